Source: an optimization exercise on an open RTL-to-GDS flow (aim: small area and a short achievable clock period). Production flows keep margins and buffers that such runs may drop. RTL that was checked went through simulation tests only; none was proved equivalent to the original. Runs are listed by start time; runs that overlapped did not see each other's results, and the first one shown may already differ from the original design. The series may have gaps, and a smaller design here may also do less where the tests do not look. Function not checked in runs 2 to 5, 7, 8, 10, 16, 21, 24, 25, 27, 28, 32, 33, 37 and 38: the RTL went through the layout flow alone.

<file path="flow/design.v">
module goertzel_filter
  (input  [13:0] input_signal,
   input  clk,
   input  rst,
   output [39:0] magnitude);
  reg [17:0] n6_q1;
  reg [17:0] n6_q2;
  wire [35:0] n16_o;
  wire [35:0] n17_o;
  wire [35:0] n20_o;
  wire [17:0] n21_o;
  wire [17:0] n22_o;
  wire [30:0] n23_o;
  wire [30:0] n25_o;
  wire [13:0] n26_o;
  wire [17:0] n28_o;
  wire [17:0] n29_o;
  wire [35:0] n30_o;
  wire [35:0] n33_o;
  wire [35:0] n36_o;
  wire [17:0] n37_o;
  wire [17:0] n38_o;
  wire [35:0] n39_o;
  wire [35:0] n42_o;
  wire [35:0] n45_o;
  wire [17:0] n46_o;
  wire [35:0] n47_o;
  wire [35:0] n48_o;
  wire [35:0] n49_o;
  wire [39:0] n50_o;
  wire [35:0] n51_o;
  wire [35:0] n52_o;
  wire [35:0] n53_o;
  wire [39:0] n54_o;
  wire [39:0] n55_o;
  reg [17:0] n84_q;
  reg [17:0] n85_q;
  wire n101_o;
  wire [39:0] n102_o;
  reg [39:0] n103_q;
  assign magnitude = n103_q;
  always @*
    n6_q1 = n84_q;  
  always @*
    n6_q2 = n85_q;  
  assign n16_o = {{18{n6_q1[17]}}, n6_q1};  
  assign n17_o = 36'b000000000000000000000100101001111111 * n16_o;  
  assign n20_o = $signed(n17_o) / $signed(36'b000000000000000000000010011100010000);  
  assign n21_o = n20_o[17:0];   
  assign n22_o = n21_o - n6_q2;
  assign n23_o = {17'b0, input_signal};   
  assign n25_o = n23_o / 31'b0000000000000000000000001100100;  
  assign n26_o = n25_o[13:0];   
  assign n28_o = {4'b0000, n26_o};
  assign n29_o = n22_o + n28_o;
  assign n30_o = {{18{n6_q1[17]}}, n6_q1};  
  assign n33_o = n30_o * 36'b000000000000000000000000001110110111;  
  assign n36_o = $signed(n33_o) / $signed(36'b000000000000000000000000001111101000);  
  assign n37_o = n36_o[17:0];   
  assign n38_o = n29_o - n37_o;
  assign n39_o = {{18{n6_q1[17]}}, n6_q1};  
  assign n42_o = n39_o * 36'b000000000000000000000000000100110101;  
  assign n45_o = $signed(n42_o) / $signed(36'b000000000000000000000000001111101000);  
  assign n46_o = n45_o[17:0];   
  assign n47_o = {{18{n38_o[17]}}, n38_o};  
  assign n48_o = {{18{n38_o[17]}}, n38_o};  
  assign n49_o = n47_o * n48_o;  
  assign n50_o = {{4{n49_o[35]}}, n49_o};  
  assign n51_o = {{18{n46_o[17]}}, n46_o};  
  assign n52_o = {{18{n46_o[17]}}, n46_o};  
  assign n53_o = n51_o * n52_o;  
  assign n54_o = {{4{n53_o[35]}}, n53_o};  
  assign n55_o = n50_o + n54_o;
  always @(posedge clk or posedge rst)
    if (rst)
      n84_q <= 18'b000000000000000000;
    else
      n84_q <= n29_o;
  always @(posedge clk or posedge rst)
    if (rst)
      n85_q <= 18'b000000000000000000;
    else
      n85_q <= n6_q1;
  assign n101_o = ~rst;
  assign n102_o = n101_o ? n55_o : n103_q;
  always @(posedge clk)
    n103_q <= n102_o;
endmodule
</file>
<file path="flow/constraint.sdc">
create_clock -name core_clock -period 45.0 [get_ports {clk}]
set_input_delay 9.0000 -clock core_clock [delete_from_list [all_inputs] [get_ports {clk}]]
set_output_delay 9.0000 -clock core_clock [all_outputs]
set_load 0.01 [all_outputs]
</file>
<file path="flow/config.mk">
export PLATFORM = sky130hd
export DESIGN_NAME = goertzel_filter
export DESIGN_NICKNAME = goertzel_filter
export VERILOG_FILES = /design/flow/design.v
export SDC_FILE = /design/flow/constraint.sdc
export NUM_CORES = 4
export LEC_CHECK = 0
export CAP_MARGIN = 20
export CORE_MARGIN = 2
export CORE_UTILIZATION = 40
export SLEW_MARGIN = 20
</file>
<file path="flow/run.sh">
#!/bin/bash
# synth_recipe.tcl (not shown) runs the flow's synth.tcl, then flattens the netlist and writes it again
# the make line also repeats each setting of config.mk as NAME=value (left out here)
make -C /OpenROAD-flow-scripts/flow DESIGN_CONFIG=/design/flow/config.mk WORK_HOME=/design/flow/orfs CLKGATE_MAP_FILE= SYNTH_SCRIPT=/design/flow/synth_recipe.tcl finish
</file>
==> flow_summary_export.csv, run 1 <==
group,metric,value,unit
timing,fin_skew,0.02038,ns
timing,relSlewSlack,0.2371,
drt,antenna_left,0,
drt,firstDrtPassIters,6,
hold_path,hold_depth,1,
critical_path,arrival,41.68,ns
clocking,cts_buffer_depth,2,
grt,grt_pass1_wl,283100,um
grt,grt_pass1_vias,52530,
floorplanning,die_area,154000,um^2
layout,final_cell_mix,"inv_1 (1488), fa_1 (929), nand2_1 (567)",
layout,final_cell_area,63720,um^2
critical_path,reg2reg_slack,3.49,ns
synthesis,synth_area,60350,um^2
place,port_buffers,55,
synthesis,ys_ff_latch,73,
critical_path,path_class,"register to register",
drt,drtIter0Drc,3349,
timing,fmax,24.09,MHz
timing,final_hold_viol_count,0,
critical_path,r2r.worst_path.cells,137,
critical_path,cp_common_cell,"a21oi_1",
floorplanning,ioPinCount,56,
timing,setup-tns-final,0,ns
drt,wire_per_inst,18.23,um
drt,vias,52140,
layout,area_delta_synth_final,5.579,%
synthesis,ys_async_sr_fraction,0.4932,
clocking,root_buffer,"clkbuf_16",
hold_path,hold_path_class,"register to register",
clocking,h-tree-depth,3,
critical_path,worstPathRequired,45.17,ns
layout,final_common_cell,"inv_1",
timing,setup_viol,0,
synthesis,synth.area.top_cells,"fa_1 (31%), ha_1 (10%), inv_1 (9.3%)",
place,dpl.cell_count,9415,
synthesis,syn_area_per_cell,8.107,um^2
critical_path,cp_max_fo,33,
clocking,clkSinkCount,73,
timing,final_max_slew_viol_count,0,
critical_path,crit_path_start_kind,"register",
hold_path,hp-start,"n84_q[0]",
drt,post-route-drc-count,0,
drt,avgViaCountPerCell,5.527,
clocking,cts_tree,"built",
layout,finalNonFillerCells,9434,
critical_path,critical_path.max_stage_delay,0.87,ns
synthesis,synthFlopType,"edfxtp_1",
place,dpl_cell_area,63360,um^2
floorplanning,start_util,0.4030,
synthesis,synthCells,7445,
critical_path,r2r-start,"n84_q[11]",
floorplanning,coreArea,149800,um^2
place,place.gp.congestion,0.9036,
synthesis,yosys.area.top_type,"fa_1",
outcome,outcome,"no timing/DRC/antenna violations",
clocking,clk_latency,0.42,ns
place,dpl.hpwl,146100,um
floorplanning,die_w,392.4,um
grt,grt_overflow,0,
critical_path,cp_slowest_cell,"dfrtp_1",
synthesis,synth.distinct_cells,134,
clocking,cts_hold_buffers,0,
clocking,path_clk_slew,0.09,ns
timing,period_needed,41.51,ns
timing,worst_pin_slew,1.139,ns
synthesis,synth-edff-count,37,
critical_path,r2r-end,"n103_q[38]",
drt,totalWireLength,172000,um
critical_path,end_kind,"register",
layout,post-route-util,0.4254,
synthesis,synth-seq-area-share,0.03334,
floorplanning,rows,142,
floorplanning,die_height,392.4,um
grt,grt_use_total,0.2267,
layout,drive_above_1_share,0.04490,
job,max_cap_violations,0,
synthesis,yosys_warnings,1,
hold_path,min_to,"n85_q[0]",
timing,rsz0062_at_grt,"false",
synthesis,synth_top_area_share,0.3085,
grt,grt_start_max_net_pins,60,
clocking,numCtsBuffers,9,
grt,antenna_found_initial,7,
timing,post-route-period-util,0.9225,
layout,nets,8845,
==> cells in the mapped netlist, drive strengths merged, types with 90 or more instances <==
cell type  instances
xnor2            393
a21oi            366
nor3             179
ha               487
a31oi            107
nand2            569
nor2             519
inv             1501
nand3            143
o21ai            256
clkbuf           137
xor2             145
fa               930
and2              90
==> how the worst max path moves through the flow <==
| stage | endpoint | start | slack [ns] | cells after the start |
|---|---|---|---|---|
| 6_report | n103_q[38] | n84_q[11] | 3.49 | 137 |
| 5_1_grt | n103_q[38] | n84_q[17] | 0.22 | 144 |
| 4_1_cts | n103_q[38] | n84_q[17] | 3.01 | 143 |
| 3_5_place_dp | n103_q[38] | n84_q[17] | 3.08 | 143 |
| 3_3_place_gp | n103_q[38] | n84_q[17] | 4.15 | 144 |
| 2_1_floorplan | n103_q[38] | n84_q[17] | 9.05 | 148 |
==> timing repair <==
action | CTS | global route
endpoints found under the setup margin | 0 | 2
setup buffers | 0 | 2
gates resized for setup | 0 | 2
==> flip-flops by register name, summed over array words and instances (netlist names) <==
register and cells:
n84_q 18, n85_q 18, n103_q 37
==> per-layer routing <==
layer  wire, um  track usage  vias up
li1           -            -    24900
met1      76560       0.3071    25650
met2      82250       0.3879     1336
met3       8170      0.01993      244
met4       4945      0.05755       10
met5         68            0        -
==> per-stage QoR <==
| stage | setup WS, ns | hold slack (ns) |
|---|---|---|
| 6_report | 3.487 | 0.6460 |
| 5_1_grt | 0.2164 | 0.6629 |
| 4_1_cts | 3.008 | 0.6468 |
| 3_5_place_dp | 3.082 | 0.6370 |
| 3_3_place_gp | 4.151 | 0.6369 |
| 2_1_floorplan | 9.052 | 0.6354 |
==> cell families (layout without fill, tap and decap cells) <==
| logic type | after synthesis | in the layout | share of synthesized area |
|---|---|---|---|
| fa+ha+maj | 1437 | 1437 | 0.4128 |
| simple gates | 1970 | 1970 | 0.1582 |
| mux | 107 | 107 | 0.01876 |
| flops | 73 | 73 | 0.03334 |
| buf+inv | 1681 | 1653 | 0.1058 |
| compound gates | 1638 | 1638 | 0.1915 |
| other cells | 0 | 1 | 0 |
| xor+xnor | 539 | 539 | 0.07963 |
==> critical path: cells and delay by family (launching register included) <==
family	cells	cell delay [ns]
AO/OA/AOI/OAI	74	19.48
XOR/XNOR	8	2.01
adder cells (fa/ha/maj)	21	9.65
buffers and inverters	8	0.92
flip-flops	1	0.87
multiplexers	6	2.42
AND/OR/NAND/NOR	20	5.89
==> cell type report <==
cell class,count,area (um^2)
Multi-Input combinational cell,5691,52110
Inverter,1509,5665
Clock inverter,7,78.83
Tap cell,2016,2522
Clock buffer,9,225.2
Sequential cell,73,2016
Timing Repair Buffer,128,1102
Antenna cell,1,2.502
Fill cell,15100,86060
Power of run 1 is not shown: default switching activity piles up to over one toggle a cycle in this logic, so the estimate is an artifact.
--- run 2: outline of the changes from run 1 ---
flow/design.v: 88 -> 2048 lines; modules unchanged: 0
  goertzel_filter: edited, 88 -> 2040 lines, shown in part
  gz_fa: new, 4 lines
  gz_ha: new, 4 lines
==> module goertzel_filter as of run 2, first 47 of 2040 lines <==
module goertzel_filter
  (input  [13:0] input_signal,
   input  clk,
   input  rst,
   output [39:0] magnitude);
  reg [17:0] q1, q2;
  reg [34:0] mag;
  assign magnitude = {5'b00000, mag};
  wire n1 = ~input_signal[0];
  wire n2 = ~input_signal[1];
  wire n3 = ~input_signal[2];
  wire n4 = ~input_signal[3];
  wire n5 = ~input_signal[4];
  wire n6 = ~input_signal[5];
  wire n7 = ~input_signal[6];
  wire n8 = ~input_signal[7];
  wire n9 = ~input_signal[8];
  wire n10 = ~input_signal[9];
  wire n11 = ~input_signal[10];
  wire n12 = ~input_signal[11];
  wire n13 = ~input_signal[12];
  wire n14 = ~input_signal[13];
  wire s15, c16;
  gz_ha us15 (.a(n13), .b(n11), .s(s15), .co(c16));
  wire s17, c18;
  gz_fa us17 (.a(n14), .b(n12), .c(input_signal[6]), .s(s17), .co(c18));
  wire s19, c20;
  gz_fa us19 (.a(n13), .b(input_signal[7]), .c(input_signal[4]), .s(s19), .co(c20));
  wire s21, c22;
  gz_fa us21 (.a(n14), .b(input_signal[8]), .c(input_signal[5]), .s(s21), .co(c22));
  wire s23, c24;
  gz_ha us23 (.a(n11), .b(n9), .s(s23), .co(c24));
  wire s25, c26;
  gz_fa us25 (.a(n12), .b(n10), .c(input_signal[4]), .s(s25), .co(c26));
  wire s27, c28;
  gz_fa us27 (.a(input_signal[5]), .b(input_signal[2]), .c(input_signal[0]), .s(s27), .co(c28));
  wire s29, c30;
  gz_fa us29 (.a(input_signal[3]), .b(input_signal[1]), .c(s17), .s(s29), .co(c30));
  wire s31, c32;
  gz_fa us31 (.a(input_signal[2]), .b(1'b1), .c(s19), .s(s31), .co(c32));
  wire s33, c34;
  gz_fa us33 (.a(input_signal[3]), .b(1'b1), .c(s21), .s(s33), .co(c34));
  wire s35, c36;
  gz_fa us35 (.a(input_signal[9]), .b(input_signal[6]), .c(input_signal[4]), .s(s35), .co(c36));
  wire s37, c38;
  gz_fa us37 (.a(input_signal[10]), .b(input_signal[7]), .c(input_signal[5]), .s(s37), .co(c38));
  wire s39, c40;
==> module gz_fa as of run 2 <==
module gz_fa(input a, input b, input c, output s, output co);
  assign s = a ^ b ^ c;
  assign co = (a & b) | (a & c) | (b & c);
endmodule
==> module gz_ha as of run 2 <==
module gz_ha(input a, input b, output s, output co);
  assign s = a ^ b;
  assign co = a & b;
endmodule
--- a/flow/config.mk
+++ b/flow/config.mk
@@ -9,3 +9,5 @@
 export CORE_MARGIN = 2
 export CORE_UTILIZATION = 40
 export SLEW_MARGIN = 20
+export SYNTH_HIERARCHICAL = 1
+export SYNTH_MINIMUM_KEEP_SIZE = 0
==> flow_summary_export.csv, run 2 <==
group,metric,value,unit
outcome,outcome,"no timing/DRC/antenna violations",
critical_path,r2r-start,"q1[17]",
timing,relSlewSlack,0.3510,
timing,whs,0.7050,ns
clocking,cts_setup_buffers,0,
synthesis,synth-edff-count,35,
clocking,clk_latency,0.39,ns
critical_path,worstSetupStartpoint,"input_signal[11]",
drt,wire_per_inst,20.72,um
synthesis,synth.distinct_cells,63,
clocking,cts_buffer_depth,2,
drt,firstDrtPassIters,5,
synthesis,synth_area,26060,um^2
layout,largest_register_ff_count,35,
place,place.gp.congestion,0.8975,
grt,antenna_found_initial,0,
layout,post-route-util,0.4423,
drt,vias,17120,
grt,grt_pass1_vias,20050,
floorplanning,die_height,259.2,um
critical_path,crit_path_start_kind,"input pin",
timing,fmax,46.65,MHz
hold_path,hold_path_class,"register to register",
synthesis,ys_async_sr_fraction,0.5070,
clocking,root_buffer,"clkbuf_16",
synthesis,synthCells,2199,
layout,antenna_cells,0,
critical_path,cp_common_cell,"fa_1",
synthesis,synth.area.top_cells,"fa_1 (56%), ha_1 (15%), nor2_1 (4.5%)",
synthesis,syn_area_per_cell,11.85,um^2
layout,nets,3411,
floorplanning,start_util,0.4042,
timing,final_hold_viol_count,0,
drt,totalWireLength,66610,um
hold_path,hp-start,"q1[0]",
floorplanning,rows,93,
timing,period_needed,21.44,ns
critical_path,cp_slowest_cell,"a41oi_1",
synthesis,synthFlopType,"dfrtp_1",
clocking,cts_hold_buffers,0,
critical_path,path_class,"input pin to register",
floorplanning,die_area,67200,um^2
job,max_cap_violations,0,
floorplanning,ioPinCount,56,
drt,avgViaCountPerCell,5.326,
timing,setup_slack,23.56,ns
grt,grt_overflow,0,
drt,post-route-drc-count,0,
critical_path,cp_max_fo,17,
critical_path,end_kind,"register",
layout,drive_above_1_share,0.03900,
floorplanning,coreArea,64460,um^2
timing,setup-tns-final,0,ns
timing,final_max_slew_viol_count,0,
synthesis,yosys_warnings,7,
drt,drtIter0Drc,950,
critical_path,critical_path.max_stage_delay,0.64,ns
place,place_ws,23.28,ns
layout,top_register,"mag",
synthesis,synth_commonest_cells,"fa_1 (733), nor2_1 (311), ha_1 (308)",
clocking,path_clk_slew,0.08,ns
synthesis,ys_ff_latch,71,
place,port_buffers,50,
layout,area_delta_synth_final,9.411,%
drt,antenna_left,0,
timing,post-route-period-util,0.4764,
synthesis,synth_top_area_share,0.5631,
grt,grt_use_total,0.2160,
place,dpl.hpwl,53770,um
timing,worst_pin_slew,0.9724,ns
clocking,clkSinkCount,71,
synthesis,yosysMostFrequentCell,"fa_1",
synthesis,synth-seq-area-share,0.07491,
floorplanning,die_w,259.2,um
clocking,numCtsBuffers,9,
critical_path,arrival,21.58,ns
timing,fin_skew,0.01556,ns
layout,final_cell_mix,"fa_1 (733), nor2_1 (311), ha_1 (308)",
clocking,ctsResizeCount,0,
synthesis,yosys.area.top_type,"fa_1",
layout,final_common_cell,"fa_1",
grt,grt_start_max_net_pins,40,
layout,reg.largest.list,"mag: 35 flops, q1: 18 flops, q2: 18 flops",
clocking,cts_tree,"built",
timing,setup_viol,0,
grt,grt_pass1_wl,111900,um
critical_path,worstPathRequired,45.14,ns
timing,rsz0062_at_grt,"false",
clocking,h-tree-depth,3,
## run 2: cell types whose count changed after synthesis, moves of 129 or more
cell,previous run,this run
ha_1,487,308
nand2_1,567,80
nor3_1,172,13
xnor2_1,385,40
a21oi_1,362,90
inv_1,1489,172
o21ai_0,201,51
fa_1,930,733
nand3_1,142,13
nor2_1,515,311
## run 2: area by class of cell
type | count | area [um^2]
clock inverter | 4 | 33.78
inverter | 172 | 646.9
fill | 6040 | 35950
sequential | 71 | 1953
timing repair buffer | 115 | 988.4
tap | 855 | 1070
clock buffer | 12 | 279.0
multi-input combinational | 1985 | 23540
## run 2: logic make-up (layout without fill, tap and decap cells)
kind of cell | Yosys count | in the layout | synth area share
XOR/XNOR | 77 | 77 | 0.02675
other | 2 | 86 | 0.0002882
buffers and inverters | 227 | 303 | 0.03428
adder cells (fa/ha/maj) | 1041 | 1041 | 0.7110
flip-flops | 71 | 71 | 0.07491
AND/OR/NAND/NOR | 480 | 480 | 0.07755
AO/OA/AOI/OAI | 301 | 301 | 0.07519
## run 2: critical path, delay by kind of cell
family / cells / cell delay, ns
xor gates and xnor gates: 2 / 0.38
adders and majority gates: 15 / 6.32
AOI/OAI and AO/OA: 16 / 3.67
buffers and inverters: 4 / 1.00
and+or+nand+nor: 5 / 1.17
## run 2: stage by stage
stage | std cells | area [um^2]
2_1_floorplan | 2283 | 26370
3_3_place_gp | 3198 | 28200
3_5_place_dp | 3198 | 28200
4_1_cts | 3214 | 28510
5_1_grt | 3214 | 28510
6_report | 3214 | 28510
## run 2: worst paths after layout
kind	end	slack, ns	cells past startpoint
setup / recovery	mag[30]	23.56	42
hold / removal	q2[0]	0.71	1
setup reg to reg	mag[30]	28.35	48
hold reg to reg	q2[0]	0.71	1
max in group asynchronous	q1[17]	34.95	3
min in group asynchronous	q1[6]	9.59	3
## run 2: per-module statistics from Yosys (local to each module, per instance)
| module | copies in the design | flip-flops and latches | cells inside |
|---|---|---|---|
| goertzel_filter | 1 | 71 | 1365 |
| gz_fa | 712 | 0 | 1 |
| gz_ha | 122 | 0 | 1 |
## run 2: per-layer routing
metal  vias up  wire [um]  share of wire  global-route usage
met2       442      32900           0.49              0.3616
met3        99       2829          0.042             0.02753
met1      9105      28850           0.43              0.2943
met5         -          0              0                   0
li1       7473          -              -                   -
met4         0       2031          0.030             0.06625
Power of run 2 is left out for the same reason.
## Run 3: large edit since run 2, in outline
flow/design.v: 2048 -> 1832 lines; modules unchanged: 2
  goertzel_filter: edited, 2040 -> 1824 lines, shown in part
==> module goertzel_filter as of run 3, first 45 of 1824 lines <==
module goertzel_filter
  (input  [13:0] input_signal,
   input  clk,
   input  rst,
   output [39:0] magnitude);
  reg [17:0] q1, q2;
  reg [34:0] mag;
  assign magnitude = {5'b00000, mag};
  wire n1 = ~input_signal[11];
  wire n2 = ~input_signal[12];
  wire n3 = ~input_signal[13];
  wire n4 = ~input_signal[9];
  wire n5 = ~input_signal[10];
  wire s6, c7;
  gz_fa us6 (.a(input_signal[4]), .b(input_signal[1]), .c(n1), .s(s6), .co(c7));
  wire s8 = ~(input_signal[5] ^ input_signal[2]);
  wire c9 = input_signal[5] | input_signal[2];
  wire s10, c11;
  gz_fa us10 (.a(input_signal[0]), .b(n2), .c(n5), .s(s10), .co(c11));
  wire s12, c13;
  gz_fa us12 (.a(s8), .b(c7), .c(s10), .s(s12), .co(c13));
  wire s14, c15;
  gz_fa us14 (.a(input_signal[6]), .b(input_signal[3]), .c(input_signal[1]), .s(s14), .co(c15));
  wire s16, c17;
  gz_fa us16 (.a(n3), .b(n1), .c(c9), .s(s16), .co(c17));
  wire s18, c19;
  gz_fa us18 (.a(s14), .b(c11), .c(s16), .s(s18), .co(c19));
  wire s20 = ~(input_signal[7] ^ input_signal[4]);
  wire c21 = input_signal[7] | input_signal[4];
  wire s22, c23;
  gz_fa us22 (.a(input_signal[2]), .b(n2), .c(s20), .s(s22), .co(c23));
  wire s24, c25;
  gz_fa us24 (.a(c15), .b(c17), .c(s22), .s(s24), .co(c25));
  wire s26 = ~(input_signal[8] ^ input_signal[5]);
  wire c27 = input_signal[8] | input_signal[5];
  wire s28, c29;
  gz_fa us28 (.a(input_signal[3]), .b(n3), .c(c21), .s(s28), .co(c29));
  wire s30, c31;
  gz_fa us30 (.a(s26), .b(c23), .c(s28), .s(s30), .co(c31));
  wire s32, c33;
  gz_fa us32 (.a(input_signal[9]), .b(input_signal[6]), .c(input_signal[4]), .s(s32), .co(c33));
  wire s34, c35;
  gz_fa us34 (.a(c27), .b(s32), .c(c29), .s(s34), .co(c35));
  wire s36 = ~(input_signal[10] ^ input_signal[7]);
  wire c37 = input_signal[10] | input_signal[7];
==> flow_summary_export.csv, run 3 <==
group,metric,value,unit
outcome,outcome,"no timing/DRC/antenna violations",
critical_path,r2r.worst_path.cells,54,
layout,regArea,1952,um^2
grt,antenna_found_initial,0,
synthesis,synth-seq-area-share,0.09308,
timing,worst_pin_slew,1.100,ns
critical_path,r2r-start,"q1[2]",
synthesis,synthMuxAreaShare,0,
critical_path,worstPathRequired,45.11,ns
critical_path,arrival,20.78,ns
layout,top_register,"mag",
grt,grt_start_max_net_pins,72,
clocking,clkSinkCount,71,
layout,fillers,4699,
layout,area_delta_synth_final,9.153,%
critical_path,end_kind,"register",
synthesis,syn_area_per_cell,12.30,um^2
synthesis,synthFlopType,"dfrtp_1",
synthesis,yosys_warnings,7,
synthesis,synthCells,1705,
job,max_cap_violations,0,
critical_path,worst-path-stages,35,
synthesis,synth_compound_area_frac,0.03652,
place,port_buffers,50,
synthesis,synth.area.top_cells,"fa_1 (63%), ha_1 (7.4%), edfxtp_1 (5.0%)",
clocking,clk_latency,0.38,ns
critical_path,critical_path.max_stage_delay,0.88,ns
drt,wire_per_inst,20.49,um
hold_path,hold_path_class,"register to register",
timing,final_hold_viol_count,0,
critical_path,cp_common_cell,"fa_1",
layout,largest_register_ff_count,35,
timing,fmax,48.37,MHz
drt,firstDrtPassIters,7,
synthesis,ys_async_sr_fraction,0.5070,
drt,avgViaCountPerCell,5.161,
place,place_ws,23.88,ns
layout,final_cell_mix,"fa_1 (663), nor2_1 (276), inv_1 (212)",
critical_path,cp_slowest_cell,"fa_1",
floorplanning,die_w,233.0,um
clocking,cts_tree,"built",
critical_path,worstSetupStartpoint,"input_signal[13]",
timing,setup_viol,0,
clocking,cts_buffer_depth,2,
clocking,numCtsBuffers,9,
layout,multiInputGateArea,18040,um^2
clocking,h-tree-depth,3,
timing,rsz0062_at_grt,"false",
timing,period_needed,20.67,ns
critical_path,crit_family,"adder cells",
floorplanning,ioPinCount,56,
place,dpl.cell_count,2451,
grt,grt_pass1_wl,83520,um
synthesis,yosysMostFrequentCell,"fa_1",
place,dpl.hpwl,40840,um
synthesis,synth_top_family_by_area,"adder cells",
floorplanning,die_area,54270,um^2
timing,setup_slack,24.33,ns
critical_path,cp-endpoint,"mag[34]",
grt,grt_pass1_vias,15000,
drt,antenna_left,0,
grt,grt_overflow,0,
clocking,cts_hold_buffers,0,
synthesis,synth_top_area_share,0.6330,
floorplanning,coreArea,51610,um^2
synthesis,yosys.area.top_type,"fa_1",
layout,final_common_cell,"fa_1",
place,place.gp.congestion,0.8741,
synthesis,ys_ff_latch,71,
drt,totalWireLength,50580,um
drt,vias,12740,
timing,relSlewSlack,0.2662,
timing,post-route-period-util,0.4594,
grt,grt_use_total,0.2038,
layout,reg.largest.list,"mag: 35 flops, q1: 18 flops, q2: 18 flops",
synthesis,synth-simple-area-share,0.08079,
layout,nets,2585,
layout,drive_above_1_share,0.05204,
clocking,root_buffer,"clkbuf_16",
clocking,ctsResizeCount,0,
drt,drtIter0Drc,755,
timing,fin_skew,0.01638,ns
synthesis,synth-xor-area-share,0.03353,
floorplanning,start_util,0.4063,
clocking,path_clk_slew,0.07,ns
drt,post-route-drc-count,0,
synthesis,synth.distinct_cells,59,
critical_path,path_class,"input pin to register",
synthesis,synth_commonest_cells,"fa_1 (663), nor2_1 (276), inv_1 (213)",
floorplanning,rows,83,
synthesis,synth-edff-count,35,
critical_path,r2r-end,"mag[32]",
synthesis,synth_area,20970,um^2
critical_path,crit_path_start_kind,"input pin",
timing,final_max_slew_viol_count,0,
layout,finalNonFillerCells,2468,
floorplanning,die_height,233.0,um
critical_path,path_buf_inv,4,
critical_path,cp_max_fo,17,
clocking,cts_setup_buffers,0,
timing,setup-tns-final,0,ns
critical_path,reg2reg_slack,27.23,ns
synthesis,synthAdderAreaFrac,0.7070,
==> run 3: worst reg2reg max path, delay by kind of cell (launching register included) <==
family	cells	cell delay, ns
adders and majority gates	32	13.02
AOI/OAI and AO/OA	10	2.15
buffers and inverters	4	1.06
and+or+nand+nor	6	0.66
DFF	1	0.37
xor gates and xnor gates	2	0.27
==> run 3: logic make-up after synthesis <==
logic type / count (synthesis)
compound gates: 106
xor+xnor: 76
fa+ha+maj: 787
buf+inv: 257
flops: 71
other cells: 1
simple gates: 407
==> run 3: worst min-delay path by stage <==
stage	slack [ns]	cells past startpoint	to	from
after detailed placement	0.64	1	q2[16]	q1[16]
final	0.64	1	q2[16]	q1[16]
after floorplan	0.60	0	q2[16]	q1[16]
after global routing	0.66	1	q2[16]	q1[16]
after CTS	0.66	1	q2[3]	q1[3]
after global placement	0.63	1	q2[16]	q1[16]
==> run 3: layer usage <==
layer  vias to the layer above  global-route usage  wire (um)
met2                       349              0.3445      25070
met1                      6929              0.2758      22080
li1                       5399                   -          -
met5                         -                   0          0
met4                         0             0.05533       1106
met3                        60             0.02904       2323
==> run 3: cell type report <==
class,count,area share
multi-input combinational,1381,0.7880
sequential,71,0.08528
timing repair buffer,105,0.03991
tap,680,0.03717
inverter,214,0.03510
clock buffer,10,0.01044
clock inverter,6,0.003991
antenna,1,0.0001093
==> run 3: metrics by stage <==
stage | utilization | cell area [um^2] | hold WS [ns]
after CTS | 0.4434 | 22890 | 0.6580
final | 0.4435 | 22890 | 0.6442
after global placement | 0.4370 | 22560 | 0.6303
after floorplan | - | 20980 | 0.6034
after detailed placement | 0.4370 | 22560 | 0.6394
after global routing | 0.4434 | 22890 | 0.6601
==> run 3: modules after synthesis (local to each module, per instance) <==
module | cell area, um^2 | flops+latches
gz_fa | 20.02 | 0
goertzel_filter | 7756 | 71
Power of run 3 is left out for the same reason.
==> run 4: too many edits to list; what changed since run 3 <==
flow/design.v: 1832 -> 1908 lines; modules unchanged: 2
  goertzel_filter: edited, 1824 -> 1900 lines, shown in part
==> module goertzel_filter, changes in run 4, first 37 of 3180 lines <==
@@ -11,1806 +11,1882 @@
   wire n3 = ~input_signal[13];
   wire n4 = ~input_signal[9];
   wire n5 = ~input_signal[10];
-  wire s6, c7;
-  gz_fa us6 (.a(input_signal[4]), .b(input_signal[1]), .c(n1), .s(s6), .co(c7));
-  wire s8 = ~(input_signal[5] ^ input_signal[2]);
-  wire c9 = input_signal[5] | input_signal[2];
-  wire s10, c11;
-  gz_fa us10 (.a(input_signal[0]), .b(n2), .c(n5), .s(s10), .co(c11));
-  wire s12, c13;
-  gz_fa us12 (.a(s8), .b(c7), .c(s10), .s(s12), .co(c13));
+  wire s6 = ~(input_signal[5] ^ input_signal[2]);
+  wire c7 = input_signal[5] | input_signal[2];
+  wire s8, c9;
+  gz_fa us8 (.a(input_signal[6]), .b(input_signal[3]), .c(input_signal[1]), .s(s8), .co(c9));
+  wire s10 = ~(input_signal[7] ^ input_signal[4]);
+  wire c11 = input_signal[7] | input_signal[4];
+  wire s12 = ~(input_signal[8] ^ input_signal[5]);
+  wire c13 = input_signal[8] | input_signal[5];
   wire s14, c15;
-  gz_fa us14 (.a(input_signal[6]), .b(input_signal[3]), .c(input_signal[1]), .s(s14), .co(c15));
+  gz_ha us14 (.a(input_signal[4]), .b(input_signal[1]), .s(s14), .co(c15));
   wire s16, c17;
-  gz_fa us16 (.a(n3), .b(n1), .c(c9), .s(s16), .co(c17));
+  gz_fa us16 (.a(input_signal[0]), .b(n2), .c(n5), .s(s16), .co(c17));
   wire s18, c19;
-  gz_fa us18 (.a(s14), .b(c11), .c(s16), .s(s18), .co(c19));
-  wire s20 = ~(input_signal[7] ^ input_signal[4]);
-  wire c21 = input_signal[7] | input_signal[4];
+  gz_fa us18 (.a(n3), .b(n1), .c(c7), .s(s18), .co(c19));
+  wire s20, c21;
+  gz_fa us20 (.a(input_signal[2]), .b(n2), .c(s10), .s(s20), .co(c21));
   wire s22, c23;
-  gz_fa us22 (.a(input_signal[2]), .b(n2), .c(s20), .s(s22), .co(c23));
+  gz_fa us22 (.a(input_signal[3]), .b(n3), .c(s12), .s(s22), .co(c23));
   wire s24, c25;
==> flow_summary_export.csv, run 4 <==
group,metric,value,unit
floorplanning,rows,88,
critical_path,cp_max_fo,19,
layout,post-route-util,0.4390,
grt,grt_start_max_net_pins,72,
critical_path,r2r.worst_path.cells,37,
synthesis,yosys_warnings,7,
critical_path,r2r-start,"q1[7]",
clocking,cts_setup_buffers,0,
drt,post-route-drc-count,0,
place,dpl.cell_count,2851,
clocking,cts_hold_buffers,0,
floorplanning,die_w,245.2,um
timing,fmax,51.93,MHz
synthesis,syn_area_per_cell,11.49,um^2
synthesis,yosysMostFrequentCell,"fa_1",
drt,firstDrtPassIters,5,
layout,reg.largest.list,"mag: 35 flops, q1: 18 flops, q2: 18 flops",
timing,rsz0062_at_grt,"false",
synthesis,synthAdderAreaFrac,0.6845,
synthesis,synth_top_area_share,0.5480,
synthesis,synth-simple-area-share,0.08156,
place,dpl_cell_area,24960,um^2
synthesis,synth-edff-count,35,
critical_path,worstPathRequired,45.13,ns
grt,grt_overflow,0,
layout,nets,3005,
layout,antenna_cells,0,
outcome,outcome,"no timing/DRC/antenna violations",
layout,finalNonFillerCells,2868,
synthesis,synth_compound_area_frac,0.07806,
clocking,clk_latency,0.38,ns
synthesis,synthCells,2025,
floorplanning,die_height,245.2,um
place,place.gp.congestion,0.9087,
synthesis,synth-xor-area-share,0.02672,
hold_path,hp-start,"q1[0]",
drt,vias,15600,
drt,drtIter0Drc,1168,
timing,setup_viol,0,
clocking,ctsResizeCount,0,
synthesis,synthFlopType,"dfrtp_1",
layout,final_cell_area,25280,um^2
synthesis,ys_async_sr_fraction,0.5070,
hold_path,hold_depth,1,
critical_path,path_class,"input pin to register",
clocking,clkSinkCount,71,
timing,post-route-period-util,0.4280,
synthesis,synth-seq-area-share,0.08387,
timing,worst_pin_slew,1.094,ns
clocking,cts_tree,"built",
timing,final_max_slew_viol_count,0,
clocking,path_clk_slew,0.07,ns
layout,regArea,1952,um^2
grt,grt_pass1_vias,17900,
layout,final_cell_mix,"fa_1 (637), nor2_1 (301), ha_1 (254)",
critical_path,r2r-end,"mag[29]",
synthesis,yosys.area.top_type,"fa_1",
floorplanning,ioPinCount,56,
job,max_cap_violations,0,
clocking,numCtsBuffers,9,
layout,top_register,"mag",
critical_path,end_kind,"register",
place,dpl.hpwl,48200,um
timing,fin_skew,0.01493,ns
critical_path,crit_path_start_kind,"input pin",
hold_path,min_to,"q2[0]",
layout,final_common_cell,"fa_1",
timing,setup-tns-final,0,ns
clocking,h-tree-depth,3,
layout,largest_register_ff_count,35,
drt,antenna_left,0,
drt,avgViaCountPerCell,5.440,
timing,final_hold_viol_count,0,
floorplanning,start_util,0.4041,
layout,multiInputGateArea,20310,um^2
critical_path,arrival,19.39,ns
clocking,cts_buffer_depth,2,
synthesis,synth_top_family_by_area,"adder cells",
grt,antenna_found_initial,0,
critical_path,reg2reg_slack,30.52,ns
synthesis,ys_ff_latch,71,
layout,drive_above_1_share,0.04184,
floorplanning,coreArea,57590,um^2
timing,relSlewSlack,0.2679,
grt,grt_pass1_wl,99520,um
drt,totalWireLength,60030,um
synthesis,synth.area.top_cells,"fa_1 (55%), ha_1 (14%), nor2_1 (4.9%)",
synthesis,synth_area,23270,um^2
synthesis,synth_commonest_cells,"fa_1 (637), nor2_1 (301), ha_1 (254)",
clocking,root_buffer,"clkbuf_16",
place,port_buffers,50,
drt,wire_per_inst,20.93,um
layout,area_delta_synth_final,8.618,%
hold_path,hold_path_class,"register to register",
floorplanning,die_area,60130,um^2
synthesis,synth.distinct_cells,65,
layout,fillers,5326,
synthesis,synthMuxAreaShare,0.0009140,
timing,period_needed,19.26,ns
grt,grt_use_total,0.2165,
## run 4: cell count changes after synthesis, moves of 16 or more
cell      change
o21a_1       +18
ha_1        +130
a211oi_1     +16
a21o_1       +26
a21oi_1      +39
fa_1         -26
o21ai_0      +40
nor2_1       +25
## run 4: area by class of cell
cell class                 count  share of cell area
multi-input combinational   1692              0.8036
timing repair buffer         108             0.03752
clock inverter                 7            0.002772
tap                          765             0.03787
sequential                    71             0.07722
inverter                     216             0.03212
clock buffer                   9            0.008910
## run 4: how the worst max path moves through the flow
stage | startpoint | endpoint | slack [ns] | cells past startpoint
finish | input_signal[12] | mag[29] | 25.74 | 27
global route | input_signal[12] | mag[29] | 25.22 | 32
CTS | input_signal[12] | mag[29] | 25.75 | 32
detailed placement | input_signal[12] | mag[29] | 25.36 | 32
global placement | input_signal[12] | mag[29] | 25.49 | 32
floorplan | input_signal[12] | mag[33] | 27.06 | 34
## run 4: critical path, cell delays in order
cell and delay (ns):
clkdlybuf4s50_1 0.72, fa_1 0.50, fa_1 0.40, fa_1 0.51
fa_1 0.43, fa_1 0.47, ha_1 0.35, o21ai_0 0.26
a211oi_1 0.17, a221oi_4 0.40, o21bai_1 0.17, or3b_1 0.44
a32oi_4 0.54, nor2_1 0.16, fa_1 0.45, fa_1 0.52
fa_1 0.44, fa_1 0.50, fa_1 0.52, fa_1 0.42
ha_1 0.39, and4_1 0.26, a221o_1 0.35, a22o_1 0.24
a31oi_1 0.42, o21ai_0 0.19, xnor2_1 0.15
## run 4: Yosys stat by module, one instance, submodules excluded
module           cells inside  flops+latches  area [um^2]
goertzel_filter          1310             71         9574
gz_fa                       1              0        20.02
gz_ha                       1              0        12.51
## run 4: cell families after synthesis
logic type,Yosys count
buf+inv,266
compound gates,272
simple gates,451
flops,71
xor+xnor,71
mux,2
other cells,1
fa+ha+maj,891
## run 4: through the flow
| step | setup slack, ns | hold slack [ns] |
|---|---|---|
| 5_1_grt | 25.22 | 0.6750 |
| 3_3_place_gp | 25.49 | 0.6484 |
| 2_1_floorplan | 27.06 | 0.6316 |
| 3_5_place_dp | 25.36 | 0.6584 |
| 6_report | 25.74 | 0.6650 |
| 4_1_cts | 25.75 | 0.6680 |
## run 4: layer usage
layer  vias up  part of all wire  track usage
li1       6714                 -            -
met1      8314              0.42       0.2918
met2       484              0.49       0.3530
met3        90             0.064      0.04570
met4         0             0.026      0.06241
met5         -                 0            0
Power of run 4 is left out for the same reason.
==> inputs of run 5 (changes only) <==
==> flow/design.v (replaced) <==
module goertzel_filter
  (input  [13:0] input_signal,
   input  clk,
   input  rst,
   output [39:0] magnitude);
  reg [17:0] q1, q2;
  reg [34:0] mag;
  assign magnitude = {5'b00000, mag};
  wire [19:0] q1x3 = {{2{q1[17]}}, q1} + {q1[17], q1, 1'b0};
  wire n1 = ~input_signal[11];
  wire n2 = ~input_signal[12];
  wire n3 = ~input_signal[13];
  wire n4 = ~input_signal[9];
  wire n5 = ~input_signal[10];
  wire s6 = ~(input_signal[5] ^ input_signal[2]);
  wire c7 = input_signal[5] | input_signal[2];
  wire s8, c9;
  gz_fa us8 (.a(input_signal[6]), .b(input_signal[3]), .c(input_signal[1]), .s(s8), .co(c9));
  wire s10 = ~(input_signal[7] ^ input_signal[4]);
  wire c11 = input_signal[7] | input_signal[4];
  wire s12 = ~(input_signal[8] ^ input_signal[5]);
  wire c13 = input_signal[8] | input_signal[5];
  wire s14, c15;
  gz_ha us14 (.a(input_signal[4]), .b(input_signal[1]), .s(s14), .co(c15));
  wire s16, c17;
  gz_fa us16 (.a(input_signal[0]), .b(n2), .c(n5), .s(s16), .co(c17));
  wire s18, c19;
  gz_fa us18 (.a(n3), .b(n1), .c(c7), .s(s18), .co(c19));
  wire s20, c21;
  gz_fa us20 (.a(input_signal[2]), .b(n2), .c(s10), .s(s20), .co(c21));
  wire s22, c23;
  gz_fa us22 (.a(input_signal[3]), .b(n3), .c(s12), .s(s22), .co(c23));
  wire s24, c25;
  gz_fa us24 (.a(input_signal[9]), .b(input_signal[6]), .c(input_signal[4]), .s(s24), .co(c25));
  wire s26 = ~(input_signal[10] ^ input_signal[7]);
  wire c27 = input_signal[10] | input_signal[7];
  wire s28 = ~(input_signal[11] ^ input_signal[8]);
  wire c29 = input_signal[11] | input_signal[8];
  wire s30, c31;
  gz_ha us30 (.a(n1), .b(n4), .s(s30), .co(c31));
  wire s32, c33;
  gz_fa us32 (.a(s6), .b(c15), .c(s16), .s(s32), .co(c33));
  wire s34, c35;
  gz_fa us34 (.a(s8), .b(c17), .c(s18), .s(s34), .co(c35));
  wire s36, c37;
  gz_fa us36 (.a(c9), .b(c19), .c(s20), .s(s36), .co(c37));
  wire s38, c39;
  gz_fa us38 (.a(c11), .b(c21), .c(s22), .s(s38), .co(c39));
  wire s40, c41;
  gz_fa us40 (.a(c13), .b(s24), .c(c23), .s(s40), .co(c41));
  wire s42, c43;
  gz_fa us42 (.a(input_signal[5]), .b(s26), .c(c25), .s(s42), .co(c43));
  wire s44, c45;
  gz_fa us44 (.a(input_signal[6]), .b(s28), .c(c27), .s(s44), .co(c45));
  wire [19:0] dlo = {s44, s42, s40, s38, s36, s34, s32, s14, 1'b0, 1'b0, 1'b0, 1'b0, 1'b0, 1'b0, 1'b0, 1'b0, 1'b0, 1'b0, 1'b0} + {c43, c41, c39, c37, c35, c33, c31, s30, 1'b0, 1'b0, 1'b0, 1'b0, 1'b0, 1'b0, 1'b0, 1'b0, 1'b0, 1'b0, 1'b0};
  wire n46 = ~q1[17];
  wire n47 = ~q1x3[7];
  wire n48 = ~q1x3[8];
  wire n49 = ~q1x3[9];
  wire n50 = ~q1x3[10];
  wire n51 = ~q1x3[11];
  wire n52 = ~q1x3[12];
  wire n53 = ~q1x3[13];
  wire n54 = ~q1x3[14];
  wire n55 = ~q1x3[15];
  wire n56 = ~q1x3[16];
  wire n57 = ~q1x3[17];
  wire n58 = ~q1x3[18];
  wire n59 = ~q1[3];
  wire n60 = ~q1[4];
  wire n61 = ~q1[5];
  wire n62 = ~q1[6];
  wire n63 = ~q1[7];
  wire n64 = ~q1[8];
  wire n65 = ~q1[9];
  wire n66 = ~q1[10];
  wire n67 = ~q1[11];
  wire n68 = ~q1[12];
  wire n69 = ~q1[13];
  wire n70 = ~q1[14];
  wire n71 = ~q1[15];
  wire n72 = ~q1[16];
  wire n73 = ~q1x3[19];
  wire n74 = ~q1x3[0];
  wire n75 = ~q1x3[1];
  wire n76 = ~q1x3[2];
  wire n77 = ~q1x3[3];
  wire n78 = ~q1x3[4];
  wire n79 = ~q1x3[5];
  wire n80 = ~q1x3[6];
  wire s81 = ~(q1[15] ^ q1[13]);
  wire c82 = q1[15] | q1[13];
  wire s83 = ~(q1[16] ^ q1[14]);
  wire c84 = q1[16] | q1[14];
  wire s85, c86;
  gz_ha us85 (.a(q1[15]), .b(q1[3]), .s(s85), .co(c86));
  wire s87 = ~(q1[12] ^ q1[10]);
  wire c88 = q1[12] | q1[10];
  wire s89, c90;
  gz_ha us89 (.a(q1[13]), .b(q1[11]), .s(s89), .co(c90));
  wire s91 = ~(q1[14] ^ q1[12]);
  wire c92 = q1[14] | q1[12];
  wire s93, c94;
  gz_ha us93 (.a(q1[0]), .b(n61), .s(s93), .co(c94));
  wire s95, c96;
  gz_fa us95 (.a(q1[1]), .b(n62), .c(n46), .s(s95), .co(c96));
  wire s97, c98;
  gz_fa us97 (.a(s81), .b(q1x3[0]), .c(n50), .s(s97), .co(c98));
  wire s99, c100;
  gz_fa us99 (.a(q1[2]), .b(n63), .c(s83), .s(s99), .co(c100));
  wire s101, c102;
  gz_fa us101 (.a(c82), .b(q1x3[1]), .c(n51), .s(s101), .co(c102));
  wire s103, c104;
  gz_fa us103 (.a(n46), .b(n64), .c(s85), .s(s103), .co(c104));
  wire s105, c106;
  gz_fa us105 (.a(c84), .b(q1x3[2]), .c(n52), .s(s105), .co(c106));
  wire s107, c108;
  gz_fa us107 (.a(q1[4]), .b(n65), .c(n72), .s(s107), .co(c108));
  wire s109, c110;
  gz_fa us109 (.a(c86), .b(q1x3[3]), .c(n53), .s(s109), .co(c110));
  wire s111, c112;
  gz_fa us111 (.a(q1[5]), .b(q1[16]), .c(n46), .s(s111), .co(c112));
  wire s113, c114;
  gz_fa us113 (.a(n66), .b(q1x3[4]), .c(n54), .s(s113), .co(c114));
  wire s115 = ~(q1[6] ^ n67);
  wire c116 = q1[6] | n67;
  wire s117, c118;
  gz_ha us117 (.a(q1x3[5]), .b(n55), .s(s117), .co(c118));
  wire s119 = ~(q1[7] ^ n68);
  wire c120 = q1[7] | n68;
  wire s121, c122;
  gz_ha us121 (.a(q1x3[6]), .b(n56), .s(s121), .co(c122));
  wire s123, c124;
  gz_fa us123 (.a(q1[8]), .b(n69), .c(q1x3[7]), .s(s123), .co(c124));
  wire s125, c126;
  gz_ha us125 (.a(n57), .b(n74), .s(s125), .co(c126));
  wire s127, c128;
  gz_fa us127 (.a(q1[9]), .b(n70), .c(q1x3[8]), .s(s127), .co(c128));
  wire s129, c130;
  gz_ha us129 (.a(n58), .b(n75), .s(s129), .co(c130));
  wire s131 = ~(q1[10] ^ n71);
  wire c132 = q1[10] | n71;
  wire s133, c134;
  gz_fa us133 (.a(q1x3[19]), .b(q1x3[9]), .c(n76), .s(s133), .co(c134));
  wire s135 = ~(q1[11] ^ n72);
  wire c136 = q1[11] | n72;
  wire s137, c138;
  gz_ha us137 (.a(q1x3[10]), .b(n77), .s(s137), .co(c138));
  wire s139, c140;
  gz_fa us139 (.a(q1[17]), .b(q1[12]), .c(q1x3[11]), .s(s139), .co(c140));
  wire s141, c142;
  gz_ha us141 (.a(q1[17]), .b(n59), .s(s141), .co(c142));
  wire s143, c144;
  gz_fa us143 (.a(n60), .b(s89), .c(c88), .s(s143), .co(c144));
  wire s145, c146;
  gz_fa us145 (.a(s91), .b(c90), .c(s93), .s(s145), .co(c146));
  wire s147, c148;
  gz_fa us147 (.a(c92), .b(c94), .c(s95), .s(s147), .co(c148));
  wire s149, c150;
  gz_fa us149 (.a(c96), .b(s99), .c(c98), .s(s149), .co(c150));
  wire s151, c152;
  gz_fa us151 (.a(c100), .b(s103), .c(c102), .s(s151), .co(c152));
  wire s153, c154;
  gz_fa us153 (.a(s107), .b(c104), .c(c106), .s(s153), .co(c154));
  wire s155, c156;
  gz_fa us155 (.a(c108), .b(s111), .c(c110), .s(s155), .co(c156));
  wire s157, c158;
  gz_fa us157 (.a(s115), .b(c112), .c(s117), .s(s157), .co(c158));
  wire s159, c160;
  gz_fa us159 (.a(s119), .b(c116), .c(s121), .s(s159), .co(c160));
  wire s161, c162;
  gz_fa us161 (.a(c120), .b(s125), .c(c122), .s(s161), .co(c162));
  wire s163, c164;
  gz_fa us163 (.a(s129), .b(c126), .c(c124), .s(s163), .co(c164));
  wire s165, c166;
  gz_fa us165 (.a(s131), .b(c130), .c(c128), .s(s165), .co(c166));
  wire s167, c168;
  gz_fa us167 (.a(s135), .b(c132), .c(s137), .s(s167), .co(c168));
  wire s169, c170;
  gz_fa us169 (.a(c136), .b(n78), .c(c138), .s(s169), .co(c170));
  wire s171, c172;
  gz_ha us171 (.a(s87), .b(s141), .s(s171), .co(c172));
  wire s173, c174;
  gz_fa us173 (.a(c142), .b(s143), .c(n48), .s(s173), .co(c174));
  wire s175, c176;
  gz_fa us175 (.a(c144), .b(s145), .c(n49), .s(s175), .co(c176));
  wire s177, c178;
  gz_fa us177 (.a(c146), .b(s147), .c(s97), .s(s177), .co(c178));
  wire s179, c180;
  gz_fa us179 (.a(c148), .b(s101), .c(s149), .s(s179), .co(c180));
  wire s181, c182;
  gz_fa us181 (.a(s105), .b(c150), .c(s151), .s(s181), .co(c182));
  wire s183, c184;
  gz_fa us183 (.a(s109), .b(c152), .c(s153), .s(s183), .co(c184));
  wire s185, c186;
  gz_fa us185 (.a(s113), .b(c154), .c(s155), .s(s185), .co(c186));
  wire s187, c188;
  gz_fa us187 (.a(c114), .b(s157), .c(c156), .s(s187), .co(c188));
  wire s189, c190;
  gz_fa us189 (.a(c118), .b(c158), .c(s159), .s(s189), .co(c190));
  wire s191, c192;
  gz_fa us191 (.a(s123), .b(c160), .c(s161), .s(s191), .co(c192));
  wire s193, c194;
  gz_fa us193 (.a(s127), .b(c162), .c(s163), .s(s193), .co(c194));
  wire s195, c196;
  gz_fa us195 (.a(s133), .b(c164), .c(s165), .s(s195), .co(c196));
  wire s197, c198;
  gz_fa us197 (.a(c134), .b(s167), .c(c166), .s(s197), .co(c198));
  wire s199, c200;
  gz_fa us199 (.a(s139), .b(c168), .c(s169), .s(s199), .co(c200));
  wire [27:0] p1lo = {s199, s197, s195, s193, s191, s189, s187, s185, s183, s181, s179, s177, s175, s173, n47, 1'b0, 1'b0, 1'b0, 1'b0, 1'b0, 1'b0, 1'b0, 1'b0, 1'b0, 1'b0, 1'b0, 1'b0} + {c198, c196, c194, c192, c190, c188, c186, c184, c182, c180, c178, c176, c174, c172, s171, 1'b0, 1'b0, 1'b0, 1'b0, 1'b0, 1'b0, 1'b0, 1'b0, 1'b0, 1'b0, 1'b0, 1'b0};
  wire n201 = ~q2[0];
  wire n202 = ~q2[1];
  wire n203 = ~q2[2];
  wire n204 = ~q2[3];
  wire n205 = ~q2[4];
  wire n206 = ~q2[5];
  wire n207 = ~q2[6];
  wire n208 = ~q2[7];
  wire n209 = ~q2[8];
  wire n210 = ~q2[9];
  wire n211 = ~q2[10];
  wire n212 = ~q2[11];
  wire n213 = ~q2[12];
  wire n214 = ~q2[13];
  wire n215 = ~q2[14];
  wire n216 = ~q2[15];
  wire n217 = ~q2[16];
  wire s218, c219;
  gz_fa us218 (.a(q1[17]), .b(q1[13]), .c(n201), .s(s218), .co(c219));
  wire s220, c221;
  gz_ha us220 (.a(q1x3[12]), .b(n79), .s(s220), .co(c221));
  wire s222, c223;
  gz_ha us222 (.a(q1[0]), .b(n202), .s(s222), .co(c223));
  wire s224 = ~(q1[15] ^ q1[1]);
  wire c225 = q1[15] | q1[1];
  wire s226, c227;
  gz_fa us226 (.a(s218), .b(s220), .c(c140), .s(s226), .co(c227));
  wire s228, c229;
  gz_fa us228 (.a(q1[14]), .b(s222), .c(c219), .s(s228), .co(c229));
  wire s230, c231;
  gz_ha us230 (.a(q1x3[13]), .b(n80), .s(s230), .co(c231));
  wire s232 = ~(n203 ^ s224);
  wire c233 = n203 | s224;
  wire s234, c235;
  gz_fa us234 (.a(c223), .b(q1x3[14]), .c(n47), .s(s234), .co(c235));
  wire s236, c237;
  gz_fa us236 (.a(q1[2]), .b(n204), .c(n72), .s(s236), .co(c237));
  wire s238, c239;
  gz_fa us238 (.a(c225), .b(q1x3[15]), .c(n48), .s(s238), .co(c239));
  wire s240, c241;
  gz_fa us240 (.a(q1[3]), .b(q1[16]), .c(n46), .s(s240), .co(c241));
  wire s242, c243;
  gz_fa us242 (.a(n205), .b(q1x3[16]), .c(n49), .s(s242), .co(c243));
  wire s244 = ~(q1[4] ^ n206);
  wire c245 = q1[4] | n206;
  wire s246, c247;
  gz_ha us246 (.a(q1x3[17]), .b(n50), .s(s246), .co(c247));
  wire s248 = ~(q1[5] ^ n207);
  wire c249 = q1[5] | n207;
  wire s250, c251;
  gz_ha us250 (.a(q1x3[18]), .b(n51), .s(s250), .co(c251));
  wire s252, c253;
  gz_fa us252 (.a(q1[6]), .b(n208), .c(n73), .s(s252), .co(c253));
  wire s254, c255;
  gz_ha us254 (.a(c170), .b(s226), .s(s254), .co(c255));
  wire s256, c257;
  gz_fa us256 (.a(s228), .b(c221), .c(s230), .s(s256), .co(c257));
  wire s258, c259;
  gz_fa us258 (.a(s232), .b(c229), .c(c231), .s(s258), .co(c259));
  wire s260, c261;
  gz_fa us260 (.a(s236), .b(c233), .c(c235), .s(s260), .co(c261));
  wire s262, c263;
  gz_fa us262 (.a(c237), .b(s240), .c(c239), .s(s262), .co(c263));
  wire s264, c265;
  gz_fa us264 (.a(s244), .b(c241), .c(s246), .s(s264), .co(c265));
  wire s266, c267;
  gz_fa us266 (.a(s248), .b(c245), .c(s250), .s(s266), .co(c267));
  wire s268, c269;
  gz_fa us268 (.a(c249), .b(n52), .c(c251), .s(s268), .co(c269));
  wire s270, c271;
  gz_fa us270 (.a(n209), .b(n63), .c(n53), .s(s270), .co(c271));
  wire s272, c273;
  gz_fa us272 (.a(q1[7]), .b(n210), .c(n64), .s(s272), .co(c273));
  wire s274, c275;
  gz_fa us274 (.a(q1[8]), .b(n211), .c(n65), .s(s274), .co(c275));
  wire s276, c277;
  gz_fa us276 (.a(q1[9]), .b(n212), .c(n66), .s(s276), .co(c277));
  wire s278, c279;
  gz_fa us278 (.a(q1[10]), .b(n213), .c(n67), .s(s278), .co(c279));
  wire s280, c281;
  gz_fa us280 (.a(q1[11]), .b(n214), .c(n68), .s(s280), .co(c281));
  wire s282, c283;
  gz_fa us282 (.a(q1[13]), .b(q1[12]), .c(n215), .s(s282), .co(c283));
  wire s284, c285;
  gz_ha us284 (.a(s254), .b(c200), .s(s284), .co(c285));
  wire s286, c287;
  gz_fa us286 (.a(s256), .b(c227), .c(c255), .s(s286), .co(c287));
  wire s288, c289;
  gz_fa us288 (.a(s234), .b(c257), .c(s258), .s(s288), .co(c289));
  wire s290, c291;
  gz_fa us290 (.a(s238), .b(c259), .c(s260), .s(s290), .co(c291));
  wire s292, c293;
  gz_fa us292 (.a(s242), .b(c261), .c(s262), .s(s292), .co(c293));
  wire s294, c295;
  gz_fa us294 (.a(c243), .b(s264), .c(c263), .s(s294), .co(c295));
  wire s296, c297;
  gz_fa us296 (.a(c247), .b(c265), .c(s266), .s(s296), .co(c297));
  wire s298, c299;
  gz_fa us298 (.a(s252), .b(c267), .c(s268), .s(s298), .co(c299));
  wire s300, c301;
  gz_fa us300 (.a(c253), .b(s270), .c(c269), .s(s300), .co(c301));
  wire s302, c303;
  gz_fa us302 (.a(s272), .b(n54), .c(c271), .s(s302), .co(c303));
  wire s304, c305;
  gz_fa us304 (.a(c273), .b(s274), .c(n55), .s(s304), .co(c305));
  wire s306, c307;
  gz_fa us306 (.a(c275), .b(s276), .c(n56), .s(s306), .co(c307));
  wire s308, c309;
  gz_fa us308 (.a(c277), .b(s278), .c(n57), .s(s308), .co(c309));
  wire s310, c311;
  gz_fa us310 (.a(c279), .b(s280), .c(n58), .s(s310), .co(c311));
  wire s312, c313;
  gz_fa us312 (.a(c281), .b(s282), .c(q1x3[19]), .s(s312), .co(c313));
  wire s314, c315;
  gz_fa us314 (.a(n216), .b(n70), .c(c283), .s(s314), .co(c315));
  wire s316, c317;
  gz_fa us316 (.a(q1[14]), .b(n217), .c(n71), .s(s316), .co(c317));
  wire s318, c319;
  gz_fa us318 (.a(q2[17]), .b(q1[16]), .c(q1[15]), .s(s318), .co(c319));
  wire n320 = ~q1[0];
  wire n321 = ~q1[1];
  wire n322 = ~q1[2];
  wire s323 = ~(q1[10] ^ q1[17]);
  wire c324 = q1[10] | q1[17];
  wire s325, c326;
  gz_ha us325 (.a(q1[11]), .b(n70), .s(s325), .co(c326));
  wire s327, c328;
  gz_ha us327 (.a(q1[12]), .b(n71), .s(s327), .co(c328));
  wire s329, c330;
  gz_fa us329 (.a(q1[13]), .b(q1[0]), .c(n72), .s(s329), .co(c330));
  wire s331 = ~(q1[17] ^ q1[14]);
  wire c332 = q1[17] | q1[14];
  wire s333, c334;
  gz_ha us333 (.a(q1[1]), .b(q1x3[6]), .s(s333), .co(c334));
  wire s335 = ~(q1[15] ^ q1[2]);
  wire c336 = q1[15] | q1[2];
  wire s337, c338;
  gz_ha us337 (.a(q1x3[7]), .b(n51), .s(s337), .co(c338));
  wire s339 = ~(q1[16] ^ q1[3]);
  wire c340 = q1[16] | q1[3];
  wire s341, c342;
  gz_fa us341 (.a(q1x3[8]), .b(q1x3[0]), .c(n52), .s(s341), .co(c342));
  wire s343, c344;
  gz_fa us343 (.a(q1[4]), .b(n46), .c(q1x3[9]), .s(s343), .co(c344));
  wire s345, c346;
  gz_ha us345 (.a(q1x3[1]), .b(n53), .s(s345), .co(c346));
  wire s347 = ~(q1[5] ^ q1x3[10]);
  wire c348 = q1[5] | q1x3[10];
  wire s349, c350;
  gz_ha us349 (.a(q1x3[2]), .b(n54), .s(s349), .co(c350));
  wire s351 = ~(q1[6] ^ q1x3[11]);
  wire c352 = q1[6] | q1x3[11];
  wire s353, c354;
  gz_ha us353 (.a(q1x3[3]), .b(n55), .s(s353), .co(c354));
  wire s355 = ~(q1[7] ^ q1x3[12]);
  wire c356 = q1[7] | q1x3[12];
  wire s357, c358;
  gz_ha us357 (.a(q1x3[4]), .b(n56), .s(s357), .co(c358));
  wire s359 = ~(q1[8] ^ q1x3[13]);
  wire c360 = q1[8] | q1x3[13];
  wire s361, c362;
  gz_ha us361 (.a(q1x3[5]), .b(n57), .s(s361), .co(c362));
  wire s363, c364;
  gz_ha us363 (.a(n69), .b(s323), .s(s363), .co(c364));
  wire s365, c366;
  gz_fa us365 (.a(c324), .b(s325), .c(q1x3[3]), .s(s365), .co(c366));
  wire s367, c368;
  gz_fa us367 (.a(s327), .b(c326), .c(q1x3[4]), .s(s367), .co(c368));
  wire s369, c370;
  gz_fa us369 (.a(c328), .b(s329), .c(q1x3[5]), .s(s369), .co(c370));
  wire s371, c372;
  gz_fa us371 (.a(s331), .b(c330), .c(n50), .s(s371), .co(c372));
  wire s373, c374;
  gz_fa us373 (.a(s335), .b(c332), .c(c334), .s(s373), .co(c374));
  wire s375, c376;
  gz_fa us375 (.a(s339), .b(c336), .c(c338), .s(s375), .co(c376));
  wire s377, c378;
  gz_fa us377 (.a(c340), .b(s345), .c(c342), .s(s377), .co(c378));
  wire s379, c380;
  gz_fa us379 (.a(s347), .b(s349), .c(c346), .s(s379), .co(c380));
  wire s381, c382;
  gz_fa us381 (.a(s351), .b(c348), .c(s353), .s(s381), .co(c382));
  wire s383, c384;
  gz_fa us383 (.a(s355), .b(c352), .c(s357), .s(s383), .co(c384));
  wire s385, c386;
  gz_fa us385 (.a(s359), .b(c356), .c(s361), .s(s385), .co(c386));
  wire s387, c388;
  gz_ha us387 (.a(s363), .b(q1x3[2]), .s(s387), .co(c388));
  wire s389, c390;
  gz_fa us389 (.a(c364), .b(n47), .c(s365), .s(s389), .co(c390));
  wire s391, c392;
  gz_fa us391 (.a(n48), .b(c366), .c(s367), .s(s391), .co(c392));
  wire s393, c394;
  gz_fa us393 (.a(n49), .b(c368), .c(s369), .s(s393), .co(c394));
  wire s395, c396;
  gz_fa us395 (.a(s333), .b(c370), .c(s371), .s(s395), .co(c396));
  wire s397, c398;
  gz_fa us397 (.a(s337), .b(c372), .c(s373), .s(s397), .co(c398));
  wire s399, c400;
  gz_fa us399 (.a(s341), .b(c374), .c(s375), .s(s399), .co(c400));
  wire s401, c402;
  gz_fa us401 (.a(s343), .b(c376), .c(s377), .s(s401), .co(c402));
  wire s403, c404;
  gz_fa us403 (.a(c344), .b(s379), .c(c378), .s(s403), .co(c404));
  wire s405, c406;
  gz_fa us405 (.a(c350), .b(c380), .c(s381), .s(s405), .co(c406));
  wire s407, c408;
  gz_fa us407 (.a(c354), .b(c382), .c(s383), .s(s407), .co(c408));
  wire s409, c410;
  gz_fa us409 (.a(c358), .b(c384), .c(s385), .s(s409), .co(c410));
  wire [27:0] p2lo = {s409, s407, s405, s403, s401, s399, s397, s395, s393, s391, s389, n80, 1'b1, 1'b1, 1'b1, 1'b1, 1'b1, 1'b1, 1'b1, 1'b1, 1'b1, 1'b1, 1'b1, 1'b1, 1'b1, 1'b1, 1'b1} + {c408, c406, c404, c402, c400, c398, c396, c394, c392, c390, c388, s387, 1'b0, 1'b0, 1'b0, 1'b0, 1'b0, 1'b0, 1'b0, 1'b0, 1'b0, 1'b0, 1'b0, 1'b0, 1'b0, 1'b0, 1'b0};
  wire s411, c412;
  gz_ha us411 (.a(n71), .b(n46), .s(s411), .co(c412));
  wire s413, c414;
  gz_ha us413 (.a(n72), .b(q1x3[6]), .s(s413), .co(c414));
  wire s415 = ~(q1[17] ^ q1x3[7]);
  wire c416 = q1[17] | q1x3[7];
  wire s417, c418;
  gz_ha us417 (.a(n320), .b(q1x3[8]), .s(s417), .co(c418));
  wire s419, c420;
  gz_ha us419 (.a(n321), .b(q1x3[9]), .s(s419), .co(c420));
  wire s421, c422;
  gz_ha us421 (.a(n322), .b(q1x3[10]), .s(s421), .co(c422));
  wire s423, c424;
  gz_ha us423 (.a(n59), .b(q1x3[11]), .s(s423), .co(c424));
  wire s425, c426;
  gz_fa us425 (.a(q1[0]), .b(n60), .c(q1x3[12]), .s(s425), .co(c426));
  wire s427, c428;
  gz_fa us427 (.a(q1[1]), .b(n61), .c(q1x3[13]), .s(s427), .co(c428));
  wire s429, c430;
  gz_fa us429 (.a(q1[2]), .b(q1[0]), .c(n62), .s(s429), .co(c430));
  wire s431, c432;
  gz_ha us431 (.a(q1x3[14]), .b(q1x3[11]), .s(s431), .co(c432));
  wire s433, c434;
  gz_fa us433 (.a(q1[3]), .b(q1[1]), .c(n63), .s(s433), .co(c434));
  wire s435, c436;
  gz_fa us435 (.a(q1x3[15]), .b(q1x3[12]), .c(n58), .s(s435), .co(c436));
  wire s437, c438;
  gz_ha us437 (.a(n70), .b(q1x3[4]), .s(s437), .co(c438));
  wire s439, c440;
  gz_fa us439 (.a(s411), .b(q1x3[5]), .c(q1x3[2]), .s(s439), .co(c440));
  wire s441, c442;
  gz_fa us441 (.a(c412), .b(q1x3[3]), .c(n49), .s(s441), .co(c442));
  wire s443, c444;
  gz_fa us443 (.a(q1x3[4]), .b(n50), .c(s415), .s(s443), .co(c444));
  wire s445, c446;
  gz_fa us445 (.a(q1x3[5]), .b(n51), .c(s417), .s(s445), .co(c446));
  wire s447, c448;
  gz_fa us447 (.a(q1x3[6]), .b(n52), .c(s419), .s(s447), .co(c448));
  wire s449, c450;
  gz_fa us449 (.a(q1x3[7]), .b(n53), .c(s421), .s(s449), .co(c450));
  wire s451, c452;
  gz_fa us451 (.a(q1x3[8]), .b(n54), .c(s423), .s(s451), .co(c452));
  wire s453, c454;
  gz_fa us453 (.a(q1x3[9]), .b(n55), .c(c424), .s(s453), .co(c454));
  wire s455, c456;
  gz_fa us455 (.a(q1x3[10]), .b(n56), .c(c426), .s(s455), .co(c456));
  wire s457, c458;
  gz_fa us457 (.a(s429), .b(n57), .c(s431), .s(s457), .co(c458));
  wire s459, c460;
  gz_fa us459 (.a(c430), .b(s433), .c(c432), .s(s459), .co(c460));
  wire s461, c462;
  gz_ha us461 (.a(q1x3[1]), .b(n47), .s(s461), .co(c462));
  wire s463, c464;
  gz_fa us463 (.a(n48), .b(c438), .c(s439), .s(s463), .co(c464));
  wire s465, c466;
  gz_fa us465 (.a(s413), .b(c440), .c(s441), .s(s465), .co(c466));
  wire s467, c468;
  gz_fa us467 (.a(c414), .b(c442), .c(s443), .s(s467), .co(c468));
  wire s469, c470;
  gz_fa us469 (.a(c416), .b(c444), .c(s445), .s(s469), .co(c470));
  wire s471, c472;
  gz_fa us471 (.a(c418), .b(c446), .c(s447), .s(s471), .co(c472));
  wire s473, c474;
  gz_fa us473 (.a(c420), .b(c448), .c(s449), .s(s473), .co(c474));
  wire s475, c476;
  gz_fa us475 (.a(c422), .b(c450), .c(s451), .s(s475), .co(c476));
  wire s477, c478;
  gz_fa us477 (.a(s425), .b(c452), .c(s453), .s(s477), .co(c478));
  wire s479, c480;
  gz_fa us479 (.a(s427), .b(c454), .c(s455), .s(s479), .co(c480));
  wire s481, c482;
  gz_fa us481 (.a(c428), .b(s457), .c(c456), .s(s481), .co(c482));
  wire s483, c484;
  gz_fa us483 (.a(s435), .b(c458), .c(s459), .s(s483), .co(c484));
  wire [27:0] p3lo = {s483, s481, s479, s477, s475, s473, s471, s469, s467, s465, s463, s437, 1'b0, 1'b0, 1'b0, 1'b0, 1'b0, 1'b0, 1'b0, 1'b0, 1'b0, 1'b0, 1'b0, 1'b0, 1'b0, 1'b0, 1'b0} + {c482, c480, c478, c476, c474, c472, c470, c468, c466, c464, c462, s461, 1'b0, 1'b0, 1'b0, 1'b0, 1'b0, 1'b0, 1'b0, 1'b0, 1'b0, 1'b0, 1'b0, 1'b0, 1'b0, 1'b0, 1'b0};
  wire s485 = ~(q1[4] ^ q1[2]);
  wire c486 = q1[4] | q1[2];
  wire s487, c488;
  gz_fa us487 (.a(q1[17]), .b(n64), .c(c434), .s(s487), .co(c488));
  wire s489, c490;
  gz_fa us489 (.a(s485), .b(s487), .c(q1x3[19]), .s(s489), .co(c490));
  wire s491, c492;
  gz_ha us491 (.a(q1x3[16]), .b(q1x3[13]), .s(s491), .co(c492));
  wire s493 = ~(q1[5] ^ q1[3]);
  wire c494 = q1[5] | q1[3];
  wire s495, c496;
  gz_fa us495 (.a(n65), .b(c486), .c(c488), .s(s495), .co(c496));
  wire s497 = ~(q1[6] ^ q1[4]);
  wire c498 = q1[6] | q1[4];
  wire s499, c500;
  gz_fa us499 (.a(s491), .b(c436), .c(s489), .s(s499), .co(c500));
  wire s501, c502;
  gz_fa us501 (.a(s493), .b(s495), .c(q1x3[17]), .s(s501), .co(c502));
  wire s503, c504;
  gz_ha us503 (.a(q1x3[14]), .b(c492), .s(s503), .co(c504));
  wire s505, c506;
  gz_fa us505 (.a(n66), .b(s497), .c(c494), .s(s505), .co(c506));
  wire s507, c508;
  gz_fa us507 (.a(c496), .b(q1x3[18]), .c(q1x3[15]), .s(s507), .co(c508));
  wire s509, c510;
  gz_fa us509 (.a(q1[7]), .b(q1[5]), .c(n67), .s(s509), .co(c510));
  wire s511, c512;
  gz_fa us511 (.a(c498), .b(q1x3[16]), .c(n73), .s(s511), .co(c512));
  wire s513 = ~(q1[8] ^ q1[6]);
  wire c514 = q1[8] | q1[6];
  wire s515, c516;
  gz_ha us515 (.a(n68), .b(q1x3[17]), .s(s515), .co(c516));
  wire s517 = ~(q1[9] ^ q1[7]);
  wire c518 = q1[9] | q1[7];
  wire s519, c520;
  gz_ha us519 (.a(n69), .b(q1x3[18]), .s(s519), .co(c520));
  wire s521, c522;
  gz_fa us521 (.a(q1[10]), .b(q1[8]), .c(n70), .s(s521), .co(c522));
  wire s523, c524;
  gz_ha us523 (.a(c460), .b(s499), .s(s523), .co(c524));
  wire s525, c526;
  gz_fa us525 (.a(c490), .b(s501), .c(s503), .s(s525), .co(c526));
  wire s527, c528;
  gz_fa us527 (.a(s505), .b(c502), .c(s507), .s(s527), .co(c528));
  wire s529, c530;
  gz_fa us529 (.a(s509), .b(c506), .c(c508), .s(s529), .co(c530));
  wire s531, c532;
  gz_fa us531 (.a(s513), .b(c510), .c(s515), .s(s531), .co(c532));
  wire s533, c534;
  gz_fa us533 (.a(s517), .b(c514), .c(s519), .s(s533), .co(c534));
  wire s535, c536;
  gz_fa us535 (.a(c518), .b(s521), .c(n73), .s(s535), .co(c536));
  wire s537, c538;
  gz_fa us537 (.a(q1[9]), .b(n71), .c(n67), .s(s537), .co(c538));
  wire s539, c540;
  gz_fa us539 (.a(q1[10]), .b(q1[11]), .c(n72), .s(s539), .co(c540));
  wire s541, c542;
  gz_fa us541 (.a(q1[17]), .b(q1[13]), .c(q1[11]), .s(s541), .co(c542));
  wire s543, c544;
  gz_ha us543 (.a(c484), .b(s523), .s(s543), .co(c544));
  wire s545, c546;
  gz_fa us545 (.a(c500), .b(s525), .c(c524), .s(s545), .co(c546));
  wire s547, c548;
  gz_fa us547 (.a(c504), .b(c526), .c(s527), .s(s547), .co(c548));
  wire s549, c550;
  gz_fa us549 (.a(s511), .b(s529), .c(c528), .s(s549), .co(c550));
  wire s551, c552;
  gz_fa us551 (.a(c512), .b(s531), .c(c530), .s(s551), .co(c552));
  wire s553, c554;
  gz_fa us553 (.a(c516), .b(c532), .c(s533), .s(s553), .co(c554));
  wire s555, c556;
  gz_fa us555 (.a(c520), .b(s535), .c(c534), .s(s555), .co(c556));
  wire s557, c558;
  gz_fa us557 (.a(c522), .b(s537), .c(c536), .s(s557), .co(c558));
  wire s559, c560;
  gz_fa us559 (.a(n68), .b(c538), .c(s539), .s(s559), .co(c560));
  wire s561, c562;
  gz_fa us561 (.a(q1[12]), .b(s541), .c(c540), .s(s561), .co(c562));
  wire s563, c564;
  gz_fa us563 (.a(q1[12]), .b(n70), .c(c542), .s(s563), .co(c564));
  wire s565, c566;
  gz_fa us565 (.a(q1[13]), .b(q1[14]), .c(n71), .s(s565), .co(c566));
  wire s567, c568;
  gz_fa us567 (.a(q1[14]), .b(q1[15]), .c(n72), .s(s567), .co(c568));
  wire s569, c570;
  gz_fa us569 (.a(q1[15]), .b(q1[16]), .c(n46), .s(s569), .co(c570));
  wire [16:0] im = {1'b1, n46, n72, s569, s567, s565, s563, s561, s559, s557, s555, s553, s551, s549, s547, s545, p3lo[27]} + {1'b0, q1[16], c570, c568, c566, c564, c562, c560, c558, c556, c554, c552, c550, c548, c546, c544, s543};
  wire s571 = ~(s284 ^ p1lo[27]);
  wire c572 = s284 | p1lo[27];
  wire s573, c574;
  gz_ha us573 (.a(input_signal[12]), .b(input_signal[9]), .s(s573), .co(c574));
  wire s575 = ~(c285 ^ s286);
  wire c576 = c285 | s286;
  wire s577, c578;
  gz_fa us577 (.a(s571), .b(input_signal[7]), .c(c29), .s(s577), .co(c578));
  wire s579, c580;
  gz_fa us579 (.a(s575), .b(c572), .c(input_signal[13]), .s(s579), .co(c580));
  wire s581, c582;
  gz_ha us581 (.a(input_signal[10]), .b(input_signal[8]), .s(s581), .co(c582));
  wire s583 = ~(s288 ^ c287);
  wire c584 = s288 | c287;
  wire s585, c586;
  gz_fa us585 (.a(c576), .b(input_signal[11]), .c(input_signal[9]), .s(s585), .co(c586));
  wire s587 = ~(c289 ^ s290);
  wire c588 = c289 | s290;
  wire s589, c590;
  gz_ha us589 (.a(input_signal[12]), .b(input_signal[10]), .s(s589), .co(c590));
  wire s591 = ~(c291 ^ s292);
  wire c592 = c291 | s292;
  wire s593, c594;
  gz_ha us593 (.a(input_signal[13]), .b(input_signal[11]), .s(s593), .co(c594));
  wire s595 = ~(s294 ^ c293);
  wire c596 = s294 | c293;
  wire n597 = ~s296;
  wire s598, c599;
  gz_ha us598 (.a(s573), .b(c45), .s(s598), .co(c599));
  wire s600, c601;
  gz_fa us600 (.a(c574), .b(s581), .c(s579), .s(s600), .co(c601));
  wire s602, c603;
  gz_fa us602 (.a(s583), .b(c582), .c(c580), .s(s602), .co(c603));
  wire s604, c605;
  gz_fa us604 (.a(s587), .b(c584), .c(s589), .s(s604), .co(c605));
  wire s606, c607;
  gz_fa us606 (.a(s591), .b(c588), .c(s593), .s(s606), .co(c607));
  wire s608, c609;
  gz_fa us608 (.a(s595), .b(c592), .c(input_signal[12]), .s(s608), .co(c609));
  wire s610, c611;
  gz_fa us610 (.a(c295), .b(n597), .c(c596), .s(s610), .co(c611));
  wire s612 = ~(c297 ^ s298);
  wire c613 = c297 | s298;
  wire n614 = ~s300;
  wire n615 = ~s302;
  wire n616 = ~s304;
  wire n617 = ~c305;
  wire n618 = ~c307;
  wire n619 = ~c309;
  wire n620 = ~c311;
  wire n621 = ~s314;
  wire n622 = ~s316;
  wire n623 = ~s318;
  wire s624, c625;
  gz_ha us624 (.a(s577), .b(s598), .s(s624), .co(c625));
  wire s626, c627;
  gz_fa us626 (.a(c578), .b(s600), .c(c599), .s(s626), .co(c627));
  wire s628, c629;
  gz_fa us628 (.a(s585), .b(s602), .c(c601), .s(s628), .co(c629));
  wire s630, c631;
  gz_fa us630 (.a(c586), .b(s604), .c(c603), .s(s630), .co(c631));
  wire s632, c633;
  gz_fa us632 (.a(c590), .b(c605), .c(s606), .s(s632), .co(c633));
  wire s634, c635;
  gz_fa us634 (.a(c594), .b(s608), .c(c607), .s(s634), .co(c635));
  wire s636, c637;
  gz_fa us636 (.a(s610), .b(input_signal[13]), .c(c609), .s(s636), .co(c637));
  wire s638, c639;
  gz_fa us638 (.a(s296), .b(s612), .c(c611), .s(s638), .co(c639));
  wire s640, c641;
  gz_fa us640 (.a(c299), .b(n614), .c(c613), .s(s640), .co(c641));
  wire s642, c643;
  gz_fa us642 (.a(n615), .b(c301), .c(s300), .s(s642), .co(c643));
  wire s644, c645;
  gz_fa us644 (.a(n616), .b(c303), .c(s302), .s(s644), .co(c645));
  wire s646, c647;
  gz_fa us646 (.a(n617), .b(s306), .c(s304), .s(s646), .co(c647));
  wire s648, c649;
  gz_fa us648 (.a(c305), .b(n618), .c(s308), .s(s648), .co(c649));
  wire s650, c651;
  gz_fa us650 (.a(c307), .b(n619), .c(s310), .s(s650), .co(c651));
  wire s652, c653;
  gz_fa us652 (.a(c309), .b(s312), .c(n620), .s(s652), .co(c653));
  wire s654, c655;
  gz_fa us654 (.a(n621), .b(c313), .c(c311), .s(s654), .co(c655));
  wire s656, c657;
  gz_fa us656 (.a(n622), .b(c315), .c(s314), .s(s656), .co(c657));
  wire s658, c659;
  gz_fa us658 (.a(c317), .b(s316), .c(n623), .s(s658), .co(c659));
  wire [17:0] q0 = {s658, s656, s654, s652, s650, s648, s646, s644, s642, s640, s638, s636, s634, s632, s630, s628, s626, dlo[19]} + {c657, c655, c653, c651, c649, c647, c645, c643, c641, c639, c637, c635, c633, c631, c629, c627, c625, s624};
  wire s660, c661;
  gz_fa us660 (.a(n320), .b(n46), .c(n65), .s(s660), .co(c661));
  wire s662, c663;
  gz_fa us662 (.a(q1x3[14]), .b(q1x3[6]), .c(n58), .s(s662), .co(c663));
  wire s664, c665;
  gz_fa us664 (.a(c360), .b(c362), .c(c386), .s(s664), .co(c665));
  wire s666, c667;
  gz_ha us666 (.a(q1[9]), .b(n321), .s(s666), .co(c667));
  wire s668, c669;
  gz_fa us668 (.a(s660), .b(s662), .c(c410), .s(s668), .co(c669));
  wire s670, c671;
  gz_fa us670 (.a(s664), .b(s284), .c(p1lo[27]), .s(s670), .co(c671));
  wire s672, c673;
  gz_fa us672 (.a(q1[10]), .b(s666), .c(c661), .s(s672), .co(c673));
  wire s674, c675;
  gz_fa us674 (.a(q1x3[19]), .b(q1x3[15]), .c(q1x3[7]), .s(s674), .co(c675));
  wire s676, c677;
  gz_fa us676 (.a(c663), .b(c665), .c(c285), .s(s676), .co(c677));
  wire s678, c679;
  gz_fa us678 (.a(q1[11]), .b(n322), .c(c667), .s(s678), .co(c679));
  wire s680, c681;
  gz_fa us680 (.a(q1x3[16]), .b(q1x3[8]), .c(s288), .s(s680), .co(c681));
  wire s682, c683;
  gz_fa us682 (.a(n59), .b(q1x3[17]), .c(q1x3[9]), .s(s682), .co(c683));
  wire s684, c685;
  gz_ha us684 (.a(n60), .b(q1x3[18]), .s(s684), .co(c685));
  wire s686, c687;
  gz_fa us686 (.a(s668), .b(p2lo[27]), .c(s670), .s(s686), .co(c687));
  wire s688, c689;
  gz_ha us688 (.a(input_signal[12]), .b(input_signal[9]), .s(s688), .co(c689));
  wire s690, c691;
  gz_fa us690 (.a(s672), .b(s674), .c(c669), .s(s690), .co(c691));
  wire s692, c693;
  gz_fa us692 (.a(s286), .b(s676), .c(c671), .s(s692), .co(c693));
  wire s694, c695;
  gz_ha us694 (.a(input_signal[13]), .b(input_signal[10]), .s(s694), .co(c695));
  wire s696 = ~(s678 ^ c673);
  wire c697 = s678 | c673;
  wire s698, c699;
  gz_fa us698 (.a(c675), .b(c287), .c(s680), .s(s698), .co(c699));
  wire s700, c701;
  gz_fa us700 (.a(c677), .b(input_signal[11]), .c(input_signal[9]), .s(s700), .co(c701));
  wire s702 = ~(q1[12] ^ c679);
  wire c703 = q1[12] | c679;
  wire s704, c705;
  gz_fa us704 (.a(s682), .b(c289), .c(s290), .s(s704), .co(c705));
  wire s706, c707;
  gz_fa us706 (.a(c681), .b(input_signal[12]), .c(input_signal[10]), .s(s706), .co(c707));
  wire s708 = ~(q1[13] ^ q1x3[10]);
  wire c709 = q1[13] | q1x3[10];
  wire s710, c711;
  gz_fa us710 (.a(s684), .b(c683), .c(c291), .s(s710), .co(c711));
  wire s712, c713;
  gz_fa us712 (.a(s292), .b(input_signal[13]), .c(input_signal[11]), .s(s712), .co(c713));
  wire s714 = ~(n61 ^ n70);
  wire c715 = n61 | n70;
  wire s716, c717;
  gz_fa us716 (.a(q1x3[11]), .b(n73), .c(c685), .s(s716), .co(c717));
  wire s718, c719;
  gz_fa us718 (.a(s294), .b(c293), .c(input_signal[12]), .s(s718), .co(c719));
  wire s720, c721;
  gz_fa us720 (.a(q1[14]), .b(n62), .c(q1x3[12]), .s(s720), .co(c721));
  wire s722, c723;
  gz_fa us722 (.a(s296), .b(c295), .c(input_signal[13]), .s(s722), .co(c723));
  wire s724, c725;
  gz_fa us724 (.a(n63), .b(q1x3[13]), .c(c297), .s(s724), .co(c725));
  wire s726 = ~(n46 ^ n64);
  wire c727 = n46 | n64;
  wire s728, c729;
  gz_fa us728 (.a(s686), .b(input_signal[7]), .c(c29), .s(s728), .co(c729));
  wire s730, c731;
  gz_fa us730 (.a(s690), .b(s692), .c(c687), .s(s730), .co(c731));
  wire s732, c733;
  gz_ha us732 (.a(input_signal[8]), .b(s694), .s(s732), .co(c733));
  wire s734, c735;
  gz_fa us734 (.a(s696), .b(c691), .c(s698), .s(s734), .co(c735));
  wire s736, c737;
  gz_fa us736 (.a(c693), .b(c695), .c(s700), .s(s736), .co(c737));
  wire s738, c739;
  gz_fa us738 (.a(s702), .b(c697), .c(s704), .s(s738), .co(c739));
  wire s740, c741;
  gz_fa us740 (.a(c699), .b(c701), .c(s706), .s(s740), .co(c741));
  wire s742, c743;
  gz_fa us742 (.a(c703), .b(s708), .c(s710), .s(s742), .co(c743));
  wire s744, c745;
  gz_fa us744 (.a(c705), .b(c707), .c(s712), .s(s744), .co(c745));
  wire s746, c747;
  gz_fa us746 (.a(s714), .b(c709), .c(s716), .s(s746), .co(c747));
  wire s748, c749;
  gz_fa us748 (.a(c711), .b(c713), .c(s718), .s(s748), .co(c749));
  wire s750, c751;
  gz_fa us750 (.a(q1[15]), .b(c715), .c(s720), .s(s750), .co(c751));
  wire s752, c753;
  gz_fa us752 (.a(c717), .b(c719), .c(s722), .s(s752), .co(c753));
  wire s754 = ~(q1[16] ^ c721);
  wire c755 = q1[16] | c721;
  wire s756, c757;
  gz_fa us756 (.a(s298), .b(s724), .c(c723), .s(s756), .co(c757));
  wire s758 = ~(s726 ^ q1x3[14]);
  wire c759 = s726 | q1x3[14];
  wire s760, c761;
  gz_fa us760 (.a(s300), .b(c299), .c(c725), .s(s760), .co(c761));
  wire s762, c763;
  gz_fa us762 (.a(n65), .b(c727), .c(q1x3[15]), .s(s762), .co(c763));
  wire s764, c765;
  gz_ha us764 (.a(s302), .b(c301), .s(s764), .co(c765));
  wire s766 = ~(n66 ^ q1x3[16]);
  wire c767 = n66 | q1x3[16];
  wire s768, c769;
  gz_ha us768 (.a(s304), .b(c303), .s(s768), .co(c769));
  wire s770 = ~(n67 ^ q1x3[17]);
  wire c771 = n67 | q1x3[17];
  wire s772, c773;
  gz_ha us772 (.a(c305), .b(s306), .s(s772), .co(c773));
  wire s774 = ~(n68 ^ q1x3[18]);
  wire c775 = n68 | q1x3[18];
  wire s776, c777;
  gz_ha us776 (.a(c307), .b(s308), .s(s776), .co(c777));
  wire s778, c779;
  gz_fa us778 (.a(n73), .b(c309), .c(s310), .s(s778), .co(c779));
  wire s780, c781;
  gz_ha us780 (.a(c311), .b(s312), .s(s780), .co(c781));
  wire s782, c783;
  gz_ha us782 (.a(s314), .b(c313), .s(s782), .co(c783));
  wire s784, c785;
  gz_ha us784 (.a(s316), .b(c315), .s(s784), .co(c785));
  wire s786 = ~(q1[17] ^ s318);
  wire c787 = q1[17] | s318;
  wire s788, c789;
  gz_ha us788 (.a(s688), .b(c45), .s(s788), .co(c789));
  wire s790, c791;
  gz_fa us790 (.a(s730), .b(c689), .c(s732), .s(s790), .co(c791));
  wire s792, c793;
  gz_fa us792 (.a(s734), .b(c731), .c(c733), .s(s792), .co(c793));
  wire s794, c795;
  gz_fa us794 (.a(s738), .b(c735), .c(c737), .s(s794), .co(c795));
  wire s796, c797;
  gz_fa us796 (.a(s742), .b(c739), .c(c741), .s(s796), .co(c797));
  wire s798, c799;
  gz_fa us798 (.a(s746), .b(c743), .c(c745), .s(s798), .co(c799));
  wire s800, c801;
  gz_fa us800 (.a(s750), .b(c747), .c(c749), .s(s800), .co(c801));
  wire s802, c803;
  gz_fa us802 (.a(s754), .b(c751), .c(s756), .s(s802), .co(c803));
  wire s804, c805;
  gz_fa us804 (.a(s758), .b(c755), .c(s760), .s(s804), .co(c805));
  wire s806, c807;
  gz_fa us806 (.a(c759), .b(s762), .c(s764), .s(s806), .co(c807));
  wire s808, c809;
  gz_fa us808 (.a(s766), .b(c763), .c(s768), .s(s808), .co(c809));
  wire s810, c811;
  gz_fa us810 (.a(s770), .b(c767), .c(s772), .s(s810), .co(c811));
  wire s812, c813;
  gz_fa us812 (.a(s774), .b(c771), .c(s776), .s(s812), .co(c813));
  wire s814, c815;
  gz_fa us814 (.a(n69), .b(c775), .c(c777), .s(s814), .co(c815));
  wire s816 = ~(n70 ^ s780);
  wire c817 = n70 | s780;
  wire s818 = ~(n71 ^ s782);
  wire c819 = n71 | s782;
  wire s820 = ~(n72 ^ s784);
  wire c821 = n72 | s784;
  wire s822 = ~(c317 ^ s786);
  wire c823 = c317 | s786;
  wire s824, c825;
  gz_ha us824 (.a(s728), .b(s788), .s(s824), .co(c825));
  wire s826, c827;
  gz_fa us826 (.a(c729), .b(c789), .c(s790), .s(s826), .co(c827));
  wire s828, c829;
  gz_fa us828 (.a(s736), .b(c791), .c(s792), .s(s828), .co(c829));
  wire s830, c831;
  gz_fa us830 (.a(s740), .b(c793), .c(s794), .s(s830), .co(c831));
  wire s832, c833;
  gz_fa us832 (.a(s744), .b(c795), .c(s796), .s(s832), .co(c833));
  wire s834, c835;
  gz_fa us834 (.a(s748), .b(c797), .c(s798), .s(s834), .co(c835));
  wire s836, c837;
  gz_fa us836 (.a(s752), .b(c799), .c(s800), .s(s836), .co(c837));
  wire s838, c839;
  gz_fa us838 (.a(c753), .b(c801), .c(s802), .s(s838), .co(c839));
  wire s840, c841;
  gz_fa us840 (.a(s804), .b(c757), .c(c803), .s(s840), .co(c841));
  wire s842, c843;
  gz_fa us842 (.a(s806), .b(c761), .c(c805), .s(s842), .co(c843));
  wire s844, c845;
  gz_fa us844 (.a(c765), .b(s808), .c(c807), .s(s844), .co(c845));
  wire s846, c847;
  gz_fa us846 (.a(c769), .b(s810), .c(c809), .s(s846), .co(c847));
  wire s848, c849;
  gz_fa us848 (.a(c773), .b(c811), .c(s812), .s(s848), .co(c849));
  wire s850, c851;
  gz_fa us850 (.a(s778), .b(c813), .c(s814), .s(s850), .co(c851));
  wire s852, c853;
  gz_fa us852 (.a(c779), .b(s816), .c(c815), .s(s852), .co(c853));
  wire s854, c855;
  gz_fa us854 (.a(c781), .b(s818), .c(c817), .s(s854), .co(c855));
  wire s856, c857;
  gz_fa us856 (.a(s820), .b(c783), .c(c819), .s(s856), .co(c857));
  wire s858, c859;
  gz_fa us858 (.a(s822), .b(c785), .c(c821), .s(s858), .co(c859));
  wire [17:0] re = {s858, s856, s854, s852, s850, s848, s846, s844, s842, s840, s838, s836, s834, s832, s830, s828, s826, dlo[19]} + {c857, c855, c853, c851, c849, c847, c845, c843, c841, c839, c837, c835, c833, c831, c829, c827, c825, s824};
  wire pp860 = im[0] & im[1];
  wire pp861 = im[0] & im[2];
  wire pp862 = im[0] & im[3];
  wire pp863 = im[0] & im[4];
  wire pp864 = im[0] & im[5];
  wire pp865 = im[0] & im[6];
  wire pp866 = im[0] & im[7];
  wire pp867 = im[0] & im[8];
  wire pp868 = im[0] & im[9];
  wire pp869 = im[0] & im[10];
  wire pp870 = im[0] & im[11];
  wire pp871 = im[0] & im[12];
  wire pp872 = im[0] & im[13];
  wire pp873 = im[0] & im[14];
  wire pp874 = im[0] & im[15];
  wire pp875 = im[1] & im[2];
  wire pp876 = im[1] & im[3];
  wire pp877 = im[1] & im[4];
  wire pp878 = im[1] & im[5];
  wire pp879 = im[1] & im[6];
  wire pp880 = im[1] & im[7];
  wire pp881 = im[1] & im[8];
  wire pp882 = im[1] & im[9];
  wire pp883 = im[1] & im[10];
  wire pp884 = im[1] & im[11];
  wire pp885 = im[1] & im[12];
  wire pp886 = im[1] & im[13];
  wire pp887 = im[1] & im[14];
  wire pp888 = im[1] & im[15];
  wire pp889 = im[2] & im[3];
  wire pp890 = im[2] & im[4];
  wire pp891 = im[2] & im[5];
  wire pp892 = im[2] & im[6];
  wire pp893 = im[2] & im[7];
  wire pp894 = im[2] & im[8];
  wire pp895 = im[2] & im[9];
  wire pp896 = im[2] & im[10];
  wire pp897 = im[2] & im[11];
  wire pp898 = im[2] & im[12];
  wire pp899 = im[2] & im[13];
  wire pp900 = im[2] & im[14];
  wire pp901 = im[2] & im[15];
  wire pp902 = im[3] & im[4];
  wire pp903 = im[3] & im[5];
  wire pp904 = im[3] & im[6];
  wire pp905 = im[3] & im[7];
  wire pp906 = im[3] & im[8];
  wire pp907 = im[3] & im[9];
  wire pp908 = im[3] & im[10];
  wire pp909 = im[3] & im[11];
  wire pp910 = im[3] & im[12];
  wire pp911 = im[3] & im[13];
  wire pp912 = im[3] & im[14];
  wire pp913 = im[3] & im[15];
  wire pp914 = im[4] & im[5];
  wire pp915 = im[4] & im[6];
  wire pp916 = im[4] & im[7];
  wire pp917 = im[4] & im[8];
  wire pp918 = im[4] & im[9];
  wire pp919 = im[4] & im[10];
  wire pp920 = im[4] & im[11];
  wire pp921 = im[4] & im[12];
  wire pp922 = im[4] & im[13];
  wire pp923 = im[4] & im[14];
  wire pp924 = im[4] & im[15];
  wire pp925 = im[5] & im[6];
  wire pp926 = im[5] & im[7];
  wire pp927 = im[5] & im[8];
  wire pp928 = im[5] & im[9];
  wire pp929 = im[5] & im[10];
  wire pp930 = im[5] & im[11];
  wire pp931 = im[5] & im[12];
  wire pp932 = im[5] & im[13];
  wire pp933 = im[5] & im[14];
  wire pp934 = im[5] & im[15];
  wire pp935 = im[6] & im[7];
  wire pp936 = im[6] & im[8];
  wire pp937 = im[6] & im[9];
  wire pp938 = im[6] & im[10];
  wire pp939 = im[6] & im[11];
  wire pp940 = im[6] & im[12];
  wire pp941 = im[6] & im[13];
  wire pp942 = im[6] & im[14];
  wire pp943 = im[6] & im[15];
  wire pp944 = im[7] & im[8];
  wire pp945 = im[7] & im[9];
  wire pp946 = im[7] & im[10];
  wire pp947 = im[7] & im[11];
  wire pp948 = im[7] & im[12];
  wire pp949 = im[7] & im[13];
  wire pp950 = im[7] & im[14];
  wire pp951 = im[7] & im[15];
  wire pp952 = im[8] & im[9];
  wire pp953 = im[8] & im[10];
  wire pp954 = im[8] & im[11];
  wire pp955 = im[8] & im[12];
  wire pp956 = im[8] & im[13];
  wire pp957 = im[8] & im[14];
  wire pp958 = im[8] & im[15];
  wire pp959 = im[9] & im[10];
  wire pp960 = im[9] & im[11];
  wire pp961 = im[9] & im[12];
  wire pp962 = im[9] & im[13];
  wire pp963 = im[9] & im[14];
  wire pp964 = im[9] & im[15];
  wire pp965 = im[10] & im[11];
  wire pp966 = im[10] & im[12];
  wire pp967 = im[10] & im[13];
  wire pp968 = im[10] & im[14];
  wire pp969 = im[10] & im[15];
  wire pp970 = im[11] & im[12];
  wire pp971 = im[11] & im[13];
  wire pp972 = im[11] & im[14];
  wire pp973 = im[11] & im[15];
  wire pp974 = im[12] & im[13];
  wire pp975 = im[12] & im[14];
  wire pp976 = im[12] & im[15];
  wire pp977 = im[13] & im[14];
  wire pp978 = im[13] & im[15];
  wire pp979 = im[14] & im[15];
  wire pp980 = ~(im[16] & im[0]);
  wire pp981 = ~(im[16] & im[1]);
  wire pp982 = ~(im[16] & im[2]);
  wire pp983 = ~(im[16] & im[3]);
  wire pp984 = ~(im[16] & im[4]);
  wire pp985 = ~(im[16] & im[5]);
  wire pp986 = ~(im[16] & im[6]);
  wire pp987 = ~(im[16] & im[7]);
  wire pp988 = ~(im[16] & im[8]);
  wire pp989 = ~(im[16] & im[9]);
  wire pp990 = ~(im[16] & im[10]);
  wire pp991 = ~(im[16] & im[11]);
  wire pp992 = ~(im[16] & im[12]);
  wire pp993 = ~(im[16] & im[13]);
  wire pp994 = ~(im[16] & im[14]);
  wire pp995 = ~(im[16] & im[15]);
  wire pp996 = re[0] & re[1];
  wire pp997 = re[0] & re[2];
  wire pp998 = re[0] & re[3];
  wire pp999 = re[0] & re[4];
  wire pp1000 = re[0] & re[5];
  wire pp1001 = re[0] & re[6];
  wire pp1002 = re[0] & re[7];
  wire pp1003 = re[0] & re[8];
  wire pp1004 = re[0] & re[9];
  wire pp1005 = re[0] & re[10];
  wire pp1006 = re[0] & re[11];
  wire pp1007 = re[0] & re[12];
  wire pp1008 = re[0] & re[13];
  wire pp1009 = re[0] & re[14];
  wire pp1010 = re[0] & re[15];
  wire pp1011 = re[0] & re[16];
  wire pp1012 = re[1] & re[2];
  wire pp1013 = re[1] & re[3];
  wire pp1014 = re[1] & re[4];
  wire pp1015 = re[1] & re[5];
  wire pp1016 = re[1] & re[6];
  wire pp1017 = re[1] & re[7];
  wire pp1018 = re[1] & re[8];
  wire pp1019 = re[1] & re[9];
  wire pp1020 = re[1] & re[10];
  wire pp1021 = re[1] & re[11];
  wire pp1022 = re[1] & re[12];
  wire pp1023 = re[1] & re[13];
  wire pp1024 = re[1] & re[14];
  wire pp1025 = re[1] & re[15];
  wire pp1026 = re[1] & re[16];
  wire pp1027 = re[2] & re[3];
  wire pp1028 = re[2] & re[4];
  wire pp1029 = re[2] & re[5];
  wire pp1030 = re[2] & re[6];
  wire pp1031 = re[2] & re[7];
  wire pp1032 = re[2] & re[8];
  wire pp1033 = re[2] & re[9];
  wire pp1034 = re[2] & re[10];
  wire pp1035 = re[2] & re[11];
  wire pp1036 = re[2] & re[12];
  wire pp1037 = re[2] & re[13];
  wire pp1038 = re[2] & re[14];
  wire pp1039 = re[2] & re[15];
  wire pp1040 = re[2] & re[16];
  wire pp1041 = re[3] & re[4];
  wire pp1042 = re[3] & re[5];
  wire pp1043 = re[3] & re[6];
  wire pp1044 = re[3] & re[7];
  wire pp1045 = re[3] & re[8];
  wire pp1046 = re[3] & re[9];
  wire pp1047 = re[3] & re[10];
  wire pp1048 = re[3] & re[11];
  wire pp1049 = re[3] & re[12];
  wire pp1050 = re[3] & re[13];
  wire pp1051 = re[3] & re[14];
  wire pp1052 = re[3] & re[15];
  wire pp1053 = re[3] & re[16];
  wire pp1054 = re[4] & re[5];
  wire pp1055 = re[4] & re[6];
  wire pp1056 = re[4] & re[7];
  wire pp1057 = re[4] & re[8];
  wire pp1058 = re[4] & re[9];
  wire pp1059 = re[4] & re[10];
  wire pp1060 = re[4] & re[11];
  wire pp1061 = re[4] & re[12];
  wire pp1062 = re[4] & re[13];
  wire pp1063 = re[4] & re[14];
  wire pp1064 = re[4] & re[15];
  wire pp1065 = re[4] & re[16];
  wire pp1066 = re[5] & re[6];
  wire pp1067 = re[5] & re[7];
  wire pp1068 = re[5] & re[8];
  wire pp1069 = re[5] & re[9];
  wire pp1070 = re[5] & re[10];
  wire pp1071 = re[5] & re[11];
  wire pp1072 = re[5] & re[12];
  wire pp1073 = re[5] & re[13];
  wire pp1074 = re[5] & re[14];
  wire pp1075 = re[5] & re[15];
  wire pp1076 = re[5] & re[16];
  wire pp1077 = re[6] & re[7];
  wire pp1078 = re[6] & re[8];
  wire pp1079 = re[6] & re[9];
  wire pp1080 = re[6] & re[10];
  wire pp1081 = re[6] & re[11];
  wire pp1082 = re[6] & re[12];
  wire pp1083 = re[6] & re[13];
  wire pp1084 = re[6] & re[14];
  wire pp1085 = re[6] & re[15];
  wire pp1086 = re[6] & re[16];
  wire pp1087 = re[7] & re[8];
  wire pp1088 = re[7] & re[9];
  wire pp1089 = re[7] & re[10];
  wire pp1090 = re[7] & re[11];
  wire pp1091 = re[7] & re[12];
  wire pp1092 = re[7] & re[13];
  wire pp1093 = re[7] & re[14];
  wire pp1094 = re[7] & re[15];
  wire pp1095 = re[7] & re[16];
  wire pp1096 = re[8] & re[9];
  wire pp1097 = re[8] & re[10];
  wire pp1098 = re[8] & re[11];
  wire pp1099 = re[8] & re[12];
  wire pp1100 = re[8] & re[13];
  wire pp1101 = re[8] & re[14];
  wire pp1102 = re[8] & re[15];
  wire pp1103 = re[8] & re[16];
  wire pp1104 = re[9] & re[10];
  wire pp1105 = re[9] & re[11];
  wire pp1106 = re[9] & re[12];
  wire pp1107 = re[9] & re[13];
  wire pp1108 = re[9] & re[14];
  wire pp1109 = re[9] & re[15];
  wire pp1110 = re[9] & re[16];
  wire pp1111 = re[10] & re[11];
  wire pp1112 = re[10] & re[12];
  wire pp1113 = re[10] & re[13];
  wire pp1114 = re[10] & re[14];
  wire pp1115 = re[10] & re[15];
  wire pp1116 = re[10] & re[16];
  wire pp1117 = re[11] & re[12];
  wire pp1118 = re[11] & re[13];
  wire pp1119 = re[11] & re[14];
  wire pp1120 = re[11] & re[15];
  wire pp1121 = re[11] & re[16];
  wire pp1122 = re[12] & re[13];
  wire pp1123 = re[12] & re[14];
  wire pp1124 = re[12] & re[15];
  wire pp1125 = re[12] & re[16];
  wire pp1126 = re[13] & re[14];
  wire pp1127 = re[13] & re[15];
  wire pp1128 = re[13] & re[16];
  wire pp1129 = re[14] & re[15];
  wire pp1130 = re[14] & re[16];
  wire pp1131 = re[15] & re[16];
  wire pp1132 = ~(re[17] & re[0]);
  wire pp1133 = ~(re[17] & re[1]);
  wire pp1134 = ~(re[17] & re[2]);
  wire pp1135 = ~(re[17] & re[3]);
  wire pp1136 = ~(re[17] & re[4]);
  wire pp1137 = ~(re[17] & re[5]);
  wire pp1138 = ~(re[17] & re[6]);
  wire pp1139 = ~(re[17] & re[7]);
  wire pp1140 = ~(re[17] & re[8]);
  wire pp1141 = ~(re[17] & re[9]);
  wire pp1142 = ~(re[17] & re[10]);
  wire pp1143 = ~(re[17] & re[11]);
  wire pp1144 = ~(re[17] & re[12]);
  wire pp1145 = ~(re[17] & re[13]);
  wire pp1146 = ~(re[17] & re[14]);
  wire pp1147 = ~(re[17] & re[15]);
  wire pp1148 = ~(re[17] & re[16]);
  wire n1149 = ~im[9];
  wire s1150, c1151;
  gz_ha us1150 (.a(im[6]), .b(pp870), .s(s1150), .co(c1151));
  wire s1152, c1153;
  gz_fa us1152 (.a(im[7]), .b(pp872), .c(pp885), .s(s1152), .co(c1153));
  wire s1154, c1155;
  gz_ha us1154 (.a(pp897), .b(pp908), .s(s1154), .co(c1155));
  wire s1156, c1157;
  gz_fa us1156 (.a(pp873), .b(pp886), .c(pp898), .s(s1156), .co(c1157));
  wire s1158, c1159;
  gz_ha us1158 (.a(pp909), .b(pp919), .s(s1158), .co(c1159));
  wire s1160, c1161;
  gz_fa us1160 (.a(im[8]), .b(pp874), .c(pp887), .s(s1160), .co(c1161));
  wire s1162, c1163;
  gz_fa us1162 (.a(pp899), .b(pp910), .c(pp920), .s(s1162), .co(c1163));
  wire s1164, c1165;
  gz_fa us1164 (.a(pp929), .b(pp937), .c(pp944), .s(s1164), .co(c1165));
  wire s1166, c1167;
  gz_ha us1166 (.a(re[8]), .b(pp1010), .s(s1166), .co(c1167));
  wire s1168 = ~(pp888 ^ pp900);
  wire c1169 = pp888 | pp900;
  wire s1170, c1171;
  gz_fa us1170 (.a(pp911), .b(pp921), .c(pp930), .s(s1170), .co(c1171));
  wire s1172, c1173;
  gz_fa us1172 (.a(pp938), .b(pp945), .c(pp980), .s(s1172), .co(c1173));
  wire s1174, c1175;
  gz_fa us1174 (.a(pp1011), .b(pp1025), .c(pp1038), .s(s1174), .co(c1175));
  wire s1176, c1177;
  gz_fa us1176 (.a(n1149), .b(pp901), .c(pp912), .s(s1176), .co(c1177));
  wire s1178, c1179;
  gz_fa us1178 (.a(pp922), .b(pp931), .c(pp939), .s(s1178), .co(c1179));
  wire s1180, c1181;
  gz_fa us1180 (.a(pp946), .b(pp952), .c(pp981), .s(s1180), .co(c1181));
  wire s1182, c1183;
  gz_fa us1182 (.a(re[9]), .b(pp1026), .c(pp1039), .s(s1182), .co(c1183));
  wire s1184, c1185;
  gz_fa us1184 (.a(pp1051), .b(pp1062), .c(pp1072), .s(s1184), .co(c1185));
  wire s1186, c1187;
  gz_fa us1186 (.a(im[9]), .b(pp913), .c(pp923), .s(s1186), .co(c1187));
  wire s1188, c1189;
  gz_fa us1188 (.a(pp932), .b(pp940), .c(pp947), .s(s1188), .co(c1189));
  wire s1190, c1191;
  gz_fa us1190 (.a(pp953), .b(pp982), .c(pp1040), .s(s1190), .co(c1191));
  wire s1192, c1193;
  gz_fa us1192 (.a(pp1052), .b(pp1063), .c(pp1073), .s(s1192), .co(c1193));
  wire s1194, c1195;
  gz_fa us1194 (.a(im[10]), .b(pp924), .c(pp933), .s(s1194), .co(c1195));
  wire s1196, c1197;
  gz_fa us1196 (.a(pp941), .b(pp948), .c(pp954), .s(s1196), .co(c1197));
  wire s1198, c1199;
  gz_fa us1198 (.a(pp959), .b(pp983), .c(re[10]), .s(s1198), .co(c1199));
  wire s1200, c1201;
  gz_fa us1200 (.a(pp1053), .b(pp1064), .c(pp1074), .s(s1200), .co(c1201));
  wire s1202, c1203;
  gz_fa us1202 (.a(pp934), .b(pp942), .c(pp949), .s(s1202), .co(c1203));
  wire s1204, c1205;
  gz_fa us1204 (.a(pp955), .b(pp960), .c(pp984), .s(s1204), .co(c1205));
  wire s1206, c1207;
  gz_fa us1206 (.a(im[11]), .b(pp943), .c(pp950), .s(s1206), .co(c1207));
  wire s1208, c1209;
  gz_fa us1208 (.a(pp956), .b(pp961), .c(pp965), .s(s1208), .co(c1209));
  wire s1210, c1211;
  gz_ha us1210 (.a(im[4]), .b(pp866), .s(s1210), .co(c1211));
  wire s1212, c1213;
  gz_fa us1212 (.a(im[5]), .b(pp868), .c(pp881), .s(s1212), .co(c1213));
  wire s1214, c1215;
  gz_ha us1214 (.a(pp893), .b(pp904), .s(s1214), .co(c1215));
  wire s1216, c1217;
  gz_fa us1216 (.a(pp869), .b(pp882), .c(pp894), .s(s1216), .co(c1217));
  wire s1218, c1219;
  gz_ha us1218 (.a(pp905), .b(pp915), .s(s1218), .co(c1219));
  wire s1220, c1221;
  gz_fa us1220 (.a(pp883), .b(pp895), .c(pp906), .s(s1220), .co(c1221));
  wire s1222, c1223;
  gz_fa us1222 (.a(pp916), .b(pp925), .c(s1150), .s(s1222), .co(c1223));
  wire s1224, c1225;
  gz_fa us1224 (.a(re[6]), .b(pp1006), .c(pp1020), .s(s1224), .co(c1225));
  wire s1226, c1227;
  gz_fa us1226 (.a(pp871), .b(pp884), .c(pp896), .s(s1226), .co(c1227));
  wire s1228, c1229;
  gz_fa us1228 (.a(pp907), .b(pp917), .c(pp926), .s(s1228), .co(c1229));
  wire s1230, c1231;
  gz_fa us1230 (.a(c1151), .b(pp1007), .c(pp1021), .s(s1230), .co(c1231));
  wire s1232, c1233;
  gz_ha us1232 (.a(pp1034), .b(pp1046), .s(s1232), .co(c1233));
  wire s1234, c1235;
  gz_fa us1234 (.a(pp918), .b(pp927), .c(pp935), .s(s1234), .co(c1235));
  wire s1236, c1237;
  gz_fa us1236 (.a(s1154), .b(s1152), .c(re[7]), .s(s1236), .co(c1237));
  wire s1238, c1239;
  gz_fa us1238 (.a(pp1008), .b(pp1022), .c(pp1035), .s(s1238), .co(c1239));
  wire s1240, c1241;
  gz_fa us1240 (.a(pp1047), .b(pp1058), .c(pp1068), .s(s1240), .co(c1241));
  wire s1242, c1243;
  gz_fa us1242 (.a(pp928), .b(pp936), .c(s1158), .s(s1242), .co(c1243));
  wire s1244, c1245;
  gz_fa us1244 (.a(c1155), .b(c1153), .c(s1156), .s(s1244), .co(c1245));
  wire s1246, c1247;
  gz_fa us1246 (.a(pp1009), .b(pp1023), .c(pp1036), .s(s1246), .co(c1247));
  wire s1248, c1249;
  gz_fa us1248 (.a(pp1048), .b(pp1059), .c(pp1069), .s(s1248), .co(c1249));
  wire s1250, c1251;
  gz_fa us1250 (.a(c1159), .b(c1157), .c(s1160), .s(s1250), .co(c1251));
  wire s1252, c1253;
  gz_fa us1252 (.a(s1162), .b(s1164), .c(pp1024), .s(s1252), .co(c1253));
  wire s1254, c1255;
  gz_fa us1254 (.a(pp1037), .b(pp1049), .c(pp1060), .s(s1254), .co(c1255));
  wire s1256, c1257;
  gz_fa us1256 (.a(pp1070), .b(pp1079), .c(pp1087), .s(s1256), .co(c1257));
  wire s1258, c1259;
  gz_fa us1258 (.a(s1168), .b(c1161), .c(c1163), .s(s1258), .co(c1259));
  wire s1260, c1261;
  gz_fa us1260 (.a(c1165), .b(s1170), .c(s1172), .s(s1260), .co(c1261));
  wire s1262, c1263;
  gz_fa us1262 (.a(pp1050), .b(pp1061), .c(pp1071), .s(s1262), .co(c1263));
  wire s1264, c1265;
  gz_fa us1264 (.a(pp1080), .b(pp1088), .c(c1167), .s(s1264), .co(c1265));
  wire s1266, c1267;
  gz_fa us1266 (.a(c1169), .b(c1171), .c(c1173), .s(s1266), .co(c1267));
  wire s1268, c1269;
  gz_fa us1268 (.a(s1176), .b(s1178), .c(s1180), .s(s1268), .co(c1269));
  wire s1270, c1271;
  gz_fa us1270 (.a(pp1081), .b(pp1089), .c(pp1096), .s(s1270), .co(c1271));
  wire s1272, c1273;
  gz_fa us1272 (.a(pp1132), .b(c1175), .c(s1182), .s(s1272), .co(c1273));
  wire s1274, c1275;
  gz_fa us1274 (.a(c1177), .b(c1179), .c(c1181), .s(s1274), .co(c1275));
  wire s1276, c1277;
  gz_fa us1276 (.a(s1186), .b(s1188), .c(pp1082), .s(s1276), .co(c1277));
  wire s1278, c1279;
  gz_fa us1278 (.a(pp1090), .b(pp1097), .c(pp1133), .s(s1278), .co(c1279));
  wire s1280, c1281;
  gz_fa us1280 (.a(c1183), .b(c1185), .c(s1190), .s(s1280), .co(c1281));
  wire s1282, c1283;
  gz_fa us1282 (.a(c1187), .b(c1189), .c(s1194), .s(s1282), .co(c1283));
  wire s1284, c1285;
  gz_fa us1284 (.a(s1196), .b(pp1083), .c(pp1091), .s(s1284), .co(c1285));
  wire s1286, c1287;
  gz_fa us1286 (.a(pp1098), .b(pp1104), .c(pp1134), .s(s1286), .co(c1287));
  wire s1288, c1289;
  gz_fa us1288 (.a(s1198), .b(c1191), .c(c1193), .s(s1288), .co(c1289));
  wire s1290, c1291;
  gz_fa us1290 (.a(c1195), .b(c1197), .c(s1202), .s(s1290), .co(c1291));
  wire s1292, c1293;
  gz_fa us1292 (.a(s1204), .b(pp1065), .c(pp1075), .s(s1292), .co(c1293));
  wire s1294, c1295;
  gz_fa us1294 (.a(pp1084), .b(pp1092), .c(pp1099), .s(s1294), .co(c1295));
  wire s1296, c1297;
  gz_fa us1296 (.a(pp1105), .b(pp1135), .c(c1199), .s(s1296), .co(c1297));
  wire s1298, c1299;
  gz_fa us1298 (.a(pp985), .b(c1203), .c(c1205), .s(s1298), .co(c1299));
  wire s1300, c1301;
  gz_fa us1300 (.a(s1206), .b(s1208), .c(re[11]), .s(s1300), .co(c1301));
  wire s1302, c1303;
  gz_fa us1302 (.a(pp1076), .b(pp1085), .c(pp1093), .s(s1302), .co(c1303));
  wire s1304, c1305;
  gz_fa us1304 (.a(pp1100), .b(pp1106), .c(pp1111), .s(s1304), .co(c1305));
  wire s1306, c1307;
  gz_fa us1306 (.a(pp951), .b(pp957), .c(pp962), .s(s1306), .co(c1307));
  wire s1308, c1309;
  gz_fa us1308 (.a(pp966), .b(pp986), .c(c1207), .s(s1308), .co(c1309));
  wire s1310, c1311;
  gz_fa us1310 (.a(c1209), .b(pp1086), .c(pp1094), .s(s1310), .co(c1311));
  wire s1312, c1313;
  gz_fa us1312 (.a(pp1101), .b(pp1107), .c(pp1112), .s(s1312), .co(c1313));
  wire s1314, c1315;
  gz_fa us1314 (.a(im[12]), .b(pp958), .c(pp963), .s(s1314), .co(c1315));
  wire s1316, c1317;
  gz_fa us1316 (.a(pp967), .b(pp970), .c(pp987), .s(s1316), .co(c1317));
  wire s1318, c1319;
  gz_fa us1318 (.a(re[12]), .b(pp1095), .c(pp1102), .s(s1318), .co(c1319));
  wire s1320, c1321;
  gz_fa us1320 (.a(pp1108), .b(pp1113), .c(pp1117), .s(s1320), .co(c1321));
  wire s1322, c1323;
  gz_fa us1322 (.a(pp964), .b(pp968), .c(pp971), .s(s1322), .co(c1323));
  wire s1324, c1325;
  gz_fa us1324 (.a(pp988), .b(pp1103), .c(pp1109), .s(s1324), .co(c1325));
  wire s1326, c1327;
  gz_fa us1326 (.a(im[13]), .b(pp969), .c(pp972), .s(s1326), .co(c1327));
  wire s1328, c1329;
  gz_fa us1328 (.a(pp974), .b(pp989), .c(re[13]), .s(s1328), .co(c1329));
  wire s1330, c1331;
  gz_fa us1330 (.a(im[3]), .b(pp864), .c(pp877), .s(s1330), .co(c1331));
  wire s1332, c1333;
  gz_ha us1332 (.a(pp865), .b(pp878), .s(s1332), .co(c1333));
  wire s1334, c1335;
  gz_fa us1334 (.a(pp879), .b(pp891), .c(pp902), .s(s1334), .co(c1335));
  wire s1336, c1337;
  gz_fa us1336 (.a(s1210), .b(re[4]), .c(pp1002), .s(s1336), .co(c1337));
  wire s1338, c1339;
  gz_fa us1338 (.a(pp867), .b(pp880), .c(pp892), .s(s1338), .co(c1339));
  wire s1340, c1341;
  gz_fa us1340 (.a(pp903), .b(c1211), .c(pp1003), .s(s1340), .co(c1341));
  wire s1342, c1343;
  gz_ha us1342 (.a(pp1017), .b(pp1030), .s(s1342), .co(c1343));
  wire s1344, c1345;
  gz_fa us1344 (.a(pp914), .b(s1214), .c(s1212), .s(s1344), .co(c1345));
  wire s1346, c1347;
  gz_fa us1346 (.a(re[5]), .b(pp1004), .c(pp1018), .s(s1346), .co(c1347));
  wire s1348, c1349;
  gz_fa us1348 (.a(pp1031), .b(pp1043), .c(pp1054), .s(s1348), .co(c1349));
  wire s1350, c1351;
  gz_fa us1350 (.a(s1218), .b(c1215), .c(c1213), .s(s1350), .co(c1351));
  wire s1352, c1353;
  gz_fa us1352 (.a(s1216), .b(pp1005), .c(pp1019), .s(s1352), .co(c1353));
  wire s1354, c1355;
  gz_fa us1354 (.a(pp1032), .b(pp1044), .c(pp1055), .s(s1354), .co(c1355));
  wire s1356, c1357;
  gz_fa us1356 (.a(c1219), .b(c1217), .c(s1220), .s(s1356), .co(c1357));
  wire s1358, c1359;
  gz_fa us1358 (.a(s1222), .b(pp1033), .c(pp1045), .s(s1358), .co(c1359));
  wire s1360, c1361;
  gz_fa us1360 (.a(pp1056), .b(pp1066), .c(s1224), .s(s1360), .co(c1361));
  wire s1362, c1363;
  gz_fa us1362 (.a(c1221), .b(s1226), .c(s1228), .s(s1362), .co(c1363));
  wire s1364, c1365;
  gz_fa us1364 (.a(c1223), .b(pp1057), .c(pp1067), .s(s1364), .co(c1365));
  wire s1366, c1367;
  gz_fa us1366 (.a(s1232), .b(c1225), .c(s1230), .s(s1366), .co(c1367));
  wire s1368, c1369;
  gz_fa us1368 (.a(c1227), .b(c1229), .c(s1234), .s(s1368), .co(c1369));
  wire s1370, c1371;
  gz_fa us1370 (.a(pp1077), .b(c1233), .c(s1236), .s(s1370), .co(c1371));
  wire s1372, c1373;
  gz_fa us1372 (.a(c1231), .b(s1238), .c(s1240), .s(s1372), .co(c1373));
  wire s1374, c1375;
  gz_fa us1374 (.a(c1235), .b(s1242), .c(s1244), .s(s1374), .co(c1375));
  wire s1376, c1377;
  gz_fa us1376 (.a(pp1078), .b(c1237), .c(c1239), .s(s1376), .co(c1377));
  wire s1378, c1379;
  gz_fa us1378 (.a(c1241), .b(s1246), .c(s1248), .s(s1378), .co(c1379));
  wire s1380, c1381;
  gz_fa us1380 (.a(c1243), .b(c1245), .c(s1250), .s(s1380), .co(c1381));
  wire s1382, c1383;
  gz_fa us1382 (.a(s1166), .b(c1247), .c(c1249), .s(s1382), .co(c1383));
  wire s1384, c1385;
  gz_fa us1384 (.a(s1252), .b(s1254), .c(s1256), .s(s1384), .co(c1385));
  wire s1386, c1387;
  gz_fa us1386 (.a(s1258), .b(c1251), .c(s1260), .s(s1386), .co(c1387));
  wire s1388, c1389;
  gz_fa us1388 (.a(c1253), .b(c1255), .c(c1257), .s(s1388), .co(c1389));
  wire s1390, c1391;
  gz_fa us1390 (.a(s1174), .b(s1262), .c(s1264), .s(s1390), .co(c1391));
  wire s1392, c1393;
  gz_fa us1392 (.a(c1259), .b(s1266), .c(c1261), .s(s1392), .co(c1393));
  wire s1394, c1395;
  gz_fa us1394 (.a(s1268), .b(c1263), .c(s1184), .s(s1394), .co(c1395));
  wire s1396, c1397;
  gz_fa us1396 (.a(s1270), .b(c1265), .c(s1272), .s(s1396), .co(c1397));
  wire s1398, c1399;
  gz_fa us1398 (.a(c1267), .b(s1274), .c(c1269), .s(s1398), .co(c1399));
  wire s1400, c1401;
  gz_fa us1400 (.a(c1271), .b(s1192), .c(s1276), .s(s1400), .co(c1401));
  wire s1402, c1403;
  gz_fa us1402 (.a(s1278), .b(c1273), .c(s1280), .s(s1402), .co(c1403));
  wire s1404, c1405;
  gz_fa us1404 (.a(c1275), .b(s1282), .c(c1277), .s(s1404), .co(c1405));
  wire s1406, c1407;
  gz_fa us1406 (.a(c1279), .b(s1200), .c(s1284), .s(s1406), .co(c1407));
  wire s1408, c1409;
  gz_fa us1408 (.a(s1286), .b(s1288), .c(c1281), .s(s1408), .co(c1409));
  wire s1410, c1411;
  gz_fa us1410 (.a(c1283), .b(s1290), .c(c1201), .s(s1410), .co(c1411));
  wire s1412, c1413;
  gz_fa us1412 (.a(c1285), .b(c1287), .c(s1292), .s(s1412), .co(c1413));
  wire s1414, c1415;
  gz_fa us1414 (.a(s1294), .b(s1296), .c(c1289), .s(s1414), .co(c1415));
  wire s1416, c1417;
  gz_fa us1416 (.a(s1298), .b(c1291), .c(pp1136), .s(s1416), .co(c1417));
  wire s1418, c1419;
  gz_fa us1418 (.a(s1300), .b(c1293), .c(c1295), .s(s1418), .co(c1419));
  wire s1420, c1421;
  gz_fa us1420 (.a(s1302), .b(s1304), .c(c1297), .s(s1420), .co(c1421));
  wire s1422, c1423;
  gz_fa us1422 (.a(s1306), .b(c1299), .c(s1308), .s(s1422), .co(c1423));
  wire s1424, c1425;
  gz_fa us1424 (.a(pp1137), .b(c1301), .c(c1303), .s(s1424), .co(c1425));
  wire s1426, c1427;
  gz_fa us1426 (.a(c1305), .b(s1310), .c(s1312), .s(s1426), .co(c1427));
  wire s1428, c1429;
  gz_fa us1428 (.a(c1307), .b(s1314), .c(s1316), .s(s1428), .co(c1429));
  wire s1430, c1431;
  gz_fa us1430 (.a(c1309), .b(pp1138), .c(c1311), .s(s1430), .co(c1431));
  wire s1432, c1433;
  gz_fa us1432 (.a(c1313), .b(s1318), .c(s1320), .s(s1432), .co(c1433));
  wire s1434, c1435;
  gz_fa us1434 (.a(c1315), .b(c1317), .c(s1322), .s(s1434), .co(c1435));
  wire s1436, c1437;
  gz_fa us1436 (.a(pp1114), .b(pp1118), .c(pp1139), .s(s1436), .co(c1437));
  wire s1438, c1439;
  gz_fa us1438 (.a(c1319), .b(c1321), .c(s1324), .s(s1438), .co(c1439));
  wire s1440, c1441;
  gz_fa us1440 (.a(c1323), .b(s1326), .c(pp1110), .s(s1440), .co(c1441));
  wire s1442, c1443;
  gz_fa us1442 (.a(pp1115), .b(pp1119), .c(pp1122), .s(s1442), .co(c1443));
  wire s1444, c1445;
  gz_fa us1444 (.a(pp1140), .b(s1328), .c(c1325), .s(s1444), .co(c1445));
  wire s1446, c1447;
  gz_fa us1446 (.a(pp973), .b(pp975), .c(pp990), .s(s1446), .co(c1447));
  wire s1448, c1449;
  gz_fa us1448 (.a(c1327), .b(pp1116), .c(pp1120), .s(s1448), .co(c1449));
  wire s1450, c1451;
  gz_fa us1450 (.a(pp1123), .b(pp1141), .c(c1329), .s(s1450), .co(c1451));
  wire s1452, c1453;
  gz_fa us1452 (.a(im[14]), .b(pp976), .c(pp977), .s(s1452), .co(c1453));
  wire s1454, c1455;
  gz_fa us1454 (.a(pp991), .b(re[14]), .c(pp1121), .s(s1454), .co(c1455));
  wire s1456, c1457;
  gz_fa us1456 (.a(pp1124), .b(pp1126), .c(pp1142), .s(s1456), .co(c1457));
  wire s1458, c1459;
  gz_fa us1458 (.a(pp978), .b(pp992), .c(pp1125), .s(s1458), .co(c1459));
  wire s1460, c1461;
  gz_fa us1460 (.a(im[15]), .b(pp979), .c(pp993), .s(s1460), .co(c1461));
  wire s1462, c1463;
  gz_fa us1462 (.a(im[2]), .b(pp862), .c(pp875), .s(s1462), .co(c1463));
  wire s1464, c1465;
  gz_ha us1464 (.a(pp863), .b(pp876), .s(s1464), .co(c1465));
  wire s1466, c1467;
  gz_fa us1466 (.a(pp889), .b(s1330), .c(re[3]), .s(s1466), .co(c1467));
  wire s1468, c1469;
  gz_ha us1468 (.a(pp1000), .b(pp1014), .s(s1468), .co(c1469));
  wire s1470, c1471;
  gz_fa us1470 (.a(pp890), .b(s1332), .c(c1331), .s(s1470), .co(c1471));
  wire s1472, c1473;
  gz_fa us1472 (.a(pp1001), .b(pp1015), .c(pp1028), .s(s1472), .co(c1473));
  wire s1474, c1475;
  gz_fa us1474 (.a(c1333), .b(s1334), .c(pp1016), .s(s1474), .co(c1475));
  wire s1476, c1477;
  gz_fa us1476 (.a(pp1029), .b(pp1041), .c(s1336), .s(s1476), .co(c1477));
  wire s1478, c1479;
  gz_fa us1478 (.a(c1335), .b(s1338), .c(pp1042), .s(s1478), .co(c1479));
  wire s1480, c1481;
  gz_fa us1480 (.a(s1342), .b(c1337), .c(s1340), .s(s1480), .co(c1481));
  wire s1482, c1483;
  gz_fa us1482 (.a(c1339), .b(s1344), .c(c1343), .s(s1482), .co(c1483));
  wire s1484, c1485;
  gz_fa us1484 (.a(c1341), .b(s1346), .c(s1348), .s(s1484), .co(c1485));
  wire s1486, c1487;
  gz_fa us1486 (.a(s1350), .b(c1345), .c(c1347), .s(s1486), .co(c1487));
  wire s1488, c1489;
  gz_fa us1488 (.a(c1349), .b(s1352), .c(s1354), .s(s1488), .co(c1489));
  wire s1490, c1491;
  gz_fa us1490 (.a(c1351), .b(s1356), .c(c1353), .s(s1490), .co(c1491));
  wire s1492, c1493;
  gz_fa us1492 (.a(c1355), .b(s1358), .c(s1360), .s(s1492), .co(c1493));
  wire s1494, c1495;
  gz_fa us1494 (.a(c1357), .b(s1362), .c(c1359), .s(s1494), .co(c1495));
  wire s1496, c1497;
  gz_fa us1496 (.a(s1364), .b(c1361), .c(s1366), .s(s1496), .co(c1497));
  wire s1498, c1499;
  gz_fa us1498 (.a(c1363), .b(s1368), .c(c1365), .s(s1498), .co(c1499));
  wire s1500, c1501;
  gz_fa us1500 (.a(s1370), .b(c1367), .c(s1372), .s(s1500), .co(c1501));
  wire s1502, c1503;
  gz_fa us1502 (.a(c1369), .b(s1374), .c(c1371), .s(s1502), .co(c1503));
  wire s1504, c1505;
  gz_fa us1504 (.a(s1376), .b(c1373), .c(s1378), .s(s1504), .co(c1505));
  wire s1506, c1507;
  gz_fa us1506 (.a(c1375), .b(s1380), .c(c1377), .s(s1506), .co(c1507));
  wire s1508, c1509;
  gz_fa us1508 (.a(s1382), .b(c1379), .c(s1384), .s(s1508), .co(c1509));
  wire s1510, c1511;
  gz_fa us1510 (.a(c1381), .b(s1386), .c(c1383), .s(s1510), .co(c1511));
  wire s1512, c1513;
  gz_fa us1512 (.a(s1388), .b(c1385), .c(s1390), .s(s1512), .co(c1513));
  wire s1514, c1515;
  gz_fa us1514 (.a(s1392), .b(c1387), .c(c1389), .s(s1514), .co(c1515));
  wire s1516, c1517;
  gz_fa us1516 (.a(s1394), .b(c1391), .c(s1396), .s(s1516), .co(c1517));
  wire s1518, c1519;
  gz_fa us1518 (.a(c1393), .b(s1398), .c(c1395), .s(s1518), .co(c1519));
  wire s1520, c1521;
  gz_fa us1520 (.a(s1400), .b(c1397), .c(s1402), .s(s1520), .co(c1521));
  wire s1522, c1523;
  gz_fa us1522 (.a(c1399), .b(s1404), .c(c1401), .s(s1522), .co(c1523));
  wire s1524, c1525;
  gz_fa us1524 (.a(s1406), .b(s1408), .c(c1403), .s(s1524), .co(c1525));
  wire s1526, c1527;
  gz_fa us1526 (.a(c1405), .b(s1410), .c(c1407), .s(s1526), .co(c1527));
  wire s1528, c1529;
  gz_fa us1528 (.a(s1412), .b(s1414), .c(c1409), .s(s1528), .co(c1529));
  wire s1530, c1531;
  gz_fa us1530 (.a(s1416), .b(c1411), .c(s1418), .s(s1530), .co(c1531));
  wire s1532, c1533;
  gz_fa us1532 (.a(c1413), .b(s1420), .c(c1415), .s(s1532), .co(c1533));
  wire s1534, c1535;
  gz_fa us1534 (.a(s1422), .b(c1417), .c(c1419), .s(s1534), .co(c1535));
  wire s1536, c1537;
  gz_fa us1536 (.a(s1424), .b(s1426), .c(c1421), .s(s1536), .co(c1537));
  wire s1538, c1539;
  gz_fa us1538 (.a(s1428), .b(c1423), .c(c1425), .s(s1538), .co(c1539));
  wire s1540, c1541;
  gz_fa us1540 (.a(s1430), .b(c1427), .c(s1432), .s(s1540), .co(c1541));
  wire s1542, c1543;
  gz_fa us1542 (.a(c1429), .b(s1434), .c(s1436), .s(s1542), .co(c1543));
  wire s1544, c1545;
  gz_fa us1544 (.a(c1431), .b(c1433), .c(s1438), .s(s1544), .co(c1545));
  wire s1546, c1547;
  gz_fa us1546 (.a(c1435), .b(c1437), .c(s1440), .s(s1546), .co(c1547));
  wire s1548, c1549;
  gz_fa us1548 (.a(s1442), .b(s1444), .c(c1439), .s(s1548), .co(c1549));
  wire s1550, c1551;
  gz_fa us1550 (.a(s1446), .b(c1441), .c(c1443), .s(s1550), .co(c1551));
  wire s1552, c1553;
  gz_fa us1552 (.a(s1448), .b(s1450), .c(c1445), .s(s1552), .co(c1553));
  wire s1554, c1555;
  gz_fa us1554 (.a(c1447), .b(s1452), .c(c1449), .s(s1554), .co(c1555));
  wire s1556, c1557;
  gz_fa us1556 (.a(s1454), .b(s1456), .c(c1451), .s(s1556), .co(c1557));
  wire s1558, c1559;
  gz_fa us1558 (.a(c1453), .b(pp1127), .c(pp1143), .s(s1558), .co(c1559));
  wire s1560, c1561;
  gz_fa us1560 (.a(c1455), .b(c1457), .c(s1458), .s(s1560), .co(c1561));
  wire s1562, c1563;
  gz_fa us1562 (.a(s1460), .b(re[15]), .c(pp1128), .s(s1562), .co(c1563));
  wire s1564, c1565;
  gz_fa us1564 (.a(pp1129), .b(pp1144), .c(c1459), .s(s1564), .co(c1565));
  wire s1566, c1567;
  gz_fa us1566 (.a(pp994), .b(c1461), .c(pp1130), .s(s1566), .co(c1567));
  wire s1568, c1569;
  gz_fa us1568 (.a(im[16]), .b(pp995), .c(re[16]), .s(s1568), .co(c1569));
  wire s1570, c1571;
  gz_ha us1570 (.a(im[1]), .b(pp860), .s(s1570), .co(c1571));
  wire s1572, c1573;
  gz_ha us1572 (.a(s1462), .b(re[2]), .s(s1572), .co(c1573));
  wire s1574, c1575;
  gz_fa us1574 (.a(s1464), .b(c1463), .c(pp999), .s(s1574), .co(c1575));
  wire s1576, c1577;
  gz_fa us1576 (.a(c1465), .b(pp1027), .c(s1468), .s(s1576), .co(c1577));
  wire s1578, c1579;
  gz_fa us1578 (.a(s1470), .b(c1467), .c(c1469), .s(s1578), .co(c1579));
  wire s1580, c1581;
  gz_fa us1580 (.a(c1471), .b(c1473), .c(s1474), .s(s1580), .co(c1581));
  wire s1582, c1583;
  gz_fa us1582 (.a(c1475), .b(s1478), .c(c1477), .s(s1582), .co(c1583));
  wire s1584, c1585;
  gz_fa us1584 (.a(c1479), .b(s1482), .c(c1481), .s(s1584), .co(c1585));
  wire s1586, c1587;
  gz_fa us1586 (.a(c1483), .b(s1486), .c(c1485), .s(s1586), .co(c1587));
  wire s1588, c1589;
  gz_fa us1588 (.a(c1487), .b(s1490), .c(c1489), .s(s1588), .co(c1589));
  wire s1590, c1591;
  gz_fa us1590 (.a(c1491), .b(s1494), .c(c1493), .s(s1590), .co(c1591));
  wire s1592, c1593;
  gz_fa us1592 (.a(c1495), .b(s1498), .c(c1497), .s(s1592), .co(c1593));
  wire s1594, c1595;
  gz_fa us1594 (.a(c1499), .b(s1502), .c(c1501), .s(s1594), .co(c1595));
  wire s1596, c1597;
  gz_fa us1596 (.a(c1503), .b(s1506), .c(c1505), .s(s1596), .co(c1597));
  wire s1598, c1599;
  gz_fa us1598 (.a(c1507), .b(s1510), .c(c1509), .s(s1598), .co(c1599));
  wire s1600, c1601;
  gz_fa us1600 (.a(c1511), .b(s1514), .c(c1513), .s(s1600), .co(c1601));
  wire s1602, c1603;
  gz_fa us1602 (.a(c1515), .b(s1518), .c(c1517), .s(s1602), .co(c1603));
  wire s1604, c1605;
  gz_fa us1604 (.a(c1519), .b(s1522), .c(s1524), .s(s1604), .co(c1605));
  wire s1606, c1607;
  gz_fa us1606 (.a(c1523), .b(s1526), .c(s1528), .s(s1606), .co(c1607));
  wire s1608, c1609;
  gz_fa us1608 (.a(c1527), .b(s1530), .c(s1532), .s(s1608), .co(c1609));
  wire s1610, c1611;
  gz_fa us1610 (.a(s1534), .b(c1531), .c(s1536), .s(s1610), .co(c1611));
  wire s1612, c1613;
  gz_fa us1612 (.a(c1535), .b(s1538), .c(s1540), .s(s1612), .co(c1613));
  wire s1614, c1615;
  gz_fa us1614 (.a(s1542), .b(c1539), .c(c1541), .s(s1614), .co(c1615));
  wire s1616, c1617;
  gz_fa us1616 (.a(c1543), .b(s1546), .c(s1548), .s(s1616), .co(c1617));
  wire s1618, c1619;
  gz_fa us1618 (.a(s1550), .b(c1547), .c(s1552), .s(s1618), .co(c1619));
  wire s1620, c1621;
  gz_fa us1620 (.a(c1551), .b(s1554), .c(s1556), .s(s1620), .co(c1621));
  wire s1622, c1623;
  gz_fa us1622 (.a(s1558), .b(c1555), .c(s1560), .s(s1622), .co(c1623));
  wire s1624, c1625;
  gz_fa us1624 (.a(c1559), .b(s1562), .c(s1564), .s(s1624), .co(c1625));
  wire s1626, c1627;
  gz_fa us1626 (.a(pp1145), .b(c1563), .c(s1566), .s(s1626), .co(c1627));
  wire s1628, c1629;
  gz_fa us1628 (.a(pp1131), .b(pp1146), .c(s1568), .s(s1628), .co(c1629));
  wire n1630 = ~pp1147;
  wire n1631 = ~re[17];
  wire s1632, c1633;
  gz_ha us1632 (.a(s1570), .b(re[1]), .s(s1632), .co(c1633));
  wire s1634, c1635;
  gz_fa us1634 (.a(pp861), .b(c1571), .c(pp997), .s(s1634), .co(c1635));
  wire s1636, c1637;
  gz_fa us1636 (.a(pp998), .b(pp1012), .c(s1572), .s(s1636), .co(c1637));
  wire s1638, c1639;
  gz_fa us1638 (.a(pp1013), .b(c1573), .c(s1574), .s(s1638), .co(c1639));
  wire s1640, c1641;
  gz_fa us1640 (.a(s1466), .b(c1575), .c(s1576), .s(s1640), .co(c1641));
  wire s1642, c1643;
  gz_fa us1642 (.a(s1472), .b(c1577), .c(s1578), .s(s1642), .co(c1643));
  wire s1644, c1645;
  gz_fa us1644 (.a(c1579), .b(s1476), .c(s1580), .s(s1644), .co(c1645));
  wire s1646, c1647;
  gz_fa us1646 (.a(c1581), .b(s1480), .c(s1582), .s(s1646), .co(c1647));
  wire s1648, c1649;
  gz_fa us1648 (.a(s1484), .b(c1583), .c(s1584), .s(s1648), .co(c1649));
  wire s1650, c1651;
  gz_fa us1650 (.a(s1488), .b(c1585), .c(s1586), .s(s1650), .co(c1651));
  wire s1652, c1653;
  gz_fa us1652 (.a(c1587), .b(s1588), .c(s1492), .s(s1652), .co(c1653));
  wire s1654, c1655;
  gz_fa us1654 (.a(c1589), .b(s1496), .c(s1590), .s(s1654), .co(c1655));
  wire s1656, c1657;
  gz_fa us1656 (.a(s1500), .b(c1591), .c(s1592), .s(s1656), .co(c1657));
  wire s1658, c1659;
  gz_fa us1658 (.a(s1504), .b(c1593), .c(s1594), .s(s1658), .co(c1659));
  wire s1660, c1661;
  gz_fa us1660 (.a(s1508), .b(c1595), .c(s1596), .s(s1660), .co(c1661));
  wire s1662, c1663;
  gz_fa us1662 (.a(s1512), .b(c1597), .c(s1598), .s(s1662), .co(c1663));
  wire s1664, c1665;
  gz_fa us1664 (.a(c1599), .b(s1516), .c(s1600), .s(s1664), .co(c1665));
  wire s1666, c1667;
  gz_fa us1666 (.a(s1520), .b(c1601), .c(s1602), .s(s1666), .co(c1667));
  wire s1668, c1669;
  gz_fa us1668 (.a(c1521), .b(c1603), .c(s1604), .s(s1668), .co(c1669));
  wire s1670, c1671;
  gz_fa us1670 (.a(c1525), .b(c1605), .c(s1606), .s(s1670), .co(c1671));
  wire s1672, c1673;
  gz_fa us1672 (.a(c1529), .b(s1608), .c(c1607), .s(s1672), .co(c1673));
  wire s1674, c1675;
  gz_fa us1674 (.a(c1533), .b(s1610), .c(c1609), .s(s1674), .co(c1675));
  wire s1676, c1677;
  gz_fa us1676 (.a(c1537), .b(s1612), .c(c1611), .s(s1676), .co(c1677));
  wire s1678, c1679;
  gz_fa us1678 (.a(s1544), .b(s1614), .c(c1613), .s(s1678), .co(c1679));
  wire s1680, c1681;
  gz_fa us1680 (.a(c1545), .b(c1615), .c(s1616), .s(s1680), .co(c1681));
  wire s1682, c1683;
  gz_fa us1682 (.a(c1549), .b(s1618), .c(c1617), .s(s1682), .co(c1683));
  wire s1684, c1685;
  gz_fa us1684 (.a(c1553), .b(s1620), .c(c1619), .s(s1684), .co(c1685));
  wire s1686, c1687;
  gz_fa us1686 (.a(c1557), .b(s1622), .c(c1621), .s(s1686), .co(c1687));
  wire s1688, c1689;
  gz_fa us1688 (.a(c1561), .b(s1624), .c(c1623), .s(s1688), .co(c1689));
  wire s1690, c1691;
  gz_fa us1690 (.a(c1565), .b(s1626), .c(c1625), .s(s1690), .co(c1691));
  wire s1692, c1693;
  gz_fa us1692 (.a(c1567), .b(s1628), .c(c1627), .s(s1692), .co(c1693));
  wire s1694, c1695;
  gz_fa us1694 (.a(n1630), .b(c1569), .c(c1629), .s(s1694), .co(c1695));
  wire s1696, c1697;
  gz_fa us1696 (.a(n1631), .b(pp1148), .c(pp1147), .s(s1696), .co(c1697));
  wire [34:0] mag_n = {s1696, s1694, s1692, s1690, s1688, s1686, s1684, s1682, s1680, s1678, s1676, s1674, s1672, s1670, s1668, s1666, s1664, s1662, s1660, s1658, s1656, s1654, s1652, s1650, s1648, s1646, s1644, s1642, s1640, s1638, s1636, s1634, pp996, 1'b0, im[0]} + {c1695, c1693, c1691, c1689, c1687, c1685, c1683, c1681, c1679, c1677, c1675, c1673, c1671, c1669, c1667, c1665, c1663, c1661, c1659, c1657, c1655, c1653, c1651, c1649, c1647, c1645, c1643, c1641, c1639, c1637, c1635, c1633, s1632, 1'b0, re[0]};
  always @(posedge clk or posedge rst)
    if (rst) begin
      q1 <= 18'd0;
      q2 <= 18'd0;
    end else begin
      q1 <= q0;
      q2 <= q1;
    end
  always @(posedge clk)
    if (!rst) mag <= mag_n;
endmodule
module gz_fa(input a, input b, input c, output s, output co);
  assign s = a ^ b ^ c;
  assign co = (a & b) | (a & c) | (b & c);
endmodule
module gz_maj(input a, input b, input c, output co);
  assign co = (a & b) | (a & c) | (b & c);
endmodule
module gz_ha(input a, input b, output s, output co);
  assign s = a ^ b;
  assign co = a & b;
endmodule
==> flow_summary_export.csv, run 5 <==
group,metric,value,unit
layout,post-route-util,0.4355,
hold_path,min_to,"q2[6]",
clocking,cts_setup_buffers,0,
layout,final_cell_mix,"fa_1 (538), nor2_1 (292), ha_1 (275)",
floorplanning,ioPinCount,56,
drt,antenna_left,0,
critical_path,crit_path_start_kind,"input pin",
critical_path,cp_max_fo,18,
floorplanning,die_height,239.3,um
synthesis,synth.area.top_cells,"fa_1 (49%), ha_1 (16%), nor2_1 (4.9%)",
critical_path,r2r.worst_path.cells,44,
critical_path,critical_path.max_stage_delay,0.69,ns
timing,worst_pin_slew,1.103,ns
synthesis,synthCells,2032,
critical_path,r2r-end,"mag[29]",
timing,fmax,52.14,MHz
clocking,numCtsBuffers,9,
synthesis,synth-seq-area-share,0.08814,
clocking,path_clk_slew,0.07,ns
drt,totalWireLength,60410,um
synthesis,synth_commonest_cells,"fa_1 (538), nor2_1 (292), ha_1 (275)",
synthesis,synthFlopType,"dfrtp_1",
layout,antenna_cells,0,
place,place.gp.congestion,0.9206,
clocking,clkSinkCount,71,
hold_path,hp-start,"q1[6]",
job,max_cap_violations,0,
synthesis,synth_area,22150,um^2
grt,antenna_found_initial,0,
layout,reg.largest.list,"mag: 35 flops, q1: 18 flops, q2: 18 flops",
synthesis,ys_async_sr_fraction,0.5070,
drt,post-route-drc-count,0,
drt,vias,15440,
synthesis,ys_ff_latch,71,
timing,post-route-period-util,0.4262,
drt,wire_per_inst,21.61,um
layout,area_delta_synth_final,7.915,%
hold_path,hold_path_class,"register to register",
clocking,root_buffer,"clkbuf_16",
critical_path,end_kind,"register",
grt,grt_pass1_vias,17340,
drt,drtIter0Drc,1074,
timing,final_hold_viol_count,0,
place,port_buffers,50,
timing,fin_skew,0.01992,ns
layout,nets,2916,
clocking,cts_buffer_depth,2,
timing,final_max_slew_viol_count,0,
grt,grt_pass1_wl,96910,um
grt,grt_start_max_net_pins,72,
timing,rsz0062_at_grt,"false",
timing,whs,0.5973,ns
layout,top_register,"mag",
synthesis,yosys_warnings,7,
synthesis,synth-edff-count,35,
clocking,cts_tree,"built",
timing,period_needed,19.18,ns
clocking,h-tree-depth,3,
critical_path,path_class,"input pin to register",
floorplanning,rows,86,
floorplanning,start_util,0.4036,
critical_path,cp_slowest_cell,"clkdlybuf4s50_1",
critical_path,arrival,19.29,ns
place,dpl.hpwl,50080,um
clocking,cts_hold_buffers,0,
layout,largest_register_ff_count,35,
critical_path,reg2reg_slack,29.03,ns
clocking,clk_latency,0.37,ns
timing,setup-tns-final,0,ns
synthesis,yosys.area.top_type,"fa_1",
timing,setup_viol,0,
grt,grt_overflow,0,
floorplanning,coreArea,54880,um^2
clocking,ctsResizeCount,0,
drt,firstDrtPassIters,5,
outcome,outcome,"no timing/DRC/antenna violations",
synthesis,synth_top_area_share,0.4863,
floorplanning,die_w,239.3,um
hold_path,hold_depth,0,
critical_path,r2r-start,"q1[0]",
floorplanning,die_area,57260,um^2
grt,grt_use_total,0.2230,
timing,relSlewSlack,0.2607,
critical_path,worstSetupStartpoint,"input_signal[12]",
synthesis,yosysMostFrequentCell,"fa_1",
layout,drive_above_1_share,0.04159,
layout,final_common_cell,"fa_1",
synthesis,syn_area_per_cell,10.90,um^2
drt,avgViaCountPerCell,5.523,
synthesis,synth.distinct_cells,67,
critical_path,cp_common_cell,"fa_1",
critical_path,worstPathRequired,45.11,ns
## run 5: metrics by stage
stage	cell area, um^2	std cells	setup slack [ns]
after detailed placement	23620	2780	25.55
after CTS	23900	2796	25.94
after global routing	23900	2796	25.35
final	23900	2796	25.82
after global placement	23620	2780	25.78
after floorplan	22160	2036	27.14
## run 5: cells by family (layout without fill, tap and decap cells)
group                    count (synthesis)  count (layout)  synth area share
adder cells (fa/ha/maj)                813             813            0.6417
AND/OR/NAND/NOR                        445             445           0.08441
XOR/XNOR                                95              95           0.04028
buffers and inverters                  296             352           0.05282
flip-flops                              71              71           0.08814
other                                    1               5         0.0001693
AO/OA/AOI/OAI                          311             311           0.09249
## run 5: how the worst max path moves through the flow
| stage | end | slack (ns) |
|---|---|---|
| after CTS | mag[29] | 25.94 |
| after global routing | mag[29] | 25.35 |
| after global placement | mag[29] | 25.78 |
| after floorplan | mag[28] | 27.14 |
| after detailed placement | mag[29] | 25.55 |
| final | mag[29] | 25.82 |
## run 5: critical path: cells and delay by family
kind / cells / cell delay, ns
AOI/OAI and AO/OA: 15 / 3.19
and+or+nand+nor: 4 / 0.44
adders and majority gates: 12 / 5.14
buffers and inverters: 2 / 0.85
xor gates and xnor gates: 2 / 0.66
## run 5: layer usage
layer / share of wire / vias to the layer above / track usage
met5: 0 / - / 0
met1: 0.42 / 8080 / 0.2929
met4: 0.028 / 0 / 0.06345
li1: - / 6713 / -
met3: 0.060 / 99 / 0.03653
met2: 0.49 / 550 / 0.3812
## run 5: layout make-up
type	instances	area, um^2
sequential	71	1952
inverter	247	928.4
timing repair buffer	89	793.3
tap	704	880.8
clock buffer	10	232.7
fill	5203	30980
clock inverter	6	42.54
multi-input combinational	1669	19070
## run 5: modules after synthesis (local to each module, per instance)
module / flip-flops and latches / copies in the design / cells
goertzel_filter: 71 / 1 / 1419
gz_fa: 0 / 533 / 1
gz_ha: 0 / 80 / 1
Power of run 5 is left out for the same reason.
--- run 6: outline of the changes from run 5 ---
flow/design.v: 1736 -> 1857 lines; modules unchanged: 3
  goertzel_filter: edited, 1725 -> 1846 lines, shown in part
==> module goertzel_filter as of run 6, first 45 of 1846 lines <==
module goertzel_filter
  (input  [13:0] input_signal,
   input  clk,
   input  rst,
   output [39:0] magnitude);
  reg [17:0] q1, q2;
  reg [34:0] mag;
  assign magnitude = {5'b00000, mag};
  wire [19:0] q1x3 = {{2{q1[17]}}, q1} + {q1[17], q1, 1'b0};
  wire n1 = ~input_signal[11];
  wire n2 = ~input_signal[12];
  wire n3 = ~input_signal[13];
  wire n4 = ~input_signal[9];
  wire n5 = ~input_signal[10];
  wire s6 = ~(input_signal[5] ^ input_signal[2]);
  wire c7 = input_signal[5] | input_signal[2];
  wire s8, c9;
  gz_fa us8 (.a(input_signal[6]), .b(input_signal[3]), .c(input_signal[1]), .s(s8), .co(c9));
  wire s10 = ~(input_signal[7] ^ input_signal[4]);
  wire c11 = input_signal[7] | input_signal[4];
  wire s12 = ~(input_signal[8] ^ input_signal[5]);
  wire c13 = input_signal[8] | input_signal[5];
  wire s14, c15;
  gz_ha us14 (.a(input_signal[4]), .b(input_signal[1]), .s(s14), .co(c15));
  wire s16, c17;
  gz_fa us16 (.a(input_signal[0]), .b(n2), .c(n5), .s(s16), .co(c17));
  wire s18, c19;
  gz_fa us18 (.a(n3), .b(n1), .c(c7), .s(s18), .co(c19));
  wire s20, c21;
  gz_fa us20 (.a(input_signal[2]), .b(n2), .c(s10), .s(s20), .co(c21));
  wire s22, c23;
  gz_fa us22 (.a(input_signal[3]), .b(n3), .c(s12), .s(s22), .co(c23));
  wire s24, c25;
  gz_fa us24 (.a(input_signal[9]), .b(input_signal[6]), .c(input_signal[4]), .s(s24), .co(c25));
  wire s26 = ~(input_signal[10] ^ input_signal[7]);
  wire c27 = input_signal[10] | input_signal[7];
  wire s28 = ~(input_signal[11] ^ input_signal[8]);
  wire c29 = input_signal[11] | input_signal[8];
  wire s30, c31;
  gz_ha us30 (.a(n1), .b(n4), .s(s30), .co(c31));
  wire s32, c33;
  gz_fa us32 (.a(s6), .b(c15), .c(s16), .s(s32), .co(c33));
  wire s34, c35;
  gz_fa us34 (.a(s8), .b(c17), .c(s18), .s(s34), .co(c35));
  wire s36, c37;
==> flow_summary_export.csv, run 6 <==
group,metric,value,unit
synthesis,synth_top_area_share,0.5041,
grt,grt_pass1_wl,91840,um
synthesis,ys_async_sr_fraction,0.5070,
drt,post-route-drc-count,0,
clocking,h-tree-depth,3,
timing,fin_skew,0.01453,ns
layout,area_delta_synth_final,7.997,%
synthesis,synth-edff-count,35,
timing,setup-tns-final,0,ns
critical_path,cp_slowest_cell,"fa_1",
clocking,clkSinkCount,71,
clocking,cts_buffer_depth,2,
grt,grt_start_max_net_pins,72,
drt,antenna_left,0,
synthesis,synthFlopType,"dfrtp_1",
synthesis,syn_area_per_cell,11.16,um^2
grt,antenna_found_initial,0,
critical_path,path_class,"register to register",
critical_path,critical_path.max_stage_delay,1.00,ns
critical_path,worstPathRequired,45.15,ns
timing,post-route-period-util,0.4202,
timing,final_hold_viol_count,0,
layout,drive_above_1_share,0.05693,
grt,grt_use_total,0.2116,
place,place.gp.congestion,0.9305,
layout,final_cell_mix,"fa_1 (552), inv_1 (234), ha_1 (224)",
synthesis,yosysMostFrequentCell,"fa_1",
floorplanning,die_area,56690,um^2
timing,relSlewSlack,0.2943,
critical_path,cp_max_fo,17,
timing,final_max_slew_viol_count,0,
floorplanning,coreArea,54030,um^2
layout,nets,2808,
drt,totalWireLength,57010,um
synthesis,yosys_warnings,7,
hold_path,hold_path_class,"register to register",
synthesis,synth_commonest_cells,"fa_1 (552), inv_1 (235), ha_1 (224)",
drt,vias,14580,
synthesis,synthCells,1964,
clocking,numCtsBuffers,9,
layout,largest_register_ff_count,35,
clocking,cts_hold_buffers,0,
clocking,cts_tree,"built",
layout,final_common_cell,"fa_1",
timing,rsz0062_at_grt,"false",
synthesis,synth.area.top_cells,"fa_1 (50%), ha_1 (13%), edfxtp_1 (4.8%)",
timing,period_needed,18.91,ns
clocking,clk_latency,0.40,ns
drt,drtIter0Drc,793,
clocking,cts_setup_buffers,0,
layout,antenna_cells,0,
layout,reg.largest.list,"mag: 35 flops, q1: 18 flops, q2: 18 flops",
job,max_cap_violations,0,
critical_path,arrival,19.06,ns
clocking,ctsResizeCount,0,
synthesis,synth.distinct_cells,71,
floorplanning,ioPinCount,56,
grt,grt_overflow,0,
critical_path,end_kind,"register",
timing,fmax,52.89,MHz
grt,grt_pass1_vias,16240,
floorplanning,die_w,238.1,um
synthesis,synth-seq-area-share,0.08905,
clocking,root_buffer,"clkbuf_16",
place,port_buffers,50,
floorplanning,start_util,0.4057,
synthesis,ys_ff_latch,71,
layout,top_register,"mag",
place,dpl.hpwl,47180,um
clocking,path_clk_slew,0.07,ns
floorplanning,rows,85,
drt,wire_per_inst,20.99,um
synthesis,synth_area,21920,um^2
critical_path,cp_common_cell,"fa_1",
synthesis,yosys.area.top_type,"fa_1",
outcome,outcome,"no timing/DRC/antenna violations",
timing,setup_viol,0,
floorplanning,die_height,238.1,um
timing,worst_pin_slew,1.055,ns
critical_path,crit_path_start_kind,"register",
drt,avgViaCountPerCell,5.367,
drt,firstDrtPassIters,5,
[run 6: layer usage]
| layer | track usage | up-vias | routed length (um) |
|---|---|---|---|
| li1 | - | 6431 | - |
| met1 | 0.2926 | 7678 | 25790 |
| met2 | 0.3506 | 411 | 27280 |
| met3 | 0.03089 | 57 | 2719 |
| met4 | 0.05511 | 0 | 1221 |
| met5 | 0 | - | 0 |
[run 6: logic make-up after synthesis]
| kind of cell | count (synthesis) | synth area share |
|---|---|---|
| muxes | 5 | 0.002454 |
| other | 1 | 0.0001711 |
| and+or+nand+nor | 492 | 0.1112 |
| DFF | 71 | 0.08905 |
| buffers and inverters | 287 | 0.05080 |
| adders and majority gates | 813 | 0.6510 |
| AOI/OAI and AO/OA | 221 | 0.06576 |
| xor gates and xnor gates | 74 | 0.02957 |
[run 6: layout make-up]
class / count / area, um^2
fill: 5002 / 30350
clock buffer: 9 / 225.2
clock inverter: 6 / 86.33
inverter: 237 / 890.9
tap: 696 / 870.8
multi-input combinational: 1611 / 18870
timing repair buffer: 86 / 774.5
sequential: 71 / 1952
[run 6: stage by stage]
stage	setup WS, ns	cells	instance area (um^2)	util	hold slack [ns]
after floorplan	27.21	1969	21940	-	0.4565
after global placement	26.01	2701	23360	0.4323	0.6148
after detailed placement	25.80	2701	23360	0.4323	0.6071
after CTS	26.14	2716	23670	0.4381	0.6273
after global routing	25.44	2716	23670	0.4382	0.6416
final	26.09	2716	23670	0.4382	0.6320
[run 6: final timing paths]
| path | startpoint | end | slack [ns] | cells past startpoint |
|---|---|---|---|---|
| worst max-delay path | q1[1] | mag[29] | 26.09 | 49 |
| worst min-delay path | q1[7] | q2[7] | 0.63 | 0 |
| worst max register to register | q1[1] | mag[29] | 26.09 | 49 |
| worst min register to register | q1[7] | q2[7] | 0.63 | 0 |
| max in group asynchronous | rst | q1[0] | 35.32 | 3 |
| min in group asynchronous | rst | q1[17] | 9.16 | 3 |
[run 6: critical path: cells and delay by family, from the launching register on]
family / cells / cell delay (ns)
AOI/OAI and AO/OA: 7 / 1.64
xor gates and xnor gates: 2 / 0.87
adders and majority gates: 35 / 14.22
buffers and inverters: 1 / 0.42
DFF: 1 / 0.56
and+or+nand+nor: 4 / 0.96
[run 6: modules after synthesis, one instance, submodules excluded]
module / copies in the design / flip-flops and latches
goertzel_filter: 1 / 71
gz_fa: 548 / 0
gz_ha: 81 / 0
gz_maj: 37 / 0
Power of run 6 is left out for the same reason.
==> run 7: too many edits to list; what changed since run 6 <==
flow/design.v: 1857 -> 1853 lines; modules unchanged: 3
  goertzel_filter: edited, 1846 -> 1842 lines, shown in part
==> module goertzel_filter, changes in run 7, first 34 of 2140 lines <==
@@ -669,1170 +669,1166 @@
   gz_fa us621 (.a(q1[14]), .b(q1[15]), .c(n72), .s(s621), .co(c622));
   wire s623, c624;
   gz_fa us623 (.a(q1[15]), .b(q1[16]), .c(n46), .s(s623), .co(c624));
-  wire s625, c626;
-  gz_ha us625 (.a(s597), .b(m538), .s(s625), .co(c626));
+  wire [16:0] im = {1'b1, n46, n72, s623, s621, s619, s617, s615, s613, s611, s609, s607, s605, s603, s601, s599, m538} + {1'b0, q1[16], c624, c622, c620, c618, c616, c614, c612, c610, c608, c606, c604, c602, c600, c598, s597};
+  wire s625 = ~(s299 ^ m215);
+  wire c626 = s299 | m215;
   wire s627, c628;
-  gz_fa us627 (.a(c598), .b(s599), .c(c626), .s(s627), .co(c628));
-  wire s629, c630;
-  gz_fa us629 (.a(s601), .b(c600), .c(c628), .s(s629), .co(c630));
+  gz_ha us627 (.a(input_signal[12]), .b(input_signal[9]), .s(s627), .co(c628));
+  wire s629 = ~(c300 ^ s301);
+  wire c630 = c300 | s301;
   wire s631, c632;
-  gz_fa us631 (.a(s603), .b(c602), .c(c630), .s(s631), .co(c632));
+  gz_fa us631 (.a(s625), .b(input_signal[7]), .c(c29), .s(s631), .co(c632));
   wire s633, c634;
-  gz_fa us633 (.a(s605), .b(c604), .c(c632), .s(s633), .co(c634));
+  gz_fa us633 (.a(s629), .b(c626), .c(input_signal[13]), .s(s633), .co(c634));
   wire s635, c636;
-  gz_fa us635 (.a(s607), .b(c606), .c(c634), .s(s635), .co(c636));
-  wire s637, c638;
-  gz_fa us637 (.a(s609), .b(c608), .c(c636), .s(s637), .co(c638));
+  gz_ha us635 (.a(input_signal[10]), .b(input_signal[8]), .s(s635), .co(c636));
+  wire s637 = ~(s303 ^ c302);
+  wire c638 = s303 | c302;
   wire s639, c640;
-  gz_fa us639 (.a(s611), .b(c610), .c(c638), .s(s639), .co(c640));
-  wire s641, c642;
-  gz_fa us641 (.a(s613), .b(c612), .c(c640), .s(s641), .co(c642));
+  gz_fa us639 (.a(c630), .b(input_signal[11]), .c(input_signal[9]), .s(s639), .co(c640));
==> flow_summary_export.csv, run 7 <==
group,metric,value,unit
outcome,outcome,"no timing/DRC/antenna violations",
synthesis,synthCells,2046,
drt,drtIter0Drc,901,
critical_path,crit_path_start_kind,"input pin",
timing,post-route-period-util,0.4209,
drt,totalWireLength,59010,um
grt,grt_pass1_vias,16770,
layout,largest_register_ff_count,35,
layout,top_register,"mag",
synthesis,synthFlopType,"dfrtp_1",
timing,setup_viol,0,
synthesis,synth_area,22140,um^2
synthesis,synth-edff-count,35,
layout,area_delta_synth_final,8.148,%
layout,reg.largest.list,"mag: 35 flops, q1: 18 flops, q2: 18 flops",
hold_path,hold_path_class,"register to register",
drt,vias,15160,
critical_path,cp_slowest_cell,"clkdlybuf4s50_1",
timing,period_needed,18.94,ns
grt,grt_overflow,0,
layout,final_common_cell,"fa_1",
clocking,h-tree-depth,3,
synthesis,synth.area.top_cells,"fa_1 (49%), ha_1 (14%), nor2_1 (5.0%)",
critical_path,critical_path.max_stage_delay,0.71,ns
synthesis,synth_commonest_cells,"fa_1 (537), nor2_1 (295), inv_1 (257)",
timing,worst_pin_slew,1.027,ns
grt,grt_pass1_wl,94360,um
layout,nets,2909,
synthesis,synth.distinct_cells,66,
timing,fin_skew,0.02179,ns
clocking,cts_setup_buffers,0,
grt,antenna_found_initial,0,
timing,setup-tns-final,0,ns
clocking,cts_buffer_depth,2,
drt,firstDrtPassIters,5,
clocking,clk_latency,0.40,ns
timing,relSlewSlack,0.3105,
clocking,numCtsBuffers,9,
synthesis,ys_async_sr_fraction,0.5070,
layout,drive_above_1_share,0.05461,
place,dpl.hpwl,48820,um
floorplanning,die_w,239.3,um
drt,wire_per_inst,21.00,um
layout,antenna_cells,0,
layout,final_cell_mix,"fa_1 (537), nor2_1 (295), inv_1 (256)",
synthesis,ys_ff_latch,71,
grt,grt_use_total,0.2152,
timing,rsz0062_at_grt,"false",
floorplanning,coreArea,54880,um^2
clocking,cts_hold_buffers,0,
critical_path,path_class,"input pin to register",
timing,final_hold_viol_count,0,
synthesis,yosys.area.top_type,"fa_1",
critical_path,arrival,19.10,ns
drt,post-route-drc-count,0,
job,max_cap_violations,0,
floorplanning,rows,86,
clocking,path_clk_slew,0.07,ns
floorplanning,start_util,0.4035,
critical_path,worstPathRequired,45.16,ns
grt,grt_start_max_net_pins,38,
place,port_buffers,50,
timing,final_max_slew_viol_count,0,
hold_path,hold_depth,0,
critical_path,end_kind,"register",
floorplanning,die_height,239.3,um
timing,whs,0.5920,ns
critical_path,cp_common_cell,"fa_1",
place,place.gp.congestion,0.9347,
synthesis,synth_top_area_share,0.4855,
clocking,ctsResizeCount,0,
floorplanning,ioPinCount,56,
drt,antenna_left,0,
critical_path,r2r.worst_path.cells,48,
timing,fmax,52.80,MHz
clocking,clkSinkCount,71,
synthesis,syn_area_per_cell,10.82,um^2
critical_path,cp_max_fo,18,
drt,avgViaCountPerCell,5.396,
clocking,cts_tree,"built",
floorplanning,die_area,57260,um^2
synthesis,yosysMostFrequentCell,"fa_1",
clocking,root_buffer,"clkbuf_16",
synthesis,synth-seq-area-share,0.08815,
synthesis,yosys_warnings,7,
run 7: changes by cell type after synthesis, moves of 10 or more:
cell     delta
a21o_1     +12
ha_1       +31
and2_1    -117
fa_1       -15
nor2_1    +111
xnor2_1    +10
inv_1      +22
a21oi_1    +17
run 7: worst paths after layout:
check	startpoint	endpoint	slack [ns]
worst max-delay path	input_signal[12]	mag[34]	26.06
worst min-delay path	q1[6]	q2[6]	0.59
worst max register to register	q1[2]	mag[34]	27.54
worst min register to register	q1[6]	q2[6]	0.59
max in group asynchronous	rst	q2[11]	34.92
min in group asynchronous	rst	q1[0]	9.10
run 7: area by class of cell:
type | count | area (um^2)
clock buffer | 9 | 225.2
clock inverter | 7 | 62.56
fill | 5168 | 30930
inverter | 257 | 965.9
multi-input combinational | 1670 | 19040
sequential | 71 | 1952
tap | 704 | 880.8
timing repair buffer | 92 | 819.5
run 7: critical path, delay by kind of cell:
family | cells | cell delay (ns)
buf+inv | 2 | 0.88
compound gates | 15 | 3.83
fa+ha+maj | 11 | 4.47
simple gates | 5 | 0.77
mux | 1 | 0.13
run 7: routing by layer:
| metal | global-route usage | wire, um | vias up |
|---|---|---|---|
| met1 | 0.2886 | 26130 | 7939 |
| li1 | - | - | 6744 |
| met2 | 0.3687 | 29030 | 414 |
| met5 | 0 | 0 | - |
| met3 | 0.03308 | 2714 | 67 |
| met4 | 0.04697 | 1129 | 0 |
run 7: Yosys stat by module (local to each module, per instance):
module | cells | flip-flops and latches
goertzel_filter | 1382 | 71
gz_maj | 1 | 0
gz_ha | 1 | 0
gz_fa | 1 | 0
run 7: cells by family after synthesis:
kind of cell,synth area share
buffers and inverters,0.05492
DFF,0.08815
xor gates and xnor gates,0.03435
AOI/OAI and AO/OA,0.08165
adders and majority gates,0.6484
other,0.0001693
muxes,0.001808
and+or+nand+nor,0.09058
run 7: per-stage QoR:
stage | cell area (um^2) | setup WS (ns) | util | std cells
finish | 23950 | 26.06 | 0.4364 | 2810
global route | 23950 | 25.41 | 0.4364 | 2810
CTS | 23940 | 26.02 | 0.4362 | 2809
detailed placement | 23650 | 25.56 | 0.4309 | 2793
global placement | 23650 | 25.84 | 0.4309 | 2793
floorplan | 22160 | 27.39 | - | 2051
Power of run 7 is left out for the same reason.
--- run 8: outline of the changes from run 7 ---
flow/design.v: 1853 -> 1886 lines; modules unchanged: 3
  goertzel_filter: edited, 1842 -> 1875 lines, shown in part
==> module goertzel_filter, changes in run 8, first 35 of 2350 lines <==
@@ -669,1166 +669,1199 @@
   gz_fa us621 (.a(q1[14]), .b(q1[15]), .c(n72), .s(s621), .co(c622));
   wire s623, c624;
   gz_fa us623 (.a(q1[15]), .b(q1[16]), .c(n46), .s(s623), .co(c624));
-  wire [16:0] im = {1'b1, n46, n72, s623, s621, s619, s617, s615, s613, s611, s609, s607, s605, s603, s601, s599, m538} + {1'b0, q1[16], c624, c622, c620, c618, c616, c614, c612, c610, c608, c606, c604, c602, c600, c598, s597};
-  wire s625 = ~(s299 ^ m215);
-  wire c626 = s299 | m215;
+  wire s625, c626;
+  gz_ha us625 (.a(s597), .b(m538), .s(s625), .co(c626));
   wire s627, c628;
-  gz_ha us627 (.a(input_signal[12]), .b(input_signal[9]), .s(s627), .co(c628));
-  wire s629 = ~(c300 ^ s301);
-  wire c630 = c300 | s301;
+  gz_fa us627 (.a(c598), .b(s599), .c(c626), .s(s627), .co(c628));
+  wire s629, c630;
+  gz_fa us629 (.a(s601), .b(c600), .c(c628), .s(s629), .co(c630));
   wire s631, c632;
-  gz_fa us631 (.a(s625), .b(input_signal[7]), .c(c29), .s(s631), .co(c632));
+  gz_fa us631 (.a(s603), .b(c602), .c(c630), .s(s631), .co(c632));
   wire s633, c634;
-  gz_fa us633 (.a(s629), .b(c626), .c(input_signal[13]), .s(s633), .co(c634));
+  gz_fa us633 (.a(s605), .b(c604), .c(c632), .s(s633), .co(c634));
   wire s635, c636;
-  gz_ha us635 (.a(input_signal[10]), .b(input_signal[8]), .s(s635), .co(c636));
-  wire s637 = ~(s303 ^ c302);
-  wire c638 = s303 | c302;
+  gz_fa us635 (.a(s607), .b(c606), .c(c634), .s(s635), .co(c636));
+  wire s637, c638;
+  gz_fa us637 (.a(s609), .b(c608), .c(c636), .s(s637), .co(c638));
   wire s639, c640;
-  gz_fa us639 (.a(c630), .b(input_signal[11]), .c(input_signal[9]), .s(s639), .co(c640));
-  wire s641 = ~(c304 ^ s305);
-  wire c642 = c304 | s305;
+  gz_fa us639 (.a(s611), .b(c610), .c(c638), .s(s639), .co(c640));
+  wire s641, c642;
==> flow_summary_export.csv, run 8 <==
group,metric,value,unit
outcome,outcome,"no timing/DRC/antenna violations",
synthesis,synth_top_area_share,0.5040,
grt,grt_use_total,0.2097,
timing,post-route-period-util,0.4357,
synthesis,synth_area,21890,um^2
layout,area_delta_synth_final,7.970,%
synthesis,synth.area.top_cells,"fa_1 (50%), ha_1 (14%), edfxtp_1 (4.8%)",
timing,fmax,51.00,MHz
critical_path,worstPathRequired,45.12,ns
layout,finalNonFillerCells,2699,
critical_path,cp_common_cell,"fa_1",
timing,setup_viol,0,
clocking,numCtsBuffers,9,
floorplanning,start_util,0.4059,
timing,worst_pin_slew,1.001,ns
synthesis,ys_async_sr_fraction,0.5070,
synthesis,yosys_warnings,7,
hold_path,hold_depth,0,
critical_path,cp_max_fo,17,
grt,grt_start_max_net_pins,72,
clocking,cts_hold_buffers,0,
synthesis,synth-edff-count,35,
critical_path,arrival,19.73,ns
place,port_buffers,50,
clocking,clkSinkCount,71,
synthesis,synth_commonest_cells,"fa_1 (551), ha_1 (240), inv_1 (235)",
layout,largest_register_ff_count,35,
timing,relSlewSlack,0.3280,
floorplanning,die_height,237.9,um
clocking,h-tree-depth,3,
critical_path,end_kind,"register",
place,dpl.hpwl,46790,um
critical_path,r2r-start,"q1[0]",
grt,grt_overflow,0,
layout,fillers,5006,
critical_path,reg2reg_slack,25.39,ns
job,max_cap_violations,0,
synthesis,synth.distinct_cells,58,
layout,reg.largest.list,"mag: 35 flops, q1: 18 flops, q2: 18 flops",
floorplanning,ioPinCount,56,
critical_path,r2r.worst_path.cells,55,
clocking,ctsResizeCount,0,
clocking,clk_latency,0.38,ns
synthesis,syn_area_per_cell,11.24,um^2
place,dpl.cell_count,2682,
clocking,path_clk_slew,0.07,ns
layout,drive_above_1_share,0.05145,
clocking,root_buffer,"clkbuf_16",
layout,multiInputGateArea,18830,um^2
layout,final_common_cell,"fa_1",
critical_path,critical_path.max_stage_delay,0.90,ns
critical_path,crit_path_start_kind,"register",
timing,final_max_slew_viol_count,0,
drt,post-route-drc-count,0,
timing,rsz0062_at_grt,"false",
hold_path,min_to,"q2[6]",
clocking,cts_buffer_depth,2,
critical_path,path_class,"register to register",
floorplanning,rows,85,
timing,fin_skew,0.01687,ns
drt,avgViaCountPerCell,5.323,
clocking,cts_tree,"built",
drt,drtIter0Drc,841,
grt,grt_pass1_wl,90340,um
synthesis,yosysMostFrequentCell,"fa_1",
layout,final_cell_mix,"fa_1 (551), ha_1 (240), inv_1 (234)",
drt,antenna_left,0,
synthesis,synthFlopType,"dfrtp_1",
place,place.gp.congestion,0.9096,
drt,wire_per_inst,20.89,um
hold_path,hp-start,"q1[6]",
timing,setup-tns-final,0,ns
layout,top_register,"mag",
synthesis,yosys.area.top_type,"fa_1",
hold_path,hold_path_class,"register to register",
synthesis,ys_ff_latch,71,
synthesis,synthCells,1948,
critical_path,cp_slowest_cell,"fa_1",
clocking,cts_setup_buffers,0,
floorplanning,die_area,56600,um^2
floorplanning,die_w,237.9,um
grt,grt_pass1_vias,16020,
layout,regArea,1952,um^2
timing,period_needed,19.61,ns
layout,nets,2804,
floorplanning,coreArea,53920,um^2
grt,antenna_found_initial,1,
critical_path,r2r-end,"mag[28]",
timing,final_hold_viol_count,0,
synthesis,synth-seq-area-share,0.08918,
drt,firstDrtPassIters,5,
drt,vias,14370,
drt,totalWireLength,56370,um
## run 8: layout make-up
class                      instances  area share
multi-input combinational       1591      0.7970
sequential                        71     0.08260
inverter                         236     0.03754
tap                              696     0.03685
timing repair buffer              88     0.03341
clock buffer                      13     0.01059
clock inverter                     3    0.001853
antenna                            1   0.0001059
## run 8: logic make-up after synthesis
kind of cell | after synthesis | share of synthesized area
adder cells (fa/ha/maj) | 828 | 0.6602
AND/OR/NAND/NOR | 450 | 0.09885
buffers and inverters | 291 | 0.05145
AO/OA/AOI/OAI | 223 | 0.06597
XOR/XNOR | 81 | 0.03276
flip-flops | 71 | 0.08918
multiplexers | 3 | 0.001372
other | 1 | 0.0001713
## run 8: modules after synthesis (local to each module, per instance)
module / flops+latches / cells
goertzel_filter: 71 / 1268
gz_fa: 0 / 1
gz_ha: 0 / 1
gz_maj: 0 / 1
## run 8: how the worst max path moves through the flow
stage | startpoint | to | slack (ns)
finish | q1[0] | mag[28] | 25.39
global route | q1[0] | mag[28] | 24.43
CTS | q1[0] | mag[28] | 25.41
detailed placement | q1[0] | mag[28] | 25.47
global placement | q1[0] | mag[28] | 25.69
floorplan | q1[0] | mag[28] | 26.58
## run 8: through the flow
step / hold WS [ns] / worst slack [ns] / area, um^2 / util
global placement: 0.5991 / 25.69 / 23320 / 0.4325
floorplan: 0.4565 / 26.58 / 21900 / -
CTS: 0.6080 / 25.41 / 23620 / 0.4381
finish: 0.6043 / 25.39 / 23630 / 0.4382
global route: 0.6303 / 24.43 / 23630 / 0.4382
detailed placement: 0.5938 / 25.47 / 23330 / 0.4327
## run 8: critical path: cells and delay by family, from the launching register on
family                   cells  cell delay, ns
AND/OR/NAND/NOR              2            0.43
flip-flops                   1            0.58
buffers and inverters        2            0.37
AO/OA/AOI/OAI               10            2.18
XOR/XNOR                     2            0.30
adder cells (fa/ha/maj)     39           15.48
## run 8: per-layer routing
layer / track usage / wire length [um]
met1: 0.2806 / 24800
met3: 0.03980 / 3271
met2: 0.3454 / 26740
met5: 0 / 0
met4: 0.06670 / 1558
Power of run 8 is left out for the same reason.
--- run 9: outline of the changes from run 8 ---
flow/design.v: 1886 -> 1852 lines; modules unchanged: 3
  goertzel_filter: edited, 1875 -> 1841 lines, shown in part
==> module goertzel_filter as of run 9, first 45 of 1841 lines <==
module goertzel_filter
  (input  [13:0] input_signal,
   input  clk,
   input  rst,
   output [39:0] magnitude);
  reg [17:0] q1, q2;
  reg [34:0] mag;
  assign magnitude = {5'b00000, mag};
  wire [19:0] q1x3 = {{2{q1[17]}}, q1} + {q1[17], q1, 1'b0};
  wire n1 = ~input_signal[11];
  wire n2 = ~input_signal[12];
  wire n3 = ~input_signal[13];
  wire n4 = ~input_signal[9];
  wire n5 = ~input_signal[10];
  wire s6 = ~(input_signal[5] ^ input_signal[2]);
  wire c7 = input_signal[5] | input_signal[2];
  wire s8, c9;
  gz_fa us8 (.a(input_signal[6]), .b(input_signal[3]), .c(input_signal[1]), .s(s8), .co(c9));
  wire s10 = ~(input_signal[7] ^ input_signal[4]);
  wire c11 = input_signal[7] | input_signal[4];
  wire s12 = ~(input_signal[8] ^ input_signal[5]);
  wire c13 = input_signal[8] | input_signal[5];
  wire s14, c15;
  gz_ha us14 (.a(input_signal[4]), .b(input_signal[1]), .s(s14), .co(c15));
  wire s16, c17;
  gz_fa us16 (.a(input_signal[0]), .b(n2), .c(n5), .s(s16), .co(c17));
  wire s18, c19;
  gz_fa us18 (.a(n3), .b(n1), .c(c7), .s(s18), .co(c19));
  wire s20, c21;
  gz_fa us20 (.a(input_signal[2]), .b(n2), .c(s10), .s(s20), .co(c21));
  wire s22, c23;
  gz_fa us22 (.a(input_signal[3]), .b(n3), .c(s12), .s(s22), .co(c23));
  wire s24, c25;
  gz_fa us24 (.a(input_signal[9]), .b(input_signal[6]), .c(input_signal[4]), .s(s24), .co(c25));
  wire s26 = ~(input_signal[10] ^ input_signal[7]);
  wire c27 = input_signal[10] | input_signal[7];
  wire s28 = ~(input_signal[11] ^ input_signal[8]);
  wire c29 = input_signal[11] | input_signal[8];
  wire s30, c31;
  gz_ha us30 (.a(n1), .b(n4), .s(s30), .co(c31));
  wire s32, c33;
  gz_fa us32 (.a(s6), .b(c15), .c(s16), .s(s32), .co(c33));
  wire s34, c35;
  gz_fa us34 (.a(s8), .b(c17), .c(s18), .s(s34), .co(c35));
  wire s36, c37;
==> flow_summary_export.csv, run 9 <==
group,metric,value,unit
critical_path,worst-path-stages,29,
timing,rsz0062_at_grt,"false",
timing,relSlewSlack,0.2545,
clocking,h-tree-depth,3,
timing,worst_pin_slew,1.107,ns
hold_path,hold_path_class,"register to register",
layout,final_cell_mix,"fa_1 (548), inv_1 (226), ha_1 (223)",
floorplanning,die_w,234.4,um
grt,antenna_found_initial,0,
grt,grt_start_max_net_pins,72,
synthesis,synth_top_area_share,0.5168,
layout,antenna_cells,0,
outcome,outcome,"no timing/DRC/antenna violations",
critical_path,path_class,"input pin to register",
job,max_cap_violations,0,
clocking,root_buffer,"clkbuf_16",
drt,drtIter0Drc,702,
drt,wire_per_inst,20.66,um
clocking,cts_hold_buffers,0,
clocking,numCtsBuffers,9,
critical_path,reg2reg_slack,25.79,ns
timing,setup_viol,0,
synthesis,synth.area.top_cells,"fa_1 (52%), ha_1 (13%), edfxtp_1 (5.0%)",
critical_path,path_buf_inv,1,
synthesis,synthCells,1827,
grt,grt_pass1_wl,87550,um
synthesis,synthFlopType,"dfrtp_1",
grt,grt_overflow,0,
timing,period_needed,19.24,ns
timing,setup-tns-final,0,ns
clocking,clk_latency,0.39,ns
place,dpl.hpwl,43450,um
timing,final_max_slew_viol_count,0,
layout,reg.largest.list,"mag: 35 flops, q1: 18 flops, q2: 18 flops",
layout,largest_register_ff_count,35,
floorplanning,start_util,0.4039,
critical_path,end_kind,"register",
grt,grt_use_total,0.2120,
layout,nets,2666,
timing,post-route-period-util,0.4275,
floorplanning,rows,84,
drt,post-route-drc-count,0,
critical_path,critical_path.max_stage_delay,0.75,ns
synthesis,syn_area_per_cell,11.62,um^2
hold_path,hold_depth,1,
place,port_buffers,50,
clocking,cts_tree,"built",
drt,firstDrtPassIters,5,
drt,antenna_left,0,
place,place_ws,25.45,ns
critical_path,cp_max_fo,18,
clocking,ctsResizeCount,0,
synthesis,synth_commonest_cells,"fa_1 (548), inv_1 (227), ha_1 (223)",
critical_path,arrival,19.38,ns
synthesis,ys_async_sr_fraction,0.5070,
layout,final_common_cell,"fa_1",
layout,post-route-util,0.4368,
synthesis,synth_area,21230,um^2
clocking,path_clk_slew,0.07,ns
layout,top_register,"mag",
floorplanning,coreArea,52550,um^2
critical_path,r2r.worst_path.cells,56,
timing,setup_slack,25.76,ns
layout,drive_above_1_share,0.05467,
critical_path,cp_common_cell,"fa_1",
timing,whs,0.6402,ns
critical_path,cp_slowest_cell,"clkdlybuf4s50_1",
synthesis,yosys_warnings,7,
timing,final_hold_viol_count,0,
timing,fmax,51.98,MHz
clocking,clkSinkCount,71,
synthesis,yosysMostFrequentCell,"fa_1",
floorplanning,ioPinCount,56,
floorplanning,die_height,234.4,um
floorplanning,die_area,54920,um^2
drt,totalWireLength,53130,um
synthesis,synth.distinct_cells,66,
drt,avgViaCountPerCell,5.257,
critical_path,crit_path_start_kind,"input pin",
timing,fin_skew,0.01439,ns
clocking,cts_buffer_depth,2,
drt,vias,13520,
place,place.gp.congestion,0.9057,
synthesis,synth-seq-area-share,0.09195,
synthesis,ys_ff_latch,71,
synthesis,yosys.area.top_type,"fa_1",
clocking,cts_setup_buffers,0,
critical_path,crit_family,"adder cells",
layout,area_delta_synth_final,8.146,%
critical_path,worstPathRequired,45.15,ns
grt,grt_pass1_vias,15600,
synthesis,synth-edff-count,35,
run 9: cell count changes in the layout (fill, tap and decap cells not counted), sizes merged, moves of 6 or more:
cell    before  now
a21oi       77   58
ha         240  223
nand2       73   57
nor2       177  162
o21ai       36   21
a21o        27   37
nand4       13    4
buf         38   30
inv        234  226
o211ai       9    1
nor3        13    6
o21a         8   14
run 9: area by class of cell:
cell class	count	area [um^2]
Clock buffer	14	295.3
Clock inverter	2	35.03
Fill cell	4925	29590
Inverter	228	857.1
Multi-Input combinational cell	1489	18230
Sequential cell	71	1952
Tap cell	688	860.8
Timing Repair Buffer	80	729.5
run 9: through the flow:
step / instances / instance area, um^2
final: 2572 / 22960
after floorplan: 1832 / 21250
after detailed placement: 2556 / 22620
after CTS: 2572 / 22950
after global routing: 2572 / 22960
after global placement: 2556 / 22620
run 9: cell families (layout without fill, tap and decap cells):
kind of cell | Yosys count | after routing | share of synthesized area
fa+ha+maj | 808 | 808 | 0.6679
simple gates | 403 | 403 | 0.09254
buf+inv | 272 | 324 | 0.05034
compound gates | 192 | 192 | 0.06290
xor+xnor | 79 | 79 | 0.03366
flops | 71 | 71 | 0.09195
other cells | 1 | 6 | 0.0001767
mux | 1 | 1 | 0.0005305
run 9: path summary, 6_finish.rpt:
kind | start | to
worst max register to register | q1[1] | mag[34]
max in group asynchronous | rst | q1[10]
worst max-delay path | input_signal[12] | mag[34]
worst min-delay path | q1[0] | q2[0]
worst min register to register | q1[0] | q2[0]
min in group asynchronous | rst | q1[3]
run 9: layer usage:
layer,track usage,up-vias,wire [um]
met5,0,-,0
met4,0.07095,0,1358
met3,0.02383,65,1808
met2,0.3648,300,26690
met1,0.2793,7226,23270
li1,-,5930,-
run 9: modules after synthesis, one instance, submodules excluded:
module / copies in the design / cells inside / cell area, um^2 / flops+latches
goertzel_filter: 1 / 1164 / 8879 / 71
gz_maj: 37 / 1 / 11.26 / 0
gz_fa: 546 / 1 / 20.02 / 0
gz_ha: 80 / 1 / 12.51 / 0
Power of run 9 is left out for the same reason.
## Run 10: large edit since run 9, in outline
flow/design.v: 1852 -> 2508 lines; modules unchanged: 3
  goertzel_filter: edited, 1841 -> 2497 lines, shown in part
==> module goertzel_filter as of run 10, first 45 of 2497 lines <==
module goertzel_filter
  (input  [13:0] input_signal,
   input  clk,
   input  rst,
   output [39:0] magnitude);
  reg [17:0] q1, q2;
  reg [34:0] mag;
  assign magnitude = {5'b00000, mag};
  wire [19:0] q1x3 = {{2{q1[17]}}, q1} + {q1[17], q1, 1'b0};
  wire n1 = ~input_signal[11];
  wire n2 = ~input_signal[12];
  wire n3 = ~input_signal[13];
  wire n4 = ~input_signal[9];
  wire n5 = ~input_signal[10];
  wire s6 = ~(input_signal[5] ^ input_signal[2]);
  wire c7 = input_signal[5] | input_signal[2];
  wire s8, c9;
  gz_fa us8 (.a(input_signal[6]), .b(input_signal[3]), .c(input_signal[1]), .s(s8), .co(c9));
  wire s10 = ~(input_signal[7] ^ input_signal[4]);
  wire c11 = input_signal[7] | input_signal[4];
  wire s12 = ~(input_signal[8] ^ input_signal[5]);
  wire c13 = input_signal[8] | input_signal[5];
  wire s14, c15;
  gz_ha us14 (.a(input_signal[4]), .b(input_signal[1]), .s(s14), .co(c15));
  wire s16, c17;
  gz_fa us16 (.a(input_signal[0]), .b(n2), .c(n5), .s(s16), .co(c17));
  wire s18, c19;
  gz_fa us18 (.a(n3), .b(n1), .c(c7), .s(s18), .co(c19));
  wire s20, c21;
  gz_fa us20 (.a(input_signal[2]), .b(n2), .c(s10), .s(s20), .co(c21));
  wire s22, c23;
  gz_fa us22 (.a(input_signal[3]), .b(n3), .c(s12), .s(s22), .co(c23));
  wire s24, c25;
  gz_fa us24 (.a(input_signal[9]), .b(input_signal[6]), .c(input_signal[4]), .s(s24), .co(c25));
  wire s26 = ~(input_signal[10] ^ input_signal[7]);
  wire c27 = input_signal[10] | input_signal[7];
  wire s28 = ~(input_signal[11] ^ input_signal[8]);
  wire c29 = input_signal[11] | input_signal[8];
  wire s30, c31;
  gz_ha us30 (.a(n1), .b(n4), .s(s30), .co(c31));
  wire s32, c33;
  gz_fa us32 (.a(s6), .b(c15), .c(s16), .s(s32), .co(c33));
  wire s34, c35;
  gz_fa us34 (.a(s8), .b(c17), .c(s18), .s(s34), .co(c35));
  wire s36, c37;
==> flow_summary_export.csv, run 10 <==
group,metric,value,unit
grt,grt_busiest_layer,"met2",
floorplanning,ioPinCount,56,
clocking,cts_buffer_depth,2,
synthesis,synth_top_family_by_area,"adder cells",
synthesis,synth.distinct_cells,60,
job,max_cap_violations,0,
timing,fin_skew,0.01841,ns
grt,grt_util_met1,0.2786,
drt,firstDrtPassIters,5,
synthesis,synth_top_area_share,0.5321,
layout,largest_register_ff_count,35,
layout,nets,2634,
grt,grt_pass1_vias,15080,
synthesis,yosysMostFrequentCell,"fa_1",
critical_path,worstPathRequired,45.14,ns
synthesis,synthMuxAreaShare,0,
clocking,cts_tree,"built",
synthesis,synth_compound_area_frac,0.04737,
synthesis,synth_area,20920,um^2
layout,fillers,4836,
synthesis,synth.area.top_cells,"fa_1 (53%), ha_1 (13%), edfxtp_1 (5.0%)",
hold_path,hold_depth,0,
critical_path,cp_max_fo,19,
critical_path,cp_common_cell,"fa_1",
drt,vias,13120,
floorplanning,start_util,0.4061,
synthesis,yosys.area.top_type,"fa_1",
synthesis,synthAdderAreaFrac,0.6848,
layout,top_register,"mag",
clocking,h-tree-depth,3,
grt,grt_pass1_wl,85520,um
clocking,clk_latency,0.40,ns
clocking,numCtsBuffers,9,
timing,setup-tns-final,0,ns
clocking,clkSinkCount,71,
layout,drive_above_1_share,0.05366,
timing,rsz0062_at_grt,"false",
layout,area_delta_synth_final,8.380,%
floorplanning,rows,83,
layout,reg.largest.list,"mag: 35 flops, q1: 18 flops, q2: 18 flops",
timing,final_hold_viol_count,0,
synthesis,synth-xor-area-share,0.02973,
synthesis,synth_commonest_cells,"fa_1 (556), inv_1 (246), ha_1 (222)",
timing,final_max_slew_viol_count,0,
timing,fmax,50.94,MHz
grt,grtUsageMet3,0.02941,
timing,relSlewSlack,0.3699,
clocking,cts_setup_buffers,0,
timing,post-route-period-util,0.4363,
synthesis,synth-seq-area-share,0.09331,
critical_path,crit_path_start_kind,"input pin",
floorplanning,die_w,232.7,um
clocking,path_clk_slew,0.06,ns
layout,final_common_cell,"fa_1",
critical_path,critical_path.max_stage_delay,0.73,ns
layout,final_cell_mix,"fa_1 (556), inv_1 (245), ha_1 (222)",
grt,grt_start_max_net_pins,72,
timing,setup_viol,0,
place,port_buffers,50,
clocking,cts_hold_buffers,0,
floorplanning,coreArea,51510,um^2
synthesis,ys_async_sr_fraction,0.5070,
synthesis,syn_area_per_cell,11.73,um^2
outcome,outcome,"no timing/DRC/antenna violations",
grt,grt_overflow,0,
clocking,ctsResizeCount,0,
timing,worst_pin_slew,0.9452,ns
clocking,root_buffer,"clkbuf_16",
drt,totalWireLength,52620,um
drt,post-route-drc-count,0,
synthesis,synth-simple-area-share,0.09104,
timing,period_needed,19.63,ns
synthesis,synthCells,1784,
synthesis,synth-edff-count,35,
place,place.gp.congestion,0.9185,
layout,antenna_cells,0,
drt,antenna_left,0,
critical_path,end_kind,"register",
floorplanning,die_area,54140,um^2
drt,wire_per_inst,20.84,um
grt,grtUsageMet2,0.3589,
critical_path,r2r.worst_path.cells,57,
place,dpl.hpwl,42620,um
critical_path,cp_slowest_cell,"clkdlybuf4s50_1",
synthesis,yosys_warnings,7,
synthesis,synthFlopType,"dfrtp_1",
drt,avgViaCountPerCell,5.195,
critical_path,arrival,19.77,ns
synthesis,ys_ff_latch,71,
critical_path,path_class,"input pin to register",
grt,antenna_found_initial,1,
hold_path,hold_path_class,"register to register",
drt,drtIter0Drc,695,
grt,grt_use_total,0.2101,
floorplanning,die_height,232.7,um
## run 10: per-stage QoR
step | std cells | worst slack (ns) | hold slack, ns | instance area [um^2] | utilization
2_1_floorplan | 1789 | 26.38 | 0.4565 | 20940 | -
3_3_place_gp | 2509 | 25.24 | 0.6150 | 22330 | 0.4336
3_5_place_dp | 2509 | 24.94 | 0.6118 | 22330 | 0.4336
4_1_cts | 2525 | 25.37 | 0.6177 | 22670 | 0.4401
5_1_grt | 2525 | 24.64 | 0.6138 | 22670 | 0.4401
6_report | 2525 | 25.37 | 0.6187 | 22670 | 0.4401
## run 10: logic make-up (layout without fill, tap and decap cells)
kind of cell,count (synthesis),after routing
adders and majority gates,815,815
xor gates and xnor gates,71,71
and+or+nand+nor,391,391
AOI/OAI and AO/OA,146,146
DFF,71,71
other,1,6
buffers and inverters,289,345
## run 10: per-layer routing
metal  routed length (um)  share of wire
met1                22880           0.43
met2                26440           0.50
met3                 2093          0.040
met4                 1201          0.023
met5                    8        0.00015
## run 10: area by class of cell
| type | count | area [um^2] | share of cell area |
|---|---|---|---|
| Tap cell | 680 | 850.8 | 0.03753 |
| Timing Repair Buffer | 81 | 737.0 | 0.03251 |
| Multi-Input combinational cell | 1429 | 17860 | 0.7880 |
| Clock inverter | 5 | 58.81 | 0.002594 |
| Inverter | 248 | 932.1 | 0.04112 |
| Sequential cell | 71 | 1952 | 0.08610 |
| Clock buffer | 11 | 275.3 | 0.01214 |
## run 10: path summary, 6_finish.rpt
path / start / to / slack, ns
max reg2reg: q1[1] / mag[33] / 25.46
max in group asynchronous: rst / q2[16] / 35.36
min reg2reg: q1[6] / q2[6] / 0.62
min in group asynchronous: rst / q2[0] / 9.14
max: input_signal[13] / mag[33] / 25.37
min: q1[6] / q2[6] / 0.62
## run 10: per-module statistics from Yosys, one instance, submodules excluded
module | cell area, um^2 | cells
gz_fa | 20.02 | 1
goertzel_filter | 8569 | 1121
gz_ha | 12.51 | 1
gz_maj | 11.26 | 1
## run 10: critical path: cells and delay by family
family,cells,cell delay (ns)
adders and majority gates,13,5.71
xor gates and xnor gates,1,0.17
buffers and inverters,2,0.97
and+or+nand+nor,6,0.98
AOI/OAI and AO/OA,10,2.93
Power of run 10 is left out for the same reason.
==> inputs of run 11 (changes only) <==
==> flow/design.v: back to that of run 9 <==
==> flow/flow/run.sh (new file) <==
#!/bin/bash
set -euo pipefail
bash standard.sh SETUP_SLACK_MARGIN=26 finish > orfs_make.log 2>&1
==> flow/standard.sh (new file) <==
#!/bin/bash
# synth_recipe.tcl (not shown) runs the flow's synth.tcl, then flattens the netlist and writes it again
# the make line also repeats each setting of config.mk as NAME=value (left out here)
make -C /OpenROAD-flow-scripts/flow DESIGN_CONFIG=/design/flow/config.mk WORK_HOME=/design/flow/orfs CLKGATE_MAP_FILE= SYNTH_SCRIPT=/design/flow/synth_recipe.tcl "${@:-finish}"
removed: flow/run.sh
==> flow_summary_export.csv, run 11 <==
group,metric,value,unit
timing,period_needed,18.63,ns
timing,post-route-period-util,0.4140,
hold_path,hp-start,"q1[2]",
hold_path,hold_depth,0,
job,max_cap_violations,0,
critical_path,path_buf_inv,1,
critical_path,crit_family,"adder cells",
drt,drtIter0Drc,728,
timing,relSlewSlack,0.3514,
layout,reg.largest.list,"mag: 35 flops, q1: 18 flops, q2: 18 flops",
grt,grt_use_total,0.2119,
clocking,root_buffer,"clkbuf_16",
synthesis,synth-seq-area-share,0.09195,
clocking,clkSinkCount,71,
timing,rsz0062_at_grt,"true",
clocking,cts_buffer_depth,2,
critical_path,worstPathRequired,45.15,ns
synthesis,synth_top_area_share,0.5168,
outcome,outcome,"no timing/DRC/antenna violations",
floorplanning,ioPinCount,56,
clocking,cts_tree,"built",
drt,firstDrtPassIters,5,
critical_path,path_class,"input pin to register",
place,port_buffers,50,
layout,area_delta_synth_final,8.529,%
timing,fmax,53.68,MHz
critical_path,worst-path-stages,29,
synthesis,synth.distinct_cells,66,
grt,grt_overflow,0,
timing,worst_pin_slew,0.9659,ns
critical_path,critical_path.max_stage_delay,0.75,ns
drt,totalWireLength,53330,um
critical_path,cp_slowest_cell,"clkdlybuf4s50_1",
synthesis,synth_area,21230,um^2
layout,final_cell_mix,"fa_1 (545), inv_1 (226), ha_1 (223)",
clocking,clk_latency,0.39,ns
clocking,path_clk_slew,0.07,ns
floorplanning,start_util,0.4039,
layout,fillers,4927,
place,dpl.hpwl,43450,um
layout,final_common_cell,"fa_1",
timing,fin_skew,0.01440,ns
synthesis,ys_async_sr_fraction,0.5070,
layout,drive_above_1_share,0.06240,
timing,setup-tns-final,0,ns
drt,post-route-drc-count,0,
clocking,h-tree-depth,3,
synthesis,synthCells,1827,
synthesis,synth.area.top_cells,"fa_1 (52%), ha_1 (13%), edfxtp_1 (5.0%)",
synthesis,yosys.area.top_type,"fa_1",
grt,antenna_found_initial,0,
drt,vias,13560,
synthesis,yosysMostFrequentCell,"fa_1",
drt,wire_per_inst,20.68,um
floorplanning,coreArea,52550,um^2
layout,largest_register_ff_count,35,
hold_path,hold_path_class,"register to register",
synthesis,ys_ff_latch,71,
synthesis,synthFlopType,"dfrtp_1",
floorplanning,rows,84,
grt,grt_start_max_net_pins,72,
synthesis,synth_commonest_cells,"fa_1 (548), inv_1 (227), ha_1 (223)",
layout,nets,2673,
clocking,numCtsBuffers,9,
floorplanning,die_height,234.4,um
timing,final_max_slew_viol_count,0,
drt,antenna_left,0,
drt,avgViaCountPerCell,5.258,
critical_path,arrival,18.78,ns
critical_path,cp_max_fo,18,
floorplanning,die_area,54920,um^2
synthesis,syn_area_per_cell,11.62,um^2
critical_path,crit_path_start_kind,"input pin",
layout,antenna_cells,0,
timing,setup_viol,0,
critical_path,cp_common_cell,"fa_1",
synthesis,synth-edff-count,35,
floorplanning,die_w,234.4,um
critical_path,r2r.worst_path.cells,57,
critical_path,end_kind,"register",
place,place.gp.congestion,0.9057,
timing,final_hold_viol_count,0,
critical_path,worstSetupStartpoint,"input_signal[12]",
synthesis,yosys_warnings,7,
grt,grt_pass1_vias,15590,
layout,top_register,"mag",
grt,grt_pass1_wl,87510,um
critical_path,r2r-start,"q1[0]",
[run 11: cell types whose count changed in the layout (fill, tap and decap cells not counted), moves of 7 or more]
| cell | change |
|---|---|
| inv_1 | -19 |
| a21oi_1 | +11 |
| fa_1 | -11 |
| o21a_1 | +8 |
| nand2_1 | +7 |
| nand3_1 | +7 |
| nor3_1 | -7 |
[run 11: worst reg2reg max path, delay by kind of cell, from the launching register on]
family	cells	cell delay, ns
adder cells (fa/ha/maj)	36	13.93
AO/OA/AOI/OAI	10	1.97
AND/OR/NAND/NOR	7	1.18
buffers and inverters	3	0.65
flip-flops	1	0.35
XOR/XNOR	1	0.14
[run 11: cells by family after synthesis]
family | count (synthesis) | share of synthesized area
AND/OR/NAND/NOR | 403 | 0.09254
buffers and inverters | 272 | 0.05034
multiplexers | 1 | 0.0005305
other | 1 | 0.0001767
flip-flops | 71 | 0.09195
AO/OA/AOI/OAI | 192 | 0.06290
adder cells (fa/ha/maj) | 808 | 0.6679
XOR/XNOR | 79 | 0.03366
[run 11: metrics by stage]
stage                       util  setup WS (ns)  cell area, um^2  std cells  hold slack, ns
after global routing      0.4384          25.85            23040       2579          0.6406
after CTS                 0.4369          26.01            22960       2572          0.6353
final                     0.4384          26.37            23040       2579          0.6214
after global placement    0.4305          25.58            22620       2556          0.6309
after floorplan                -          27.29            21250       1832          0.4565
after detailed placement  0.4305          25.45            22620       2556          0.6137
[run 11: per-module statistics from Yosys (local to each module, per instance)]
module | area (um^2) | cells inside | flip-flops and latches | copies in the design
goertzel_filter | 8879 | 1164 | 71 | 1
gz_fa | 20.02 | 1 | 0 | 546
gz_ha | 12.51 | 1 | 0 | 80
gz_maj | 11.26 | 1 | 0 | 37
[run 11: cell type report]
type / instances / area, um^2 / area share
clock buffer: 14 / 295.3 / 0.01282
clock inverter: 2 / 35.03 / 0.001521
inverter: 228 / 857.1 / 0.03720
multi-input combinational: 1489 / 18250 / 0.7923
sequential: 71 / 1954 / 0.08484
tap: 688 / 860.8 / 0.03737
timing repair buffer: 87 / 782.0 / 0.03395
[run 11: layer usage]
metal,vias to the layer above,wire length (um),track usage
li1,5944,-,-
met1,7235,23080,0.2792
met2,313,26910,0.3646
met3,68,1964,0.02383
met4,0,1374,0.07095
met5,-,0,0
[run 11: worst paths after layout]
| path | endpoint | slack, ns |
|---|---|---|
| setup / recovery | mag[34] | 26.37 |
| hold / removal | q2[2] | 0.62 |
| setup reg to reg | mag[34] | 26.54 |
| hold reg to reg | q2[2] | 0.62 |
| max in group asynchronous | q1[1] | 35.35 |
| min in group asynchronous | q1[3] | 9.13 |
[run 11: repair_timing]
item / CTS / global route
setup buffers: 0 / 7
resized for setup: 3 / 8
hold buffers: 0 / 0
endpoints found under the setup margin: 2 / 10
cloned: 0 / 0
endpoints found under the hold margin: 0 / 0
pin swaps: 0 / 2
Power of run 11 is left out for the same reason.
==> inputs of run 12 (changes only) <==
==> flow/flow/run.sh (replaced) <==
#!/bin/bash
set -euo pipefail
bash standard.sh SETUP_SLACK_MARGIN=28 finish > orfs_make.log 2>&1
==> flow_summary_export.csv, run 12 <==
group,metric,value,unit
outcome,outcome,"no timing/DRC/antenna violations",
layout,nets,2741,
critical_path,worstPathRequired,45.20,ns
clocking,clkSinkCount,71,
layout,final_common_cell,"fa_1",
synthesis,synthCells,1827,
clocking,numCtsBuffers,9,
layout,largest_register_ff_count,35,
synthesis,synth-edff-count,35,
clocking,root_buffer,"clkbuf_16",
synthesis,synth-seq-area-share,0.09195,
timing,final_max_slew_viol_count,0,
floorplanning,rows,84,
drt,totalWireLength,55790,um
critical_path,r2r.worst_path.cells,58,
drt,vias,14070,
critical_path,r2r-end,"mag[30]",
drt,avgViaCountPerCell,5.314,
critical_path,critical_path.max_stage_delay,0.54,ns
synthesis,synth.area.top_cells,"fa_1 (52%), ha_1 (13%), edfxtp_1 (5.0%)",
timing,rsz0062_at_grt,"true",
timing,fmax,57.31,MHz
hold_path,hold_depth,0,
clocking,cts_buffer_depth,2,
synthesis,yosysMostFrequentCell,"fa_1",
grt,grt_start_max_net_pins,72,
layout,antenna_cells,0,
synthesis,synth.distinct_cells,66,
hold_path,hp-start,"q1[3]",
drt,wire_per_inst,21.08,um
grt,antenna_found_initial,1,
synthesis,synth_top_area_share,0.5168,
floorplanning,die_area,54920,um^2
grt,grt_pass1_vias,16090,
synthesis,syn_area_per_cell,11.62,um^2
floorplanning,die_w,234.4,um
place,port_buffers,50,
critical_path,cp_slowest_cell,"fa_2",
grt,grt_pass1_wl,90700,um
grt,grt_overflow,0,
timing,post-route-period-util,0.3878,
critical_path,r2r-start,"q1[0]",
place,place.gp.congestion,0.9121,
layout,drive_above_1_share,0.1521,
place,dpl.hpwl,43250,um
critical_path,cp_common_cell,"buf_6",
clocking,cts_tree,"built",
floorplanning,ioPinCount,56,
hold_path,min_to,"q2[3]",
critical_path,arrival,17.65,ns
clocking,h-tree-depth,3,
synthesis,ys_ff_latch,71,
synthesis,yosys.area.top_type,"fa_1",
synthesis,ys_async_sr_fraction,0.5070,
floorplanning,start_util,0.4039,
grt,grt_use_total,0.2184,
timing,worst_pin_slew,1.188,ns
drt,antenna_left,0,
timing,relSlewSlack,0.2021,
critical_path,end_kind,"register",
clocking,cts_hold_buffers,0,
clocking,clk_latency,0.39,ns
floorplanning,die_height,234.4,um
timing,fin_skew,0.01154,ns
synthesis,synth_area,21230,um^2
job,max_cap_violations,0,
critical_path,reg2reg_slack,27.77,ns
critical_path,crit_path_start_kind,"input pin",
synthesis,synthFlopType,"dfrtp_1",
hold_path,hold_path_class,"register to register",
clocking,path_clk_slew,0.06,ns
synthesis,yosys_warnings,7,
drt,firstDrtPassIters,5,
layout,area_delta_synth_final,13.96,%
drt,drtIter0Drc,759,
critical_path,cp_max_fo,5,
synthesis,synth_commonest_cells,"fa_1 (548), inv_1 (227), ha_1 (223)",
layout,final_cell_mix,"fa_1 (523), inv_1 (220), ha_1 (203)",
timing,period_needed,17.45,ns
timing,final_hold_viol_count,0,
layout,reg.largest.list,"mag: 35 flops, q1: 18 flops, q2: 18 flops",
timing,setup_viol,0,
floorplanning,coreArea,52550,um^2
drt,post-route-drc-count,0,
layout,top_register,"mag",
critical_path,path_class,"input pin to register",
timing,setup-tns-final,0,ns
run 12: stage by stage:
| stage | utilization | hold WS (ns) | area [um^2] | worst slack (ns) | cells |
|---|---|---|---|---|---|
| 2_1_floorplan | - | 0.4565 | 21400 | 27.68 | 1832 |
| 3_3_place_gp | 0.4334 | 0.5936 | 22770 | 26.00 | 2559 |
| 3_5_place_dp | 0.4334 | 0.6024 | 22770 | 25.80 | 2559 |
| 4_1_cts | 0.4541 | 0.6013 | 23860 | 27.61 | 2625 |
| 5_1_grt | 0.4603 | 0.6144 | 24190 | 27.28 | 2647 |
| 6_report | 0.4603 | 0.6045 | 24190 | 27.55 | 2647 |
run 12: kinds of logic (layout without fill, tap and decap cells):
family,after synthesis,count (layout),share of synthesized area
adder cells (fa/ha/maj),808,808,0.6679
AND/OR/NAND/NOR,403,403,0.09254
buffers and inverters,272,399,0.05034
AO/OA/AOI/OAI,192,192,0.06290
XOR/XNOR,79,79,0.03366
flip-flops,71,71,0.09195
other,1,6,0.0001767
multiplexers,1,1,0.0005305
run 12: what timing repair did:
item                                   in CTS  in global routing
endpoints found under the hold margin       0                  0
pin swaps                                  60                 34
setup endpoints to repair                  21                 16
cloned                                      0                  1
gates resized for setup                   160                 37
setup buffers                              50                 20
run 12: Yosys stat by module, one instance, submodules excluded:
| module | cells inside | cell area (um^2) |
|---|---|---|
| gz_maj | 1 | 11.26 |
| gz_fa | 1 | 20.02 |
| gz_ha | 1 | 12.51 |
| goertzel_filter | 1164 | 8879 |
run 12: worst max-delay path by stage:
stage	startpoint	end	slack [ns]	depth (start not counted)
floorplan	input_signal[12]	mag[34]	27.68	29
global placement	input_signal[12]	mag[34]	26.00	29
detailed placement	input_signal[12]	mag[34]	25.80	29
CTS	input_signal[12]	mag[34]	27.61	32
global route	input_signal[12]	mag[34]	27.28	30
finish	input_signal[12]	mag[30]	27.55	35
run 12: critical path, delay by kind of cell:
kind	cells	cell delay [ns]
AO/OA/AOI/OAI	6	1.17
XOR/XNOR	1	0.23
adder cells (fa/ha/maj)	12	5.20
buffers and inverters	9	1.09
AND/OR/NAND/NOR	7	0.91
run 12: cell type report:
| class | count | area (um^2) |
|---|---|---|
| inverters | 228 | 870.8 |
| multi-input cells | 1489 | 18830 |
| repair buffers | 155 | 1390 |
| fillers | 4742 | 28360 |
| clock buffers | 9 | 225.2 |
| clock inverters | 7 | 52.55 |
| flip-flops and latches | 71 | 1957 |
| well taps | 688 | 860.8 |
run 12: layer usage:
| layer | vias to the layer above | wire length [um] | global-route usage |
|---|---|---|---|
| li1 | 6087 | - | - |
| met1 | 7520 | 23730 | 0.2928 |
| met2 | 381 | 27760 | 0.3732 |
| met3 | 79 | 2862 | 0.02444 |
| met4 | 0 | 1439 | 0.06702 |
| met5 | - | 0 | 0 |
Power of run 12 is left out for the same reason.
==> inputs of run 13 (changes only) <==
==> flow/flow/run.sh (replaced) <==
#!/bin/bash
set -euo pipefail
bash standard.sh SETUP_SLACK_MARGIN=29 finish > orfs_make.log 2>&1
==> flow_summary_export.csv, run 13 <==
group,metric,value,unit
clocking,clkSinkCount,71,
floorplanning,die_height,234.4,um
layout,multiInputGateArea,19140,um^2
synthesis,synth.distinct_cells,66,
clocking,root_buffer,"clkbuf_16",
timing,setup-tns-final,0,ns
hold_path,hp-start,"q1[3]",
clocking,numCtsBuffers,9,
grt,grt_start_max_net_pins,72,
critical_path,arrival,17.46,ns
timing,setup_slack,27.69,ns
critical_path,critical_path.max_stage_delay,0.56,ns
critical_path,path_buf_inv,2,
drt,vias,14120,
clocking,h-tree-depth,3,
drt,avgViaCountPerCell,5.283,
layout,regArea,1962,um^2
clocking,cts_hold_buffers,0,
drt,antenna_left,0,
critical_path,worstSetupStartpoint,"input_signal[10]",
timing,setup_viol,0,
grt,grt_pass1_wl,90270,um
place,dpl.cell_count,2561,
layout,fillers,4783,
clocking,cts_tree,"built",
critical_path,cp_max_fo,7,
clocking,cts_buffer_depth,2,
critical_path,end_kind,"register",
drt,wire_per_inst,21.01,um
synthesis,ys_async_sr_fraction,0.5070,
synthesis,syn_area_per_cell,11.62,um^2
layout,top_register,"mag",
critical_path,worstPathRequired,45.14,ns
timing,relSlewSlack,0.3256,
critical_path,crit_family,"adder cells",
job,max_cap_violations,0,
synthesis,yosysMostFrequentCell,"fa_1",
place,dpl.hpwl,43500,um
grt,grt_overflow,0,
hold_path,hold_path_class,"register to register",
layout,finalNonFillerCells,2672,
clocking,path_clk_slew,0.06,ns
drt,totalWireLength,56140,um
place,port_buffers,50,
timing,final_hold_viol_count,0,
drt,post-route-drc-count,0,
timing,fmax,57.76,MHz
synthesis,yosys_warnings,7,
layout,antenna_cells,0,
grt,antenna_found_initial,0,
synthesis,yosys.area.top_type,"fa_1",
timing,rsz0062_at_grt,"true",
timing,final_max_slew_viol_count,0,
layout,nets,2766,
layout,reg.largest.list,"mag: 35 flops, q1: 18 flops, q2: 18 flops",
synthesis,synth_top_area_share,0.5168,
synthesis,ys_ff_latch,71,
floorplanning,start_util,0.4039,
floorplanning,ioPinCount,56,
grt,grt_pass1_vias,15970,
floorplanning,die_w,234.4,um
synthesis,synth_commonest_cells,"fa_1 (548), inv_1 (227), ha_1 (223)",
critical_path,cp_common_cell,"fa_1",
layout,final_common_cell,"fa_1",
floorplanning,die_area,54920,um^2
synthesis,synthCells,1827,
synthesis,synth-edff-count,35,
synthesis,synth_area,21230,um^2
critical_path,crit_path_start_kind,"input pin",
place,place.gp.congestion,0.9098,
floorplanning,coreArea,52550,um^2
drt,firstDrtPassIters,5,
grt,grt_use_total,0.2197,
critical_path,path_class,"input pin to register",
timing,fin_skew,0.02083,ns
clocking,clk_latency,0.40,ns
drt,drtIter0Drc,744,
layout,drive_above_1_share,0.1840,
critical_path,reg2reg_slack,28.04,ns
timing,post-route-period-util,0.3847,
critical_path,r2r-start,"q1[0]",
outcome,outcome,"no timing/DRC/antenna violations",
synthesis,synthFlopType,"dfrtp_1",
layout,area_delta_synth_final,16.86,%
synthesis,synth.area.top_cells,"fa_1 (52%), ha_1 (13%), edfxtp_1 (5.0%)",
place,place_ws,26.01,ns
layout,largest_register_ff_count,35,
layout,final_cell_mix,"fa_1 (503), inv_1 (221), ha_1 (201)",
timing,period_needed,17.31,ns
timing,worst_pin_slew,1.012,ns
synthesis,synth-seq-area-share,0.09195,
critical_path,cp_slowest_cell,"fa_1",
floorplanning,rows,84,
==> run 13: cell counts after synthesis <==
No cell type changed its count.
==> run 13: cell families (layout without fill, tap and decap cells) <==
logic type / after synthesis / count (layout) / share of synthesized area
AO/OA/AOI/OAI: 192 / 192 / 0.06290
multiplexers: 1 / 1 / 0.0005305
XOR/XNOR: 79 / 79 / 0.03366
AND/OR/NAND/NOR: 403 / 403 / 0.09254
adder cells (fa/ha/maj): 808 / 808 / 0.6679
flip-flops: 71 / 71 / 0.09195
buffers and inverters: 272 / 424 / 0.05034
other: 1 / 6 / 0.0001767
==> run 13: final cells by class <==
class / count / share of cell area
clock buffer: 13 / 0.01135
tap: 688 / 0.03470
sequential: 71 / 0.07909
clock inverter: 3 / 0.0008575
timing repair buffer: 180 / 0.06734
multi-input combinational: 1489 / 0.7716
inverter: 228 / 0.03506
==> run 13: what timing repair did <==
action,CTS,global route
buffers inserted,59,35
setup endpoints to repair,22,22
gates resized for setup,167,71
gates cloned,1,0
pin swaps,72,51
==> run 13: stage by stage <==
step                      area, um^2    util  hold slack [ns]
after floorplan                21520       -           0.4565
after global placement         22920  0.4361           0.6212
after detailed placement       22920  0.4361           0.6140
after CTS                      24200  0.4605           0.5994
after global routing           24810  0.4720           0.6049
final                          24810  0.4720           0.6001
==> run 13: per-module statistics from Yosys (local to each module, per instance) <==
module           area (um^2)  flip-flops and latches  times used  cells inside
goertzel_filter         8879                      71           1          1164
gz_fa                  20.02                       0         546             1
gz_ha                  12.51                       0          80             1
gz_maj                 11.26                       0          37             1
==> run 13: worst paths after layout <==
| path | to | depth (start not counted) |
|---|---|---|
| max | mag[34] | 30 |
| min | q2[3] | 0 |
| max reg2reg | mag[34] | 55 |
| min reg2reg | q2[3] | 0 |
| max in group asynchronous | q1[1] | 3 |
| min in group asynchronous | q2[17] | 3 |
==> run 13: per-layer routing <==
metal | routed length (um) | global-route usage | vias up
met1 | 23350 | 0.2822 | 7503
met2 | 27970 | 0.3737 | 366
met5 | 0 | 0 | -
met3 | 3084 | 0.03660 | 96
li1 | - | - | 6151
met4 | 1745 | 0.08156 | 0
Power of run 13 is left out for the same reason.
==> inputs of run 14 (changes only) <==
==> flow/flow/run.sh (replaced) <==
#!/bin/bash
set -euo pipefail
bash standard.sh SETUP_SLACK_MARGIN=27.5 finish > orfs_make.log 2>&1
==> flow_summary_export.csv, run 14 <==
group,metric,value,unit
synthesis,synth_commonest_cells,"fa_1 (548), inv_1 (227), ha_1 (223)",
hold_path,hold_path_class,"register to register",
synthesis,yosys_warnings,7,
place,place.gp.congestion,0.8947,
timing,period_needed,17.45,ns
drt,wire_per_inst,20.78,um
timing,fin_skew,0.009524,ns
synthesis,synth-seq-area-share,0.09195,
layout,fillers,4851,
critical_path,cp_slowest_cell,"fa_1",
layout,drive_above_1_share,0.1263,
critical_path,end_kind,"register",
critical_path,r2r-end,"mag[34]",
floorplanning,die_height,234.4,um
outcome,outcome,"no timing/DRC/antenna violations",
grt,grtUsageMet3,0.02712,
grt,grt_busiest_layer,"met2",
synthesis,synthCells,1827,
synthesis,synthFlopType,"dfrtp_1",
timing,rsz0062_at_grt,"true",
drt,vias,13810,
synthesis,syn_area_per_cell,11.62,um^2
layout,largest_register_ff_count,35,
synthesis,synth-edff-count,35,
grt,grt_pass1_vias,15810,
timing,relSlewSlack,0.3105,
grt,grt_overflow,0,
timing,post-route-period-util,0.3878,
clocking,root_buffer,"clkbuf_16",
drt,avgViaCountPerCell,5.255,
hold_path,min_to,"q2[2]",
clocking,clk_latency,0.39,ns
synthesis,ys_ff_latch,71,
place,port_buffers,50,
critical_path,path_class,"input pin to register",
floorplanning,die_area,54920,um^2
job,max_cap_violations,0,
timing,setup-tns-final,0,ns
clocking,path_clk_slew,0.06,ns
grt,grt_pass1_wl,88800,um
synthesis,yosys.area.top_type,"fa_1",
drt,drtIter0Drc,909,
critical_path,r2r-start,"q1[0]",
hold_path,hp-start,"q1[2]",
synthesis,yosysMostFrequentCell,"fa_1",
layout,top_register,"mag",
clocking,cts_tree,"built",
place,dpl.hpwl,43570,um
critical_path,cp_common_cell,"fa_1",
critical_path,reg2reg_slack,27.82,ns
critical_path,crit_path_start_kind,"input pin",
drt,antenna_left,0,
synthesis,ys_async_sr_fraction,0.5070,
timing,setup_viol,0,
clocking,numCtsBuffers,9,
grt,antenna_found_initial,0,
critical_path,arrival,17.59,ns
synthesis,synth_area,21230,um^2
critical_path,critical_path.max_stage_delay,0.57,ns
floorplanning,coreArea,52550,um^2
layout,area_delta_synth_final,12.37,%
floorplanning,rows,84,
timing,final_max_slew_viol_count,0,
clocking,cts_buffer_depth,2,
critical_path,worstPathRequired,45.14,ns
layout,nets,2723,
layout,final_common_cell,"fa_1",
clocking,clkSinkCount,71,
synthesis,synth.distinct_cells,66,
layout,reg.largest.list,"mag: 35 flops, q1: 18 flops, q2: 18 flops",
drt,firstDrtPassIters,5,
timing,fmax,57.30,MHz
synthesis,synth_top_area_share,0.5168,
timing,worst_pin_slew,1.027,ns
floorplanning,start_util,0.4039,
layout,post-route-util,0.4539,
hold_path,hold_depth,0,
clocking,h-tree-depth,3,
layout,antenna_cells,0,
grt,grtUsageMet2,0.3697,
grt,grt_util_met1,0.2832,
drt,post-route-drc-count,0,
synthesis,synth.area.top_cells,"fa_1 (52%), ha_1 (13%), edfxtp_1 (5.0%)",
floorplanning,die_w,234.4,um
layout,final_cell_mix,"fa_1 (525), inv_1 (221), ha_1 (209)",
grt,grt_use_total,0.2148,
floorplanning,ioPinCount,56,
drt,totalWireLength,54620,um
critical_path,r2r.worst_path.cells,58,
timing,final_hold_viol_count,0,
critical_path,cp_max_fo,8,
grt,grt_start_max_net_pins,37,
[run 14: cell types whose count changed in the layout (fill, tap and decap cells not counted), moves of 7 or more]
cell	before	now
buf_6	28	4
fa_1	503	525
fa_2	45	23
buf_4	98	82
a21oi_1	35	47
a21oi_2	18	8
ha_1	201	209
ha_4	18	11
nor2_1	150	157
[run 14: worst max-delay path, delay by kind of cell]
kind | cells | cell delay, ns
compound gates | 9 | 1.89
buf+inv | 2 | 0.27
simple gates | 7 | 1.20
fa+ha+maj | 12 | 5.21
[run 14: stage by stage]
| stage | hold WS, ns | setup slack, ns | instance area, um^2 | std cells |
|---|---|---|---|---|
| 2_1_floorplan | 0.4565 | 27.52 | 21290 | 1832 |
| 3_3_place_gp | 0.6266 | 25.77 | 22680 | 2558 |
| 3_5_place_dp | 0.6212 | 25.59 | 22680 | 2558 |
| 4_1_cts | 0.6060 | 27.50 | 23480 | 2606 |
| 5_1_grt | 0.5418 | 27.34 | 23850 | 2628 |
| 6_report | 0.5338 | 27.55 | 23850 | 2628 |
[run 14: per-layer routing]
layer / vias to the layer above / part of all wire
met4: 0 / 0.027
li1: 6052 / -
met1: 7353 / 0.43
met2: 329 / 0.50
met3: 77 / 0.042
met5: - / 0
[run 14: per-module statistics from Yosys, one instance, submodules excluded]
| module | cells inside | cell area (um^2) | flops+latches |
|---|---|---|---|
| goertzel_filter | 1164 | 8879 | 71 |
| gz_fa | 1 | 20.02 | 0 |
| gz_ha | 1 | 12.51 | 0 |
| gz_maj | 1 | 11.26 | 0 |
[run 14: logic make-up (layout without fill, tap and decap cells)]
family,after synthesis,in the layout,share of synthesized area
AO/OA/AOI/OAI,192,192,0.06290
adder cells (fa/ha/maj),808,808,0.6679
buffers and inverters,272,380,0.05034
multiplexers,1,1,0.0005305
XOR/XNOR,79,79,0.03366
AND/OR/NAND/NOR,403,403,0.09254
other,1,6,0.0001767
flip-flops,71,71,0.09195
[run 14: cell type report]
| cell class | instances | area, um^2 | area share |
|---|---|---|---|
| Multi-Input combinational cell | 1489 | 18710 | 0.7845 |
| Sequential cell | 71 | 1956 | 0.08199 |
| Timing Repair Buffer | 137 | 1194 | 0.05004 |
| Inverter | 228 | 860.8 | 0.03609 |
| Tap cell | 688 | 860.8 | 0.03609 |
| Clock buffer | 14 | 264.0 | 0.01107 |
| Clock inverter | 1 | 5.005 | 0.0002098 |
[run 14: worst max-delay path by stage]
stage,from,end,slack (ns),cells past startpoint
floorplan,input_signal[12],mag[34],27.52,30
global placement,input_signal[12],mag[33],25.77,27
detailed placement,input_signal[12],mag[29],25.59,27
CTS,input_signal[9],mag[34],27.50,31
global route,input_signal[12],mag[34],27.34,30
finish,input_signal[12],mag[34],27.55,30
[run 14: timing repair]
item / CTS / global route
endpoints found under the setup margin: 20 / 13
hold buffers: 0 / 0
setup buffers: 33 / 22
resized for setup: 90 / 65
pin swaps: 22 / 42
Power of run 14 is left out for the same reason.
==> run 15: too many edits to list; what changed since run 14 <==
flow/design.v: 1852 -> 1890 lines; modules unchanged: 3
  goertzel_filter: edited, 1841 -> 1879 lines, shown in part
==> module goertzel_filter, changes in run 15, first 37 of 2191 lines <==
@@ -668,1166 +668,1204 @@
   gz_fa us621 (.a(q1[14]), .b(q1[15]), .c(n72), .s(s621), .co(c622));
   wire s623, c624;
   gz_fa us623 (.a(q1[15]), .b(q1[16]), .c(n46), .s(s623), .co(c624));
-  wire s625, c626;
-  gz_ha us625 (.a(s597), .b(m538), .s(s625), .co(c626));
-  wire s627, c628;
-  gz_fa us627 (.a(c598), .b(s599), .c(c626), .s(s627), .co(c628));
-  wire s629, c630;
-  gz_fa us629 (.a(s601), .b(c600), .c(c628), .s(s629), .co(c630));
-  wire s631, c632;
-  gz_fa us631 (.a(s603), .b(c602), .c(c630), .s(s631), .co(c632));
-  wire s633, c634;
-  gz_fa us633 (.a(s605), .b(c604), .c(c632), .s(s633), .co(c634));
-  wire s635, c636;
-  gz_fa us635 (.a(s607), .b(c606), .c(c634), .s(s635), .co(c636));
-  wire s637, c638;
-  gz_fa us637 (.a(s609), .b(c608), .c(c636), .s(s637), .co(c638));
-  wire s639, c640;
-  gz_fa us639 (.a(s611), .b(c610), .c(c638), .s(s639), .co(c640));
-  wire s641, c642;
-  gz_fa us641 (.a(s613), .b(c612), .c(c640), .s(s641), .co(c642));
-  wire s643, c644;
-  gz_fa us643 (.a(s615), .b(c614), .c(c642), .s(s643), .co(c644));
-  wire s645, c646;
-  gz_fa us645 (.a(s617), .b(c616), .c(c644), .s(s645), .co(c646));
-  wire s647, c648;
-  gz_fa us647 (.a(s619), .b(c618), .c(c646), .s(s647), .co(c648));
+  wire [16:0] im = {1'b1, n46, n72, s623, s621, s619, s617, s615, s613, s611, s609, s607, s605, s603, s601, s599, m538} + {1'b0, q1[16], c624, c622, c620, c618, c616, c614, c612, c610, c608, c606, c604, c602, c600, c598, s597};
+  wire s625 = ~(s299 ^ m215);
+  wire c626 = s299 | m215;
+  wire n627 = ~c300;
+  wire s628, c629;
+  gz_fa us628 (.a(s625), .b(input_signal[12]), .c(input_signal[9]), .s(s628), .co(c629));
+  wire s630, c631;
+  gz_fa us630 (.a(n627), .b(s301), .c(c626), .s(s630), .co(c631));
+  wire s632, c633;
==> flow_summary_export.csv, run 15 <==
group,metric,value,unit
drt,avgViaCountPerCell,5.248,
synthesis,synth-simple-area-share,0.08602,
grt,antenna_found_initial,0,
hold_path,min_to,"q2[6]",
synthesis,synth-seq-area-share,0.08835,
layout,reg.largest.list,"mag: 35 flops, q1: 18 flops, q2: 18 flops",
hold_path,hold_depth,0,
floorplanning,die_area,57130,um^2
grt,grt_pass1_wl,90710,um
timing,final_hold_viol_count,0,
critical_path,end_kind,"register",
timing,worst_pin_slew,1.051,ns
clocking,path_clk_slew,0.07,ns
drt,wire_per_inst,20.44,um
critical_path,path_class,"input pin to register",
layout,top_register,"mag",
hold_path,hp-start,"q1[6]",
critical_path,reg2reg_slack,28.22,ns
critical_path,arrival,17.35,ns
grt,grt_start_max_net_pins,72,
synthesis,syn_area_per_cell,11.00,um^2
synthesis,synth_top_area_share,0.4975,
synthesis,synth_top_family_by_area,"adder cells",
place,port_buffers,50,
synthesis,synth.distinct_cells,69,
layout,final_cell_area,24110,um^2
floorplanning,start_util,0.4026,
timing,setup-tns-final,0,ns
place,dpl.hpwl,46400,um
synthesis,synth.area.top_cells,"fa_1 (50%), ha_1 (14%), nor2_1 (5.3%)",
synthesis,synthFlopType,"dfrtp_1",
layout,antenna_cells,0,
drt,post-route-drc-count,0,
drt,drtIter0Drc,888,
clocking,cts_buffer_depth,2,
critical_path,worstSetupStartpoint,"input_signal[11]",
clocking,clkSinkCount,71,
synthesis,synth_compound_area_frac,0.07283,
clocking,clk_latency,0.39,ns
synthesis,synth-edff-count,35,
clocking,cts_tree,"built",
critical_path,r2r.worst_path.cells,54,
floorplanning,die_height,239.0,um
floorplanning,rows,86,
timing,relSlewSlack,0.2997,
layout,nets,2897,
drt,vias,14620,
timing,fmax,58.08,MHz
clocking,numCtsBuffers,9,
timing,setup_viol,0,
clocking,root_buffer,"clkbuf_16",
timing,final_max_slew_viol_count,0,
timing,post-route-period-util,0.3826,
critical_path,cp_max_fo,17,
floorplanning,coreArea,54880,um^2
synthesis,synth_area,22090,um^2
synthesis,yosys.area.top_type,"fa_1",
floorplanning,die_w,239.0,um
outcome,outcome,"no timing/DRC/antenna violations",
drt,firstDrtPassIters,5,
synthesis,synthCells,2008,
layout,largest_register_ff_count,35,
floorplanning,ioPinCount,56,
synthesis,ys_ff_latch,71,
timing,rsz0062_at_grt,"true",
synthesis,synthAdderAreaFrac,0.6607,
timing,fin_skew,0.01369,ns
critical_path,worstPathRequired,45.14,ns
place,place.gp.congestion,0.8930,
timing,period_needed,17.22,ns
synthesis,synthMuxAreaShare,0,
synthesis,synth_commonest_cells,"fa_1 (549), nor2_1 (310), inv_1 (264)",
critical_path,r2r-end,"mag[31]",
clocking,cts_hold_buffers,0,
place,dpl_cell_area,23640,um^2
hold_path,hold_path_class,"register to register",
clocking,h-tree-depth,3,
synthesis,ys_async_sr_fraction,0.5070,
grt,grt_pass1_vias,16310,
grt,grt_use_total,0.2091,
synthesis,yosysMostFrequentCell,"fa_1",
synthesis,synth-xor-area-share,0.03472,
layout,final_cell_mix,"fa_1 (549), nor2_1 (310), inv_1 (263)",
drt,totalWireLength,56960,um
critical_path,r2r-start,"q1[1]",
grt,grt_overflow,0,
synthesis,yosys_warnings,7,
critical_path,crit_path_start_kind,"input pin",
job,max_cap_violations,0,
layout,drive_above_1_share,0.07205,
drt,antenna_left,0,
layout,final_common_cell,"fa_1",
layout,area_delta_synth_final,9.118,%
[run 15: changes by cell type after synthesis, sizes merged, moves of 5 or more]
cell | previous run | this run
nand3 | 16 | 9
inv | 227 | 265
nor3 | 6 | 16
and2 | 125 | 5
xnor2 | 49 | 58
nand2 | 57 | 64
nor2b | 6 | 11
ha | 223 | 255
a21oi | 58 | 70
nor2 | 162 | 311
a21o | 37 | 46
o21ai | 21 | 42
o21a | 14 | 19
[run 15: repair_timing]
action,CTS,global route
setup buffers,2,3
setup endpoints to repair,10,10
pin swaps,2,4
gates resized for setup,9,15
[run 15: logic make-up (layout without fill, tap and decap cells)]
kind of cell	Yosys count	after routing
AND/OR/NAND/NOR	457	457
AO/OA/AOI/OAI	238	238
buffers and inverters	315	384
other	1	6
flip-flops	71	71
adder cells (fa/ha/maj)	841	841
XOR/XNOR	85	85
[run 15: per-layer routing]
| layer | global-route usage | wire (um) | vias up |
|---|---|---|---|
| met5 | 0 | 0 | - |
| met4 | 0.05795 | 1323 | 0 |
| met3 | 0.03303 | 2460 | 70 |
| met2 | 0.3457 | 27490 | 360 |
| met1 | 0.2861 | 25680 | 7627 |
| li1 | - | - | 6563 |
[run 15: cell type report]
class / count / area [um^2]
fill: 5111 / 30770
multi-input combinational: 1627 / 19060
sequential: 71 / 1952
inverter: 265 / 996.0
timing repair buffer: 103 / 918.4
tap: 704 / 880.8
clock buffer: 10 / 229.0
clock inverter: 6 / 68.82
[run 15: modules after synthesis, one instance, submodules excluded]
module | flops+latches | times used
goertzel_filter | 71 | 1
gz_fa | 0 | 546
gz_ha | 0 | 96
gz_maj | 0 | 37
[run 15: how the worst max path moves through the flow]
stage / to / cells past startpoint / slack, ns
finish: mag[31] / 28 / 27.78
global route: mag[31] / 28 / 27.46
CTS: mag[31] / 32 / 27.51
detailed placement: mag[31] / 29 / 26.62
global placement: mag[31] / 29 / 26.83
floorplan: mag[31] / 32 / 28.45
[run 15: worst max-delay path, stage by stage]
cell and delay, ns:
clkdlybuf4s50_1 0.63, inv_1 0.17, fa_1 0.55, fa_1 0.42
ha_1 0.32, nand4_1 0.14, a211oi_4 0.34, o2111ai_2 0.20
a21o_2 0.29, a31oi_4 0.20, a21oi_4 0.12, a221o_2 0.56
nor2_1 0.21, fa_1 0.45, fa_1 0.47, fa_1 0.40
fa_1 0.51, fa_1 0.41, ha_1 0.36, nand2_1 0.14
a2bb2oi_1 0.27, a21oi_1 0.14, nor3_2 0.22, a211oi_2 0.14
o2111ai_2 0.24, nand3_1 0.10, and2_1 0.17, xor2_1 0.13
[run 15: stage by stage]
step	util	hold slack, ns	cells	worst slack, ns
after floorplan	-	0.4565	2013	28.45
after global placement	0.4306	0.5689	2765	26.83
after detailed placement	0.4308	0.5687	2765	26.62
after CTS	0.4373	0.5882	2783	27.51
after global routing	0.4393	0.6117	2786	27.46
final	0.4393	0.5984	2786	27.78
Power of run 15 is left out for the same reason.
## Run 16: large edit since run 15, in outline
flow/design.v: 1890 -> 1894 lines; modules unchanged: 3
  goertzel_filter: edited, 1879 -> 1883 lines, shown in part
==> module goertzel_filter, changes in run 16, first 38 of 2211 lines <==
@@ -668,1204 +668,1208 @@
   gz_fa us621 (.a(q1[14]), .b(q1[15]), .c(n72), .s(s621), .co(c622));
   wire s623, c624;
   gz_fa us623 (.a(q1[15]), .b(q1[16]), .c(n46), .s(s623), .co(c624));
-  wire [16:0] im = {1'b1, n46, n72, s623, s621, s619, s617, s615, s613, s611, s609, s607, s605, s603, s601, s599, m538} + {1'b0, q1[16], c624, c622, c620, c618, c616, c614, c612, c610, c608, c606, c604, c602, c600, c598, s597};
-  wire s625 = ~(s299 ^ m215);
-  wire c626 = s299 | m215;
-  wire n627 = ~c300;
-  wire s628, c629;
-  gz_fa us628 (.a(s625), .b(input_signal[12]), .c(input_signal[9]), .s(s628), .co(c629));
-  wire s630, c631;
-  gz_fa us630 (.a(n627), .b(s301), .c(c626), .s(s630), .co(c631));
-  wire s632, c633;
-  gz_ha us632 (.a(input_signal[13]), .b(input_signal[10]), .s(s632), .co(c633));
-  wire s634 = ~(s303 ^ c300);
-  wire c635 = s303 | c300;
-  wire s636, c637;
-  gz_fa us636 (.a(c302), .b(input_signal[11]), .c(input_signal[9]), .s(s636), .co(c637));
-  wire s638 = ~(c304 ^ s305);
-  wire c639 = c304 | s305;
-  wire s640, c641;
-  gz_ha us640 (.a(input_signal[12]), .b(input_signal[10]), .s(s640), .co(c641));
-  wire s642 = ~(c306 ^ s307);
-  wire c643 = c306 | s307;
-  wire s644, c645;
-  gz_ha us644 (.a(input_signal[13]), .b(input_signal[11]), .s(s644), .co(c645));
-  wire s646 = ~(s309 ^ c308);
-  wire c647 = s309 | c308;
-  wire n648 = ~s311;
+  wire s625, c626;
+  gz_ha us625 (.a(s597), .b(m538), .s(s625), .co(c626));
+  wire s627, c628;
+  gz_fa us627 (.a(c598), .b(s599), .c(c626), .s(s627), .co(c628));
+  wire s629, c630;
+  gz_fa us629 (.a(s601), .b(c600), .c(c628), .s(s629), .co(c630));
+  wire s631, c632;
+  gz_fa us631 (.a(s603), .b(c602), .c(c630), .s(s631), .co(c632));
+  wire s633, c634;
==> flow_summary_export.csv, run 16 <==
group,metric,value,unit
synthesis,synth_top_area_share,0.5137,
grt,grt_pass1_wl,91630,um
drt,drtIter0Drc,791,
layout,reg.largest.list,"mag: 35 flops, q1: 18 flops, q2: 18 flops",
place,dpl.cell_count,2640,
timing,period_needed,17.15,ns
synthesis,synth-simple-area-share,0.1011,
critical_path,cp_common_cell,"fa_1",
floorplanning,coreArea,54030,um^2
floorplanning,die_area,56840,um^2
synthesis,synth-seq-area-share,0.08880,
synthesis,synth-edff-count,35,
synthesis,yosys.area.top_type,"fa_1",
synthesis,ys_async_sr_fraction,0.5070,
synthesis,syn_area_per_cell,11.54,um^2
layout,area_delta_synth_final,11.12,%
clocking,h-tree-depth,3,
floorplanning,ioPinCount,56,
timing,final_hold_viol_count,0,
critical_path,path_class,"input pin to register",
synthesis,yosysMostFrequentCell,"fa_1",
synthesis,synth_area,21980,um^2
critical_path,worstPathRequired,45.14,ns
critical_path,crit_path_start_kind,"input pin",
timing,fin_skew,0.03132,ns
synthesis,synth_top_family_by_area,"adder cells",
job,max_cap_violations,0,
outcome,outcome,"no timing/DRC/antenna violations",
layout,antenna_cells,0,
synthesis,ys_ff_latch,71,
floorplanning,die_w,238.4,um
timing,rsz0062_at_grt,"false",
clocking,clkSinkCount,71,
synthesis,synthMuxAreaShare,0,
place,port_buffers,50,
synthesis,synthCells,1904,
synthesis,synth_commonest_cells,"fa_1 (564), inv_1 (234), ha_1 (224)",
grt,antenna_found_initial,0,
drt,firstDrtPassIters,5,
synthesis,synth.area.top_cells,"fa_1 (51%), ha_1 (13%), edfxtp_1 (4.8%)",
floorplanning,rows,85,
hold_path,hold_path_class,"register to register",
drt,antenna_left,0,
place,place.gp.congestion,0.9302,
place,dpl.hpwl,46150,um
synthesis,synth.distinct_cells,73,
layout,finalNonFillerCells,2699,
critical_path,cp_slowest_cell,"fa_1",
synthesis,yosys_warnings,7,
timing,worst_pin_slew,0.9698,ns
grt,grt_overflow,0,
layout,nets,2802,
timing,setup-tns-final,0,ns
synthesis,synth_compound_area_frac,0.06330,
clocking,numCtsBuffers,9,
synthesis,synth-xor-area-share,0.03438,
drt,wire_per_inst,21.55,um
critical_path,cp_max_fo,6,
grt,grt_use_total,0.2140,
critical_path,end_kind,"register",
grt,grt_pass1_vias,16190,
drt,totalWireLength,58170,um
layout,drive_above_1_share,0.1078,
layout,largest_register_ff_count,35,
clocking,clk_latency,0.41,ns
layout,final_common_cell,"fa_1",
clocking,cts_tree,"built",
layout,final_cell_mix,"fa_1 (549), inv_1 (231), ha_1 (214)",
drt,post-route-drc-count,0,
floorplanning,die_height,238.4,um
clocking,root_buffer,"clkbuf_16",
critical_path,critical_path.max_stage_delay,0.55,ns
clocking,path_clk_slew,0.07,ns
timing,fmax,58.32,MHz
layout,top_register,"mag",
timing,setup_viol,0,
critical_path,arrival,17.29,ns
timing,post-route-period-util,0.3811,
floorplanning,start_util,0.4069,
timing,final_max_slew_viol_count,0,
drt,vias,14410,
clocking,cts_hold_buffers,0,
synthesis,synthFlopType,"dfrtp_1",
drt,avgViaCountPerCell,5.337,
clocking,cts_buffer_depth,2,
timing,relSlewSlack,0.3513,
grt,grt_start_max_net_pins,72,
synthesis,synthAdderAreaFrac,0.6601,
## run 16: stage by stage
| step | cell area, um^2 | util | hold slack [ns] | setup slack, ns |
|---|---|---|---|---|
| finish | 24420 | 0.4521 | 0.6119 | 27.85 |
| global route | 24420 | 0.4521 | 0.6324 | 27.48 |
| CTS | 24090 | 0.4459 | 0.6291 | 27.47 |
| detailed placement | 23370 | 0.4326 | 0.6109 | 26.40 |
| global placement | 23370 | 0.4326 | 0.6050 | 26.53 |
| floorplan | 22000 | - | 0.4565 | 27.84 |
## run 16: cells by family after synthesis
kind of cell             after synthesis
adder cells (fa/ha/maj)              825
XOR/XNOR                              76
buffers and inverters                286
flip-flops                            71
AND/OR/NAND/NOR                      450
AO/OA/AOI/OAI                        195
other                                  1
## run 16: routing by layer
metal  vias up  GRT usage  part of all wire
met5         -          0                 0
met1      7635     0.2821              0.44
met4         0    0.08125             0.033
met2       426     0.3629              0.49
li1       6252          -                 -
met3        92    0.02557             0.043
## run 16: path summary, 6_finish.rpt
path / end / slack, ns / start / cells past startpoint
min: q2[0] / 0.61 / q1[0] / 1
max: mag[29] / 27.85 / input_signal[6] / 29
min in group asynchronous: q2[15] / 9.40 / rst / 4
max reg2reg: mag[31] / 28.04 / q1[2] / 50
min reg2reg: q2[0] / 0.61 / q1[0] / 1
max in group asynchronous: q1[1] / 35.35 / rst / 4
## run 16: per-module statistics from Yosys (local to each module, per instance)
module           cell area [um^2]  copies in the design  cells
gz_maj                      11.26                    37      1
gz_ha                       12.51                    82      1
gz_fa                       20.02                   562      1
goertzel_filter              9288                     1   1223
## run 16: layout make-up
cell class | instances | area [um^2]
Sequential cell | 71 | 1953
Multi-Input combinational cell | 1552 | 19220
Clock buffer | 12 | 267.8
Tap cell | 696 | 870.8
Fill cell | 4993 | 29600
Clock inverter | 4 | 52.55
Timing Repair Buffer | 127 | 1161
Inverter | 237 | 894.6
## run 16: timing repair
| item | in CTS | in global routing |
|---|---|---|
| setup buffers | 33 | 9 |
| endpoints found under the setup margin | 15 | 14 |
| pin swaps | 8 | 23 |
| resized for setup | 26 | 62 |
## run 16: critical path, delay by kind of cell
| kind | cells | cell delay (ns) |
|---|---|---|
| and+or+nand+nor | 3 | 0.61 |
| adders and majority gates | 10 | 4.43 |
| AOI/OAI and AO/OA | 10 | 1.91 |
| buffers and inverters | 4 | 0.89 |
| xor gates and xnor gates | 2 | 0.42 |
Power of run 16 is left out for the same reason.
==> inputs of run 17 (changes only) <==
==> flow/design.v: back to that of run 15 <==
==> flow/flow/run.sh (replaced) <==
#!/bin/bash
set -euo pipefail
bash standard.sh SETUP_SLACK_MARGIN=28.5 finish > orfs_make.log 2>&1
==> flow_summary_export.csv, run 17 <==
group,metric,value,unit
synthesis,synth_top_area_share,0.4975,
critical_path,cp_slowest_cell,"fa_2",
critical_path,critical_path.max_stage_delay,0.61,ns
drt,totalWireLength,58120,um
timing,period_needed,16.40,ns
synthesis,yosys_warnings,7,
synthesis,synth.distinct_cells,69,
synthesis,syn_area_per_cell,11.00,um^2
clocking,clkSinkCount,71,
floorplanning,start_util,0.4026,
timing,post-route-period-util,0.3644,
synthesis,ys_ff_latch,71,
critical_path,arrival,16.53,ns
clocking,h-tree-depth,3,
clocking,clk_latency,0.39,ns
timing,worst_pin_slew,1.081,ns
drt,vias,15030,
layout,nets,2933,
floorplanning,die_area,57130,um^2
layout,post-route-util,0.4506,
synthesis,synth.area.top_cells,"fa_1 (50%), ha_1 (14%), nor2_1 (5.3%)",
grt,grt_pass1_vias,16420,
floorplanning,rows,86,
layout,final_cell_mix,"fa_1 (541), nor2_1 (298), inv_1 (253)",
layout,top_register,"mag",
place,port_buffers,50,
drt,antenna_left,0,
drt,avgViaCountPerCell,5.327,
place,place.gp.congestion,0.9180,
timing,setup-tns-final,0,ns
clocking,cts_hold_buffers,0,
synthesis,synth_commonest_cells,"fa_1 (549), nor2_1 (310), inv_1 (264)",
critical_path,worstPathRequired,45.13,ns
layout,antenna_cells,0,
synthesis,ys_async_sr_fraction,0.5070,
layout,reg.largest.list,"mag: 35 flops, q1: 18 flops, q2: 18 flops",
timing,final_max_slew_viol_count,0,
drt,firstDrtPassIters,7,
layout,largest_register_ff_count,35,
critical_path,cp_max_fo,7,
layout,finalNonFillerCells,2822,
critical_path,end_kind,"register",
layout,drive_above_1_share,0.1232,
grt,grt_pass1_wl,91540,um
outcome,outcome,"no timing/DRC/antenna violations",
synthesis,synth-edff-count,35,
drt,wire_per_inst,20.59,um
timing,fin_skew,0.01275,ns
grt,antenna_found_initial,0,
layout,fillers,5109,
floorplanning,die_height,239.0,um
drt,drtIter0Drc,874,
synthesis,yosys.area.top_type,"fa_1",
critical_path,crit_family,"adder cells",
critical_path,cp_common_cell,"fa_1",
layout,final_common_cell,"fa_1",
clocking,numCtsBuffers,9,
place,dpl_cell_area,23660,um^2
place,dpl.hpwl,46980,um
critical_path,crit_path_start_kind,"input pin",
synthesis,synthCells,2008,
synthesis,synth-seq-area-share,0.08835,
grt,grt_start_max_net_pins,72,
job,max_cap_violations,0,
floorplanning,coreArea,54880,um^2
timing,fmax,60.98,MHz
synthesis,yosysMostFrequentCell,"fa_1",
synthesis,synthFlopType,"dfrtp_1",
place,dpl.cell_count,2768,
timing,setup_viol,0,
critical_path,path_class,"input pin to register",
clocking,root_buffer,"clkbuf_16",
grt,grt_use_total,0.2111,
clocking,path_clk_slew,0.07,ns
timing,final_hold_viol_count,0,
grt,grt_overflow,0,
floorplanning,die_w,239.0,um
floorplanning,ioPinCount,56,
clocking,cts_buffer_depth,2,
timing,rsz0062_at_grt,"true",
hold_path,hold_path_class,"register to register",
synthesis,synth_area,22090,um^2
layout,area_delta_synth_final,11.92,%
drt,post-route-drc-count,0,
critical_path,path_buf_inv,5,
clocking,cts_tree,"built",
timing,relSlewSlack,0.2792,
layout,final_cell_area,24730,um^2
-- run 17: changes by cell type after synthesis, sizes merged, moves of 6 or more --
cell	change
and3	-6
nor2	+135
fa	-15
inv	+29
a21oi	+11
nand2	+9
o21ai	+10
o21bai	+6
nand2b	-6
a21o	+17
and2	-118
ha	+31
nand3	-7
-- run 17: area by class of cell --
type	count	area, um^2	area share
Multi-Input combinational cell	1627	19380	0.7836
Sequential cell	71	1952	0.07894
Clock buffer	12	256.5	0.01037
Inverter	265	1008	0.04078
Timing Repair Buffer	139	1227	0.04964
Clock inverter	4	26.28	0.001063
Tap cell	704	880.8	0.03562
-- run 17: worst paths after layout --
path / slack, ns / start / end / cells past startpoint
min in group asynchronous: 9.14 / rst / q2[16] / 3
max in group asynchronous: 35.34 / rst / q1[0] / 3
min: 0.62 / q1[6] / q2[6] / 0
min reg2reg: 0.62 / q1[6] / q2[6] / 0
max: 28.60 / input_signal[5] / mag[31] / 33
max reg2reg: 28.92 / q1[1] / mag[31] / 55
-- run 17: through the flow --
stage	hold WS, ns	worst slack [ns]
finish	0.6167	28.60
global route	0.6312	28.32
CTS	0.6078	28.51
detailed placement	0.5879	26.85
global placement	0.5943	26.98
floorplan	0.4565	28.51
-- run 17: Yosys stat by module, one instance, submodules excluded --
module           times used  flip-flops and latches  cell area, um^2
gz_fa                   546                       0            20.02
gz_maj                   37                       0            11.26
gz_ha                    96                       0            12.51
goertzel_filter           1                      71             9545
-- run 17: timing repair --
| item | in CTS | in global routing |
|---|---|---|
| resized for setup | 108 | 69 |
| setup endpoints to repair | 18 | 17 |
| pin swaps | 41 | 49 |
| endpoints found under the hold margin | 0 | 0 |
| buffers inserted | 24 | 14 |
-- run 17: cell families after synthesis --
kind of cell / synth area share
other cells: 0.0001697
buf+inv: 0.05720
compound gates: 0.07283
simple gates: 0.08602
flops: 0.08835
xor+xnor: 0.03472
fa+ha+maj: 0.6607
-- run 17: metal layers --
metal | share of wire | GRT usage | wire length (um)
met1 | 0.45 | 0.2891 | 25900
met2 | 0.48 | 0.3421 | 27890
met3 | 0.047 | 0.03441 | 2731
met4 | 0.027 | 0.07008 | 1594
met5 | 0 | 0 | 0
-- run 17: worst register-to-register path: cells and delay by family (launching register included) --
kind            cells  cell delay [ns]
simple gates        5             0.65
buf+inv             5             0.78
fa+ha+maj          27            10.44
compound gates     16             3.00
flops               1             0.67
xor+xnor            2             0.32
Power of run 17 is left out for the same reason.
==> inputs of run 18 (changes only) <==
==> flow/flow/run.sh (replaced) <==
#!/bin/bash
set -euo pipefail
bash standard.sh SETUP_SLACK_MARGIN=29.5 finish > orfs_make.log 2>&1
==> flow_summary_export.csv, run 18 <==
group,metric,value,unit
synthesis,ys_ff_latch,71,
synthesis,synth_commonest_cells,"fa_1 (549), nor2_1 (310), inv_1 (264)",
timing,worst_pin_slew,1.122,ns
layout,drive_above_1_share,0.1437,
drt,antenna_left,0,
hold_path,hold_path_class,"register to register",
timing,fmax,60.86,MHz
timing,relSlewSlack,0.2485,
grt,antenna_found_initial,0,
critical_path,path_class,"input pin to register",
clocking,cts_tree,"built",
job,max_cap_violations,0,
synthesis,synth_area,22090,um^2
timing,rsz0062_at_grt,"true",
synthesis,syn_area_per_cell,11.00,um^2
layout,top_register,"mag",
timing,post-route-period-util,0.3652,
floorplanning,die_w,239.0,um
synthesis,synth-seq-area-share,0.08835,
layout,largest_register_ff_count,35,
clocking,numCtsBuffers,9,
critical_path,cp_slowest_cell,"fa_1",
drt,totalWireLength,58250,um
place,port_buffers,50,
timing,setup-tns-final,0,ns
synthesis,synth_top_area_share,0.4975,
place,place.gp.congestion,0.9176,
grt,grt_start_max_net_pins,72,
critical_path,critical_path.max_stage_delay,0.57,ns
drt,post-route-drc-count,0,
synthesis,synthFlopType,"dfrtp_1",
synthesis,synth.area.top_cells,"fa_1 (50%), ha_1 (14%), nor2_1 (5.3%)",
drt,vias,15080,
layout,final_common_cell,"fa_1",
grt,grt_pass1_vias,16730,
synthesis,yosysMostFrequentCell,"fa_1",
critical_path,arrival,16.56,ns
synthesis,synthCells,2008,
floorplanning,die_area,57130,um^2
synthesis,synth-edff-count,35,
synthesis,ys_async_sr_fraction,0.5070,
clocking,clkSinkCount,71,
timing,setup_viol,0,
floorplanning,die_height,239.0,um
clocking,cts_buffer_depth,2,
grt,grt_overflow,0,
clocking,path_clk_slew,0.07,ns
clocking,h-tree-depth,3,
layout,nets,2951,
grt,grt_pass1_wl,92530,um
critical_path,cp_common_cell,"fa_1",
timing,final_max_slew_viol_count,0,
critical_path,worstPathRequired,45.12,ns
drt,drtIter0Drc,849,
clocking,clk_latency,0.39,ns
clocking,root_buffer,"clkbuf_16",
critical_path,cp_max_fo,8,
timing,period_needed,16.43,ns
critical_path,end_kind,"register",
layout,antenna_cells,0,
floorplanning,start_util,0.4026,
floorplanning,ioPinCount,56,
floorplanning,coreArea,54880,um^2
floorplanning,rows,86,
grt,grt_use_total,0.2133,
timing,final_hold_viol_count,0,
drt,wire_per_inst,20.51,um
timing,setup_slack,28.57,ns
place,dpl.hpwl,46990,um
layout,post-route-util,0.4591,
layout,area_delta_synth_final,14.04,%
layout,final_cell_mix,"fa_1 (533), nor2_1 (294), inv_1 (255)",
place,place_ws,26.98,ns
critical_path,crit_path_start_kind,"input pin",
outcome,outcome,"no timing/DRC/antenna violations",
timing,fin_skew,0.01407,ns
synthesis,yosys_warnings,7,
layout,reg.largest.list,"mag: 35 flops, q1: 18 flops, q2: 18 flops",
drt,avgViaCountPerCell,5.308,
drt,firstDrtPassIters,5,
timing,whs,0.5975,ns
synthesis,yosys.area.top_type,"fa_1",
synthesis,synth.distinct_cells,69,
## run 18: cell counts after synthesis
Identical to the previous run, type by type.
## run 18: layout make-up
| class | instances | area [um^2] |
|---|---|---|
| multi-input cells | 1627 | 19640 |
| flip-flops and latches | 71 | 1953 |
| fillers | 4993 | 29680 |
| clock inverters | 4 | 51.30 |
| inverters | 265 | 1016 |
| repair buffers | 157 | 1385 |
| clock buffers | 12 | 267.8 |
| well taps | 704 | 880.8 |
## run 18: worst max-delay path, delay by kind of cell
kind | cells | cell delay (ns)
buffers and inverters | 6 | 0.60
AOI/OAI and AO/OA | 11 | 1.98
xor gates and xnor gates | 2 | 0.30
adders and majority gates | 10 | 4.08
and+or+nand+nor | 5 | 0.58
## run 18: worst paths after layout
path / start / to / slack [ns] / depth (start not counted)
worst max register to register: q1[1] / mag[31] / 29.05 / 52
max in group asynchronous: rst / q1[1] / 35.28 / 3
worst min-delay path: q1[6] / q2[6] / 0.60 / 0
min in group asynchronous: rst / q2[16] / 9.16 / 3
worst min register to register: q1[6] / q2[6] / 0.60 / 0
worst max-delay path: input_signal[2] / mag[31] / 28.57 / 34
## run 18: Yosys stat by module, one instance, submodules excluded
module	cell area, um^2	cells inside
goertzel_filter	9545	1329
gz_maj	11.26	1
gz_fa	20.02	1
gz_ha	12.51	1
## run 18: per-stage QoR
step	cells	instance area (um^2)
2_1_floorplan	2013	22330
3_3_place_gp	2762	23800
3_5_place_dp	2762	23800
4_1_cts	2814	24770
5_1_grt	2840	25200
6_report	2840	25200
## run 18: per-layer routing
metal  part of all wire  vias up  GRT usage
met5                  0        -          0
met4              0.031        0    0.06686
met3              0.049       76    0.04238
met2               0.49      400     0.3578
met1               0.43     7930     0.2786
li1                   -     6669          -
## run 18: kinds of logic after synthesis
family                     share of synthesized area
and+or+nand+nor                              0.08602
adders and majority gates                     0.6607
other                                      0.0001697
AOI/OAI and AO/OA                            0.07283
buffers and inverters                        0.05720
DFF                                          0.08835
xor gates and xnor gates                     0.03472
## run 18: timing repair
action,4_1_cts,5_1_grt
gates cloned,0,0
resized for setup,124,61
pin swaps,59,47
endpoints found under the setup margin,24,21
hold buffers,0,0
setup buffers,36,26
Power of run 18 is left out for the same reason.
==> inputs of run 19 (changes only) <==
==> flow/flow/run.sh (replaced) <==
#!/bin/bash
set -euo pipefail
bash standard.sh SETUP_SLACK_MARGIN=28.5 finish > orfs_make.log 2>&1
--- a/flow/config.mk
+++ b/flow/config.mk
@@ -7,7 +7,7 @@
 export LEC_CHECK = 0
 export CAP_MARGIN = 20
 export CORE_MARGIN = 2
-export CORE_UTILIZATION = 40
+export CORE_UTILIZATION = 70
 export SLEW_MARGIN = 20
 export SYNTH_HIERARCHICAL = 1
 export SYNTH_MINIMUM_KEEP_SIZE = 0
==> flow_summary_export.csv, run 19 <==
group,metric,value,unit
grt,grt_use_total,0.3536,
outcome,outcome,"no timing/DRC/antenna violations",
place,port_buffers,50,
clocking,cts_hold_buffers,0,
clocking,cts_tree,"built",
critical_path,crit_path_start_kind,"input pin",
critical_path,path_class,"input pin to register",
job,max_cap_violations,0,
clocking,clkSinkCount,71,
synthesis,synth-simple-area-share,0.08602,
hold_path,hold_path_class,"register to register",
timing,final_max_slew_viol_count,0,
floorplanning,die_height,181.7,um
grt,antenna_found_initial,0,
critical_path,reg2reg_slack,28.89,ns
layout,area_delta_synth_final,10.01,%
layout,drive_above_1_share,0.1148,
synthesis,synthFlopType,"dfrtp_1",
synthesis,yosys.area.top_type,"fa_1",
floorplanning,ioPinCount,56,
timing,final_hold_viol_count,0,
critical_path,arrival,16.58,ns
critical_path,r2r.worst_path.cells,56,
synthesis,ys_async_sr_fraction,0.5070,
timing,setup_viol,0,
layout,fillers,2079,
place,dpl.hpwl,43760,um
synthesis,synth-xor-area-share,0.03472,
critical_path,worstPathRequired,45.14,ns
timing,whs,0.5602,ns
drt,vias,15410,
layout,nets,2932,
layout,top_register,"mag",
synthesis,synth_area,22090,um^2
synthesis,ys_ff_latch,71,
critical_path,end_kind,"register",
synthesis,synth_top_area_share,0.4975,
grt,grt_pass1_vias,16680,
drt,firstDrtPassIters,6,
synthesis,synth-edff-count,35,
layout,multiInputGateArea,19340,um^2
floorplanning,start_util,0.7056,
floorplanning,coreArea,31310,um^2
timing,period_needed,16.44,ns
critical_path,r2r-start,"q1[2]",
synthesis,synth-seq-area-share,0.08835,
place,dpl.cell_count,2464,
timing,post-route-period-util,0.3654,
critical_path,cp-endpoint,"mag[31]",
layout,regArea,1953,um^2
place,place.gp.congestion,0.9576,
timing,fin_skew,0.01469,ns
critical_path,cp_slowest_cell,"fa_1",
synthesis,yosysMostFrequentCell,"fa_1",
grt,grt_start_max_net_pins,72,
layout,final_common_cell,"fa_1",
critical_path,cp_max_fo,5,
layout,final_cell_mix,"fa_1 (545), nor2_1 (302), inv_1 (258)",
layout,antenna_cells,0,
layout,finalNonFillerCells,2519,
grt,grt_overflow,0,
critical_path,critical_path.max_stage_delay,0.57,ns
drt,wire_per_inst,21.55,um
layout,post-route-util,0.7762,
synthesis,synthCells,2008,
clocking,numCtsBuffers,9,
synthesis,synth.area.top_cells,"fa_1 (50%), ha_1 (14%), nor2_1 (5.3%)",
layout,reg.largest.list,"mag: 35 flops, q1: 18 flops, q2: 18 flops",
synthesis,syn_area_per_cell,11.00,um^2
clocking,cts_buffer_depth,2,
synthesis,synthMuxAreaShare,0,
drt,antenna_left,0,
critical_path,worstSetupStartpoint,"input_signal[11]",
floorplanning,die_area,33000,um^2
clocking,root_buffer,"clkbuf_16",
clocking,path_clk_slew,0.07,ns
synthesis,synth_top_family_by_area,"adder cells",
timing,relSlewSlack,0.2926,
drt,totalWireLength,54300,um
floorplanning,rows,65,
grt,grt_pass1_wl,88120,um
drt,drtIter0Drc,1210,
timing,rsz0062_at_grt,"true",
synthesis,synth_commonest_cells,"fa_1 (549), nor2_1 (310), inv_1 (264)",
synthesis,synthAdderAreaFrac,0.6607,
synthesis,synth.distinct_cells,69,
synthesis,yosys_warnings,7,
floorplanning,die_w,181.7,um
clocking,h-tree-depth,3,
critical_path,cp_common_cell,"fa_1",
synthesis,synth_compound_area_frac,0.07283,
critical_path,r2r-end,"mag[31]",
timing,fmax,60.81,MHz
timing,setup-tns-final,0,ns
layout,largest_register_ff_count,35,
timing,worst_pin_slew,1.061,ns
clocking,clk_latency,0.38,ns
drt,post-route-drc-count,0,
drt,avgViaCountPerCell,6.116,
## run 19: metal layers
layer | vias to the layer above | wire [um] | global-route usage
li1 | 6632 | - | -
met1 | 8002 | 21890 | 0.5013
met2 | 665 | 25930 | 0.5539
met3 | 106 | 5279 | 0.09146
met4 | 0 | 1194 | 0.09008
met5 | - | 0 | 0
## run 19: worst min-delay path by stage
stage	from	to	slack, ns	cells past startpoint
CTS	q1[6]	q2[6]	0.56	0
detailed placement	q1[6]	q2[6]	0.55	0
global placement	q1[6]	q2[6]	0.54	0
floorplan	q1[6]	q2[6]	0.46	0
global route	q1[6]	q2[6]	0.57	0
finish	q1[6]	q2[6]	0.56	0
## run 19: kinds of logic after synthesis
logic type	Yosys count
buffers and inverters	315
AND/OR/NAND/NOR	457
XOR/XNOR	85
flip-flops	71
AO/OA/AOI/OAI	238
other	1
adder cells (fa/ha/maj)	841
## run 19: Yosys stat by module (local to each module, per instance)
module | flops+latches | area, um^2
goertzel_filter | 71 | 9545
gz_fa | 0 | 20.02
gz_ha | 0 | 12.51
gz_maj | 0 | 11.26
## run 19: metrics by stage
| step | cell area [um^2] | setup slack [ns] |
|---|---|---|
| 2_1_floorplan | 22130 | 28.51 |
| 5_1_grt | 24300 | 28.29 |
| 4_1_cts | 23870 | 28.50 |
| 3_5_place_dp | 23240 | 26.80 |
| 3_3_place_gp | 23240 | 27.05 |
| 6_report | 24300 | 28.56 |
## run 19: layout make-up
type	count	area share
Clock buffer	11	0.01133
Inverter	265	0.04149
Tap cell	402	0.02069
Sequential cell	71	0.08036
Clock inverter	5	0.001750
Multi-Input combinational cell	1627	0.7957
Timing Repair Buffer	138	0.04870
## run 19: timing repair
action	4_1_cts	5_1_grt
setup endpoints to repair	18	14
pin swaps	20	48
setup buffers	16	23
resized for setup	62	89
## run 19: critical path: cells and delay by family
family          cells  cell delay [ns]
fa+ha+maj          10             4.09
xor+xnor            2             0.45
simple gates        5             0.84
buf+inv             3             0.58
compound gates     10             1.60
Power of run 19 is left out for the same reason.
==> inputs of run 20 (changes only) <==
--- a/flow/config.mk
+++ b/flow/config.mk
@@ -7,7 +7,7 @@
 export LEC_CHECK = 0
 export CAP_MARGIN = 20
 export CORE_MARGIN = 2
-export CORE_UTILIZATION = 70
+export CORE_UTILIZATION = 55
 export SLEW_MARGIN = 20
 export SYNTH_HIERARCHICAL = 1
 export SYNTH_MINIMUM_KEEP_SIZE = 0
==> flow_summary_export.csv, run 20 <==
group,metric,value,unit
critical_path,cp_max_fo,5,
clocking,path_clk_slew,0.07,ns
synthesis,syn_area_per_cell,11.00,um^2
floorplanning,die_height,204.4,um
layout,final_common_cell,"fa_1",
timing,relSlewSlack,0.3837,
place,dpl_cell_area,23400,um^2
clocking,root_buffer,"clkbuf_16",
layout,antenna_cells,0,
drt,post-route-drc-count,0,
layout,area_delta_synth_final,10.58,%
synthesis,synth.distinct_cells,69,
drt,vias,15020,
critical_path,r2r.worst_path.cells,55,
timing,fmax,61.09,MHz
synthesis,synth-seq-area-share,0.08835,
place,place.gp.congestion,0.9314,
clocking,clkSinkCount,71,
clocking,cts_tree,"built",
grt,grt_pass1_vias,16200,
synthesis,synth_commonest_cells,"fa_1 (549), nor2_1 (310), inv_1 (264)",
synthesis,synth_area,22090,um^2
job,max_cap_violations,0,
drt,avgViaCountPerCell,5.694,
synthesis,ys_async_sr_fraction,0.5070,
layout,post-route-util,0.6149,
critical_path,cp_slowest_cell,"fa_1",
place,port_buffers,50,
synthesis,ys_ff_latch,71,
synthesis,synth-edff-count,35,
critical_path,end_kind,"register",
drt,totalWireLength,55890,um
floorplanning,ioPinCount,56,
hold_path,hold_path_class,"register to register",
floorplanning,die_w,204.4,um
synthesis,yosysMostFrequentCell,"fa_1",
synthesis,synthFlopType,"dfrtp_1",
timing,worst_pin_slew,0.9200,ns
floorplanning,rows,73,
floorplanning,start_util,0.5561,
drt,antenna_left,0,
timing,final_hold_viol_count,0,
timing,period_needed,16.37,ns
floorplanning,die_area,41790,um^2
layout,reg.largest.list,"mag: 35 flops, q1: 18 flops, q2: 18 flops",
grt,grt_pass1_wl,88760,um
timing,setup_viol,0,
critical_path,worstSetupStartpoint,"input_signal[5]",
timing,fin_skew,0.01080,ns
layout,final_cell_mix,"fa_1 (543), nor2_1 (301), inv_1 (254)",
critical_path,path_class,"input pin to register",
layout,largest_register_ff_count,35,
layout,final_cell_area,24430,um^2
critical_path,cp_common_cell,"fa_1",
drt,firstDrtPassIters,5,
critical_path,cp-endpoint,"mag[31]",
layout,drive_above_1_share,0.1160,
critical_path,crit_path_start_kind,"input pin",
critical_path,worstPathRequired,45.12,ns
drt,drtIter0Drc,990,
grt,grt_overflow,0,
grt,grt_start_max_net_pins,72,
timing,setup-tns-final,0,ns
critical_path,reg2reg_slack,29.06,ns
critical_path,r2r-start,"q1[1]",
timing,post-route-period-util,0.3638,
outcome,outcome,"no timing/DRC/antenna violations",
critical_path,arrival,16.49,ns
clocking,cts_buffer_depth,2,
drt,wire_per_inst,21.19,um
critical_path,r2r-end,"mag[31]",
synthesis,synth_top_area_share,0.4975,
synthesis,synthCells,2008,
timing,final_max_slew_viol_count,0,
clocking,numCtsBuffers,9,
synthesis,yosys.area.top_type,"fa_1",
place,dpl.hpwl,46170,um
floorplanning,coreArea,39730,um^2
critical_path,critical_path.max_stage_delay,0.55,ns
synthesis,yosys_warnings,7,
grt,grt_use_total,0.2846,
layout,nets,2927,
clocking,h-tree-depth,3,
synthesis,synth.area.top_cells,"fa_1 (50%), ha_1 (14%), nor2_1 (5.3%)",
layout,top_register,"mag",
grt,antenna_found_initial,0,
clocking,clk_latency,0.38,ns
timing,rsz0062_at_grt,"true",
-- run 20: worst min-delay path by stage --
stage,from,to,cells after the start
final,q1[13],q2[13],0
after global routing,q1[6],q2[6],0
after CTS,q1[6],q2[6],0
after detailed placement,q1[6],q2[6],0
after global placement,q1[6],q2[6],0
after floorplan,q1[6],q2[6],0
-- run 20: timing repair --
action                     CTS  global route
resized for setup          114            50
pin swaps                   41            27
buffers inserted            22            12
setup endpoints to repair   20            18
hold buffers                 0             0
-- run 20: cells by family after synthesis --
kind of cell,after synthesis,synth area share
other,1,0.0001697
XOR/XNOR,85,0.03472
flip-flops,71,0.08835
adder cells (fa/ha/maj),841,0.6607
buffers and inverters,315,0.05720
AND/OR/NAND/NOR,457,0.08602
AO/OA/AOI/OAI,238,0.07283
-- run 20: stage by stage --
step	hold slack, ns	cells	setup WS [ns]
after floorplan	0.4565	2013	28.51
after global routing	0.5980	2637	28.37
final	0.5812	2637	28.63
after CTS	0.5876	2625	28.51
after detailed placement	0.5714	2587	26.55
after global placement	0.5731	2587	26.82
-- run 20: Yosys stat by module, one instance, submodules excluded --
module | flops+latches | cell area [um^2] | cells inside
gz_maj | 0 | 11.26 | 1
gz_fa | 0 | 20.02 | 1
goertzel_filter | 71 | 9545 | 1329
gz_ha | 0 | 12.51 | 1
-- run 20: metal layers --
metal  GRT usage  up-vias  wire length [um]
met2      0.4406      485             26150
met5           0        -                 0
met3     0.07876       42              4896
li1            -     6626                 -
met4     0.05072        0               661
met1      0.4082     7862             24180
-- run 20: cell type report --
cell class	instances	area (um^2)
Timing Repair Buffer	133	1176
Inverter	265	1003
Sequential cell	71	1954
Clock buffer	11	257.7
Fill cell	3327	15300
Tap cell	525	656.9
Multi-Input combinational cell	1627	19350
Clock inverter	5	37.54
-- run 20: worst max-delay path: cells and delay by family --
family	cells	cell delay [ns]
buffers and inverters	5	0.51
XOR/XNOR	2	0.33
adder cells (fa/ha/maj)	10	3.93
AO/OA/AOI/OAI	11	2.09
AND/OR/NAND/NOR	5	0.60
Power of run 20 is left out for the same reason.
## Run 21: large edit since run 20, in outline
flow/design.v: 1890 -> 1888 lines; modules unchanged: 3
  goertzel_filter: edited, 1879 -> 1877 lines, shown in part
==> module goertzel_filter, changes in run 21, first 41 of 2648 lines <==
@@ -254,199 +254,199 @@
   wire n231 = ~q2[15];
   wire n232 = ~q2[16];
   wire s233, c234;
-  gz_fa us233 (.a(q1[17]), .b(q1[13]), .c(n216), .s(s233), .co(c234));
+  gz_fa us233 (.a(q1[13]), .b(q1[17]), .c(n216), .s(s233), .co(c234));
   wire s235, c236;
   gz_ha us235 (.a(q1x3[12]), .b(n79), .s(s235), .co(c236));
   wire s237, c238;
-  gz_ha us237 (.a(q1[0]), .b(n217), .s(s237), .co(c238));
-  wire s239 = ~(q1[15] ^ q1[1]);
-  wire c240 = q1[15] | q1[1];
+  gz_ha us237 (.a(q1[14]), .b(q1[0]), .s(s237), .co(c238));
+  wire s239, c240;
+  gz_fa us239 (.a(s233), .b(s235), .c(c140), .s(s239), .co(c240));
   wire s241, c242;
-  gz_fa us241 (.a(s233), .b(s235), .c(c140), .s(s241), .co(c242));
+  gz_fa us241 (.a(n217), .b(s237), .c(c234), .s(s241), .co(c242));
   wire s243, c244;
-  gz_fa us243 (.a(q1[14]), .b(s237), .c(c234), .s(s243), .co(c244));
+  gz_ha us243 (.a(q1x3[13]), .b(n80), .s(s243), .co(c244));
   wire s245, c246;
-  gz_ha us245 (.a(q1x3[13]), .b(n80), .s(s245), .co(c246));
-  wire s247 = ~(n218 ^ s239);
-  wire c248 = n218 | s239;
+  gz_fa us245 (.a(q1[15]), .b(q1[1]), .c(n218), .s(s245), .co(c246));
+  wire s247, c248;
+  gz_fa us247 (.a(c238), .b(q1x3[14]), .c(n47), .s(s247), .co(c248));
   wire s249, c250;
-  gz_fa us249 (.a(c238), .b(q1x3[14]), .c(n47), .s(s249), .co(c250));
+  gz_fa us249 (.a(q1[16]), .b(q1[2]), .c(n219), .s(s249), .co(c250));
   wire s251, c252;
-  gz_fa us251 (.a(q1[2]), .b(n219), .c(n72), .s(s251), .co(c252));
-  wire s253, c254;
-  gz_fa us253 (.a(c240), .b(q1x3[15]), .c(n48), .s(s253), .co(c254));
+  gz_ha us251 (.a(q1x3[15]), .b(n48), .s(s251), .co(c252));
+  wire s253 = ~(q1[3] ^ n46);
+  wire c254 = q1[3] | n46;
   wire s255, c256;
-  gz_fa us255 (.a(q1[3]), .b(q1[16]), .c(n46), .s(s255), .co(c256));
-  wire s257, c258;
==> flow_summary_export.csv, run 21 <==
group,metric,value,unit
timing,setup-tns-final,0,ns
drt,antenna_left,0,
drt,vias,14600,
floorplanning,coreArea,38830,um^2
timing,relSlewSlack,0.2251,
drt,dr_wl_met2,25800,um
synthesis,syn_area_per_cell,11.16,um^2
grt,grt_pass1_vias,15910,
drt,routed.top_layer,"met4",
layout,final_cell_mix,"fa_1 (539), nor2_1 (284), inv_1 (247)",
clocking,clkSinkCount,71,
floorplanning,die_height,202.9,um
timing,worst_pin_slew,1.154,ns
drt,post-route-drc-count,0,
synthesis,yosys.area.top_type,"fa_1",
drt,routedLengthMet1,24710,um
drt,wire_per_inst,21.43,um
synthesis,synthCells,1949,
grt,antenna_found_initial,0,
layout,post-route-util,0.6299,
layout,reg.largest.list,"mag: 35 flops, q1: 18 flops, q2: 18 flops",
layout,largest_register_ff_count,35,
clocking,cts_tree,"built",
floorplanning,die_area,41160,um^2
job,max_cap_violations,0,
synthesis,synth.area.top_cells,"fa_1 (50%), ha_1 (15%), nor2_1 (5.0%)",
layout,nets,2880,
layout,drive_above_1_share,0.1278,
synthesis,synth-seq-area-share,0.08971,
clocking,cts_buffer_depth,2,
critical_path,cp_max_fo,5,
timing,final_hold_viol_count,0,
synthesis,ys_async_sr_fraction,0.5070,
drt,drtIter0Drc,897,
timing,final_max_slew_viol_count,0,
timing,rsz0062_at_grt,"true",
clocking,h-tree-depth,3,
synthesis,synthFlopType,"dfrtp_1",
outcome,outcome,"no timing/DRC/antenna violations",
synthesis,synth-edff-count,35,
timing,fin_skew,0.01443,ns
layout,fillers,3252,
floorplanning,start_util,0.5604,
place,dpl.hpwl,44590,um
critical_path,critical_path.max_stage_delay,0.57,ns
clocking,numCtsBuffers,9,
critical_path,worstPathRequired,45.15,ns
critical_path,crit_path_start_kind,"input pin",
grt,grt_pass1_wl,88820,um
layout,top_register,"mag",
place,port_buffers,50,
critical_path,cp_common_cell,"fa_1",
grt,grt_start_max_net_pins,72,
synthesis,synth_commonest_cells,"fa_1 (548), nor2_1 (289), inv_1 (259)",
clocking,clk_latency,0.39,ns
critical_path,end_kind,"register",
synthesis,synth.distinct_cells,62,
critical_path,cp_slowest_cell,"fa_1",
timing,period_needed,16.64,ns
critical_path,arrival,16.78,ns
critical_path,path_class,"input pin to register",
synthesis,synth_top_area_share,0.5042,
drt,wl_met3,3953,um
timing,setup_viol,0,
layout,final_common_cell,"fa_1",
grt,grt_overflow,0,
floorplanning,rows,72,
floorplanning,die_w,202.9,um
synthesis,yosysMostFrequentCell,"fa_1",
timing,post-route-period-util,0.3697,
timing,fmax,60.11,MHz
clocking,root_buffer,"clkbuf_16",
hold_path,hold_path_class,"register to register",
synthesis,synth_area,21760,um^2
synthesis,yosys_warnings,7,
drt,firstDrtPassIters,5,
layout,area_delta_synth_final,12.40,%
grt,grt_use_total,0.2866,
drt,avgViaCountPerCell,5.651,
floorplanning,ioPinCount,56,
layout,antenna_cells,0,
place,place.gp.congestion,0.9186,
synthesis,ys_ff_latch,71,
clocking,path_clk_slew,0.07,ns
drt,totalWireLength,55380,um
-- run 21: changes by cell type after synthesis, moves of 6 or more --
cell	previous run	this run
xnor2_1	56	64
nand4_1	8	2
o21a_1	19	7
nor2_1	310	289
o21ai_0	38	18
nand3_1	9	19
-- run 21: through the flow --
stage / hold WS [ns] / area, um^2 / worst slack (ns) / std cells
after floorplan: 0.4565 / 21900 / 28.45 / 1954
after CTS: 0.6152 / 24090 / 28.38 / 2573
after global routing: 0.6117 / 24460 / 28.07 / 2584
after detailed placement: 0.5983 / 23200 / 26.56 / 2525
after global placement: 0.5952 / 23200 / 26.78 / 2525
final: 0.6082 / 24460 / 28.36 / 2584
-- run 21: cell families after synthesis --
family / Yosys count / share of synthesized area
buf+inv: 303 / 0.05440
flops: 71 / 0.08971
compound gates: 191 / 0.05935
other cells: 1 / 0.0001724
xor+xnor: 96 / 0.04037
simple gates: 447 / 0.08597
fa+ha+maj: 840 / 0.6700
-- run 21: worst paths after layout --
kind                                 start       to  slack (ns)  cells after the start
hold / removal                       q1[3]    q2[3]        0.61                      0
setup reg to reg                     q1[0]  mag[29]       28.72                     58
setup / recovery           input_signal[7]  mag[29]       28.36                     33
hold reg to reg                      q1[3]    q2[3]        0.61                      0
min in group asynchronous              rst    q1[5]        9.29                      3
max in group asynchronous              rst    q1[2]       35.01                      3
-- run 21: what timing repair did --
action	4_1_cts	5_1_grt
resized for setup	122	57
buffers inserted	32	11
setup endpoints to repair	21	16
pin swaps	38	44
hold buffers	0	0
-- run 21: layout make-up --
| cell class | instances | area [um^2] | share of cell area |
|---|---|---|---|
| tap | 518 | 648.1 | 0.02650 |
| inverter | 260 | 987.2 | 0.04037 |
| clock buffer | 9 | 225.2 | 0.009209 |
| sequential | 71 | 1954 | 0.07991 |
| timing repair buffer | 139 | 1229 | 0.05024 |
| clock inverter | 7 | 121.4 | 0.004963 |
| multi-input combinational | 1580 | 19290 | 0.7888 |
-- run 21: Yosys stat by module, one instance, submodules excluded --
module           cell area, um^2  times used
gz_ha                      12.51          97
gz_maj                     11.26          37
gz_fa                      20.02         545
goertzel_filter             9216           1
-- run 21: critical path: cells and delay by family --
| family | cells | cell delay (ns) |
|---|---|---|
| AND/OR/NAND/NOR | 6 | 0.53 |
| XOR/XNOR | 2 | 0.30 |
| AO/OA/AOI/OAI | 9 | 2.23 |
| buffers and inverters | 6 | 0.62 |
| adder cells (fa/ha/maj) | 10 | 4.08 |
-- run 21: metal layers --
metal  up-vias  GRT usage
met4         0    0.06465
li1       6416          -
met5         -          0
met1      7711     0.4228
met3        53    0.05907
met2       423     0.4407
Power of run 21 is left out for the same reason.
==> inputs of run 22 (changes only) <==
==> flow/design.v: back to that of run 15 <==
==> flow/flow/run.sh (replaced) <==
#!/bin/bash
set -euo pipefail
bash standard.sh SETUP_SLACK_MARGIN=29 SETUP_MOVE_SEQUENCE=unbuffer,sizeup,swap finish > orfs_make.log 2>&1
==> flow_summary_export.csv, run 22 <==
group,metric,value,unit
grt,grt_pass1_vias,15980,
clocking,cts_tree,"built",
synthesis,synthFlopType,"dfrtp_1",
drt,post-route-drc-count,0,
floorplanning,rows,73,
floorplanning,die_area,41790,um^2
drt,antenna_left,0,
critical_path,reg2reg_slack,28.61,ns
timing,final_hold_viol_count,0,
grt,grt_use_total,0.2793,
clocking,cts_buffer_depth,2,
synthesis,syn_area_per_cell,11.00,um^2
clocking,numCtsBuffers,9,
layout,final_common_cell,"fa_1",
grt,grt_start_max_net_pins,72,
place,port_buffers,50,
layout,antenna_cells,0,
clocking,clk_latency,0.38,ns
grt,grt_overflow,0,
layout,top_register,"mag",
hold_path,min_to,"q2[6]",
hold_path,hold_depth,0,
synthesis,ys_async_sr_fraction,0.5070,
critical_path,critical_path.max_stage_delay,0.57,ns
critical_path,cp_common_cell,"fa_2",
synthesis,synth-edff-count,35,
synthesis,ys_ff_latch,71,
drt,firstDrtPassIters,7,
layout,final_cell_area,24370,um^2
synthesis,synthCells,2008,
place,dpl_cell_area,23530,um^2
critical_path,cp_max_fo,18,
drt,totalWireLength,54760,um
critical_path,cp_slowest_cell,"xor2_4",
outcome,outcome,"no timing/DRC/antenna violations",
timing,fmax,60.31,MHz
synthesis,synth_area,22090,um^2
drt,drtIter0Drc,921,
place,dpl.hpwl,45840,um
clocking,root_buffer,"clkbuf_16",
critical_path,worstPathRequired,45.12,ns
floorplanning,die_height,204.4,um
timing,setup-tns-final,0,ns
synthesis,yosysMostFrequentCell,"fa_1",
drt,avgViaCountPerCell,5.642,
synthesis,synth-xor-area-share,0.03472,
synthesis,synth.distinct_cells,69,
critical_path,r2r-end,"mag[31]",
critical_path,end_kind,"register",
synthesis,synth_top_area_share,0.4975,
drt,vias,14660,
critical_path,r2r-start,"q1[11]",
critical_path,path_class,"input pin to register",
job,max_cap_violations,0,
layout,final_cell_mix,"fa_1 (533), nor2_1 (294), inv_1 (253)",
synthesis,synth_compound_area_frac,0.07283,
layout,drive_above_1_share,0.1138,
clocking,clkSinkCount,71,
clocking,path_clk_slew,0.08,ns
synthesis,synthAdderAreaFrac,0.6607,
floorplanning,coreArea,39730,um^2
floorplanning,die_w,204.4,um
synthesis,synthMuxAreaShare,0,
clocking,cts_hold_buffers,0,
layout,fillers,3379,
grt,antenna_found_initial,1,
synthesis,synth-simple-area-share,0.08602,
layout,area_delta_synth_final,10.28,%
synthesis,synth_commonest_cells,"fa_1 (549), nor2_1 (310), inv_1 (264)",
clocking,h-tree-depth,3,
drt,wire_per_inst,21.07,um
timing,fin_skew,0.01790,ns
floorplanning,ioPinCount,56,
synthesis,yosys_warnings,7,
timing,post-route-period-util,0.3685,
timing,relSlewSlack,0.2381,
layout,reg.largest.list,"mag: 35 flops, q1: 18 flops, q2: 18 flops",
timing,setup_viol,0,
timing,worst_pin_slew,1.135,ns
synthesis,synth_top_family_by_area,"adder cells",
critical_path,r2r.worst_path.cells,50,
hold_path,hp-start,"q1[6]",
synthesis,yosys.area.top_type,"fa_1",
layout,nets,2889,
layout,multiInputGateArea,19590,um^2
layout,post-route-util,0.6133,
synthesis,synth.area.top_cells,"fa_1 (50%), ha_1 (14%), nor2_1 (5.3%)",
grt,grt_pass1_wl,87550,um
critical_path,arrival,16.70,ns
timing,final_max_slew_viol_count,0,
layout,regArea,1954,um^2
timing,period_needed,16.58,ns
floorplanning,start_util,0.5561,
timing,rsz0062_at_grt,"true",
place,place.gp.congestion,0.9318,
hold_path,hold_path_class,"register to register",
layout,largest_register_ff_count,35,
synthesis,synth-seq-area-share,0.08835,
critical_path,crit_path_start_kind,"input pin",
run 22: cell type report:
cell class | count | share of cell area
Sequential cell | 71 | 0.08021
Multi-Input combinational cell | 1627 | 0.8038
Clock buffer | 9 | 0.009243
Timing Repair Buffer | 95 | 0.03384
Tap cell | 525 | 0.02696
Inverter | 265 | 0.04175
Clock inverter | 7 | 0.004159
run 22: modules after synthesis, one instance, submodules excluded:
module	cells	cell area, um^2	times used	flip-flops and latches
gz_fa	1	20.02	546	0
gz_maj	1	11.26	37	0
goertzel_filter	1329	9545	1	71
gz_ha	1	12.51	96	0
run 22: per-layer routing:
layer,up-vias,global-route usage,part of all wire
met3,37,0.07717,0.081
li1,6541,-,-
met4,0,0.05254,0.013
met1,7691,0.4077,0.44
met2,394,0.4230,0.46
met5,-,0,0
run 22: how the worst max path moves through the flow:
stage	from	slack, ns	cells past startpoint	endpoint
after detailed placement	input_signal[13]	26.95	29	mag[31]
after floorplan	input_signal[8]	28.73	31	mag[31]
after global placement	input_signal[13]	27.08	29	mag[31]
after global routing	q1[11]	28.11	50	mag[31]
final	input_signal[8]	28.42	31	mag[31]
after CTS	input_signal[8]	28.26	31	mag[31]
run 22: worst max-delay path: cells and delay by family:
kind | cells | cell delay [ns]
AO/OA/AOI/OAI | 9 | 1.86
XOR/XNOR | 2 | 0.62
adder cells (fa/ha/maj) | 10 | 4.25
buffers and inverters | 3 | 0.16
AND/OR/NAND/NOR | 7 | 0.78
run 22: logic make-up (layout without fill, tap and decap cells):
family,count (synthesis),count (layout)
adders and majority gates,841,841
and+or+nand+nor,457,457
buffers and inverters,315,376
AOI/OAI and AO/OA,238,238
xor gates and xnor gates,85,85
DFF,71,71
other,1,6
run 22: stage by stage:
| step | worst slack (ns) | cells | hold slack [ns] |
|---|---|---|---|
| after CTS | 28.26 | 2599 | 0.5845 |
| after detailed placement | 26.95 | 2583 | 0.5649 |
| after global routing | 28.11 | 2599 | 0.6083 |
| after floorplan | 28.73 | 2013 | 0.4565 |
| after global placement | 27.08 | 2583 | 0.5635 |
| final | 28.42 | 2599 | 0.5825 |
run 22: timing repair:
item	in CTS	in global routing
pin swaps	53	52
gates resized for setup	131	42
buffers inserted	0	0
endpoints found under the setup margin	22	20
Power of run 22 is left out for the same reason.
==> inputs of run 23 (changes only) <==
==> flow/flow/run.sh (replaced) <==
#!/bin/bash
set -euo pipefail
bash standard.sh SETUP_SLACK_MARGIN=28.5 SETUP_MOVE_SEQUENCE=unbuffer,sizeup,swap,buffer finish > orfs_make.log 2>&1
==> flow_summary_export.csv, run 23 <==
group,metric,value,unit
grt,grt_overflow,0,
timing,worst_pin_slew,0.9200,ns
drt,antenna_left,0,
synthesis,syn_area_per_cell,11.00,um^2
layout,top_register,"mag",
synthesis,ys_async_sr_fraction,0.5070,
layout,area_delta_synth_final,10.58,%
critical_path,worstPathRequired,45.12,ns
critical_path,path_class,"input pin to register",
clocking,path_clk_slew,0.07,ns
synthesis,synth.distinct_cells,69,
clocking,cts_hold_buffers,0,
layout,reg.largest.list,"mag: 35 flops, q1: 18 flops, q2: 18 flops",
layout,final_common_cell,"fa_1",
clocking,root_buffer,"clkbuf_16",
place,dpl.hpwl,46170,um
timing,final_max_slew_viol_count,0,
drt,wire_per_inst,21.19,um
drt,totalWireLength,55890,um
layout,nets,2927,
critical_path,cp_slowest_cell,"fa_1",
timing,fmax,61.09,MHz
drt,post-route-drc-count,0,
grt,grt_start_max_net_pins,72,
synthesis,synthCells,2008,
critical_path,cp_common_cell,"fa_1",
timing,final_hold_viol_count,0,
critical_path,cp_max_fo,5,
floorplanning,die_w,204.4,um
synthesis,synth.area.top_cells,"fa_1 (50%), ha_1 (14%), nor2_1 (5.3%)",
synthesis,synth_commonest_cells,"fa_1 (549), nor2_1 (310), inv_1 (264)",
clocking,clkSinkCount,71,
timing,fin_skew,0.01080,ns
place,place.gp.congestion,0.9314,
drt,vias,15020,
place,port_buffers,50,
synthesis,ys_ff_latch,71,
synthesis,synthFlopType,"dfrtp_1",
grt,grt_pass1_wl,88760,um
timing,setup_viol,0,
synthesis,synth_top_area_share,0.4975,
timing,post-route-period-util,0.3638,
critical_path,crit_path_start_kind,"input pin",
grt,antenna_found_initial,0,
synthesis,synth_area,22090,um^2
critical_path,end_kind,"register",
drt,drtIter0Drc,990,
synthesis,yosys_warnings,7,
grt,grt_pass1_vias,16200,
floorplanning,start_util,0.5561,
layout,fillers,3327,
hold_path,hold_path_class,"register to register",
timing,rsz0062_at_grt,"true",
floorplanning,rows,73,
critical_path,arrival,16.49,ns
timing,period_needed,16.37,ns
synthesis,yosysMostFrequentCell,"fa_1",
layout,largest_register_ff_count,35,
drt,avgViaCountPerCell,5.694,
floorplanning,die_height,204.4,um
grt,grt_use_total,0.2846,
clocking,h-tree-depth,3,
synthesis,synth-seq-area-share,0.08835,
critical_path,critical_path.max_stage_delay,0.55,ns
clocking,clk_latency,0.38,ns
clocking,cts_buffer_depth,2,
timing,setup-tns-final,0,ns
synthesis,yosys.area.top_type,"fa_1",
drt,firstDrtPassIters,5,
timing,relSlewSlack,0.3837,
job,max_cap_violations,0,
synthesis,synth-edff-count,35,
floorplanning,ioPinCount,56,
layout,final_cell_area,24430,um^2
clocking,numCtsBuffers,9,
outcome,outcome,"no timing/DRC/antenna violations",
floorplanning,die_area,41790,um^2
clocking,cts_tree,"built",
floorplanning,coreArea,39730,um^2
place,dpl_cell_area,23400,um^2
layout,antenna_cells,0,
layout,drive_above_1_share,0.1160,
timing,whs,0.5812,ns
layout,final_cell_mix,"fa_1 (543), nor2_1 (301), inv_1 (254)",
==> run 23: cell counts after synthesis <==
No cell type changed its count.
==> run 23: repair_timing <==
item,4_1_cts,5_1_grt
setup buffers,22,12
endpoints found under the setup margin,20,18
resized for setup,114,50
pin swaps,41,27
==> run 23: path summary, 6_finish.rpt <==
check	slack, ns	start	endpoint	cells past startpoint
max	28.63	input_signal[5]	mag[31]	33
max reg2reg	29.06	q1[1]	mag[31]	55
max in group asynchronous	35.31	rst	q1[2]	3
min	0.58	q1[13]	q2[13]	0
min in group asynchronous	9.16	rst	q1[0]	3
min reg2reg	0.58	q1[13]	q2[13]	0
==> run 23: cell families (layout without fill, tap and decap cells) <==
group                      Yosys count  in the layout  synth area share
other                                1              6         0.0001697
DFF                                 71             71           0.08835
AOI/OAI and AO/OA                  238            238           0.07283
xor gates and xnor gates            85             85           0.03472
adders and majority gates          841            841            0.6607
and+or+nand+nor                    457            457           0.08602
buffers and inverters              315            414           0.05720
==> run 23: per-layer routing <==
layer  up-vias  part of all wire  global-route usage
li1       6626                 -                   -
met4         0             0.012             0.05072
met2       485              0.47              0.4406
met3        42             0.088             0.07876
met1      7862              0.43              0.4082
met5         -                 0                   0
==> run 23: worst max-delay path, delay by kind of cell <==
kind	cells	cell delay, ns
compound gates	11	2.09
xor+xnor	2	0.33
fa+ha+maj	10	3.93
buf+inv	5	0.51
simple gates	5	0.60
==> run 23: Yosys stat by module, one instance, submodules excluded <==
module	cells	times used	flip-flops and latches
gz_fa	1	546	0
goertzel_filter	1329	1	71
gz_maj	1	37	0
gz_ha	1	96	0
==> run 23: stage by stage <==
step / worst slack, ns / utilization / std cells
finish: 28.63 / 0.6149 / 2637
global route: 28.37 / 0.6149 / 2637
CTS: 28.51 / 0.6076 / 2625
detailed placement: 26.55 / 0.5889 / 2587
global placement: 26.82 / 0.5889 / 2587
floorplan: 28.51 / - / 2013
==> run 23: final cells by class <==
| class | instances | area, um^2 | share of cell area |
|---|---|---|---|
| tap | 525 | 656.9 | 0.02689 |
| sequential | 71 | 1954 | 0.07999 |
| multi-input combinational | 1627 | 19350 | 0.7918 |
| inverter | 265 | 1003 | 0.04107 |
| clock buffer | 11 | 257.7 | 0.01055 |
| timing repair buffer | 133 | 1176 | 0.04814 |
| clock inverter | 5 | 37.54 | 0.001536 |
Power of run 23 is left out for the same reason.
==> inputs of run 24 (changes only) <==
==> flow/design.v: back to that of run 21 <==
==> flow/flow/run.sh (replaced) <==
#!/bin/bash
set -euo pipefail
bash standard.sh SETUP_SLACK_MARGIN=28 finish > orfs_make.log 2>&1
==> flow_summary_export.csv, run 24 <==
group,metric,value,unit
layout,final_cell_area,24150,um^2
drt,vias,14410,
synthesis,syn_area_per_cell,11.16,um^2
synthesis,ys_ff_latch,71,
grt,grtUsageMet3,0.08170,
drt,post-route-drc-count,0,
timing,setup_viol,0,
synthesis,synth-edff-count,35,
place,place_ws,26.27,ns
timing,final_hold_viol_count,0,
drt,wire_per_inst,20.78,um
clocking,clk_latency,0.39,ns
clocking,path_clk_slew,0.07,ns
synthesis,synth_commonest_cells,"fa_1 (548), nor2_1 (289), inv_1 (259)",
clocking,cts_hold_buffers,0,
drt,totalWireLength,53690,um
synthesis,synth_top_area_share,0.5042,
clocking,h-tree-depth,3,
critical_path,cp_max_fo,5,
place,dpl_cell_area,23160,um^2
grt,grt_util_met1,0.4024,
critical_path,crit_path_start_kind,"input pin",
grt,grt_pass1_vias,16260,
critical_path,critical_path.max_stage_delay,0.58,ns
hold_path,hold_depth,0,
grt,grt_use_total,0.2831,
layout,final_common_cell,"fa_1",
timing,setup_slack,28.21,ns
synthesis,synth-seq-area-share,0.08971,
timing,rsz0062_at_grt,"true",
floorplanning,coreArea,38830,um^2
layout,largest_register_ff_count,35,
hold_path,hold_path_class,"register to register",
timing,setup-tns-final,0,ns
grt,grtUsageMet2,0.4445,
layout,antenna_cells,0,
layout,reg.largest.list,"mag: 35 flops, q1: 18 flops, q2: 18 flops",
synthesis,yosys_warnings,7,
clocking,numCtsBuffers,9,
timing,worst_pin_slew,0.9866,ns
grt,grt_overflow,0,
drt,antenna_left,0,
place,dpl.hpwl,44140,um
grt,antenna_found_initial,0,
clocking,cts_tree,"built",
synthesis,yosysMostFrequentCell,"fa_1",
outcome,outcome,"no timing/DRC/antenna violations",
layout,post-route-util,0.6219,
clocking,clkSinkCount,71,
floorplanning,ioPinCount,56,
floorplanning,die_area,41160,um^2
critical_path,end_kind,"register",
timing,fin_skew,0.01622,ns
job,max_cap_violations,0,
critical_path,path_class,"input pin to register",
layout,area_delta_synth_final,10.99,%
synthesis,yosys.area.top_type,"fa_1",
grt,grt_start_max_net_pins,54,
timing,period_needed,16.79,ns
synthesis,ys_async_sr_fraction,0.5070,
drt,avgViaCountPerCell,5.577,
grt,grt_busiest_layer,"met2",
clocking,cts_buffer_depth,2,
timing,final_max_slew_viol_count,0,
layout,nets,2880,
floorplanning,rows,72,
critical_path,arrival,16.93,ns
critical_path,r2r.worst_path.cells,57,
layout,top_register,"mag",
timing,fmax,59.55,MHz
timing,relSlewSlack,0.3390,
grt,grt_pass1_wl,87910,um
synthesis,synth.distinct_cells,62,
drt,drtIter0Drc,952,
synthesis,synthFlopType,"dfrtp_1",
place,port_buffers,50,
layout,drive_above_1_share,0.1123,
timing,post-route-period-util,0.3732,
floorplanning,die_height,202.9,um
clocking,root_buffer,"clkbuf_16",
critical_path,cp_slowest_cell,"fa_1",
layout,final_cell_mix,"fa_1 (543), nor2_1 (286), inv_1 (251)",
critical_path,cp_common_cell,"fa_1",
synthesis,synth.area.top_cells,"fa_1 (50%), ha_1 (15%), nor2_1 (5.0%)",
place,place.gp.congestion,0.9048,
synthesis,synthCells,1949,
synthesis,synth_area,21760,um^2
critical_path,worstPathRequired,45.13,ns
floorplanning,die_w,202.9,um
drt,firstDrtPassIters,5,
floorplanning,start_util,0.5604,
## run 24: per-layer routing
layer | wire, um | share of wire
met1 | 23470 | 0.44
met2 | 25530 | 0.48
met3 | 4094 | 0.076
met4 | 598 | 0.011
met5 | 0 | 0
## run 24: area by class of cell
type / count / area (um^2)
fill: 3188 / 14680
tap: 518 / 648.1
inverter: 260 / 984.7
sequential: 71 / 1952
clock buffer: 10 / 239.0
timing repair buffer: 139 / 1181
clock inverter: 6 / 88.84
multi-input combinational: 1580 / 19050
## run 24: kinds of logic (layout without fill, tap and decap cells)
kind of cell / Yosys count / count (layout) / synth area share
AO/OA/AOI/OAI: 191 / 191 / 0.05935
XOR/XNOR: 96 / 96 / 0.04037
adder cells (fa/ha/maj): 840 / 840 / 0.6700
buffers and inverters: 303 / 415 / 0.05440
flip-flops: 71 / 71 / 0.08971
other: 1 / 6 / 0.0001724
AND/OR/NAND/NOR: 447 / 447 / 0.08597
## run 24: repair_timing
action                                  CTS  global route
gates resized for setup                  47            86
buffers inserted                         24             9
pin swaps                                21            39
endpoints found under the setup margin   17            13
## run 24: modules after synthesis, one instance, submodules excluded
module / cells / cell area [um^2] / times used
goertzel_filter: 1270 / 9216 / 1
gz_fa: 1 / 20.02 / 545
gz_ha: 1 / 12.51 / 97
gz_maj: 1 / 11.26 / 37
## run 24: per-stage QoR
| stage | instances | hold slack, ns |
|---|---|---|
| final | 2584 | 0.5962 |
| after global routing | 2584 | 0.6257 |
| after CTS | 2575 | 0.6178 |
| after detailed placement | 2535 | 0.6017 |
| after global placement | 2535 | 0.5967 |
| after floorplan | 1954 | 0.4565 |
## run 24: worst max-delay path: cells and delay by family
kind	cells	cell delay, ns
xor+xnor	2	0.40
simple gates	2	0.16
compound gates	14	2.62
fa+ha+maj	10	4.20
buf+inv	5	0.50
## run 24: worst paths after layout
kind                                       from       to  slack (ns)
worst max-delay path            input_signal[8]  mag[30]       28.21
worst min-delay path                     q1[13]   q2[13]        0.60
worst max register to register            q1[3]  mag[30]       28.68
worst min register to register           q1[13]   q2[13]        0.60
max in group asynchronous                   rst   q1[14]       34.97
min in group asynchronous                   rst    q1[1]        8.90
Power of run 24 is left out for the same reason.
==> inputs of run 25 (changes only) <==
==> flow/flow/run.sh (replaced) <==
#!/bin/bash
set -euo pipefail
bash standard.sh SETUP_SLACK_MARGIN=29 finish > orfs_make.log 2>&1
==> flow_summary_export.csv, run 25 <==
group,metric,value,unit
outcome,outcome,"no timing/DRC/antenna violations",
synthesis,synth.area.top_cells,"fa_1 (50%), ha_1 (15%), nor2_1 (5.0%)",
layout,area_delta_synth_final,13.03,%
layout,final_cell_mix,"fa_1 (538), nor2_1 (283), inv_1 (250)",
synthesis,yosysMostFrequentCell,"fa_1",
layout,reg.largest.list,"mag: 35 flops, q1: 18 flops, q2: 18 flops",
synthesis,ys_ff_latch,71,
synthesis,yosys_warnings,7,
floorplanning,start_util,0.5604,
clocking,clk_latency,0.39,ns
synthesis,synth_top_area_share,0.5042,
timing,final_max_slew_viol_count,0,
timing,final_hold_viol_count,0,
drt,firstDrtPassIters,5,
grt,grt_pass1_wl,88930,um
synthesis,synth_area,21760,um^2
drt,avgViaCountPerCell,5.622,
drt,antenna_left,0,
synthesis,syn_area_per_cell,11.16,um^2
clocking,numCtsBuffers,9,
timing,relSlewSlack,0.3635,
hold_path,hold_path_class,"register to register",
floorplanning,rows,72,
place,place.gp.congestion,0.9128,
timing,setup-tns-final,0,ns
floorplanning,die_area,41160,um^2
critical_path,critical_path.max_stage_delay,0.60,ns
layout,multiInputGateArea,19420,um^2
timing,post-route-period-util,0.3673,
drt,post-route-drc-count,0,
place,dpl.cell_count,2529,
synthesis,synth.distinct_cells,62,
place,port_buffers,50,
layout,final_common_cell,"fa_1",
grt,grt_start_max_net_pins,72,
timing,rsz0062_at_grt,"true",
critical_path,worstPathRequired,45.14,ns
grt,grtUsageMet3,0.06918,
drt,totalWireLength,55380,um
critical_path,arrival,16.67,ns
clocking,cts_buffer_depth,2,
grt,grt_util_met1,0.4170,
floorplanning,die_height,202.9,um
floorplanning,coreArea,38830,um^2
clocking,cts_tree,"built",
clocking,path_clk_slew,0.06,ns
timing,setup_slack,28.47,ns
layout,antenna_cells,0,
layout,fillers,3169,
job,max_cap_violations,0,
drt,vias,14530,
timing,fin_skew,0.01656,ns
timing,worst_pin_slew,0.9501,ns
critical_path,cp_slowest_cell,"fa_1",
critical_path,crit_path_start_kind,"input pin",
grt,grt_use_total,0.2878,
floorplanning,die_w,202.9,um
layout,largest_register_ff_count,35,
critical_path,cp_common_cell,"fa_1",
grt,grt_overflow,0,
synthesis,synth-seq-area-share,0.08971,
grt,antenna_found_initial,1,
floorplanning,ioPinCount,56,
timing,period_needed,16.53,ns
layout,regArea,1954,um^2
synthesis,synth_commonest_cells,"fa_1 (548), nor2_1 (289), inv_1 (259)",
place,dpl.hpwl,44980,um
synthesis,yosys.area.top_type,"fa_1",
timing,whs,0.6057,ns
grt,grtUsageMet2,0.4430,
clocking,root_buffer,"clkbuf_16",
critical_path,path_class,"input pin to register",
synthesis,synthCells,1949,
layout,nets,2881,
layout,finalNonFillerCells,2585,
layout,drive_above_1_share,0.1326,
grt,grt_pass1_vias,16220,
synthesis,synth-edff-count,35,
layout,top_register,"mag",
timing,fmax,60.50,MHz
drt,drtIter0Drc,1010,
synthesis,ys_async_sr_fraction,0.5070,
critical_path,end_kind,"register",
drt,wire_per_inst,21.42,um
place,place_ws,26.56,ns
timing,setup_viol,0,
clocking,clkSinkCount,71,
clocking,h-tree-depth,3,
critical_path,cp_max_fo,5,
grt,grt_busiest_layer,"met2",
clocking,cts_hold_buffers,0,
synthesis,synthFlopType,"dfrtp_1",
[run 25: cell count changes in the layout (fill, tap and decap cells not counted), moves of 3 or more]
cell / previous run / this run
dlygate4sd2_1: 0 / 3
clkbuf_2: 4 / 1
dlymetal6s2s_1: 4 / 0
xnor2_1: 61 / 58
fa_1: 543 / 538
buf_6: 8 / 11
a21oi_2: 9 / 15
nor2_1: 286 / 283
fa_2: 5 / 10
ha_1: 239 / 232
ha_4: 12 / 20
nor2_2: 1 / 4
a21oi_1: 62 / 54
[run 25: logic make-up after synthesis]
kind of cell | count (synthesis) | share of synthesized area
fa+ha+maj | 840 | 0.6700
simple gates | 447 | 0.08597
buf+inv | 303 | 0.05440
compound gates | 191 | 0.05935
xor+xnor | 96 | 0.04037
flops | 71 | 0.08971
other cells | 1 | 0.0001724
[run 25: what timing repair did]
item	CTS	global route
resized for setup	110	70
pin swaps	30	41
setup endpoints to repair	22	20
setup buffers	25	14
[run 25: worst paths after layout]
kind,startpoint,endpoint,slack (ns),cells past startpoint
hold / removal,q1[13],q2[13],0.61,0
hold reg to reg,q1[13],q2[13],0.61,0
setup / recovery,input_signal[10],mag[29],28.47,30
min in group asynchronous,rst,q1[11],9.42,4
max in group asynchronous,rst,q1[2],35.34,4
setup reg to reg,q1[2],mag[29],28.77,58
[run 25: per-layer routing]
layer / vias to the layer above / routed length, um
met5: - / 13
met4: 2 / 815
met3: 48 / 4401
met2: 431 / 25710
met1: 7633 / 24440
li1: 6418 / -
[run 25: final cells by class]
class	instances	area share
well taps	518	0.02636
clock buffers	12	0.01002
repair buffers	140	0.04986
inverters	260	0.04055
multi-input cells	1580	0.7899
flip-flops and latches	71	0.07947
clock inverters	4	0.003816
[run 25: per-module statistics from Yosys, one instance, submodules excluded]
| module | times used | flops+latches | cells |
|---|---|---|---|
| gz_ha | 97 | 0 | 1 |
| gz_maj | 37 | 0 | 1 |
| goertzel_filter | 1 | 71 | 1270 |
| gz_fa | 545 | 0 | 1 |
[run 25: per-stage QoR]
stage	utilization	instance area, um^2
floorplan	-	21980
global placement	0.6002	23300
detailed placement	0.6002	23300
CTS	0.6207	24100
global route	0.6333	24590
finish	0.6333	24590
[run 25: worst max-delay path, delay by kind of cell]
kind | cells | cell delay (ns)
buffers and inverters | 2 | 0.31
xor gates and xnor gates | 2 | 0.31
and+or+nand+nor | 4 | 0.37
adders and majority gates | 10 | 4.15
AOI/OAI and AO/OA | 12 | 2.51
Power of run 25 is left out for the same reason.
==> inputs of run 26 (changes only) <==
==> flow/design.v: back to that of run 15 <==
==> flow/flow/run.sh (replaced) <==
#!/bin/bash
set -euo pipefail
bash standard.sh SETUP_SLACK_MARGIN=28.5 finish > orfs_make.log 2>&1
--- a/flow/config.mk
+++ b/flow/config.mk
@@ -8,6 +8,7 @@
 export CAP_MARGIN = 20
 export CORE_MARGIN = 2
 export CORE_UTILIZATION = 55
+export CTS_BUF_LIST = sky130_fd_sc_hd__clkbuf_4 sky130_fd_sc_hd__clkbuf_8
 export SLEW_MARGIN = 20
 export SYNTH_HIERARCHICAL = 1
 export SYNTH_MINIMUM_KEEP_SIZE = 0
==> flow_summary_export.csv, run 26 <==
group,metric,value,unit
timing,setup_viol,0,
place,port_buffers,50,
drt,post-route-drc-count,0,
synthesis,synth.area.top_cells,"fa_1 (50%), ha_1 (14%), nor2_1 (5.3%)",
drt,drtIter0Drc,857,
grt,grt_pass1_vias,16130,
drt,antenna_left,0,
synthesis,synth-seq-area-share,0.08835,
critical_path,r2r.worst_path.cells,56,
critical_path,path_class,"input pin to register",
timing,worst_pin_slew,0.9402,ns
layout,multiInputGateArea,19310,um^2
timing,period_needed,16.37,ns
job,max_cap_violations,0,
place,dpl.hpwl,46170,um
hold_path,hold_depth,0,
critical_path,end_kind,"register",
timing,final_hold_viol_count,0,
layout,largest_register_ff_count,35,
layout,top_register,"mag",
critical_path,crit_path_start_kind,"input pin",
layout,drive_above_1_share,0.1096,
critical_path,critical_path.max_stage_delay,0.56,ns
synthesis,synthCells,2008,
floorplanning,die_w,204.4,um
layout,area_delta_synth_final,9.843,%
clocking,cts_hold_buffers,0,
timing,post-route-period-util,0.3637,
floorplanning,coreArea,39730,um^2
drt,firstDrtPassIters,5,
synthesis,syn_area_per_cell,11.00,um^2
clocking,clk_latency,0.44,ns
layout,final_common_cell,"fa_1",
synthesis,ys_async_sr_fraction,0.5070,
drt,avgViaCountPerCell,5.685,
layout,final_cell_mix,"fa_1 (542), nor2_1 (302), inv_1 (256)",
clocking,numCtsBuffers,9,
grt,grtUsageMet2,0.4413,
clocking,path_clk_slew,0.09,ns
floorplanning,rows,73,
hold_path,hold_path_class,"register to register",
grt,grt_overflow,0,
drt,totalWireLength,55800,um
floorplanning,start_util,0.5561,
clocking,cts_tree,"built",
grt,grt_util_met1,0.4072,
synthesis,synth_commonest_cells,"fa_1 (549), nor2_1 (310), inv_1 (264)",
layout,regArea,1954,um^2
timing,setup-tns-final,0,ns
hold_path,min_to,"q2[13]",
drt,vias,14960,
drt,wire_per_inst,21.20,um
synthesis,synthFlopType,"dfrtp_1",
grt,grt_busiest_layer,"met2",
synthesis,ys_ff_latch,71,
critical_path,cp_common_cell,"fa_1",
synthesis,synth_top_area_share,0.4975,
timing,fmax,61.10,MHz
timing,final_max_slew_viol_count,0,
synthesis,synth-edff-count,35,
floorplanning,die_area,41790,um^2
synthesis,yosys.area.top_type,"fa_1",
grt,grtUsageMet3,0.08355,
floorplanning,die_height,204.4,um
outcome,outcome,"no timing/DRC/antenna violations",
clocking,h-tree-depth,3,
critical_path,arrival,16.55,ns
synthesis,synth.distinct_cells,69,
critical_path,r2r-start,"q1[1]",
synthesis,yosys_warnings,7,
grt,grt_start_max_net_pins,72,
synthesis,synth_area,22090,um^2
timing,relSlewSlack,0.3727,
timing,rsz0062_at_grt,"true",
layout,nets,2922,
clocking,clkSinkCount,71,
grt,grt_pass1_wl,88580,um
layout,reg.largest.list,"mag: 35 flops, q1: 18 flops, q2: 18 flops",
critical_path,cp_slowest_cell,"fa_1",
critical_path,worstPathRequired,45.18,ns
critical_path,cp_max_fo,5,
place,place.gp.congestion,0.9314,
synthesis,yosysMostFrequentCell,"fa_1",
critical_path,r2r-end,"mag[31]",
grt,antenna_found_initial,0,
grt,grt_use_total,0.2844,
layout,fillers,3339,
critical_path,reg2reg_slack,28.99,ns
floorplanning,ioPinCount,56,
hold_path,hp-start,"q1[13]",
clocking,root_buffer,"clkbuf_8",
layout,antenna_cells,0,
timing,fin_skew,0.02098,ns
clocking,cts_buffer_depth,2,
## run 26: cell types whose count changed in the layout (fill, tap and decap cells not counted), moves of 7 or more
cell	before	now
buf_4	81	70
ha_4	20	8
clkbuf_8	1	9
nor2_1	283	302
clkbuf_16	9	0
a21oi_2	15	8
o21a_1	6	19
nand3_1	18	9
o21ai_0	14	35
ha_1	232	242
## run 26: cell families (layout without fill, tap and decap cells)
logic type	count (synthesis)	count (layout)	share of synthesized area
xor+xnor	85	85	0.03472
other cells	1	6	0.0001697
fa+ha+maj	841	841	0.6607
simple gates	457	457	0.08602
buf+inv	315	409	0.05720
flops	71	71	0.08835
compound gates	238	238	0.07283
## run 26: worst max-delay path: cells and delay by family
family	cells	cell delay, ns
AOI/OAI and AO/OA	11	1.98
xor gates and xnor gates	2	0.33
adders and majority gates	10	4.22
buffers and inverters	5	0.51
and+or+nand+nor	5	0.48
## run 26: cell type report
cell class / count / area share
Multi-Input combinational cell: 1627 / 0.7956
Clock buffer: 10 / 0.005413
Inverter: 265 / 0.04135
Tap cell: 525 / 0.02707
Clock inverter: 6 / 0.002784
Sequential cell: 71 / 0.08053
Timing Repair Buffer: 128 / 0.04728
## run 26: modules after synthesis, one instance, submodules excluded
module,flip-flops and latches,cells
goertzel_filter,71,1329
gz_fa,0,1
gz_ha,0,1
gz_maj,0,1
## run 26: how the worst max path moves through the flow
stage | start | end | slack (ns) | depth (start not counted)
final | input_signal[4] | mag[31] | 28.63 | 33
after global placement | input_signal[13] | mag[31] | 26.82 | 29
after global routing | input_signal[13] | mag[31] | 28.41 | 30
after detailed placement | input_signal[13] | mag[33] | 26.55 | 28
after floorplan | input_signal[5] | mag[31] | 28.51 | 32
after CTS | input_signal[8] | mag[31] | 28.51 | 33
## run 26: timing repair
action                                  CTS  global route
endpoints found under the setup margin   20            14
resized for setup                       109            44
pin swaps                                38            33
buffers inserted                         22             6
## run 26: through the flow
step,worst slack [ns],hold slack (ns),cells,area (um^2),utilization
after CTS,28.51,0.5900,2625,24020,0.6046
final,28.63,0.5837,2632,24270,0.6108
after floorplan,28.51,0.4565,2013,22130,-
after global placement,26.82,0.5731,2587,23400,0.5889
after global routing,28.41,0.6032,2632,24270,0.6108
after detailed placement,26.55,0.5714,2587,23400,0.5889
## run 26: metal layers
layer  share of wire  routed length, um
met4           0.011                632
met1            0.43              24080
met5               0                  0
met2            0.47              26130
met3           0.089               4952
Power of run 26 is left out for the same reason.
## Run 27: large edit since run 26, in outline
flow/design.v: 1890 -> 1927 lines; modules unchanged: 3
  goertzel_filter: edited, 1879 -> 1916 lines, shown in part
==> module goertzel_filter, changes in run 27, first 42 of 1954 lines <==
@@ -910,962 +910,999 @@
   gz_fa us861 (.a(c330), .b(s825), .c(c824), .s(s861), .co(c862));
   wire s863, c864;
   gz_fa us863 (.a(c332), .b(s827), .c(c826), .s(s863), .co(c864));
-  wire s865 = ~(s829 ^ m452);
-  wire c866 = s829 | m452;
-  wire n867 = ~s831;
-  wire s868, c869;
-  gz_fa us868 (.a(s865), .b(input_signal[12]), .c(input_signal[9]), .s(s868), .co(c869));
-  wire s870, c871;
-  gz_fa us870 (.a(n867), .b(c830), .c(c866), .s(s870), .co(c871));
-  wire s872, c873;
-  gz_ha us872 (.a(input_signal[13]), .b(input_signal[10]), .s(s872), .co(c873));
-  wire s874 = ~(c832 ^ s831);
-  wire c875 = c832 | s831;
-  wire s876, c877;
-  gz_fa us876 (.a(s833), .b(input_signal[11]), .c(input_signal[9]), .s(s876), .co(c877));
-  wire s878 = ~(c834 ^ s835);
-  wire c879 = c834 | s835;
-  wire s880, c881;
-  gz_ha us880 (.a(input_signal[12]), .b(input_signal[10]), .s(s880), .co(c881));
-  wire s882 = ~(s837 ^ c836);
-  wire c883 = s837 | c836;
-  wire s884, c885;
-  gz_ha us884 (.a(input_signal[13]), .b(input_signal[11]), .s(s884), .co(c885));
-  wire s886 = ~(s839 ^ c838);
-  wire c887 = s839 | c838;
-  wire n888 = ~s841;
+  wire s865 = ~(input_signal[5] ^ input_signal[2]);
+  wire c866 = input_signal[5] | input_signal[2];
+  wire s867, c868;
+  gz_fa us867 (.a(input_signal[6]), .b(input_signal[3]), .c(input_signal[1]), .s(s867), .co(c868));
+  wire s869 = ~(input_signal[7] ^ input_signal[4]);
+  wire c870 = input_signal[7] | input_signal[4];
+  wire s871 = ~(input_signal[8] ^ input_signal[5]);
+  wire c872 = input_signal[8] | input_signal[5];
+  wire s873 = ~(s829 ^ m452);
+  wire c874 = s829 | m452;
+  wire s875 = ~(s831 ^ c830);
+  wire c876 = s831 | c830;
+  wire s877, c878;
+  gz_ha us877 (.a(input_signal[13]), .b(input_signal[10]), .s(s877), .co(c878));
--- a/flow/config.mk
+++ b/flow/config.mk
@@ -8,7 +8,6 @@
 export CAP_MARGIN = 20
 export CORE_MARGIN = 2
 export CORE_UTILIZATION = 55
-export CTS_BUF_LIST = sky130_fd_sc_hd__clkbuf_4 sky130_fd_sc_hd__clkbuf_8
 export SLEW_MARGIN = 20
 export SYNTH_HIERARCHICAL = 1
 export SYNTH_MINIMUM_KEEP_SIZE = 0
==> flow_summary_export.csv, run 27 <==
group,metric,value,unit
grt,grt_use_total,0.2855,
synthesis,synth-xor-area-share,0.03820,
synthesis,synth.distinct_cells,64,
clocking,clk_latency,0.39,ns
critical_path,critical_path.max_stage_delay,0.58,ns
critical_path,reg2reg_slack,28.98,ns
floorplanning,ioPinCount,56,
timing,fmax,60.71,MHz
floorplanning,die_w,206.3,um
clocking,cts_buffer_depth,2,
critical_path,r2r-end,"mag[34]",
timing,final_max_slew_viol_count,0,
drt,avgViaCountPerCell,5.682,
drt,totalWireLength,56640,um
synthesis,synth_area,22500,um^2
timing,final_hold_viol_count,0,
floorplanning,coreArea,40650,um^2
critical_path,cp_slowest_cell,"fa_2",
timing,setup-tns-final,0,ns
outcome,outcome,"no timing/DRC/antenna violations",
grt,grt_start_max_net_pins,45,
synthesis,synth-edff-count,35,
hold_path,hp-start,"q1[6]",
synthesis,synth.area.top_cells,"fa_1 (50%), ha_1 (15%), nor2_1 (4.9%)",
synthesis,synth_commonest_cells,"fa_1 (561), nor2_1 (291), inv_1 (269)",
clocking,root_buffer,"clkbuf_16",
layout,reg.largest.list,"mag: 35 flops, q1: 18 flops, q2: 18 flops",
place,port_buffers,50,
synthesis,ys_ff_latch,71,
layout,multiInputGateArea,19790,um^2
clocking,cts_hold_buffers,0,
hold_path,hold_depth,0,
synthesis,synth-seq-area-share,0.08675,
grt,grt_pass1_wl,89760,um
layout,final_cell_mix,"fa_1 (553), nor2_1 (288), inv_1 (258)",
synthesis,synth_top_area_share,0.4991,
critical_path,path_class,"input pin to register",
synthesis,yosysMostFrequentCell,"fa_1",
floorplanning,die_area,42540,um^2
drt,drtIter0Drc,961,
critical_path,cp_common_cell,"fa_1",
job,max_cap_violations,0,
layout,final_common_cell,"fa_1",
synthesis,yosys_warnings,7,
grt,grt_pass1_vias,16300,
grt,antenna_found_initial,0,
timing,fin_skew,0.01464,ns
clocking,h-tree-depth,3,
grt,grt_overflow,0,
layout,antenna_cells,0,
timing,worst_pin_slew,0.9176,ns
synthesis,synth_compound_area_frac,0.06512,
synthesis,syn_area_per_cell,11.05,um^2
floorplanning,rows,74,
synthesis,synthAdderAreaFrac,0.6645,
place,dpl_cell_area,23920,um^2
synthesis,yosys.area.top_type,"fa_1",
critical_path,worstPathRequired,45.14,ns
synthesis,synth_top_family_by_area,"adder cells",
timing,period_needed,16.47,ns
critical_path,crit_family,"adder cells",
floorplanning,start_util,0.5536,
critical_path,path_buf_inv,5,
timing,setup_viol,0,
layout,largest_register_ff_count,35,
critical_path,end_kind,"register",
synthesis,ys_async_sr_fraction,0.5070,
layout,top_register,"mag",
critical_path,crit_path_start_kind,"input pin",
timing,post-route-period-util,0.3660,
critical_path,r2r.worst_path.cells,55,
layout,nets,2990,
drt,antenna_left,0,
drt,firstDrtPassIters,5,
clocking,clkSinkCount,71,
hold_path,hold_path_class,"register to register",
critical_path,cp_max_fo,5,
layout,final_cell_area,25000,um^2
layout,fillers,3440,
drt,vias,15260,
place,place.gp.congestion,0.9029,
layout,drive_above_1_share,0.1212,
drt,post-route-drc-count,0,
clocking,cts_tree,"built",
timing,rsz0062_at_grt,"true",
synthesis,synth-simple-area-share,0.08942,
floorplanning,die_height,206.3,um
clocking,numCtsBuffers,9,
layout,area_delta_synth_final,11.12,%
synthesis,synthFlopType,"dfrtp_1",
synthesis,synthCells,2037,
layout,regArea,1952,um^2
hold_path,min_to,"q2[6]",
timing,relSlewSlack,0.3853,
critical_path,arrival,16.61,ns
drt,wire_per_inst,21.09,um
place,dpl.hpwl,46550,um
clocking,path_clk_slew,0.08,ns
critical_path,r2r-start,"q1[1]",
synthesis,synthMuxAreaShare,0.0006673,
-- run 27: changes by cell type after synthesis, sizes merged, moves of 8 or more --
cell,before,now
o21a,19,2
nor2b,11,19
nand3,9,19
xor2,27,37
ha,255,264
fa,549,561
a21o,46,35
nor2,311,291
-- run 27: area by class of cell --
cell class              instances  area share
inverters                     269     0.04139
flip-flops and latches         71     0.07807
clock inverters                 5    0.001501
clock buffers                  11     0.01011
well taps                     532     0.02662
repair buffers                147     0.05090
multi-input cells            1651      0.7914
-- run 27: routing by layer --
metal	GRT usage	vias to the layer above	wire [um]
met5	0	-	0
met4	0.07041	0	1128
met3	0.06591	70	4109
met2	0.4424	444	26780
met1	0.4100	8013	24620
li1	-	6736	-
-- run 27: stage by stage --
stage	cells	worst slack, ns	hold slack [ns]	util
5_1_grt	2686	28.27	0.5870	0.6151
3_3_place_gp	2630	26.71	0.5626	0.5886
3_5_place_dp	2630	26.59	0.5635	0.5886
2_1_floorplan	2042	28.50	0.4565	-
6_report	2686	28.53	0.5681	0.6151
4_1_cts	2669	28.48	0.5792	0.6039
-- run 27: kinds of logic (layout without fill, tap and decap cells) --
kind of cell | after synthesis | in the layout
XOR/XNOR | 93 | 93
AND/OR/NAND/NOR | 470 | 470
buffers and inverters | 320 | 432
AO/OA/AOI/OAI | 219 | 219
other | 1 | 6
multiplexers | 1 | 1
adder cells (fa/ha/maj) | 862 | 862
flip-flops | 71 | 71
-- run 27: worst max path at each step --
stage / start / slack, ns / to / depth (start not counted)
floorplan: input_signal[2] / 28.50 / mag[29] / 29
global placement: input_signal[13] / 26.71 / mag[29] / 27
detailed placement: input_signal[13] / 26.59 / mag[29] / 27
CTS: input_signal[5] / 28.48 / mag[29] / 29
global route: input_signal[5] / 28.27 / mag[34] / 32
finish: input_signal[4] / 28.53 / mag[34] / 31
-- run 27: repair_timing --
item | 4_1_cts | 5_1_grt
setup buffers | 23 | 17
pin swaps | 9 | 56
gates resized for setup | 65 | 117
endpoints found under the setup margin | 20 | 13
-- run 27: per-module statistics from Yosys (local to each module, per instance) --
module | flops+latches | times used | area (um^2) | cells inside
goertzel_filter | 71 | 1 | 9699 | 1345
gz_ha | 0 | 97 | 12.51 | 1
gz_fa | 0 | 558 | 20.02 | 1
gz_maj | 0 | 37 | 11.26 | 1
Power of run 27 is left out for the same reason.
==> run 28: too many edits to list; what changed since run 27 <==
flow/design.v: 1927 -> 1925 lines; modules unchanged: 3
  goertzel_filter: edited, 1916 -> 1914 lines, shown in part
==> module goertzel_filter, changes in run 28, first 41 of 2709 lines <==
@@ -254,199 +254,199 @@
   wire n231 = ~q2[15];
   wire n232 = ~q2[16];
   wire s233, c234;
-  gz_fa us233 (.a(q1[17]), .b(q1[13]), .c(n216), .s(s233), .co(c234));
+  gz_fa us233 (.a(q1[13]), .b(q1[17]), .c(n216), .s(s233), .co(c234));
   wire s235, c236;
   gz_ha us235 (.a(q1x3[12]), .b(n79), .s(s235), .co(c236));
   wire s237, c238;
-  gz_ha us237 (.a(q1[0]), .b(n217), .s(s237), .co(c238));
-  wire s239 = ~(q1[15] ^ q1[1]);
-  wire c240 = q1[15] | q1[1];
+  gz_ha us237 (.a(q1[14]), .b(q1[0]), .s(s237), .co(c238));
+  wire s239, c240;
+  gz_fa us239 (.a(s233), .b(s235), .c(c140), .s(s239), .co(c240));
   wire s241, c242;
-  gz_fa us241 (.a(s233), .b(s235), .c(c140), .s(s241), .co(c242));
+  gz_fa us241 (.a(n217), .b(s237), .c(c234), .s(s241), .co(c242));
   wire s243, c244;
-  gz_fa us243 (.a(q1[14]), .b(s237), .c(c234), .s(s243), .co(c244));
+  gz_ha us243 (.a(q1x3[13]), .b(n80), .s(s243), .co(c244));
   wire s245, c246;
-  gz_ha us245 (.a(q1x3[13]), .b(n80), .s(s245), .co(c246));
-  wire s247 = ~(n218 ^ s239);
-  wire c248 = n218 | s239;
+  gz_fa us245 (.a(q1[15]), .b(q1[1]), .c(n218), .s(s245), .co(c246));
+  wire s247, c248;
+  gz_fa us247 (.a(c238), .b(q1x3[14]), .c(n47), .s(s247), .co(c248));
   wire s249, c250;
-  gz_fa us249 (.a(c238), .b(q1x3[14]), .c(n47), .s(s249), .co(c250));
+  gz_fa us249 (.a(q1[16]), .b(q1[2]), .c(n219), .s(s249), .co(c250));
   wire s251, c252;
-  gz_fa us251 (.a(q1[2]), .b(n219), .c(n72), .s(s251), .co(c252));
-  wire s253, c254;
-  gz_fa us253 (.a(c240), .b(q1x3[15]), .c(n48), .s(s253), .co(c254));
+  gz_ha us251 (.a(q1x3[15]), .b(n48), .s(s251), .co(c252));
+  wire s253 = ~(q1[3] ^ n46);
+  wire c254 = q1[3] | n46;
   wire s255, c256;
-  gz_fa us255 (.a(q1[3]), .b(q1[16]), .c(n46), .s(s255), .co(c256));
-  wire s257, c258;
==> flow_summary_export.csv, run 28 <==
group,metric,value,unit
synthesis,synth-xor-area-share,0.03846,
layout,regArea,1953,um^2
timing,fmax,60.75,MHz
floorplanning,die_w,207.0,um
floorplanning,coreArea,40740,um^2
critical_path,worstSetupStartpoint,"input_signal[5]",
clocking,cts_tree,"built",
synthesis,synth-seq-area-share,0.08608,
synthesis,synthFlopType,"dfrtp_1",
grt,grt_overflow,0,
grt,grt_start_max_net_pins,72,
critical_path,cp_max_fo,4,
hold_path,hold_path_class,"register to register",
layout,fillers,3443,
floorplanning,die_area,42870,um^2
floorplanning,rows,74,
clocking,numCtsBuffers,9,
synthesis,yosys_warnings,7,
synthesis,synthCells,2067,
clocking,clk_latency,0.40,ns
clocking,clkSinkCount,71,
layout,final_cell_mix,"fa_1 (546), nor2_1 (292), inv_1 (264)",
timing,relSlewSlack,0.2933,
place,dpl.hpwl,48360,um
critical_path,r2r-start,"q1[1]",
layout,top_register,"mag",
layout,largest_register_ff_count,35,
critical_path,arrival,16.60,ns
synthesis,yosysMostFrequentCell,"fa_1",
timing,final_hold_viol_count,0,
clocking,cts_hold_buffers,0,
drt,avgViaCountPerCell,5.629,
clocking,cts_buffer_depth,2,
critical_path,crit_path_start_kind,"input pin",
critical_path,worstPathRequired,45.14,ns
synthesis,yosys.area.top_type,"fa_1",
job,max_cap_violations,0,
layout,multiInputGateArea,19880,um^2
layout,drive_above_1_share,0.1232,
drt,totalWireLength,59210,um
synthesis,synthAdderAreaFrac,0.6585,
critical_path,path_class,"input pin to register",
layout,antenna_cells,0,
timing,period_needed,16.46,ns
drt,drtIter0Drc,825,
timing,setup_viol,0,
synthesis,synth_top_family_by_area,"adder cells",
timing,rsz0062_at_grt,"true",
hold_path,hp-start,"q1[13]",
drt,wire_per_inst,21.74,um
critical_path,critical_path.max_stage_delay,0.60,ns
synthesis,ys_ff_latch,71,
critical_path,end_kind,"register",
synthesis,synth_compound_area_frac,0.06809,
critical_path,cp_slowest_cell,"fa_2",
floorplanning,start_util,0.5566,
drt,vias,15330,
drt,antenna_left,0,
clocking,h-tree-depth,3,
drt,firstDrtPassIters,5,
synthesis,synth-simple-area-share,0.09166,
grt,grt_pass1_vias,16970,
timing,post-route-period-util,0.3658,
synthesis,synthMuxAreaShare,0.001104,
layout,final_cell_area,25220,um^2
critical_path,cp_common_cell,"fa_2",
timing,fin_skew,0.01671,ns
synthesis,synth_commonest_cells,"fa_1 (560), nor2_1 (300), inv_1 (277)",
clocking,root_buffer,"clkbuf_16",
synthesis,synth-edff-count,35,
place,dpl_cell_area,24130,um^2
place,port_buffers,50,
synthesis,syn_area_per_cell,10.97,um^2
layout,area_delta_synth_final,11.23,%
layout,reg.largest.list,"mag: 35 flops, q1: 18 flops, q2: 18 flops",
outcome,outcome,"no timing/DRC/antenna violations",
layout,nets,3027,
timing,setup-tns-final,0,ns
grt,antenna_found_initial,0,
timing,worst_pin_slew,1.060,ns
timing,final_max_slew_viol_count,0,
floorplanning,die_height,207.0,um
synthesis,synth.distinct_cells,78,
synthesis,synth_area,22670,um^2
synthesis,synth_top_area_share,0.4944,
layout,final_common_cell,"fa_1",
synthesis,ys_async_sr_fraction,0.5070,
clocking,path_clk_slew,0.07,ns
place,place.gp.congestion,0.9649,
floorplanning,ioPinCount,56,
grt,grt_pass1_wl,94450,um
synthesis,synth.area.top_cells,"fa_1 (49%), ha_1 (15%), nor2_1 (5.0%)",
drt,post-route-drc-count,0,
grt,grt_use_total,0.2887,
[run 28: cell types whose count changed after synthesis, sizes merged, moves of 4 or more]
cell | before | now
nor2b | 19 | 13
nand3 | 19 | 24
nand2 | 70 | 79
nand2b | 16 | 22
nand4 | 5 | 9
a211o | 1 | 5
nor2 | 291 | 300
nor3 | 19 | 13
a31oi | 10 | 6
o21a | 2 | 6
inv | 269 | 277
[run 28: timing repair]
| action | in CTS | in global routing |
|---|---|---|
| buffers inserted | 25 | 17 |
| gates resized for setup | 99 | 82 |
| setup endpoints to repair | 18 | 13 |
| pin swaps | 28 | 52 |
[run 28: path summary, 6_finish.rpt]
| kind | endpoint | slack (ns) | cells past startpoint |
|---|---|---|---|
| max | mag[34] | 28.54 | 32 |
| min | q2[13] | 0.58 | 0 |
| max reg2reg | mag[34] | 28.90 | 53 |
| min reg2reg | q2[13] | 0.58 | 0 |
| max in group asynchronous | q1[1] | 35.03 | 3 |
| min in group asynchronous | q2[2] | 9.27 | 3 |
[run 28: final cells by class]
type / count / area share
Tap cell: 532 / 0.02639
Timing Repair Buffer: 151 / 0.05274
Inverter: 277 / 0.04222
Multi-Input combinational cell: 1677 / 0.7884
Clock inverter: 6 / 0.002927
Sequential cell: 71 / 0.07744
Clock buffer: 10 / 0.009922
[run 28: routing by layer]
layer / up-vias / track usage / share of wire
li1: 6845 / - / -
met1: 7966 / 0.3740 / 0.42
met2: 418 / 0.4955 / 0.49
met3: 104 / 0.03548 / 0.041
met4: 0 / 0.1167 / 0.040
met5: - / 0 / 0
[run 28: stage by stage]
stage,std cells,worst slack [ns],utilization,hold slack (ns)
floorplan,2072,28.50,-,0.4565
global placement,2666,26.91,0.5924,0.5781
detailed placement,2666,26.77,0.5924,0.5724
CTS,2707,28.51,0.6094,0.5865
global route,2724,28.31,0.6191,0.5994
finish,2724,28.54,0.6191,0.5775
[run 28: cells by family after synthesis]
| group | Yosys count |
|---|---|
| simple gates | 489 |
| mux | 2 |
| other cells | 1 |
| fa+ha+maj | 861 |
| xor+xnor | 94 |
| flops | 71 |
| compound gates | 225 |
| buf+inv | 324 |
[run 28: per-module statistics from Yosys, one instance, submodules excluded]
module | copies in the design | cells inside | area, um^2
goertzel_filter | 1 | 1375 | 9881
gz_ha | 98 | 1 | 12.51
gz_fa | 557 | 1 | 20.02
gz_maj | 37 | 1 | 11.26
[run 28: worst max-delay path, delay by kind of cell]
kind | cells | cell delay (ns)
AOI/OAI and AO/OA | 12 | 2.67
xor gates and xnor gates | 2 | 0.35
adders and majority gates | 10 | 3.90
buffers and inverters | 4 | 0.34
and+or+nand+nor | 4 | 0.32
Power of run 28 is left out for the same reason.
==> inputs of run 29 (changes only) <==
==> flow/design.v: back to that of run 15 <==
--- a/flow/config.mk
+++ b/flow/config.mk
@@ -8,6 +8,8 @@
 export CAP_MARGIN = 20
 export CORE_MARGIN = 2
 export CORE_UTILIZATION = 55
+export CTS_BUF_LIST = sky130_fd_sc_hd__clkbuf_8
+export CTS_CLUSTER_SIZE = 40
 export SLEW_MARGIN = 20
 export SYNTH_HIERARCHICAL = 1
 export SYNTH_MINIMUM_KEEP_SIZE = 0
==> flow_summary_export.csv, run 29 <==
group,metric,value,unit
floorplanning,die_height,204.4,um
synthesis,synthCells,2008,
drt,vias,14990,
critical_path,critical_path.max_stage_delay,0.56,ns
floorplanning,rows,73,
layout,largest_register_ff_count,35,
layout,drive_above_1_share,0.1106,
critical_path,arrival,16.54,ns
clocking,numCtsBuffers,9,
critical_path,reg2reg_slack,28.97,ns
layout,final_common_cell,"fa_1",
synthesis,yosysMostFrequentCell,"fa_1",
synthesis,ys_ff_latch,71,
clocking,cts_buffer_depth,2,
clocking,h-tree-depth,3,
timing,rsz0062_at_grt,"true",
layout,antenna_cells,0,
critical_path,cp_common_cell,"fa_1",
critical_path,path_class,"input pin to register",
place,place_ws,26.55,ns
grt,grt_start_max_net_pins,72,
timing,setup-tns-final,0,ns
drt,firstDrtPassIters,5,
timing,fin_skew,0.02231,ns
synthesis,synth-seq-area-share,0.08835,
drt,routedLengthMet1,24230,um
grt,grt_overflow,0,
synthesis,synth-edff-count,35,
timing,final_hold_viol_count,0,
timing,period_needed,16.37,ns
synthesis,syn_area_per_cell,11.00,um^2
critical_path,worst-path-stages,33,
floorplanning,coreArea,39730,um^2
synthesis,synth_area,22090,um^2
clocking,clk_latency,0.44,ns
synthesis,synth.area.top_cells,"fa_1 (50%), ha_1 (14%), nor2_1 (5.3%)",
timing,relSlewSlack,0.3790,
critical_path,r2r-end,"mag[31]",
synthesis,synth_commonest_cells,"fa_1 (549), nor2_1 (310), inv_1 (264)",
timing,fmax,61.11,MHz
synthesis,yosys_warnings,7,
critical_path,cp_slowest_cell,"fa_1",
drt,wire_per_inst,21.18,um
timing,setup_slack,28.63,ns
layout,final_cell_mix,"fa_1 (542), nor2_1 (302), inv_1 (256)",
layout,reg.largest.list,"mag: 35 flops, q1: 18 flops, q2: 18 flops",
grt,grt_pass1_wl,88580,um
drt,avgViaCountPerCell,5.695,
timing,worst_pin_slew,0.9270,ns
critical_path,path_buf_inv,5,
synthesis,synthFlopType,"dfrtp_1",
critical_path,crit_family,"adder cells",
drt,routed.top_layer,"met4",
drt,dr_wl_met2,26100,um
drt,antenna_left,0,
critical_path,end_kind,"register",
critical_path,worstSetupStartpoint,"input_signal[5]",
floorplanning,die_w,204.4,um
floorplanning,start_util,0.5561,
clocking,cts_hold_buffers,0,
critical_path,worstPathRequired,45.18,ns
timing,post-route-period-util,0.3637,
timing,final_max_slew_viol_count,0,
critical_path,crit_path_start_kind,"input pin",
layout,area_delta_synth_final,9.797,%
synthesis,ys_async_sr_fraction,0.5070,
place,place.gp.congestion,0.9314,
floorplanning,die_area,41790,um^2
drt,totalWireLength,55750,um
layout,top_register,"mag",
synthesis,yosys.area.top_type,"fa_1",
outcome,outcome,"no timing/DRC/antenna violations",
job,max_cap_violations,0,
place,dpl.hpwl,46170,um
place,port_buffers,50,
grt,grt_pass1_vias,16150,
grt,grt_use_total,0.2844,
clocking,root_buffer,"clkbuf_8",
clocking,clkSinkCount,71,
floorplanning,ioPinCount,56,
critical_path,r2r.worst_path.cells,56,
drt,post-route-drc-count,0,
critical_path,r2r-start,"q1[1]",
drt,drtIter0Drc,967,
clocking,path_clk_slew,0.09,ns
timing,setup_viol,0,
critical_path,cp_max_fo,5,
drt,wl_met3,4846,um
grt,antenna_found_initial,0,
clocking,cts_tree,"built",
critical_path,cp-endpoint,"mag[31]",
layout,nets,2922,
synthesis,synth_top_area_share,0.4975,
hold_path,hold_path_class,"register to register",
synthesis,synth.distinct_cells,69,
==> run 29: cell types whose count changed in the layout (fill, tap and decap cells not counted), sizes merged, moves of 11 or more <==
| cell | before | now |
|---|---|---|
| buf | 111 | 87 |
| nand2 | 79 | 64 |
| nand3 | 24 | 9 |
| a21o | 33 | 46 |
| o21a | 6 | 19 |
| fa | 560 | 549 |
| nor2 | 300 | 311 |
==> run 29: kinds of logic (layout without fill, tap and decap cells) <==
logic type,after synthesis,after routing,synth area share
adders and majority gates,841,841,0.6607
and+or+nand+nor,457,457,0.08602
DFF,71,71,0.08835
xor gates and xnor gates,85,85,0.03472
other,1,6,0.0001697
AOI/OAI and AO/OA,238,238,0.07283
buffers and inverters,315,409,0.05720
==> run 29: routing by layer <==
| metal | vias to the layer above | GRT usage |
|---|---|---|
| li1 | 6611 | - |
| met5 | - | 0 |
| met1 | 7837 | 0.4070 |
| met3 | 40 | 0.08355 |
| met2 | 500 | 0.4412 |
| met4 | 0 | 0.04296 |
==> run 29: modules after synthesis (local to each module, per instance) <==
module,area (um^2),flops+latches,cells inside
goertzel_filter,9545,71,1329
gz_ha,12.51,0,1
gz_fa,20.02,0,1
gz_maj,11.26,0,1
==> run 29: timing repair <==
item / CTS / global route
endpoints found under the setup margin: 20 / 14
buffers inserted: 22 / 6
pin swaps: 38 / 32
resized for setup: 108 / 50
==> run 29: final cells by class <==
type | count | area (um^2)
Clock inverter | 7 | 71.32
Sequential cell | 71 | 1954
Clock buffer | 9 | 123.9
Timing Repair Buffer | 128 | 1137
Tap cell | 525 | 656.9
Fill cell | 3338 | 15470
Inverter | 265 | 1003
Multi-Input combinational cell | 1627 | 19310
==> run 29: worst min path at each step <==
stage            from  depth (start not counted)      to  slack [ns]
2_1_floorplan   q1[6]                          0   q2[6]        0.46
3_3_place_gp    q1[6]                          0   q2[6]        0.57
3_5_place_dp    q1[6]                          0   q2[6]        0.57
4_1_cts         q1[6]                          0   q2[6]        0.59
5_1_grt         q1[6]                          0   q2[6]        0.60
6_report       q1[13]                          0  q2[13]        0.58
==> run 29: stage by stage <==
stage	instance area [um^2]	hold slack (ns)	instances	utilization
after floorplan	22130	0.4565	2013	-
after detailed placement	23400	0.5714	2587	0.5889
final	24260	0.5797	2632	0.6106
after global placement	23400	0.5731	2587	0.5889
after global routing	24260	0.6032	2632	0.6106
after CTS	24020	0.5900	2625	0.6045
==> run 29: worst reg2reg max path: cells and delay by family, from the launching register on <==
kind	cells	cell delay [ns]
AND/OR/NAND/NOR	5	0.51
XOR/XNOR	3	0.84
AO/OA/AOI/OAI	16	2.87
flip-flops	1	0.56
buffers and inverters	5	0.87
adder cells (fa/ha/maj)	27	10.14
Power of run 29 is left out for the same reason.
==> inputs of run 30 (changes only) <==
--- a/flow/config.mk
+++ b/flow/config.mk
@@ -8,8 +8,7 @@
 export CAP_MARGIN = 20
 export CORE_MARGIN = 2
 export CORE_UTILIZATION = 55
-export CTS_BUF_LIST = sky130_fd_sc_hd__clkbuf_8
-export CTS_CLUSTER_SIZE = 40
 export SLEW_MARGIN = 20
 export SYNTH_HIERARCHICAL = 1
 export SYNTH_MINIMUM_KEEP_SIZE = 0
+export TNS_END_PERCENT = 10
==> flow_summary_export.csv, run 30 <==
group,metric,value,unit
synthesis,synth-seq-area-share,0.08835,
clocking,path_clk_slew,0.07,ns
timing,setup_slack,28.58,ns
layout,largest_register_ff_count,35,
job,max_cap_violations,0,
floorplanning,die_height,204.4,um
layout,area_delta_synth_final,9.690,%
layout,drive_above_1_share,0.1023,
synthesis,synth_commonest_cells,"fa_1 (549), nor2_1 (310), inv_1 (264)",
layout,final_cell_mix,"fa_1 (546), nor2_1 (306), inv_1 (255)",
clocking,root_buffer,"clkbuf_16",
grt,antenna_found_initial,0,
critical_path,worstPathRequired,45.12,ns
floorplanning,ioPinCount,56,
layout,top_register,"mag",
floorplanning,coreArea,39730,um^2
drt,firstDrtPassIters,5,
timing,fin_skew,0.01058,ns
synthesis,syn_area_per_cell,11.00,um^2
critical_path,crit_path_start_kind,"input pin",
critical_path,r2r-end,"mag[31]",
drt,avgViaCountPerCell,5.700,
synthesis,ys_ff_latch,71,
critical_path,end_kind,"register",
critical_path,reg2reg_slack,28.98,ns
timing,final_max_slew_viol_count,0,
hold_path,hold_depth,0,
drt,antenna_left,0,
layout,nets,2917,
grt,grt_start_max_net_pins,72,
place,dpl_cell_area,23400,um^2
outcome,outcome,"no timing/DRC/antenna violations",
critical_path,arrival,16.54,ns
floorplanning,die_area,41790,um^2
clocking,h-tree-depth,3,
floorplanning,start_util,0.5561,
critical_path,critical_path.max_stage_delay,0.57,ns
clocking,cts_hold_buffers,0,
timing,setup_viol,0,
synthesis,synthCells,2008,
floorplanning,rows,73,
synthesis,synth.distinct_cells,69,
timing,period_needed,16.42,ns
timing,post-route-period-util,0.3650,
clocking,cts_buffer_depth,2,
critical_path,cp_common_cell,"fa_1",
clocking,numCtsBuffers,9,
hold_path,min_to,"q2[13]",
critical_path,r2r-start,"q1[1]",
grt,grt_pass1_wl,88760,um
drt,wire_per_inst,21.22,um
timing,final_hold_viol_count,0,
critical_path,path_class,"input pin to register",
place,place.gp.congestion,0.9314,
layout,antenna_cells,0,
synthesis,yosys.area.top_type,"fa_1",
place,port_buffers,50,
clocking,clkSinkCount,71,
drt,drtIter0Drc,970,
grt,grt_use_total,0.2846,
synthesis,synth.area.top_cells,"fa_1 (50%), ha_1 (14%), nor2_1 (5.3%)",
synthesis,synth-edff-count,35,
critical_path,r2r.worst_path.cells,55,
layout,final_common_cell,"fa_1",
layout,reg.largest.list,"mag: 35 flops, q1: 18 flops, q2: 18 flops",
clocking,cts_tree,"built",
critical_path,cp_slowest_cell,"fa_1",
floorplanning,die_w,204.4,um
timing,worst_pin_slew,0.9364,ns
layout,final_cell_area,24230,um^2
synthesis,synth_top_area_share,0.4975,
clocking,clk_latency,0.38,ns
place,place_ws,26.55,ns
hold_path,hp-start,"q1[13]",
synthesis,synthFlopType,"dfrtp_1",
timing,fmax,60.89,MHz
synthesis,yosys_warnings,7,
timing,setup-tns-final,0,ns
hold_path,hold_path_class,"register to register",
synthesis,synth_area,22090,um^2
grt,grt_overflow,0,
synthesis,ys_async_sr_fraction,0.5070,
place,dpl.hpwl,46170,um
drt,vias,14970,
drt,post-route-drc-count,0,
grt,grt_pass1_vias,16200,
critical_path,cp_max_fo,5,
timing,relSlewSlack,0.3727,
synthesis,yosysMostFrequentCell,"fa_1",
timing,rsz0062_at_grt,"true",
drt,totalWireLength,55740,um
[run 30: how the worst max path moves through the flow]
stage                      from  slack (ns)  endpoint  cells past startpoint
2_1_floorplan   input_signal[5]       28.51   mag[31]                     32
3_3_place_gp   input_signal[13]       26.82   mag[31]                     29
3_5_place_dp   input_signal[13]       26.55   mag[33]                     28
4_1_cts         input_signal[8]       28.51   mag[31]                     33
5_1_grt         input_signal[8]       28.31   mag[31]                     33
6_report        input_signal[2]       28.58   mag[31]                     32
[run 30: per-stage QoR]
step	utilization	cells	hold slack (ns)
after floorplan	-	2013	0.4565
after global placement	0.5889	2587	0.5731
after detailed placement	0.5889	2587	0.5714
after CTS	0.6076	2625	0.5876
after global routing	0.6100	2627	0.5980
final	0.6100	2627	0.5750
[run 30: modules after synthesis (local to each module, per instance)]
module	copies in the design	cell area, um^2	flops+latches
gz_maj	37	11.26	0
gz_fa	546	20.02	0
gz_ha	96	12.51	0
goertzel_filter	1	9545	71
[run 30: logic make-up (layout without fill, tap and decap cells)]
group	count (synthesis)	after routing	share of synthesized area
and+or+nand+nor	457	457	0.08602
xor gates and xnor gates	85	85	0.03472
buffers and inverters	315	404	0.05720
AOI/OAI and AO/OA	238	238	0.07283
DFF	71	71	0.08835
adders and majority gates	841	841	0.6607
other	1	6	0.0001697
[run 30: critical path: cells and delay by family]
| family | cells | cell delay (ns) |
|---|---|---|
| fa+ha+maj | 10 | 4.04 |
| buf+inv | 4 | 0.37 |
| compound gates | 10 | 1.79 |
| simple gates | 6 | 1.01 |
| xor+xnor | 2 | 0.32 |
[run 30: layout make-up]
type	instances	area (um^2)
multi-input combinational	1627	19250
clock buffer	11	257.7
tap	525	656.9
sequential	71	1954
timing repair buffer	123	1080
inverter	265	998.5
clock inverter	5	37.54
fill	3350	15500
[run 30: timing repair]
item                                    in CTS  in global routing
gates resized for setup                    114                 19
endpoints found under the setup margin      20                 18
endpoints found under the hold margin        0                  0
pin swaps                                   41                 16
buffers inserted                            22                  2
[run 30: per-layer routing]
layer / wire length, um / up-vias / track usage / part of all wire
met5: 0 / - / 0 / 0
met4: 621 / 0 / 0.05072 / 0.011
met3: 4604 / 32 / 0.07876 / 0.083
met2: 26200 / 470 / 0.4406 / 0.47
met1: 24310 / 7873 / 0.4082 / 0.44
li1: - / 6599 / - / -
Power of run 30 is left out for the same reason.
==> inputs of run 31 (changes only) <==
--- a/flow/config.mk
+++ b/flow/config.mk
@@ -11,4 +11,4 @@
 export SLEW_MARGIN = 20
 export SYNTH_HIERARCHICAL = 1
 export SYNTH_MINIMUM_KEEP_SIZE = 0
-export TNS_END_PERCENT = 10
+export TNS_END_PERCENT = 30
==> flow_summary_export.csv, run 31 <==
group,metric,value,unit
critical_path,cp_common_cell,"fa_1",
layout,nets,2921,
critical_path,critical_path.max_stage_delay,0.55,ns
critical_path,arrival,16.55,ns
clocking,cts_buffer_depth,2,
timing,setup_viol,0,
synthesis,synthCells,2008,
clocking,clkSinkCount,71,
synthesis,yosys_warnings,7,
drt,drtIter0Drc,957,
grt,grt_pass1_vias,16200,
synthesis,yosysMostFrequentCell,"fa_1",
synthesis,synth-edff-count,35,
grt,grt_use_total,0.2846,
drt,vias,14920,
timing,relSlewSlack,0.3749,
critical_path,worstPathRequired,45.12,ns
layout,final_cell_mix,"fa_1 (546), nor2_1 (302), inv_1 (255)",
clocking,cts_tree,"built",
layout,top_register,"mag",
synthesis,syn_area_per_cell,11.00,um^2
layout,final_common_cell,"fa_1",
drt,antenna_left,0,
floorplanning,start_util,0.5561,
clocking,h-tree-depth,3,
job,max_cap_violations,0,
drt,avgViaCountPerCell,5.671,
synthesis,synth_area,22090,um^2
synthesis,synth-seq-area-share,0.08835,
synthesis,ys_ff_latch,71,
timing,post-route-period-util,0.3652,
timing,rsz0062_at_grt,"true",
timing,fmax,60.84,MHz
place,port_buffers,50,
clocking,clk_latency,0.38,ns
timing,setup-tns-final,0,ns
critical_path,cp_max_fo,5,
outcome,outcome,"no timing/DRC/antenna violations",
drt,wire_per_inst,21.22,um
synthesis,synth_commonest_cells,"fa_1 (549), nor2_1 (310), inv_1 (264)",
drt,post-route-drc-count,0,
critical_path,crit_path_start_kind,"input pin",
layout,fillers,3339,
floorplanning,ioPinCount,56,
critical_path,cp_slowest_cell,"fa_1",
synthesis,yosys.area.top_type,"fa_1",
grt,antenna_found_initial,0,
floorplanning,rows,73,
grt,grt_start_max_net_pins,72,
synthesis,synth.distinct_cells,69,
timing,fin_skew,0.01094,ns
critical_path,end_kind,"register",
floorplanning,die_w,204.4,um
layout,reg.largest.list,"mag: 35 flops, q1: 18 flops, q2: 18 flops",
drt,totalWireLength,55830,um
floorplanning,die_area,41790,um^2
layout,drive_above_1_share,0.1092,
layout,regArea,1954,um^2
clocking,root_buffer,"clkbuf_16",
floorplanning,coreArea,39730,um^2
synthesis,ys_async_sr_fraction,0.5070,
timing,final_max_slew_viol_count,0,
synthesis,synthFlopType,"dfrtp_1",
floorplanning,die_height,204.4,um
critical_path,path_class,"input pin to register",
synthesis,synth_top_area_share,0.4975,
clocking,numCtsBuffers,9,
drt,firstDrtPassIters,6,
timing,final_hold_viol_count,0,
layout,antenna_cells,0,
hold_path,hold_path_class,"register to register",
layout,largest_register_ff_count,35,
layout,area_delta_synth_final,10.16,%
clocking,path_clk_slew,0.07,ns
place,dpl.hpwl,46170,um
grt,grt_pass1_wl,88760,um
grt,grt_overflow,0,
synthesis,synth.area.top_cells,"fa_1 (50%), ha_1 (14%), nor2_1 (5.3%)",
timing,worst_pin_slew,0.9330,ns
layout,multiInputGateArea,19320,um^2
place,place.gp.congestion,0.9314,
timing,period_needed,16.44,ns
==> run 31: path summary, 6_finish.rpt <==
kind	startpoint	end	slack (ns)	cells after the start
setup / recovery	input_signal[2]	mag[31]	28.56	33
hold / removal	q1[13]	q2[13]	0.59	0
setup reg to reg	q1[1]	mag[31]	29.01	55
hold reg to reg	q1[13]	q2[13]	0.59	0
max in group asynchronous	rst	q1[2]	35.31	3
min in group asynchronous	rst	q1[0]	9.16	3
==> run 31: logic make-up (layout without fill, tap and decap cells) <==
group                      Yosys count  count (layout)  synth area share
AOI/OAI and AO/OA                  238             238           0.07283
xor gates and xnor gates            85              85           0.03472
adders and majority gates          841             841            0.6607
buffers and inverters              315             408           0.05720
DFF                                 71              71           0.08835
other                                1               6         0.0001697
and+or+nand+nor                    457             457           0.08602
==> run 31: metrics by stage <==
step           cell area [um^2]  setup slack (ns)  cells  hold WS (ns)  utilization
2_1_floorplan             22130             28.51   2013        0.4565            -
3_3_place_gp              23400             26.82   2587        0.5731       0.5889
3_5_place_dp              23400             26.55   2587        0.5714       0.5889
6_report                  24340             28.56   2631        0.5896       0.6126
4_1_cts                   24140             28.51   2625        0.5876       0.6076
5_1_grt                   24340             28.32   2631        0.5980       0.6126
==> run 31: per-module statistics from Yosys (local to each module, per instance) <==
module | cells inside | flip-flops and latches
goertzel_filter | 1329 | 71
gz_fa | 1 | 0
gz_ha | 1 | 0
gz_maj | 1 | 0
==> run 31: what timing repair did <==
| action | CTS | global route |
|---|---|---|
| pin swaps | 41 | 18 |
| setup endpoints to repair | 20 | 18 |
| gates resized for setup | 114 | 35 |
| hold buffers | 0 | 0 |
| buffers inserted | 22 | 6 |
==> run 31: layout make-up <==
class,count,share of cell area
Sequential cell,71,0.08030
Inverter,265,0.04102
Multi-Input combinational cell,1627,0.7936
Clock inverter,5,0.001542
Timing Repair Buffer,127,0.04591
Clock buffer,11,0.01059
Tap cell,525,0.02699
==> run 31: worst max-delay path, delay by kind of cell <==
family                     cells  cell delay (ns)
xor gates and xnor gates       2             0.33
adders and majority gates     10             3.97
AOI/OAI and AO/OA             11             2.09
buffers and inverters          5             0.53
and+or+nand+nor                5             0.60
==> run 31: metal layers <==
layer | wire [um] | part of all wire | global-route usage | vias up
li1 | - | - | - | 6609
met1 | 24280 | 0.43 | 0.4082 | 7803
met2 | 26150 | 0.47 | 0.4406 | 470
met3 | 4757 | 0.085 | 0.07876 | 38
met4 | 639 | 0.011 | 0.05072 | 0
met5 | 0 | 0 | 0 | -
Power of run 31 is left out for the same reason.
==> inputs of run 32 (changes only) <==
==> flow/design.v: back to that of run 21 <==
--- a/flow/config.mk
+++ b/flow/config.mk
@@ -11,4 +11,4 @@
 export SLEW_MARGIN = 20
 export SYNTH_HIERARCHICAL = 1
 export SYNTH_MINIMUM_KEEP_SIZE = 0
-export TNS_END_PERCENT = 30
+export TNS_END_PERCENT = 10
==> flow_summary_export.csv, run 32 <==
group,metric,value,unit
timing,rsz0062_at_grt,"true",
synthesis,yosys_warnings,7,
floorplanning,die_area,41160,um^2
floorplanning,ioPinCount,56,
layout,final_cell_mix,"fa_1 (541), nor2_1 (283), inv_1 (248)",
timing,final_hold_viol_count,0,
floorplanning,coreArea,38830,um^2
critical_path,reg2reg_slack,28.77,ns
critical_path,critical_path.max_stage_delay,0.53,ns
critical_path,worstPathRequired,45.13,ns
drt,totalWireLength,54940,um
job,max_cap_violations,0,
timing,worst_pin_slew,1.059,ns
synthesis,synth.area.top_cells,"fa_1 (50%), ha_1 (15%), nor2_1 (5.0%)",
clocking,root_buffer,"clkbuf_16",
drt,wire_per_inst,21.22,um
drt,firstDrtPassIters,8,
critical_path,cp_common_cell,"fa_1",
synthesis,synthFlopType,"dfrtp_1",
drt,avgViaCountPerCell,5.663,
synthesis,synth_commonest_cells,"fa_1 (548), nor2_1 (289), inv_1 (259)",
synthesis,synth-edff-count,35,
synthesis,synthCells,1949,
drt,vias,14660,
place,place.gp.congestion,0.8899,
layout,largest_register_ff_count,35,
clocking,clkSinkCount,71,
clocking,clk_latency,0.38,ns
synthesis,syn_area_per_cell,11.16,um^2
grt,antenna_found_initial,0,
critical_path,r2r.worst_path.cells,53,
floorplanning,rows,72,
grt,grt_use_total,0.2866,
timing,post-route-period-util,0.3658,
synthesis,synth_top_area_share,0.5042,
synthesis,yosys.area.top_type,"fa_1",
outcome,outcome,"no timing/DRC/antenna violations",
layout,final_common_cell,"fa_1",
grt,grtUsageMet2,0.4381,
critical_path,arrival,16.59,ns
hold_path,hold_path_class,"register to register",
synthesis,ys_ff_latch,71,
hold_path,min_to,"q2[6]",
critical_path,crit_path_start_kind,"input pin",
clocking,cts_hold_buffers,0,
floorplanning,die_height,202.9,um
critical_path,r2r-end,"mag[33]",
synthesis,synth-seq-area-share,0.08971,
hold_path,hp-start,"q1[6]",
layout,antenna_cells,0,
drt,antenna_left,0,
grt,grt_busiest_layer,"met2",
place,port_buffers,50,
synthesis,ys_async_sr_fraction,0.5070,
layout,top_register,"mag",
synthesis,synth_area,21760,um^2
timing,fin_skew,0.009851,ns
grt,grtUsageMet3,0.07368,
grt,grt_util_met1,0.4167,
clocking,cts_buffer_depth,2,
floorplanning,die_w,202.9,um
clocking,path_clk_slew,0.07,ns
critical_path,cp_slowest_cell,"fa_1",
timing,final_max_slew_viol_count,0,
clocking,numCtsBuffers,9,
clocking,cts_tree,"built",
critical_path,cp_max_fo,5,
place,dpl.hpwl,44840,um
critical_path,worstSetupStartpoint,"input_signal[13]",
floorplanning,start_util,0.5604,
critical_path,r2r-start,"q1[9]",
critical_path,end_kind,"register",
clocking,h-tree-depth,3,
drt,drtIter0Drc,854,
grt,grt_pass1_wl,88690,um
grt,grt_pass1_vias,16240,
layout,area_delta_synth_final,12.32,%
layout,reg.largest.list,"mag: 35 flops, q1: 18 flops, q2: 18 flops",
timing,setup-tns-final,0,ns
layout,fillers,3198,
hold_path,hold_depth,0,
synthesis,synth.distinct_cells,62,
layout,nets,2885,
synthesis,yosysMostFrequentCell,"fa_1",
grt,grt_start_max_net_pins,72,
critical_path,path_class,"input pin to register",
drt,post-route-drc-count,0,
timing,setup_viol,0,
timing,fmax,60.75,MHz
timing,relSlewSlack,0.2916,
timing,period_needed,16.46,ns
layout,drive_above_1_share,0.1284,
grt,grt_overflow,0,
run 32: changes by cell type after synthesis, moves of 5 or more:
cell     previous run  this run
nand4_1             8         2
o21ai_0            38        18
nor2_1            310       289
inv_1             264       259
xnor2_1            56        64
nand3_1             9        19
o21a_1             19         7
run 32: modules after synthesis, one instance, submodules excluded:
module | flip-flops and latches | cells inside
gz_fa | 0 | 1
goertzel_filter | 71 | 1270
gz_maj | 0 | 1
gz_ha | 0 | 1
run 32: kinds of logic after synthesis:
logic type                 Yosys count  synth area share
adders and majority gates          840            0.6700
and+or+nand+nor                    447           0.08597
buffers and inverters              303           0.05440
AOI/OAI and AO/OA                  191           0.05935
xor gates and xnor gates            96           0.04037
DFF                                 71           0.08971
other                                1         0.0001724
run 32: worst max path at each step:
stage / endpoint / slack (ns) / depth (start not counted)
floorplan: mag[31] / 28.41 / 29
global placement: mag[34] / 26.69 / 28
detailed placement: mag[34] / 26.49 / 28
CTS: mag[29] / 28.31 / 33
global route: mag[29] / 28.30 / 33
finish: mag[33] / 28.54 / 30
run 32: stage by stage:
step	cells	setup slack [ns]	utilization	area (um^2)	hold WS (ns)
after floorplan	1954	28.41	-	21840	0.4565
after global placement	2529	26.69	0.5967	23170	0.5689
after detailed placement	2529	26.49	0.5967	23170	0.5681
after CTS	2580	28.31	0.6216	24130	0.5851
after global routing	2589	28.30	0.6294	24440	0.6049
final	2589	28.54	0.6294	24440	0.5978
run 32: critical path: cells and delay by family:
kind,cells,cell delay [ns]
fa+ha+maj,10,4.11
buf+inv,5,0.75
compound gates,9,1.94
simple gates,4,0.43
xor+xnor,2,0.33
run 32: routing by layer:
metal,vias to the layer above,wire length (um)
li1,6427,-
met1,7728,24380
met2,441,25540
met3,65,4051
met4,0,963
met5,-,0
run 32: final cells by class:
class	instances	area, um^2	share of cell area
Multi-Input combinational cell	1580	19270	0.7884
Sequential cell	71	1953	0.07992
Clock buffer	9	225.2	0.009216
Timing Repair Buffer	144	1264	0.05171
Clock inverter	7	87.58	0.003584
Inverter	260	993.5	0.04065
Tap cell	518	648.1	0.02652
run 32: repair_timing:
item,4_1_cts,5_1_grt
resized for setup,130,51
pin swaps,57,49
buffers inserted,35,9
setup endpoints to repair,21,18
Power of run 32 is left out for the same reason.
--- run 33: outline of the changes from run 32 ---
flow/design.v: 1888 -> 1802 lines; modules unchanged: 3
  goertzel_filter: edited, 1877 -> 1791 lines, shown in part
==> module goertzel_filter as of run 33, first 45 of 1791 lines <==
module goertzel_filter
  (input  [13:0] input_signal,
   input  clk,
   input  rst,
   output [39:0] magnitude);
  reg [17:0] q1, q2;
  reg [34:0] mag;
  assign magnitude = {5'b00000, mag};
  wire [19:0] q1x3 = {{2{q1[17]}}, q1} + {q1[17], q1, 1'b0};
  wire n1 = ~input_signal[11];
  wire n2 = ~input_signal[12];
  wire n3 = ~input_signal[13];
  wire n4 = ~input_signal[9];
  wire n5 = ~input_signal[10];
  wire s6 = ~(input_signal[5] ^ input_signal[2]);
  wire c7 = input_signal[5] | input_signal[2];
  wire s8, c9;
  gz_fa us8 (.a(input_signal[6]), .b(input_signal[3]), .c(input_signal[1]), .s(s8), .co(c9));
  wire s10 = ~(input_signal[7] ^ input_signal[4]);
  wire c11 = input_signal[7] | input_signal[4];
  wire s12 = ~(input_signal[8] ^ input_signal[5]);
  wire c13 = input_signal[8] | input_signal[5];
  wire s14, c15;
  gz_ha us14 (.a(input_signal[4]), .b(input_signal[1]), .s(s14), .co(c15));
  wire s16, c17;
  gz_fa us16 (.a(input_signal[0]), .b(n2), .c(n5), .s(s16), .co(c17));
  wire s18, c19;
  gz_fa us18 (.a(n3), .b(n1), .c(c7), .s(s18), .co(c19));
  wire s20, c21;
  gz_fa us20 (.a(input_signal[2]), .b(n2), .c(s10), .s(s20), .co(c21));
  wire s22, c23;
  gz_fa us22 (.a(input_signal[3]), .b(n3), .c(s12), .s(s22), .co(c23));
  wire s24, c25;
  gz_fa us24 (.a(input_signal[9]), .b(input_signal[6]), .c(input_signal[4]), .s(s24), .co(c25));
  wire s26 = ~(input_signal[10] ^ input_signal[7]);
  wire c27 = input_signal[10] | input_signal[7];
  wire s28 = ~(input_signal[11] ^ input_signal[8]);
  wire c29 = input_signal[11] | input_signal[8];
  wire s30, c31;
  gz_ha us30 (.a(n1), .b(n4), .s(s30), .co(c31));
  wire s32, c33;
  gz_fa us32 (.a(s6), .b(c15), .c(s16), .s(s32), .co(c33));
  wire s34, c35;
  gz_fa us34 (.a(s8), .b(c17), .c(s18), .s(s34), .co(c35));
  wire s36, c37;
==> flow_summary_export.csv, run 33 <==
group,metric,value,unit
synthesis,yosys.area.top_type,"fa_1",
layout,reg.largest.list,"mag: 35 flops, q1: 18 flops, q2: 18 flops",
critical_path,r2r-start,"q1[1]",
floorplanning,coreArea,40830,um^2
timing,fin_skew,0.02151,ns
layout,fillers,3383,
place,port_buffers,50,
clocking,numCtsBuffers,9,
synthesis,synth_commonest_cells,"fa_1 (549), ha_1 (291), nor2_1 (284)",
hold_path,hold_path_class,"register to register",
synthesis,yosys_warnings,7,
synthesis,synth-edff-count,35,
hold_path,hold_depth,0,
place,dpl.cell_count,2672,
place,place.gp.congestion,0.9311,
critical_path,arrival,16.60,ns
synthesis,ys_ff_latch,71,
timing,worst_pin_slew,1.086,ns
grt,grt_pass1_vias,17630,
hold_path,min_to,"q2[6]",
layout,multiInputGateArea,20100,um^2
timing,fmax,61.15,MHz
drt,drtIter0Drc,1112,
critical_path,worstPathRequired,45.25,ns
critical_path,path_buf_inv,5,
critical_path,cp_max_fo,7,
clocking,root_buffer,"clkbuf_16",
critical_path,cp_slowest_cell,"fa_1",
timing,setup-tns-final,0,ns
timing,relSlewSlack,0.2707,
clocking,cts_buffer_depth,2,
grt,grt_use_total,0.3082,
timing,post-route-period-util,0.3634,
layout,finalNonFillerCells,2750,
place,dpl_cell_area,24130,um^2
critical_path,r2r.worst_path.cells,44,
critical_path,r2r-end,"mag[29]",
clocking,h-tree-depth,3,
clocking,path_clk_slew,0.07,ns
drt,avgViaCountPerCell,5.823,
timing,final_hold_viol_count,0,
timing,rsz0062_at_grt,"true",
clocking,cts_tree,"built",
synthesis,syn_area_per_cell,10.92,um^2
hold_path,hp-start,"q1[6]",
clocking,clkSinkCount,71,
synthesis,synth.area.top_cells,"fa_1 (48%), ha_1 (16%), nor2_1 (4.7%)",
layout,regArea,1952,um^2
floorplanning,start_util,0.5575,
clocking,clk_latency,0.39,ns
layout,area_delta_synth_final,11.59,%
drt,vias,16010,
grt,grt_start_max_net_pins,41,
critical_path,crit_path_start_kind,"input pin",
drt,wire_per_inst,23.27,um
layout,top_register,"mag",
floorplanning,ioPinCount,56,
synthesis,synth.distinct_cells,72,
layout,largest_register_ff_count,35,
layout,drive_above_1_share,0.1159,
synthesis,synth_area,22760,um^2
synthesis,synth_top_area_share,0.4828,
grt,grt_pass1_wl,100300,um
place,dpl.hpwl,51270,um
layout,final_cell_area,25400,um^2
outcome,outcome,"no timing/DRC/antenna violations",
drt,antenna_left,0,
synthesis,synth-seq-area-share,0.08575,
layout,final_cell_mix,"fa_1 (538), ha_1 (278), nor2_1 (277)",
layout,antenna_cells,0,
timing,final_max_slew_viol_count,0,
drt,firstDrtPassIters,5,
job,max_cap_violations,0,
timing,period_needed,16.35,ns
clocking,cts_hold_buffers,0,
drt,post-route-drc-count,0,
synthesis,ys_async_sr_fraction,0.5070,
critical_path,crit_family,"adder cells",
critical_path,path_class,"input pin to register",
floorplanning,die_height,207.4,um
layout,nets,3069,
synthesis,yosysMostFrequentCell,"fa_1",
floorplanning,die_w,207.4,um
drt,totalWireLength,64000,um
floorplanning,rows,74,
critical_path,cp_common_cell,"fa_1",
synthesis,synthCells,2085,
grt,antenna_found_initial,0,
layout,final_common_cell,"fa_1",
critical_path,end_kind,"register",
grt,grt_overflow,0,
timing,setup_viol,0,
floorplanning,die_area,43030,um^2
critical_path,reg2reg_slack,30.13,ns
critical_path,critical_path.max_stage_delay,0.57,ns
synthesis,synthFlopType,"dfrtp_1",
## run 33: changes by cell type after synthesis, sizes merged, moves of 11 or more
cell   before  now
a31oi       6   18
xnor2      67   49
o21ai      19   57
nor3       13   31
maj3       37    0
a21o       41   71
ha        255  291
nand4       2   13
## run 33: cell type report
type / instances / area share
multi-input cells: 1702 / 0.7913
well taps: 532 / 0.02621
inverters: 270 / 0.04024
repair buffers: 159 / 0.05369
clock buffers: 9 / 0.008867
clock inverters: 7 / 0.002857
flip-flops and latches: 71 / 0.07684
## run 33: Yosys stat by module (local to each module, per instance)
module,times used,cell area [um^2],cells,flops+latches
goertzel_filter,1,10630,1443,71
gz_ha,96,12.51,1,0
gz_fa,546,20.02,1,0
## run 33: worst max path at each step
stage                     endpoint              from  depth (start not counted)  slack (ns)
after floorplan            mag[32]   input_signal[5]                         30       28.52
after global placement     mag[33]  input_signal[13]                         26       27.18
after detailed placement   mag[34]  input_signal[13]                         25       26.95
after CTS                  mag[27]   input_signal[5]                         31       28.49
after global routing       mag[27]   input_signal[8]                         33       28.43
final                      mag[27]   input_signal[8]                         31       28.65
## run 33: metrics by stage
step | hold WS, ns | worst slack, ns | util
after detailed placement | 0.6041 | 26.95 | 0.5910
after floorplan | 0.4565 | 28.52 | -
after global routing | 0.6437 | 28.43 | 0.6221
after global placement | 0.5949 | 27.18 | 0.5910
final | 0.6374 | 28.65 | 0.6221
after CTS | 0.6214 | 28.49 | 0.6132
## run 33: timing repair
action                     4_1_cts  5_1_grt
buffers inserted                35       24
setup endpoints to repair       21       17
resized for setup               84       75
gates cloned                     1        2
pin swaps                       30       45
## run 33: worst reg2reg max path: cells and delay by family, from the launching register on
family                   cells  cell delay (ns)
AND/OR/NAND/NOR              4             0.79
AO/OA/AOI/OAI               21             4.34
flip-flops                   1             0.75
buffers and inverters        1             0.24
XOR/XNOR                     3             1.72
adder cells (fa/ha/maj)     15             6.78
## run 33: metal layers
metal	part of all wire	GRT usage
met2	0.51	0.5341
met1	0.39	0.3765
met3	0.041	0.03858
met4	0.065	0.1667
met5	0	0
## run 33: kinds of logic after synthesis
logic type / after synthesis / synth area share
other cells: 1 / 0.0001647
fa+ha+maj: 840 / 0.6428
compound gates: 311 / 0.09355
flops: 71 / 0.08575
simple gates: 460 / 0.08817
mux: 1 / 0.0004397
buf+inv: 317 / 0.05436
xor+xnor: 84 / 0.03479
Power of run 33 is left out for the same reason.
==> inputs of run 34 (changes only) <==
==> flow/design.v: back to that of run 15 <==
==> flow/run.sh (new file) <==
#!/bin/bash
# synth_recipe.tcl (not shown) runs the flow's synth.tcl, then flattens the netlist and writes it again
# the make line also repeats each setting of config.mk as NAME=value (left out here)
make -C /OpenROAD-flow-scripts/flow DESIGN_CONFIG=/design/flow/config.mk WORK_HOME=/design/flow/orfs CLKGATE_MAP_FILE= SYNTH_SCRIPT=/design/flow/synth_recipe.tcl finish
--- a/flow/config.mk
+++ b/flow/config.mk
@@ -8,7 +8,7 @@
 export CAP_MARGIN = 20
 export CORE_MARGIN = 2
 export CORE_UTILIZATION = 55
+export SETUP_SLACK_MARGIN = 5
 export SLEW_MARGIN = 20
 export SYNTH_HIERARCHICAL = 1
 export SYNTH_MINIMUM_KEEP_SIZE = 0
-export TNS_END_PERCENT = 10
removed: flow/flow/run.sh
removed: flow/standard.sh
==> flow_summary_export.csv, run 34 <==
group,metric,value,unit
floorplanning,die_w,204.4,um
place,port_buffers,50,
floorplanning,die_height,204.4,um
floorplanning,coreArea,39730,um^2
timing,rsz0062_at_grt,"false",
layout,top_register,"mag",
synthesis,yosysMostFrequentCell,"fa_1",
floorplanning,die_area,41790,um^2
hold_path,hold_path_class,"register to register",
synthesis,synth-seq-area-share,0.08835,
clocking,h-tree-depth,3,
grt,grt_pass1_vias,16170,
critical_path,arrival,18.16,ns
critical_path,crit_path_start_kind,"input pin",
synthesis,synth_commonest_cells,"fa_1 (549), nor2_1 (310), inv_1 (264)",
clocking,cts_setup_buffers,0,
critical_path,cp_slowest_cell,"xor2_2",
clocking,cts_hold_buffers,0,
drt,avgViaCountPerCell,5.695,
critical_path,end_kind,"register",
grt,antenna_found_initial,0,
floorplanning,ioPinCount,56,
critical_path,critical_path.max_stage_delay,0.82,ns
layout,reg.largest.list,"mag: 35 flops, q1: 18 flops, q2: 18 flops",
timing,worst_pin_slew,1.047,ns
drt,totalWireLength,53900,um
synthesis,synth_top_area_share,0.4975,
drt,antenna_left,0,
layout,drive_above_1_share,0.06069,
place,place.gp.congestion,0.9208,
layout,final_cell_mix,"fa_1 (549), nor2_1 (310), inv_1 (263)",
layout,largest_register_ff_count,35,
synthesis,syn_area_per_cell,11.00,um^2
synthesis,synth.distinct_cells,69,
synthesis,yosys_warnings,7,
timing,setup-tns-final,0,ns
grt,grt_pass1_wl,87130,um
drt,post-route-drc-count,0,
synthesis,yosys.area.top_type,"fa_1",
synthesis,synth_area,22090,um^2
timing,post-route-period-util,0.4005,
floorplanning,start_util,0.5561,
synthesis,synthCells,2008,
synthesis,synth.area.top_cells,"fa_1 (50%), ha_1 (14%), nor2_1 (5.3%)",
drt,vias,14810,
outcome,outcome,"no timing/DRC/antenna violations",
timing,final_max_slew_viol_count,0,
grt,grt_overflow,0,
critical_path,cp_common_cell,"fa_1",
clocking,cts_tree,"built",
synthesis,ys_async_sr_fraction,0.5070,
clocking,path_clk_slew,0.07,ns
layout,final_common_cell,"fa_1",
synthesis,synthFlopType,"dfrtp_1",
drt,wire_per_inst,20.72,um
layout,nets,2891,
clocking,ctsResizeCount,0,
critical_path,path_buf_inv,2,
critical_path,crit_family,"adder cells",
job,max_cap_violations,0,
timing,period_needed,18.02,ns
timing,relSlewSlack,0.2983,
critical_path,worstPathRequired,45.13,ns
clocking,numCtsBuffers,9,
layout,area_delta_synth_final,7.118,%
grt,grt_use_total,0.2774,
timing,whs,0.5970,ns
synthesis,synth-edff-count,35,
layout,regArea,1952,um^2
timing,setup_viol,0,
floorplanning,rows,73,
drt,drtIter0Drc,1028,
timing,final_hold_viol_count,0,
clocking,clkSinkCount,71,
timing,fin_skew,0.01300,ns
synthesis,ys_ff_latch,71,
timing,fmax,55.48,MHz
place,dpl.hpwl,45510,um
clocking,clk_latency,0.38,ns
layout,fillers,3401,
grt,grt_start_max_net_pins,72,
clocking,root_buffer,"clkbuf_16",
clocking,cts_buffer_depth,2,
critical_path,path_class,"input pin to register",
layout,antenna_cells,0,
layout,multiInputGateArea,18910,um^2
drt,firstDrtPassIters,5,
critical_path,cp_max_fo,18,
[run 34: cell count changes after synthesis, moves of 11 or more]
cell,before,now
o21ai_0,49,38
maj3_2,0,37
ha_1,291,255
nor3_1,30,16
a31oi_1,17,5
nor2_1,284,310
a21o_1,71,45
xnor2_1,44,56
[run 34: cell type report]
| class | count | share of cell area |
|---|---|---|
| Inverter | 265 | 0.04208 |
| Sequential cell | 71 | 0.08247 |
| Clock inverter | 4 | 0.001057 |
| Clock buffer | 12 | 0.01131 |
| Tap cell | 525 | 0.02776 |
| Timing Repair Buffer | 97 | 0.03621 |
| Multi-Input combinational cell | 1627 | 0.7991 |
[run 34: modules after synthesis, one instance, submodules excluded]
module | cell area, um^2 | flip-flops and latches | cells
goertzel_filter | 9545 | 71 | 1329
gz_fa | 20.02 | 0 | 1
gz_ha | 12.51 | 0 | 1
gz_maj | 11.26 | 0 | 1
[run 34: layer usage]
layer  share of wire  global-route usage  vias to the layer above
li1                -                   -                     6551
met1            0.43              0.3875                     7750
met2            0.46              0.4274                      451
met3           0.092             0.08594                       61
met4           0.017             0.06392                        0
met5               0                   0                        -
[run 34: logic make-up after synthesis]
family / synth area share
other: 0.0001697
adders and majority gates: 0.6607
buffers and inverters: 0.05720
AOI/OAI and AO/OA: 0.07283
DFF: 0.08835
xor gates and xnor gates: 0.03472
and+or+nand+nor: 0.08602
[run 34: final timing paths]
check                                       from  endpoint  slack (ns)  cells past startpoint
max in group asynchronous                    rst    q2[13]       35.34                      3
worst max register to register             q1[1]   mag[31]       27.74                     53
worst min-delay path                       q1[6]     q2[6]        0.60                      0
min in group asynchronous                    rst     q2[1]        9.16                      3
worst min register to register             q1[6]     q2[6]        0.60                      0
worst max-delay path            input_signal[13]   mag[31]       26.98                     29
[run 34: through the flow]
stage                     cell area (um^2)  std cells  worst slack (ns)    util
after floorplan                      22110       2013             28.45       -
after global placement               23370       2585             26.85  0.5882
after detailed placement             23370       2585             26.67  0.5882
after CTS                            23660       2601             27.07  0.5956
after global routing                 23670       2601             26.33  0.5957
final                                23670       2601             26.98  0.5957
Power of run 34 is left out for the same reason.
==> inputs of run 35 (changes only) <==
==> flow/flow/run.sh (new file) <==
#!/bin/bash
set -euo pipefail
bash standard.sh SETUP_SLACK_MARGIN=28.5 finish > orfs_make.log 2>&1
==> flow/standard.sh (new file) <==
#!/bin/bash
# synth_recipe.tcl (not shown) runs the flow's synth.tcl, then flattens the netlist and writes it again
# the make line also repeats each setting of config.mk as NAME=value (left out here)
make -C /OpenROAD-flow-scripts/flow DESIGN_CONFIG=/design/flow/config.mk WORK_HOME=/design/flow/orfs CLKGATE_MAP_FILE= SYNTH_SCRIPT=/design/flow/synth_recipe.tcl "${@:-finish}"
--- a/flow/config.mk
+++ b/flow/config.mk
@@ -8,7 +8,9 @@
 export CAP_MARGIN = 20
 export CORE_MARGIN = 2
 export CORE_UTILIZATION = 55
-export SETUP_SLACK_MARGIN = 5
+export CTS_BUF_LIST = sky130_fd_sc_hd__clkbuf_8
+export CTS_CLUSTER_SIZE = 40
 export SLEW_MARGIN = 20
 export SYNTH_HIERARCHICAL = 1
 export SYNTH_MINIMUM_KEEP_SIZE = 0
+export TNS_END_PERCENT = 10
removed: flow/run.sh
==> flow_summary_export.csv, run 35 <==
group,metric,value,unit
clocking,clk_latency,0.44,ns
job,max_cap_violations,0,
place,place_ws,26.55,ns
drt,antenna_left,0,
drt,avgViaCountPerCell,5.696,
timing,fin_skew,0.02186,ns
critical_path,cp_common_cell,"fa_1",
place,place.gp.congestion,0.9314,
grt,grt_start_max_net_pins,72,
grt,grt_overflow,0,
floorplanning,ioPinCount,56,
synthesis,synth.distinct_cells,69,
synthesis,synth_top_area_share,0.4975,
timing,final_max_slew_viol_count,0,
layout,reg.largest.list,"mag: 35 flops, q1: 18 flops, q2: 18 flops",
critical_path,arrival,16.56,ns
synthesis,yosys.area.top_type,"fa_1",
critical_path,end_kind,"register",
timing,worst_pin_slew,0.9404,ns
floorplanning,start_util,0.5561,
layout,final_cell_area,24150,um^2
synthesis,yosys_warnings,7,
drt,post-route-drc-count,0,
clocking,clkSinkCount,71,
drt,drtIter0Drc,985,
floorplanning,die_height,204.4,um
layout,top_register,"mag",
synthesis,synthCells,2008,
synthesis,synthFlopType,"dfrtp_1",
layout,nets,2918,
synthesis,ys_async_sr_fraction,0.5070,
floorplanning,die_area,41790,um^2
layout,drive_above_1_share,0.1008,
hold_path,hold_path_class,"register to register",
synthesis,synth_area,22090,um^2
clocking,cts_buffer_depth,2,
drt,vias,14970,
clocking,cts_tree,"built",
timing,relSlewSlack,0.3700,
critical_path,critical_path.max_stage_delay,0.56,ns
place,dpl_cell_area,23400,um^2
synthesis,synth_commonest_cells,"fa_1 (549), nor2_1 (310), inv_1 (264)",
floorplanning,rows,73,
grt,grt_pass1_vias,16150,
layout,final_common_cell,"fa_1",
drt,totalWireLength,55710,um
clocking,h-tree-depth,3,
timing,post-route-period-util,0.3642,
synthesis,synth.area.top_cells,"fa_1 (50%), ha_1 (14%), nor2_1 (5.3%)",
layout,antenna_cells,0,
timing,setup_viol,0,
critical_path,crit_path_start_kind,"input pin",
clocking,cts_hold_buffers,0,
place,dpl.hpwl,46170,um
clocking,numCtsBuffers,9,
synthesis,ys_ff_latch,71,
timing,final_hold_viol_count,0,
synthesis,synth-edff-count,35,
critical_path,worstPathRequired,45.17,ns
timing,rsz0062_at_grt,"true",
outcome,outcome,"no timing/DRC/antenna violations",
synthesis,synth-seq-area-share,0.08835,
synthesis,yosysMostFrequentCell,"fa_1",
floorplanning,coreArea,39730,um^2
timing,fmax,61.02,MHz
clocking,root_buffer,"clkbuf_8",
layout,final_cell_mix,"fa_1 (544), nor2_1 (307), inv_1 (259)",
drt,firstDrtPassIters,5,
synthesis,syn_area_per_cell,11.00,um^2
timing,setup-tns-final,0,ns
layout,largest_register_ff_count,35,
layout,fillers,3354,
grt,antenna_found_initial,0,
timing,period_needed,16.39,ns
place,port_buffers,50,
layout,area_delta_synth_final,9.288,%
clocking,path_clk_slew,0.09,ns
timing,setup_slack,28.61,ns
critical_path,cp_max_fo,17,
floorplanning,die_w,204.4,um
critical_path,path_class,"input pin to register",
grt,grt_pass1_wl,88580,um
drt,wire_per_inst,21.20,um
grt,grt_use_total,0.2844,
critical_path,cp_slowest_cell,"fa_1",
-- run 35: area by class of cell --
type / instances / area, um^2 / share of cell area
clock buffer: 9 / 123.9 / 0.005130
clock inverter: 7 / 71.32 / 0.002954
inverter: 265 / 998.5 / 0.04135
multi-input combinational: 1627 / 19240 / 0.7970
sequential: 71 / 1954 / 0.08094
tap: 525 / 656.9 / 0.02720
timing repair buffer: 124 / 1097 / 0.04544
-- run 35: critical path, delay by kind of cell --
family                   cells  cell delay, ns
XOR/XNOR                     2            0.27
AO/OA/AOI/OAI                7            1.37
AND/OR/NAND/NOR              7            0.80
buffers and inverters        7            0.96
adder cells (fa/ha/maj)     10            4.14
-- run 35: Yosys stat by module, one instance, submodules excluded --
module           times used  cells
gz_ha                    96      1
gz_fa                   546      1
goertzel_filter           1   1329
gz_maj                   37      1
-- run 35: through the flow --
| stage | utilization | hold slack [ns] | instances |
|---|---|---|---|
| 2_1_floorplan | - | 0.4565 | 2013 |
| 4_1_cts | 0.6045 | 0.5900 | 2625 |
| 6_report | 0.6077 | 0.5791 | 2628 |
| 3_5_place_dp | 0.5889 | 0.5714 | 2587 |
| 3_3_place_gp | 0.5889 | 0.5731 | 2587 |
| 5_1_grt | 0.6077 | 0.6032 | 2628 |
-- run 35: worst paths after layout --
check,startpoint,endpoint,slack (ns),depth (start not counted)
worst max-delay path,input_signal[2],mag[31],28.61,33
worst min-delay path,q1[13],q2[13],0.58,0
worst max register to register,q1[1],mag[31],29.01,55
worst min register to register,q1[13],q2[13],0.58,0
max in group asynchronous,rst,q2[10],35.41,4
min in group asynchronous,rst,q1[0],9.35,4
-- run 35: cells by family (layout without fill, tap and decap cells) --
logic type | Yosys count | after routing | share of synthesized area
buffers and inverters | 315 | 405 | 0.05720
AND/OR/NAND/NOR | 457 | 457 | 0.08602
flip-flops | 71 | 71 | 0.08835
AO/OA/AOI/OAI | 238 | 238 | 0.07283
adder cells (fa/ha/maj) | 841 | 841 | 0.6607
XOR/XNOR | 85 | 85 | 0.03472
other | 1 | 6 | 0.0001697
-- run 35: timing repair --
action	CTS	global route
pin swaps	38	18
gates resized for setup	108	19
endpoints found under the setup margin	20	14
buffers inserted	22	2
-- run 35: layer usage --
metal	part of all wire	wire length, um	GRT usage	vias up
met2	0.47	26080	0.4412	444
met3	0.084	4693	0.08355	36
met4	0.010	555	0.04296	0
met1	0.44	24390	0.4070	7889
li1	-	-	-	6599
met5	0	0	0	-
Power of run 35 is left out for the same reason.
==> inputs of run 36 (changes only) <==
==> flow/flow/run.sh (replaced) <==
#!/bin/bash
set -euo pipefail
bash standard.sh SETUP_SLACK_MARGIN=29 finish > orfs_make.log 2>&1
--- a/flow/config.mk
+++ b/flow/config.mk
@@ -13,4 +13,3 @@
 export SLEW_MARGIN = 20
 export SYNTH_HIERARCHICAL = 1
 export SYNTH_MINIMUM_KEEP_SIZE = 0
-export TNS_END_PERCENT = 10
==> flow_summary_export.csv, run 36 <==
group,metric,value,unit
outcome,outcome,"no timing/DRC/antenna violations",
drt,totalWireLength,55760,um
floorplanning,start_util,0.5561,
grt,grt_pass1_vias,16190,
grt,grt_pass1_wl,88600,um
critical_path,crit_path_start_kind,"input pin",
critical_path,r2r-start,"q1[1]",
layout,antenna_cells,0,
layout,final_common_cell,"fa_1",
timing,final_max_slew_viol_count,0,
timing,post-route-period-util,0.3636,
floorplanning,die_height,204.4,um
timing,relSlewSlack,0.3217,
drt,wire_per_inst,21.05,um
synthesis,synth_commonest_cells,"fa_1 (549), nor2_1 (310), inv_1 (264)",
grt,grt_overflow,0,
critical_path,crit_family,"adder cells",
place,place.gp.congestion,0.9318,
synthesis,synth_area,22090,um^2
synthesis,synth.area.top_cells,"fa_1 (50%), ha_1 (14%), nor2_1 (5.3%)",
critical_path,path_class,"input pin to register",
layout,final_cell_mix,"fa_1 (532), nor2_1 (295), inv_1 (255)",
drt,vias,15000,
drt,avgViaCountPerCell,5.662,
synthesis,ys_ff_latch,71,
synthesis,synthFlopType,"dfrtp_1",
timing,worst_pin_slew,1.017,ns
timing,final_hold_viol_count,0,
timing,fin_skew,0.02675,ns
floorplanning,coreArea,39730,um^2
timing,setup_slack,28.64,ns
grt,antenna_found_initial,1,
place,place_ws,26.95,ns
critical_path,worstSetupStartpoint,"input_signal[8]",
floorplanning,die_w,204.4,um
place,port_buffers,50,
critical_path,critical_path.max_stage_delay,0.57,ns
critical_path,worstPathRequired,45.17,ns
synthesis,ys_async_sr_fraction,0.5070,
clocking,h-tree-depth,3,
critical_path,path_buf_inv,4,
floorplanning,die_area,41790,um^2
job,max_cap_violations,0,
drt,firstDrtPassIters,5,
timing,period_needed,16.36,ns
synthesis,synthCells,2008,
drt,antenna_left,0,
synthesis,synth_top_area_share,0.4975,
synthesis,synth-edff-count,35,
layout,finalNonFillerCells,2649,
synthesis,synth-seq-area-share,0.08835,
synthesis,syn_area_per_cell,11.00,um^2
clocking,clkSinkCount,71,
layout,top_register,"mag",
clocking,numCtsBuffers,9,
critical_path,cp_slowest_cell,"fa_1",
layout,nets,2939,
timing,whs,0.5960,ns
layout,reg.largest.list,"mag: 35 flops, q1: 18 flops, q2: 18 flops",
synthesis,synth.distinct_cells,69,
drt,post-route-drc-count,0,
clocking,path_clk_slew,0.11,ns
layout,area_delta_synth_final,11.86,%
critical_path,arrival,16.53,ns
place,dpl.hpwl,45840,um
timing,fmax,61.12,MHz
grt,grt_use_total,0.2827,
critical_path,cp_common_cell,"fa_1",
synthesis,yosys_warnings,7,
clocking,clk_latency,0.43,ns
grt,grt_start_max_net_pins,72,
synthesis,yosysMostFrequentCell,"fa_1",
hold_path,hp-start,"q1[6]",
hold_path,hold_path_class,"register to register",
drt,drtIter0Drc,994,
timing,rsz0062_at_grt,"true",
layout,largest_register_ff_count,35,
timing,setup-tns-final,0,ns
timing,setup_viol,0,
critical_path,cp_max_fo,4,
floorplanning,rows,73,
place,dpl.cell_count,2583,
synthesis,yosys.area.top_type,"fa_1",
clocking,cts_tree,"built",
critical_path,end_kind,"register",
clocking,root_buffer,"clkbuf_8",
floorplanning,ioPinCount,56,
clocking,cts_buffer_depth,2,
layout,drive_above_1_share,0.1375,
-- run 36: cell types whose count changed in the layout (fill, tap and decap cells not counted), sizes merged --
cell	delta
buf	+20
clkbuf	+1
bufinv	+1
clkinv	-1
-- run 36: area by class of cell --
| cell class | count | area [um^2] |
|---|---|---|
| Fill cell | 3353 | 15020 |
| Inverter | 265 | 1017 |
| Multi-Input combinational cell | 1627 | 19590 |
| Clock inverter | 7 | 101.3 |
| Tap cell | 525 | 656.9 |
| Clock buffer | 9 | 123.9 |
| Timing Repair Buffer | 145 | 1274 |
| Sequential cell | 71 | 1954 |
-- run 36: modules after synthesis (local to each module, per instance) --
module | copies in the design | cell area [um^2] | cells inside | flops+latches
goertzel_filter | 1 | 9545 | 1329 | 71
gz_fa | 546 | 20.02 | 1 | 0
gz_ha | 96 | 12.51 | 1 | 0
gz_maj | 37 | 11.26 | 1 | 0
-- run 36: path summary, 6_finish.rpt --
check                           to  slack [ns]  depth (start not counted)
setup / recovery           mag[31]       28.64                         32
hold / removal               q2[6]        0.60                          0
setup reg to reg           mag[31]       28.96                         55
hold reg to reg              q2[6]        0.60                          0
max in group asynchronous    q1[2]       35.09                          3
min in group asynchronous    q2[0]        9.22                          3
-- run 36: what timing repair did --
action	4_1_cts	5_1_grt
gates resized for setup	125	73
endpoints found under the hold margin	0	0
setup endpoints to repair	21	20
pin swaps	56	62
buffers inserted	27	23
hold buffers	0	0
-- run 36: through the flow --
stage / util / instance area, um^2
5_1_grt: 0.6220 / 24710
3_3_place_gp: 0.5920 / 23520
3_5_place_dp: 0.5922 / 23530
6_report: 0.6220 / 24710
2_1_floorplan: - / 22300
4_1_cts: 0.6100 / 24240
-- run 36: routing by layer --
layer  global-route usage  vias up  wire, um
li1                     -     6645         -
met1               0.4163     7841     24510
met2               0.4268      462     25740
met3              0.07382       50      4712
met4              0.05461        0       794
met5                    0        -         0
-- run 36: kinds of logic (layout without fill, tap and decap cells) --
| kind of cell | Yosys count | count (layout) | share of synthesized area |
|---|---|---|---|
| simple gates | 457 | 457 | 0.08602 |
| flops | 71 | 71 | 0.08835 |
| buf+inv | 315 | 426 | 0.05720 |
| fa+ha+maj | 841 | 841 | 0.6607 |
| compound gates | 238 | 238 | 0.07283 |
| other cells | 1 | 6 | 0.0001697 |
| xor+xnor | 85 | 85 | 0.03472 |
Power of run 36 is left out for the same reason.
--- run 37: outline of the changes from run 36 ---
flow/design.v: 1890 -> 1888 lines; modules unchanged: 3
  goertzel_filter: edited, 1879 -> 1877 lines, shown in part
==> module goertzel_filter, changes in run 37, first 50 of 2808 lines <==
@@ -20,8 +20,8 @@
   wire c11 = input_signal[7] | input_signal[4];
   wire s12 = ~(input_signal[8] ^ input_signal[5]);
   wire c13 = input_signal[8] | input_signal[5];
-  wire s14, c15;
-  gz_ha us14 (.a(input_signal[4]), .b(input_signal[1]), .s(s14), .co(c15));
+  wire s14 = input_signal[4] ^ input_signal[1];
+  wire c15 = input_signal[4] & input_signal[1];
   wire s16, c17;
   gz_fa us16 (.a(input_signal[0]), .b(n2), .c(n5), .s(s16), .co(c17));
   wire s18, c19;
@@ -36,8 +36,8 @@
   wire c27 = input_signal[10] | input_signal[7];
   wire s28 = ~(input_signal[11] ^ input_signal[8]);
   wire c29 = input_signal[11] | input_signal[8];
-  wire s30, c31;
-  gz_ha us30 (.a(n1), .b(n4), .s(s30), .co(c31));
+  wire s30 = n1 ^ n4;
+  wire c31 = n1 & n4;
   wire s32, c33;
   gz_fa us32 (.a(s6), .b(c15), .c(s16), .s(s32), .co(c33));
   wire s34, c35;
@@ -91,16 +91,16 @@
   wire c82 = q1[15] | q1[13];
   wire s83 = ~(q1[16] ^ q1[14]);
   wire c84 = q1[16] | q1[14];
-  wire s85, c86;
-  gz_ha us85 (.a(q1[15]), .b(q1[3]), .s(s85), .co(c86));
+  wire s85 = q1[15] ^ q1[3];
+  wire c86 = q1[15] & q1[3];
   wire s87 = ~(q1[12] ^ q1[10]);
   wire c88 = q1[12] | q1[10];
-  wire s89, c90;
-  gz_ha us89 (.a(q1[13]), .b(q1[11]), .s(s89), .co(c90));
+  wire s89 = q1[13] ^ q1[11];
+  wire c90 = q1[13] & q1[11];
   wire s91 = ~(q1[14] ^ q1[12]);
   wire c92 = q1[14] | q1[12];
-  wire s93, c94;
-  gz_ha us93 (.a(q1[0]), .b(n61), .s(s93), .co(c94));
+  wire s93 = q1[0] ^ n61;
+  wire c94 = q1[0] & n61;
   wire s95, c96;
   gz_fa us95 (.a(q1[1]), .b(n62), .c(n46), .s(s95), .co(c96));
   wire s97, c98;
@@ -123,32 +123,32 @@
   gz_fa us113 (.a(n66), .b(q1x3[4]), .c(n54), .s(s113), .co(c114));
   wire s115 = ~(q1[6] ^ n67);
   wire c116 = q1[6] | n67;
-  wire s117, c118;
==> flow/flow/run.sh (replaced) <==
#!/bin/bash
set -euo pipefail
bash standard.sh SETUP_SLACK_MARGIN=28.5 finish > orfs_make.log 2>&1
--- a/flow/config.mk
+++ b/flow/config.mk
@@ -13,3 +13,4 @@
 export SLEW_MARGIN = 20
 export SYNTH_HIERARCHICAL = 1
 export SYNTH_MINIMUM_KEEP_SIZE = 0
+export TNS_END_PERCENT = 10
==> flow_summary_export.csv, run 37 <==
group,metric,value,unit
synthesis,synth_top_area_share,0.4921,
critical_path,r2r.worst_path.cells,55,
critical_path,arrival,16.53,ns
clocking,cts_buffer_depth,2,
timing,period_needed,16.34,ns
timing,rsz0062_at_grt,"true",
clocking,clkSinkCount,71,
timing,relSlewSlack,0.3258,
layout,drive_above_1_share,0.1188,
layout,final_common_cell,"fa_1",
synthesis,synth.area.top_cells,"fa_1 (49%), ha_1 (14%), edfxtp_1 (4.7%)",
floorplanning,start_util,0.5585,
hold_path,hold_path_class,"register to register",
timing,fin_skew,0.04157,ns
layout,nets,2954,
timing,setup-tns-final,0,ns
floorplanning,coreArea,39910,um^2
drt,antenna_left,0,
timing,post-route-period-util,0.3631,
critical_path,end_kind,"register",
critical_path,worstPathRequired,45.19,ns
hold_path,hold_depth,1,
synthesis,synth-seq-area-share,0.08756,
drt,post-route-drc-count,0,
critical_path,crit_path_start_kind,"input pin",
layout,antenna_cells,0,
floorplanning,ioPinCount,56,
drt,wl_met3,2769,um
critical_path,cp_max_fo,9,
layout,reg.largest.list,"mag: 35 flops, q1: 18 flops, q2: 18 flops",
synthesis,yosys.area.top_type,"fa_1",
clocking,path_clk_slew,0.12,ns
synthesis,synth-edff-count,35,
timing,final_max_slew_viol_count,0,
synthesis,synth_area,22290,um^2
layout,largest_register_ff_count,35,
synthesis,synth.distinct_cells,77,
timing,setup_viol,0,
timing,fmax,61.20,MHz
timing,worst_pin_slew,1.006,ns
grt,antenna_found_initial,0,
grt,grt_use_total,0.3126,
drt,routed.top_layer,"met4",
floorplanning,rows,73,
grt,grt_pass1_wl,97480,um
synthesis,synth_commonest_cells,"fa_1 (548), nor2_1 (270), inv_1 (257)",
job,max_cap_violations,0,
drt,dr_wl_met2,32070,um
clocking,clk_latency,0.47,ns
clocking,numCtsBuffers,9,
clocking,cts_tree,"built",
drt,drtIter0Drc,1077,
clocking,h-tree-depth,3,
grt,grt_start_max_net_pins,72,
floorplanning,die_area,42160,um^2
outcome,outcome,"no timing/DRC/antenna violations",
drt,avgViaCountPerCell,5.858,
drt,firstDrtPassIters,5,
place,dpl.hpwl,49920,um
layout,area_delta_synth_final,11.39,%
floorplanning,die_w,205.3,um
synthesis,ys_ff_latch,71,
place,port_buffers,50,
layout,final_cell_mix,"fa_1 (541), nor2_1 (267), inv_1 (255)",
clocking,root_buffer,"clkbuf_8",
synthesis,synthCells,2028,
synthesis,syn_area_per_cell,10.99,um^2
drt,wire_per_inst,23.44,um
synthesis,yosys_warnings,7,
floorplanning,die_height,205.3,um
critical_path,path_class,"input pin to register",
drt,routedLengthMet1,25690,um
drt,vias,15650,
drt,totalWireLength,62610,um
synthesis,yosysMostFrequentCell,"fa_1",
synthesis,synthFlopType,"dfrtp_1",
place,place.gp.congestion,0.9447,
grt,grt_pass1_vias,17020,
grt,grt_overflow,0,
timing,final_hold_viol_count,0,
layout,top_register,"mag",
synthesis,ys_async_sr_fraction,0.5070,
==> run 37: cell types whose count changed after synthesis, sizes merged, moves of 8 or more <==
| cell | change |
|---|---|
| nand2 | +9 |
| nand3 | +9 |
| nor3 | +33 |
| nor2 | -41 |
| o21a | -9 |
| xnor2 | +8 |
==> run 37: metrics by stage <==
stage / setup slack, ns / cells / hold WS, ns / cell area [um^2] / utilization
6_report: 28.66 / 2671 / 0.6171 / 24830 / 0.6221
5_1_grt: 28.39 / 2671 / 0.6379 / 24830 / 0.6221
4_1_cts: 28.50 / 2649 / 0.6270 / 24340 / 0.6098
3_5_place_dp: 26.96 / 2602 / 0.5942 / 23640 / 0.5923
3_3_place_gp: 27.09 / 2602 / 0.5924 / 23640 / 0.5923
2_1_floorplan: 28.50 / 2033 / 0.4565 / 22360 / -
==> run 37: final cells by class <==
class	count	area (um^2)
multi-input combinational	1653	19670
fill	3305	15080
sequential	71	1953
timing repair buffer	148	1334
inverter	258	969.7
tap	525	656.9
clock buffer	9	123.9
clock inverter	7	120.1
==> run 37: worst max-delay path, cell delays in order <==
cell and delay, ns:
dlygate4sd2_1 0.30, inv_1 0.10, ha_1 0.28, inv_1 0.05, fa_1 0.50, fa_1 0.43, ha_1 0.30, a2111o_1 0.49
buf_4 0.17, a31oi_4 0.26, o21ai_2 0.14, a31o_2 0.30, xnor2_4 0.20, buf_6 0.20, inv_1 0.07, fa_1 0.44
fa_1 0.49, fa_2 0.44, fa_1 0.55, ha_2 0.31, a21o_1 0.20, a21o_1 0.21, a21oi_2 0.18, nand2_1 0.06
or3_1 0.35, a31o_2 0.27, a21oi_2 0.15, xnor2_1 0.09
==> run 37: cells by family (layout without fill, tap and decap cells) <==
logic type / count (synthesis) / after routing / share of synthesized area
compound gates: 238 / 239 / 0.07173
xor+xnor: 96 / 96 / 0.03940
fa+ha+maj: 834 / 834 / 0.6506
buf+inv: 310 / 422 / 0.05528
flops: 71 / 71 / 0.08756
mux: 2 / 2 / 0.0009541
other cells: 1 / 6 / 0.0001682
simple gates: 476 / 476 / 0.09435
==> run 37: timing repair <==
item / in CTS / in global routing
resized for setup: 73 / 65
gates cloned: 1 / 1
hold buffers: 0 / 0
buffers inserted: 30 / 20
pin swaps: 33 / 29
setup endpoints to repair: 19 / 16
==> run 37: Yosys stat by module, one instance, submodules excluded <==
module / flops+latches / times used / cells inside / cell area (um^2)
goertzel_filter: 71 / 1 / 1446 / 10970
gz_fa: 0 / 545 / 1 / 20.02
gz_maj: 0 / 37 / 1 / 11.26
==> run 37: final timing paths <==
path                                end            start  slack (ns)
worst max-delay path            mag[22]  input_signal[8]       28.66
max in group asynchronous         q1[2]              rst       35.37
worst min register to register   q2[12]           q1[12]        0.62
worst max register to register  mag[32]            q1[0]       28.94
min in group asynchronous         q1[0]              rst        9.35
worst min-delay path             q2[12]           q1[12]        0.62
==> run 37: routing by layer <==
layer  vias up  GRT usage
met4         0     0.1033
met3       120    0.03358
li1       6790          -
met2       516     0.5449
met1      8220     0.4104
met5         -          0
Power of run 37 is left out for the same reason.
==> inputs of run 38 (changes only) <==
==> flow/design.v: back to that of run 21 <==
==> flow_summary_export.csv, run 38 <==
group,metric,value,unit
outcome,outcome,"no timing/DRC/antenna violations",
drt,avgViaCountPerCell,5.650,
layout,largest_register_ff_count,35,
drt,vias,14640,
drt,antenna_left,0,
layout,final_cell_mix,"fa_1 (541), nor2_1 (283), inv_1 (247)",
grt,grt_use_total,0.2858,
clocking,path_clk_slew,0.09,ns
job,max_cap_violations,0,
timing,rsz0062_at_grt,"true",
grt,grt_pass1_wl,88400,um
timing,period_needed,16.45,ns
layout,antenna_cells,0,
critical_path,arrival,16.64,ns
critical_path,cp_max_fo,6,
grt,grt_overflow,0,
synthesis,synth_top_area_share,0.5042,
critical_path,end_kind,"register",
timing,fin_skew,0.01796,ns
layout,final_common_cell,"fa_1",
layout,reg.largest.list,"mag: 35 flops, q1: 18 flops, q2: 18 flops",
floorplanning,die_w,202.9,um
floorplanning,die_height,202.9,um
drt,post-route-drc-count,0,
timing,fmax,60.77,MHz
floorplanning,die_area,41160,um^2
clocking,cts_buffer_depth,2,
timing,worst_pin_slew,0.8736,ns
timing,relSlewSlack,0.4114,
critical_path,path_class,"input pin to register",
drt,wire_per_inst,21.11,um
floorplanning,coreArea,38830,um^2
floorplanning,rows,72,
clocking,numCtsBuffers,9,
clocking,h-tree-depth,3,
timing,setup_viol,0,
hold_path,hold_depth,0,
place,place.gp.congestion,0.8899,
critical_path,critical_path.max_stage_delay,0.56,ns
synthesis,yosysMostFrequentCell,"fa_1",
layout,top_register,"mag",
grt,grt_start_max_net_pins,72,
layout,nets,2887,
critical_path,crit_path_start_kind,"input pin",
critical_path,cp_common_cell,"fa_1",
synthesis,yosys.area.top_type,"fa_1",
floorplanning,ioPinCount,56,
timing,post-route-period-util,0.3657,
place,dpl.hpwl,44840,um
layout,drive_above_1_share,0.1317,
grt,grt_pass1_vias,16130,
synthesis,synth_area,21760,um^2
critical_path,r2r.worst_path.cells,61,
synthesis,ys_ff_latch,71,
clocking,clk_latency,0.44,ns
floorplanning,start_util,0.5604,
synthesis,yosys_warnings,7,
place,port_buffers,50,
timing,setup-tns-final,0,ns
timing,final_max_slew_viol_count,0,
synthesis,synth.distinct_cells,62,
clocking,clkSinkCount,71,
drt,totalWireLength,54690,um
grt,antenna_found_initial,0,
critical_path,worstPathRequired,45.18,ns
drt,firstDrtPassIters,6,
synthesis,synthFlopType,"dfrtp_1",
clocking,cts_tree,"built",
hold_path,hold_path_class,"register to register",
drt,drtIter0Drc,800,
critical_path,cp_slowest_cell,"fa_1",
synthesis,synthCells,1949,
synthesis,ys_async_sr_fraction,0.5070,
clocking,root_buffer,"clkbuf_8",
synthesis,synth.area.top_cells,"fa_1 (50%), ha_1 (15%), nor2_1 (5.0%)",
layout,area_delta_synth_final,12.12,%
synthesis,synth-edff-count,35,
synthesis,syn_area_per_cell,11.16,um^2
synthesis,synth-seq-area-share,0.08971,
synthesis,synth_commonest_cells,"fa_1 (548), nor2_1 (289), inv_1 (259)",
timing,final_hold_viol_count,0,
-- run 38: changes by cell type in the layout (fill, tap and decap cells not counted), moves of 5 or more --
| cell | previous run | this run |
|---|---|---|
| a21oi_1 | 64 | 57 |
| dlygate4sd2_1 | 8 | 1 |
| ha_4 | 9 | 18 |
| inv_1 | 255 | 247 |
| nor2_1 | 267 | 283 |
| nor3_1 | 37 | 11 |
| nor3_2 | 7 | 2 |
| nor3_4 | 5 | 0 |
| o21ai_0 | 25 | 16 |
| o21ai_1 | 8 | 1 |
| or2_2 | 2 | 7 |
-- run 38: path summary, 6_finish.rpt --
check,startpoint,to,slack (ns)
worst min register to register,q1[6],q2[6],0.59
worst max register to register,q1[0],mag[30],28.85
max in group asynchronous,rst,q1[2],35.34
min in group asynchronous,rst,q2[4],9.12
worst min-delay path,q1[6],q2[6],0.59
worst max-delay path,input_signal[13],mag[30],28.55
-- run 38: per-stage QoR --
stage / hold slack (ns) / worst slack (ns) / instance area (um^2) / util / instances
floorplan: 0.4565 / 28.41 / 21840 / - / 1954
global placement: 0.5689 / 26.69 / 23170 / 0.5967 / 2529
detailed placement: 0.5681 / 26.49 / 23170 / 0.5967 / 2529
CTS: 0.5893 / 28.38 / 23990 / 0.6178 / 2578
global route: 0.6092 / 28.35 / 24390 / 0.6283 / 2591
finish: 0.5858 / 28.55 / 24390 / 0.6283 / 2591
-- run 38: routing by layer --
metal	track usage	vias to the layer above	routed length [um]
met2	0.4349	418	25470
met4	0.06257	0	959
li1	-	6437	-
met5	0	-	0
met3	0.07319	64	4055
met1	0.4168	7720	24210
-- run 38: critical path, delay by kind of cell --
kind	cells	cell delay, ns
AOI/OAI and AO/OA	9	1.83
xor gates and xnor gates	2	0.36
adders and majority gates	10	4.00
buffers and inverters	8	1.09
and+or+nand+nor	2	0.31
-- run 38: area by class of cell --
type,instances,area (um^2)
Tap cell,518,648.1
Clock buffer,9,123.9
Fill cell,3207,14430
Sequential cell,71,1953
Clock inverter,7,87.58
Timing Repair Buffer,146,1290
Multi-Input combinational cell,1580,19290
Inverter,260,997.2
-- run 38: logic make-up after synthesis --
| family | synth area share |
|---|---|
| buffers and inverters | 0.05440 |
| AND/OR/NAND/NOR | 0.08597 |
| XOR/XNOR | 0.04037 |
| AO/OA/AOI/OAI | 0.05935 |
| other | 0.0001724 |
| flip-flops | 0.08971 |
| adder cells (fa/ha/maj) | 0.6700 |
-- run 38: Yosys stat by module (local to each module, per instance) --
module,flip-flops and latches,copies in the design
gz_ha,0,97
goertzel_filter,71,1
gz_fa,0,545
gz_maj,0,37
-- run 38: timing repair --
item                                    in CTS  in global routing
hold buffers                                 0                  0
endpoints found under the setup margin      20                 18
setup buffers                               33                 13
resized for setup                          124                 65
pin swaps                                   57                 57
Power of run 38 is left out for the same reason.

[what the ideal ports hide]
The flow's constraints put no driver on any port. The routed layouts listed below were extracted and timed again, unchanged, in two steps.
Step 1 assumes that a clkbuf_16 drives the clock port and a buf_2 every other input.
Step 2 also shifts input and output timing later by t, the mid clock arrival at the registers, as if the neighbouring blocks saw the same clock.
a / b / c = ideal / step 1 / step 2; a / b = the first two.
run	shift t [ns]	setup slack, ns	cell pins on the clock port's net
run 1	0.466	3.487 / 3.487 / 3.487	1
run 2	0.442	23.564 / 23.594 / 23.152	1
run 3	0.419	24.328 / 24.341 / 23.922	1
run 4	0.427	25.742 / 25.771 / 25.344	1
run 5	0.413	25.821 / 25.849 / 25.436	1
run 6	0.439	26.091 / 26.091 / 25.799	1
run 7	0.447	26.061 / 26.096 / 25.649	1
run 8	0.428	25.393 / 25.393 / 25.393	1
run 9	0.442	25.763 / 25.788 / 25.346	1
run 10	0.448	25.368 / 25.403 / 24.955	1
run 11	0.441	26.371 / 26.395 / 25.955	1
run 12	0.438	27.551 / 27.558 / 27.120	1
run 13	0.448	27.687 / 27.708 / 27.261	1
run 14	0.440	27.548 / 27.552 / 27.112	1
run 15	0.439	27.783 / 27.802 / 27.364	1
run 16	0.445	27.852 / 27.885 / 27.440	1
run 17	0.439	28.600 / 28.609 / 28.170	1
run 18	0.436	28.568 / 28.548 / 28.112	1
run 19	0.432	28.556 / 28.583 / 28.150	1
run 20	0.426	28.630 / 28.646 / 28.220	1
run 21	0.439	28.363 / 28.375 / 27.936	1
run 22	0.429	28.418 / 28.409 / 27.980	1
run 23	0.426	28.630 / 28.646 / 28.220	1
run 24	0.434	28.207 / 28.206 / 27.771	1
run 25	0.440	28.471 / 28.476 / 28.037	1
run 26	0.483	28.632 / 28.646 / 28.163	1
run 27	0.443	28.528 / 28.545 / 28.102	1
run 28	0.453	28.539 / 28.553 / 28.100	1
run 29	0.482	28.635 / 28.649 / 28.166	1
run 30	0.429	28.577 / 28.611 / 28.182	1
run 31	0.426	28.565 / 28.597 / 28.171	1
run 32	0.434	28.540 / 28.546 / 28.112	1
run 33	0.439	28.648 / 28.654 / 28.215	1
run 34	0.427	26.976 / 26.998 / 26.571	1
run 35	0.482	28.613 / 28.647 / 28.165	1
run 36	0.473	28.638 / 28.625 / 28.152	1
run 37	0.497	28.661 / 28.692 / 28.195	1
run 38	0.484	28.545 / 28.548 / 28.063	1
After both steps every run listed still meets setup and hold. The setup slack of run 36, which loses most, moves by -0.013 ns with the drivers and by -0.486 ns with both steps.
